This design comes from an exercise in tuning for small area, a short achievable clock period and few clock cycles per item on the open sky130 flow, not from production work. At most, simulation tests tie the RTL to the original design; equivalence was not proved. Runs are listed by start time; runs that overlapped did not see each other's results, and the first one shown may already differ from the original design. Some runs may be left out. An edit can pass the tests and still lose a function that they never use. The RTL of runs 2 to 8, 11, 12, 14, 19, 20 and 28 was laid out without a check of its function. Power and IR drop assume default switching activity.

$ cat design/flow/design.v
`timescale 1ns/1ps
`default_nettype none
module multiplier #(parameter WIDTH = 64) (
    input  wire [WIDTH+1:0] s_in,
    input  wire [WIDTH+1:0] c_in,
    input  wire             e_in,
    input  wire [1:0]       a_in,
    input  wire [WIDTH-1:0] b_in,
    input  wire [WIDTH-1:0] n_in,
    input  wire             n1_in,    
    input  wire             iter,     
    input  wire             sub,      
    output logic [WIDTH+1:0] s_out,
    output logic [WIDTH+1:0] c_out,
    output logic            e_out
    );
    localparam TW = WIDTH + 4;
    logic [TW-1:0] s, c, r1, r2, r3, r4;
    logic [TW-1:0] s1, c1, s2, c2, s3, c3, s4, c4;
    logic [1:0] t, q;
    assign s  = {2'b00, s_in};
    assign c  = {2'b00, c_in};
    assign r1 = a_in[0] ? {4'b0000, b_in} : {TW{1'b0}};
    assign r2 = a_in[1] ? {3'b000, b_in, 1'b0} : {TW{1'b0}};
    assign t = s_in[1:0] + c_in[1:0] + {1'b0, e_in} + r1[1:0] + r2[1:0];
    assign q = {iter & (t[1] ^ (t[0] & ~n1_in)), iter & t[0]};
    assign r3 = sub  ? {4'b1111, ~n_in} : (q[0] ? {4'b0000, n_in} : {TW{1'b0}});
    assign r4 = q[1] ? {3'b000, n_in, 1'b0} : {TW{1'b0}};
    assign s1 = s ^ c ^ r1;
    assign c1 = {(s[TW-2:0] & c[TW-2:0]) | (s[TW-2:0] & r1[TW-2:0]) | (c[TW-2:0] & r1[TW-2:0]), e_in};
    assign s2 = s1 ^ c1 ^ r2;
    assign c2 = {(s1[TW-2:0] & c1[TW-2:0]) | (s1[TW-2:0] & r2[TW-2:0]) | (c1[TW-2:0] & r2[TW-2:0]), sub};
    assign s3 = s2 ^ c2 ^ r3;
    assign c3 = {(s2[TW-2:0] & c2[TW-2:0]) | (s2[TW-2:0] & r3[TW-2:0]) | (c2[TW-2:0] & r3[TW-2:0]), 1'b0};
    assign s4 = s3 ^ c3 ^ r4;
    assign c4 = {(s3[TW-2:0] & c3[TW-2:0]) | (s3[TW-2:0] & r4[TW-2:0]) | (c3[TW-2:0] & r4[TW-2:0]), 1'b0};
    always_comb begin
        if (iter) begin
            s_out = s4[TW-1:2];
            c_out = c4[TW-1:2];
            e_out = s4[1] & c4[1];
        end else begin
            s_out = s4[WIDTH+1:0];
            c_out = c4[WIDTH+1:0];
            e_out = 1'b0;
        end
    end
endmodule
`default_nettype wire
`timescale 1ns/1ps
`default_nettype none
module mont_reduction (
    input  wire [7:0]  x,
    output logic [2:0] pos
    );
    always_comb begin
        pos = 3'd0;
        for (int i = 0; i < 8; i++)
            if (x[i]) pos = i[2:0];
    end
endmodule
`default_nettype wire
`timescale 1ns/1ps
`default_nettype none
module mod_exponent #(parameter WIDTH = 64) (
    input wire clk_in,
    input wire rst_in,
    input wire [WIDTH-1:0] base,
    input wire [WIDTH-1:0] exponent,
    input wire [WIDTH-1:0] modulo,
    input wire [WIDTH-1:0] inv_modulo,
    input wire [WIDTH:0] R,
    input wire [WIDTH-1:0] start_product,
    input wire valid_in,
    input wire ready_in,
    output logic [WIDTH-1:0] c_out,
    output logic valid_out,
    output logic busy_out
    );
    localparam ST_IDLE = 3'd0, ST_SCAN = 3'd1, ST_ITER = 3'd2, ST_SETTLE = 3'd3,
               ST_FIX = 3'd4, ST_DONE = 3'd5;
    localparam OP_SQ = 2'd0, OP_MUL = 2'd1, OP_CONV = 2'd2;
    logic [2:0] state;
    logic [1:0] op;
    logic [WIDTH-1:0] acc, n_r, b_r;
    logic [WIDTH+1:0] s_r, c_r;
    logic e_r;
    logic [1:0] a_r;
    logic [4:0] cnt;
    logic [6:0] idx, idx_n;      
    logic [7:0] grp;             
    logic [WIDTH+1:0] s_nx, c_nx;
    logic e_nx;
    logic iter, sub;
    multiplier #(.WIDTH(WIDTH)) step (
        .s_in(s_r), .c_in(c_r), .e_in(e_r), .a_in(a_r), .b_in(acc), .n_in(n_r),
        .n1_in(n_r[1]), .iter(iter), .sub(sub),
        .s_out(s_nx), .c_out(c_nx), .e_out(e_nx));
    logic [2:0] top_pos;
    mont_reduction lead (.x(grp), .pos(top_pos));
    assign c_out = acc;
    wire settled = (c_r == '0) && !e_r;
    wire ebit = grp[idx[2:0]];
    wire [WIDTH-1:0] res = s_r[WIDTH-1:0];
    logic fin_sq, fin_mul, fin_conv, need_sub;
    always_comb begin
        need_sub = s_r[WIDTH];
        fin_sq   = state == ST_SETTLE && settled && !need_sub && op == OP_SQ;
        fin_mul  = state == ST_SETTLE && settled && !need_sub && op == OP_MUL;
        fin_conv = state == ST_SETTLE && settled && !need_sub && op == OP_CONV;
    end
    always_comb begin
        iter = state == ST_ITER;
        sub  = (state == ST_SETTLE && settled && (need_sub || op == OP_CONV));
    end
    always_comb begin
        idx_n = idx;
        case (state)
            ST_IDLE: idx_n = 7'd63;
            ST_SCAN: begin
                if (grp != 8'd0) idx_n = {1'b0, idx[5:3], top_pos} - 7'd1;
                else idx_n = idx - 7'd8;
            end
            ST_SETTLE: if ((fin_sq && !ebit) || fin_mul) idx_n = idx - 7'd1;
            default: ;
        endcase
    end
    always_ff @(posedge clk_in) begin
        n_r <= modulo;
        b_r <= base;
        grp <= exponent[{idx_n[5:3], 3'b000} +: 8];
        idx <= idx_n;
        if (rst_in) begin
            state <= ST_IDLE;
            busy_out <= 1'b0;
            valid_out <= 1'b0;
        end else begin
            case (state)
                ST_IDLE: begin
                    if (valid_in) begin
                        busy_out <= 1'b1;
                        state <= ST_SCAN;
                    end
                end
                ST_SCAN: begin
                    acc <= b_r;
                    s_r <= '0;
                    c_r <= '0;
                    e_r <= 1'b0;
                    cnt <= 5'd0;
                    if (grp != 8'd0) begin
                        state <= ST_ITER;
                        if (idx[5:3] == 3'd0 && top_pos == 3'd0) begin
                            op <= OP_CONV;
                            a_r <= 2'b01;
                        end else begin
                            op <= OP_SQ;
                            a_r <= b_r[1:0];
                        end
                    end else if (idx[5:3] == 3'd0) begin
                        op <= OP_CONV;
                        s_r <= {{(WIDTH+1){1'b0}}, 1'b1};
                        state <= ST_SETTLE;
                    end
                end
                ST_ITER: begin
                    s_r <= s_nx;
                    c_r <= c_nx;
                    e_r <= e_nx;
                    cnt <= cnt + 5'd1;
                    if (cnt == 5'd31) begin
                        a_r <= 2'b00;
                        state <= ST_SETTLE;
                    end else begin
                        case (op)
                            OP_SQ:   a_r <= acc[{cnt + 5'd1, 1'b0} +: 2];
                            OP_MUL:  a_r <= b_r[{cnt + 5'd1, 1'b0} +: 2];
                            default: a_r <= 2'b00;
                        endcase
                    end
                end
                ST_SETTLE: begin
                    if (!settled || need_sub) begin
                        s_r <= s_nx;
                        c_r <= c_nx;
                        e_r <= e_nx;
                    end else begin
                        acc <= res;
                        cnt <= 5'd0;
                        if (op == OP_CONV) begin
                            s_r <= s_nx;
                            c_r <= c_nx;
                            e_r <= e_nx;
                            state <= ST_FIX;
                        end else begin
                            s_r <= '0;
                            c_r <= '0;
                            e_r <= 1'b0;
                            state <= ST_ITER;
                            if (op == OP_SQ && ebit) begin
                                op <= OP_MUL;
                                a_r <= b_r[1:0];
                            end else if (idx[5:0] == 6'd0) begin
                                op <= OP_CONV;
                                a_r <= 2'b01;
                            end else begin
                                op <= OP_SQ;
                                a_r <= res[1:0];
                            end
                        end
                    end
                end
                ST_FIX: begin
                    if (!settled) begin
                        s_r <= s_nx;
                        c_r <= c_nx;
                        e_r <= e_nx;
                    end else begin
                        if (!s_r[WIDTH+1]) acc <= res;
                        valid_out <= 1'b1;
                        busy_out <= 1'b0;
                        state <= ST_DONE;
                    end
                end
                ST_DONE: begin
                    if (ready_in) begin
                        valid_out <= 1'b0;
                        state <= ST_IDLE;
                    end
                end
                default: state <= ST_IDLE;
            endcase
        end
    end
endmodule
`default_nettype wire
$ cat design/flow/run.sh
#!/bin/bash
# synth_recipe.tcl (not shown) runs the flow's synth.tcl, then flattens the netlist and writes it again
# the make line also repeats each setting of config.mk as NAME=value (left out here)
make -C /OpenROAD-flow-scripts/flow DESIGN_CONFIG=/design/flow/config.mk WORK_HOME=/design/flow/orfs CLKGATE_MAP_FILE= SYNTH_SCRIPT=/design/flow/synth_recipe.tcl finish
$ cat design/flow/config.mk
export PLATFORM = sky130hd
export DESIGN_NAME = mod_exponent
export DESIGN_NICKNAME = mod_exponent
export VERILOG_FILES = /design/flow/design.v
export SDC_FILE = /design/flow/constraint.sdc
export NUM_CORES = 4
export LEC_CHECK = 0
export CAP_MARGIN = 20
export CORE_MARGIN = 2
export CORE_UTILIZATION = 30
export PLACE_DENSITY = 0.4
export SLEW_MARGIN = 20
$ cat design/flow/constraint.sdc
create_clock -name core_clock -period 10.0 [get_ports {clk_in}]
set_input_delay 2.0000 -clock core_clock [delete_from_list [all_inputs] [get_ports {clk_in}]]
set_output_delay 2.0000 -clock core_clock [all_outputs]
set_load 0.01 [all_outputs]
==> results of run 1 <==
-- cell type report --
class / count / area [um^2]
clock buffer: 65 / 1450
clock inverter: 21 / 188
fill: 7452 / 46700
inverter: 244 / 916
multi-input combinational: 1464 / 12200
sequential: 352 / 9130
tap: 969 / 1210
timing repair buffer: 280 / 2770
-- metal layers --
metal | share of wire | global-route usage | routed length [um] | vias up
li1 | - | - | - | 7617
met1 | 0.48 | 0.287 | 36300 | 8408
met2 | 0.45 | 0.309 | 34200 | 458
met3 | 0.049 | 0.0286 | 3680 | 76
met4 | 0.016 | 0.0380 | 1220 | 0
met5 | 0 | 0 | 0 | -
-- through the flow --
step	instances	hold slack [ns]
6_report	3395	0.512
5_1_grt	3395	0.530
2_1_floorplan	2181	0.486
3_3_place_gp	3309	0.501
3_5_place_dp	3309	0.501
4_1_cts	3395	0.516
-- critical path: cells and delay by family, from the launching register on --
kind | cells | cell delay [ns]
buf+inv | 1 | 0.42
flops | 1 | 0.47
compound gates | 3 | 0.46
simple gates | 7 | 2.67
fa+ha+maj | 2 | 1.07
-- sequential cells by signal, summed over array words and instances (netlist names), 5 cells and up --
| signal | cells |
|---|---|
| c_r | 66 |
| s_r | 66 |
| acc | 64 |
| b_r | 64 |
| n_r | 64 |
| grp | 8 |
| idx | 6 |
| cnt | 5 |
-- power groups by stage --
stage	clock (mW)	sequential [mW]	combinational, mW
2_1_floorplan	0	2.19	3.32
3_3_place_gp	0	2.27	4.97
3_5_place_dp	0	2.27	4.96
4_1_cts	1.83	2.24	5.03
5_1_grt	1.88	2.28	5.66
6_report	1.77	2.23	4.95
-- path summary, 6_finish.rpt --
| kind | startpoint | end | slack, ns | depth (start not counted) |
|---|---|---|---|---|
| max | c_r[51] | s_r[0] | 4.60 | 13 |
| min | b_r[53] | acc[53] | 0.51 | 2 |
| min reg2reg | b_r[53] | acc[53] | 0.51 | 2 |
| max reg2reg | c_r[51] | s_r[0] | 4.60 | 13 |
-- cell families (layout without fill, tap and decap cells) --
| group | count (synthesis) | in the layout | synth area share |
|---|---|---|---|
| fa+ha+maj | 274 | 274 | 0.237 |
| compound gates | 292 | 292 | 0.0767 |
| xor+xnor | 10 | 10 | 0.00387 |
| flops | 352 | 352 | 0.404 |
| buf+inv | 365 | 610 | 0.0618 |
| simple gates | 824 | 824 | 0.162 |
| mux | 64 | 64 | 0.0549 |
-- cells in the mapped netlist, drive strengths merged, types with 7 or more instances --
master | count | area share
a2111oi | 8 | 0.0031
xnor2 | 7 | 0.0027
ha | 17 | 0.0094
nor4 | 22 | 0.0069
and2 | 80 | 0.022
nand2 | 528 | 0.088
edfxtp | 208 | 0.28
o211ai | 15 | 0.0050
mux2 | 15 | 0.0076
dfxtp | 144 | 0.13
o311ai | 7 | 0.0027
a31o | 9 | 0.0035
nor3b | 7 | 0.0023
nor2 | 76 | 0.013
inv | 244 | 0.040
fa | 257 | 0.23
nor3 | 10 | 0.0022
o21ai | 71 | 0.016
a22oi | 19 | 0.0063
a211oi | 17 | 0.0056
a21oi | 127 | 0.028
mux4 | 46 | 0.046
clkbuf | 102 | 0.017
and3 | 63 | 0.017
buf | 19 | 0.0044
==> impl_metrics.toml, run 1 <==
[final_layout]
finalCoreUtilization = 0.374
drive_gt1_frac = 0.0754
syn2layout_area_growth_pct = 23.2
nets = 3051
final_common_cell = "sky130_fd_sc_hd__nand2_1"
final_cell_area_mm2 = 0.0279
antennaDiodeCount = 0
layout.cells.most_common_list = "sky130_fd_sc_hd__nand2_1, sky130_fd_sc_hd__clkdlybuf4s50_1, sky130_fd_sc_hd__fa_1"

[worst_setup_path]
worst-endpoint-required_ns = 10.30
worstSetupStartpointType = "register"
cp_slowest_stage_delay_ns = 0.69
cp.arrival_ns = 5.70
critical_path.max_fanout = 68
worst_setup_path_end_kind = "register"
start_to_end_type_of_the_worst_setup_path = "reg2reg"
crit_path_cell_trace = "nor4_1, nand4_1, nor4_2, nand2_1, or3_2, buf_4, nor2_1, a21oi_1, fa_1, fa_1, nor2_1, a41oi_1, o31ai_1"
crit_slowest_cell = "sky130_fd_sc_hd__nor4_1"

[yosys]
synth-warning-count = 3
synth_top_flop_cell = "sky130_fd_sc_hd__edfxtp_1"
register_bit_total_from_synthesis = 352
synth_async_sr_flop_share = 0
syn-instance-count = 2181
synth-edff-count = 208
synth_fp_nets = 2844
synth-seq-area-share = 0.404
synth.avg_cell_area_um2 = 10.4
syn_area_mm2 = 0.0226
synth.lib_cells_used.distinct = 62

[global_routing]
first_global_vias = 17633
grt_overflow_total = 0
track_usage = 0.196
wire_length_of_the_first_global_routing_pass_mm = 115
antenna_found_initial = 4
grt_max_degree = 189

[cts]
clk_latency_ns = 0.59
total_clock_buffers_created_by_cts = 46
htree_levels = 2
cts_hold_repair.buffers = 0
ctsRootBufferMaster = "sky130_fd_sc_hd__clkbuf_16"
post_cts_resized = 0
tritoncts_num_sinks = 352
cts_max_path_buffers = 3
cts_tree = "built"
post-cts-setup-buffer-count = 0
clock_input_transition_at_the_sequential_cells_of_the_worst_setup_and_hold_paths_ns = 0.06

[sta]
report.final.setup_viol = 0
fmaxAchievable_mhz = 185
rsz0062_at_grt = "false"
timing_max_transition_violations_final = 0
worstMarginPinSlew_ns = 1.08
maxSlewHeadroom = 0.274
hold_viol_final = 0
final_period_minus_worst_setup_slack_ns = 5.40
fin_setup_tns_ns = 0
layout_worst_path_cycle_share = 0.540
fin_skew_ns = 0.0218
post-route-worst-setup-slack_ns = 4.60

[die]
die_h_um = 279
site_row_count = 100
die_area_mm2 = 0.0776
num_io_pins = 455
dieWidth_um = 279
floorplan.initialDensity = 0.303
floorplan.core_area_mm2 = 0.0746

[worst_hold_path]
hp-class = "reg2reg"

[pwr]
cellInternalPower_mw = 5.00
p_total_mw = 8.96
peakVddDrop_mv = 0.223
seqPwrFrac = 0.249
combinationalPowerShare = 0.553
sw_frac_of_total = 0.441
static-leakage-power_nw = 11.2
power_per_cell_area_mw_per_mm2 = 321
power.switching_mw = 3.95
power.clock.fraction = 0.198

[drt]
antenna_left = 0
drt-wirelength-per-cell_um = 22.2
drt_wl_total_mm = 75.3
drc_errors = 0
routed-via-count = 16559
drt_pre_antenna_iters = 6
route.detailed.vias_per_inst = 4.88
first_iter_violations = 823

[placed_design]
dp.final_hpwl_mm = 53.1
post_dp_cell_area_mm2 = 0.0262
pre_cts_slack_ns = 4.58
globalplace.congestion = 0.825
place.port_buffers = 261

[run_status]
outcome = "finished clean"

[run]
timing.max_cap.violations = 0
Testbench counts, summed over its fixed seeds: cycles 62,945, items 32.
==> inputs of run 2 (changes only) <==
--- a/design/flow/design.v
+++ b/design/flow/design.v
@@ -78,7 +78,7 @@
     output logic busy_out
     );
     localparam ST_IDLE = 3'd0, ST_SCAN = 3'd1, ST_ITER = 3'd2, ST_SETTLE = 3'd3,
-               ST_FIX = 3'd4, ST_DONE = 3'd5;
+               ST_FIX = 3'd4, ST_DONE = 3'd5, ST_SUB = 3'd6;
     localparam OP_SQ = 2'd0, OP_MUL = 2'd1, OP_CONV = 2'd2;
     logic [2:0] state;
     logic [1:0] op;
@@ -111,7 +111,7 @@
     end
     always_comb begin
         iter = state == ST_ITER;
-        sub  = (state == ST_SETTLE && settled && (need_sub || op == OP_CONV));
+        sub  = state == ST_SUB;
     end
     always_comb begin
         idx_n = idx;
@@ -130,6 +130,9 @@
         b_r <= base;
         grp <= exponent[{idx_n[5:3], 3'b000} +: 8];
         idx <= idx_n;
+        s_r <= s_nx;
+        c_r <= c_nx;
+        e_r <= e_nx;
         if (rst_in) begin
             state <= ST_IDLE;
             busy_out <= 1'b0;
@@ -164,9 +167,6 @@
                     end
                 end
                 ST_ITER: begin
-                    s_r <= s_nx;
-                    c_r <= c_nx;
-                    e_r <= e_nx;
                     cnt <= cnt + 5'd1;
                     if (cnt == 5'd31) begin
                         a_r <= 2'b00;
@@ -179,19 +179,17 @@
                         endcase
                     end
                 end
+                ST_SUB: begin
+                    state <= (op == OP_CONV) ? ST_FIX : ST_SETTLE;
+                end
                 ST_SETTLE: begin
-                    if (!settled || need_sub) begin
-                        s_r <= s_nx;
-                        c_r <= c_nx;
-                        e_r <= e_nx;
-                    end else begin
+                    if (settled && need_sub) begin
+                        state <= ST_SUB;
+                    end else if (settled) begin
                         acc <= res;
                         cnt <= 5'd0;
                         if (op == OP_CONV) begin
-                            s_r <= s_nx;
-                            c_r <= c_nx;
-                            e_r <= e_nx;
-                            state <= ST_FIX;
+                            state <= ST_SUB;
                         end else begin
                             s_r <= '0;
                             c_r <= '0;
@@ -211,11 +209,7 @@
                     end
                 end
                 ST_FIX: begin
-                    if (!settled) begin
-                        s_r <= s_nx;
-                        c_r <= c_nx;
-                        e_r <= e_nx;
-                    end else begin
+                    if (settled) begin
                         if (!s_r[WIDTH+1]) acc <= res;
                         valid_out <= 1'b1;
                         busy_out <= 1'b0;
--- a/design/flow/config.mk
+++ b/design/flow/config.mk
@@ -5,6 +5,7 @@
 export SDC_FILE = /design/flow/constraint.sdc
 export NUM_CORES = 4
 export LEC_CHECK = 0
+export ABC_CLOCK_PERIOD_IN_PS = 3000
 export CAP_MARGIN = 20
 export CORE_MARGIN = 2
 export CORE_UTILIZATION = 30
==> run 2 against run 1 <==
Compared with the run above: synthesized area shrank 1.5%; core utilization about the same; clock power decreased by 3%; largest cell class unchanged; flip-flop and latch count unchanged; via count about the same.
==> impl_metrics.toml, run 2 <==
[worst_setup_path]
crit_slowest_cell = "sky130_fd_sc_hd__nor4_1"
crit_path_cell_trace = "nor4_1, nand4_1, or4_1, buf_4, nor3_1, nand2_1, a21boi_4, buf_4, buf_4, a211oi_1"
crit_top_cell = "sky130_fd_sc_hd__buf_4"
critical_path.max_fanout = 61
cp_slowest_stage_delay_ns = 0.76
worst_setup_path_end_kind = "register"
start_to_end_type_of_the_worst_setup_path = "reg2reg"
worstSetupStartpointType = "register"
cp.arrival_ns = 5.54
worst-endpoint-required_ns = 10.42

[worst_hold_path]
hp-class = "reg2reg"

[placed_design]
place.port_buffers = 261
pre_cts_slack_ns = 4.75
globalplace.congestion = 0.803
dp.final_hpwl_mm = 53.6

[yosys]
synth_fp_nets = 2736
post-synth-top-area-cell = "sky130_fd_sc_hd__dfxtp_1"
synth-warning-count = 3
synth_top_area_frac = 0.248
ys_top_cells_by_count = "sky130_fd_sc_hd__dfxtp_1, sky130_fd_sc_hd__fa_1, sky130_fd_sc_hd__and2_1"
synth_async_sr_flop_share = 0
synth_top_flop_cell = "sky130_fd_sc_hd__dfxtp_1"
synth.avg_cell_area_um2 = 10.7
yosys-top-cells-area = "sky130_fd_sc_hd__dfxtp_1, sky130_fd_sc_hd__fa_1, sky130_fd_sc_hd__edfxtp_1"
syn_area_mm2 = 0.0223
synth.lib_cells_used.distinct = 61
post-synth-top-count-cell = "sky130_fd_sc_hd__dfxtp_1"
synth-edff-count = 76
synth-seq-area-share = 0.351
syn-instance-count = 2074
register_bit_total_from_synthesis = 352

[global_routing]
antenna_found_initial = 5
first_global_vias = 17811
grt_max_degree = 95
track_usage = 0.200
grt_overflow_total = 0
wire_length_of_the_first_global_routing_pass_mm = 117

[drt]
drc_errors = 0
antenna_left = 0
drt_pre_antenna_iters = 7
drt_wl_total_mm = 76.8
drt-wirelength-per-cell_um = 23.7
first_iter_violations = 1150
route.detailed.vias_per_inst = 5.10
routed-via-count = 16569

[sta]
rsz0062_at_grt = "false"
post-route-worst-setup-slack_ns = 4.88
fin_setup_tns_ns = 0
layout_worst_path_cycle_share = 0.512
maxSlewHeadroom = 0.242
final_period_minus_worst_setup_slack_ns = 5.12
fin_skew_ns = 0.0193
timing_max_transition_violations_final = 0
worstMarginPinSlew_ns = 1.13
fmaxAchievable_mhz = 195
hold_viol_final = 0
report.final.setup_viol = 0

[cts]
post-cts-setup-buffer-count = 0
cts_max_path_buffers = 3
total_clock_buffers_created_by_cts = 45
clk_latency_ns = 0.58
clock_input_transition_at_the_sequential_cells_of_the_worst_setup_and_hold_paths_ns = 0.06
ctsRootBufferMaster = "sky130_fd_sc_hd__clkbuf_16"
cts_tree = "built"
cts_hold_repair.buffers = 0
post_cts_resized = 0
tritoncts_num_sinks = 352
htree_levels = 2

[run_status]
outcome = "finished clean"

[die]
num_io_pins = 455
site_row_count = 99
die_h_um = 276
die_area_mm2 = 0.0764
floorplan.core_area_mm2 = 0.0732
floorplan.initialDensity = 0.304
dieWidth_um = 276

[pwr]
peakVddDrop_mv = 0.117
power_per_cell_area_mw_per_mm2 = 357
static-leakage-power_nw = 9.83

[run]
timing.max_cap.violations = 0

[final_layout]
reg.largest.list = "c_r (66), s_r (66)"
drive_gt1_frac = 0.105
syn2layout_area_growth_pct = 22.8
final_common_cell = "sky130_fd_sc_hd__dfxtp_1"
nets = 2913
layout.cells.most_common_list = "sky130_fd_sc_hd__dfxtp_1, sky130_fd_sc_hd__clkdlybuf4s50_1, sky130_fd_sc_hd__fa_1"
[run 2: cell count changes in the layout (fill, tap and decap cells not counted), moves of 56 or more]
cell | before | now
sky130_fd_sc_hd__and2_1 | 80 | 181
sky130_fd_sc_hd__inv_1 | 242 | 151
sky130_fd_sc_hd__a211oi_1 | 17 | 129
sky130_fd_sc_hd__nand2_1 | 526 | 153
sky130_fd_sc_hd__mux2_2 | 14 | 70
sky130_fd_sc_hd__dfxtp_1 | 144 | 275
sky130_fd_sc_hd__edfxtp_1 | 208 | 76
[run 2: worst max-delay path: cells and delay by family (launching register included)]
kind	cells	cell delay [ns]
AOI/OAI and AO/OA	2	0.77
buffers and inverters	3	1.67
DFF	1	0.34
and+or+nand+nor	5	2.10
[run 2: final cells by class]
type                            instances  area (um^2)
Multi-Input combinational cell       1409        13400
Fill cell                            7135        45900
Clock buffer                           55         1230
Inverter                              151          567
Clock inverter                         27          320
Antenna cell                            2         5.00
Tap cell                              959         1200
Sequential cell                       352         7810
Timing Repair Buffer                  292         2850
[run 2: cells by family (layout without fill, tap and decap cells)]
family,after synthesis,count (layout),synth area share
buffers and inverters,313,525,0.0548
other,0,2,0
and+or+nand+nor,652,652,0.156
xor gates and xnor gates,8,8,0.00315
AOI/OAI and AO/OA,345,345,0.109
adders and majority gates,273,273,0.240
DFF,352,352,0.351
muxes,131,131,0.0870
[run 2: path summary, 6_finish.rpt]
path         cells after the start       end  slack (ns)  startpoint
min reg2reg                      2  busy_out        0.53    busy_out
max                             10   s_r[22]        4.88     c_r[22]
min                              2  busy_out        0.53    busy_out
max reg2reg                     10   s_r[22]        4.88     c_r[22]
[run 2: power breakdown]
group	switching, mW	internal [mW]	total, mW
clock network	0.685	1.03	1.72
logic	3.13	2.62	5.75
registers	0.387	1.91	2.29
[run 2: metal layers]
metal / vias up / share of wire / global-route usage
li1: 7651 / - / -
met1: 8440 / 0.46 / 0.280
met2: 391 / 0.48 / 0.333
met3: 87 / 0.040 / 0.0256
met4: 0 / 0.017 / 0.0422
met5: - / 0 / 0
[run 2: metrics by stage]
step | std cells | util | hold WS [ns] | total power [mW] | cell area, um^2
global placement | 3163 | 0.352 | 0.531 | 8.11 | 25800
floorplan | 2074 | - | 0.499 | 6.13 | 22300
detailed placement | 3163 | 0.352 | 0.521 | 8.11 | 25800
global route | 3247 | 0.373 | 0.547 | 10.7 | 27300
finish | 3247 | 0.373 | 0.530 | 9.76 | 27300
CTS | 3245 | 0.373 | 0.534 | 9.94 | 27300
==> inputs of run 3 (changes only) <==
--- a/design/flow/config.mk
+++ b/design/flow/config.mk
@@ -5,7 +5,6 @@
 export SDC_FILE = /design/flow/constraint.sdc
 export NUM_CORES = 4
 export LEC_CHECK = 0
-export ABC_CLOCK_PERIOD_IN_PS = 3000
 export CAP_MARGIN = 20
 export CORE_MARGIN = 2
 export CORE_UTILIZATION = 30
==> run 3 against run 2 <==
Compared with the run above: register-to-register slack is essentially flat; largest cell class unchanged; die area unchanged; cell count stayed put; highest routed layer unchanged; non-clock buffer count unchanged; via count is the same; combinational power about the same; global-route usage unchanged; design area is the same; largest power group unchanged; setup slack unchanged; critical path type unchanged; critical path depth did not move; routed wire length is the same.
==> impl_metrics.toml, run 3 <==
[run_status]
outcome = "finished clean"

[worst_setup_path]
cp_num_buf_inv = 3
crit_top_cell = "sky130_fd_sc_hd__buf_4"
r2r-end = "s_r[22]"
cp_slowest_stage_delay_ns = 0.76
worst_r2r_startpoint = "c_r[22]"
ff2ff_setup_slack_ns = 4.88
worst_setup_path_end_kind = "register"
worstSetupStartpointType = "register"
crit_path_cell_trace = "nor4_1, nand4_1, or4_1, buf_4, nor3_1, nand2_1, a21boi_4, buf_4, buf_4, a211oi_1"
logic_depth_of_the_worst_register_to_register_path = 10
cp_delay_by_family_top = "simple AND/OR/NAND/NOR gates"
cp.arrival_ns = 5.54
worst-endpoint-required_ns = 10.42
crit_slowest_cell = "sky130_fd_sc_hd__nor4_1"
start_to_end_type_of_the_worst_setup_path = "reg2reg"
critical_path.max_fanout = 61

[final_layout]
finalCoreUtilization = 0.373
fin_cells = 3247
nets = 2913
layout.cells.most_common_list = "sky130_fd_sc_hd__dfxtp_1, sky130_fd_sc_hd__clkdlybuf4s50_1, sky130_fd_sc_hd__fa_1"
syn2layout_area_growth_pct = 22.8
drive_gt1_frac = 0.105
reg.largest.list = "c_r (66), s_r (66)"
final_cell_area_mm2 = 0.0273
layout.filler_cells = 7135
final_common_cell = "sky130_fd_sc_hd__dfxtp_1"

[sta]
timing_max_transition_violations_final = 0
layout_worst_path_cycle_share = 0.512
rsz0062_at_grt = "false"
hold_ws_ns = 0.530
final_period_minus_worst_setup_slack_ns = 5.12
fmaxAchievable_mhz = 195
maxSlewHeadroom = 0.242
hold_viol_final = 0
report.final.setup_viol = 0
worstMarginPinSlew_ns = 1.13
fin_skew_ns = 0.0193
fin_setup_tns_ns = 0
post-route-worst-setup-slack_ns = 4.88

[yosys]
syn_area_mm2 = 0.0223
post-synth-top-count-cell = "sky130_fd_sc_hd__dfxtp_1"
post-synth-top-area-cell = "sky130_fd_sc_hd__dfxtp_1"
synth.avg_cell_area_um2 = 10.7
yosys-top-cells-area = "sky130_fd_sc_hd__dfxtp_1, sky130_fd_sc_hd__fa_1, sky130_fd_sc_hd__edfxtp_1"
synth-warning-count = 3
syn-instance-count = 2074
ys_top_cells_by_count = "sky130_fd_sc_hd__dfxtp_1, sky130_fd_sc_hd__fa_1, sky130_fd_sc_hd__and2_1"
synth-edff-count = 76
synth_async_sr_flop_share = 0
register_bit_total_from_synthesis = 352
synth_top_flop_cell = "sky130_fd_sc_hd__dfxtp_1"
synth-seq-area-share = 0.351
synth_fp_nets = 2736
synth.lib_cells_used.distinct = 61
synth_top_area_frac = 0.248

[global_routing]
track_usage = 0.200
grt_max_degree = 95
first_global_vias = 17811
wire_length_of_the_first_global_routing_pass_mm = 117
antenna_found_initial = 5
grt_overflow_total = 0

[placed_design]
globalplace.congestion = 0.803
pre_cts_slack_ns = 4.75
place.port_buffers = 261
dpl.cell_count = 3163
dp.final_hpwl_mm = 53.6
post_dp_cell_area_mm2 = 0.0258

[die]
die_area_mm2 = 0.0764
site_row_count = 99
dieWidth_um = 276
floorplan.initialDensity = 0.304
floorplan.core_area_mm2 = 0.0732
die_h_um = 276
num_io_pins = 455

[drt]
drt_pre_antenna_iters = 7
drt_wl_total_mm = 76.8
routed-via-count = 16569
first_iter_violations = 1150
drc_errors = 0
route.detailed.vias_per_inst = 5.10
antenna_left = 0
drt-wirelength-per-cell_um = 23.7

[pwr]
combinationalPowerShare = 0.589
seqPwrFrac = 0.235
sw_frac_of_total = 0.430
cellInternalPower_mw = 5.56
power.clock.fraction = 0.176
peakVddDrop_mv = 0.117
static-leakage-power_nw = 9.83
p_total_mw = 9.76
power.switching_mw = 4.20
power_per_cell_area_mw_per_mm2 = 357

[cts]
clock_input_transition_at_the_sequential_cells_of_the_worst_setup_and_hold_paths_ns = 0.06
total_clock_buffers_created_by_cts = 45
clk_latency_ns = 0.58
htree_levels = 2
post_cts_resized = 0
cts_tree = "built"
cts_max_path_buffers = 3
cts_hold_repair.buffers = 0
tritoncts_num_sinks = 352
post-cts-setup-buffer-count = 0
ctsRootBufferMaster = "sky130_fd_sc_hd__clkbuf_16"

[worst_hold_path]
hold-path-endpoint = "busy_out"
worstHoldPathCells = 2
hold_start = "busy_out"
hp-class = "reg2reg"

[run]
timing.max_cap.violations = 0
run 3: cell counts after synthesis:
Identical to the previous run, type by type.
run 3: cell families (layout without fill, tap and decap cells):
family | count (synthesis) | after routing | share of synthesized area
other | 0 | 2 | 0
adder cells (fa/ha/maj) | 273 | 273 | 0.240
buffers and inverters | 313 | 525 | 0.0548
multiplexers | 131 | 131 | 0.0870
flip-flops | 352 | 352 | 0.351
AND/OR/NAND/NOR | 652 | 652 | 0.156
XOR/XNOR | 8 | 8 | 0.00315
AO/OA/AOI/OAI | 345 | 345 | 0.109
run 3: worst reg2reg max path, stage by stage, from the launching register on:
cell	delay [ns]
sky130_fd_sc_hd__dfxtp_1	0.34
sky130_fd_sc_hd__nor4_1	0.76
sky130_fd_sc_hd__nand4_1	0.39
sky130_fd_sc_hd__or4_1	0.57
sky130_fd_sc_hd__buf_4	0.30
sky130_fd_sc_hd__nor3_1	0.25
sky130_fd_sc_hd__nand2_1	0.13
sky130_fd_sc_hd__a21boi_4	0.66
sky130_fd_sc_hd__buf_4	0.65
sky130_fd_sc_hd__buf_4	0.73
sky130_fd_sc_hd__a211oi_1	0.17
run 3: power groups by stage:
stage / registers (mW) / clock network [mW] / logic (mW)
2_1_floorplan: 2.17 / 0 / 3.97
3_3_place_gp: 2.34 / 0 / 5.77
3_5_place_dp: 2.34 / 0 / 5.78
4_1_cts: 2.31 / 1.77 / 5.85
5_1_grt: 2.36 / 1.82 / 6.51
6_report: 2.29 / 1.72 / 5.75
run 3: cell type report:
type                    instances  area [um^2]  share of cell area
diodes                          2         5.00            0.000183
well taps                     959         1200              0.0439
multi-input cells            1409        13400               0.489
inverters                     151          567              0.0207
repair buffers                292         2850               0.104
flip-flops and latches        352         7810               0.286
clock buffers                  55         1230              0.0448
clock inverters                27          320              0.0117
run 3: layer usage:
layer	routed length [um]	global-route usage
met1	35600	0.280
met5	0	0
met3	3070	0.0256
met2	36900	0.333
met4	1310	0.0422
run 3: worst max-delay path by stage:
| stage | startpoint | to | slack (ns) | cells after the start |
|---|---|---|---|---|
| final | c_r[22] | s_r[22] | 4.88 | 10 |
| after global routing | c_r[22] | c_r[32] | 4.58 | 10 |
| after CTS | c_r[22] | s_r[38] | 4.80 | 10 |
| after detailed placement | rst_in | s_r[38] | 4.75 | 6 |
| after global placement | rst_in | s_r[39] | 4.70 | 6 |
| after floorplan | rst_in | acc[0] | 4.20 | 2 |
==> inputs of run 4 (changes only) <==
==> design/flow/design.v (replaced) <==
`timescale 1ns/1ps
`default_nettype none
module multiplier #(parameter WIDTH = 64) (
    input  wire [WIDTH+1:0] s_in,
    input  wire [WIDTH+1:0] c_in,
    input  wire             e_in,
    input  wire [1:0]       a_in,
    input  wire [WIDTH-1:0] b_in,
    input  wire [WIDTH-1:0] n_in,
    input  wire             n1_in,    
    input  wire             iter,     
    input  wire             sub,      
    output logic [WIDTH+1:0] s_out,
    output logic [WIDTH+1:0] c_out,
    output logic            e_out
    );
    localparam TW = WIDTH + 4;
    logic [TW-1:0] s, c, r1, r2, r3, r4;
    logic [TW-1:0] s1, c1, s2, c2, s3, c3, s4, c4;
    logic [1:0] t, q;
    assign s  = {2'b00, s_in};
    assign c  = {2'b00, c_in};
    assign r1 = a_in[0] ? {4'b0000, b_in} : {TW{1'b0}};
    assign r2 = a_in[1] ? {3'b000, b_in, 1'b0} : {TW{1'b0}};
    assign t = s_in[1:0] + c_in[1:0] + {1'b0, e_in} + r1[1:0] + r2[1:0];
    assign q = {iter & (t[1] ^ (t[0] & ~n1_in)), iter & t[0]};
    assign r3 = sub  ? {4'b1111, ~n_in} : (q[0] ? {4'b0000, n_in} : {TW{1'b0}});
    assign r4 = q[1] ? {3'b000, n_in, 1'b0} : {TW{1'b0}};
    assign s1 = s ^ c ^ r1;
    assign c1 = {(s[TW-2:0] & c[TW-2:0]) | (s[TW-2:0] & r1[TW-2:0]) | (c[TW-2:0] & r1[TW-2:0]), e_in};
    assign s2 = s1 ^ c1 ^ r2;
    assign c2 = {(s1[TW-2:0] & c1[TW-2:0]) | (s1[TW-2:0] & r2[TW-2:0]) | (c1[TW-2:0] & r2[TW-2:0]), sub};
    assign s3 = s2 ^ c2 ^ r3;
    assign c3 = {(s2[TW-2:0] & c2[TW-2:0]) | (s2[TW-2:0] & r3[TW-2:0]) | (c2[TW-2:0] & r3[TW-2:0]), 1'b0};
    assign s4 = s3 ^ c3 ^ r4;
    assign c4 = {(s3[TW-2:0] & c3[TW-2:0]) | (s3[TW-2:0] & r4[TW-2:0]) | (c3[TW-2:0] & r4[TW-2:0]), 1'b0};
    always_comb begin
        if (iter) begin
            s_out = s4[TW-1:2];
            c_out = c4[TW-1:2];
            e_out = s4[1] & c4[1];
        end else begin
            s_out = s4[WIDTH+1:0];
            c_out = c4[WIDTH+1:0];
            e_out = 1'b0;
        end
    end
endmodule
`default_nettype wire
`timescale 1ns/1ps
`default_nettype none
module mont_reduction (
    input  wire [7:0]  x,
    output logic [2:0] pos
    );
    always_comb begin
        pos = 3'd0;
        for (int i = 0; i < 8; i++)
            if (x[i]) pos = i[2:0];
    end
endmodule
`default_nettype wire
`timescale 1ns/1ps
`default_nettype none
module mod_exponent #(parameter WIDTH = 64) (
    input wire clk_in,
    input wire rst_in,
    input wire [WIDTH-1:0] base,
    input wire [WIDTH-1:0] exponent,
    input wire [WIDTH-1:0] modulo,
    input wire [WIDTH-1:0] inv_modulo,
    input wire [WIDTH:0] R,
    input wire [WIDTH-1:0] start_product,
    input wire valid_in,
    input wire ready_in,
    output logic [WIDTH-1:0] c_out,
    output logic valid_out,
    output logic busy_out
    );
    localparam ST_IDLE = 3'd0, ST_SCAN = 3'd1, ST_ITER = 3'd2, ST_SETTLE = 3'd3,
               ST_FIX = 3'd4, ST_DONE = 3'd5, ST_SUB = 3'd6;
    localparam OP_SQ = 2'd0, OP_MUL = 2'd1, OP_CONV = 2'd2;
    logic [2:0] state, state_n;
    logic [1:0] op, op_n;
    logic [WIDTH-1:0] acc, n_r;
    logic [7:0] bgrp;            
    logic [WIDTH+1:0] s_r, c_r;
    logic e_r;
    logic [1:0] a_r;
    logic [4:0] cnt;
    logic [6:0] idx, idx_n;      
    logic [7:0] grp;             
    logic iter_r, sub_r;         
    logic [WIDTH+1:0] s_nx, c_nx;
    logic e_nx;
    multiplier #(.WIDTH(WIDTH)) step (
        .s_in(s_r), .c_in(c_r), .e_in(e_r), .a_in(a_r), .b_in(acc), .n_in(n_r),
        .n1_in(n_r[1]), .iter(iter_r), .sub(sub_r),
        .s_out(s_nx), .c_out(c_nx), .e_out(e_nx));
    logic [2:0] top_pos;
    mont_reduction lead (.x(grp), .pos(top_pos));
    assign c_out = acc;
    logic zq, sv;
    wire settled = zq && sv;
    wire ebit = grp[idx[2:0]];
    wire need_sub = s_r[WIDTH];
    wire [4:0] cnt1 = cnt + 5'd1;
    wire [4:0] cnt2 = cnt + 5'd2;
    logic ld_acc, ld_base, clr, set_one;
    logic [1:0] a_n;
    always_comb begin
        state_n = state;
        op_n = op;
        idx_n = idx;
        ld_acc = 1'b0;       
        ld_base = 1'b0;      
        clr = 1'b0;          
        set_one = 1'b0;      
        a_n = 2'b00;
        case (op)
            OP_SQ:   a_n = acc[{cnt1, 1'b0} +: 2];
            OP_MUL:  a_n = bgrp[{cnt1[1:0], 1'b0} +: 2];
            default: a_n = 2'b00;
        endcase
        if (state != ST_ITER || cnt == 5'd31) a_n = 2'b00;
        case (state)
            ST_IDLE: begin
                idx_n = 7'd63;
                if (valid_in) state_n = ST_SCAN;
            end
            ST_SCAN: begin
                ld_base = 1'b1;
                clr = 1'b1;
                if (grp != 8'd0) begin
                    idx_n = {1'b0, idx[5:3], top_pos} - 7'd1;
                    state_n = ST_ITER;
                    if (idx[5:3] == 3'd0 && top_pos == 3'd0) begin
                        op_n = OP_CONV;
                        a_n = 2'b01;
                    end else begin
                        op_n = OP_SQ;
                        a_n = base[1:0];
                    end
                end else if (idx[5:3] == 3'd0) begin
                    op_n = OP_CONV;
                    set_one = 1'b1;
                    state_n = ST_SETTLE;
                end else begin
                    idx_n = idx - 7'd8;
                end
            end
            ST_ITER: begin
                if (cnt == 5'd31) state_n = ST_SETTLE;
            end
            ST_SETTLE: begin
                if (settled && need_sub) begin
                    state_n = ST_SUB;
                end else if (settled) begin
                    ld_acc = 1'b1;
                    if (op == OP_CONV) begin
                        state_n = ST_SUB;
                    end else begin
                        clr = 1'b1;
                        state_n = ST_ITER;
                        if (op == OP_SQ && ebit) begin
                            op_n = OP_MUL;
                            a_n = bgrp[1:0];
                        end else if (idx[5:0] == 6'd0) begin
                            op_n = OP_CONV;
                            a_n = 2'b01;
                        end else begin
                            idx_n = idx - 7'd1;
                            op_n = OP_SQ;
                            a_n = s_r[1:0];
                        end
                    end
                end
            end
            ST_SUB: state_n = (op == OP_CONV) ? ST_FIX : ST_SETTLE;
            ST_FIX: begin
                if (settled) begin
                    ld_acc = !s_r[WIDTH+1];
                    state_n = ST_DONE;
                end
            end
            ST_DONE: if (ready_in) state_n = ST_IDLE;
            default: state_n = ST_IDLE;
        endcase
        if (rst_in) begin
            state_n = ST_IDLE;
            idx_n = 7'd63;
        end
    end
    always_ff @(posedge clk_in) begin
        n_r <= modulo;
        bgrp <= base[{(state == ST_ITER) ? cnt2[4:2] : 3'd0, 3'b000} +: 8];
        grp <= exponent[{idx_n[5:3], 3'b000} +: 8];
        idx <= idx_n;
        state <= state_n;
        op <= op_n;
        iter_r <= state_n == ST_ITER;
        sub_r <= state_n == ST_SUB;
        a_r <= a_n;
        cnt <= (state == ST_ITER) ? cnt1 : 5'd0;
        if (clr || set_one) begin
            s_r <= {{(WIDTH+1){1'b0}}, set_one};
            c_r <= '0;
            e_r <= 1'b0;
        end else begin
            s_r <= s_nx;
            c_r <= c_nx;
            e_r <= e_nx;
        end
        zq <= (c_r == '0) && !e_r;
        sv <= (state == ST_SETTLE || state == ST_FIX) && !settled;
        if (ld_base) acc <= base;
        else if (ld_acc) acc <= s_r[WIDTH-1:0];
        if (rst_in) begin
            busy_out <= 1'b0;
            valid_out <= 1'b0;
        end else begin
            if (state == ST_IDLE && valid_in) busy_out <= 1'b1;
            if (state == ST_FIX && settled) begin
                busy_out <= 1'b0;
                valid_out <= 1'b1;
            end
            if (state == ST_DONE && ready_in) valid_out <= 1'b0;
        end
    end
endmodule
`default_nettype wire
==> run 4 against run 3 <==
Compared with the run above: still clean; design area shrank 6.4%; via count fell by 10%; synthesized cell count down 4.6%; setup slack better by 0.62 ns; core utilization rose by 0.099 points; clock-buffer cell count decreased by 3.
==> impl_metrics.toml, run 4 <==
[global_routing]
grt_overflow_total = 0
track_usage = 0.198
grt_max_degree = 75
wire_length_of_the_first_global_routing_pass_mm = 105
antenna_found_initial = 4
first_global_vias = 16257

[final_layout]
syn2layout_area_growth_pct = 23.9
nets = 2848
seq_area_mm2 = 0.00667
layout.filler_cells = 6843
finalCoreUtilization = 0.374
total_area_of_multi_input_combinational_cells_mm2 = 0.0125
final_common_cell = "sky130_fd_sc_hd__inv_1"
reg.largest.list = "c_r (66), s_r (66)"
layout.cells.most_common_list = "sky130_fd_sc_hd__inv_1, sky130_fd_sc_hd__clkdlybuf4s50_1, sky130_fd_sc_hd__fa_1"
drive_gt1_frac = 0.0861

[placed_design]
pre_cts_slack_ns = 4.93
place.port_buffers = 261
globalplace.congestion = 0.806
dp.final_hpwl_mm = 52.4

[yosys]
synth_async_sr_flop_share = 0
register_bit_total_from_synthesis = 300
synth_fp_nets = 2642
synth_top_flop_cell = "sky130_fd_sc_hd__dfxtp_1"
synth.lib_cells_used.distinct = 65
syn_area_mm2 = 0.0207
synth-warning-count = 3
synth-edff-count = 66
synth-seq-area-share = 0.323
ys_top_cells_by_count = "sky130_fd_sc_hd__inv_1, sky130_fd_sc_hd__fa_1, sky130_fd_sc_hd__dfxtp_1"
yosys-top-cells-area = "sky130_fd_sc_hd__fa_1, sky130_fd_sc_hd__dfxtp_1, sky130_fd_sc_hd__mux2i_1"
synth.avg_cell_area_um2 = 10.4
syn-instance-count = 1978
post-synth-top-area-cell = "sky130_fd_sc_hd__fa_1"
post-synth-top-count-cell = "sky130_fd_sc_hd__inv_1"
synth_top_area_frac = 0.250

[sta]
fin_setup_tns_ns = 0
layout_worst_path_cycle_share = 0.450
rsz0062_at_grt = "false"
hold_viol_final = 0
report.final.setup_viol = 0
fin_skew_ns = 0.0167
post-route-worst-setup-slack_ns = 5.50
fmaxAchievable_mhz = 222
maxSlewHeadroom = 0.277
worstMarginPinSlew_ns = 1.08
timing_max_transition_violations_final = 0
final_period_minus_worst_setup_slack_ns = 4.50
hold_ws_ns = 0.530

[drt]
drt_pre_antenna_iters = 5
first_iter_violations = 921
drt-wirelength-per-cell_um = 22.3
drt_wl_total_mm = 69.3
routed-via-count = 14860
drc_errors = 0
route.detailed.vias_per_inst = 4.79
antenna_left = 0

[cts]
cts_hold_repair.buffers = 0
cts_tree = "built"
post-cts-setup-buffer-count = 0
clk_latency_ns = 0.57
clock_input_transition_at_the_sequential_cells_of_the_worst_setup_and_hold_paths_ns = 0.05
ctsRootBufferMaster = "sky130_fd_sc_hd__clkbuf_16"
total_clock_buffers_created_by_cts = 43
cts_max_path_buffers = 3
tritoncts_num_sinks = 300
post_cts_resized = 0
htree_levels = 2

[die]
site_row_count = 96
floorplan.core_area_mm2 = 0.0683
dieWidth_um = 266
num_io_pins = 455
floorplan.initialDensity = 0.302
die_area_mm2 = 0.0710
die_h_um = 266

[worst_setup_path]
critical_path.max_fanout = 17
worstSetupStartpointType = "input pin"
worst_r2r_startpoint = "idx[0]"
crit_start = "rst_in"
start_to_end_type_of_the_worst_setup_path = "in2reg"
cp.arrival_ns = 4.88
worst-endpoint-required_ns = 10.39
worst_setup_path_end_kind = "register"

[worst_hold_path]
hold_start = "busy_out"
hp-class = "reg2reg"

[pwr]
peakVddDrop_mv = 0.115
static-leakage-power_nw = 10.7
power_per_cell_area_mw_per_mm2 = 221

[run]
timing.max_cap.violations = 0

[run_status]
outcome = "finished clean"
run 4: cell count changes after synthesis, sizes merged, moves of 33 or more:
cell,change
mux2i,+185
inv,+121
a211oi,-112
and2,-109
nor2,+89
and3,+86
a21oi,-50
dfxtp,-42
nor4,-33
run 4: layer usage:
metal,up-vias,share of wire,global-route usage
met5,-,0.00029,0
met4,4,0.020,0.0481
met1,7604,0.45,0.260
li1,6909,-,-
met2,269,0.50,0.342
met3,74,0.036,0.0281
run 4: path summary, 6_finish.rpt:
kind / end / slack (ns) / depth (start not counted)
hold reg to reg: busy_out / 0.53 / 2
hold / removal: busy_out / 0.53 / 2
setup / recovery: grp[6] / 5.50 / 6
setup reg to reg: grp[6] / 5.86 / 10
run 4: power by group:
group / internal, mW / switching, mW / total, mW
Clock: 0.962 / 0.625 / 1.59
Combinational: 1.03 / 1.29 / 2.31
Sequential: 1.51 / 0.251 / 1.77
run 4: cells by family (layout without fill, tap and decap cells):
group	Yosys count	in the layout	share of synthesized area
other	0	1	0
AND/OR/NAND/NOR	571	571	0.134
multiplexers	289	289	0.158
XOR/XNOR	11	11	0.00466
adder cells (fa/ha/maj)	275	275	0.260
flip-flops	300	300	0.323
AO/OA/AOI/OAI	142	142	0.0475
buffers and inverters	390	631	0.0729
run 4: stage by stage:
| step | instances | cell area, um^2 | power [mW] |
|---|---|---|---|
| floorplan | 1978 | 20700 | 3.20 |
| global placement | 3019 | 24100 | 4.13 |
| detailed placement | 3021 | 24100 | 4.14 |
| CTS | 3101 | 25600 | 5.78 |
| global route | 3101 | 25600 | 6.09 |
| finish | 3102 | 25600 | 5.67 |
run 4: cell type report:
type / instances / share of cell area
Timing Repair Buffer: 277 / 0.108
Clock inverter: 28 / 0.0104
Multi-Input combinational cell: 1288 / 0.490
Sequential cell: 300 / 0.261
Antenna cell: 1 / 0.0000978
Inverter: 274 / 0.0407
Tap cell: 882 / 0.0431
Clock buffer: 52 / 0.0470
run 4: critical path, cell delays in order:
cell and delay (ns):
sky130_fd_sc_hd__clkdlybuf4s50_1 0.60, sky130_fd_sc_hd__a31oi_1 0.26, sky130_fd_sc_hd__o31a_1 0.59, sky130_fd_sc_hd__clkinv_1 0.49, sky130_fd_sc_hd__nor2_1 0.68, sky130_fd_sc_hd__a2111oi_1 0.25
==> inputs of run 5 (changes only) <==
--- a/design/flow/config.mk
+++ b/design/flow/config.mk
@@ -9,4 +9,5 @@
 export CORE_MARGIN = 2
 export CORE_UTILIZATION = 30
 export PLACE_DENSITY = 0.4
+export SETUP_SLACK_MARGIN = 5
 export SLEW_MARGIN = 20
==> run 5 against run 4 <==
Compared with the run above: sequential share of layout area unchanged; routed wire length is the same; largest cell class unchanged; hold slack unchanged; flip-flop and latch count did not move; combinational power is essentially flat; still clean; largest power group unchanged; maximum frequency did not move; highest routed layer unchanged; first-iteration DRC count unchanged; synthesized cell count unchanged; core utilization did not move.
==> impl_metrics.toml, run 5 <==
[cts]
tritoncts_num_sinks = 300
cts_max_path_buffers = 3
ctsRootBufferMaster = "sky130_fd_sc_hd__clkbuf_16"
total_clock_buffers_created_by_cts = 43
cts_hold_repair.buffers = 0
clk_latency_ns = 0.57
post_cts_resized = 0
htree_levels = 2
cts_tree = "built"
clock_input_transition_at_the_sequential_cells_of_the_worst_setup_and_hold_paths_ns = 0.05
post-cts-setup-buffer-count = 0

[final_layout]
layout.filler_cells = 6843
syn2layout_area_growth_pct = 23.9
finalCoreUtilization = 0.374
reg.largest.list = "c_r (66), s_r (66)"
drive_gt1_frac = 0.0861
seq_area_mm2 = 0.00667
total_area_of_multi_input_combinational_cells_mm2 = 0.0125
final_common_cell = "sky130_fd_sc_hd__inv_1"
nets = 2848
layout.cells.most_common_list = "sky130_fd_sc_hd__inv_1, sky130_fd_sc_hd__clkdlybuf4s50_1, sky130_fd_sc_hd__fa_1"

[global_routing]
grt_overflow_total = 0
track_usage = 0.198
antenna_found_initial = 4
wire_length_of_the_first_global_routing_pass_mm = 105
first_global_vias = 16257
grt_max_degree = 75

[worst_setup_path]
start_to_end_type_of_the_worst_setup_path = "in2reg"
worst-endpoint-required_ns = 10.39
worstSetupStartpointType = "input pin"
cp.arrival_ns = 4.88
crit_slowest_cell = "sky130_fd_sc_hd__nor2_1"
cp_delay_by_family_top = "compound AO/OA/AOI/OAI gates"
critical_path.max_fanout = 17
cp_num_buf_inv = 2
crit_path_cell_trace = "clkdlybuf4s50_1, a31oi_1, o31a_1, clkinv_1, nor2_1, a2111oi_1"
cp_slowest_stage_delay_ns = 0.68
worst_setup_path_end_kind = "register"

[sta]
fmaxAchievable_mhz = 222
final_period_minus_worst_setup_slack_ns = 4.50
hold_viol_final = 0
rsz0062_at_grt = "false"
timing_max_transition_violations_final = 0
layout_worst_path_cycle_share = 0.450
hold_ws_ns = 0.530
worstMarginPinSlew_ns = 1.08
fin_skew_ns = 0.0167
fin_setup_tns_ns = 0
maxSlewHeadroom = 0.277
post-route-worst-setup-slack_ns = 5.50
report.final.setup_viol = 0

[yosys]
synth.avg_cell_area_um2 = 10.4
synth-warning-count = 3
synth_fp_nets = 2642
post-synth-top-count-cell = "sky130_fd_sc_hd__inv_1"
synth.lib_cells_used.distinct = 65
synth_async_sr_flop_share = 0
syn_area_mm2 = 0.0207
register_bit_total_from_synthesis = 300
syn-instance-count = 1978
synth-seq-area-share = 0.323
ys_top_cells_by_count = "sky130_fd_sc_hd__inv_1, sky130_fd_sc_hd__fa_1, sky130_fd_sc_hd__dfxtp_1"
synth-edff-count = 66
synth_top_flop_cell = "sky130_fd_sc_hd__dfxtp_1"
post-synth-top-area-cell = "sky130_fd_sc_hd__fa_1"
synth_top_area_frac = 0.250
yosys-top-cells-area = "sky130_fd_sc_hd__fa_1, sky130_fd_sc_hd__dfxtp_1, sky130_fd_sc_hd__mux2i_1"

[die]
die_h_um = 266
site_row_count = 96
die_area_mm2 = 0.0710
floorplan.core_area_mm2 = 0.0683
num_io_pins = 455
dieWidth_um = 266
floorplan.initialDensity = 0.302

[placed_design]
dp.final_hpwl_mm = 52.4
globalplace.congestion = 0.806
place.port_buffers = 261
pre_cts_slack_ns = 4.93

[pwr]
static-leakage-power_nw = 10.7
peakVddDrop_mv = 0.115
p_total_mw = 5.67
power_per_cell_area_mw_per_mm2 = 221

[drt]
route.detailed.vias_per_inst = 4.79
antenna_left = 0
routed-via-count = 14860
drt-wirelength-per-cell_um = 22.3
drc_errors = 0
first_iter_violations = 921
drt_wl_total_mm = 69.3
drt_pre_antenna_iters = 5

[run]
timing.max_cap.violations = 0

[worst_hold_path]
hp-class = "reg2reg"

[run_status]
outcome = "finished clean"
run 5: cell counts after synthesis:
No cell type changed its count.
run 5: cells by family after synthesis:
group / synth area share
buffers and inverters: 0.0729
multiplexers: 0.158
XOR/XNOR: 0.00466
AND/OR/NAND/NOR: 0.134
flip-flops: 0.323
AO/OA/AOI/OAI: 0.0475
adder cells (fa/ha/maj): 0.260
run 5: per-layer routing:
layer	track usage	vias up	part of all wire
met5	0	-	0.00029
met4	0.0481	4	0.020
met3	0.0281	74	0.036
met2	0.342	269	0.50
met1	0.260	7604	0.45
li1	-	6909	-
run 5: stage by stage:
step / instance area [um^2] / instances
CTS: 25600 / 3101
floorplan: 20700 / 1978
detailed placement: 24100 / 3021
finish: 25600 / 3102
global placement: 24100 / 3019
global route: 25600 / 3101
run 5: final cells by class:
class	instances	area share
Clock inverter	28	0.0104
Sequential cell	300	0.261
Multi-Input combinational cell	1288	0.490
Timing Repair Buffer	277	0.108
Clock buffer	52	0.0470
Antenna cell	1	0.0000978
Tap cell	882	0.0431
Inverter	274	0.0407
run 5: path summary, 6_finish.rpt:
| check | startpoint | endpoint | slack [ns] | cells after the start |
|---|---|---|---|---|
| worst max-delay path | rst_in | grp[6] | 5.50 | 6 |
| worst min-delay path | busy_out | busy_out | 0.53 | 2 |
| worst max register to register | idx[0] | grp[6] | 5.86 | 10 |
| worst min register to register | busy_out | busy_out | 0.53 | 2 |
run 5: worst min-delay path: cells and delay by family, from the launching register on:
family	cells	cell delay, ns
AOI/OAI and AO/OA	1	0.07
and+or+nand+nor	1	0.07
DFF	1	0.35
run 5: report_power, final:
part / internal [mW] / total, mW / switching [mW]
Clock: 0.962 / 1.59 / 0.625
Combinational: 1.03 / 2.31 / 1.29
Sequential: 1.51 / 1.77 / 0.251
Total: 3.50 / 5.67 / 2.16
==> inputs of run 6 (changes only) <==
--- a/design/flow/design.v
+++ b/design/flow/design.v
@@ -24,7 +24,7 @@
     assign r2 = a_in[1] ? {3'b000, b_in, 1'b0} : {TW{1'b0}};
     assign t = s_in[1:0] + c_in[1:0] + {1'b0, e_in} + r1[1:0] + r2[1:0];
     assign q = {iter & (t[1] ^ (t[0] & ~n1_in)), iter & t[0]};
-    assign r3 = sub  ? {4'b1111, ~n_in} : (q[0] ? {4'b0000, n_in} : {TW{1'b0}});
+    assign r3 = {{4{sub}}, (n_in & {WIDTH{q[0]}}) | (~n_in & {WIDTH{sub}})};
     assign r4 = q[1] ? {3'b000, n_in, 1'b0} : {TW{1'b0}};
     assign s1 = s ^ c ^ r1;
     assign c1 = {(s[TW-2:0] & c[TW-2:0]) | (s[TW-2:0] & r1[TW-2:0]) | (c[TW-2:0] & r1[TW-2:0]), e_in};
@@ -186,10 +186,7 @@
             ST_DONE: if (ready_in) state_n = ST_IDLE;
             default: state_n = ST_IDLE;
         endcase
-        if (rst_in) begin
-            state_n = ST_IDLE;
-            idx_n = 7'd63;
-        end
+        if (rst_in) state_n = ST_IDLE;
     end
     always_ff @(posedge clk_in) begin
         n_r <= modulo;
--- a/design/flow/config.mk
+++ b/design/flow/config.mk
@@ -9,5 +9,4 @@
 export CORE_MARGIN = 2
 export CORE_UTILIZATION = 30
 export PLACE_DENSITY = 0.4
-export SETUP_SLACK_MARGIN = 5
 export SLEW_MARGIN = 20
==> run 6 against run 5 <==
Compared with the run above: setup slack worse by 0.31 ns; clock-buffer cell count up 8; critical path depth up 4; highest routed layer is now met4; flip-flop and latch count unchanged; sequential share of layout area up 0.32 points; hold slack worse by 0.0019 ns; routed wire length up 3.1%; cell count down 0.48%; critical endpoint is now s_r[40]; still clean; critical path type is now reg2reg.
==> impl_metrics.toml, run 6 <==
[pwr]
p_total_mw = 5.29
power_per_cell_area_mw_per_mm2 = 208
peakVddDrop_mv = 0.130
static-leakage-power_nw = 10.6

[yosys]
synth.lib_cells_used.distinct = 58
synth-edff-count = 69
post-synth-top-area-cell = "sky130_fd_sc_hd__fa_1"
synth_top_area_frac = 0.252
synth-warning-count = 3
ys_top_cells_by_count = "sky130_fd_sc_hd__inv_1, sky130_fd_sc_hd__fa_1, sky130_fd_sc_hd__dfxtp_1"
synth_top_flop_cell = "sky130_fd_sc_hd__dfxtp_1"
syn-instance-count = 1965
syn_area_mm2 = 0.0206
synth_fp_nets = 2629
post-synth-top-count-cell = "sky130_fd_sc_hd__inv_1"
synth-seq-area-share = 0.325
register_bit_total_from_synthesis = 300
yosys-top-cells-area = "sky130_fd_sc_hd__fa_1, sky130_fd_sc_hd__dfxtp_1, sky130_fd_sc_hd__edfxtp_1"
synth_async_sr_flop_share = 0
synth.avg_cell_area_um2 = 10.5

[drt]
drc_errors = 0
drt_pre_antenna_iters = 4
first_iter_violations = 824
antenna_left = 0
drt_wl_total_mm = 71.4
drt-wirelength-per-cell_um = 23.1
routed-via-count = 14979
route.detailed.vias_per_inst = 4.85

[worst_setup_path]
worst_setup_path_end_kind = "register"
ff2ff_setup_slack_ns = 5.19
r2r-end = "s_r[40]"
logic_depth_of_the_worst_register_to_register_path = 10
worstSetupStartpointType = "register"
worst_r2r_startpoint = "a_r[0]"
critical_path.max_fanout = 64
worst-endpoint-required_ns = 10.43
cp.arrival_ns = 5.24
start_to_end_type_of_the_worst_setup_path = "reg2reg"

[placed_design]
dp.final_hpwl_mm = 53.6
post_dp_cell_area_mm2 = 0.0241
place.port_buffers = 261
globalplace.congestion = 0.813
pre_cts_slack_ns = 5.12

[final_layout]
reg.largest.list = "c_r (66), s_r (66)"
final_cell_area_mm2 = 0.0254
syn2layout_area_growth_pct = 23.3
layout.filler_cells = 6788
drive_gt1_frac = 0.0853
nets = 2835
layout.cells.most_common_list = "sky130_fd_sc_hd__inv_1, sky130_fd_sc_hd__clkdlybuf4s50_1, sky130_fd_sc_hd__fa_1"
final_common_cell = "sky130_fd_sc_hd__inv_1"

[cts]
cts_hold_repair.buffers = 0
post_cts_resized = 0
ctsRootBufferMaster = "sky130_fd_sc_hd__clkbuf_16"
cts_max_path_buffers = 3
htree_levels = 2
clock_input_transition_at_the_sequential_cells_of_the_worst_setup_and_hold_paths_ns = 0.06
clk_latency_ns = 0.58
total_clock_buffers_created_by_cts = 42
post-cts-setup-buffer-count = 0
cts_tree = "built"
tritoncts_num_sinks = 300

[die]
floorplan.initialDensity = 0.302
num_io_pins = 455
die_area_mm2 = 0.0708
dieWidth_um = 266
floorplan.core_area_mm2 = 0.0683
die_h_um = 266
site_row_count = 96

[run_status]
outcome = "finished clean"

[global_routing]
first_global_vias = 15960
antenna_found_initial = 0
grt_max_degree = 73
grt_overflow_total = 0
wire_length_of_the_first_global_routing_pass_mm = 106
track_usage = 0.203

[sta]
maxSlewHeadroom = 0.307
fmaxAchievable_mhz = 208
report.final.setup_viol = 0
layout_worst_path_cycle_share = 0.481
hold_ws_ns = 0.528
fin_skew_ns = 0.0209
worstMarginPinSlew_ns = 1.04
rsz0062_at_grt = "false"
final_period_minus_worst_setup_slack_ns = 4.81
hold_viol_final = 0
timing_max_transition_violations_final = 0
post-route-worst-setup-slack_ns = 5.19
fin_setup_tns_ns = 0

[worst_hold_path]
hp-class = "reg2reg"
hold_start = "c_r[64]"
hold-path-endpoint = "zq"
worstHoldPathCells = 3

[run]
timing.max_cap.violations = 0
==> run 6: worst max-delay path by stage <==
stage / start / to / slack [ns] / cells after the start
floorplan: state[2] / acc[0] / 1.98 / 4
global placement: a_r[0] / s_r[40] / 5.09 / 10
detailed placement: a_r[0] / s_r[40] / 5.12 / 10
CTS: a_r[0] / s_r[61] / 5.11 / 10
global route: a_r[0] / s_r[56] / 4.87 / 10
finish: a_r[0] / s_r[40] / 5.19 / 10
==> run 6: through the flow <==
stage                     std cells   util
final                          3087  0.372
after CTS                      3086  0.372
after global routing           3086  0.372
after floorplan                1965      -
after detailed placement       3009  0.352
after global placement         3009  0.352
==> run 6: report_power, final <==
group | total [mW] | switching, mW | internal, mW
Clock | 1.50 | 0.608 | 0.890
Sequential | 1.75 | 0.250 | 1.50
Combinational | 2.04 | 1.12 | 0.922
==> run 6: worst max-delay path, cell delays in order, from the launching register on <==
cell and delay, ns:
sky130_fd_sc_hd__dfxtp_4 0.94, sky130_fd_sc_hd__nand2_1 0.15, sky130_fd_sc_hd__fa_1 0.56, sky130_fd_sc_hd__nor2b_4 0.75
sky130_fd_sc_hd__buf_4 0.64, sky130_fd_sc_hd__mux2i_1 0.21, sky130_fd_sc_hd__fa_1 0.57, sky130_fd_sc_hd__inv_1 0.05
sky130_fd_sc_hd__fa_1 0.51, sky130_fd_sc_hd__mux2i_1 0.20, sky130_fd_sc_hd__nor2_1 0.05
==> run 6: layout make-up <==
cell class / instances / area [um^2] / share of cell area
repair buffers: 277 / 2730 / 0.108
multi-input cells: 1276 / 12500 / 0.492
inverters: 274 / 1030 / 0.0405
flip-flops and latches: 300 / 6710 / 0.264
clock inverters: 17 / 135 / 0.00532
diodes: 1 / 2.50 / 0.0000984
clock buffers: 60 / 1210 / 0.0476
well taps: 882 / 1100 / 0.0434
==> run 6: cells by family (layout without fill, tap and decap cells) <==
family | Yosys count | after routing | share of synthesized area
adder cells (fa/ha/maj) | 275 | 275 | 0.261
buffers and inverters | 389 | 628 | 0.0716
flip-flops | 300 | 300 | 0.325
XOR/XNOR | 11 | 11 | 0.00467
other | 0 | 1 | 0
AND/OR/NAND/NOR | 569 | 569 | 0.134
AO/OA/AOI/OAI | 138 | 138 | 0.0462
multiplexers | 283 | 283 | 0.157
==> run 6: layer usage <==
layer	track usage	wire length, um
met5	0	0
met4	0.0468	1470
met3	0.0279	2620
met2	0.334	33900
met1	0.284	33400
==> inputs of run 7 (changes only) <==
==> design/flow/flow/run.sh (new file) <==
#!/bin/bash
# Standard layout, with timing repair aiming well below the clock period so
# the resizer works on the paths that set the achieved period.
set -euo pipefail
export SETUP_SLACK_MARGIN=7
bash standard.sh > standard.log 2>&1
==> design/flow/standard.sh (new file) <==
#!/bin/bash
# synth_recipe.tcl (not shown) runs the flow's synth.tcl, then flattens the netlist and writes it again
# the make line also repeats each setting of config.mk as NAME=value (left out here)
make -C /OpenROAD-flow-scripts/flow DESIGN_CONFIG=/design/flow/config.mk WORK_HOME=/design/flow/orfs CLKGATE_MAP_FILE= SYNTH_SCRIPT=/design/flow/synth_recipe.tcl "${@:-finish}"
removed: design/flow/run.sh
==> run 7 against run 6 <==
Compared with the run above: clock power grew 3%; cell count grew 5.0%; power rose by 8.3%; register-to-register slack gained 1.5 ns; combinational power grew about 20%; core utilization increased by 4.3 points; critical endpoint is now s_r[26]; largest cell class unchanged; critical path depth increased by 2; clock skew increased by 0.0011 ns; setup slack improved by 1.5 ns; hold slack better by 0.067 ns; synthesized area unchanged; design area grew 12%.
==> impl_metrics.toml, run 7 <==
[worst_setup_path]
ff2ff_setup_slack_ns = 6.65
start_to_end_type_of_the_worst_setup_path = "reg2reg"
crit_slowest_cell = "sky130_fd_sc_hd__fa_2"
crit_top_cell = "sky130_fd_sc_hd__fa_2"
critical_path.max_fanout = 8
worstSetupStartpointType = "register"
crit_path_cell_trace = "buf_6, buf_12, buf_16, and2_4, fa_2, inv_2, fa_2, fa_1, inv_1, fa_2, mux2i_1, nor2_1"
worst_setup_path_end_kind = "register"
logic_depth_of_the_worst_register_to_register_path = 12
cp_slowest_stage_delay_ns = 0.52
cp.arrival_ns = 3.78
worst-endpoint-required_ns = 10.43
r2r-end = "s_r[26]"
worst_r2r_startpoint = "a_r[0]"

[global_routing]
wire_length_of_the_first_global_routing_pass_mm = 116
antenna_found_initial = 3
grt_max_degree = 70
grt_overflow_total = 0
track_usage = 0.225
first_global_vias = 17028

[cts]
cts_max_path_buffers = 3
cts_hold_repair.buffers = 0
cts_tree = "built"
clock_input_transition_at_the_sequential_cells_of_the_worst_setup_and_hold_paths_ns = 0.06
clk_latency_ns = 0.60
tritoncts_num_sinks = 300
htree_levels = 2
total_clock_buffers_created_by_cts = 42
ctsRootBufferMaster = "sky130_fd_sc_hd__clkbuf_16"

[sta]
hold_viol_final = 0
hold_ws_ns = 0.594
worstMarginPinSlew_ns = 1.01
fmaxAchievable_mhz = 299
timing_max_transition_violations_final = 0
rsz0062_at_grt = "true"
fin_skew_ns = 0.0220
report.final.setup_viol = 0
layout_worst_path_cycle_share = 0.335
fin_setup_tns_ns = 0
final_period_minus_worst_setup_slack_ns = 3.35
maxSlewHeadroom = 0.325
post-route-worst-setup-slack_ns = 6.65

[worst_hold_path]
worstHoldPathCells = 2
hold_start = "busy_out"
hp-class = "reg2reg"
hold-path-endpoint = "busy_out"

[die]
dieWidth_um = 266
num_io_pins = 455
site_row_count = 96
die_area_mm2 = 0.0708
die_h_um = 266
floorplan.core_area_mm2 = 0.0683
floorplan.initialDensity = 0.302

[yosys]
syn-instance-count = 1965
syn_area_mm2 = 0.0206
register_bit_total_from_synthesis = 300
ys_top_cells_by_count = "sky130_fd_sc_hd__inv_1, sky130_fd_sc_hd__fa_1, sky130_fd_sc_hd__dfxtp_1"
synth-warning-count = 3
synth-seq-area-share = 0.325
synth-edff-count = 69
synth.avg_cell_area_um2 = 10.5
yosys-top-cells-area = "sky130_fd_sc_hd__fa_1, sky130_fd_sc_hd__dfxtp_1, sky130_fd_sc_hd__edfxtp_1"
synth.lib_cells_used.distinct = 58
synth_fp_nets = 2629
post-synth-top-count-cell = "sky130_fd_sc_hd__inv_1"
post-synth-top-area-cell = "sky130_fd_sc_hd__fa_1"
synth_top_area_frac = 0.252
synth_async_sr_flop_share = 0
synth_top_flop_cell = "sky130_fd_sc_hd__dfxtp_1"

[placed_design]
globalplace.congestion = 0.827
dp.final_hpwl_mm = 53.1
place.port_buffers = 261
pre_cts_slack_ns = 5.67
post_dp_cell_area_mm2 = 0.0241

[drt]
antenna_left = 0
first_iter_violations = 879
drt_pre_antenna_iters = 5
drt-wirelength-per-cell_um = 24.5
drc_errors = 0
drt_wl_total_mm = 79.5
route.detailed.vias_per_inst = 4.92
routed-via-count = 15945

[final_layout]
final_common_cell = "sky130_fd_sc_hd__inv_1"
drive_gt1_frac = 0.285
layout.filler_cells = 6615
layout.cells.most_common_list = "sky130_fd_sc_hd__inv_1, sky130_fd_sc_hd__dfxtp_1, sky130_fd_sc_hd__clkdlybuf4s50_1"
syn2layout_area_growth_pct = 37.7
finalCoreUtilization = 0.415
nets = 2990
seq_area_mm2 = 0.00672
reg.largest.list = "c_r (66), s_r (66)"
total_area_of_multi_input_combinational_cells_mm2 = 0.0138
antennaDiodeCount = 0
final_cell_area_mm2 = 0.0284

[pwr]
static-leakage-power_nw = 11.5
power_per_cell_area_mw_per_mm2 = 202
peakVddDrop_mv = 0.106

[run]
timing.max_cap.violations = 0

[run_status]
outcome = "finished clean"
run 7: cell count changes in the layout (fill, tap and decap cells not counted), moves of 46 or more:
cell                              previous run  this run
sky130_fd_sc_hd__buf_6                       0        51
sky130_fd_sc_hd__buf_4                      16       104
sky130_fd_sc_hd__fa_1                      259       172
sky130_fd_sc_hd__clkdlybuf4s50_1           261       194
sky130_fd_sc_hd__buf_2                       0        46
sky130_fd_sc_hd__fa_2                        0        87
run 7: area by class of cell:
cell class	instances	area share
Tap cell	882	0.0389
Clock inverter	6	0.00450
Inverter	274	0.0367
Sequential cell	300	0.237
Clock buffer	71	0.0451
Timing Repair Buffer	429	0.152
Multi-Input combinational cell	1279	0.486
run 7: per-stage QoR:
stage	cells	power (mW)
2_1_floorplan	1965	3.02
3_3_place_gp	3012	3.83
3_5_place_dp	3012	3.82
4_1_cts	3210	5.66
5_1_grt	3241	6.13
6_report	3241	5.73
run 7: worst max-delay path: cells and delay by family (launching register included):
kind / cells / cell delay [ns]
buffers and inverters: 5 / 0.54
and+or+nand+nor: 2 / 0.22
DFF: 1 / 0.37
muxes: 1 / 0.18
adders and majority gates: 4 / 1.89
run 7: power breakdown:
part / total [mW] / leakage, nW / switching, mW / internal, mW
Sequential: 1.73 / 2.57 / 0.228 / 1.50
Clock: 1.55 / 0.684 / 0.604 / 0.948
Combinational: 2.45 / 8.25 / 1.31 / 1.15
run 7: worst max-delay path by stage:
stage / startpoint / endpoint / slack (ns) / cells past startpoint
after floorplan: state[2] / acc[0] / 6.75 / 4
after detailed placement: acc[0] / s_r[62] / 5.67 / 10
after global placement: acc[0] / s_r[62] / 5.71 / 10
after CTS: acc[63] / c_out[63] / 6.66 / 1
final: a_r[0] / s_r[26] / 6.65 / 12
after global routing: a_r[0] / s_r[26] / 6.57 / 12
run 7: what timing repair did:
| action | in CTS | in global routing |
|---|---|---|
| pin swaps | 31 | 105 |
| gates cloned | 17 | 1 |
| setup buffers | 104 | 30 |
| resized for setup | 519 | 184 |
| setup endpoints to repair | 209 | 208 |
run 7: kinds of logic (layout without fill, tap and decap cells):
| kind of cell | count (synthesis) | in the layout | share of synthesized area |
|---|---|---|---|
| AND/OR/NAND/NOR | 569 | 572 | 0.134 |
| buffers and inverters | 389 | 780 | 0.0716 |
| flip-flops | 300 | 300 | 0.325 |
| multiplexers | 283 | 283 | 0.157 |
| adder cells (fa/ha/maj) | 275 | 275 | 0.261 |
| AO/OA/AOI/OAI | 138 | 138 | 0.0462 |
| XOR/XNOR | 11 | 11 | 0.00467 |
run 7: metal layers:
metal	GRT usage	part of all wire	up-vias
met1	0.313	0.46	8135
met3	0.0323	0.047	133
met4	0.0805	0.037	2
met5	0	0.00013	-
met2	0.355	0.46	443
li1	-	-	7232
==> inputs of run 8 (changes only) <==
--- a/design/flow/design.v
+++ b/design/flow/design.v
@@ -82,7 +82,8 @@
     localparam OP_SQ = 2'd0, OP_MUL = 2'd1, OP_CONV = 2'd2;
     logic [2:0] state, state_n;
     logic [1:0] op, op_n;
-    logic [WIDTH-1:0] acc, n_r;
+    logic [WIDTH-1:0] acc;
+    logic n1_r;                  
     logic [7:0] bgrp;            
     logic [WIDTH+1:0] s_r, c_r;
     logic e_r;
@@ -94,14 +95,13 @@
     logic [WIDTH+1:0] s_nx, c_nx;
     logic e_nx;
     multiplier #(.WIDTH(WIDTH)) step (
-        .s_in(s_r), .c_in(c_r), .e_in(e_r), .a_in(a_r), .b_in(acc), .n_in(n_r),
-        .n1_in(n_r[1]), .iter(iter_r), .sub(sub_r),
+        .s_in(s_r), .c_in(c_r), .e_in(e_r), .a_in(a_r), .b_in(acc), .n_in(modulo),
+        .n1_in(n1_r), .iter(iter_r), .sub(sub_r),
         .s_out(s_nx), .c_out(c_nx), .e_out(e_nx));
     logic [2:0] top_pos;
     mont_reduction lead (.x(grp), .pos(top_pos));
     assign c_out = acc;
-    logic zq, sv;
-    wire settled = zq && sv;
+    wire settled = (c_r == '0) && !e_r;
     wire ebit = grp[idx[2:0]];
     wire need_sub = s_r[WIDTH];
     wire [4:0] cnt1 = cnt + 5'd1;
@@ -189,7 +189,7 @@
         if (rst_in) state_n = ST_IDLE;
     end
     always_ff @(posedge clk_in) begin
-        n_r <= modulo;
+        n1_r <= modulo[1];
         bgrp <= base[{(state == ST_ITER) ? cnt2[4:2] : 3'd0, 3'b000} +: 8];
         grp <= exponent[{idx_n[5:3], 3'b000} +: 8];
         idx <= idx_n;
@@ -208,8 +208,6 @@
             c_r <= c_nx;
             e_r <= e_nx;
         end
-        zq <= (c_r == '0) && !e_r;
-        sv <= (state == ST_SETTLE || state == ST_FIX) && !settled;
         if (ld_base) acc <= base;
         else if (ld_acc) acc <= s_r[WIDTH-1:0];
         if (rst_in) begin
==> design/flow/flow/run.sh (replaced) <==
#!/bin/bash
# Standard layout, with timing repair aiming well below the clock period so
# the resizer works on the paths that set the achieved period.
set -euo pipefail
export SETUP_SLACK_MARGIN=6.7
bash standard.sh > standard.log 2>&1
==> run 8 against run 7 <==
Compared with the run above: routed wire length increased by 1.4%; largest cell class unchanged; largest power group unchanged; synthesized area down 5.1%; die area decreased by 5.0%; clock skew increased by 0.0021 ns; maximum frequency is 0.46% lower; via count shrank 2.0%; cell count fell by 3.5%; critical endpoint is now grp[5]; sequential power is 12% lower; clock power shrank 18%; highest routed layer is now met4.
==> impl_metrics.toml, run 8 <==
[run_status]
outcome = "finished clean"

[sta]
hold_viol_final = 0
hold_ws_ns = 0.532
maxSlewHeadroom = 0.329
worstMarginPinSlew_ns = 1.01
fin_setup_tns_ns = 0
rsz0062_at_grt = "true"
report.final.setup_viol = 0
final_period_minus_worst_setup_slack_ns = 3.36
fin_skew_ns = 0.0241
timing_max_transition_violations_final = 0
fmaxAchievable_mhz = 297
layout_worst_path_cycle_share = 0.336

[worst_setup_path]
worst_setup_path_end_kind = "register"
ff2ff_setup_slack_ns = 6.64
crit_path_end = "grp[5]"
r2r-end = "grp[5]"
logic_depth_of_the_worst_register_to_register_path = 11
worst-endpoint-required_ns = 10.41
crit_start = "c_r[24]"
worst_r2r_startpoint = "c_r[24]"
cp.arrival_ns = 3.77
critical_path.max_fanout = 14
start_to_end_type_of_the_worst_setup_path = "reg2reg"
worstSetupStartpointType = "register"

[final_layout]
layout.filler_cells = 6316
nets = 2909
finalCoreUtilization = 0.420
syn2layout_area_growth_pct = 38.4
reg.largest.list = "c_r (66), s_r (66), acc (64)"
drive_gt1_frac = 0.274
layout.cells.most_common_list = "sky130_fd_sc_hd__inv_1, sky130_fd_sc_hd__fa_1, sky130_fd_sc_hd__nor2_1"
final_common_cell = "sky130_fd_sc_hd__inv_1"

[run]
timing.max_cap.violations = 0

[cts]
clock_input_transition_at_the_sequential_cells_of_the_worst_setup_and_hold_paths_ns = 0.06
cts_max_path_buffers = 3
clk_latency_ns = 0.55
htree_levels = 2
cts_hold_repair.buffers = 0
total_clock_buffers_created_by_cts = 34
tritoncts_num_sinks = 235
ctsRootBufferMaster = "sky130_fd_sc_hd__clkbuf_16"
cts_tree = "built"

[worst_hold_path]
hp-class = "reg2reg"

[drt]
antenna_left = 0
first_iter_violations = 1120
routed-via-count = 15623
drt-wirelength-per-cell_um = 25.8
drt_wl_total_mm = 80.7
drt_pre_antenna_iters = 6
drc_errors = 0
route.detailed.vias_per_inst = 5.00

[placed_design]
place.port_buffers = 261
globalplace.congestion = 0.814
dp.final_hpwl_mm = 53.4

[yosys]
synth_async_sr_flop_share = 0
synth-edff-count = 69
register_bit_total_from_synthesis = 235
synth.lib_cells_used.distinct = 69
synth.mux.area_fraction = 0.172
synth_fa_ha_area_frac = 0.275
synth_fp_nets = 2559
post_synth_and_or_nand_nor_area_fraction = 0.126
syn_area_mm2 = 0.0196
synth-compound-area-share = 0.0610
yosys-top-cells-area = "sky130_fd_sc_hd__fa_1, sky130_fd_sc_hd__dfxtp_1, sky130_fd_sc_hd__edfxtp_1"
post_synth_xor_area_fraction = 0.00493
synth_top_area_frac = 0.265
synth.avg_cell_area_um2 = 10.3
synth_top_flop_cell = "sky130_fd_sc_hd__dfxtp_1"
post-synth-top-count-cell = "sky130_fd_sc_hd__inv_1"
post-synth-top-area-cell = "sky130_fd_sc_hd__fa_1"
synth-seq-area-share = 0.276
ys_top_cells_by_count = "sky130_fd_sc_hd__inv_1, sky130_fd_sc_hd__fa_1, sky130_fd_sc_hd__mux2i_1"
synth-warning-count = 3
main_combinational_cell_family_by_area_after_synthesis = "adder cells"
syn-instance-count = 1895

[die]
dieWidth_um = 259
die_h_um = 259
die_area_mm2 = 0.0673
site_row_count = 93
num_io_pins = 455
floorplan.initialDensity = 0.303
floorplan.core_area_mm2 = 0.0645

[global_routing]
met3_routing_resource_usage_after_global_routing = 0.0461
track_usage = 0.235
grt_overflow_total = 0
wire_length_of_the_first_global_routing_pass_mm = 115
grt_max_degree = 66
met1_usage = 0.314
global_route.usage.met2 = 0.379
antenna_found_initial = 3
busiest_layer = "met2"
first_global_vias = 16457

[pwr]
power_per_cell_area_mw_per_mm2 = 229
static-leakage-power_nw = 11.2
peakVddDrop_mv = 0.140
run 8: cell count changes after synthesis, moves of 7 or more:
cell and delta:
sky130_fd_sc_hd__nand2_1 -24, sky130_fd_sc_hd__nand3_1 -13, sky130_fd_sc_hd__buf_2 +8, sky130_fd_sc_hd__inv_1 +30, sky130_fd_sc_hd__dfxtp_1 -65, sky130_fd_sc_hd__and3_1 -32, sky130_fd_sc_hd__a211oi_1 +23, sky130_fd_sc_hd__clkbuf_1 -7
run 8: worst min-delay path by stage:
stage                     endpoint  cells past startpoint      from  slack (ns)
after floorplan           busy_out                      2  busy_out        0.53
after global placement    busy_out                      2  busy_out        0.51
after detailed placement  busy_out                      2  busy_out        0.53
after CTS                 busy_out                      2  busy_out        0.53
after global routing      busy_out                      2  busy_out        0.59
final                     busy_out                      2  busy_out        0.53
run 8: metal layers:
metal	share of wire	vias up
met3	0.052	118
li1	-	6995
met5	0	-
met4	0.036	0
met2	0.48	427
met1	0.44	8083
run 8: power by group:
part	leakage [nW]	internal [mW]	switching [mW]
clock network	0.561	0.769	0.500
logic	8.59	1.54	1.88
registers	2.02	1.27	0.245
run 8: cell type report:
class                           instances  area (um^2)  share of cell area
Multi-Input combinational cell       1245        14000               0.517
Sequential cell                       235         5420               0.200
Timing Repair Buffer                  424         4290               0.158
Inverter                              305         1160              0.0430
Tap cell                              855         1070              0.0395
Clock buffer                           42          933              0.0345
Clock inverter                         19          209             0.00772
Antenna cell                            2         5.00            0.000185
run 8: critical path, stage by stage (launching register included):
cell,delay [ns]
sky130_fd_sc_hd__dfxtp_4,0.37
sky130_fd_sc_hd__nor4_4,0.35
sky130_fd_sc_hd__nand4_1,0.30
sky130_fd_sc_hd__nor4_4,0.48
sky130_fd_sc_hd__buf_4,0.21
sky130_fd_sc_hd__nand4_1,0.13
sky130_fd_sc_hd__a22o_4,0.32
sky130_fd_sc_hd__buf_12,0.16
sky130_fd_sc_hd__a21o_4,0.25
sky130_fd_sc_hd__buf_4,0.17
sky130_fd_sc_hd__a2111oi_4,0.39
sky130_fd_sc_hd__nor4_4,0.07
run 8: logic make-up (layout without fill, tap and decap cells):
family,count (synthesis),in the layout
AO/OA/AOI/OAI,162,167
AND/OR/NAND/NOR,501,502
flip-flops,235,235
buffers and inverters,421,790
XOR/XNOR,11,11
multiplexers,290,290
other,0,2
adder cells (fa/ha/maj),275,275
run 8: timing repair:
item	CTS	global route
endpoints found under the setup margin	282	210
buffers inserted	100	31
gates resized for setup	440	239
gates cloned	14	7
endpoints found under the hold margin	0	0
pin swaps	100	151
run 8: metrics by stage:
| step | power [mW] | cell area [um^2] | setup WS (ns) | instances |
|---|---|---|---|---|
| after floorplan | 3.31 | 19600 | 6.58 | 1895 |
| after global placement | 4.37 | 22900 | 4.69 | 2912 |
| after detailed placement | 4.36 | 22900 | 4.73 | 2912 |
| after CTS | 6.04 | 25800 | 6.53 | 3087 |
| after global routing | 6.68 | 27100 | 6.56 | 3126 |
| final | 6.21 | 27100 | 6.64 | 3127 |
==> inputs of run 9 (changes only) <==
--- a/design/flow/design.v
+++ b/design/flow/design.v
@@ -82,8 +82,7 @@
     localparam OP_SQ = 2'd0, OP_MUL = 2'd1, OP_CONV = 2'd2;
     logic [2:0] state, state_n;
     logic [1:0] op, op_n;
-    logic [WIDTH-1:0] acc;
-    logic n1_r;                  
+    logic [WIDTH-1:0] acc, n_r;
     logic [7:0] bgrp;            
     logic [WIDTH+1:0] s_r, c_r;
     logic e_r;
@@ -95,8 +94,8 @@
     logic [WIDTH+1:0] s_nx, c_nx;
     logic e_nx;
     multiplier #(.WIDTH(WIDTH)) step (
-        .s_in(s_r), .c_in(c_r), .e_in(e_r), .a_in(a_r), .b_in(acc), .n_in(modulo),
-        .n1_in(n1_r), .iter(iter_r), .sub(sub_r),
+        .s_in(s_r), .c_in(c_r), .e_in(e_r), .a_in(a_r), .b_in(acc), .n_in(n_r),
+        .n1_in(n_r[1]), .iter(iter_r), .sub(sub_r),
         .s_out(s_nx), .c_out(c_nx), .e_out(e_nx));
     logic [2:0] top_pos;
     mont_reduction lead (.x(grp), .pos(top_pos));
@@ -189,7 +188,7 @@
         if (rst_in) state_n = ST_IDLE;
     end
     always_ff @(posedge clk_in) begin
-        n1_r <= modulo[1];
+        n_r <= modulo;
         bgrp <= base[{(state == ST_ITER) ? cnt2[4:2] : 3'd0, 3'b000} +: 8];
         grp <= exponent[{idx_n[5:3], 3'b000} +: 8];
         idx <= idx_n;
==> run 9 against run 8 <==
Compared with the run above: non-clock buffer count is 29 lower; routed wire length fell by 2.8%; still clean on timing, DRC and antenna; largest power group unchanged; critical endpoint is now c_out[0]; combinational power fell by 9.1%; synthesized area is 4.9% higher; critical path depth fell by 8; hold slack gained 0.0013 ns; clock-buffer cell count is 19 higher; first-iteration DRC count down 28%; clock power up 13%; power rose by 1.9%; largest cell class unchanged; sequential power increased by 18%.
==> impl_metrics.toml, run 9 <==
[run_status]
outcome = "finished clean"

[drt]
drt_wl_total_mm = 78.4
detailroute.wirelength.met3_mm = 3.96
drt-wirelength-per-cell_um = 25.0
route.detailed.vias_per_inst = 4.78
drc_errors = 0
met2_wirelength_mm = 37.4
drt_pre_antenna_iters = 5
routed-via-count = 14982
route.top_layer_used = "met5"
antenna_left = 0
wl_met1_mm = 34.4
first_iter_violations = 809

[cts]
tritoncts_num_sinks = 298
htree_levels = 2
total_clock_buffers_created_by_cts = 41
cts_hold_repair.buffers = 0
ctsRootBufferMaster = "sky130_fd_sc_hd__clkbuf_16"
cts_max_path_buffers = 3
clock_input_transition_at_the_sequential_cells_of_the_worst_setup_and_hold_paths_ns = 0.06
cts_tree = "built"
clk_latency_ns = 0.58

[yosys]
syn-instance-count = 1887
post-synth-top-count-cell = "sky130_fd_sc_hd__inv_1"
ys_top_cells_by_count = "sky130_fd_sc_hd__inv_1, sky130_fd_sc_hd__fa_1, sky130_fd_sc_hd__mux2i_1"
synth.lib_cells_used.distinct = 61
yosys-top-cells-area = "sky130_fd_sc_hd__fa_1, sky130_fd_sc_hd__dfxtp_1, sky130_fd_sc_hd__mux2i_1"
register_bit_total_from_synthesis = 298
synth_top_flop_cell = "sky130_fd_sc_hd__dfxtp_1"
synth_async_sr_flop_share = 0
synth-warning-count = 3
synth.avg_cell_area_um2 = 10.9
post-synth-top-area-cell = "sky130_fd_sc_hd__fa_1"
synth_fp_nets = 2551
synth-seq-area-share = 0.325
synth-edff-count = 69
synth_top_area_frac = 0.253
syn_area_mm2 = 0.0205

[pwr]
power_per_cell_area_mw_per_mm2 = 236
power.clock.fraction = 0.226
sw_frac_of_total = 0.405
cellInternalPower_mw = 3.77
peakVddDrop_mv = 0.118
seqPwrFrac = 0.282
p_total_mw = 6.33
power.switching_mw = 2.56
static-leakage-power_nw = 11.5
combinationalPowerShare = 0.492

[run]
timing.max_cap.violations = 0

[global_routing]
track_usage = 0.215
grt_overflow_total = 0
antenna_found_initial = 8
grt_max_degree = 69
first_global_vias = 16047
wire_length_of_the_first_global_routing_pass_mm = 110

[sta]
fmaxAchievable_mhz = 297
fin_setup_tns_ns = 0
report.final.setup_viol = 0
worstMarginPinSlew_ns = 1.03
maxSlewHeadroom = 0.314
hold_ws_ns = 0.533
post-route-worst-setup-slack_ns = 6.64
rsz0062_at_grt = "true"
timing_max_transition_violations_final = 0
fin_skew_ns = 0.0203
layout_worst_path_cycle_share = 0.336
hold_viol_final = 0
final_period_minus_worst_setup_slack_ns = 3.36

[die]
floorplan.core_area_mm2 = 0.0674
die_area_mm2 = 0.0705
die_h_um = 265
site_row_count = 95
dieWidth_um = 265
num_io_pins = 455
floorplan.initialDensity = 0.304

[worst_hold_path]
worstHoldPathCells = 2
hold-path-endpoint = "busy_out"
hp-class = "reg2reg"
hold_start = "busy_out"

[final_layout]
layout.cells.most_common_list = "sky130_fd_sc_hd__inv_1, sky130_fd_sc_hd__fa_1, sky130_fd_sc_hd__mux2i_1"
syn2layout_area_growth_pct = 30.9
layout.filler_cells = 6583
reg.largest.list = "c_r (66), s_r (66)"
fin_cells = 3134
final_common_cell = "sky130_fd_sc_hd__inv_1"
drive_gt1_frac = 0.190
nets = 2891

[worst_setup_path]
worst_setup_path_end_kind = "primary output"
r2r-end = "s_r[49]"
ff2ff_setup_slack_ns = 6.72
worst-endpoint-required_ns = 8.00
critical_path.max_fanout = 3
logic_depth_of_the_worst_register_to_register_path = 11
worstSetupStartpointType = "register"
start_to_end_type_of_the_worst_setup_path = "reg2out"
worst_r2r_startpoint = "a_r[0]"
cp.arrival_ns = 1.36

[placed_design]
place.port_buffers = 261
pre_cts_slack_ns = 5.51
dp.final_hpwl_mm = 52.6
globalplace.congestion = 0.827
dpl.cell_count = 2934
## run 9: cell types whose count changed in the layout (fill, tap and decap cells not counted), moves of 33 or more
cell / delta
sky130_fd_sc_hd__dfxtp_1: +65
sky130_fd_sc_hd__fa_1: +33
sky130_fd_sc_hd__clkdlybuf4s50_1: +63
sky130_fd_sc_hd__fa_2: -33
sky130_fd_sc_hd__mux2i_1: +62
sky130_fd_sc_hd__dlygate4sd2_1: -34
## run 9: area by class of cell
class | instances | area [um^2] | area share
multi-input combinational | 1219 | 12900 | 0.479
sequential | 298 | 6680 | 0.249
timing repair buffer | 395 | 3910 | 0.146
clock buffer | 61 | 1180 | 0.0440
tap | 873 | 1090 | 0.0407
inverter | 272 | 1020 | 0.0380
clock inverter | 13 | 96.3 | 0.00359
antenna | 3 | 7.51 | 0.000280
## run 9: worst max-delay path: stages (launching register included)
cell and delay, ns:
sky130_fd_sc_hd__edfxtp_1 0.39, sky130_fd_sc_hd__buf_4 0.15, sky130_fd_sc_hd__buf_6 0.12, sky130_fd_sc_hd__buf_2 0.14
## run 9: how the worst max path moves through the flow
| stage | from | endpoint | slack [ns] | cells after the start |
|---|---|---|---|---|
| after floorplan | a_r[0] | s_r[1] | 6.65 | 13 |
| after global placement | a_r[0] | s_r[6] | 5.46 | 11 |
| after detailed placement | a_r[0] | s_r[6] | 5.51 | 11 |
| after CTS | acc[0] | s_r[6] | 6.67 | 11 |
| after global routing | c_r[46] | grp[6] | 6.58 | 13 |
| final | acc[0] | c_out[0] | 6.64 | 3 |
## run 9: timing repair
action                                  CTS  global route
pin swaps                                 7            16
endpoints found under the setup margin  270           190
gates resized for setup                 223            97
gates cloned                              5             8
buffers inserted                         92            18
## run 9: metrics by stage
step / utilization / instance area, um^2
CTS: 0.388 / 26100
global placement: 0.355 / 23900
detailed placement: 0.355 / 23900
floorplan: - / 20500
global route: 0.398 / 26800
finish: 0.398 / 26800
## run 9: cells by family (layout without fill, tap and decap cells)
kind of cell,count (synthesis),in the layout,synth area share
buffers and inverters,375,741,0.0720
muxes,346,346,0.192
DFF,298,298,0.325
xor gates and xnor gates,12,13,0.00512
and+or+nand+nor,480,483,0.112
adders and majority gates,275,275,0.263
AOI/OAI and AO/OA,101,102,0.0318
other,0,3,0
## run 9: power groups by stage
stage / sequential [mW] / combinational [mW] / clock, mW
floorplan: 1.74 / 1.72 / 0
global placement: 1.88 / 2.65 / 0
detailed placement: 1.87 / 2.65 / 0
CTS: 1.80 / 2.93 / 1.48
global route: 1.82 / 3.43 / 1.51
finish: 1.79 / 3.11 / 1.43
## run 9: per-layer routing
layer,track usage,up-vias
met4,0.0738,6
met1,0.285,7631
met5,0,-
met3,0.0392,113
li1,-,6851
met2,0.354,381
Testbench counts for the RTL of run 9, summed over its fixed seeds: cycles 63,204, items 32.
==> inputs of run 10 (changes only) <==
==> design/flow/flow/run.sh (replaced) <==
#!/bin/bash
# Standard layout, with timing repair aiming well below the clock period so
# the resizer works on the paths that set the achieved period, and small
# port buffers (every port still gets one).
set -euo pipefail
export SETUP_SLACK_MARGIN=6.7
export BUFFER_PORTS_ARGS="-buffer_cell sky130_fd_sc_hd__buf_1"
bash standard.sh > standard.log 2>&1
==> run 10 against run 9 <==
Compared with the run above: critical path depth rose by 9; sequential share of layout area rose by 2.0 points; critical endpoint is now grp[6]; clock-buffer cell count rose by 5; hold slack got worse by 0.013 ns; design area fell by 7.6%; register-to-register slack got worse by 0.02 ns; clock power rose by 8%; largest cell class unchanged; via count fell by 2.3%.
==> impl_metrics.toml, run 10 <==
[drt]
routed-via-count = 14635
drc_errors = 0
drt_wl_total_mm = 75.0
drt_pre_antenna_iters = 5
first_iter_violations = 806
antenna_left = 0
drt-wirelength-per-cell_um = 24.5
route.detailed.vias_per_inst = 4.78

[worst_setup_path]
crit_top_cell = "sky130_fd_sc_hd__buf_4"
worst_r2r_startpoint = "c_r[51]"
start_to_end_type_of_the_worst_setup_path = "reg2reg"
critical_path.max_fanout = 5
worst_setup_path_end_kind = "register"
cp_slowest_stage_delay_ns = 0.39
worst-endpoint-required_ns = 10.45
crit_path_cell_trace = "nor4_4, buf_4, nand4_1, nor4_4, buf_4, nand4_1, buf_4, nand2b_4, o31a_1, o21a_4, mux2i_1, mux2_2"
cp_num_buf_inv = 3
cp_delay_by_family_top = "simple AND/OR/NAND/NOR gates"
crit_start = "c_r[51]"
cp.arrival_ns = 3.75
worstSetupStartpointType = "register"
crit_slowest_cell = "sky130_fd_sc_hd__nor4_4"

[sta]
final_period_minus_worst_setup_slack_ns = 3.30
fin_setup_tns_ns = 0
rsz0062_at_grt = "true"
fmaxAchievable_mhz = 303
layout_worst_path_cycle_share = 0.330
report.final.setup_viol = 0
maxSlewHeadroom = 0.311
timing_max_transition_violations_final = 0
post-route-worst-setup-slack_ns = 6.70
hold_viol_final = 0
worstMarginPinSlew_ns = 1.03
fin_skew_ns = 0.0199

[yosys]
synth_top_flop_cell = "sky130_fd_sc_hd__dfxtp_1"
synth_async_sr_flop_share = 0
post-synth-top-area-cell = "sky130_fd_sc_hd__fa_1"
synth.lib_cells_used.distinct = 61
syn_area_mm2 = 0.0205
ys_top_cells_by_count = "sky130_fd_sc_hd__inv_1, sky130_fd_sc_hd__fa_1, sky130_fd_sc_hd__mux2i_1"
syn-instance-count = 1887
register_bit_total_from_synthesis = 298
synth_top_area_frac = 0.253
synth.avg_cell_area_um2 = 10.9
synth-warning-count = 3
synth-edff-count = 69
synth-seq-area-share = 0.325
yosys-top-cells-area = "sky130_fd_sc_hd__fa_1, sky130_fd_sc_hd__dfxtp_1, sky130_fd_sc_hd__mux2i_1"
post-synth-top-count-cell = "sky130_fd_sc_hd__inv_1"
synth_fp_nets = 2551

[global_routing]
met1_usage = 0.277
busiest_layer = "met2"
grt_max_degree = 80
met3_routing_resource_usage_after_global_routing = 0.0288
first_global_vias = 15938
grt_overflow_total = 0
track_usage = 0.207
wire_length_of_the_first_global_routing_pass_mm = 107
antenna_found_initial = 5
global_route.usage.met2 = 0.342

[die]
floorplan.core_area_mm2 = 0.0674
site_row_count = 95
die_area_mm2 = 0.0705
die_h_um = 265
dieWidth_um = 265
num_io_pins = 455
floorplan.initialDensity = 0.304

[final_layout]
final_cell_area_mm2 = 0.0248
drive_gt1_frac = 0.139
layout.cells.most_common_list = "sky130_fd_sc_hd__inv_1, sky130_fd_sc_hd__buf_1, sky130_fd_sc_hd__fa_1"
syn2layout_area_growth_pct = 20.9
final_common_cell = "sky130_fd_sc_hd__inv_1"
fin_cells = 3060
finalCoreUtilization = 0.368
reg.largest.list = "c_r (66), s_r (66)"
nets = 2813

[placed_design]
pre_cts_slack_ns = 5.16
dp.final_hpwl_mm = 51.8
place.port_buffers = 261
globalplace.congestion = 0.833
dpl.cell_count = 2934
post_dp_cell_area_mm2 = 0.0223

[cts]
cts_hold_repair.buffers = 0
cts_max_path_buffers = 3
ctsRootBufferMaster = "sky130_fd_sc_hd__clkbuf_16"
htree_levels = 2
tritoncts_num_sinks = 298
clk_latency_ns = 0.58
clock_input_transition_at_the_sequential_cells_of_the_worst_setup_and_hold_paths_ns = 0.05
total_clock_buffers_created_by_cts = 42
cts_tree = "built"

[run]
timing.max_cap.violations = 0

[pwr]
peakVddDrop_mv = 0.110
power_per_cell_area_mw_per_mm2 = 247
static-leakage-power_nw = 10.4

[run_status]
outcome = "finished clean"

[worst_hold_path]
hold_start = "busy_out"
hp-class = "reg2reg"
[run 10: what timing repair did]
| item | in CTS | in global routing |
|---|---|---|
| setup buffers | 22 | 10 |
| gates cloned | 5 | 7 |
| pin swaps | 6 | 32 |
| resized for setup | 38 | 67 |
| endpoints found under the setup margin | 228 | 166 |
[run 10: layout make-up]
cell class / instances / area, um^2
clock inverter: 11 / 106
sequential: 298 / 6670
multi-input combinational: 1217 / 12800
inverter: 272 / 1020
tap: 873 / 1090
fill: 6710 / 42600
timing repair buffer: 318 / 1780
antenna: 5 / 12.5
clock buffer: 66 / 1290
[run 10: stage by stage]
step           total power [mW]  hold WS, ns
2_1_floorplan              3.46        0.473
3_3_place_gp               4.39        0.514
3_5_place_dp               4.40        0.519
4_1_cts                    6.13        0.525
5_1_grt                    6.59        0.559
6_report                   6.13        0.520
[run 10: report_power, final]
part / switching, mW / internal (mW) / leakage, nW
clock network: 0.600 / 0.936 / 0.694
logic: 1.60 / 1.18 / 7.11
registers: 0.281 / 1.54 / 2.55
[run 10: tightest hold or removal path, delay by kind of cell, from the launching register on]
family | cells | cell delay, ns
compound gates | 2 | 0.16
flops | 1 | 0.31
[run 10: kinds of logic (layout without fill, tap and decap cells)]
logic type,count (synthesis),in the layout,synth area share
buf+inv,375,667,0.0720
fa+ha+maj,275,275,0.263
mux,346,346,0.192
other cells,0,5,0
simple gates,480,480,0.112
compound gates,101,104,0.0318
xor+xnor,12,12,0.00512
flops,298,298,0.325
[run 10: final timing paths]
kind	to	slack, ns	cells after the start
min	busy_out	0.52	2
min reg2reg	busy_out	0.52	2
max	grp[6]	6.70	12
max reg2reg	grp[6]	6.70	12
[run 10: metal layers]
metal  up-vias  wire length (um)
met1      7480             33400
met5         -                23
met4         4              2440
met3        97              3340
li1       6709                 -
met2       345             35700
## Run 11: large edit since run 10, in outline
design/flow/design.v: 225 -> 1391 lines; modules unchanged: 1
  multiplier: edited, 46 -> 1188 lines, shown in part
  mod_exponent: edited, 160 -> 184 lines
==> module multiplier, changes in run 11, first 43 of 1225 lines <==
@@ -1,45 +1,1187 @@
 module multiplier #(parameter WIDTH = 64) (
-    input  wire [WIDTH+1:0] s_in,
-    input  wire [WIDTH+1:0] c_in,
-    input  wire             e_in,
-    input  wire [1:0]       a_in,
-    input  wire [WIDTH-1:0] b_in,
-    input  wire [WIDTH-1:0] n_in,
-    input  wire             n1_in,    
-    input  wire             iter,     
-    input  wire             sub,      
-    output logic [WIDTH+1:0] s_out,
-    output logic [WIDTH+1:0] c_out,
-    output logic            e_out
+    input  wire [64:0] s_in,
+    input  wire [64:0] c_in,
+    input  wire        e_in,
+    input  wire [3:0]  a_in,      
+    input  wire [3:0]  pb_in,     
+    input  wire [63:0] b_in,
+    input  wire [63:0] n_in,
+    input  wire [3:0]  nn_in,     
+    input  wire        iter,      
+    input  wire        sub,       
+    output logic [64:0] s_out,
+    output logic [64:0] c_out,
+    output logic       e_out
     );
-    localparam TW = WIDTH + 4;
-    logic [TW-1:0] s, c, r1, r2, r3, r4;
-    logic [TW-1:0] s1, c1, s2, c2, s3, c3, s4, c4;
-    logic [1:0] t, q;
-    assign s  = {2'b00, s_in};
-    assign c  = {2'b00, c_in};
-    assign r1 = a_in[0] ? {4'b0000, b_in} : {TW{1'b0}};
-    assign r2 = a_in[1] ? {3'b000, b_in, 1'b0} : {TW{1'b0}};
-    assign t = s_in[1:0] + c_in[1:0] + {1'b0, e_in} + r1[1:0] + r2[1:0];
-    assign q = {iter & (t[1] ^ (t[0] & ~n1_in)), iter & t[0]};
-    assign r3 = {{4{sub}}, (n_in & {WIDTH{q[0]}}) | (~n_in & {WIDTH{sub}})};
-    assign r4 = q[1] ? {3'b000, n_in, 1'b0} : {TW{1'b0}};
-    assign s1 = s ^ c ^ r1;
-    assign c1 = {(s[TW-2:0] & c[TW-2:0]) | (s[TW-2:0] & r1[TW-2:0]) | (c[TW-2:0] & r1[TW-2:0]), e_in};
-    assign s2 = s1 ^ c1 ^ r2;
==> module mod_exponent as of run 11 <==
module mod_exponent #(parameter WIDTH = 64) (
    input wire clk_in,
    input wire rst_in,
    input wire [WIDTH-1:0] base,
    input wire [WIDTH-1:0] exponent,
    input wire [WIDTH-1:0] modulo,
    input wire [WIDTH-1:0] inv_modulo,
    input wire [WIDTH:0] R,
    input wire [WIDTH-1:0] start_product,
    input wire valid_in,
    input wire ready_in,
    output logic [WIDTH-1:0] c_out,
    output logic valid_out,
    output logic busy_out
    );
    localparam K = 4;                                 
    localparam D = (WIDTH + K - 1) / K;               
    localparam SHIFT = D * K - WIDTH;
    localparam CW = $clog2(D);
    localparam [WIDTH-1:0] ONE = 1;
    localparam [CW-1:0] ZD = 0, LAST = D - 1;
    localparam ST_IDLE = 3'd0, ST_SCAN = 3'd1, ST_ITER = 3'd2, ST_SETTLE = 3'd3,
               ST_FIX = 3'd4, ST_DONE = 3'd5, ST_SUB = 3'd6;
    localparam OP_SQ = 2'd0, OP_MUL = 2'd1, OP_CONV = 2'd2;
    logic [2:0] state, state_n;
    logic [1:0] op, op_n;
    logic [WIDTH-1:0] acc, n_r;
    logic [WIDTH:0] s_r, c_r;
    logic e_r;
    logic [K-1:0] a_r, pb_r, nn_r;
    logic [CW-1:0] cnt;
    logic [6:0] idx, idx_n;      
    logic [7:0] grp;             
    logic iter_r, sub_r;         
    logic [WIDTH:0] s_nx, c_nx;
    logic e_nx;
    multiplier #(.WIDTH(WIDTH)) step (
        .s_in(s_r), .c_in(c_r), .e_in(e_r), .a_in(a_r), .pb_in(pb_r), .b_in(acc),
        .n_in(n_r), .nn_in(nn_r), .iter(iter_r), .sub(sub_r),
        .s_out(s_nx), .c_out(c_nx), .e_out(e_nx));
    logic [2:0] top_pos;
    mont_reduction lead (.x(grp), .pos(top_pos));
    assign c_out = acc;
    function automatic [K-1:0] digit(input [WIDTH-1:0] x, input [CW-1:0] i);
        logic [D*K-1:0] xs;
        xs = '0;
        xs[WIDTH-1:0] = x;
        xs = xs << SHIFT;
        digit = xs[K*i +: K];
    endfunction
    function automatic [K-1:0] neg_inv(input [K-1:0] n);
        logic [K-1:0] x, y, two;
        two = 2;
        x = n;
        y = n * x;
        y = two - y;
        x = x * y;
        neg_inv = ~x + 1'b1;
    endfunction
    wire settled = ((s_r & c_r) == '0) && !e_r;
    wire [WIDTH:0] val = s_r | c_r;
    wire ebit = grp[idx[2:0]];
    wire need_sub = val[WIDTH];
    wire [CW-1:0] cnt1 = cnt + 1'b1;
    logic ld_acc, ld_base, clr, set_one;
    logic [K-1:0] a_n;
    logic [WIDTH-1:0] b_n;
    always_comb begin
        state_n = state;
        op_n = op;
        idx_n = idx;
        ld_acc = 1'b0;       
        ld_base = 1'b0;      
        clr = 1'b0;          
        set_one = 1'b0;      
        a_n = '0;
        if (state == ST_ITER && cnt != LAST) begin
            case (op)
                OP_SQ:   a_n = digit(acc, cnt1);
                OP_MUL:  a_n = digit(base, cnt1);
                default: a_n = '0;
            endcase
        end
        case (state)
            ST_IDLE: begin
                idx_n = 7'd63;
                if (valid_in) state_n = ST_SCAN;
            end
            ST_SCAN: begin
                ld_base = 1'b1;
                clr = 1'b1;
                if (grp != 8'd0) begin
                    idx_n = {1'b0, idx[5:3], top_pos} - 7'd1;
                    state_n = ST_ITER;
                    if (idx[5:3] == 3'd0 && top_pos == 3'd0) begin
                        op_n = OP_CONV;
                        a_n = digit(ONE, ZD);
                    end else begin
                        op_n = OP_SQ;
                        a_n = digit(base, ZD);
                    end
                end else if (idx[5:3] == 3'd0) begin
                    op_n = OP_CONV;
                    set_one = 1'b1;
                    state_n = ST_SETTLE;
                end else begin
                    idx_n = idx - 7'd8;
                end
            end
            ST_ITER: begin
                if (cnt == LAST) state_n = ST_SETTLE;
            end
            ST_SETTLE: begin
                if (settled && need_sub) begin
                    state_n = ST_SUB;
                end else if (settled) begin
                    ld_acc = 1'b1;
                    if (op == OP_CONV) begin
                        state_n = ST_SUB;
                    end else begin
                        clr = 1'b1;
                        state_n = ST_ITER;
                        if (op == OP_SQ && ebit) begin
                            op_n = OP_MUL;
                            a_n = digit(base, ZD);
                        end else if (idx[5:0] == 6'd0) begin
                            op_n = OP_CONV;
                            a_n = digit(ONE, ZD);
                        end else begin
                            idx_n = idx - 7'd1;
                            op_n = OP_SQ;
                            a_n = digit(val[WIDTH-1:0], ZD);
                        end
                    end
                end
            end
            ST_SUB: state_n = (op == OP_CONV) ? ST_FIX : ST_SETTLE;
            ST_FIX: begin
                if (settled) begin
                    ld_acc = !val[WIDTH];
                    state_n = ST_DONE;
                end
            end
            ST_DONE: if (ready_in) state_n = ST_IDLE;
            default: state_n = ST_IDLE;
        endcase
        if (rst_in) state_n = ST_IDLE;
        b_n = ld_base ? base : (ld_acc ? val[WIDTH-1:0] : acc);
    end
    always_ff @(posedge clk_in) begin
        n_r <= modulo;
        nn_r <= neg_inv(modulo[K-1:0]);
        grp <= exponent[{idx_n[5:3], 3'b000} +: 8];
        idx <= idx_n;
        state <= state_n;
        op <= op_n;
        iter_r <= state_n == ST_ITER;
        sub_r <= state_n == ST_SUB;
        a_r <= a_n;
        pb_r <= a_n * b_n[K-1:0];
        cnt <= (state == ST_ITER) ? cnt1 : '0;
        if (clr || set_one) begin
            s_r <= {{WIDTH{1'b0}}, set_one};
            c_r <= '0;
            e_r <= 1'b0;
        end else begin
            s_r <= s_nx;
            c_r <= c_nx;
            e_r <= e_nx;
        end
        acc <= b_n;
        if (rst_in) begin
            busy_out <= 1'b0;
            valid_out <= 1'b0;
        end else begin
            if (state == ST_IDLE && valid_in) busy_out <= 1'b1;
            if (state == ST_FIX && settled) begin
                busy_out <= 1'b0;
                valid_out <= 1'b1;
            end
            if (state == ST_DONE && ready_in) valid_out <= 1'b0;
        end
    end
endmodule
==> design/flow/flow/run.sh (replaced) <==
#!/bin/bash
# Standard layout, with timing repair aiming well below the clock period so
# the resizer works on the paths that set the achieved period, and small
# port buffers (every port still gets one).
set -euo pipefail
export SETUP_SLACK_MARGIN=5.8
export BUFFER_PORTS_ARGS="-buffer_cell sky130_fd_sc_hd__buf_1"
bash standard.sh > standard.log 2>&1
==> run 11 against run 10 <==
Compared with the run above: still clean on timing, DRC and antenna; power up 72%; global-route usage grew 0.11 points; first-iteration DRC count up 55%; synthesized area rose by 47%; sequential share of layout area is 8.2 points lower; clock-buffer cell count decreased by 10; critical endpoint is now c_r[51].
==> impl_metrics.toml, run 11 <==
[global_routing]
grt_overflow_total = 0
first_global_vias = 23909
wire_length_of_the_first_global_routing_pass_mm = 158
antenna_found_initial = 9
grt_max_degree = 71
track_usage = 0.208

[drt]
drt_pre_antenna_iters = 5
route.detailed.vias_per_inst = 4.63
drc_errors = 0
routed-via-count = 21374
drt-wirelength-per-cell_um = 22.5
antenna_left = 0
drt_wl_total_mm = 104
first_iter_violations = 1246

[final_layout]
layout.cells.most_common_list = "sky130_fd_sc_hd__inv_1, sky130_fd_sc_hd__fa_1, sky130_fd_sc_hd__nand2_1"
drive_gt1_frac = 0.135
reg.largest.list = "c_r (65), s_r (65), acc (64)"
nets = 4334
syn2layout_area_growth_pct = 17.1
final_common_cell = "sky130_fd_sc_hd__inv_1"
finalCoreUtilization = 0.353

[die]
dieWidth_um = 321
die_area_mm2 = 0.103
num_io_pins = 455
floorplan.initialDensity = 0.302
floorplan.core_area_mm2 = 0.0999
die_h_um = 321
site_row_count = 116

[yosys]
yosys-top-cells-area = "sky130_fd_sc_hd__fa_1, sky130_fd_sc_hd__dfxtp_1, sky130_fd_sc_hd__inv_1"
syn_area_mm2 = 0.0301
synth.avg_cell_area_um2 = 9.89
synth-seq-area-share = 0.219
synth_top_area_frac = 0.340
synth-warning-count = 3
register_bit_total_from_synthesis = 297
ys_top_cells_by_count = "sky130_fd_sc_hd__inv_1, sky130_fd_sc_hd__fa_1, sky130_fd_sc_hd__nand2_1"
post-synth-top-count-cell = "sky130_fd_sc_hd__inv_1"
synth-edff-count = 65
synth_top_flop_cell = "sky130_fd_sc_hd__dfxtp_1"
synth.lib_cells_used.distinct = 62
synth_fp_nets = 4104
synth_async_sr_flop_share = 0
post-synth-top-area-cell = "sky130_fd_sc_hd__fa_1"
syn-instance-count = 3048

[pwr]
seqPwrFrac = 0.181
peakVddDrop_mv = 0.169
power.switching_mw = 5.06
combinationalPowerShare = 0.660
sw_frac_of_total = 0.479
cellInternalPower_mw = 5.50
power_per_cell_area_mw_per_mm2 = 299
power.clock.fraction = 0.158
static-leakage-power_nw = 15.8
p_total_mw = 10.6

[worst_setup_path]
cp.arrival_ns = 6.06
worstSetupStartpointType = "register"
worst_setup_path_end_kind = "register"
ff2ff_setup_slack_ns = 4.48
worst-endpoint-required_ns = 10.54
critical_path.max_fanout = 7
logic_depth_of_the_worst_register_to_register_path = 22
start_to_end_type_of_the_worst_setup_path = "reg2reg"

[worst_hold_path]
hp-class = "reg2reg"
worstHoldPathCells = 2

[run_status]
outcome = "finished clean"

[sta]
maxSlewHeadroom = 0.288
fin_skew_ns = 0.0330
post-route-worst-setup-slack_ns = 4.48
fmaxAchievable_mhz = 181
worstMarginPinSlew_ns = 1.07
fin_setup_tns_ns = 0
layout_worst_path_cycle_share = 0.552
rsz0062_at_grt = "true"
report.final.setup_viol = 0
hold_viol_final = 0
timing_max_transition_violations_final = 0
hold_ws_ns = 0.535
final_period_minus_worst_setup_slack_ns = 5.52

[placed_design]
globalplace.congestion = 0.834
dp.final_hpwl_mm = 79.2
place.port_buffers = 261
pre_cts_slack_ns = 3.07

[cts]
cts_tree = "built"
cts_hold_repair.buffers = 0
clk_latency_ns = 0.62
cts_max_path_buffers = 3
ctsRootBufferMaster = "sky130_fd_sc_hd__clkbuf_16"
tritoncts_num_sinks = 297
htree_levels = 2
total_clock_buffers_created_by_cts = 44
clock_input_transition_at_the_sequential_cells_of_the_worst_setup_and_hold_paths_ns = 0.06

[run]
timing.max_cap.violations = 0
[run 11: metal layers]
metal / track usage / part of all wire / up-vias
met3: 0.0308 / 0.055 / 99
met5: 0 / 0.00012 / -
met1: 0.293 / 0.46 / 11132
met4: 0.0464 / 0.019 / 2
met2: 0.336 / 0.47 / 549
li1: - / - / 9592
[run 11: final cells by class]
cell class / instances / area (um^2)
fillers: 10184 / 64600
multi-input cells: 1904 / 21200
flip-flops and latches: 297 / 6620
inverters: 718 / 2700
well taps: 1298 / 1620
repair buffers: 313 / 1620
clock buffers: 56 / 1220
clock inverters: 26 / 307
diodes: 3 / 7.51
[run 11: cells by family after synthesis]
family,after synthesis,synth area share
buf+inv,848,0.107
simple gates,779,0.121
fa+ha+maj,667,0.404
mux,298,0.114
flops,297,0.219
compound gates,136,0.0265
xor+xnor,23,0.00801
[run 11: what timing repair did]
action	CTS	global route
pin swaps	111	88
resized for setup	179	53
setup buffers	23	7
gates cloned	4	0
endpoints found under the setup margin	258	134
[run 11: worst paths after layout]
kind         endpoint     start
min reg2reg  busy_out  busy_out
max           c_r[51]    c_r[0]
min          busy_out  busy_out
max reg2reg   c_r[51]    c_r[0]
[run 11: power groups by stage]
stage	clock [mW]	combinational (mW)	sequential [mW]
final	1.67	6.97	1.91
after global placement	0	6.25	1.93
after CTS	1.73	6.98	1.92
after global routing	1.77	7.82	1.96
after detailed placement	0	6.26	1.94
after floorplan	0	4.15	1.75
[run 11: stage by stage]
step                      std cells  cell area [um^2]
final                          4615             35300
after CTS                      4605             35000
after floorplan                3048             30400
after global routing           4613             35300
after detailed placement       4496             32600
after global placement         4496             32600
[run 11: critical path, stage by stage (launching register included)]
cell	delay, ns
sky130_fd_sc_hd__dfxtp_4	0.35
sky130_fd_sc_hd__fa_1	0.54
sky130_fd_sc_hd__ha_2	0.19
sky130_fd_sc_hd__fa_2	0.48
sky130_fd_sc_hd__and2_4	0.17
sky130_fd_sc_hd__ha_4	0.26
sky130_fd_sc_hd__ha_4	0.19
sky130_fd_sc_hd__ha_4	0.17
sky130_fd_sc_hd__xnor2_4	0.13
sky130_fd_sc_hd__xnor2_2	0.15
sky130_fd_sc_hd__xnor2_2	0.25
sky130_fd_sc_hd__xnor2_4	0.17
sky130_fd_sc_hd__and2_4	0.21
sky130_fd_sc_hd__buf_6	0.11
sky130_fd_sc_hd__buf_12	0.14
sky130_fd_sc_hd__buf_12	0.17
sky130_fd_sc_hd__nand2_4	0.06
sky130_fd_sc_hd__fa_2	0.34
sky130_fd_sc_hd__inv_2	0.07
sky130_fd_sc_hd__fa_1	0.45
sky130_fd_sc_hd__fa_2	0.63
sky130_fd_sc_hd__mux2i_1	0.08
sky130_fd_sc_hd__nor2_1	0.11
==> inputs of run 12 (changes only) <==
==> design/flow/flow/run.sh (replaced) <==
#!/bin/bash
# Standard layout, with timing repair aiming well below the clock period so
# the resizer works on the paths that set the achieved period, and small
# port buffers (every port still gets one).
set -euo pipefail
export SETUP_SLACK_MARGIN=6.3
export BUFFER_PORTS_ARGS="-buffer_cell sky130_fd_sc_hd__buf_1"
bash standard.sh > standard.log 2>&1
==> run 12 against run 11 <==
Compared with the run above: still clean on timing, DRC and antenna; cell count rose by 0.20%; power fell by 0.77%; via count rose by 0.43%.
==> impl_metrics.toml, run 12 <==
[pwr]
peakVddDrop_mv = 0.155
static-leakage-power_nw = 15.7
power_per_cell_area_mw_per_mm2 = 296

[yosys]
post_synth_and_or_nand_nor_area_fraction = 0.121
synth_fa_ha_area_frac = 0.404
main_combinational_cell_family_by_area_after_synthesis = "adder cells"
synth_async_sr_flop_share = 0
register_bit_total_from_synthesis = 297
synth-warning-count = 3
synth_top_flop_cell = "sky130_fd_sc_hd__dfxtp_1"
post-synth-top-area-cell = "sky130_fd_sc_hd__fa_1"
ys_top_cells_by_count = "sky130_fd_sc_hd__inv_1, sky130_fd_sc_hd__fa_1, sky130_fd_sc_hd__nand2_1"
yosys-top-cells-area = "sky130_fd_sc_hd__fa_1, sky130_fd_sc_hd__dfxtp_1, sky130_fd_sc_hd__inv_1"
synth.avg_cell_area_um2 = 9.89
post-synth-top-count-cell = "sky130_fd_sc_hd__inv_1"
post_synth_xor_area_fraction = 0.00801
synth-compound-area-share = 0.0265
synth.mux.area_fraction = 0.114
synth_top_area_frac = 0.340
syn-instance-count = 3048
synth-edff-count = 65
synth_fp_nets = 4104
synth.lib_cells_used.distinct = 62
synth-seq-area-share = 0.219
syn_area_mm2 = 0.0301

[sta]
final_period_minus_worst_setup_slack_ns = 5.45
maxSlewHeadroom = 0.259
fin_skew_ns = 0.0188
layout_worst_path_cycle_share = 0.545
report.final.setup_viol = 0
hold_viol_final = 0
fmaxAchievable_mhz = 184
timing_max_transition_violations_final = 0
rsz0062_at_grt = "true"
fin_setup_tns_ns = 0
worstMarginPinSlew_ns = 1.11

[worst_setup_path]
worst_setup_path_end_kind = "register"
worst_r2r_startpoint = "pb_r[0]"
r2r-end = "c_r[52]"
start_to_end_type_of_the_worst_setup_path = "reg2reg"
crit_path_cell_trace = "fa_1, ha_2, fa_2, and2_4, ha_4, ha_4, ha_4, xnor2_4, xnor2_2, xnor2_2, xnor2_2, and2_4, buf_4, buf_12, buf_16, buf_12, nand2_2, fa_2, inv_2, fa_1, fa_2, mux2i_1, nor2_1"
crit_slowest_cell = "sky130_fd_sc_hd__fa_2"
worst-endpoint-required_ns = 10.55
cp.arrival_ns = 5.99
cp_slowest_stage_delay_ns = 0.60
worstSetupStartpointType = "register"
logic_depth_of_the_worst_register_to_register_path = 23
critical_path.max_fanout = 6
ff2ff_setup_slack_ns = 4.55

[run]
timing.max_cap.violations = 0

[global_routing]
met3_routing_resource_usage_after_global_routing = 0.0446
first_global_vias = 23914
track_usage = 0.207
global_route.usage.met2 = 0.326
grt_overflow_total = 0
antenna_found_initial = 18
grt_max_degree = 79
busiest_layer = "met2"
wire_length_of_the_first_global_routing_pass_mm = 157
met1_usage = 0.286

[placed_design]
globalplace.congestion = 0.829
place.port_buffers = 261
dp.final_hpwl_mm = 79.1
post_dp_cell_area_mm2 = 0.0327

[die]
num_io_pins = 455
floorplan.core_area_mm2 = 0.0999
site_row_count = 116
die_h_um = 321
dieWidth_um = 321
floorplan.initialDensity = 0.302
die_area_mm2 = 0.103

[cts]
total_clock_buffers_created_by_cts = 45
clock_input_transition_at_the_sequential_cells_of_the_worst_setup_and_hold_paths_ns = 0.06
cts_max_path_buffers = 3
clk_latency_ns = 0.62
cts_tree = "built"
tritoncts_num_sinks = 297
cts_hold_repair.buffers = 0
htree_levels = 2
ctsRootBufferMaster = "sky130_fd_sc_hd__clkbuf_16"

[drt]
drt_wl_total_mm = 104
routed-via-count = 21465
first_iter_violations = 1230
drc_errors = 0
antenna_left = 0
drt_pre_antenna_iters = 5
drt-wirelength-per-cell_um = 22.5
route.detailed.vias_per_inst = 4.64

[final_layout]
layout.filler_cells = 10213
reg.largest.list = "c_r (65), s_r (65), acc (64)"
nets = 4340
syn2layout_area_growth_pct = 17.3
layout.cells.most_common_list = "sky130_fd_sc_hd__inv_1, sky130_fd_sc_hd__fa_1, sky130_fd_sc_hd__nand2_1"
drive_gt1_frac = 0.131
final_common_cell = "sky130_fd_sc_hd__inv_1"
final_cell_area_mm2 = 0.0354

[worst_hold_path]
hp-class = "reg2reg"
hold_start = "valid_out"
worstHoldPathCells = 2
hold-path-endpoint = "valid_out"

[run_status]
outcome = "finished clean"
[run 12: cell type report]
class / count / area (um^2) / area share
multi-input cells: 1905 / 21200 / 0.598
flip-flops and latches: 297 / 6620 / 0.187
inverters: 718 / 2700 / 0.0762
repair buffers: 317 / 1680 / 0.0475
well taps: 1298 / 1620 / 0.0459
clock buffers: 68 / 1370 / 0.0387
clock inverters: 16 / 199 / 0.00563
diodes: 5 / 12.5 / 0.000354
[run 12: how the worst max path moves through the flow]
stage | startpoint | endpoint | cells after the start
4_1_cts | s_r[0] | c_r[62] | 22
6_report | pb_r[0] | c_r[52] | 23
3_3_place_gp | c_r[0] | c_r[42] | 20
2_1_floorplan | c_r[0] | c_r[32] | 22
3_5_place_dp | c_r[0] | c_r[42] | 20
5_1_grt | pb_r[0] | c_r[62] | 22
[run 12: cell families (layout without fill, tap and decap cells)]
kind of cell | count (synthesis) | in the layout
compound gates | 136 | 137
xor+xnor | 23 | 23
fa+ha+maj | 667 | 667
buf+inv | 848 | 1119
flops | 297 | 297
mux | 298 | 298
other cells | 0 | 5
simple gates | 779 | 780
[run 12: stage by stage]
step                      total power [mW]  instances   util  hold slack (ns)  worst slack [ns]
after floorplan                       5.90       3048      -            0.529              4.77
after global placement                8.21       4499  0.327            0.519              2.93
after detailed placement              8.23       4499  0.327            0.516              2.90
after CTS                             10.5       4610  0.351            0.532              4.44
after global routing                  11.5       4620  0.354            0.587              4.37
final                                 10.5       4624  0.354            0.534              4.55
[run 12: routing by layer]
metal	part of all wire	vias up	wire length, um
li1	-	9609	-
met1	0.45	11058	46900
met2	0.45	633	47100
met3	0.069	151	7190
met4	0.029	14	3020
met5	0.00077	-	80
[run 12: where the power goes]
part	internal (mW)	leakage (nW)	total, mW	switching (mW)
sequential	1.57	2.55	1.89	0.323
clock	1.05	0.755	1.70	0.656
combinational	2.88	12.4	6.88	4.00
[run 12: worst max-delay path: cells and delay by family, from the launching register on]
kind / cells / cell delay (ns)
and+or+nand+nor: 4 / 0.52
DFF: 1 / 0.32
adders and majority gates: 9 / 3.22
xor gates and xnor gates: 4 / 0.64
muxes: 1 / 0.09
buffers and inverters: 5 / 0.55
[run 12: what timing repair did]
action / in CTS / in global routing
resized for setup: 121 / 64
pin swaps: 40 / 47
endpoints found under the setup margin: 212 / 142
cloned: 4 / 0
buffers inserted: 23 / 9
==> inputs of run 13 (changes only) <==
==> design/flow/design.v: back to that of run 9 <==
==> design/flow/flow/run.sh (replaced) <==
#!/bin/bash
# Standard layout, with timing repair aiming well below the clock period so
# the resizer works on the paths that set the achieved period, and small
# port buffers (every port still gets one).
set -euo pipefail
export SETUP_SLACK_MARGIN=6.7
export BUFFER_PORTS_ARGS="-buffer_cell sky130_fd_sc_hd__buf_1"
bash standard.sh > standard.log 2>&1
--- a/design/flow/config.mk
+++ b/design/flow/config.mk
@@ -7,6 +7,6 @@
 export LEC_CHECK = 0
 export CAP_MARGIN = 20
 export CORE_MARGIN = 2
-export CORE_UTILIZATION = 30
-export PLACE_DENSITY = 0.4
+export CORE_UTILIZATION = 55
+export PLACE_DENSITY = 0.65
 export SLEW_MARGIN = 20
==> run 13 against run 12 <==
Compared with the run above: still clean; setup slack gained 2.1 ns; register-to-register slack gained 2.1 ns; critical path depth down 20; maximum frequency is 61% higher; clock power decreased by 19%; sequential power down 4%; synthesized area fell by 32%; power fell by 45%; sequential share of layout area grew 9.6 points; largest cell class unchanged.
==> impl_metrics.toml, run 13 <==
[placed_design]
place.port_buffers = 261
dp.final_hpwl_mm = 42.4
globalplace.congestion = 0.917
dpl.cell_count = 2528

[global_routing]
wire_length_of_the_first_global_routing_pass_mm = 90.0
grt_max_degree = 79
antenna_found_initial = 7
grt_overflow_total = 0
first_global_vias = 15243
track_usage = 0.312

[sta]
rsz0062_at_grt = "true"
report.final.setup_viol = 0
hold_viol_final = 0
fmaxAchievable_mhz = 296
maxSlewHeadroom = 0.309
fin_skew_ns = 0.0228
layout_worst_path_cycle_share = 0.337
final_period_minus_worst_setup_slack_ns = 3.37
fin_setup_tns_ns = 0
worstMarginPinSlew_ns = 1.04
timing_max_transition_violations_final = 0

[yosys]
ys_top_cells_by_count = "sky130_fd_sc_hd__inv_1, sky130_fd_sc_hd__fa_1, sky130_fd_sc_hd__mux2i_1"
syn_area_mm2 = 0.0205
synth-edff-count = 69
post-synth-top-count-cell = "sky130_fd_sc_hd__inv_1"
synth_top_flop_cell = "sky130_fd_sc_hd__dfxtp_1"
yosys-top-cells-area = "sky130_fd_sc_hd__fa_1, sky130_fd_sc_hd__dfxtp_1, sky130_fd_sc_hd__mux2i_1"
post-synth-top-area-cell = "sky130_fd_sc_hd__fa_1"
synth_fp_nets = 2551
register_bit_total_from_synthesis = 298
synth_async_sr_flop_share = 0
synth_top_area_frac = 0.253
synth-warning-count = 3
synth.avg_cell_area_um2 = 10.9
synth-seq-area-share = 0.325
syn-instance-count = 1887
synth.lib_cells_used.distinct = 61

[worst_setup_path]
worstSetupStartpointType = "register"
worst-endpoint-required_ns = 8.00
critical_path.max_fanout = 3
worst_setup_path_end_kind = "primary output"
cp.arrival_ns = 1.37
start_to_end_type_of_the_worst_setup_path = "reg2out"

[die]
site_row_count = 70
num_io_pins = 455
die_h_um = 197
floorplan.initialDensity = 0.559
floorplan.core_area_mm2 = 0.0367
dieWidth_um = 197
die_area_mm2 = 0.0389

[pwr]
p_total_mw = 5.81
static-leakage-power_nw = 10.2
peakVddDrop_mv = 0.140
power_per_cell_area_mw_per_mm2 = 246

[drt]
drt_wl_total_mm = 60.8
antenna_left = 0
drt-wirelength-per-cell_um = 23.2
routed-via-count = 14928
route.detailed.vias_per_inst = 5.70
drt_pre_antenna_iters = 6
drc_errors = 0
first_iter_violations = 1121

[run]
timing.max_cap.violations = 0

[cts]
clock_input_transition_at_the_sequential_cells_of_the_worst_setup_and_hold_paths_ns = 0.06
cts_hold_repair.buffers = 0
cts_max_path_buffers = 3
clk_latency_ns = 0.56
htree_levels = 2
ctsRootBufferMaster = "sky130_fd_sc_hd__clkbuf_16"
total_clock_buffers_created_by_cts = 37
tritoncts_num_sinks = 298
cts_tree = "built"

[final_layout]
syn2layout_area_growth_pct = 14.9
layout.cells.most_common_list = "sky130_fd_sc_hd__inv_1, sky130_fd_sc_hd__buf_1, sky130_fd_sc_hd__fa_1"
reg.largest.list = "c_r (66), s_r (66)"
layout.filler_cells = 3037
finalCoreUtilization = 0.642
final_common_cell = "sky130_fd_sc_hd__inv_1"
drive_gt1_frac = 0.108
fin_cells = 2620
nets = 2786

[worst_hold_path]
hp-class = "reg2reg"

[run_status]
outcome = "finished clean"
[run 13: changes by cell type in the layout (fill, tap and decap cells not counted), moves of 41 or more]
| cell | change |
|---|---|
| sky130_fd_sc_hd__fa_2 | -100 |
| sky130_fd_sc_hd__fa_1 | -153 |
| sky130_fd_sc_hd__inv_1 | -405 |
| sky130_fd_sc_hd__mux2_2 | +56 |
| sky130_fd_sc_hd__and2_1 | -127 |
| sky130_fd_sc_hd__and3_1 | +55 |
| sky130_fd_sc_hd__ha_1 | -126 |
| sky130_fd_sc_hd__inv_2 | -41 |
| sky130_fd_sc_hd__o21ai_0 | -47 |
| sky130_fd_sc_hd__nand2_1 | -211 |
[run 13: worst paths after layout]
| kind | startpoint | to | slack, ns | depth (start not counted) |
|---|---|---|---|---|
| min | busy_out | busy_out | 0.53 | 2 |
| max | acc[0] | c_out[0] | 6.63 | 3 |
| min reg2reg | busy_out | busy_out | 0.53 | 2 |
| max reg2reg | acc[0] | s_r[28] | 6.68 | 10 |
[run 13: cell families after synthesis]
group,Yosys count,share of synthesized area
muxes,346,0.192
AOI/OAI and AO/OA,101,0.0318
adders and majority gates,275,0.263
xor gates and xnor gates,12,0.00512
buffers and inverters,375,0.0720
DFF,298,0.325
and+or+nand+nor,480,0.112
[run 13: final cells by class]
type	instances	area, um^2	area share
inverter	272	1020	0.0433
antenna	1	2.50	0.000106
sequential	298	6670	0.283
multi-input combinational	1215	12600	0.534
clock buffer	53	1090	0.0463
clock inverter	15	149	0.00632
timing repair buffer	298	1460	0.0618
tap	468	586	0.0249
[run 13: repair_timing]
item,in CTS,in global routing
gates cloned,3,6
resized for setup,20,28
setup endpoints to repair,212,165
buffers inserted,3,11
pin swaps,1,11
[run 13: metrics by stage]
| step | worst slack, ns | hold WS (ns) | area, um^2 |
|---|---|---|---|
| finish | 6.63 | 0.527 | 23600 |
| global route | 6.58 | 0.539 | 23600 |
| CTS | 6.70 | 0.523 | 23200 |
| detailed placement | 5.73 | 0.516 | 21800 |
| global placement | 5.82 | 0.510 | 21800 |
| floorplan | 6.65 | 0.473 | 20500 |
[run 13: critical path: stages (launching register included)]
cell	delay, ns
sky130_fd_sc_hd__edfxtp_1	0.41
sky130_fd_sc_hd__buf_4	0.15
sky130_fd_sc_hd__buf_4	0.14
sky130_fd_sc_hd__buf_1	0.12
[run 13: report_power, final]
| part | switching (mW) | internal [mW] |
|---|---|---|
| Clock | 0.548 | 0.836 |
| Combinational | 1.50 | 1.10 |
| Sequential | 0.283 | 1.54 |
| Total | 2.33 | 3.48 |
[run 13: layer usage]
metal	global-route usage	part of all wire	up-vias	routed length, um
li1	-	-	6632	-
met1	0.439	0.42	7505	25300
met2	0.473	0.45	647	27400
met3	0.0693	0.093	134	5640
met4	0.121	0.040	10	2410
met5	0	0.0011	-	68
Testbench counts for the RTL of run 13, summed over its fixed seeds: cycles 63,204, items 32.
==> inputs of run 14 (changes only) <==
==> design/flow/design.v (replaced) <==
`timescale 1ns/1ps
`default_nettype none
module multiplier #(parameter WIDTH = 64) (
    input  wire [64:0] s_in,
    input  wire [64:0] c_in,
    input  wire        e_in,
    input  wire [1:0]  a_in,      
    input  wire [1:0]  pb_in,     
    input  wire [63:0] b_in,
    input  wire [63:0] n_in,
    input  wire [1:0]  nn_in,     
    input  wire        iter,      
    input  wire        sub,       
    output logic [64:0] s_out,
    output logic [64:0] c_out,
    output logic       e_out
    );
    logic [1:0] t, q, tq;
    assign t = s_in[1:0] + c_in[1:0] + {1'd0, e_in} + pb_in;
    assign tq = t * nn_in;
    assign q = iter ? tq : 2'd0;
    logic fs0, fc0, fs1, fc1, fs2, fc2, fs3, fc3;
    logic fs4, fc4, fs5, fc5, fs6, fc6, fs7, fc7;
    logic fs8, fc8, fs9, fc9, fs10, fc10, fs11, fc11;
    logic fs12, fc12, fs13, fc13, fs14, fc14, fs15, fc15;
    logic fs16, fc16, fs17, fc17, fs18, fc18, fs19, fc19;
    logic fs20, fc20, fs21, fc21, fs22, fc22, fs23, fc23;
    logic fs24, fc24, fs25, fc25, fs26, fc26, fs27, fc27;
    logic fs28, fc28, fs29, fc29, fs30, fc30, fs31, fc31;
    logic fs32, fc32, fs33, fc33, fs34, fc34, fs35, fc35;
    logic fs36, fc36, fs37, fc37, fs38, fc38, fs39, fc39;
    logic fs40, fc40, fs41, fc41, fs42, fc42, fs43, fc43;
    logic fs44, fc44, fs45, fc45, fs46, fc46, fs47, fc47;
    logic fs48, fc48, fs49, fc49, fs50, fc50, fs51, fc51;
    logic fs52, fc52, fs53, fc53, fs54, fc54, fs55, fc55;
    logic fs56, fc56, fs57, fc57, fs58, fc58, fs59, fc59;
    logic fs60, fc60, fs61, fc61, fs62, fc62, fs63, fc63;
    logic fs64, fc64, fs65, fc65, fs66, fc66, fs67, fc67;
    logic fs68, fc68, fs69, fc69, fs70, fc70, fs71, fc71;
    logic fs72, fc72, fs73, fc73, fs74, fc74, fs75, fc75;
    logic fs76, fc76, fs77, fc77, fs78, fc78, fs79, fc79;
    logic fs80, fc80, fs81, fc81, fs82, fc82, fs83, fc83;
    logic fs84, fc84, fs85, fc85, fs86, fc86, fs87, fc87;
    logic fs88, fc88, fs89, fc89, fs90, fc90, fs91, fc91;
    logic fs92, fc92, fs93, fc93, fs94, fc94, fs95, fc95;
    logic fs96, fc96, fs97, fc97, fs98, fc98, fs99, fc99;
    logic fs100, fc100, fs101, fc101, fs102, fc102, fs103, fc103;
    logic fs104, fc104, fs105, fc105, fs106, fc106, fs107, fc107;
    logic fs108, fc108, fs109, fc109, fs110, fc110, fs111, fc111;
    logic fs112, fc112, fs113, fc113, fs114, fc114, fs115, fc115;
    logic fs116, fc116, fs117, fc117, fs118, fc118, fs119, fc119;
    logic fs120, fc120, fs121, fc121, fs122, fc122, fs123, fc123;
    logic fs124, fc124, fs125, fc125, fs126, fc126, fs127, fc127;
    logic fs128, fc128, fs129, fc129, fs130, fc130, fs131, fc131;
    logic fs132, fc132, fs133, fc133, fs134, fc134, fs135, fc135;
    logic fs136, fc136, fs137, fc137, fs138, fc138, fs139, fc139;
    logic fs140, fc140, fs141, fc141, fs142, fc142, fs143, fc143;
    logic fs144, fc144, fs145, fc145, fs146, fc146, fs147, fc147;
    logic fs148, fc148, fs149, fc149, fs150, fc150, fs151, fc151;
    logic fs152, fc152, fs153, fc153, fs154, fc154, fs155, fc155;
    logic fs156, fc156, fs157, fc157, fs158, fc158, fs159, fc159;
    logic fs160, fc160, fs161, fc161, fs162, fc162, fs163, fc163;
    logic fs164, fc164, fs165, fc165, fs166, fc166, fs167, fc167;
    logic fs168, fc168, fs169, fc169, fs170, fc170, fs171, fc171;
    logic fs172, fc172, fs173, fc173, fs174, fc174, fs175, fc175;
    logic fs176, fc176, fs177, fc177, fs178, fc178, fs179, fc179;
    logic fs180, fc180, fs181, fc181, fs182, fc182, fs183, fc183;
    logic fs184, fc184, fs185, fc185, fs186, fc186, fs187, fc187;
    logic fs188, fc188, fs189, fc189, fs190, fc190, fs191, fc191;
    logic fs192, fc192, fs193, fc193, fs194, fc194, fs195, fc195;
    logic fs196, fc196, fs197, fc197, fs198, fc198, fs199, fc199;
    logic fs200, fc200, fs201, fc201, fs202, fc202, fs203, fc203;
    logic fs204, fc204, fs205, fc205, fs206, fc206, fs207, fc207;
    logic fs208, fc208, fs209, fc209, fs210, fc210, fs211, fc211;
    logic fs212, fc212, fs213, fc213, fs214, fc214, fs215, fc215;
    logic fs216, fc216, fs217, fc217, fs218, fc218, fs219, fc219;
    logic fs220, fc220, fs221, fc221, fs222, fc222, fs223, fc223;
    logic fs224, fc224, fs225, fc225, fs226, fc226, fs227, fc227;
    logic fs228, fc228, fs229, fc229, fs230, fc230, fs231, fc231;
    logic fs232, fc232, fs233, fc233, fs234, fc234, fs235, fc235;
    logic fs236, fc236, fs237, fc237, fs238, fc238, fs239, fc239;
    logic fs240, fc240, fs241, fc241, fs242, fc242, fs243, fc243;
    logic fs244, fc244, fs245, fc245, fs246, fc246, fs247, fc247;
    logic fs248, fc248, fs249, fc249, fs250, fc250, fs251, fc251;
    logic fs252, fc252, fs253, fc253, fs254, fc254, fs255, fc255;
    logic fs256, fc256, fs257, fc257;
    assign fs0 = s_in[0] ^ c_in[0] ^ e_in;
    assign fc0 = (s_in[0] & c_in[0]) | (s_in[0] & e_in) | (c_in[0] & e_in);
    assign fs1 = sub ^ fs0 ^ (a_in[0] & b_in[0]);
    assign fc1 = (sub & fs0) | (sub & (a_in[0] & b_in[0])) | (fs0 & (a_in[0] & b_in[0]));
    assign fs2 = s_in[1] ^ c_in[1] ^ fc0;
    assign fc2 = (s_in[1] & c_in[1]) | (s_in[1] & fc0) | (c_in[1] & fc0);
    assign fs3 = (a_in[0] & b_in[1]) ^ (a_in[1] & b_in[0]) ^ fs2;
    assign fc3 = ((a_in[0] & b_in[1]) & (a_in[1] & b_in[0])) | ((a_in[0] & b_in[1]) & fs2) | ((a_in[1] & b_in[0]) & fs2);
    assign fs4 = fc1 ^ (n_in[1] ? q[0] : sub) ^ fs3;
    assign fc4 = (fc1 & (n_in[1] ? q[0] : sub)) | (fc1 & fs3) | ((n_in[1] ? q[0] : sub) & fs3);
    assign fs5 = s_in[2] ^ c_in[2] ^ (a_in[0] & b_in[2]);
    assign fc5 = (s_in[2] & c_in[2]) | (s_in[2] & (a_in[0] & b_in[2])) | (c_in[2] & (a_in[0] & b_in[2]));
    assign fs6 = fc2 ^ fs5 ^ (a_in[1] & b_in[1]);
    assign fc6 = (fc2 & fs5) | (fc2 & (a_in[1] & b_in[1])) | (fs5 & (a_in[1] & b_in[1]));
    assign fs7 = (n_in[2] ? q[0] : sub) ^ fs6 ^ fc3;
    assign fc7 = ((n_in[2] ? q[0] : sub) & fs6) | ((n_in[2] ? q[0] : sub) & fc3) | (fs6 & fc3);
    assign fs8 = (q[1] & n_in[1]) ^ fc4;
    assign fc8 = (q[1] & n_in[1]) & fc4;
    assign fs9 = s_in[3] ^ c_in[3] ^ (a_in[0] & b_in[3]);
    assign fc9 = (s_in[3] & c_in[3]) | (s_in[3] & (a_in[0] & b_in[3])) | (c_in[3] & (a_in[0] & b_in[3]));
    assign fs10 = fc5 ^ fs9 ^ (a_in[1] & b_in[2]);
    assign fc10 = (fc5 & fs9) | (fc5 & (a_in[1] & b_in[2])) | (fs9 & (a_in[1] & b_in[2]));
    assign fs11 = (n_in[3] ? q[0] : sub) ^ fc6 ^ fs10;
    assign fc11 = ((n_in[3] ? q[0] : sub) & fc6) | ((n_in[3] ? q[0] : sub) & fs10) | (fc6 & fs10);
    assign fs12 = fc7 ^ fs11 ^ (q[1] & n_in[2]);
    assign fc12 = (fc7 & fs11) | (fc7 & (q[1] & n_in[2])) | (fs11 & (q[1] & n_in[2]));
    assign fs13 = s_in[4] ^ c_in[4] ^ (a_in[0] & b_in[4]);
    assign fc13 = (s_in[4] & c_in[4]) | (s_in[4] & (a_in[0] & b_in[4])) | (c_in[4] & (a_in[0] & b_in[4]));
    assign fs14 = fc9 ^ fs13 ^ (a_in[1] & b_in[3]);
    assign fc14 = (fc9 & fs13) | (fc9 & (a_in[1] & b_in[3])) | (fs13 & (a_in[1] & b_in[3]));
    assign fs15 = (n_in[4] ? q[0] : sub) ^ fc10 ^ fs14;
    assign fc15 = ((n_in[4] ? q[0] : sub) & fc10) | ((n_in[4] ? q[0] : sub) & fs14) | (fc10 & fs14);
    assign fs16 = fc11 ^ fs15 ^ (q[1] & n_in[3]);
    assign fc16 = (fc11 & fs15) | (fc11 & (q[1] & n_in[3])) | (fs15 & (q[1] & n_in[3]));
    assign fs17 = s_in[5] ^ c_in[5] ^ (a_in[0] & b_in[5]);
    assign fc17 = (s_in[5] & c_in[5]) | (s_in[5] & (a_in[0] & b_in[5])) | (c_in[5] & (a_in[0] & b_in[5]));
    assign fs18 = fc13 ^ fs17 ^ (a_in[1] & b_in[4]);
    assign fc18 = (fc13 & fs17) | (fc13 & (a_in[1] & b_in[4])) | (fs17 & (a_in[1] & b_in[4]));
    assign fs19 = (n_in[5] ? q[0] : sub) ^ fc14 ^ fs18;
    assign fc19 = ((n_in[5] ? q[0] : sub) & fc14) | ((n_in[5] ? q[0] : sub) & fs18) | (fc14 & fs18);
    assign fs20 = fc15 ^ fs19 ^ (q[1] & n_in[4]);
    assign fc20 = (fc15 & fs19) | (fc15 & (q[1] & n_in[4])) | (fs19 & (q[1] & n_in[4]));
    assign fs21 = s_in[6] ^ c_in[6] ^ (a_in[0] & b_in[6]);
    assign fc21 = (s_in[6] & c_in[6]) | (s_in[6] & (a_in[0] & b_in[6])) | (c_in[6] & (a_in[0] & b_in[6]));
    assign fs22 = fc17 ^ fs21 ^ (a_in[1] & b_in[5]);
    assign fc22 = (fc17 & fs21) | (fc17 & (a_in[1] & b_in[5])) | (fs21 & (a_in[1] & b_in[5]));
    assign fs23 = (n_in[6] ? q[0] : sub) ^ fc18 ^ fs22;
    assign fc23 = ((n_in[6] ? q[0] : sub) & fc18) | ((n_in[6] ? q[0] : sub) & fs22) | (fc18 & fs22);
    assign fs24 = fc19 ^ fs23 ^ (q[1] & n_in[5]);
    assign fc24 = (fc19 & fs23) | (fc19 & (q[1] & n_in[5])) | (fs23 & (q[1] & n_in[5]));
    assign fs25 = s_in[7] ^ c_in[7] ^ (a_in[0] & b_in[7]);
    assign fc25 = (s_in[7] & c_in[7]) | (s_in[7] & (a_in[0] & b_in[7])) | (c_in[7] & (a_in[0] & b_in[7]));
    assign fs26 = fc21 ^ fs25 ^ (a_in[1] & b_in[6]);
    assign fc26 = (fc21 & fs25) | (fc21 & (a_in[1] & b_in[6])) | (fs25 & (a_in[1] & b_in[6]));
    assign fs27 = (n_in[7] ? q[0] : sub) ^ fc22 ^ fs26;
    assign fc27 = ((n_in[7] ? q[0] : sub) & fc22) | ((n_in[7] ? q[0] : sub) & fs26) | (fc22 & fs26);
    assign fs28 = fc23 ^ fs27 ^ (q[1] & n_in[6]);
    assign fc28 = (fc23 & fs27) | (fc23 & (q[1] & n_in[6])) | (fs27 & (q[1] & n_in[6]));
    assign fs29 = s_in[8] ^ c_in[8] ^ (a_in[0] & b_in[8]);
    assign fc29 = (s_in[8] & c_in[8]) | (s_in[8] & (a_in[0] & b_in[8])) | (c_in[8] & (a_in[0] & b_in[8]));
    assign fs30 = fc25 ^ fs29 ^ (a_in[1] & b_in[7]);
    assign fc30 = (fc25 & fs29) | (fc25 & (a_in[1] & b_in[7])) | (fs29 & (a_in[1] & b_in[7]));
    assign fs31 = (n_in[8] ? q[0] : sub) ^ fc26 ^ fs30;
    assign fc31 = ((n_in[8] ? q[0] : sub) & fc26) | ((n_in[8] ? q[0] : sub) & fs30) | (fc26 & fs30);
    assign fs32 = fc27 ^ fs31 ^ (q[1] & n_in[7]);
    assign fc32 = (fc27 & fs31) | (fc27 & (q[1] & n_in[7])) | (fs31 & (q[1] & n_in[7]));
    assign fs33 = s_in[9] ^ c_in[9] ^ (a_in[0] & b_in[9]);
    assign fc33 = (s_in[9] & c_in[9]) | (s_in[9] & (a_in[0] & b_in[9])) | (c_in[9] & (a_in[0] & b_in[9]));
    assign fs34 = fc29 ^ fs33 ^ (a_in[1] & b_in[8]);
    assign fc34 = (fc29 & fs33) | (fc29 & (a_in[1] & b_in[8])) | (fs33 & (a_in[1] & b_in[8]));
    assign fs35 = (n_in[9] ? q[0] : sub) ^ fc30 ^ fs34;
    assign fc35 = ((n_in[9] ? q[0] : sub) & fc30) | ((n_in[9] ? q[0] : sub) & fs34) | (fc30 & fs34);
    assign fs36 = fc31 ^ fs35 ^ (q[1] & n_in[8]);
    assign fc36 = (fc31 & fs35) | (fc31 & (q[1] & n_in[8])) | (fs35 & (q[1] & n_in[8]));
    assign fs37 = s_in[10] ^ c_in[10] ^ (a_in[0] & b_in[10]);
    assign fc37 = (s_in[10] & c_in[10]) | (s_in[10] & (a_in[0] & b_in[10])) | (c_in[10] & (a_in[0] & b_in[10]));
    assign fs38 = fc33 ^ fs37 ^ (a_in[1] & b_in[9]);
    assign fc38 = (fc33 & fs37) | (fc33 & (a_in[1] & b_in[9])) | (fs37 & (a_in[1] & b_in[9]));
    assign fs39 = (n_in[10] ? q[0] : sub) ^ fc34 ^ fs38;
    assign fc39 = ((n_in[10] ? q[0] : sub) & fc34) | ((n_in[10] ? q[0] : sub) & fs38) | (fc34 & fs38);
    assign fs40 = fc35 ^ fs39 ^ (q[1] & n_in[9]);
    assign fc40 = (fc35 & fs39) | (fc35 & (q[1] & n_in[9])) | (fs39 & (q[1] & n_in[9]));
    assign fs41 = s_in[11] ^ c_in[11] ^ (a_in[0] & b_in[11]);
    assign fc41 = (s_in[11] & c_in[11]) | (s_in[11] & (a_in[0] & b_in[11])) | (c_in[11] & (a_in[0] & b_in[11]));
    assign fs42 = fc37 ^ fs41 ^ (a_in[1] & b_in[10]);
    assign fc42 = (fc37 & fs41) | (fc37 & (a_in[1] & b_in[10])) | (fs41 & (a_in[1] & b_in[10]));
    assign fs43 = (n_in[11] ? q[0] : sub) ^ fc38 ^ fs42;
    assign fc43 = ((n_in[11] ? q[0] : sub) & fc38) | ((n_in[11] ? q[0] : sub) & fs42) | (fc38 & fs42);
    assign fs44 = fc39 ^ fs43 ^ (q[1] & n_in[10]);
    assign fc44 = (fc39 & fs43) | (fc39 & (q[1] & n_in[10])) | (fs43 & (q[1] & n_in[10]));
    assign fs45 = s_in[12] ^ c_in[12] ^ (a_in[0] & b_in[12]);
    assign fc45 = (s_in[12] & c_in[12]) | (s_in[12] & (a_in[0] & b_in[12])) | (c_in[12] & (a_in[0] & b_in[12]));
    assign fs46 = fc41 ^ fs45 ^ (a_in[1] & b_in[11]);
    assign fc46 = (fc41 & fs45) | (fc41 & (a_in[1] & b_in[11])) | (fs45 & (a_in[1] & b_in[11]));
    assign fs47 = (n_in[12] ? q[0] : sub) ^ fc42 ^ fs46;
    assign fc47 = ((n_in[12] ? q[0] : sub) & fc42) | ((n_in[12] ? q[0] : sub) & fs46) | (fc42 & fs46);
    assign fs48 = fc43 ^ fs47 ^ (q[1] & n_in[11]);
    assign fc48 = (fc43 & fs47) | (fc43 & (q[1] & n_in[11])) | (fs47 & (q[1] & n_in[11]));
    assign fs49 = s_in[13] ^ c_in[13] ^ (a_in[0] & b_in[13]);
    assign fc49 = (s_in[13] & c_in[13]) | (s_in[13] & (a_in[0] & b_in[13])) | (c_in[13] & (a_in[0] & b_in[13]));
    assign fs50 = fc45 ^ fs49 ^ (a_in[1] & b_in[12]);
    assign fc50 = (fc45 & fs49) | (fc45 & (a_in[1] & b_in[12])) | (fs49 & (a_in[1] & b_in[12]));
    assign fs51 = (n_in[13] ? q[0] : sub) ^ fc46 ^ fs50;
    assign fc51 = ((n_in[13] ? q[0] : sub) & fc46) | ((n_in[13] ? q[0] : sub) & fs50) | (fc46 & fs50);
    assign fs52 = fc47 ^ fs51 ^ (q[1] & n_in[12]);
    assign fc52 = (fc47 & fs51) | (fc47 & (q[1] & n_in[12])) | (fs51 & (q[1] & n_in[12]));
    assign fs53 = s_in[14] ^ c_in[14] ^ (a_in[0] & b_in[14]);
    assign fc53 = (s_in[14] & c_in[14]) | (s_in[14] & (a_in[0] & b_in[14])) | (c_in[14] & (a_in[0] & b_in[14]));
    assign fs54 = fc49 ^ fs53 ^ (a_in[1] & b_in[13]);
    assign fc54 = (fc49 & fs53) | (fc49 & (a_in[1] & b_in[13])) | (fs53 & (a_in[1] & b_in[13]));
    assign fs55 = (n_in[14] ? q[0] : sub) ^ fc50 ^ fs54;
    assign fc55 = ((n_in[14] ? q[0] : sub) & fc50) | ((n_in[14] ? q[0] : sub) & fs54) | (fc50 & fs54);
    assign fs56 = fc51 ^ fs55 ^ (q[1] & n_in[13]);
    assign fc56 = (fc51 & fs55) | (fc51 & (q[1] & n_in[13])) | (fs55 & (q[1] & n_in[13]));
    assign fs57 = s_in[15] ^ c_in[15] ^ (a_in[0] & b_in[15]);
    assign fc57 = (s_in[15] & c_in[15]) | (s_in[15] & (a_in[0] & b_in[15])) | (c_in[15] & (a_in[0] & b_in[15]));
    assign fs58 = fc53 ^ fs57 ^ (a_in[1] & b_in[14]);
    assign fc58 = (fc53 & fs57) | (fc53 & (a_in[1] & b_in[14])) | (fs57 & (a_in[1] & b_in[14]));
    assign fs59 = (n_in[15] ? q[0] : sub) ^ fc54 ^ fs58;
    assign fc59 = ((n_in[15] ? q[0] : sub) & fc54) | ((n_in[15] ? q[0] : sub) & fs58) | (fc54 & fs58);
    assign fs60 = fc55 ^ fs59 ^ (q[1] & n_in[14]);
    assign fc60 = (fc55 & fs59) | (fc55 & (q[1] & n_in[14])) | (fs59 & (q[1] & n_in[14]));
    assign fs61 = s_in[16] ^ c_in[16] ^ (a_in[0] & b_in[16]);
    assign fc61 = (s_in[16] & c_in[16]) | (s_in[16] & (a_in[0] & b_in[16])) | (c_in[16] & (a_in[0] & b_in[16]));
    assign fs62 = fc57 ^ fs61 ^ (a_in[1] & b_in[15]);
    assign fc62 = (fc57 & fs61) | (fc57 & (a_in[1] & b_in[15])) | (fs61 & (a_in[1] & b_in[15]));
    assign fs63 = (n_in[16] ? q[0] : sub) ^ fc58 ^ fs62;
    assign fc63 = ((n_in[16] ? q[0] : sub) & fc58) | ((n_in[16] ? q[0] : sub) & fs62) | (fc58 & fs62);
    assign fs64 = fc59 ^ fs63 ^ (q[1] & n_in[15]);
    assign fc64 = (fc59 & fs63) | (fc59 & (q[1] & n_in[15])) | (fs63 & (q[1] & n_in[15]));
    assign fs65 = s_in[17] ^ c_in[17] ^ (a_in[0] & b_in[17]);
    assign fc65 = (s_in[17] & c_in[17]) | (s_in[17] & (a_in[0] & b_in[17])) | (c_in[17] & (a_in[0] & b_in[17]));
    assign fs66 = fc61 ^ fs65 ^ (a_in[1] & b_in[16]);
    assign fc66 = (fc61 & fs65) | (fc61 & (a_in[1] & b_in[16])) | (fs65 & (a_in[1] & b_in[16]));
    assign fs67 = (n_in[17] ? q[0] : sub) ^ fc62 ^ fs66;
    assign fc67 = ((n_in[17] ? q[0] : sub) & fc62) | ((n_in[17] ? q[0] : sub) & fs66) | (fc62 & fs66);
    assign fs68 = fc63 ^ fs67 ^ (q[1] & n_in[16]);
    assign fc68 = (fc63 & fs67) | (fc63 & (q[1] & n_in[16])) | (fs67 & (q[1] & n_in[16]));
    assign fs69 = s_in[18] ^ c_in[18] ^ (a_in[0] & b_in[18]);
    assign fc69 = (s_in[18] & c_in[18]) | (s_in[18] & (a_in[0] & b_in[18])) | (c_in[18] & (a_in[0] & b_in[18]));
    assign fs70 = fc65 ^ fs69 ^ (a_in[1] & b_in[17]);
    assign fc70 = (fc65 & fs69) | (fc65 & (a_in[1] & b_in[17])) | (fs69 & (a_in[1] & b_in[17]));
    assign fs71 = (n_in[18] ? q[0] : sub) ^ fc66 ^ fs70;
    assign fc71 = ((n_in[18] ? q[0] : sub) & fc66) | ((n_in[18] ? q[0] : sub) & fs70) | (fc66 & fs70);
    assign fs72 = fc67 ^ fs71 ^ (q[1] & n_in[17]);
    assign fc72 = (fc67 & fs71) | (fc67 & (q[1] & n_in[17])) | (fs71 & (q[1] & n_in[17]));
    assign fs73 = s_in[19] ^ c_in[19] ^ (a_in[0] & b_in[19]);
    assign fc73 = (s_in[19] & c_in[19]) | (s_in[19] & (a_in[0] & b_in[19])) | (c_in[19] & (a_in[0] & b_in[19]));
    assign fs74 = fc69 ^ fs73 ^ (a_in[1] & b_in[18]);
    assign fc74 = (fc69 & fs73) | (fc69 & (a_in[1] & b_in[18])) | (fs73 & (a_in[1] & b_in[18]));
    assign fs75 = (n_in[19] ? q[0] : sub) ^ fc70 ^ fs74;
    assign fc75 = ((n_in[19] ? q[0] : sub) & fc70) | ((n_in[19] ? q[0] : sub) & fs74) | (fc70 & fs74);
    assign fs76 = fc71 ^ fs75 ^ (q[1] & n_in[18]);
    assign fc76 = (fc71 & fs75) | (fc71 & (q[1] & n_in[18])) | (fs75 & (q[1] & n_in[18]));
    assign fs77 = s_in[20] ^ c_in[20] ^ (a_in[0] & b_in[20]);
    assign fc77 = (s_in[20] & c_in[20]) | (s_in[20] & (a_in[0] & b_in[20])) | (c_in[20] & (a_in[0] & b_in[20]));
    assign fs78 = fc73 ^ fs77 ^ (a_in[1] & b_in[19]);
    assign fc78 = (fc73 & fs77) | (fc73 & (a_in[1] & b_in[19])) | (fs77 & (a_in[1] & b_in[19]));
    assign fs79 = (n_in[20] ? q[0] : sub) ^ fc74 ^ fs78;
    assign fc79 = ((n_in[20] ? q[0] : sub) & fc74) | ((n_in[20] ? q[0] : sub) & fs78) | (fc74 & fs78);
    assign fs80 = fc75 ^ fs79 ^ (q[1] & n_in[19]);
    assign fc80 = (fc75 & fs79) | (fc75 & (q[1] & n_in[19])) | (fs79 & (q[1] & n_in[19]));
    assign fs81 = s_in[21] ^ c_in[21] ^ (a_in[0] & b_in[21]);
    assign fc81 = (s_in[21] & c_in[21]) | (s_in[21] & (a_in[0] & b_in[21])) | (c_in[21] & (a_in[0] & b_in[21]));
    assign fs82 = fc77 ^ fs81 ^ (a_in[1] & b_in[20]);
    assign fc82 = (fc77 & fs81) | (fc77 & (a_in[1] & b_in[20])) | (fs81 & (a_in[1] & b_in[20]));
    assign fs83 = (n_in[21] ? q[0] : sub) ^ fc78 ^ fs82;
    assign fc83 = ((n_in[21] ? q[0] : sub) & fc78) | ((n_in[21] ? q[0] : sub) & fs82) | (fc78 & fs82);
    assign fs84 = fc79 ^ fs83 ^ (q[1] & n_in[20]);
    assign fc84 = (fc79 & fs83) | (fc79 & (q[1] & n_in[20])) | (fs83 & (q[1] & n_in[20]));
    assign fs85 = s_in[22] ^ c_in[22] ^ (a_in[0] & b_in[22]);
    assign fc85 = (s_in[22] & c_in[22]) | (s_in[22] & (a_in[0] & b_in[22])) | (c_in[22] & (a_in[0] & b_in[22]));
    assign fs86 = fc81 ^ fs85 ^ (a_in[1] & b_in[21]);
    assign fc86 = (fc81 & fs85) | (fc81 & (a_in[1] & b_in[21])) | (fs85 & (a_in[1] & b_in[21]));
    assign fs87 = (n_in[22] ? q[0] : sub) ^ fc82 ^ fs86;
    assign fc87 = ((n_in[22] ? q[0] : sub) & fc82) | ((n_in[22] ? q[0] : sub) & fs86) | (fc82 & fs86);
    assign fs88 = fc83 ^ fs87 ^ (q[1] & n_in[21]);
    assign fc88 = (fc83 & fs87) | (fc83 & (q[1] & n_in[21])) | (fs87 & (q[1] & n_in[21]));
    assign fs89 = s_in[23] ^ c_in[23] ^ (a_in[0] & b_in[23]);
    assign fc89 = (s_in[23] & c_in[23]) | (s_in[23] & (a_in[0] & b_in[23])) | (c_in[23] & (a_in[0] & b_in[23]));
    assign fs90 = fc85 ^ fs89 ^ (a_in[1] & b_in[22]);
    assign fc90 = (fc85 & fs89) | (fc85 & (a_in[1] & b_in[22])) | (fs89 & (a_in[1] & b_in[22]));
    assign fs91 = (n_in[23] ? q[0] : sub) ^ fc86 ^ fs90;
    assign fc91 = ((n_in[23] ? q[0] : sub) & fc86) | ((n_in[23] ? q[0] : sub) & fs90) | (fc86 & fs90);
    assign fs92 = fc87 ^ fs91 ^ (q[1] & n_in[22]);
    assign fc92 = (fc87 & fs91) | (fc87 & (q[1] & n_in[22])) | (fs91 & (q[1] & n_in[22]));
    assign fs93 = s_in[24] ^ c_in[24] ^ (a_in[0] & b_in[24]);
    assign fc93 = (s_in[24] & c_in[24]) | (s_in[24] & (a_in[0] & b_in[24])) | (c_in[24] & (a_in[0] & b_in[24]));
    assign fs94 = fc89 ^ fs93 ^ (a_in[1] & b_in[23]);
    assign fc94 = (fc89 & fs93) | (fc89 & (a_in[1] & b_in[23])) | (fs93 & (a_in[1] & b_in[23]));
    assign fs95 = (n_in[24] ? q[0] : sub) ^ fc90 ^ fs94;
    assign fc95 = ((n_in[24] ? q[0] : sub) & fc90) | ((n_in[24] ? q[0] : sub) & fs94) | (fc90 & fs94);
    assign fs96 = fc91 ^ fs95 ^ (q[1] & n_in[23]);
    assign fc96 = (fc91 & fs95) | (fc91 & (q[1] & n_in[23])) | (fs95 & (q[1] & n_in[23]));
    assign fs97 = s_in[25] ^ c_in[25] ^ (a_in[0] & b_in[25]);
    assign fc97 = (s_in[25] & c_in[25]) | (s_in[25] & (a_in[0] & b_in[25])) | (c_in[25] & (a_in[0] & b_in[25]));
    assign fs98 = fc93 ^ fs97 ^ (a_in[1] & b_in[24]);
    assign fc98 = (fc93 & fs97) | (fc93 & (a_in[1] & b_in[24])) | (fs97 & (a_in[1] & b_in[24]));
    assign fs99 = (n_in[25] ? q[0] : sub) ^ fc94 ^ fs98;
    assign fc99 = ((n_in[25] ? q[0] : sub) & fc94) | ((n_in[25] ? q[0] : sub) & fs98) | (fc94 & fs98);
    assign fs100 = fc95 ^ fs99 ^ (q[1] & n_in[24]);
    assign fc100 = (fc95 & fs99) | (fc95 & (q[1] & n_in[24])) | (fs99 & (q[1] & n_in[24]));
    assign fs101 = s_in[26] ^ c_in[26] ^ (a_in[0] & b_in[26]);
    assign fc101 = (s_in[26] & c_in[26]) | (s_in[26] & (a_in[0] & b_in[26])) | (c_in[26] & (a_in[0] & b_in[26]));
    assign fs102 = fc97 ^ fs101 ^ (a_in[1] & b_in[25]);
    assign fc102 = (fc97 & fs101) | (fc97 & (a_in[1] & b_in[25])) | (fs101 & (a_in[1] & b_in[25]));
    assign fs103 = (n_in[26] ? q[0] : sub) ^ fc98 ^ fs102;
    assign fc103 = ((n_in[26] ? q[0] : sub) & fc98) | ((n_in[26] ? q[0] : sub) & fs102) | (fc98 & fs102);
    assign fs104 = fc99 ^ fs103 ^ (q[1] & n_in[25]);
    assign fc104 = (fc99 & fs103) | (fc99 & (q[1] & n_in[25])) | (fs103 & (q[1] & n_in[25]));
    assign fs105 = s_in[27] ^ c_in[27] ^ (a_in[0] & b_in[27]);
    assign fc105 = (s_in[27] & c_in[27]) | (s_in[27] & (a_in[0] & b_in[27])) | (c_in[27] & (a_in[0] & b_in[27]));
    assign fs106 = fc101 ^ fs105 ^ (a_in[1] & b_in[26]);
    assign fc106 = (fc101 & fs105) | (fc101 & (a_in[1] & b_in[26])) | (fs105 & (a_in[1] & b_in[26]));
    assign fs107 = (n_in[27] ? q[0] : sub) ^ fc102 ^ fs106;
    assign fc107 = ((n_in[27] ? q[0] : sub) & fc102) | ((n_in[27] ? q[0] : sub) & fs106) | (fc102 & fs106);
    assign fs108 = fc103 ^ fs107 ^ (q[1] & n_in[26]);
    assign fc108 = (fc103 & fs107) | (fc103 & (q[1] & n_in[26])) | (fs107 & (q[1] & n_in[26]));
    assign fs109 = s_in[28] ^ c_in[28] ^ (a_in[0] & b_in[28]);
    assign fc109 = (s_in[28] & c_in[28]) | (s_in[28] & (a_in[0] & b_in[28])) | (c_in[28] & (a_in[0] & b_in[28]));
    assign fs110 = fc105 ^ fs109 ^ (a_in[1] & b_in[27]);
    assign fc110 = (fc105 & fs109) | (fc105 & (a_in[1] & b_in[27])) | (fs109 & (a_in[1] & b_in[27]));
    assign fs111 = (n_in[28] ? q[0] : sub) ^ fc106 ^ fs110;
    assign fc111 = ((n_in[28] ? q[0] : sub) & fc106) | ((n_in[28] ? q[0] : sub) & fs110) | (fc106 & fs110);
    assign fs112 = fc107 ^ fs111 ^ (q[1] & n_in[27]);
    assign fc112 = (fc107 & fs111) | (fc107 & (q[1] & n_in[27])) | (fs111 & (q[1] & n_in[27]));
    assign fs113 = s_in[29] ^ c_in[29] ^ (a_in[0] & b_in[29]);
    assign fc113 = (s_in[29] & c_in[29]) | (s_in[29] & (a_in[0] & b_in[29])) | (c_in[29] & (a_in[0] & b_in[29]));
    assign fs114 = fc109 ^ fs113 ^ (a_in[1] & b_in[28]);
    assign fc114 = (fc109 & fs113) | (fc109 & (a_in[1] & b_in[28])) | (fs113 & (a_in[1] & b_in[28]));
    assign fs115 = (n_in[29] ? q[0] : sub) ^ fc110 ^ fs114;
    assign fc115 = ((n_in[29] ? q[0] : sub) & fc110) | ((n_in[29] ? q[0] : sub) & fs114) | (fc110 & fs114);
    assign fs116 = fc111 ^ fs115 ^ (q[1] & n_in[28]);
    assign fc116 = (fc111 & fs115) | (fc111 & (q[1] & n_in[28])) | (fs115 & (q[1] & n_in[28]));
    assign fs117 = s_in[30] ^ c_in[30] ^ (a_in[0] & b_in[30]);
    assign fc117 = (s_in[30] & c_in[30]) | (s_in[30] & (a_in[0] & b_in[30])) | (c_in[30] & (a_in[0] & b_in[30]));
    assign fs118 = fc113 ^ fs117 ^ (a_in[1] & b_in[29]);
    assign fc118 = (fc113 & fs117) | (fc113 & (a_in[1] & b_in[29])) | (fs117 & (a_in[1] & b_in[29]));
    assign fs119 = (n_in[30] ? q[0] : sub) ^ fc114 ^ fs118;
    assign fc119 = ((n_in[30] ? q[0] : sub) & fc114) | ((n_in[30] ? q[0] : sub) & fs118) | (fc114 & fs118);
    assign fs120 = fc115 ^ fs119 ^ (q[1] & n_in[29]);
    assign fc120 = (fc115 & fs119) | (fc115 & (q[1] & n_in[29])) | (fs119 & (q[1] & n_in[29]));
    assign fs121 = s_in[31] ^ c_in[31] ^ (a_in[0] & b_in[31]);
    assign fc121 = (s_in[31] & c_in[31]) | (s_in[31] & (a_in[0] & b_in[31])) | (c_in[31] & (a_in[0] & b_in[31]));
    assign fs122 = fc117 ^ fs121 ^ (a_in[1] & b_in[30]);
    assign fc122 = (fc117 & fs121) | (fc117 & (a_in[1] & b_in[30])) | (fs121 & (a_in[1] & b_in[30]));
    assign fs123 = (n_in[31] ? q[0] : sub) ^ fc118 ^ fs122;
    assign fc123 = ((n_in[31] ? q[0] : sub) & fc118) | ((n_in[31] ? q[0] : sub) & fs122) | (fc118 & fs122);
    assign fs124 = fc119 ^ fs123 ^ (q[1] & n_in[30]);
    assign fc124 = (fc119 & fs123) | (fc119 & (q[1] & n_in[30])) | (fs123 & (q[1] & n_in[30]));
    assign fs125 = s_in[32] ^ c_in[32] ^ (a_in[0] & b_in[32]);
    assign fc125 = (s_in[32] & c_in[32]) | (s_in[32] & (a_in[0] & b_in[32])) | (c_in[32] & (a_in[0] & b_in[32]));
    assign fs126 = fc121 ^ fs125 ^ (a_in[1] & b_in[31]);
    assign fc126 = (fc121 & fs125) | (fc121 & (a_in[1] & b_in[31])) | (fs125 & (a_in[1] & b_in[31]));
    assign fs127 = (n_in[32] ? q[0] : sub) ^ fc122 ^ fs126;
    assign fc127 = ((n_in[32] ? q[0] : sub) & fc122) | ((n_in[32] ? q[0] : sub) & fs126) | (fc122 & fs126);
    assign fs128 = fc123 ^ fs127 ^ (q[1] & n_in[31]);
    assign fc128 = (fc123 & fs127) | (fc123 & (q[1] & n_in[31])) | (fs127 & (q[1] & n_in[31]));
    assign fs129 = s_in[33] ^ c_in[33] ^ (a_in[0] & b_in[33]);
    assign fc129 = (s_in[33] & c_in[33]) | (s_in[33] & (a_in[0] & b_in[33])) | (c_in[33] & (a_in[0] & b_in[33]));
    assign fs130 = fc125 ^ fs129 ^ (a_in[1] & b_in[32]);
    assign fc130 = (fc125 & fs129) | (fc125 & (a_in[1] & b_in[32])) | (fs129 & (a_in[1] & b_in[32]));
    assign fs131 = (n_in[33] ? q[0] : sub) ^ fc126 ^ fs130;
    assign fc131 = ((n_in[33] ? q[0] : sub) & fc126) | ((n_in[33] ? q[0] : sub) & fs130) | (fc126 & fs130);
    assign fs132 = fc127 ^ fs131 ^ (q[1] & n_in[32]);
    assign fc132 = (fc127 & fs131) | (fc127 & (q[1] & n_in[32])) | (fs131 & (q[1] & n_in[32]));
    assign fs133 = s_in[34] ^ c_in[34] ^ (a_in[0] & b_in[34]);
    assign fc133 = (s_in[34] & c_in[34]) | (s_in[34] & (a_in[0] & b_in[34])) | (c_in[34] & (a_in[0] & b_in[34]));
    assign fs134 = fc129 ^ fs133 ^ (a_in[1] & b_in[33]);
    assign fc134 = (fc129 & fs133) | (fc129 & (a_in[1] & b_in[33])) | (fs133 & (a_in[1] & b_in[33]));
    assign fs135 = (n_in[34] ? q[0] : sub) ^ fc130 ^ fs134;
    assign fc135 = ((n_in[34] ? q[0] : sub) & fc130) | ((n_in[34] ? q[0] : sub) & fs134) | (fc130 & fs134);
    assign fs136 = fc131 ^ fs135 ^ (q[1] & n_in[33]);
    assign fc136 = (fc131 & fs135) | (fc131 & (q[1] & n_in[33])) | (fs135 & (q[1] & n_in[33]));
    assign fs137 = s_in[35] ^ c_in[35] ^ (a_in[0] & b_in[35]);
    assign fc137 = (s_in[35] & c_in[35]) | (s_in[35] & (a_in[0] & b_in[35])) | (c_in[35] & (a_in[0] & b_in[35]));
    assign fs138 = fc133 ^ fs137 ^ (a_in[1] & b_in[34]);
    assign fc138 = (fc133 & fs137) | (fc133 & (a_in[1] & b_in[34])) | (fs137 & (a_in[1] & b_in[34]));
    assign fs139 = (n_in[35] ? q[0] : sub) ^ fc134 ^ fs138;
    assign fc139 = ((n_in[35] ? q[0] : sub) & fc134) | ((n_in[35] ? q[0] : sub) & fs138) | (fc134 & fs138);
    assign fs140 = fc135 ^ fs139 ^ (q[1] & n_in[34]);
    assign fc140 = (fc135 & fs139) | (fc135 & (q[1] & n_in[34])) | (fs139 & (q[1] & n_in[34]));
    assign fs141 = s_in[36] ^ c_in[36] ^ (a_in[0] & b_in[36]);
    assign fc141 = (s_in[36] & c_in[36]) | (s_in[36] & (a_in[0] & b_in[36])) | (c_in[36] & (a_in[0] & b_in[36]));
    assign fs142 = fc137 ^ fs141 ^ (a_in[1] & b_in[35]);
    assign fc142 = (fc137 & fs141) | (fc137 & (a_in[1] & b_in[35])) | (fs141 & (a_in[1] & b_in[35]));
    assign fs143 = (n_in[36] ? q[0] : sub) ^ fc138 ^ fs142;
    assign fc143 = ((n_in[36] ? q[0] : sub) & fc138) | ((n_in[36] ? q[0] : sub) & fs142) | (fc138 & fs142);
    assign fs144 = fc139 ^ fs143 ^ (q[1] & n_in[35]);
    assign fc144 = (fc139 & fs143) | (fc139 & (q[1] & n_in[35])) | (fs143 & (q[1] & n_in[35]));
    assign fs145 = s_in[37] ^ c_in[37] ^ (a_in[0] & b_in[37]);
    assign fc145 = (s_in[37] & c_in[37]) | (s_in[37] & (a_in[0] & b_in[37])) | (c_in[37] & (a_in[0] & b_in[37]));
    assign fs146 = fc141 ^ fs145 ^ (a_in[1] & b_in[36]);
    assign fc146 = (fc141 & fs145) | (fc141 & (a_in[1] & b_in[36])) | (fs145 & (a_in[1] & b_in[36]));
    assign fs147 = (n_in[37] ? q[0] : sub) ^ fc142 ^ fs146;
    assign fc147 = ((n_in[37] ? q[0] : sub) & fc142) | ((n_in[37] ? q[0] : sub) & fs146) | (fc142 & fs146);
    assign fs148 = fc143 ^ fs147 ^ (q[1] & n_in[36]);
    assign fc148 = (fc143 & fs147) | (fc143 & (q[1] & n_in[36])) | (fs147 & (q[1] & n_in[36]));
    assign fs149 = s_in[38] ^ c_in[38] ^ (a_in[0] & b_in[38]);
    assign fc149 = (s_in[38] & c_in[38]) | (s_in[38] & (a_in[0] & b_in[38])) | (c_in[38] & (a_in[0] & b_in[38]));
    assign fs150 = fc145 ^ fs149 ^ (a_in[1] & b_in[37]);
    assign fc150 = (fc145 & fs149) | (fc145 & (a_in[1] & b_in[37])) | (fs149 & (a_in[1] & b_in[37]));
    assign fs151 = (n_in[38] ? q[0] : sub) ^ fc146 ^ fs150;
    assign fc151 = ((n_in[38] ? q[0] : sub) & fc146) | ((n_in[38] ? q[0] : sub) & fs150) | (fc146 & fs150);
    assign fs152 = fc147 ^ fs151 ^ (q[1] & n_in[37]);
    assign fc152 = (fc147 & fs151) | (fc147 & (q[1] & n_in[37])) | (fs151 & (q[1] & n_in[37]));
    assign fs153 = s_in[39] ^ c_in[39] ^ (a_in[0] & b_in[39]);
    assign fc153 = (s_in[39] & c_in[39]) | (s_in[39] & (a_in[0] & b_in[39])) | (c_in[39] & (a_in[0] & b_in[39]));
    assign fs154 = fc149 ^ fs153 ^ (a_in[1] & b_in[38]);
    assign fc154 = (fc149 & fs153) | (fc149 & (a_in[1] & b_in[38])) | (fs153 & (a_in[1] & b_in[38]));
    assign fs155 = (n_in[39] ? q[0] : sub) ^ fc150 ^ fs154;
    assign fc155 = ((n_in[39] ? q[0] : sub) & fc150) | ((n_in[39] ? q[0] : sub) & fs154) | (fc150 & fs154);
    assign fs156 = fc151 ^ fs155 ^ (q[1] & n_in[38]);
    assign fc156 = (fc151 & fs155) | (fc151 & (q[1] & n_in[38])) | (fs155 & (q[1] & n_in[38]));
    assign fs157 = s_in[40] ^ c_in[40] ^ (a_in[0] & b_in[40]);
    assign fc157 = (s_in[40] & c_in[40]) | (s_in[40] & (a_in[0] & b_in[40])) | (c_in[40] & (a_in[0] & b_in[40]));
    assign fs158 = fc153 ^ fs157 ^ (a_in[1] & b_in[39]);
    assign fc158 = (fc153 & fs157) | (fc153 & (a_in[1] & b_in[39])) | (fs157 & (a_in[1] & b_in[39]));
    assign fs159 = (n_in[40] ? q[0] : sub) ^ fc154 ^ fs158;
    assign fc159 = ((n_in[40] ? q[0] : sub) & fc154) | ((n_in[40] ? q[0] : sub) & fs158) | (fc154 & fs158);
    assign fs160 = fc155 ^ fs159 ^ (q[1] & n_in[39]);
    assign fc160 = (fc155 & fs159) | (fc155 & (q[1] & n_in[39])) | (fs159 & (q[1] & n_in[39]));
    assign fs161 = s_in[41] ^ c_in[41] ^ (a_in[0] & b_in[41]);
    assign fc161 = (s_in[41] & c_in[41]) | (s_in[41] & (a_in[0] & b_in[41])) | (c_in[41] & (a_in[0] & b_in[41]));
    assign fs162 = fc157 ^ fs161 ^ (a_in[1] & b_in[40]);
    assign fc162 = (fc157 & fs161) | (fc157 & (a_in[1] & b_in[40])) | (fs161 & (a_in[1] & b_in[40]));
    assign fs163 = (n_in[41] ? q[0] : sub) ^ fc158 ^ fs162;
    assign fc163 = ((n_in[41] ? q[0] : sub) & fc158) | ((n_in[41] ? q[0] : sub) & fs162) | (fc158 & fs162);
    assign fs164 = fc159 ^ fs163 ^ (q[1] & n_in[40]);
    assign fc164 = (fc159 & fs163) | (fc159 & (q[1] & n_in[40])) | (fs163 & (q[1] & n_in[40]));
    assign fs165 = s_in[42] ^ c_in[42] ^ (a_in[0] & b_in[42]);
    assign fc165 = (s_in[42] & c_in[42]) | (s_in[42] & (a_in[0] & b_in[42])) | (c_in[42] & (a_in[0] & b_in[42]));
    assign fs166 = fc161 ^ fs165 ^ (a_in[1] & b_in[41]);
    assign fc166 = (fc161 & fs165) | (fc161 & (a_in[1] & b_in[41])) | (fs165 & (a_in[1] & b_in[41]));
    assign fs167 = (n_in[42] ? q[0] : sub) ^ fc162 ^ fs166;
    assign fc167 = ((n_in[42] ? q[0] : sub) & fc162) | ((n_in[42] ? q[0] : sub) & fs166) | (fc162 & fs166);
    assign fs168 = fc163 ^ fs167 ^ (q[1] & n_in[41]);
    assign fc168 = (fc163 & fs167) | (fc163 & (q[1] & n_in[41])) | (fs167 & (q[1] & n_in[41]));
    assign fs169 = s_in[43] ^ c_in[43] ^ (a_in[0] & b_in[43]);
    assign fc169 = (s_in[43] & c_in[43]) | (s_in[43] & (a_in[0] & b_in[43])) | (c_in[43] & (a_in[0] & b_in[43]));
    assign fs170 = fc165 ^ fs169 ^ (a_in[1] & b_in[42]);
    assign fc170 = (fc165 & fs169) | (fc165 & (a_in[1] & b_in[42])) | (fs169 & (a_in[1] & b_in[42]));
    assign fs171 = (n_in[43] ? q[0] : sub) ^ fc166 ^ fs170;
    assign fc171 = ((n_in[43] ? q[0] : sub) & fc166) | ((n_in[43] ? q[0] : sub) & fs170) | (fc166 & fs170);
    assign fs172 = fc167 ^ fs171 ^ (q[1] & n_in[42]);
    assign fc172 = (fc167 & fs171) | (fc167 & (q[1] & n_in[42])) | (fs171 & (q[1] & n_in[42]));
    assign fs173 = s_in[44] ^ c_in[44] ^ (a_in[0] & b_in[44]);
    assign fc173 = (s_in[44] & c_in[44]) | (s_in[44] & (a_in[0] & b_in[44])) | (c_in[44] & (a_in[0] & b_in[44]));
    assign fs174 = fc169 ^ fs173 ^ (a_in[1] & b_in[43]);
    assign fc174 = (fc169 & fs173) | (fc169 & (a_in[1] & b_in[43])) | (fs173 & (a_in[1] & b_in[43]));
    assign fs175 = (n_in[44] ? q[0] : sub) ^ fc170 ^ fs174;
    assign fc175 = ((n_in[44] ? q[0] : sub) & fc170) | ((n_in[44] ? q[0] : sub) & fs174) | (fc170 & fs174);
    assign fs176 = fc171 ^ fs175 ^ (q[1] & n_in[43]);
    assign fc176 = (fc171 & fs175) | (fc171 & (q[1] & n_in[43])) | (fs175 & (q[1] & n_in[43]));
    assign fs177 = s_in[45] ^ c_in[45] ^ (a_in[0] & b_in[45]);
    assign fc177 = (s_in[45] & c_in[45]) | (s_in[45] & (a_in[0] & b_in[45])) | (c_in[45] & (a_in[0] & b_in[45]));
    assign fs178 = fc173 ^ fs177 ^ (a_in[1] & b_in[44]);
    assign fc178 = (fc173 & fs177) | (fc173 & (a_in[1] & b_in[44])) | (fs177 & (a_in[1] & b_in[44]));
    assign fs179 = (n_in[45] ? q[0] : sub) ^ fc174 ^ fs178;
    assign fc179 = ((n_in[45] ? q[0] : sub) & fc174) | ((n_in[45] ? q[0] : sub) & fs178) | (fc174 & fs178);
    assign fs180 = fc175 ^ fs179 ^ (q[1] & n_in[44]);
    assign fc180 = (fc175 & fs179) | (fc175 & (q[1] & n_in[44])) | (fs179 & (q[1] & n_in[44]));
    assign fs181 = s_in[46] ^ c_in[46] ^ (a_in[0] & b_in[46]);
    assign fc181 = (s_in[46] & c_in[46]) | (s_in[46] & (a_in[0] & b_in[46])) | (c_in[46] & (a_in[0] & b_in[46]));
    assign fs182 = fc177 ^ fs181 ^ (a_in[1] & b_in[45]);
    assign fc182 = (fc177 & fs181) | (fc177 & (a_in[1] & b_in[45])) | (fs181 & (a_in[1] & b_in[45]));
    assign fs183 = (n_in[46] ? q[0] : sub) ^ fc178 ^ fs182;
    assign fc183 = ((n_in[46] ? q[0] : sub) & fc178) | ((n_in[46] ? q[0] : sub) & fs182) | (fc178 & fs182);
    assign fs184 = fc179 ^ fs183 ^ (q[1] & n_in[45]);
    assign fc184 = (fc179 & fs183) | (fc179 & (q[1] & n_in[45])) | (fs183 & (q[1] & n_in[45]));
    assign fs185 = s_in[47] ^ c_in[47] ^ (a_in[0] & b_in[47]);
    assign fc185 = (s_in[47] & c_in[47]) | (s_in[47] & (a_in[0] & b_in[47])) | (c_in[47] & (a_in[0] & b_in[47]));
    assign fs186 = fc181 ^ fs185 ^ (a_in[1] & b_in[46]);
    assign fc186 = (fc181 & fs185) | (fc181 & (a_in[1] & b_in[46])) | (fs185 & (a_in[1] & b_in[46]));
    assign fs187 = (n_in[47] ? q[0] : sub) ^ fc182 ^ fs186;
    assign fc187 = ((n_in[47] ? q[0] : sub) & fc182) | ((n_in[47] ? q[0] : sub) & fs186) | (fc182 & fs186);
    assign fs188 = fc183 ^ fs187 ^ (q[1] & n_in[46]);
    assign fc188 = (fc183 & fs187) | (fc183 & (q[1] & n_in[46])) | (fs187 & (q[1] & n_in[46]));
    assign fs189 = s_in[48] ^ c_in[48] ^ (a_in[0] & b_in[48]);
    assign fc189 = (s_in[48] & c_in[48]) | (s_in[48] & (a_in[0] & b_in[48])) | (c_in[48] & (a_in[0] & b_in[48]));
    assign fs190 = fc185 ^ fs189 ^ (a_in[1] & b_in[47]);
    assign fc190 = (fc185 & fs189) | (fc185 & (a_in[1] & b_in[47])) | (fs189 & (a_in[1] & b_in[47]));
    assign fs191 = (n_in[48] ? q[0] : sub) ^ fc186 ^ fs190;
    assign fc191 = ((n_in[48] ? q[0] : sub) & fc186) | ((n_in[48] ? q[0] : sub) & fs190) | (fc186 & fs190);
    assign fs192 = fc187 ^ fs191 ^ (q[1] & n_in[47]);
    assign fc192 = (fc187 & fs191) | (fc187 & (q[1] & n_in[47])) | (fs191 & (q[1] & n_in[47]));
    assign fs193 = s_in[49] ^ c_in[49] ^ (a_in[0] & b_in[49]);
    assign fc193 = (s_in[49] & c_in[49]) | (s_in[49] & (a_in[0] & b_in[49])) | (c_in[49] & (a_in[0] & b_in[49]));
    assign fs194 = fc189 ^ fs193 ^ (a_in[1] & b_in[48]);
    assign fc194 = (fc189 & fs193) | (fc189 & (a_in[1] & b_in[48])) | (fs193 & (a_in[1] & b_in[48]));
    assign fs195 = (n_in[49] ? q[0] : sub) ^ fc190 ^ fs194;
    assign fc195 = ((n_in[49] ? q[0] : sub) & fc190) | ((n_in[49] ? q[0] : sub) & fs194) | (fc190 & fs194);
    assign fs196 = fc191 ^ fs195 ^ (q[1] & n_in[48]);
    assign fc196 = (fc191 & fs195) | (fc191 & (q[1] & n_in[48])) | (fs195 & (q[1] & n_in[48]));
    assign fs197 = s_in[50] ^ c_in[50] ^ (a_in[0] & b_in[50]);
    assign fc197 = (s_in[50] & c_in[50]) | (s_in[50] & (a_in[0] & b_in[50])) | (c_in[50] & (a_in[0] & b_in[50]));
    assign fs198 = fc193 ^ fs197 ^ (a_in[1] & b_in[49]);
    assign fc198 = (fc193 & fs197) | (fc193 & (a_in[1] & b_in[49])) | (fs197 & (a_in[1] & b_in[49]));
    assign fs199 = (n_in[50] ? q[0] : sub) ^ fc194 ^ fs198;
    assign fc199 = ((n_in[50] ? q[0] : sub) & fc194) | ((n_in[50] ? q[0] : sub) & fs198) | (fc194 & fs198);
    assign fs200 = fc195 ^ fs199 ^ (q[1] & n_in[49]);
    assign fc200 = (fc195 & fs199) | (fc195 & (q[1] & n_in[49])) | (fs199 & (q[1] & n_in[49]));
    assign fs201 = s_in[51] ^ c_in[51] ^ (a_in[0] & b_in[51]);
    assign fc201 = (s_in[51] & c_in[51]) | (s_in[51] & (a_in[0] & b_in[51])) | (c_in[51] & (a_in[0] & b_in[51]));
    assign fs202 = fc197 ^ fs201 ^ (a_in[1] & b_in[50]);
    assign fc202 = (fc197 & fs201) | (fc197 & (a_in[1] & b_in[50])) | (fs201 & (a_in[1] & b_in[50]));
    assign fs203 = (n_in[51] ? q[0] : sub) ^ fc198 ^ fs202;
    assign fc203 = ((n_in[51] ? q[0] : sub) & fc198) | ((n_in[51] ? q[0] : sub) & fs202) | (fc198 & fs202);
    assign fs204 = fc199 ^ fs203 ^ (q[1] & n_in[50]);
    assign fc204 = (fc199 & fs203) | (fc199 & (q[1] & n_in[50])) | (fs203 & (q[1] & n_in[50]));
    assign fs205 = s_in[52] ^ c_in[52] ^ (a_in[0] & b_in[52]);
    assign fc205 = (s_in[52] & c_in[52]) | (s_in[52] & (a_in[0] & b_in[52])) | (c_in[52] & (a_in[0] & b_in[52]));
    assign fs206 = fc201 ^ fs205 ^ (a_in[1] & b_in[51]);
    assign fc206 = (fc201 & fs205) | (fc201 & (a_in[1] & b_in[51])) | (fs205 & (a_in[1] & b_in[51]));
    assign fs207 = (n_in[52] ? q[0] : sub) ^ fc202 ^ fs206;
    assign fc207 = ((n_in[52] ? q[0] : sub) & fc202) | ((n_in[52] ? q[0] : sub) & fs206) | (fc202 & fs206);
    assign fs208 = fc203 ^ fs207 ^ (q[1] & n_in[51]);
    assign fc208 = (fc203 & fs207) | (fc203 & (q[1] & n_in[51])) | (fs207 & (q[1] & n_in[51]));
    assign fs209 = s_in[53] ^ c_in[53] ^ (a_in[0] & b_in[53]);
    assign fc209 = (s_in[53] & c_in[53]) | (s_in[53] & (a_in[0] & b_in[53])) | (c_in[53] & (a_in[0] & b_in[53]));
    assign fs210 = fc205 ^ fs209 ^ (a_in[1] & b_in[52]);
    assign fc210 = (fc205 & fs209) | (fc205 & (a_in[1] & b_in[52])) | (fs209 & (a_in[1] & b_in[52]));
    assign fs211 = (n_in[53] ? q[0] : sub) ^ fc206 ^ fs210;
    assign fc211 = ((n_in[53] ? q[0] : sub) & fc206) | ((n_in[53] ? q[0] : sub) & fs210) | (fc206 & fs210);
    assign fs212 = fc207 ^ fs211 ^ (q[1] & n_in[52]);
    assign fc212 = (fc207 & fs211) | (fc207 & (q[1] & n_in[52])) | (fs211 & (q[1] & n_in[52]));
    assign fs213 = s_in[54] ^ c_in[54] ^ (a_in[0] & b_in[54]);
    assign fc213 = (s_in[54] & c_in[54]) | (s_in[54] & (a_in[0] & b_in[54])) | (c_in[54] & (a_in[0] & b_in[54]));
    assign fs214 = fc209 ^ fs213 ^ (a_in[1] & b_in[53]);
    assign fc214 = (fc209 & fs213) | (fc209 & (a_in[1] & b_in[53])) | (fs213 & (a_in[1] & b_in[53]));
    assign fs215 = (n_in[54] ? q[0] : sub) ^ fc210 ^ fs214;
    assign fc215 = ((n_in[54] ? q[0] : sub) & fc210) | ((n_in[54] ? q[0] : sub) & fs214) | (fc210 & fs214);
    assign fs216 = fc211 ^ fs215 ^ (q[1] & n_in[53]);
    assign fc216 = (fc211 & fs215) | (fc211 & (q[1] & n_in[53])) | (fs215 & (q[1] & n_in[53]));
    assign fs217 = s_in[55] ^ c_in[55] ^ (a_in[0] & b_in[55]);
    assign fc217 = (s_in[55] & c_in[55]) | (s_in[55] & (a_in[0] & b_in[55])) | (c_in[55] & (a_in[0] & b_in[55]));
    assign fs218 = fc213 ^ fs217 ^ (a_in[1] & b_in[54]);
    assign fc218 = (fc213 & fs217) | (fc213 & (a_in[1] & b_in[54])) | (fs217 & (a_in[1] & b_in[54]));
    assign fs219 = (n_in[55] ? q[0] : sub) ^ fc214 ^ fs218;
    assign fc219 = ((n_in[55] ? q[0] : sub) & fc214) | ((n_in[55] ? q[0] : sub) & fs218) | (fc214 & fs218);
    assign fs220 = fc215 ^ fs219 ^ (q[1] & n_in[54]);
    assign fc220 = (fc215 & fs219) | (fc215 & (q[1] & n_in[54])) | (fs219 & (q[1] & n_in[54]));
    assign fs221 = s_in[56] ^ c_in[56] ^ (a_in[0] & b_in[56]);
    assign fc221 = (s_in[56] & c_in[56]) | (s_in[56] & (a_in[0] & b_in[56])) | (c_in[56] & (a_in[0] & b_in[56]));
    assign fs222 = fc217 ^ fs221 ^ (a_in[1] & b_in[55]);
    assign fc222 = (fc217 & fs221) | (fc217 & (a_in[1] & b_in[55])) | (fs221 & (a_in[1] & b_in[55]));
    assign fs223 = (n_in[56] ? q[0] : sub) ^ fc218 ^ fs222;
    assign fc223 = ((n_in[56] ? q[0] : sub) & fc218) | ((n_in[56] ? q[0] : sub) & fs222) | (fc218 & fs222);
    assign fs224 = fc219 ^ fs223 ^ (q[1] & n_in[55]);
    assign fc224 = (fc219 & fs223) | (fc219 & (q[1] & n_in[55])) | (fs223 & (q[1] & n_in[55]));
    assign fs225 = s_in[57] ^ c_in[57] ^ (a_in[0] & b_in[57]);
    assign fc225 = (s_in[57] & c_in[57]) | (s_in[57] & (a_in[0] & b_in[57])) | (c_in[57] & (a_in[0] & b_in[57]));
    assign fs226 = fc221 ^ fs225 ^ (a_in[1] & b_in[56]);
    assign fc226 = (fc221 & fs225) | (fc221 & (a_in[1] & b_in[56])) | (fs225 & (a_in[1] & b_in[56]));
    assign fs227 = (n_in[57] ? q[0] : sub) ^ fc222 ^ fs226;
    assign fc227 = ((n_in[57] ? q[0] : sub) & fc222) | ((n_in[57] ? q[0] : sub) & fs226) | (fc222 & fs226);
    assign fs228 = fc223 ^ fs227 ^ (q[1] & n_in[56]);
    assign fc228 = (fc223 & fs227) | (fc223 & (q[1] & n_in[56])) | (fs227 & (q[1] & n_in[56]));
    assign fs229 = s_in[58] ^ c_in[58] ^ (a_in[0] & b_in[58]);
    assign fc229 = (s_in[58] & c_in[58]) | (s_in[58] & (a_in[0] & b_in[58])) | (c_in[58] & (a_in[0] & b_in[58]));
    assign fs230 = fc225 ^ fs229 ^ (a_in[1] & b_in[57]);
    assign fc230 = (fc225 & fs229) | (fc225 & (a_in[1] & b_in[57])) | (fs229 & (a_in[1] & b_in[57]));
    assign fs231 = (n_in[58] ? q[0] : sub) ^ fc226 ^ fs230;
    assign fc231 = ((n_in[58] ? q[0] : sub) & fc226) | ((n_in[58] ? q[0] : sub) & fs230) | (fc226 & fs230);
    assign fs232 = fc227 ^ fs231 ^ (q[1] & n_in[57]);
    assign fc232 = (fc227 & fs231) | (fc227 & (q[1] & n_in[57])) | (fs231 & (q[1] & n_in[57]));
    assign fs233 = s_in[59] ^ c_in[59] ^ (a_in[0] & b_in[59]);
    assign fc233 = (s_in[59] & c_in[59]) | (s_in[59] & (a_in[0] & b_in[59])) | (c_in[59] & (a_in[0] & b_in[59]));
    assign fs234 = fc229 ^ fs233 ^ (a_in[1] & b_in[58]);
    assign fc234 = (fc229 & fs233) | (fc229 & (a_in[1] & b_in[58])) | (fs233 & (a_in[1] & b_in[58]));
    assign fs235 = (n_in[59] ? q[0] : sub) ^ fc230 ^ fs234;
    assign fc235 = ((n_in[59] ? q[0] : sub) & fc230) | ((n_in[59] ? q[0] : sub) & fs234) | (fc230 & fs234);
    assign fs236 = fc231 ^ fs235 ^ (q[1] & n_in[58]);
    assign fc236 = (fc231 & fs235) | (fc231 & (q[1] & n_in[58])) | (fs235 & (q[1] & n_in[58]));
    assign fs237 = s_in[60] ^ c_in[60] ^ (a_in[0] & b_in[60]);
    assign fc237 = (s_in[60] & c_in[60]) | (s_in[60] & (a_in[0] & b_in[60])) | (c_in[60] & (a_in[0] & b_in[60]));
    assign fs238 = fc233 ^ fs237 ^ (a_in[1] & b_in[59]);
    assign fc238 = (fc233 & fs237) | (fc233 & (a_in[1] & b_in[59])) | (fs237 & (a_in[1] & b_in[59]));
    assign fs239 = (n_in[60] ? q[0] : sub) ^ fc234 ^ fs238;
    assign fc239 = ((n_in[60] ? q[0] : sub) & fc234) | ((n_in[60] ? q[0] : sub) & fs238) | (fc234 & fs238);
    assign fs240 = fc235 ^ fs239 ^ (q[1] & n_in[59]);
    assign fc240 = (fc235 & fs239) | (fc235 & (q[1] & n_in[59])) | (fs239 & (q[1] & n_in[59]));
    assign fs241 = s_in[61] ^ c_in[61] ^ (a_in[0] & b_in[61]);
    assign fc241 = (s_in[61] & c_in[61]) | (s_in[61] & (a_in[0] & b_in[61])) | (c_in[61] & (a_in[0] & b_in[61]));
    assign fs242 = fc237 ^ fs241 ^ (a_in[1] & b_in[60]);
    assign fc242 = (fc237 & fs241) | (fc237 & (a_in[1] & b_in[60])) | (fs241 & (a_in[1] & b_in[60]));
    assign fs243 = (n_in[61] ? q[0] : sub) ^ fc238 ^ fs242;
    assign fc243 = ((n_in[61] ? q[0] : sub) & fc238) | ((n_in[61] ? q[0] : sub) & fs242) | (fc238 & fs242);
    assign fs244 = fc239 ^ fs243 ^ (q[1] & n_in[60]);
    assign fc244 = (fc239 & fs243) | (fc239 & (q[1] & n_in[60])) | (fs243 & (q[1] & n_in[60]));
    assign fs245 = s_in[62] ^ c_in[62] ^ (a_in[0] & b_in[62]);
    assign fc245 = (s_in[62] & c_in[62]) | (s_in[62] & (a_in[0] & b_in[62])) | (c_in[62] & (a_in[0] & b_in[62]));
    assign fs246 = fc241 ^ fs245 ^ (a_in[1] & b_in[61]);
    assign fc246 = (fc241 & fs245) | (fc241 & (a_in[1] & b_in[61])) | (fs245 & (a_in[1] & b_in[61]));
    assign fs247 = (n_in[62] ? q[0] : sub) ^ fc242 ^ fs246;
    assign fc247 = ((n_in[62] ? q[0] : sub) & fc242) | ((n_in[62] ? q[0] : sub) & fs246) | (fc242 & fs246);
    assign fs248 = fc243 ^ fs247 ^ (q[1] & n_in[61]);
    assign fc248 = (fc243 & fs247) | (fc243 & (q[1] & n_in[61])) | (fs247 & (q[1] & n_in[61]));
    assign fs249 = s_in[63] ^ c_in[63] ^ (a_in[0] & b_in[63]);
    assign fc249 = (s_in[63] & c_in[63]) | (s_in[63] & (a_in[0] & b_in[63])) | (c_in[63] & (a_in[0] & b_in[63]));
    assign fs250 = fc245 ^ fs249 ^ (a_in[1] & b_in[62]);
    assign fc250 = (fc245 & fs249) | (fc245 & (a_in[1] & b_in[62])) | (fs249 & (a_in[1] & b_in[62]));
    assign fs251 = (n_in[63] ? q[0] : sub) ^ fc246 ^ fs250;
    assign fc251 = ((n_in[63] ? q[0] : sub) & fc246) | ((n_in[63] ? q[0] : sub) & fs250) | (fc246 & fs250);
    assign fs252 = fc247 ^ fs251 ^ (q[1] & n_in[62]);
    assign fc252 = (fc247 & fs251) | (fc247 & (q[1] & n_in[62])) | (fs251 & (q[1] & n_in[62]));
    assign fs253 = s_in[64] ^ c_in[64] ^ (a_in[1] & b_in[63]);
    assign fc253 = (s_in[64] & c_in[64]) | (s_in[64] & (a_in[1] & b_in[63])) | (c_in[64] & (a_in[1] & b_in[63]));
    assign fs254 = fc249 ^ fs253 ^ sub;
    assign fc254 = (fc249 & fs253) | (fc249 & sub) | (fs253 & sub);
    assign fs255 = fc250 ^ fs254 ^ (q[1] & n_in[63]);
    assign fc255 = (fc250 & fs254) | (fc250 & (q[1] & n_in[63])) | (fs254 & (q[1] & n_in[63]));
    assign fs256 = fc251 ^ fs255;
    assign fc256 = fc251 & fs255;
    assign fs257 = fc253 ^ fc254 ^ fc255;
    assign fc257 = (fc253 & fc254) | (fc253 & fc255) | (fc254 & fc255);
    always_comb begin
        if (iter) begin
            s_out = {fc257, fc256, fc252, fc248, fc244, fc240, fc236, fc232, fc228, fc224, fc220, fc216, fc212, fc208, fc204, fc200, fc196, fc192, fc188, fc184, fc180, fc176, fc172, fc168, fc164, fc160, fc156, fc152, fc148, fc144, fc140, fc136, fc132, fc128, fc124, fc120, fc116, fc112, fc108, fc104, fc100, fc96, fc92, fc88, fc84, fc80, fc76, fc72, fc68, fc64, fc60, fc56, fc52, fc48, fc44, fc40, fc36, fc32, fc28, fc24, fc20, fc16, fc12, fc8, fs7};
            c_out = {1'b0, fs257, fs256, fs252, fs248, fs244, fs240, fs236, fs232, fs228, fs224, fs220, fs216, fs212, fs208, fs204, fs200, fs196, fs192, fs188, fs184, fs180, fs176, fs172, fs168, fs164, fs160, fs156, fs152, fs148, fs144, fs140, fs136, fs132, fs128, fs124, fs120, fs116, fs112, fs108, fs104, fs100, fs96, fs92, fs88, fs84, fs80, fs76, fs72, fs68, fs64, fs60, fs56, fs52, fs48, fs44, fs40, fs36, fs32, fs28, fs24, fs20, fs16, fs12, fs8};
            e_out = (n_in[0] ? q[0] : sub) | fs1 | (q[1] & n_in[0]) | fs4;
        end else begin
            s_out = {fc252, fc248, fc244, fc240, fc236, fc232, fc228, fc224, fc220, fc216, fc212, fc208, fc204, fc200, fc196, fc192, fc188, fc184, fc180, fc176, fc172, fc168, fc164, fc160, fc156, fc152, fc148, fc144, fc140, fc136, fc132, fc128, fc124, fc120, fc116, fc112, fc108, fc104, fc100, fc96, fc92, fc88, fc84, fc80, fc76, fc72, fc68, fc64, fc60, fc56, fc52, fc48, fc44, fc40, fc36, fc32, fc28, fc24, fc20, fc16, fc12, fc8, fs7, (q[1] & n_in[0]), (n_in[0] ? q[0] : sub)};
            c_out = {fs256, fs252, fs248, fs244, fs240, fs236, fs232, fs228, fs224, fs220, fs216, fs212, fs208, fs204, fs200, fs196, fs192, fs188, fs184, fs180, fs176, fs172, fs168, fs164, fs160, fs156, fs152, fs148, fs144, fs140, fs136, fs132, fs128, fs124, fs120, fs116, fs112, fs108, fs104, fs100, fs96, fs92, fs88, fs84, fs80, fs76, fs72, fs68, fs64, fs60, fs56, fs52, fs48, fs44, fs40, fs36, fs32, fs28, fs24, fs20, fs16, fs12, fs8, fs4, fs1};
            e_out = 1'b0;
        end
    end
endmodule
`default_nettype wire
`timescale 1ns/1ps
`default_nettype none
module mont_reduction (
    input  wire [7:0]  x,
    output logic [2:0] pos
    );
    always_comb begin
        pos = 3'd0;
        for (int i = 0; i < 8; i++)
            if (x[i]) pos = i[2:0];
    end
endmodule
`default_nettype wire
`timescale 1ns/1ps
`default_nettype none
module mod_exponent #(parameter WIDTH = 64) (
    input wire clk_in,
    input wire rst_in,
    input wire [WIDTH-1:0] base,
    input wire [WIDTH-1:0] exponent,
    input wire [WIDTH-1:0] modulo,
    input wire [WIDTH-1:0] inv_modulo,
    input wire [WIDTH:0] R,
    input wire [WIDTH-1:0] start_product,
    input wire valid_in,
    input wire ready_in,
    output logic [WIDTH-1:0] c_out,
    output logic valid_out,
    output logic busy_out
    );
    localparam K = 2;                                 
    localparam D = (WIDTH + K - 1) / K;               
    localparam SHIFT = D * K - WIDTH;
    localparam CW = $clog2(D);
    localparam [WIDTH-1:0] ONE = 1;
    localparam [CW-1:0] ZD = 0, LAST = D - 1;
    localparam ST_IDLE = 3'd0, ST_SCAN = 3'd1, ST_ITER = 3'd2, ST_SETTLE = 3'd3,
               ST_FIX = 3'd4, ST_DONE = 3'd5, ST_SUB = 3'd6;
    localparam OP_SQ = 2'd0, OP_MUL = 2'd1, OP_CONV = 2'd2;
    logic [2:0] state, state_n;
    logic [1:0] op, op_n;
    logic [WIDTH-1:0] acc, n_r;
    logic [WIDTH:0] s_r, c_r;
    logic e_r;
    logic [K-1:0] a_r, pb_r, nn_r;
    logic [CW-1:0] cnt;
    logic [6:0] idx, idx_n;      
    logic [7:0] grp;             
    logic iter_r, sub_r;         
    logic [WIDTH:0] s_nx, c_nx;
    logic e_nx;
    multiplier #(.WIDTH(WIDTH)) step (
        .s_in(s_r), .c_in(c_r), .e_in(e_r), .a_in(a_r), .pb_in(pb_r), .b_in(acc),
        .n_in(n_r), .nn_in(nn_r), .iter(iter_r), .sub(sub_r),
        .s_out(s_nx), .c_out(c_nx), .e_out(e_nx));
    logic [2:0] top_pos;
    mont_reduction lead (.x(grp), .pos(top_pos));
    assign c_out = acc;
    function automatic [K-1:0] digit(input [WIDTH-1:0] x, input [CW-1:0] i);
        logic [D*K-1:0] xs;
        xs = '0;
        xs[WIDTH-1:0] = x;
        xs = xs << SHIFT;
        digit = xs[K*i +: K];
    endfunction
    function automatic [K-1:0] neg_inv(input [K-1:0] n);
        logic [K-1:0] x, y, two;
        two = 2;
        x = n;
        y = n * x;
        y = two - y;
        x = x * y;
        neg_inv = ~x + 1'b1;
    endfunction
    wire settled = ((s_r & c_r) == '0) && !e_r;
    wire [WIDTH:0] val = s_r | c_r;
    wire ebit = grp[idx[2:0]];
    wire need_sub = val[WIDTH];
    wire [CW-1:0] cnt1 = cnt + 1'b1;
    logic ld_acc, ld_base, clr, set_one;
    logic [K-1:0] a_n;
    logic [WIDTH-1:0] b_n;
    always_comb begin
        state_n = state;
        op_n = op;
        idx_n = idx;
        ld_acc = 1'b0;       
        ld_base = 1'b0;      
        clr = 1'b0;          
        set_one = 1'b0;      
        a_n = '0;
        if (state == ST_ITER && cnt != LAST) begin
            case (op)
                OP_SQ:   a_n = digit(acc, cnt1);
                OP_MUL:  a_n = digit(base, cnt1);
                default: a_n = '0;
            endcase
        end
        case (state)
            ST_IDLE: begin
                idx_n = 7'd63;
                if (valid_in) state_n = ST_SCAN;
            end
            ST_SCAN: begin
                ld_base = 1'b1;
                clr = 1'b1;
                if (grp != 8'd0) begin
                    idx_n = {1'b0, idx[5:3], top_pos} - 7'd1;
                    state_n = ST_ITER;
                    if (idx[5:3] == 3'd0 && top_pos == 3'd0) begin
                        op_n = OP_CONV;
                        a_n = digit(ONE, ZD);
                    end else begin
                        op_n = OP_SQ;
                        a_n = digit(base, ZD);
                    end
                end else if (idx[5:3] == 3'd0) begin
                    op_n = OP_CONV;
                    set_one = 1'b1;
                    state_n = ST_SETTLE;
                end else begin
                    idx_n = idx - 7'd8;
                end
            end
            ST_ITER: begin
                if (cnt == LAST) state_n = ST_SETTLE;
            end
            ST_SETTLE: begin
                if (settled && need_sub) begin
                    state_n = ST_SUB;
                end else if (settled) begin
                    ld_acc = 1'b1;
                    if (op == OP_CONV) begin
                        state_n = ST_SUB;
                    end else begin
                        clr = 1'b1;
                        state_n = ST_ITER;
                        if (op == OP_SQ && ebit) begin
                            op_n = OP_MUL;
                            a_n = digit(base, ZD);
                        end else if (idx[5:0] == 6'd0) begin
                            op_n = OP_CONV;
                            a_n = digit(ONE, ZD);
                        end else begin
                            idx_n = idx - 7'd1;
                            op_n = OP_SQ;
                            a_n = digit(val[WIDTH-1:0], ZD);
                        end
                    end
                end
            end
            ST_SUB: state_n = (op == OP_CONV) ? ST_FIX : ST_SETTLE;
            ST_FIX: begin
                if (settled) begin
                    ld_acc = !val[WIDTH];
                    state_n = ST_DONE;
                end
            end
            ST_DONE: if (ready_in) state_n = ST_IDLE;
            default: state_n = ST_IDLE;
        endcase
        if (rst_in) state_n = ST_IDLE;
        b_n = ld_base ? base : (ld_acc ? val[WIDTH-1:0] : acc);
    end
    always_ff @(posedge clk_in) begin
        n_r <= modulo;
        nn_r <= neg_inv(modulo[K-1:0]);
        grp <= exponent[{idx_n[5:3], 3'b000} +: 8];
        idx <= idx_n;
        state <= state_n;
        op <= op_n;
        iter_r <= state_n == ST_ITER;
        sub_r <= state_n == ST_SUB;
        a_r <= a_n;
        pb_r <= a_n * b_n[K-1:0];
        cnt <= (state == ST_ITER) ? cnt1 : '0;
        if (clr || set_one) begin
            s_r <= {{WIDTH{1'b0}}, set_one};
            c_r <= '0;
            e_r <= 1'b0;
        end else begin
            s_r <= s_nx;
            c_r <= c_nx;
            e_r <= e_nx;
        end
        acc <= b_n;
        if (rst_in) begin
            busy_out <= 1'b0;
            valid_out <= 1'b0;
        end else begin
            if (state == ST_IDLE && valid_in) busy_out <= 1'b1;
            if (state == ST_FIX && settled) begin
                busy_out <= 1'b0;
                valid_out <= 1'b1;
            end
            if (state == ST_DONE && ready_in) valid_out <= 1'b0;
        end
    end
endmodule
`default_nettype wire
--- a/design/flow/config.mk
+++ b/design/flow/config.mk
@@ -7,6 +7,6 @@
 export LEC_CHECK = 0
 export CAP_MARGIN = 20
 export CORE_MARGIN = 2
-export CORE_UTILIZATION = 55
-export PLACE_DENSITY = 0.65
+export CORE_UTILIZATION = 30
+export PLACE_DENSITY = 0.4
 export SLEW_MARGIN = 20
==> run 14 against run 13 <==
Compared with the run above: still clean on timing, DRC and antenna; clock skew barely moved; hold slack worse by 0.0086 ns; sequential power is essentially flat; sequential share of layout area is 4.8 points lower; combinational power rose by 66%.
==> impl_metrics.toml, run 14 <==
[cts]
clock_input_transition_at_the_sequential_cells_of_the_worst_setup_and_hold_paths_ns = 0.06
cts_max_path_buffers = 3
total_clock_buffers_created_by_cts = 42
htree_levels = 2
tritoncts_num_sinks = 292
cts_tree = "built"
ctsRootBufferMaster = "sky130_fd_sc_hd__clkbuf_16"
clk_latency_ns = 0.58

[final_layout]
reg.largest.list = "c_r (65), s_r (65), acc (64)"
drive_gt1_frac = 0.221
syn2layout_area_growth_pct = 28.4
layout.cells.most_common_list = "sky130_fd_sc_hd__inv_1, sky130_fd_sc_hd__buf_1, sky130_fd_sc_hd__dfxtp_1"
antennaDiodeCount = 0
nets = 3182
finalCoreUtilization = 0.389
final_cell_area_mm2 = 0.0278
final_common_cell = "sky130_fd_sc_hd__inv_1"

[placed_design]
globalplace.congestion = 0.797
dp.final_hpwl_mm = 51.0
post_dp_cell_area_mm2 = 0.0235
place.port_buffers = 261

[sta]
worstMarginPinSlew_ns = 1.24
rsz0062_at_grt = "true"
fmaxAchievable_mhz = 292
hold_viol_final = 0
hold_ws_ns = 0.519
fin_skew_ns = 0.0233
report.final.setup_viol = 0
fin_setup_tns_ns = 0
maxSlewHeadroom = 0.170
final_period_minus_worst_setup_slack_ns = 3.43
timing_max_transition_violations_final = 0
layout_worst_path_cycle_share = 0.343

[die]
dieWidth_um = 273
floorplan.initialDensity = 0.303
die_h_um = 273
site_row_count = 98
num_io_pins = 455
floorplan.core_area_mm2 = 0.0715
die_area_mm2 = 0.0744

[yosys]
synth_fp_nets = 2851
synth-edff-count = 67
synth-seq-area-share = 0.301
synth_top_flop_cell = "sky130_fd_sc_hd__dfxtp_1"
yosys-top-cells-area = "sky130_fd_sc_hd__fa_1, sky130_fd_sc_hd__dfxtp_1, sky130_fd_sc_hd__edfxtp_1"
synth-warning-count = 3
register_bit_total_from_synthesis = 292
post-synth-top-area-cell = "sky130_fd_sc_hd__fa_1"
syn_area_mm2 = 0.0217
synth.avg_cell_area_um2 = 10.5
synth.lib_cells_used.distinct = 68
synth_top_area_frac = 0.237
synth_async_sr_flop_share = 0
syn-instance-count = 2065
ys_top_cells_by_count = "sky130_fd_sc_hd__inv_1, sky130_fd_sc_hd__fa_1, sky130_fd_sc_hd__dfxtp_1"
post-synth-top-count-cell = "sky130_fd_sc_hd__inv_1"

[worst_setup_path]
worst-endpoint-required_ns = 10.50
crit_top_cell = "sky130_fd_sc_hd__buf_12"
crit_slowest_cell = "sky130_fd_sc_hd__fa_2"
start_to_end_type_of_the_worst_setup_path = "reg2reg"
worst_setup_path_end_kind = "register"
worstSetupStartpointType = "register"
critical_path.max_fanout = 8
crit_path_cell_trace = "fa_1, ha_4, and3_4, buf_12, buf_12, buf_16, buf_12, mux2i_4, fa_2, fa_2, buf_4, a211oi_2"
cp_slowest_stage_delay_ns = 0.64
cp.arrival_ns = 3.93

[global_routing]
track_usage = 0.206
grt_max_degree = 94
grt_overflow_total = 0
wire_length_of_the_first_global_routing_pass_mm = 113
first_global_vias = 17328
antenna_found_initial = 4

[worst_hold_path]
hp-class = "reg2reg"

[drt]
route.detailed.vias_per_inst = 4.79
drt-wirelength-per-cell_um = 23.1
drt_pre_antenna_iters = 4
routed-via-count = 16184
drt_wl_total_mm = 78.1
first_iter_violations = 950
antenna_left = 0
drc_errors = 0

[pwr]
static-leakage-power_nw = 10.5
power_per_cell_area_mw_per_mm2 = 276
p_total_mw = 7.67
peakVddDrop_mv = 0.122

[run]
timing.max_cap.violations = 0

[run_status]
outcome = "finished clean"
[run 14: cell count changes after synthesis, moves of 14 or more]
cell and delta:
sky130_fd_sc_hd__ha_1 +124, sky130_fd_sc_hd__nor2b_1 +114, sky130_fd_sc_hd__nand2_1 +127, sky130_fd_sc_hd__o21ai_0 +51, sky130_fd_sc_hd__inv_1 +14, sky130_fd_sc_hd__a211oi_1 +109, sky130_fd_sc_hd__nor2_1 -140, sky130_fd_sc_hd__and3_1 -60
sky130_fd_sc_hd__mux2_2 -58, sky130_fd_sc_hd__mux2i_1 -121
[run 14: cell type report]
class / instances / area [um^2]
multi-input combinational: 1378 / 14800
timing repair buffer: 397 / 2850
sequential: 292 / 6540
inverter: 285 / 1070
clock buffer: 60 / 1230
clock inverter: 16 / 130
fill: 7176 / 43700
tap: 950 / 1190
[run 14: per-stage QoR]
stage / setup WS (ns) / std cells
final: 6.57 / 3378
after global placement: 5.26 / 3179
after detailed placement: 5.29 / 3179
after CTS: 6.57 / 3331
after global routing: 6.48 / 3378
after floorplan: 6.38 / 2065
[run 14: worst max-delay path: cells and delay by family, from the launching register on]
kind | cells | cell delay, ns
fa+ha+maj | 4 | 1.89
buf+inv | 5 | 0.65
flops | 1 | 0.36
simple gates | 1 | 0.23
compound gates | 1 | 0.15
mux | 1 | 0.06
[run 14: worst paths after layout]
path | startpoint | to | slack (ns) | depth (start not counted)
max | c_r[0] | c_r[46] | 6.57 | 12
min | busy_out | busy_out | 0.52 | 2
max reg2reg | c_r[0] | c_r[46] | 6.57 | 12
min reg2reg | busy_out | busy_out | 0.52 | 2
[run 14: power breakdown]
| part | internal [mW] | switching [mW] |
|---|---|---|
| Sequential | 1.52 | 0.335 |
| Combinational | 2.13 | 2.18 |
| Clock | 0.902 | 0.602 |
[run 14: cells by family after synthesis]
group | count (synthesis) | synth area share
xor+xnor | 10 | 0.00404
buf+inv | 398 | 0.0715
compound gates | 251 | 0.0773
simple gates | 545 | 0.127
flops | 292 | 0.301
fa+ha+maj | 397 | 0.318
mux | 172 | 0.101
[run 14: what timing repair did]
item / CTS / global route
cloned: 14 / 7
endpoints found under the setup margin: 284 / 174
hold buffers: 0 / 0
setup buffers: 62 / 40
pin swaps: 77 / 164
gates resized for setup: 199 / 201
[run 14: metal layers]
layer	vias to the layer above	global-route usage	part of all wire
met4	4	0.0461	0.023
met2	349	0.339	0.47
met5	-	0	0.00032
li1	7420	-	-
met1	8324	0.288	0.46
met3	87	0.0254	0.044
==> inputs of run 15 (changes only) <==
==> design/flow/design.v (replaced) <==
`timescale 1ns/1ps
`default_nettype none
module multiplier #(parameter WIDTH = 64) (
    input  wire [WIDTH:0]   s_in,
    input  wire [WIDTH:0]   c_in,
    input  wire             e_in,
    input  wire [1:0]       a_in,
    input  wire [WIDTH-1:0] b_in,
    input  wire [WIDTH-1:0] n_in,
    input  wire             n1_in,    
    input  wire             iter,     
    input  wire             sub,      
    output logic [WIDTH:0]   s_out,
    output logic [WIDTH:0]   c_out,
    output logic            e_out
    );
    localparam TW = WIDTH + 3;
    logic [TW-1:0] s, c, r1, r2, r3, r4;
    logic [TW-1:0] s1, c1, s2, c2, s3, c3, s4, c4;
    logic [1:0] t, q;
    assign s  = {2'b00, s_in};
    assign c  = {2'b00, c_in};
    assign r1 = a_in[0] ? {3'b000, b_in} : {TW{1'b0}};
    assign r2 = a_in[1] ? {2'b00, b_in, 1'b0} : {TW{1'b0}};
    assign t = s_in[1:0] + c_in[1:0] + {1'b0, e_in} + r1[1:0] + r2[1:0];
    assign q = {iter & (t[1] ^ (t[0] & ~n1_in)), iter & t[0]};
    assign r3 = {{3{sub}}, (n_in & {WIDTH{q[0]}}) | (~n_in & {WIDTH{sub}})};
    assign r4 = q[1] ? {2'b00, n_in, 1'b0} : {TW{1'b0}};
    assign s1 = s ^ c ^ r1;
    assign c1 = {(s[TW-2:0] & c[TW-2:0]) | (s[TW-2:0] & r1[TW-2:0]) | (c[TW-2:0] & r1[TW-2:0]), e_in};
    assign s2 = s1 ^ c1 ^ r2;
    assign c2 = {(s1[TW-2:0] & c1[TW-2:0]) | (s1[TW-2:0] & r2[TW-2:0]) | (c1[TW-2:0] & r2[TW-2:0]), sub};
    assign s3 = s2 ^ c2 ^ r3;
    assign c3 = {(s2[TW-2:0] & c2[TW-2:0]) | (s2[TW-2:0] & r3[TW-2:0]) | (c2[TW-2:0] & r3[TW-2:0]), 1'b0};
    assign s4 = s3 ^ c3 ^ r4;
    assign c4 = {(s3[TW-2:0] & c3[TW-2:0]) | (s3[TW-2:0] & r4[TW-2:0]) | (c3[TW-2:0] & r4[TW-2:0]), 1'b0};
    always_comb begin
        if (iter) begin
            s_out = s4[TW-1:2];
            c_out = c4[TW-1:2];
            e_out = s4[1] & c4[1];
        end else begin
            s_out = s4[WIDTH:0];
            c_out = c4[WIDTH:0];
            e_out = 1'b0;
        end
    end
endmodule
`default_nettype wire
`timescale 1ns/1ps
`default_nettype none
module mont_reduction (
    input  wire [7:0]  x,
    output logic [2:0] pos
    );
    always_comb begin
        pos = 3'd0;
        for (int i = 0; i < 8; i++)
            if (x[i]) pos = i[2:0];
    end
endmodule
`default_nettype wire
`timescale 1ns/1ps
`default_nettype none
module mod_exponent #(parameter WIDTH = 64) (
    input wire clk_in,
    input wire rst_in,
    input wire [WIDTH-1:0] base,
    input wire [WIDTH-1:0] exponent,
    input wire [WIDTH-1:0] modulo,
    input wire [WIDTH-1:0] inv_modulo,
    input wire [WIDTH:0] R,
    input wire [WIDTH-1:0] start_product,
    input wire valid_in,
    input wire ready_in,
    output logic [WIDTH-1:0] c_out,
    output logic valid_out,
    output logic busy_out
    );
    localparam ST_IDLE = 3'd0, ST_SCAN = 3'd1, ST_ITER = 3'd2, ST_SETTLE = 3'd3,
               ST_FIX = 3'd4, ST_DONE = 3'd5, ST_SUB = 3'd6;
    localparam OP_SQ = 2'd0, OP_MUL = 2'd1, OP_CONV = 2'd2;
    logic [2:0] state, state_n;
    logic [1:0] op, op_n;
    logic [WIDTH-1:0] acc, n_r;
    logic [7:0] bgrp;            
    logic [WIDTH:0] s_r, c_r;
    logic e_r;
    logic [1:0] a_r;
    logic [4:0] cnt;
    logic [6:0] idx, idx_n;      
    logic [7:0] grp;             
    logic scan_wait;             
    logic iter_r, sub_r;         
    logic [WIDTH:0] s_nx, c_nx;
    logic e_nx;
    multiplier #(.WIDTH(WIDTH)) step (
        .s_in(s_r), .c_in(c_r), .e_in(e_r), .a_in(a_r), .b_in(acc), .n_in(n_r),
        .n1_in(n_r[1]), .iter(iter_r), .sub(sub_r),
        .s_out(s_nx), .c_out(c_nx), .e_out(e_nx));
    logic [2:0] top_pos;
    mont_reduction lead (.x(grp), .pos(top_pos));
    assign c_out = acc;
    wire settled = (c_r == '0) && !e_r;
    wire ebit = grp[idx[2:0]];
    wire need_sub = s_r[WIDTH];
    wire [4:0] cnt1 = cnt + 5'd1;
    wire [4:0] cnt2 = cnt + 5'd2;
    logic ld_acc, ld_base, clr, set_one;
    logic [1:0] a_n;
    always_comb begin
        state_n = state;
        op_n = op;
        idx_n = idx;
        ld_acc = 1'b0;       
        ld_base = 1'b0;      
        clr = 1'b0;          
        set_one = 1'b0;      
        a_n = 2'b00;
        case (op)
            OP_SQ:   a_n = acc[{cnt1, 1'b0} +: 2];
            OP_MUL:  a_n = bgrp[{cnt1[1:0], 1'b0} +: 2];
            default: a_n = 2'b00;
        endcase
        if (state != ST_ITER || cnt == 5'd31) a_n = 2'b00;
        case (state)
            ST_IDLE: begin
                idx_n = 7'd63;
                if (valid_in) state_n = ST_SCAN;
            end
            ST_SCAN: begin
                ld_base = 1'b1;
                clr = 1'b1;
                if (scan_wait) begin
                end else if (grp != 8'd0) begin
                    idx_n = {1'b0, idx[5:3], top_pos} - 7'd1;
                    state_n = ST_ITER;
                    if (idx[5:3] == 3'd0 && top_pos == 3'd0) begin
                        op_n = OP_CONV;
                        a_n = 2'b01;
                    end else begin
                        op_n = OP_SQ;
                        a_n = base[1:0];
                    end
                end else if (idx[5:3] == 3'd0) begin
                    op_n = OP_CONV;
                    set_one = 1'b1;
                    state_n = ST_SETTLE;
                end else begin
                    idx_n = idx - 7'd8;
                end
            end
            ST_ITER: begin
                if (cnt == 5'd31) state_n = ST_SETTLE;
            end
            ST_SETTLE: begin
                if (settled && need_sub) begin
                    state_n = ST_SUB;
                end else if (settled) begin
                    ld_acc = 1'b1;
                    if (op == OP_CONV) begin
                        state_n = ST_SUB;
                    end else begin
                        clr = 1'b1;
                        state_n = ST_ITER;
                        if (op == OP_SQ && ebit) begin
                            op_n = OP_MUL;
                            a_n = bgrp[1:0];
                        end else if (idx[5:0] == 6'd0) begin
                            op_n = OP_CONV;
                            a_n = 2'b01;
                        end else begin
                            idx_n = idx - 7'd1;
                            op_n = OP_SQ;
                            a_n = s_r[1:0];
                        end
                    end
                end
            end
            ST_SUB: state_n = (op == OP_CONV) ? ST_FIX : ST_SETTLE;
            ST_FIX: begin
                if (settled) begin
                    ld_acc = !s_r[WIDTH];
                    state_n = ST_DONE;
                end
            end
            ST_DONE: if (ready_in) state_n = ST_IDLE;
            default: state_n = ST_IDLE;
        endcase
        if (rst_in) state_n = ST_IDLE;
    end
    always_ff @(posedge clk_in) begin
        n_r <= modulo;
        bgrp <= base[{(state == ST_ITER) ? cnt2[4:2] : 3'd0, 3'b000} +: 8];
        grp <= exponent[{idx[5:3], 3'b000} +: 8];
        scan_wait <= (state == ST_IDLE) || ((state == ST_SCAN) && !scan_wait);
        idx <= idx_n;
        state <= state_n;
        op <= op_n;
        iter_r <= state_n == ST_ITER;
        sub_r <= state_n == ST_SUB;
        a_r <= a_n;
        cnt <= (state == ST_ITER) ? cnt1 : 5'd0;
        if (clr || set_one) begin
            s_r <= {{WIDTH{1'b0}}, set_one};
            c_r <= '0;
            e_r <= 1'b0;
        end else begin
            s_r <= s_nx;
            c_r <= c_nx;
            e_r <= e_nx;
        end
        if (ld_base) acc <= base;
        else if (ld_acc) acc <= s_r[WIDTH-1:0];
        if (rst_in) begin
            busy_out <= 1'b0;
            valid_out <= 1'b0;
        end else begin
            if (state == ST_IDLE && valid_in) busy_out <= 1'b1;
            if (state == ST_FIX && settled) begin
                busy_out <= 1'b0;
                valid_out <= 1'b1;
            end
            if (state == ST_DONE && ready_in) valid_out <= 1'b0;
        end
    end
endmodule
`default_nettype wire
==> run 15 against run 14 <==
Compared with the run above: synthesized area down 6.2%; die area down 6.1%; highest routed layer unchanged; clock power down 3%; critical path depth down 1; hold slack worse by 0.033 ns; still clean on timing, DRC and antenna; design area down 13%; sequential share of layout area up 4.0 points.
==> impl_metrics.toml, run 15 <==
[run_status]
outcome = "finished clean"

[final_layout]
layout.cells.most_common_list = "sky130_fd_sc_hd__nand2_1, sky130_fd_sc_hd__inv_1, sky130_fd_sc_hd__buf_1"
nets = 2954
layout.filler_cells = 6894
drive_gt1_frac = 0.0945
reg.largest.list = "c_r (65), s_r (65)"
final_common_cell = "sky130_fd_sc_hd__nand2_1"
syn2layout_area_growth_pct = 19.4
finalCoreUtilization = 0.361

[drt]
first_iter_violations = 982
drc_errors = 0
antenna_left = 0
drt-wirelength-per-cell_um = 24.1
route.detailed.vias_per_inst = 4.85
drt_pre_antenna_iters = 4
drt_wl_total_mm = 77.2
routed-via-count = 15552

[global_routing]
first_global_vias = 16675
antenna_found_initial = 3
wire_length_of_the_first_global_routing_pass_mm = 111
grt_max_degree = 77
track_usage = 0.216
grt_overflow_total = 0

[worst_setup_path]
worst-endpoint-required_ns = 10.51
critical_path.max_fanout = 12
cp_num_buf_inv = 4
crit_slowest_cell = "sky130_fd_sc_hd__fa_2"
cp.arrival_ns = 3.78
crit_top_cell = "sky130_fd_sc_hd__fa_1"
crit_path_cell_trace = "buf_12, buf_12, and2_1, fa_1, inv_1, fa_1, fa_1, inv_1, fa_2, mux2i_1, nor2_1"
cp_delay_by_family_top = "adder cells"
cp_slowest_stage_delay_ns = 0.56
start_to_end_type_of_the_worst_setup_path = "reg2reg"
worst_setup_path_end_kind = "register"
worstSetupStartpointType = "register"

[sta]
hold_ws_ns = 0.485
fin_setup_tns_ns = 0
post-route-worst-setup-slack_ns = 6.73
final_period_minus_worst_setup_slack_ns = 3.27
layout_worst_path_cycle_share = 0.327
maxSlewHeadroom = 0.291
timing_max_transition_violations_final = 0
worstMarginPinSlew_ns = 1.06
rsz0062_at_grt = "true"
hold_viol_final = 0
fin_skew_ns = 0.0256
report.final.setup_viol = 0
fmaxAchievable_mhz = 305

[yosys]
synth_top_flop_cell = "sky130_fd_sc_hd__dfxtp_1"
synth.mux.area_fraction = 0.138
synth_fp_nets = 2693
post_synth_and_or_nand_nor_area_fraction = 0.159
synth-warning-count = 3
yosys-top-cells-area = "sky130_fd_sc_hd__fa_1, sky130_fd_sc_hd__dfxtp_1, sky130_fd_sc_hd__edfxtp_1"
register_bit_total_from_synthesis = 297
synth.avg_cell_area_um2 = 9.99
synth.lib_cells_used.distinct = 52
syn-instance-count = 2034
main_combinational_cell_family_by_area_after_synthesis = "adder cells"
syn_area_mm2 = 0.0203
synth-seq-area-share = 0.328
ys_top_cells_by_count = "sky130_fd_sc_hd__nand2_1, sky130_fd_sc_hd__inv_1, sky130_fd_sc_hd__fa_1"
post-synth-top-area-cell = "sky130_fd_sc_hd__fa_1"
post_synth_xor_area_fraction = 0.00603
synth-edff-count = 72
synth-compound-area-share = 0.0350
synth_fa_ha_area_frac = 0.261
post-synth-top-count-cell = "sky130_fd_sc_hd__nand2_1"
synth_async_sr_flop_share = 0
synth_top_area_frac = 0.253

[pwr]
peakVddDrop_mv = 0.129
sw_frac_of_total = 0.421
power_per_cell_area_mw_per_mm2 = 233
seqPwrFrac = 0.343
power.switching_mw = 2.38
cellInternalPower_mw = 3.28
power.clock.fraction = 0.258
p_total_mw = 5.66
static-leakage-power_nw = 10.2
combinationalPowerShare = 0.398

[die]
num_io_pins = 455
die_h_um = 264
dieWidth_um = 264
floorplan.core_area_mm2 = 0.0672
site_row_count = 95
floorplan.initialDensity = 0.303
die_area_mm2 = 0.0699

[cts]
clock_input_transition_at_the_sequential_cells_of_the_worst_setup_and_hold_paths_ns = 0.06
cts_hold_repair.buffers = 0
cts_max_path_buffers = 3
tritoncts_num_sinks = 297
total_clock_buffers_created_by_cts = 42
cts_tree = "built"
ctsRootBufferMaster = "sky130_fd_sc_hd__clkbuf_16"
clk_latency_ns = 0.59
htree_levels = 2

[placed_design]
place.port_buffers = 261
globalplace.congestion = 0.816
dp.final_hpwl_mm = 52.0
pre_cts_slack_ns = 5.39

[worst_hold_path]
hp-class = "reg2reg"

[run]
timing.max_cap.violations = 0
-- run 15: changes by cell type in the layout (fill, tap and decap cells not counted), moves of 54 or more --
cell | previous run | this run
sky130_fd_sc_hd__nor2b_1 | 94 | 2
sky130_fd_sc_hd__a211oi_1 | 73 | 19
sky130_fd_sc_hd__fa_1 | 183 | 249
sky130_fd_sc_hd__nor2_1 | 53 | 195
sky130_fd_sc_hd__mux2i_1 | 107 | 191
sky130_fd_sc_hd__and3_1 | 5 | 70
sky130_fd_sc_hd__ha_1 | 135 | 13
sky130_fd_sc_hd__nand2_1 | 197 | 312
sky130_fd_sc_hd__fa_2 | 74 | 8
-- run 15: repair_timing --
| action | CTS | global route |
|---|---|---|
| resized for setup | 28 | 31 |
| pin swaps | 2 | 15 |
| setup endpoints to repair | 211 | 172 |
| gates cloned | 5 | 7 |
| setup buffers | 23 | 14 |
-- run 15: logic make-up after synthesis --
logic type,after synthesis
AND/OR/NAND/NOR,719
buffers and inverters,385
flip-flops,297
AO/OA/AOI/OAI,112
XOR/XNOR,14
adder cells (fa/ha/maj),270
multiplexers,237
-- run 15: per-layer routing --
metal | vias to the layer above | wire, um | share of wire | track usage
li1 | 7067 | - | - | -
met1 | 8008 | 34500 | 0.45 | 0.290
met2 | 387 | 37600 | 0.49 | 0.366
met3 | 88 | 3460 | 0.045 | 0.0337
met4 | 2 | 1570 | 0.020 | 0.0467
met5 | - | 8 | 0.00010 | 0
-- run 15: per-stage QoR --
stage / cell area, um^2 / cells
2_1_floorplan: 20300 / 2034
3_3_place_gp: 22100 / 3074
3_5_place_dp: 22200 / 3075
4_1_cts: 23900 / 3181
5_1_grt: 24300 / 3204
6_report: 24300 / 3204
-- run 15: tightest hold or removal path, cell delays in order, from the launching register on --
cell	delay, ns
sky130_fd_sc_hd__dfxtp_1	0.31
sky130_fd_sc_hd__o21ai_0	0.07
sky130_fd_sc_hd__a21oi_1	0.06
-- run 15: area by class of cell --
type	count	area, um^2	share of cell area
Antenna cell	2	5.00	0.000206
Clock buffer	54	1120	0.0460
Clock inverter	24	193	0.00794
Inverter	272	1020	0.0421
Multi-Input combinational cell	1354	12300	0.507
Sequential cell	297	6680	0.275
Tap cell	873	1090	0.0450
Timing Repair Buffer	328	1850	0.0763
-- run 15: final timing paths --
kind / depth (start not counted) / startpoint / end / slack (ns)
setup / recovery: 11 / a_r[0] / s_r[35] / 6.73
hold reg to reg: 2 / valid_out / valid_out / 0.49
setup reg to reg: 11 / a_r[0] / s_r[35] / 6.73
hold / removal: 2 / valid_out / valid_out / 0.49
-- run 15: power by group through the flow --
stage | registers [mW] | logic [mW] | clock network [mW]
2_1_floorplan | 1.85 | 1.23 | 0
3_3_place_gp | 2.02 | 1.98 | 0
3_5_place_dp | 2.01 | 2.00 | 0
4_1_cts | 1.96 | 2.19 | 1.51
5_1_grt | 1.98 | 2.51 | 1.55
6_report | 1.94 | 2.26 | 1.46
Testbench counts for the RTL of run 15, summed over its fixed seeds: cycles 63,316, items 32.
==> inputs of run 16 (changes only) <==
--- a/design/flow/config.mk
+++ b/design/flow/config.mk
@@ -7,6 +7,9 @@
 export LEC_CHECK = 0
 export CAP_MARGIN = 20
 export CORE_MARGIN = 2
-export CORE_UTILIZATION = 30
-export PLACE_DENSITY = 0.4
+export CORE_UTILIZATION = 55
+export CTS_BUF_LIST = sky130_fd_sc_hd__clkbuf_4 sky130_fd_sc_hd__clkbuf_8
+export CTS_CLUSTER_DIAMETER = 60
+export CTS_CLUSTER_SIZE = 30
+export PLACE_DENSITY = 0.65
 export SLEW_MARGIN = 20
==> run 16 against run 15 <==
Compared with the run above: design area is 5.2% lower; core utilization is 27 points higher; routed wire length is 20% lower; clock power is 31% lower; flip-flop and latch count stayed put; critical path depth is 1 lower; setup slack worse by 0.027 ns; maximum frequency is 0.83% lower; hold slack worse by 0.0063 ns; first-iteration DRC count is 18% higher; synthesized area stayed put; critical path type unchanged; largest cell class unchanged; highest routed layer is now met4.
==> impl_metrics.toml, run 16 <==
[run_status]
outcome = "finished clean"

[final_layout]
reg.largest.list = "c_r (65), s_r (65)"
drive_gt1_frac = 0.0829
final_common_cell = "sky130_fd_sc_hd__nand2_1"
layout.filler_cells = 3092
layout.cells.most_common_list = "sky130_fd_sc_hd__nand2_1, sky130_fd_sc_hd__inv_1, sky130_fd_sc_hd__buf_1"
syn2layout_area_growth_pct = 13.2
nets = 2938
final_cell_area_mm2 = 0.0230
finalCoreUtilization = 0.630
fin_cells = 2773

[yosys]
synth_top_area_frac = 0.253
syn_area_mm2 = 0.0203
synth-seq-area-share = 0.328
synth-edff-count = 72
synth-warning-count = 3
synth.avg_cell_area_um2 = 9.99
synth.lib_cells_used.distinct = 52
synth_top_flop_cell = "sky130_fd_sc_hd__dfxtp_1"
synth_fp_nets = 2693
post-synth-top-count-cell = "sky130_fd_sc_hd__nand2_1"
yosys-top-cells-area = "sky130_fd_sc_hd__fa_1, sky130_fd_sc_hd__dfxtp_1, sky130_fd_sc_hd__edfxtp_1"
post-synth-top-area-cell = "sky130_fd_sc_hd__fa_1"
syn-instance-count = 2034
synth_async_sr_flop_share = 0
ys_top_cells_by_count = "sky130_fd_sc_hd__nand2_1, sky130_fd_sc_hd__inv_1, sky130_fd_sc_hd__fa_1"
register_bit_total_from_synthesis = 297

[worst_setup_path]
worst-endpoint-required_ns = 10.46
worstSetupStartpointType = "register"
critical_path.max_fanout = 64
crit_slowest_cell = "sky130_fd_sc_hd__fa_2"
cp.arrival_ns = 3.77
cp_slowest_stage_delay_ns = 0.62
worst_setup_path_end_kind = "register"
start_to_end_type_of_the_worst_setup_path = "reg2reg"
crit_path_cell_trace = "nand2_2, fa_2, nor2_1, xnor2_1, xnor2_2, buf_8, and3_1, fa_1, a21oi_1, o22ai_1"

[global_routing]
grt_max_degree = 77
wire_length_of_the_first_global_routing_pass_mm = 93.3
antenna_found_initial = 1
track_usage = 0.322
grt_overflow_total = 0
first_global_vias = 16025

[sta]
maxSlewHeadroom = 0.186
rsz0062_at_grt = "true"
worstMarginPinSlew_ns = 1.21
timing_max_transition_violations_final = 0
fin_skew_ns = 0.0342
hold_viol_final = 0
fmaxAchievable_mhz = 303
layout_worst_path_cycle_share = 0.330
final_period_minus_worst_setup_slack_ns = 3.30
report.final.setup_viol = 0
post-route-worst-setup-slack_ns = 6.70
fin_setup_tns_ns = 0

[die]
floorplan.core_area_mm2 = 0.0365
floorplan.initialDensity = 0.557
dieWidth_um = 196
num_io_pins = 455
site_row_count = 70
die_area_mm2 = 0.0385
die_h_um = 196

[drt]
drc_errors = 0
routed-via-count = 15793
drt_wl_total_mm = 62.1
first_iter_violations = 1155
antenna_left = 0
drt_pre_antenna_iters = 5
drt-wirelength-per-cell_um = 22.4
route.detailed.vias_per_inst = 5.70

[pwr]
peakVddDrop_mv = 0.142
static-leakage-power_nw = 9.90
power_per_cell_area_mw_per_mm2 = 218

[cts]
cts_hold_repair.buffers = 0
ctsRootBufferMaster = "sky130_fd_sc_hd__clkbuf_8"
total_clock_buffers_created_by_cts = 34
htree_levels = 2
cts_tree = "built"
clock_input_transition_at_the_sequential_cells_of_the_worst_setup_and_hold_paths_ns = 0.09
clk_latency_ns = 0.62
cts_max_path_buffers = 3
tritoncts_num_sinks = 297

[run]
timing.max_cap.violations = 0

[placed_design]
dpl.cell_count = 2665
pre_cts_slack_ns = 5.37
globalplace.congestion = 0.896
place.port_buffers = 261
post_dp_cell_area_mm2 = 0.0216
dp.final_hpwl_mm = 43.0

[worst_hold_path]
hp-class = "reg2reg"
-- run 16: metal layers --
| layer | track usage | share of wire | up-vias |
|---|---|---|---|
| met5 | 0 | 0 | - |
| met4 | 0.125 | 0.041 | 0 |
| met3 | 0.0588 | 0.091 | 157 |
| met2 | 0.516 | 0.46 | 756 |
| met1 | 0.439 | 0.41 | 7866 |
| li1 | - | - | 7014 |
-- run 16: timing repair --
action / CTS / global route
gates resized for setup: 20 / 17
setup endpoints to repair: 212 / 185
cloned: 4 / 4
pin swaps: 1 / 5
buffers inserted: 27 / 10
endpoints found under the hold margin: 0 / 0
-- run 16: final cells by class --
type,instances,area [um^2],area share
Multi-Input combinational cell,1355,12300,0.535
Sequential cell,297,6680,0.290
Timing Repair Buffer,319,1630,0.0707
Inverter,272,1020,0.0444
Tap cell,468,586,0.0254
Clock buffer,37,497,0.0216
Clock inverter,24,299,0.0130
Antenna cell,1,2.50,0.000109
-- run 16: path summary, 6_finish.rpt --
kind,cells past startpoint,endpoint,start,slack (ns)
setup / recovery,10,s_r[0],a_r[0],6.70
hold / removal,2,valid_out,valid_out,0.48
setup reg to reg,10,s_r[0],a_r[0],6.70
hold reg to reg,2,valid_out,valid_out,0.48
-- run 16: report_power, final --
group	internal (mW)	switching, mW	total, mW	leakage, nW
sequential	1.58	0.333	1.91	2.57
clock	0.486	0.521	1.01	0.388
combinational	0.803	1.29	2.09	6.94
-- run 16: worst max-delay path, delay by kind of cell, from the launching register on --
kind	cells	cell delay, ns
fa+ha+maj	2	1.08
flops	1	0.47
simple gates	3	0.46
xor+xnor	2	0.42
compound gates	2	0.31
buf+inv	1	0.30
-- run 16: cell families (layout without fill, tap and decap cells) --
logic type / Yosys count / count (layout) / synth area share
flip-flops: 297 / 297 / 0.328
buffers and inverters: 385 / 652 / 0.0728
AND/OR/NAND/NOR: 719 / 720 / 0.159
AO/OA/AOI/OAI: 112 / 114 / 0.0350
adder cells (fa/ha/maj): 270 / 270 / 0.261
other: 0 / 1 / 0
multiplexers: 237 / 237 / 0.138
XOR/XNOR: 14 / 14 / 0.00603
-- run 16: per-stage QoR --
| step | hold slack (ns) | power, mW |
|---|---|---|
| final | 0.479 | 5.01 |
| after global placement | 0.461 | 3.79 |
| after detailed placement | 0.475 | 3.84 |
| after CTS | 0.488 | 4.96 |
| after global routing | 0.548 | 5.32 |
| after floorplan | 0.492 | 3.08 |
==> inputs of run 17 (changes only) <==
--- a/design/flow/design.v
+++ b/design/flow/design.v
@@ -82,7 +82,8 @@
     localparam OP_SQ = 2'd0, OP_MUL = 2'd1, OP_CONV = 2'd2;
     logic [2:0] state, state_n;
     logic [1:0] op, op_n;
-    logic [WIDTH-1:0] acc, n_r;
+    logic [WIDTH-1:0] acc;
+    logic n1_r;                  
     logic [7:0] bgrp;            
     logic [WIDTH:0] s_r, c_r;
     logic e_r;
@@ -95,8 +96,8 @@
     logic [WIDTH:0] s_nx, c_nx;
     logic e_nx;
     multiplier #(.WIDTH(WIDTH)) step (
-        .s_in(s_r), .c_in(c_r), .e_in(e_r), .a_in(a_r), .b_in(acc), .n_in(n_r),
-        .n1_in(n_r[1]), .iter(iter_r), .sub(sub_r),
+        .s_in(s_r), .c_in(c_r), .e_in(e_r), .a_in(a_r), .b_in(acc), .n_in(modulo),
+        .n1_in(n1_r), .iter(iter_r), .sub(sub_r),
         .s_out(s_nx), .c_out(c_nx), .e_out(e_nx));
     logic [2:0] top_pos;
     mont_reduction lead (.x(grp), .pos(top_pos));
@@ -190,7 +191,7 @@
         if (rst_in) state_n = ST_IDLE;
     end
     always_ff @(posedge clk_in) begin
-        n_r <= modulo;
+        n1_r <= modulo[1];
         bgrp <= base[{(state == ST_ITER) ? cnt2[4:2] : 3'd0, 3'b000} +: 8];
         grp <= exponent[{idx[5:3], 3'b000} +: 8];
         scan_wait <= (state == ST_IDLE) || ((state == ST_SCAN) && !scan_wait);
==> design/flow/flow/run.sh (replaced) <==
#!/bin/bash
# Standard layout, with timing repair aiming well below the clock period so
# the resizer works on the paths that set the achieved period, and small
# port buffers (every port still gets one).
set -euo pipefail
export SETUP_SLACK_MARGIN=6.55
export BUFFER_PORTS_ARGS="-buffer_cell sky130_fd_sc_hd__buf_1"
bash standard.sh > standard.log 2>&1
--- a/design/flow/config.mk
+++ b/design/flow/config.mk
@@ -8,8 +8,5 @@
 export CAP_MARGIN = 20
 export CORE_MARGIN = 2
 export CORE_UTILIZATION = 55
-export CTS_BUF_LIST = sky130_fd_sc_hd__clkbuf_4 sky130_fd_sc_hd__clkbuf_8
-export CTS_CLUSTER_DIAMETER = 60
-export CTS_CLUSTER_SIZE = 30
 export PLACE_DENSITY = 0.65
 export SLEW_MARGIN = 20
==> run 17 against run 16 <==
Compared with the run above: still clean; clock skew fell by 0.022 ns; critical path depth rose by 1; maximum frequency fell by 2.6%; combinational power fell by 14%; via count fell by 6.8%; critical path type unchanged; largest cell class unchanged.
==> impl_metrics.toml, run 17 <==
[die]
num_io_pins = 455
site_row_count = 68
die_h_um = 190
floorplan.initialDensity = 0.555
die_area_mm2 = 0.0361
floorplan.core_area_mm2 = 0.0343
dieWidth_um = 190

[yosys]
post-synth-top-count-cell = "sky130_fd_sc_hd__nand2_1"
syn-instance-count = 1933
synth_top_flop_cell = "sky130_fd_sc_hd__dfxtp_1"
post-synth-top-area-cell = "sky130_fd_sc_hd__fa_1"
synth_fp_nets = 2592
synth_top_area_frac = 0.270
synth-edff-count = 72
synth.avg_cell_area_um2 = 9.85
syn_area_mm2 = 0.0190
synth-seq-area-share = 0.284
synth_async_sr_flop_share = 0
synth.lib_cells_used.distinct = 55
ys_top_cells_by_count = "sky130_fd_sc_hd__nand2_1, sky130_fd_sc_hd__inv_1, sky130_fd_sc_hd__fa_1"
synth-warning-count = 3
yosys-top-cells-area = "sky130_fd_sc_hd__fa_1, sky130_fd_sc_hd__dfxtp_1, sky130_fd_sc_hd__edfxtp_1"
register_bit_total_from_synthesis = 234

[placed_design]
globalplace.congestion = 0.914
dpl.cell_count = 2553
place.port_buffers = 261
dp.final_hpwl_mm = 41.2
post_dp_cell_area_mm2 = 0.0203
pre_cts_slack_ns = 5.91

[worst_setup_path]
start_to_end_type_of_the_worst_setup_path = "reg2reg"
cp_num_buf_inv = 3
worst_setup_path_end_kind = "register"
worstSetupStartpointType = "register"
cp_slowest_stage_delay_ns = 0.62
crit_path_cell_trace = "and2_4, fa_2, and2_4, buf_12, buf_6, mux2i_1, fa_1, inv_1, fa_1, mux2i_1, nor2_1"
crit_slowest_cell = "sky130_fd_sc_hd__fa_2"
worst_r2r_startpoint = "acc[0]"
crit_start = "acc[0]"
critical_path.max_fanout = 5
ff2ff_setup_slack_ns = 6.61
cp_delay_by_family_top = "adder cells"
worst-endpoint-required_ns = 10.43
cp.arrival_ns = 3.82

[final_layout]
layout.cells.most_common_list = "sky130_fd_sc_hd__nand2_1, sky130_fd_sc_hd__inv_1, sky130_fd_sc_hd__buf_1"
layout.filler_cells = 2960
final_common_cell = "sky130_fd_sc_hd__nand2_1"
syn2layout_area_growth_pct = 12.7
drive_gt1_frac = 0.0679
nets = 2802
fin_cells = 2621
final_cell_area_mm2 = 0.0215
reg.largest.list = "c_r (65), s_r (65), acc (64)"

[cts]
cts_max_path_buffers = 3
ctsRootBufferMaster = "sky130_fd_sc_hd__clkbuf_16"
htree_levels = 1
total_clock_buffers_created_by_cts = 28
tritoncts_num_sinks = 234
clk_latency_ns = 0.55
clock_input_transition_at_the_sequential_cells_of_the_worst_setup_and_hold_paths_ns = 0.06
cts_tree = "built"
cts_hold_repair.buffers = 0

[sta]
post-route-worst-setup-slack_ns = 6.61
maxSlewHeadroom = 0.358
report.final.setup_viol = 0
timing_max_transition_violations_final = 0
hold_viol_final = 0
fin_setup_tns_ns = 0
fin_skew_ns = 0.0119
rsz0062_at_grt = "true"
layout_worst_path_cycle_share = 0.339
worstMarginPinSlew_ns = 0.963
fmaxAchievable_mhz = 295
final_period_minus_worst_setup_slack_ns = 3.39

[pwr]
p_total_mw = 4.44
seqPwrFrac = 0.368
power.switching_mw = 1.84
cellInternalPower_mw = 2.59
static-leakage-power_nw = 9.26
combinationalPowerShare = 0.403
peakVddDrop_mv = 0.145
power_per_cell_area_mw_per_mm2 = 207
power.clock.fraction = 0.229
sw_frac_of_total = 0.415

[worst_hold_path]
hp-class = "reg2reg"
hold_start = "valid_out"

[global_routing]
antenna_found_initial = 6
first_global_vias = 15130
grt_max_degree = 80
grt_overflow_total = 0
wire_length_of_the_first_global_routing_pass_mm = 85.8
track_usage = 0.314

[drt]
drt_wl_total_mm = 56.0
antenna_left = 0
drt_pre_antenna_iters = 5
route.detailed.vias_per_inst = 5.62
first_iter_violations = 1019
routed-via-count = 14717
drc_errors = 0
drt-wirelength-per-cell_um = 21.4

[run]
timing.max_cap.violations = 0

[run_status]
outcome = "finished clean"
run 17: cell types whose count changed after synthesis, moves of 5 or more:
cell / previous run / this run
sky130_fd_sc_hd__mux2_2: 9 / 16
sky130_fd_sc_hd__clkbuf_1: 77 / 83
sky130_fd_sc_hd__buf_2: 28 / 10
sky130_fd_sc_hd__mux2i_1: 194 / 199
sky130_fd_sc_hd__nor2_1: 196 / 184
sky130_fd_sc_hd__dfxtp_1: 225 / 162
sky130_fd_sc_hd__a21oi_1: 35 / 29
sky130_fd_sc_hd__buf_4: 0 / 14
sky130_fd_sc_hd__nand3_1: 16 / 24
sky130_fd_sc_hd__nand2_1: 312 / 281
run 17: cell families after synthesis:
logic type | count (synthesis) | synth area share
simple gates | 679 | 0.162
fa+ha+maj | 270 | 0.279
flops | 234 | 0.284
mux | 252 | 0.157
xor+xnor | 13 | 0.00598
buf+inv | 384 | 0.0791
compound gates | 101 | 0.0333
run 17: worst paths after layout:
kind / endpoint / cells past startpoint
setup / recovery: s_r[54] / 11
hold / removal: valid_out / 1
setup reg to reg: s_r[54] / 11
hold reg to reg: valid_out / 1
run 17: metal layers:
layer  GRT usage  share of wire  vias to the layer above
li1            -              -                     6646
met1       0.448           0.43                     7331
met2       0.483           0.45                      632
met3      0.0714          0.093                      104
met4      0.0894          0.027                        4
met5           0        0.00048                        -
run 17: through the flow:
stage | hold WS (ns) | utilization
floorplan | 0.508 | -
global placement | 0.457 | 0.591
detailed placement | 0.457 | 0.591
CTS | 0.470 | 0.622
global route | 0.504 | 0.626
finish | 0.463 | 0.626
run 17: cell type report:
class / instances / area, um^2 / share of cell area
Timing Repair Buffer: 290 / 1330 / 0.0619
Clock inverter: 8 / 72.6 / 0.00338
Sequential cell: 234 / 5420 / 0.252
Antenna cell: 1 / 2.50 / 0.000117
Tap cell: 455 / 569 / 0.0265
Inverter: 271 / 1020 / 0.0474
Multi-Input combinational cell: 1318 / 12200 / 0.569
Clock buffer: 44 / 842 / 0.0392
run 17: worst register-to-register path: cells and delay by family, from the launching register on:
family / cells / cell delay (ns)
AND/OR/NAND/NOR: 3 / 0.49
multiplexers: 2 / 0.28
adder cells (fa/ha/maj): 3 / 1.69
buffers and inverters: 3 / 0.38
flip-flops: 1 / 0.42
run 17: timing repair:
item                                    CTS  global route
gates resized for setup                   9            11
pin swaps                                 1            22
setup buffers                             5             2
gates cloned                              3             4
endpoints found under the setup margin  155           143
run 17: power groups by stage:
| stage | combinational [mW] | sequential (mW) | clock, mW |
|---|---|---|---|
| after floorplan | 1.14 | 1.56 | 0 |
| after global placement | 1.68 | 1.65 | 0 |
| after detailed placement | 1.72 | 1.65 | 0 |
| after CTS | 1.76 | 1.63 | 1.02 |
| after global routing | 2.00 | 1.67 | 1.06 |
| final | 1.79 | 1.63 | 1.02 |
Testbench counts for the RTL of run 17, summed over its fixed seeds: cycles 63,316, items 32.
==> inputs of run 18 (changes only) <==
==> design/flow/flow/run.sh (replaced) <==
#!/bin/bash
# Standard layout, with timing repair aiming well below the clock period so
# the resizer works on the paths that set the achieved period, and small
# port buffers (every port still gets one).
set -euo pipefail
export SETUP_SLACK_MARGIN=6.7
export BUFFER_PORTS_ARGS="-buffer_cell sky130_fd_sc_hd__buf_1"
bash standard.sh > standard.log 2>&1
==> run 18 against run 17 <==
Compared with the run above: still clean; clock skew is 0.0052 ns higher; non-clock buffer count rose by 3; routed wire length grew 3.7%; design area is 1.1% higher; hold slack improved by 0.012 ns; power up 3.3%; setup slack better by 0.077 ns; critical path type unchanged; largest cell class unchanged; largest power group unchanged.
==> impl_metrics.toml, run 18 <==
[pwr]
power.clock.fraction = 0.233
power.switching_mw = 1.90
seqPwrFrac = 0.358
power_per_cell_area_mw_per_mm2 = 211
combinationalPowerShare = 0.409
peakVddDrop_mv = 0.132
cellInternalPower_mw = 2.68
sw_frac_of_total = 0.414
static-leakage-power_nw = 9.35

[die]
num_io_pins = 455
die_area_mm2 = 0.0361
floorplan.initialDensity = 0.555
site_row_count = 68
floorplan.core_area_mm2 = 0.0343
die_h_um = 190
dieWidth_um = 190

[final_layout]
total_area_of_multi_input_combinational_cells_mm2 = 0.0123
nets = 2805
seq_area_mm2 = 0.00542
fin_cells = 2622
reg.largest.list = "c_r (65), s_r (65), acc (64)"
drive_gt1_frac = 0.0918
syn2layout_area_growth_pct = 13.9
final_common_cell = "sky130_fd_sc_hd__nand2_1"
layout.cells.most_common_list = "sky130_fd_sc_hd__nand2_1, sky130_fd_sc_hd__buf_1, sky130_fd_sc_hd__inv_1"
layout.filler_cells = 2975
antennaDiodeCount = 0
final_cell_area_mm2 = 0.0217

[sta]
hold_viol_final = 0
hold_ws_ns = 0.475
layout_worst_path_cycle_share = 0.331
report.final.setup_viol = 0
timing_max_transition_violations_final = 0
rsz0062_at_grt = "true"
worstMarginPinSlew_ns = 1.13
fin_skew_ns = 0.0171
fmaxAchievable_mhz = 302
fin_setup_tns_ns = 0
maxSlewHeadroom = 0.244
final_period_minus_worst_setup_slack_ns = 3.31

[worst_setup_path]
cp.arrival_ns = 3.73
crit_top_cell = "sky130_fd_sc_hd__fa_1"
cp_slowest_stage_delay_ns = 0.57
cp_num_buf_inv = 3
start_to_end_type_of_the_worst_setup_path = "reg2reg"
worstSetupStartpointType = "register"
critical_path.max_fanout = 16
crit_slowest_cell = "sky130_fd_sc_hd__fa_1"
worst-endpoint-required_ns = 10.42
crit_path_cell_trace = "clkbuf_16, and2_1, fa_1, inv_1, fa_1, fa_1, inv_1, fa_1, mux2i_1, nor2_1"
worst_setup_path_end_kind = "register"
cp_delay_by_family_top = "adder cells"

[placed_design]
dp.final_hpwl_mm = 41.9
place.port_buffers = 261
dpl.cell_count = 2553
globalplace.congestion = 0.905
post_dp_cell_area_mm2 = 0.0203

[global_routing]
grt_overflow_total = 0
wire_length_of_the_first_global_routing_pass_mm = 87.1
first_global_vias = 15091
antenna_found_initial = 4
grt_max_degree = 76
track_usage = 0.317

[cts]
ctsRootBufferMaster = "sky130_fd_sc_hd__clkbuf_16"
cts_hold_repair.buffers = 0
clock_input_transition_at_the_sequential_cells_of_the_worst_setup_and_hold_paths_ns = 0.06
htree_levels = 1
total_clock_buffers_created_by_cts = 27
clk_latency_ns = 0.55
cts_tree = "built"
cts_max_path_buffers = 3
tritoncts_num_sinks = 234

[drt]
drc_errors = 0
drt_wl_total_mm = 58.1
routed-via-count = 14891
first_iter_violations = 1180
drt_pre_antenna_iters = 5
route.detailed.vias_per_inst = 5.68
drt-wirelength-per-cell_um = 22.2
antenna_left = 0

[yosys]
register_bit_total_from_synthesis = 234
synth-edff-count = 72
yosys-top-cells-area = "sky130_fd_sc_hd__fa_1, sky130_fd_sc_hd__dfxtp_1, sky130_fd_sc_hd__edfxtp_1"
syn_area_mm2 = 0.0190
synth_fp_nets = 2592
synth.lib_cells_used.distinct = 55
synth.avg_cell_area_um2 = 9.85
syn-instance-count = 1933
post-synth-top-area-cell = "sky130_fd_sc_hd__fa_1"
synth_async_sr_flop_share = 0
synth_top_flop_cell = "sky130_fd_sc_hd__dfxtp_1"
ys_top_cells_by_count = "sky130_fd_sc_hd__nand2_1, sky130_fd_sc_hd__inv_1, sky130_fd_sc_hd__fa_1"
synth-seq-area-share = 0.284
synth-warning-count = 3
synth_top_area_frac = 0.270
post-synth-top-count-cell = "sky130_fd_sc_hd__nand2_1"

[worst_hold_path]
hp-class = "reg2reg"

[run_status]
outcome = "finished clean"

[run]
timing.max_cap.violations = 0
[run 18: cell counts after synthesis]
Identical to the previous run, type by type.
[run 18: timing repair]
action,4_1_cts,5_1_grt
hold endpoints to repair,0,0
setup buffers,4,3
pin swaps,1,38
resized for setup,16,49
gates cloned,4,7
endpoints found under the setup margin,166,167
[run 18: logic make-up (layout without fill, tap and decap cells)]
kind of cell / count (synthesis) / after routing / synth area share
compound gates: 101 / 102 / 0.0333
fa+ha+maj: 270 / 270 / 0.279
simple gates: 679 / 682 / 0.162
buf+inv: 384 / 614 / 0.0791
mux: 252 / 252 / 0.157
xor+xnor: 13 / 13 / 0.00598
flops: 234 / 234 / 0.284
[run 18: final cells by class]
class                   count  share of cell area
multi-input cells        1319               0.567
repair buffers            293              0.0656
clock buffers              37              0.0381
inverters                 271              0.0469
clock inverters            13             0.00686
flip-flops and latches    234               0.250
well taps                 455              0.0262
[run 18: worst paths after layout]
kind / startpoint / end / slack (ns) / cells after the start
worst max register to register: a_r[0] / s_r[18] / 6.69 / 10
worst min-delay path: valid_out / valid_out / 0.47 / 1
worst max-delay path: a_r[0] / s_r[18] / 6.69 / 10
worst min register to register: valid_out / valid_out / 0.47 / 1
[run 18: through the flow]
stage               total power, mW  setup slack, ns  utilization
floorplan                      2.74             6.59            -
global placement               3.37             6.00        0.591
detailed placement             3.42             5.91        0.591
CTS                            4.53             6.72        0.624
global route                   4.87             6.63        0.633
finish                         4.58             6.69        0.633
[run 18: power by group through the flow]
stage / sequential [mW] / clock, mW / combinational (mW)
6_report: 1.64 / 1.07 / 1.87
5_1_grt: 1.67 / 1.11 / 2.09
4_1_cts: 1.63 / 1.08 / 1.82
3_5_place_dp: 1.65 / 0 / 1.77
3_3_place_gp: 1.65 / 0 / 1.72
2_1_floorplan: 1.56 / 0 / 1.18
[run 18: metal layers]
layer / routed length (um) / track usage
met5: 33 / 0
met4: 1600 / 0.0713
met3: 5010 / 0.0535
met2: 26400 / 0.498
met1: 25000 / 0.465
[run 18: worst register-to-register path: stages, from the launching register on]
cell and delay (ns):
sky130_fd_sc_hd__dfxtp_4 0.49, sky130_fd_sc_hd__clkbuf_16 0.25, sky130_fd_sc_hd__and2_1 0.16, sky130_fd_sc_hd__fa_1 0.42
sky130_fd_sc_hd__inv_1 0.08, sky130_fd_sc_hd__fa_1 0.47, sky130_fd_sc_hd__fa_1 0.57, sky130_fd_sc_hd__inv_1 0.05
sky130_fd_sc_hd__fa_1 0.47, sky130_fd_sc_hd__mux2i_1 0.18, sky130_fd_sc_hd__nor2_1 0.06
==> inputs of run 19 (changes only) <==
--- a/design/flow/design.v
+++ b/design/flow/design.v
@@ -93,16 +93,23 @@
     logic [7:0] grp;             
     logic scan_wait;             
     logic iter_r, sub_r;         
+    logic subbed;                
+    logic first_r, one_r;
+    logic [WIDTH:0] s_g, c_g;
+    logic e_g;
+    assign s_g = first_r ? '0 : s_r;
+    assign c_g = first_r ? '0 : c_r;
+    assign e_g = first_r ? one_r : e_r;
     logic [WIDTH:0] s_nx, c_nx;
     logic e_nx;
     multiplier #(.WIDTH(WIDTH)) step (
-        .s_in(s_r), .c_in(c_r), .e_in(e_r), .a_in(a_r), .b_in(acc), .n_in(modulo),
+        .s_in(s_g), .c_in(c_g), .e_in(e_g), .a_in(a_r), .b_in(acc), .n_in(modulo),
         .n1_in(n1_r), .iter(iter_r), .sub(sub_r),
         .s_out(s_nx), .c_out(c_nx), .e_out(e_nx));
     logic [2:0] top_pos;
     mont_reduction lead (.x(grp), .pos(top_pos));
     assign c_out = acc;
-    wire settled = (c_r == '0) && !e_r;
+    wire settled = !first_r && (c_r == '0) && !e_r;
     wire ebit = grp[idx[2:0]];
     wire need_sub = s_r[WIDTH];
     wire [4:0] cnt1 = cnt + 5'd1;
@@ -157,6 +164,8 @@
             ST_SETTLE: begin
                 if (settled && need_sub) begin
                     state_n = ST_SUB;
+                end else if (!settled && !first_r && !subbed && (s_r[WIDTH] || c_r[WIDTH])) begin
+                    state_n = ST_SUB;
                 end else if (settled) begin
                     ld_acc = 1'b1;
                     if (op == OP_CONV) begin
@@ -200,17 +209,15 @@
         op <= op_n;
         iter_r <= state_n == ST_ITER;
         sub_r <= state_n == ST_SUB;
+        if (state == ST_SUB) subbed <= 1'b1;
+        else if (state == ST_ITER) subbed <= 1'b0;
         a_r <= a_n;
         cnt <= (state == ST_ITER) ? cnt1 : 5'd0;
-        if (clr || set_one) begin
-            s_r <= {{WIDTH{1'b0}}, set_one};
-            c_r <= '0;
-            e_r <= 1'b0;
-        end else begin
-            s_r <= s_nx;
-            c_r <= c_nx;
-            e_r <= e_nx;
-        end
+        s_r <= s_nx;
+        c_r <= c_nx;
+        e_r <= e_nx;
+        first_r <= clr || set_one;
+        one_r <= set_one;
         if (ld_base) acc <= base;
         else if (ld_acc) acc <= s_r[WIDTH-1:0];
         if (rst_in) begin
==> run 19 against run 18 <==
Compared with the run above: still clean on timing, DRC and antenna; clock power is essentially flat; routed wire length grew 9.6%; synthesized area grew 3.7%; core utilization grew 1.7 points; hold slack gained 0.022 ns; power shrank 9.3%; highest routed layer unchanged.
==> impl_metrics.toml, run 19 <==
[global_routing]
wire_length_of_the_first_global_routing_pass_mm = 96.6
grt_max_degree = 80
antenna_found_initial = 8
track_usage = 0.341
first_global_vias = 16009
grt_overflow_total = 0

[worst_setup_path]
worst_setup_path_end_kind = "register"
worstSetupStartpointType = "register"
ff2ff_setup_slack_ns = 6.45
crit_path_cell_trace = "and2_4, fa_1, ha_4, nor2b_4, xnor2_2, xnor2_2, xnor2_4, buf_6, buf_12, buf_16, and3_4, fa_2, mux2_2"
cp_delay_by_family_top = "adder cells"
r2r-end = "s_r[43]"
crit_slowest_cell = "sky130_fd_sc_hd__fa_1"
cp_num_buf_inv = 3
start_to_end_type_of_the_worst_setup_path = "reg2reg"
worst_r2r_startpoint = "acc[0]"
cp_slowest_stage_delay_ns = 0.48
crit_top_cell = "sky130_fd_sc_hd__xnor2_2"
cp.arrival_ns = 3.98
critical_path.max_fanout = 8
worst-endpoint-required_ns = 10.43
logic_depth_of_the_worst_register_to_register_path = 13

[run]
timing.max_cap.violations = 0

[yosys]
syn_area_mm2 = 0.0197
synth.avg_cell_area_um2 = 10.0
ys_top_cells_by_count = "sky130_fd_sc_hd__nand2_1, sky130_fd_sc_hd__inv_1, sky130_fd_sc_hd__fa_1"
synth_top_flop_cell = "sky130_fd_sc_hd__dfxtp_1"
synth_top_area_frac = 0.263
post-synth-top-count-cell = "sky130_fd_sc_hd__nand2_1"
post-synth-top-area-cell = "sky130_fd_sc_hd__fa_1"
syn-instance-count = 1974
yosys-top-cells-area = "sky130_fd_sc_hd__fa_1, sky130_fd_sc_hd__dfxtp_1, sky130_fd_sc_hd__edfxtp_1"
synth-edff-count = 72
synth-seq-area-share = 0.277
synth-warning-count = 3
synth.lib_cells_used.distinct = 62
register_bit_total_from_synthesis = 237
synth_async_sr_flop_share = 0
synth_fp_nets = 2635

[placed_design]
post_dp_cell_area_mm2 = 0.0211
dp.final_hpwl_mm = 43.5
globalplace.congestion = 0.921
pre_cts_slack_ns = 5.37
place.port_buffers = 261

[final_layout]
nets = 2859
final_common_cell = "sky130_fd_sc_hd__nand2_1"
reg.largest.list = "c_r (65), s_r (65), acc (64)"
final_cell_area_mm2 = 0.0231
syn2layout_area_growth_pct = 16.8
drive_gt1_frac = 0.176
layout.filler_cells = 2962
layout.cells.most_common_list = "sky130_fd_sc_hd__nand2_1, sky130_fd_sc_hd__inv_1, sky130_fd_sc_hd__buf_1"

[sta]
post-route-worst-setup-slack_ns = 6.45
maxSlewHeadroom = 0.278
report.final.setup_viol = 0
fin_skew_ns = 0.0162
fin_setup_tns_ns = 0
hold_viol_final = 0
rsz0062_at_grt = "true"
layout_worst_path_cycle_share = 0.355
fmaxAchievable_mhz = 282
worstMarginPinSlew_ns = 1.08
timing_max_transition_violations_final = 0
final_period_minus_worst_setup_slack_ns = 3.55

[drt]
drt-wirelength-per-cell_um = 23.7
routed-via-count = 15419
drt_wl_total_mm = 63.7
antenna_left = 0
drt_pre_antenna_iters = 5
route.detailed.vias_per_inst = 5.74
first_iter_violations = 1283
drc_errors = 0

[pwr]
static-leakage-power_nw = 9.90
peakVddDrop_mv = 0.162
power_per_cell_area_mw_per_mm2 = 180

[cts]
cts_tree = "built"
clock_input_transition_at_the_sequential_cells_of_the_worst_setup_and_hold_paths_ns = 0.06
ctsRootBufferMaster = "sky130_fd_sc_hd__clkbuf_16"
cts_max_path_buffers = 3
tritoncts_num_sinks = 237
htree_levels = 1
total_clock_buffers_created_by_cts = 28
clk_latency_ns = 0.56
cts_hold_repair.buffers = 0

[worst_hold_path]
hp-class = "reg2reg"
worstHoldPathCells = 2
hold-path-endpoint = "subbed"
hold_start = "subbed"

[run_status]
outcome = "finished clean"

[die]
floorplan.core_area_mm2 = 0.0355
die_area_mm2 = 0.0374
floorplan.initialDensity = 0.556
die_h_um = 193
site_row_count = 69
dieWidth_um = 193
num_io_pins = 455
[run 19: cell count changes after synthesis, moves of 14 or more]
cell,delta
sky130_fd_sc_hd__a21oi_1,-18
sky130_fd_sc_hd__buf_4,-14
sky130_fd_sc_hd__mux2_2,+111
sky130_fd_sc_hd__mux2i_1,-128
sky130_fd_sc_hd__nand2_1,+76
sky130_fd_sc_hd__nor2_1,-157
sky130_fd_sc_hd__nor2b_1,+126
[run 19: worst max-delay path by stage]
| stage | startpoint | endpoint | slack [ns] | depth (start not counted) |
|---|---|---|---|---|
| 6_report | acc[0] | s_r[43] | 6.45 | 13 |
| 5_1_grt | acc[0] | s_r[61] | 6.36 | 13 |
| 4_1_cts | acc[0] | s_r[38] | 6.44 | 13 |
| 3_5_place_dp | first_r | s_r[48] | 5.37 | 11 |
| 3_3_place_gp | first_r | s_r[2] | 5.42 | 9 |
| 2_1_floorplan | modulo[2] | s_r[2] | 6.50 | 5 |
[run 19: stage by stage]
| step | hold slack, ns | power [mW] | cells | utilization |
|---|---|---|---|---|
| finish | 0.497 | 4.15 | 2688 | 0.650 |
| global route | 0.529 | 4.35 | 2687 | 0.650 |
| CTS | 0.489 | 4.12 | 2678 | 0.646 |
| detailed placement | 0.468 | 2.75 | 2593 | 0.596 |
| global placement | 0.443 | 2.71 | 2593 | 0.596 |
| floorplan | 0.426 | 2.24 | 1974 | - |
[run 19: kinds of logic after synthesis]
logic type,Yosys count,synth area share
compound gates,84,0.0313
mux,232,0.147
buf+inv,389,0.0766
flops,237,0.277
xor+xnor,20,0.00925
simple gates,740,0.188
fa+ha+maj,272,0.271
[run 19: worst min-delay path, delay by kind of cell (launching register included)]
kind / cells / cell delay (ns)
DFF: 1 / 0.32
AOI/OAI and AO/OA: 1 / 0.07
and+or+nand+nor: 1 / 0.05
[run 19: power by group]
part           switching, mW  internal (mW)  total [mW]
registers              0.229           1.23        1.46
clock network          0.435          0.665        1.10
logic                  0.921          0.675        1.60
[run 19: routing by layer]
metal	share of wire	global-route usage	vias to the layer above
li1	-	-	6788
met1	0.42	0.475	7774
met2	0.46	0.536	705
met3	0.079	0.0582	150
met4	0.044	0.132	2
met5	0.00020	0	-
[run 19: cell type report]
cell class / count / area (um^2) / area share
Timing Repair Buffer: 306 / 1670 / 0.0723
Clock inverter: 10 / 106 / 0.00461
Inverter: 274 / 1030 / 0.0446
Antenna cell: 7 / 17.5 / 0.000760
Tap cell: 461 / 577 / 0.0250
Sequential cell: 237 / 5480 / 0.238
Multi-Input combinational cell: 1351 / 13300 / 0.576
Clock buffer: 42 / 888 / 0.0385
[run 19: what timing repair did]
action	4_1_cts	5_1_grt
endpoints found under the setup margin	194	131
pin swaps	24	6
buffers inserted	24	0
cloned	9	1
endpoints found under the hold margin	0	0
resized for setup	73	16
==> inputs of run 20 (changes only) <==
--- a/design/flow/design.v
+++ b/design/flow/design.v
@@ -94,22 +94,16 @@
     logic scan_wait;             
     logic iter_r, sub_r;         
     logic subbed;                
-    logic first_r, one_r;
-    logic [WIDTH:0] s_g, c_g;
-    logic e_g;
-    assign s_g = first_r ? '0 : s_r;
-    assign c_g = first_r ? '0 : c_r;
-    assign e_g = first_r ? one_r : e_r;
     logic [WIDTH:0] s_nx, c_nx;
     logic e_nx;
     multiplier #(.WIDTH(WIDTH)) step (
-        .s_in(s_g), .c_in(c_g), .e_in(e_g), .a_in(a_r), .b_in(acc), .n_in(modulo),
+        .s_in(s_r), .c_in(c_r), .e_in(e_r), .a_in(a_r), .b_in(acc), .n_in(modulo),
         .n1_in(n1_r), .iter(iter_r), .sub(sub_r),
         .s_out(s_nx), .c_out(c_nx), .e_out(e_nx));
     logic [2:0] top_pos;
     mont_reduction lead (.x(grp), .pos(top_pos));
     assign c_out = acc;
-    wire settled = !first_r && (c_r == '0) && !e_r;
+    wire settled = (c_r == '0) && !e_r;
     wire ebit = grp[idx[2:0]];
     wire need_sub = s_r[WIDTH];
     wire [4:0] cnt1 = cnt + 5'd1;
@@ -164,7 +158,7 @@
             ST_SETTLE: begin
                 if (settled && need_sub) begin
                     state_n = ST_SUB;
-                end else if (!settled && !first_r && !subbed && (s_r[WIDTH] || c_r[WIDTH])) begin
+                end else if (!settled && !subbed && (s_r[WIDTH] || c_r[WIDTH])) begin
                     state_n = ST_SUB;
                 end else if (settled) begin
                     ld_acc = 1'b1;
@@ -213,11 +207,15 @@
         else if (state == ST_ITER) subbed <= 1'b0;
         a_r <= a_n;
         cnt <= (state == ST_ITER) ? cnt1 : 5'd0;
-        s_r <= s_nx;
-        c_r <= c_nx;
-        e_r <= e_nx;
-        first_r <= clr || set_one;
-        one_r <= set_one;
+        if (clr || set_one) begin
+            s_r <= {{WIDTH{1'b0}}, set_one};
+            c_r <= '0;
+            e_r <= 1'b0;
+        end else begin
+            s_r <= s_nx;
+            c_r <= c_nx;
+            e_r <= e_nx;
+        end
         if (ld_base) acc <= base;
         else if (ld_acc) acc <= s_r[WIDTH-1:0];
         if (rst_in) begin
--- a/design/flow/config.mk
+++ b/design/flow/config.mk
@@ -8,5 +8,8 @@
 export CAP_MARGIN = 20
 export CORE_MARGIN = 2
 export CORE_UTILIZATION = 55
+export CTS_BUF_LIST = sky130_fd_sc_hd__clkbuf_16
+export CTS_CLUSTER_DIAMETER = 60
+export CTS_CLUSTER_SIZE = 22
 export PLACE_DENSITY = 0.65
 export SLEW_MARGIN = 20
==> run 20 against run 19 <==
Compared with the run above: setup slack gained 0.23 ns; routed wire length shrank 4.2%; combinational power is essentially flat; core utilization shrank 1.4 points; global-route usage shrank 1.4 points; power shrank 5.4%; critical endpoint is now s_r[41]; largest cell class unchanged.
==> impl_metrics.toml, run 20 <==
[worst_setup_path]
crit_path_cell_trace = "buf_12, and2_1, fa_1, and2_4, buf_4, buf_12, mux2i_1, fa_1, inv_1, fa_1, mux2i_1, nor2_1"
ff2ff_setup_slack_ns = 6.68
start_to_end_type_of_the_worst_setup_path = "reg2reg"
cp_num_buf_inv = 4
r2r-end = "s_r[41]"
worst-endpoint-required_ns = 10.41
cp.arrival_ns = 3.73
cp_delay_by_family_top = "adder cells"
crit_top_cell = "sky130_fd_sc_hd__fa_1"
critical_path.max_fanout = 10
worst_r2r_startpoint = "a_r[0]"
crit_slowest_cell = "sky130_fd_sc_hd__fa_1"
worstSetupStartpointType = "register"
logic_depth_of_the_worst_register_to_register_path = 12
cp_slowest_stage_delay_ns = 0.52
worst_setup_path_end_kind = "register"

[yosys]
post-synth-top-count-cell = "sky130_fd_sc_hd__nand2_1"
synth.mux.area_fraction = 0.157
synth.avg_cell_area_um2 = 9.83
synth-seq-area-share = 0.284
synth-compound-area-share = 0.0290
main_combinational_cell_family_by_area_after_synthesis = "adder cells"
synth.lib_cells_used.distinct = 55
syn-instance-count = 1945
synth-warning-count = 3
register_bit_total_from_synthesis = 235
post_synth_and_or_nand_nor_area_fraction = 0.166
synth-edff-count = 72
ys_top_cells_by_count = "sky130_fd_sc_hd__nand2_1, sky130_fd_sc_hd__inv_1, sky130_fd_sc_hd__fa_1"
synth_fp_nets = 2604
syn_area_mm2 = 0.0191
yosys-top-cells-area = "sky130_fd_sc_hd__fa_1, sky130_fd_sc_hd__dfxtp_1, sky130_fd_sc_hd__edfxtp_1"
synth_fa_ha_area_frac = 0.278
synth_top_area_frac = 0.269
post-synth-top-area-cell = "sky130_fd_sc_hd__fa_1"
synth_top_flop_cell = "sky130_fd_sc_hd__dfxtp_1"
synth_async_sr_flop_share = 0
post_synth_xor_area_fraction = 0.00779

[sta]
hold_ws_ns = 0.526
rsz0062_at_grt = "true"
hold_viol_final = 0
maxSlewHeadroom = 0.351
worstMarginPinSlew_ns = 0.972
fin_skew_ns = 0.0156
fmaxAchievable_mhz = 301
layout_worst_path_cycle_share = 0.332
fin_setup_tns_ns = 0
final_period_minus_worst_setup_slack_ns = 3.32
report.final.setup_viol = 0
timing_max_transition_violations_final = 0

[final_layout]
layout.cells.most_common_list = "sky130_fd_sc_hd__nand2_1, sky130_fd_sc_hd__buf_1, sky130_fd_sc_hd__inv_1"
layout.filler_cells = 2963
syn2layout_area_growth_pct = 14.4
final_common_cell = "sky130_fd_sc_hd__nand2_1"
finalCoreUtilization = 0.636
drive_gt1_frac = 0.0892
nets = 2828
reg.largest.list = "c_r (65), s_r (65), acc (64)"

[cts]
total_clock_buffers_created_by_cts = 22
cts_tree = "built"
htree_levels = 1
clock_input_transition_at_the_sequential_cells_of_the_worst_setup_and_hold_paths_ns = 0.07
cts_max_path_buffers = 3
ctsRootBufferMaster = "sky130_fd_sc_hd__clkbuf_16"
cts_hold_repair.buffers = 0
tritoncts_num_sinks = 235
clk_latency_ns = 0.54

[die]
floorplan.initialDensity = 0.556
site_row_count = 68
dieWidth_um = 190
die_h_um = 190
floorplan.core_area_mm2 = 0.0344
num_io_pins = 455
die_area_mm2 = 0.0363

[drt]
route.detailed.vias_per_inst = 5.73
drc_errors = 0
antenna_left = 0
drt_wl_total_mm = 61.0
routed-via-count = 15139
first_iter_violations = 1586
drt_pre_antenna_iters = 5
drt-wirelength-per-cell_um = 23.1

[run]
timing.max_cap.violations = 0

[global_routing]
wire_length_of_the_first_global_routing_pass_mm = 88.5
grt_max_degree = 83
first_global_vias = 15126
grt_overflow_total = 0
track_usage = 0.327
antenna_found_initial = 3

[worst_hold_path]
worstHoldPathCells = 1
hold_start = "subbed"
hp-class = "reg2reg"
hold-path-endpoint = "subbed"

[pwr]
static-leakage-power_nw = 9.34
power_per_cell_area_mw_per_mm2 = 180
peakVddDrop_mv = 0.123

[run_status]
outcome = "finished clean"

[placed_design]
globalplace.congestion = 0.888
dp.final_hpwl_mm = 42.9
place.port_buffers = 261
-- run 20: cell count changes after synthesis, moves of 8 or more --
cell | previous run | this run
sky130_fd_sc_hd__nor2_1 | 27 | 179
sky130_fd_sc_hd__mux2_2 | 127 | 9
sky130_fd_sc_hd__nand4_1 | 15 | 3
sky130_fd_sc_hd__nor2b_1 | 132 | 4
sky130_fd_sc_hd__a21oi_1 | 11 | 27
sky130_fd_sc_hd__mux2i_1 | 71 | 208
sky130_fd_sc_hd__buf_4 | 0 | 16
sky130_fd_sc_hd__buf_1 | 12 | 4
sky130_fd_sc_hd__nand2_1 | 357 | 309
sky130_fd_sc_hd__a311oi_1 | 10 | 0
-- run 20: metrics by stage --
step	cells	total power [mW]	setup WS, ns	instance area, um^2
after floorplan	1945	2.43	6.59	19100
after global placement	2564	2.93	5.45	20300
after detailed placement	2564	2.96	5.43	20300
after CTS	2613	3.88	6.68	21300
after global routing	2641	4.19	6.62	21900
final	2643	3.93	6.68	21900
-- run 20: worst max path at each step --
stage,startpoint,endpoint,slack [ns],cells past startpoint
2_1_floorplan,modulo[3],s_r[1],6.59,6
3_3_place_gp,a_r[0],s_r[41],5.45,11
3_5_place_dp,a_r[0],s_r[41],5.43,11
4_1_cts,c_r[33],idx[5],6.68,6
5_1_grt,a_r[0],s_r[41],6.62,12
6_report,a_r[0],s_r[41],6.68,12
-- run 20: layout make-up --
cell class / instances / area [um^2] / area share
multi-input cells: 1330 / 12400 / 0.568
flip-flops and latches: 235 / 5440 / 0.249
repair buffers: 309 / 1660 / 0.0761
inverters: 271 / 1020 / 0.0465
well taps: 455 / 569 / 0.0260
clock buffers: 22 / 551 / 0.0252
clock inverters: 18 / 205 / 0.00938
diodes: 3 / 7.51 / 0.000343
-- run 20: kinds of logic after synthesis --
family,after synthesis
simple gates,704
buf+inv,383
fa+ha+maj,270
mux,253
flops,235
compound gates,83
xor+xnor,17
-- run 20: layer usage --
| metal | GRT usage | up-vias | routed length [um] |
|---|---|---|---|
| met1 | 0.467 | 7512 | 24400 |
| met2 | 0.507 | 764 | 27800 |
| met3 | 0.0488 | 155 | 5820 |
| met5 | 0 | - | 139 |
| met4 | 0.123 | 4 | 2750 |
| li1 | - | 6704 | - |
-- run 20: repair_timing --
action	4_1_cts	5_1_grt
pin swaps	0	35
endpoints found under the setup margin	194	170
gates cloned	5	9
setup buffers	4	17
gates resized for setup	21	65
-- run 20: worst register-to-register path, stage by stage, from the launching register on --
cell and delay, ns:
sky130_fd_sc_hd__dfxtp_4 0.39, sky130_fd_sc_hd__buf_12 0.16, sky130_fd_sc_hd__and2_1 0.15, sky130_fd_sc_hd__fa_1 0.50, sky130_fd_sc_hd__and2_4 0.23, sky130_fd_sc_hd__buf_4 0.15, sky130_fd_sc_hd__buf_12 0.15, sky130_fd_sc_hd__mux2i_1 0.13
sky130_fd_sc_hd__fa_1 0.52, sky130_fd_sc_hd__inv_1 0.06, sky130_fd_sc_hd__fa_1 0.47, sky130_fd_sc_hd__mux2i_1 0.23, sky130_fd_sc_hd__nor2_1 0.07
-- run 20: power by group --
group / internal, mW / total [mW] / switching [mW] / leakage, nW
Combinational: 0.634 / 1.58 / 0.947 / 6.95
Sequential: 1.22 / 1.46 / 0.241 / 2.01
Clock: 0.437 / 0.885 / 0.448 / 0.374
Total: 2.29 / 3.93 / 1.64 / 9.34
==> inputs of run 21 (changes only) <==
--- a/design/flow/design.v
+++ b/design/flow/design.v
@@ -93,7 +93,6 @@
     logic [7:0] grp;             
     logic scan_wait;             
     logic iter_r, sub_r;         
-    logic subbed;                
     logic [WIDTH:0] s_nx, c_nx;
     logic e_nx;
     multiplier #(.WIDTH(WIDTH)) step (
@@ -158,8 +157,6 @@
             ST_SETTLE: begin
                 if (settled && need_sub) begin
                     state_n = ST_SUB;
-                end else if (!settled && !subbed && (s_r[WIDTH] || c_r[WIDTH])) begin
-                    state_n = ST_SUB;
                 end else if (settled) begin
                     ld_acc = 1'b1;
                     if (op == OP_CONV) begin
@@ -203,8 +200,6 @@
         op <= op_n;
         iter_r <= state_n == ST_ITER;
         sub_r <= state_n == ST_SUB;
-        if (state == ST_SUB) subbed <= 1'b1;
-        else if (state == ST_ITER) subbed <= 1'b0;
         a_r <= a_n;
         cnt <= (state == ST_ITER) ? cnt1 : 5'd0;
         if (clr || set_one) begin
--- a/design/flow/config.mk
+++ b/design/flow/config.mk
@@ -7,9 +7,9 @@
 export LEC_CHECK = 0
 export CAP_MARGIN = 20
 export CORE_MARGIN = 2
-export CORE_UTILIZATION = 55
+export CORE_UTILIZATION = 70
 export CTS_BUF_LIST = sky130_fd_sc_hd__clkbuf_16
 export CTS_CLUSTER_DIAMETER = 60
 export CTS_CLUSTER_SIZE = 22
-export PLACE_DENSITY = 0.65
+export PLACE_DENSITY = 0.8
 export SLEW_MARGIN = 20
==> run 21 against run 20 <==
Compared with the run above: largest power group unchanged; core utilization grew 17 points; global-route usage grew 6.5 points; die area shrank 21%; design area shrank 1.3%; largest cell class unchanged; critical path type unchanged; critical path depth shrank 1; flip-flop and latch count shrank 1.
==> impl_metrics.toml, run 21 <==
[run_status]
outcome = "finished clean"

[drt]
route.detailed.vias_per_inst = 6.17
routed-via-count = 15472
drc_errors = 0
antenna_left = 0
first_iter_violations = 1737
drt_wl_total_mm = 58.7
drt_pre_antenna_iters = 6
drt-wirelength-per-cell_um = 23.4

[yosys]
ys_top_cells_by_count = "sky130_fd_sc_hd__nand2_1, sky130_fd_sc_hd__inv_1, sky130_fd_sc_hd__fa_1"
syn_area_mm2 = 0.0190
synth_fp_nets = 2592
synth-seq-area-share = 0.284
synth_async_sr_flop_share = 0
synth_top_flop_cell = "sky130_fd_sc_hd__dfxtp_1"
syn-instance-count = 1933
synth_top_area_frac = 0.270
register_bit_total_from_synthesis = 234
post-synth-top-count-cell = "sky130_fd_sc_hd__nand2_1"
synth-edff-count = 72
synth.avg_cell_area_um2 = 9.85
synth.lib_cells_used.distinct = 55
post-synth-top-area-cell = "sky130_fd_sc_hd__fa_1"
yosys-top-cells-area = "sky130_fd_sc_hd__fa_1, sky130_fd_sc_hd__dfxtp_1, sky130_fd_sc_hd__edfxtp_1"
synth-warning-count = 3

[sta]
worstMarginPinSlew_ns = 1.05
fin_skew_ns = 0.0316
fmaxAchievable_mhz = 293
final_period_minus_worst_setup_slack_ns = 3.42
layout_worst_path_cycle_share = 0.342
rsz0062_at_grt = "true"
timing_max_transition_violations_final = 0
hold_viol_final = 0
fin_setup_tns_ns = 0
report.final.setup_viol = 0
maxSlewHeadroom = 0.302

[final_layout]
drive_gt1_frac = 0.105
final_common_cell = "sky130_fd_sc_hd__nand2_1"
fin_cells = 2509
layout.cells.most_common_list = "sky130_fd_sc_hd__nand2_1, sky130_fd_sc_hd__buf_1, sky130_fd_sc_hd__inv_1"
reg.largest.list = "c_r (65), s_r (65), acc (64)"
nets = 2813
syn2layout_area_growth_pct = 13.4

[die]
dieWidth_um = 169
floorplan.core_area_mm2 = 0.0268
floorplan.initialDensity = 0.710
site_row_count = 60
num_io_pins = 455
die_area_mm2 = 0.0285
die_h_um = 169

[worst_setup_path]
cp_delay_by_family_top = "adder cells"
crit_top_cell = "sky130_fd_sc_hd__fa_1"
crit_path_cell_trace = "buf_12, clkbuf_16, and2_4, fa_1, inv_2, fa_1, fa_1, inv_2, fa_1, mux2i_1, nor2_1"
crit_slowest_cell = "sky130_fd_sc_hd__fa_1"
critical_path.max_fanout = 8
cp.arrival_ns = 3.81
start_to_end_type_of_the_worst_setup_path = "reg2reg"
cp_slowest_stage_delay_ns = 0.54
worstSetupStartpointType = "register"
worst_setup_path_end_kind = "register"
cp_num_buf_inv = 4
worst-endpoint-required_ns = 10.39

[pwr]
sw_frac_of_total = 0.443
static-leakage-power_nw = 9.26
combinationalPowerShare = 0.449
power_per_cell_area_mw_per_mm2 = 206
power.clock.fraction = 0.184
cellInternalPower_mw = 2.48
seqPwrFrac = 0.367
power.switching_mw = 1.98
peakVddDrop_mv = 0.120

[cts]
cts_tree = "built"
ctsRootBufferMaster = "sky130_fd_sc_hd__clkbuf_16"
htree_levels = 1
clock_input_transition_at_the_sequential_cells_of_the_worst_setup_and_hold_paths_ns = 0.08
tritoncts_num_sinks = 234
total_clock_buffers_created_by_cts = 20
clk_latency_ns = 0.53
cts_max_path_buffers = 3

[placed_design]
dpl.cell_count = 2439
place.port_buffers = 261
globalplace.congestion = 0.930
dp.final_hpwl_mm = 39.8

[global_routing]
antenna_found_initial = 5
first_global_vias = 15399
wire_length_of_the_first_global_routing_pass_mm = 84.9
grt_overflow_total = 0
track_usage = 0.392
grt_max_degree = 77

[run]
timing.max_cap.violations = 0

[worst_hold_path]
hp-class = "reg2reg"
==> run 21: repair_timing <==
item / in CTS / in global routing
resized for setup: 24 / 85
hold buffers: 0 / 0
setup endpoints to repair: 173 / 116
buffers inserted: 5 / 15
pin swaps: 2 / 65
gates cloned: 4 / 9
==> run 21: final cells by class <==
type	count	area (um^2)
Timing Repair Buffer	310	1700
Tap cell	341	427
Clock inverter	14	150
Sequential cell	234	5420
Antenna cell	1	2.50
Multi-Input combinational cell	1317	12300
Clock buffer	21	526
Fill cell	1716	5210
Inverter	271	1020
==> run 21: cells by family after synthesis <==
family / Yosys count / synth area share
adders and majority gates: 270 / 0.279
buffers and inverters: 384 / 0.0791
and+or+nand+nor: 679 / 0.162
muxes: 252 / 0.157
AOI/OAI and AO/OA: 101 / 0.0333
xor gates and xnor gates: 13 / 0.00598
DFF: 234 / 0.284
==> run 21: worst paths after layout <==
path / start / endpoint / slack [ns] / cells past startpoint
worst min register to register: valid_out / valid_out / 0.50 / 1
worst max register to register: a_r[0] / s_r[6] / 6.58 / 11
worst min-delay path: valid_out / valid_out / 0.50 / 1
worst max-delay path: a_r[0] / s_r[6] / 6.58 / 11
==> run 21: power by group through the flow <==
stage	clock, mW	sequential [mW]	combinational (mW)
6_report	0.819	1.63	2.00
5_1_grt	0.855	1.66	2.19
3_5_place_dp	0	1.64	1.74
4_1_cts	0.816	1.62	1.80
2_1_floorplan	0	1.56	1.18
3_3_place_gp	0	1.63	1.68
==> run 21: metal layers <==
layer | track usage | up-vias | part of all wire
met4 | 0.124 | 6 | 0.042
met2 | 0.614 | 1081 | 0.46
met5 | 0 | - | 0.00070
met1 | 0.543 | 7528 | 0.36
li1 | - | 6662 | -
met3 | 0.101 | 195 | 0.14
==> run 21: stage by stage <==
step	setup slack [ns]	hold slack (ns)	power (mW)	instance area [um^2]	utilization
2_1_floorplan	6.59	0.508	2.74	19100	-
4_1_cts	6.68	0.487	4.25	21000	0.784
6_report	6.58	0.498	4.46	21600	0.805
5_1_grt	6.58	0.535	4.70	21600	0.805
3_5_place_dp	5.81	0.462	3.38	20100	0.751
3_3_place_gp	5.90	0.452	3.32	20100	0.751
Testbench counts for the RTL of run 21, summed over its fixed seeds: cycles 63,316, items 32.
==> inputs of run 22 (changes only) <==
--- a/design/flow/config.mk
+++ b/design/flow/config.mk
@@ -7,9 +7,9 @@
 export LEC_CHECK = 0
 export CAP_MARGIN = 20
 export CORE_MARGIN = 2
-export CORE_UTILIZATION = 70
+export CORE_UTILIZATION = 55
 export CTS_BUF_LIST = sky130_fd_sc_hd__clkbuf_16
 export CTS_CLUSTER_DIAMETER = 60
 export CTS_CLUSTER_SIZE = 22
-export PLACE_DENSITY = 0.8
+export PLACE_DENSITY = 0.65
 export SLEW_MARGIN = 20
==> run 22 against run 21 <==
Compared with the run above: maximum frequency increased by 4.1%; clock-buffer cell count increased by 4; synthesized area unchanged; clock power increased by 18%; hold slack got worse by 0.022 ns; flip-flop and latch count unchanged; register-to-register slack improved by 0.14 ns; global-route usage decreased by 7.5 points; design area decreased by 0.50%; critical path type unchanged; largest power group unchanged.
==> impl_metrics.toml, run 22 <==
[run_status]
outcome = "finished clean"

[global_routing]
grt_max_degree = 76
antenna_found_initial = 3
track_usage = 0.317
first_global_vias = 14989
wire_length_of_the_first_global_routing_pass_mm = 87.1
grt_overflow_total = 0

[yosys]
synth-warning-count = 3
post-synth-top-count-cell = "sky130_fd_sc_hd__nand2_1"
syn_area_mm2 = 0.0190
ys_top_cells_by_count = "sky130_fd_sc_hd__nand2_1, sky130_fd_sc_hd__inv_1, sky130_fd_sc_hd__fa_1"
synth-edff-count = 72
synth.lib_cells_used.distinct = 55
synth-seq-area-share = 0.284
synth.avg_cell_area_um2 = 9.85
register_bit_total_from_synthesis = 234
synth_async_sr_flop_share = 0
synth_top_flop_cell = "sky130_fd_sc_hd__dfxtp_1"
synth_top_area_frac = 0.270
post-synth-top-area-cell = "sky130_fd_sc_hd__fa_1"
synth_fp_nets = 2592
syn-instance-count = 1933
yosys-top-cells-area = "sky130_fd_sc_hd__fa_1, sky130_fd_sc_hd__dfxtp_1, sky130_fd_sc_hd__edfxtp_1"

[final_layout]
antennaDiodeCount = 0
final_cell_area_mm2 = 0.0215
final_common_cell = "sky130_fd_sc_hd__nand2_1"
layout.filler_cells = 3010
total_area_of_multi_input_combinational_cells_mm2 = 0.0122
reg.largest.list = "c_r (65), s_r (65), acc (64)"
finalCoreUtilization = 0.626
seq_area_mm2 = 0.00542
syn2layout_area_growth_pct = 12.8
layout.cells.most_common_list = "sky130_fd_sc_hd__nand2_1, sky130_fd_sc_hd__inv_1, sky130_fd_sc_hd__fa_1"
nets = 2798
drive_gt1_frac = 0.0742

[cts]
clock_input_transition_at_the_sequential_cells_of_the_worst_setup_and_hold_paths_ns = 0.07
htree_levels = 1
clk_latency_ns = 0.54
cts_hold_repair.buffers = 0
cts_max_path_buffers = 3
cts_tree = "built"
total_clock_buffers_created_by_cts = 24
ctsRootBufferMaster = "sky130_fd_sc_hd__clkbuf_16"
tritoncts_num_sinks = 234

[die]
dieWidth_um = 190
die_h_um = 190
site_row_count = 68
die_area_mm2 = 0.0361
floorplan.core_area_mm2 = 0.0343
floorplan.initialDensity = 0.555
num_io_pins = 455

[worst_hold_path]
hp-class = "reg2reg"

[placed_design]
post_dp_cell_area_mm2 = 0.0203
globalplace.congestion = 0.905
dp.final_hpwl_mm = 41.9
place.port_buffers = 261

[sta]
final_period_minus_worst_setup_slack_ns = 3.28
worstMarginPinSlew_ns = 1.13
fin_skew_ns = 0.0225
fin_setup_tns_ns = 0
hold_viol_final = 0
report.final.setup_viol = 0
timing_max_transition_violations_final = 0
rsz0062_at_grt = "true"
maxSlewHeadroom = 0.248
hold_ws_ns = 0.475
fmaxAchievable_mhz = 305
layout_worst_path_cycle_share = 0.328

[drt]
antenna_left = 0
route.detailed.vias_per_inst = 5.64
drt_wl_total_mm = 57.4
drt-wirelength-per-cell_um = 22.0
drc_errors = 0
drt_pre_antenna_iters = 5
routed-via-count = 14744
first_iter_violations = 1260

[worst_setup_path]
ff2ff_setup_slack_ns = 6.72
cp_num_buf_inv = 3
start_to_end_type_of_the_worst_setup_path = "reg2reg"
cp_delay_by_family_top = "adder cells"
worstSetupStartpointType = "register"
cp_slowest_stage_delay_ns = 0.56
crit_path_cell_trace = "clkbuf_16, and2_1, fa_1, inv_1, fa_1, fa_1, inv_1, fa_1, mux2i_1, nor2_1"
crit_top_cell = "sky130_fd_sc_hd__fa_1"
crit_slowest_cell = "sky130_fd_sc_hd__fa_1"
cp.arrival_ns = 3.70
critical_path.max_fanout = 16
worst-endpoint-required_ns = 10.41
worst_setup_path_end_kind = "register"

[pwr]
power_per_cell_area_mw_per_mm2 = 207
static-leakage-power_nw = 9.26
p_total_mw = 4.45
peakVddDrop_mv = 0.132

[run]
timing.max_cap.violations = 0
-- run 22: worst register-to-register path, cell delays in order, from the launching register on --
cell and delay [ns]:
sky130_fd_sc_hd__dfxtp_4 0.41, sky130_fd_sc_hd__clkbuf_16 0.22, sky130_fd_sc_hd__and2_1 0.16, sky130_fd_sc_hd__fa_1 0.49
sky130_fd_sc_hd__inv_1 0.05, sky130_fd_sc_hd__fa_1 0.50, sky130_fd_sc_hd__fa_1 0.56, sky130_fd_sc_hd__inv_1 0.05
sky130_fd_sc_hd__fa_1 0.47, sky130_fd_sc_hd__mux2i_1 0.19, sky130_fd_sc_hd__nor2_1 0.06
-- run 22: path summary, 6_finish.rpt --
| path | from | endpoint | cells after the start |
|---|---|---|---|
| min | valid_out | valid_out | 1 |
| max reg2reg | a_r[0] | s_r[18] | 10 |
| max | a_r[0] | s_r[18] | 10 |
| min reg2reg | valid_out | valid_out | 1 |
-- run 22: kinds of logic after synthesis --
group | share of synthesized area
simple gates | 0.162
buf+inv | 0.0791
fa+ha+maj | 0.279
mux | 0.157
flops | 0.284
compound gates | 0.0333
xor+xnor | 0.00598
-- run 22: power by group --
part / internal [mW] / total, mW / switching, mW
logic: 0.714 / 1.85 / 1.13
registers: 1.31 / 1.64 / 0.328
clock network: 0.511 / 0.964 / 0.454
total: 2.53 / 4.45 / 1.92
-- run 22: final cells by class --
| type | instances | share of cell area |
|---|---|---|
| multi-input combinational | 1318 | 0.570 |
| sequential | 234 | 0.252 |
| timing repair buffer | 290 | 0.0643 |
| inverter | 271 | 0.0474 |
| clock buffer | 25 | 0.0291 |
| tap | 455 | 0.0265 |
| clock inverter | 19 | 0.0109 |
-- run 22: timing repair --
item,in CTS,in global routing
setup endpoints to repair,174,142
gates resized for setup,18,18
endpoints found under the hold margin,0,0
pin swaps,2,12
gates cloned,4,5
buffers inserted,4,1
-- run 22: layer usage --
metal / global-route usage / up-vias / share of wire
li1: - / 6633 / -
met1: 0.468 / 7405 / 0.43
met2: 0.502 / 630 / 0.46
met3: 0.0465 / 72 / 0.085
met4: 0.0611 / 4 / 0.021
met5: 0 / - / 0.00058
-- run 22: per-stage QoR --
step,worst slack [ns],instances
floorplan,6.59,1933
global placement,6.00,2553
detailed placement,5.91,2553
CTS,6.70,2605
global route,6.64,2612
finish,6.72,2612
==> inputs of run 23 (changes only) <==
--- a/design/flow/config.mk
+++ b/design/flow/config.mk
@@ -7,9 +7,9 @@
 export LEC_CHECK = 0
 export CAP_MARGIN = 20
 export CORE_MARGIN = 2
-export CORE_UTILIZATION = 55
+export CORE_UTILIZATION = 60
 export CTS_BUF_LIST = sky130_fd_sc_hd__clkbuf_16
 export CTS_CLUSTER_DIAMETER = 60
 export CTS_CLUSTER_SIZE = 22
-export PLACE_DENSITY = 0.65
+export PLACE_DENSITY = 0.7
 export SLEW_MARGIN = 20
==> run 23 against run 22 <==
Compared with the run above: synthesized area is the same; cell count shrank 2.2%; critical path depth grew 1; routed wire length is essentially flat; largest power group unchanged.
==> impl_metrics.toml, run 23 <==
[cts]
cts_tree = "built"
tritoncts_num_sinks = 234
clk_latency_ns = 0.52
ctsRootBufferMaster = "sky130_fd_sc_hd__clkbuf_16"
htree_levels = 1
clock_input_transition_at_the_sequential_cells_of_the_worst_setup_and_hold_paths_ns = 0.08
total_clock_buffers_created_by_cts = 21
cts_max_path_buffers = 3

[final_layout]
seq_area_mm2 = 0.00542
fin_cells = 2554
reg.largest.list = "c_r (65), s_r (65), acc (64)"
layout.cells.most_common_list = "sky130_fd_sc_hd__nand2_1, sky130_fd_sc_hd__inv_1, sky130_fd_sc_hd__buf_1"
finalCoreUtilization = 0.680
syn2layout_area_growth_pct = 12.2
drive_gt1_frac = 0.0898
total_area_of_multi_input_combinational_cells_mm2 = 0.0123
final_common_cell = "sky130_fd_sc_hd__nand2_1"
nets = 2796
layout.filler_cells = 2535

[placed_design]
dp.final_hpwl_mm = 41.1
globalplace.congestion = 0.903
dpl.cell_count = 2499
place.port_buffers = 261

[yosys]
synth_fp_nets = 2592
synth-edff-count = 72
synth_async_sr_flop_share = 0
synth-warning-count = 3
syn_area_mm2 = 0.0190
register_bit_total_from_synthesis = 234
synth.lib_cells_used.distinct = 55
yosys-top-cells-area = "sky130_fd_sc_hd__fa_1, sky130_fd_sc_hd__dfxtp_1, sky130_fd_sc_hd__edfxtp_1"
synth_top_flop_cell = "sky130_fd_sc_hd__dfxtp_1"
synth.avg_cell_area_um2 = 9.85
post-synth-top-area-cell = "sky130_fd_sc_hd__fa_1"
synth_top_area_frac = 0.270
syn-instance-count = 1933
synth-seq-area-share = 0.284
post-synth-top-count-cell = "sky130_fd_sc_hd__nand2_1"
ys_top_cells_by_count = "sky130_fd_sc_hd__nand2_1, sky130_fd_sc_hd__inv_1, sky130_fd_sc_hd__fa_1"

[sta]
layout_worst_path_cycle_share = 0.331
fmaxAchievable_mhz = 302
fin_skew_ns = 0.0155
fin_setup_tns_ns = 0
timing_max_transition_violations_final = 0
report.final.setup_viol = 0
worstMarginPinSlew_ns = 1.07
hold_ws_ns = 0.578
hold_viol_final = 0
final_period_minus_worst_setup_slack_ns = 3.31
maxSlewHeadroom = 0.287
rsz0062_at_grt = "true"

[die]
site_row_count = 65
floorplan.core_area_mm2 = 0.0314
die_h_um = 182
num_io_pins = 455
die_area_mm2 = 0.0332
floorplan.initialDensity = 0.606
dieWidth_um = 182

[worst_setup_path]
cp_num_buf_inv = 4
crit_slowest_cell = "sky130_fd_sc_hd__fa_1"
cp_slowest_stage_delay_ns = 0.57
start_to_end_type_of_the_worst_setup_path = "reg2reg"
worstSetupStartpointType = "register"
worst-endpoint-required_ns = 10.40
crit_top_cell = "sky130_fd_sc_hd__fa_1"
cp_delay_by_family_top = "adder cells"
critical_path.max_fanout = 8
worst_setup_path_end_kind = "register"
cp.arrival_ns = 3.71
crit_path_cell_trace = "buf_6, buf_12, and2_1, fa_1, inv_1, fa_1, fa_1, inv_1, fa_1, mux2i_1, nor2_1"

[drt]
drt_pre_antenna_iters = 5
drt_wl_total_mm = 57.4
first_iter_violations = 1468
antenna_left = 0
routed-via-count = 14911
drc_errors = 0
drt-wirelength-per-cell_um = 22.5
route.detailed.vias_per_inst = 5.84

[global_routing]
antenna_found_initial = 5
grt_overflow_total = 0
wire_length_of_the_first_global_routing_pass_mm = 86.5
track_usage = 0.343
first_global_vias = 15265
grt_max_degree = 73

[pwr]
p_total_mw = 4.38
static-leakage-power_nw = 9.23
peakVddDrop_mv = 0.133
power_per_cell_area_mw_per_mm2 = 205

[run]
timing.max_cap.violations = 0

[worst_hold_path]
hp-class = "reg2reg"

[run_status]
outcome = "finished clean"
run 23: changes by cell type in the layout (fill, tap and decap cells not counted), sizes merged:
cell,before,now
buf,279,278
clkinv,11,4
o21ai,27,26
bufinv,1,3
diode,0,2
clkbuf,36,35
inv,277,278
run 23: cells by family after synthesis:
family / after synthesis / synth area share
mux: 252 / 0.157
fa+ha+maj: 270 / 0.279
xor+xnor: 13 / 0.00598
flops: 234 / 0.284
compound gates: 101 / 0.0333
simple gates: 679 / 0.162
buf+inv: 384 / 0.0791
run 23: metal layers:
layer  vias up  part of all wire  GRT usage
li1       6611                 -          -
met1      7354              0.40      0.483
met2       804              0.45      0.526
met3       138              0.11     0.0838
met4         4             0.041      0.114
met5         -           0.00049          0
run 23: path summary, 6_finish.rpt:
check	to	start	slack (ns)	cells past startpoint
worst min register to register	acc[41]	s_r[41]	0.58	2
worst min-delay path	acc[41]	s_r[41]	0.58	2
worst max-delay path	s_r[29]	a_r[0]	6.69	11
worst max register to register	s_r[29]	a_r[0]	6.69	11
run 23: timing repair:
item                                    4_1_cts  5_1_grt
setup buffers                                 3        3
pin swaps                                     1       47
endpoints found under the setup margin      145      158
cloned                                        2        8
resized for setup                            15       68
hold buffers                                  0        0
run 23: final cells by class:
class,count,share of cell area
flip-flops and latches,234,0.254
clock inverters,15,0.00791
repair buffers,292,0.0677
diodes,2,0.000234
multi-input cells,1317,0.575
well taps,402,0.0236
clock buffers,21,0.0246
inverters,271,0.0476
run 23: per-stage QoR:
step / setup WS [ns] / cell area [um^2]
after detailed placement: 5.97 / 20200
final: 6.69 / 21400
after CTS: 6.70 / 21000
after global placement: 6.03 / 20200
after global routing: 6.62 / 21400
after floorplan: 6.59 / 19100
run 23: worst register-to-register path, delay by kind of cell, from the launching register on:
family                   cells  cell delay (ns)
flip-flops                   1             0.41
AND/OR/NAND/NOR              2             0.21
adder cells (fa/ha/maj)      4             2.03
multiplexers                 1             0.16
buffers and inverters        4             0.39
run 23: power breakdown:
group	internal [mW]	switching [mW]	leakage, nW
clock network	0.468	0.390	0.354
registers	1.31	0.339	2.03
logic	0.735	1.14	6.85
==> inputs of run 24 (changes only) <==
==> design/flow/flow/run.sh (replaced) <==
#!/bin/bash
# Standard layout, with timing repair aiming well below the clock period so
# the resizer works on the paths that set the achieved period, and small
# port buffers (every port still gets one).
set -euo pipefail
export SETUP_SLACK_MARGIN=6.8
export BUFFER_PORTS_ARGS="-buffer_cell sky130_fd_sc_hd__buf_1"
bash standard.sh > standard.log 2>&1
--- a/design/flow/config.mk
+++ b/design/flow/config.mk
@@ -7,9 +7,9 @@
 export LEC_CHECK = 0
 export CAP_MARGIN = 20
 export CORE_MARGIN = 2
-export CORE_UTILIZATION = 60
+export CORE_UTILIZATION = 55
 export CTS_BUF_LIST = sky130_fd_sc_hd__clkbuf_16
 export CTS_CLUSTER_DIAMETER = 60
 export CTS_CLUSTER_SIZE = 22
-export PLACE_DENSITY = 0.7
+export PLACE_DENSITY = 0.65
 export SLEW_MARGIN = 20
==> run 24 against run 23 <==
Compared with the run above: still clean; die area rose by 8.9%; first-iteration DRC count fell by 8.5%; sequential power barely moved; critical endpoint is now c_out[0].
==> impl_metrics.toml, run 24 <==
[yosys]
syn-instance-count = 1933
ys_top_cells_by_count = "sky130_fd_sc_hd__nand2_1, sky130_fd_sc_hd__inv_1, sky130_fd_sc_hd__fa_1"
register_bit_total_from_synthesis = 234
synth.avg_cell_area_um2 = 9.85
synth_top_flop_cell = "sky130_fd_sc_hd__dfxtp_1"
synth-seq-area-share = 0.284
post-synth-top-area-cell = "sky130_fd_sc_hd__fa_1"
syn_area_mm2 = 0.0190
synth_top_area_frac = 0.270
synth_async_sr_flop_share = 0
yosys-top-cells-area = "sky130_fd_sc_hd__fa_1, sky130_fd_sc_hd__dfxtp_1, sky130_fd_sc_hd__edfxtp_1"
synth-warning-count = 3
post-synth-top-count-cell = "sky130_fd_sc_hd__nand2_1"
synth.lib_cells_used.distinct = 55
synth_fp_nets = 2592
synth-edff-count = 72

[placed_design]
place.port_buffers = 261
pre_cts_slack_ns = 5.94
post_dp_cell_area_mm2 = 0.0204
dp.final_hpwl_mm = 42.0
dpl.cell_count = 2551
globalplace.congestion = 0.894

[worst_setup_path]
worst-endpoint-required_ns = 8.00
critical_path.max_fanout = 2
start_to_end_type_of_the_worst_setup_path = "reg2out"
crit_slowest_cell = "sky130_fd_sc_hd__edfxtp_1"
cp_num_buf_inv = 3
crit_path_cell_trace = "buf_6, buf_6, buf_6"
crit_top_cell = "sky130_fd_sc_hd__buf_6"
worstSetupStartpointType = "register"
cp_delay_by_family_top = "flip-flops"
cp.arrival_ns = 1.38
cp_slowest_stage_delay_ns = 0.46
worst_setup_path_end_kind = "primary output"

[sta]
report.final.setup_viol = 0
maxSlewHeadroom = 0.292
final_period_minus_worst_setup_slack_ns = 3.38
hold_viol_final = 0
rsz0062_at_grt = "true"
fmaxAchievable_mhz = 296
fin_setup_tns_ns = 0
worstMarginPinSlew_ns = 1.06
hold_ws_ns = 0.487
timing_max_transition_violations_final = 0
fin_skew_ns = 0.0290
layout_worst_path_cycle_share = 0.338
post-route-worst-setup-slack_ns = 6.62

[pwr]
power_per_cell_area_mw_per_mm2 = 215
static-leakage-power_nw = 9.56
peakVddDrop_mv = 0.150

[final_layout]
final_common_cell = "sky130_fd_sc_hd__nand2_1"
syn2layout_area_growth_pct = 18.7
layout.cells.most_common_list = "sky130_fd_sc_hd__nand2_1, sky130_fd_sc_hd__inv_1, sky130_fd_sc_hd__buf_1"
final_cell_area_mm2 = 0.0226
drive_gt1_frac = 0.145
reg.largest.list = "c_r (65), s_r (65), acc (64)"
fin_cells = 2685
nets = 2866

[global_routing]
antenna_found_initial = 6
first_global_vias = 15477
wire_length_of_the_first_global_routing_pass_mm = 90.2
grt_overflow_total = 0
track_usage = 0.333
grt_max_degree = 77

[cts]
htree_levels = 1
ctsRootBufferMaster = "sky130_fd_sc_hd__clkbuf_16"
cts_max_path_buffers = 3
cts_tree = "built"
clk_latency_ns = 0.56
clock_input_transition_at_the_sequential_cells_of_the_worst_setup_and_hold_paths_ns = 0.07
tritoncts_num_sinks = 234
total_clock_buffers_created_by_cts = 26

[drt]
antenna_left = 0
route.detailed.vias_per_inst = 5.68
drc_errors = 0
routed-via-count = 15256
drt-wirelength-per-cell_um = 22.5
drt_pre_antenna_iters = 5
drt_wl_total_mm = 60.4
first_iter_violations = 1343

[die]
die_area_mm2 = 0.0361
die_h_um = 190
floorplan.core_area_mm2 = 0.0343
site_row_count = 68
floorplan.initialDensity = 0.555
num_io_pins = 455
dieWidth_um = 190

[run]
timing.max_cap.violations = 0

[worst_hold_path]
hp-class = "reg2reg"

[run_status]
outcome = "finished clean"
==> run 24: worst paths after layout <==
| kind | start | endpoint | slack (ns) | depth (start not counted) |
|---|---|---|---|---|
| setup reg to reg | acc[0] | s_r[33] | 6.70 | 11 |
| hold reg to reg | valid_out | valid_out | 0.49 | 1 |
| hold / removal | valid_out | valid_out | 0.49 | 1 |
| setup / recovery | acc[0] | c_out[0] | 6.62 | 3 |
==> run 24: metrics by stage <==
step                 util  power (mW)
finish              0.659        4.86
global route        0.659        5.16
CTS                 0.645        4.75
detailed placement  0.596        3.46
global placement    0.596        3.41
floorplan               -        2.76
==> run 24: timing repair <==
item                                    CTS  global route
resized for setup                        42            36
pin swaps                                 8            10
endpoints found under the setup margin  218           245
hold buffers                              0             0
setup buffers                            38            32
cloned                                    9             3
==> run 24: layer usage <==
metal	vias to the layer above	wire length, um	part of all wire	GRT usage
li1	6777	-	-	-
met1	7618	25400	0.42	0.476
met2	752	27000	0.45	0.512
met3	105	5990	0.099	0.0742
met4	4	1900	0.031	0.0996
met5	-	30	0.00050	0
==> run 24: kinds of logic (layout without fill, tap and decap cells) <==
family	after synthesis	after routing	share of synthesized area
muxes	252	252	0.157
DFF	234	234	0.284
xor gates and xnor gates	13	14	0.00598
other	0	3	0
AOI/OAI and AO/OA	101	102	0.0333
adders and majority gates	270	270	0.279
buffers and inverters	384	674	0.0791
and+or+nand+nor	679	681	0.162
==> run 24: area by class of cell <==
cell class | count | area [um^2]
antenna | 3 | 7.51
clock buffer | 27 | 676
clock inverter | 21 | 272
fill | 2864 | 11700
inverter | 271 | 1020
multi-input combinational | 1319 | 12600
sequential | 234 | 5420
tap | 455 | 569
timing repair buffer | 355 | 2070
==> run 24: where the power goes <==
part | total (mW) | internal, mW | switching, mW
logic | 2.19 | 0.938 | 1.25
registers | 1.63 | 1.31 | 0.324
clock network | 1.05 | 0.541 | 0.508
==> inputs of run 25 (changes only) <==
==> design/flow/flow/run.sh (replaced) <==
#!/bin/bash
# Standard layout, with timing repair aiming well below the clock period so
# the resizer works on the paths that set the achieved period, and small
# port buffers (every port still gets one).
set -euo pipefail
export SETUP_SLACK_MARGIN=6.7
export BUFFER_PORTS_ARGS="-buffer_cell sky130_fd_sc_hd__buf_1"
bash standard.sh > standard.log 2>&1
--- a/design/flow/config.mk
+++ b/design/flow/config.mk
@@ -9,7 +9,7 @@
 export CORE_MARGIN = 2
 export CORE_UTILIZATION = 55
 export CTS_BUF_LIST = sky130_fd_sc_hd__clkbuf_16
-export CTS_CLUSTER_DIAMETER = 60
-export CTS_CLUSTER_SIZE = 22
+export CTS_CLUSTER_DIAMETER = 70
+export CTS_CLUSTER_SIZE = 28
 export PLACE_DENSITY = 0.65
 export SLEW_MARGIN = 20
==> run 25 against run 24 <==
Compared with the run above: synthesized area did not move; flip-flop and latch count stayed put; core utilization down 3.8 points; synthesized cell count is the same; critical path type is now in2reg; first-iteration DRC count shrank 5.4%; clock skew is 0.0075 ns higher; still clean on timing, DRC and antenna; setup slack better by 0.14 ns; global-route usage decreased by 1.7 points; critical path depth increased by 4.
==> impl_metrics.toml, run 25 <==
[cts]
ctsRootBufferMaster = "sky130_fd_sc_hd__clkbuf_16"
total_clock_buffers_created_by_cts = 19
cts_max_path_buffers = 3
htree_levels = 1
clk_latency_ns = 0.54
clock_input_transition_at_the_sequential_cells_of_the_worst_setup_and_hold_paths_ns = 0.09
cts_tree = "built"
tritoncts_num_sinks = 234

[worst_setup_path]
start_to_end_type_of_the_worst_setup_path = "in2reg"
logic_depth_of_the_worst_register_to_register_path = 10
worst-endpoint-required_ns = 10.42
crit_slowest_cell = "sky130_fd_sc_hd__fa_1"
cp_delay_by_family_top = "adder cells"
worstSetupStartpointType = "input pin"
r2r-end = "s_r[23]"
worst_setup_path_end_kind = "register"
cp_slowest_stage_delay_ns = 0.48
critical_path.max_fanout = 2
worst_r2r_startpoint = "a_r[0]"
cp_num_buf_inv = 2
ff2ff_setup_slack_ns = 6.77
cp.arrival_ns = 3.65
crit_path_cell_trace = "buf_1, mux2i_1, fa_1, inv_1, fa_1, mux2i_1, nor2_1"

[final_layout]
final_common_cell = "sky130_fd_sc_hd__nand2_1"
layout.cells.most_common_list = "sky130_fd_sc_hd__nand2_1, sky130_fd_sc_hd__inv_1, sky130_fd_sc_hd__fa_1, sky130_fd_sc_hd__buf_1, sky130_fd_sc_hd__mux2i_1"
syn2layout_area_growth_pct = 11.7
antennaDiodeCount = 0
final_cell_area_mm2 = 0.0213
reg.largest.list = "c_r (65), s_r (65), acc (64)"
drive_gt1_frac = 0.0703
nets = 2795

[drt]
drt-wirelength-per-cell_um = 21.9
routed-via-count = 14605
antenna_left = 0
first_iter_violations = 1270
drt_pre_antenna_iters = 5
drt_wl_total_mm = 56.9
drc_errors = 0
route.detailed.vias_per_inst = 5.61

[yosys]
synth_top_area_frac = 0.270
yosys-top-cells-area = "sky130_fd_sc_hd__fa_1, sky130_fd_sc_hd__dfxtp_1, sky130_fd_sc_hd__edfxtp_1"
ys_top_cells_by_count = "sky130_fd_sc_hd__nand2_1, sky130_fd_sc_hd__inv_1, sky130_fd_sc_hd__fa_1"
synth-warning-count = 3
syn_area_mm2 = 0.0190
synth-seq-area-share = 0.284
syn-instance-count = 1933
register_bit_total_from_synthesis = 234
synth_top_flop_cell = "sky130_fd_sc_hd__dfxtp_1"
synth.lib_cells_used.distinct = 55
synth.avg_cell_area_um2 = 9.85
synth-edff-count = 72
synth_fp_nets = 2592
post-synth-top-count-cell = "sky130_fd_sc_hd__nand2_1"
synth_async_sr_flop_share = 0
post-synth-top-area-cell = "sky130_fd_sc_hd__fa_1"

[placed_design]
place.port_buffers = 261
globalplace.congestion = 0.905
pre_cts_slack_ns = 5.91
dp.final_hpwl_mm = 41.9
post_dp_cell_area_mm2 = 0.0203

[pwr]
power_per_cell_area_mw_per_mm2 = 202
p_total_mw = 4.30
peakVddDrop_mv = 0.142
static-leakage-power_nw = 9.17

[sta]
layout_worst_path_cycle_share = 0.324
report.final.setup_viol = 0
maxSlewHeadroom = 0.248
worstMarginPinSlew_ns = 1.13
rsz0062_at_grt = "true"
timing_max_transition_violations_final = 0
fin_skew_ns = 0.0365
fmaxAchievable_mhz = 309
fin_setup_tns_ns = 0
hold_viol_final = 0
hold_ws_ns = 0.487
post-route-worst-setup-slack_ns = 6.76
final_period_minus_worst_setup_slack_ns = 3.24

[worst_hold_path]
worstHoldPathCells = 1
hold_start = "valid_out"
hold-path-endpoint = "valid_out"
hp-class = "reg2reg"

[run_status]
outcome = "finished clean"

[die]
dieWidth_um = 190
die_h_um = 190
num_io_pins = 455
floorplan.initialDensity = 0.555
site_row_count = 68
die_area_mm2 = 0.0361
floorplan.core_area_mm2 = 0.0343

[global_routing]
antenna_found_initial = 3
track_usage = 0.316
first_global_vias = 14880
grt_max_degree = 76
grt_overflow_total = 0
wire_length_of_the_first_global_routing_pass_mm = 86.7

[run]
timing.max_cap.violations = 0
[run 25: how the worst max path moves through the flow]
stage	slack [ns]	startpoint	depth (start not counted)	endpoint
global route	6.66	a_r[0]	10	s_r[6]
global placement	6.00	acc[0]	10	s_r[7]
detailed placement	5.91	acc[0]	10	s_r[7]
finish	6.76	modulo[40]	7	s_r[38]
floorplan	6.59	modulo[3]	6	s_r[1]
CTS	6.70	c_r[27]	6	idx[1]
[run 25: routing by layer]
layer / global-route usage / share of wire / up-vias / wire (um)
li1: - / - / 6615 / -
met1: 0.467 / 0.43 / 7289 / 24700
met2: 0.498 / 0.46 / 628 / 26100
met3: 0.0509 / 0.088 / 69 / 5000
met4: 0.0614 / 0.021 / 4 / 1170
met5: 0 / 0.00058 / - / 33
[run 25: final cells by class]
type / count / area [um^2]
tap: 455 / 569
multi-input combinational: 1318 / 12200
clock inverter: 14 / 175
fill: 3021 / 13000
inverter: 271 / 1020
sequential: 234 / 5420
clock buffer: 20 / 500
timing repair buffer: 292 / 1360
[run 25: power by group]
group          leakage [nW]  switching, mW  internal [mW]  total, mW
combinational          6.81           1.13          0.708       1.84
clock                 0.332          0.433          0.399      0.832
sequential             2.03          0.327           1.31       1.63
total                  9.17           1.89           2.41       4.30
[run 25: kinds of logic (layout without fill, tap and decap cells)]
group	Yosys count	in the layout	share of synthesized area
muxes	252	252	0.157
buffers and inverters	384	597	0.0791
adders and majority gates	270	270	0.279
AOI/OAI and AO/OA	101	102	0.0333
xor gates and xnor gates	13	13	0.00598
DFF	234	234	0.284
and+or+nand+nor	679	681	0.162
[run 25: timing repair]
| action | in CTS | in global routing |
|---|---|---|
| setup buffers | 4 | 5 |
| cloned | 4 | 3 |
| hold buffers | 0 | 0 |
| setup endpoints to repair | 182 | 165 |
| resized for setup | 17 | 12 |
| pin swaps | 1 | 2 |
[run 25: through the flow]
| stage | util | std cells |
|---|---|---|
| after floorplan | - | 1933 |
| after global placement | 0.591 | 2553 |
| after detailed placement | 0.591 | 2553 |
| after CTS | 0.615 | 2595 |
| after global routing | 0.620 | 2604 |
| final | 0.620 | 2604 |
==> inputs of run 26 (changes only) <==
--- a/design/flow/config.mk
+++ b/design/flow/config.mk
@@ -9,7 +9,7 @@
 export CORE_MARGIN = 2
 export CORE_UTILIZATION = 55
 export CTS_BUF_LIST = sky130_fd_sc_hd__clkbuf_16
-export CTS_CLUSTER_DIAMETER = 70
-export CTS_CLUSTER_SIZE = 28
+export CTS_CLUSTER_DIAMETER = 80
+export CTS_CLUSTER_SIZE = 34
 export PLACE_DENSITY = 0.65
 export SLEW_MARGIN = 20
==> run 26 against run 25 <==
Compared with the run above: maximum frequency down 1.4%; sequential share of layout area up 0.090 points; sequential power about the same; synthesized cell count unchanged; design area down 0.35%; power down 2.1%; critical path type is now reg2reg; highest routed layer unchanged.
==> impl_metrics.toml, run 26 <==
[pwr]
static-leakage-power_nw = 9.11
power_per_cell_area_mw_per_mm2 = 199
p_total_mw = 4.22
peakVddDrop_mv = 0.144

[drt]
drt_pre_antenna_iters = 5
drt_wl_total_mm = 56.9
first_iter_violations = 1232
route.detailed.vias_per_inst = 5.66
routed-via-count = 14691
antenna_left = 0
drt-wirelength-per-cell_um = 21.9
drc_errors = 0

[global_routing]
grt_overflow_total = 0
global_route.usage.met2 = 0.495
wire_length_of_the_first_global_routing_pass_mm = 86.1
track_usage = 0.314
met1_usage = 0.465
busiest_layer = "met2"
grt_max_degree = 76
met3_routing_resource_usage_after_global_routing = 0.0443
antenna_found_initial = 3
first_global_vias = 14916

[cts]
clock_input_transition_at_the_sequential_cells_of_the_worst_setup_and_hold_paths_ns = 0.10
ctsRootBufferMaster = "sky130_fd_sc_hd__clkbuf_16"
clk_latency_ns = 0.51
htree_levels = 1
cts_hold_repair.buffers = 0
tritoncts_num_sinks = 234
total_clock_buffers_created_by_cts = 15
cts_tree = "built"
cts_max_path_buffers = 3

[worst_hold_path]
hp-class = "reg2reg"
hold_start = "valid_out"

[yosys]
synth.avg_cell_area_um2 = 9.85
syn_area_mm2 = 0.0190
synth_top_flop_cell = "sky130_fd_sc_hd__dfxtp_1"
synth_top_area_frac = 0.270
synth_fp_nets = 2592
synth_async_sr_flop_share = 0
synth-seq-area-share = 0.284
register_bit_total_from_synthesis = 234
post-synth-top-area-cell = "sky130_fd_sc_hd__fa_1"
synth-edff-count = 72
yosys-top-cells-area = "sky130_fd_sc_hd__fa_1, sky130_fd_sc_hd__dfxtp_1, sky130_fd_sc_hd__edfxtp_1"
post-synth-top-count-cell = "sky130_fd_sc_hd__nand2_1"
ys_top_cells_by_count = "sky130_fd_sc_hd__nand2_1, sky130_fd_sc_hd__inv_1, sky130_fd_sc_hd__fa_1"
synth-warning-count = 3
syn-instance-count = 1933
synth.lib_cells_used.distinct = 55

[sta]
hold_viol_final = 0
fin_setup_tns_ns = 0
final_period_minus_worst_setup_slack_ns = 3.28
worstMarginPinSlew_ns = 1.13
rsz0062_at_grt = "true"
timing_max_transition_violations_final = 0
maxSlewHeadroom = 0.245
post-route-worst-setup-slack_ns = 6.72
fin_skew_ns = 0.0309
hold_ws_ns = 0.485
layout_worst_path_cycle_share = 0.328
fmaxAchievable_mhz = 305
report.final.setup_viol = 0

[final_layout]
finalCoreUtilization = 0.618
reg.largest.list = "c_r (65), s_r (65), acc (64)"
fin_cells = 2595
drive_gt1_frac = 0.0752
final_common_cell = "sky130_fd_sc_hd__nand2_1"
antennaDiodeCount = 0
final_cell_area_mm2 = 0.0212
nets = 2790
layout.cells.most_common_list = "sky130_fd_sc_hd__nand2_1, sky130_fd_sc_hd__inv_1, sky130_fd_sc_hd__buf_1"
syn2layout_area_growth_pct = 11.3
layout.filler_cells = 3041

[run_status]
outcome = "finished clean"

[worst_setup_path]
critical_path.max_fanout = 8
start_to_end_type_of_the_worst_setup_path = "reg2reg"
crit_slowest_cell = "sky130_fd_sc_hd__fa_1"
worst_setup_path_end_kind = "register"
worst_r2r_startpoint = "a_r[0]"
crit_start = "a_r[0]"
crit_path_cell_trace = "clkbuf_16, and2_4, fa_1, inv_2, fa_2, fa_1, inv_1, fa_1, mux2i_1, nor2_1"
worst-endpoint-required_ns = 10.38
cp_slowest_stage_delay_ns = 0.53
worstSetupStartpointType = "register"
cp.arrival_ns = 3.66
crit_top_cell = "sky130_fd_sc_hd__fa_1"

[die]
floorplan.initialDensity = 0.555
num_io_pins = 455
die_area_mm2 = 0.0361
site_row_count = 68
floorplan.core_area_mm2 = 0.0343
die_h_um = 190
dieWidth_um = 190

[placed_design]
dp.final_hpwl_mm = 41.9
globalplace.congestion = 0.905
dpl.cell_count = 2553
pre_cts_slack_ns = 5.91
place.port_buffers = 261
post_dp_cell_area_mm2 = 0.0203

[run]
timing.max_cap.violations = 0
-- run 26: changes by cell type in the layout (fill, tap and decap cells not counted), sizes merged --
cell	delta
clkinv	-3
inv	-4
clkbuf	-5
clkinvlp	+1
bufinv	+2
-- run 26: cells by family after synthesis --
kind of cell,after synthesis,synth area share
adder cells (fa/ha/maj),270,0.279
AO/OA/AOI/OAI,101,0.0333
AND/OR/NAND/NOR,679,0.162
flip-flops,234,0.284
multiplexers,252,0.157
XOR/XNOR,13,0.00598
buffers and inverters,384,0.0791
-- run 26: final cells by class --
| class | instances | area [um^2] | share of cell area |
|---|---|---|---|
| Clock buffer | 16 | 400 | 0.0189 |
| Clock inverter | 10 | 146 | 0.00691 |
| Inverter | 271 | 1020 | 0.0480 |
| Multi-Input combinational cell | 1318 | 12300 | 0.579 |
| Sequential cell | 234 | 5420 | 0.256 |
| Tap cell | 455 | 569 | 0.0269 |
| Timing Repair Buffer | 291 | 1360 | 0.0643 |
-- run 26: worst paths after layout --
| kind | end | slack [ns] | cells past startpoint |
|---|---|---|---|
| max | s_r[16] | 6.72 | 10 |
| min | valid_out | 0.49 | 1 |
| max reg2reg | s_r[16] | 6.72 | 10 |
| min reg2reg | valid_out | 0.49 | 1 |
-- run 26: critical path: cells and delay by family, from the launching register on --
kind,cells,cell delay (ns)
muxes,1,0.17
and+or+nand+nor,2,0.22
buffers and inverters,3,0.36
adders and majority gates,4,1.91
DFF,1,0.49
-- run 26: per-layer routing --
layer  share of wire  wire (um)
met4           0.022       1260
met1            0.44      24900
met5         0.00058         33
met2            0.46      26200
met3           0.080       4550
-- run 26: timing repair --
item                                    in CTS  in global routing
gates cloned                                 4                  5
resized for setup                           18                 33
buffers inserted                             4                  1
endpoints found under the setup margin     175                122
pin swaps                                    2                 16
-- run 26: where the power goes --
part,internal [mW],switching (mW)
clock,0.359,0.366
sequential,1.31,0.331
combinational,0.716,1.14
total,2.38,1.83
==> inputs of run 27 (changes only) <==
--- a/design/flow/config.mk
+++ b/design/flow/config.mk
@@ -7,9 +7,9 @@
 export LEC_CHECK = 0
 export CAP_MARGIN = 20
 export CORE_MARGIN = 2
-export CORE_UTILIZATION = 55
+export CORE_UTILIZATION = 60
 export CTS_BUF_LIST = sky130_fd_sc_hd__clkbuf_16
-export CTS_CLUSTER_DIAMETER = 80
-export CTS_CLUSTER_SIZE = 34
-export PLACE_DENSITY = 0.65
+export CTS_CLUSTER_DIAMETER = 70
+export CTS_CLUSTER_SIZE = 28
+export PLACE_DENSITY = 0.7
 export SLEW_MARGIN = 20
==> run 27 against run 26 <==
Compared with the run above: non-clock buffer count decreased by 2; critical path depth unchanged; maximum frequency increased by 0.11%; sequential share of layout area increased by 0.054 points; routed wire length increased by 0.25%; first-iteration DRC count increased by 25%; core utilization increased by 5.6 points; hold slack improved by 0.083 ns.
==> impl_metrics.toml, run 27 <==
[final_layout]
finalCoreUtilization = 0.674
nets = 2789
syn2layout_area_growth_pct = 11.2
reg.largest.list = "c_r (65), s_r (65), acc (64)"
final_common_cell = "sky130_fd_sc_hd__nand2_1"
drive_gt1_frac = 0.0813
layout.cells.most_common_list = "sky130_fd_sc_hd__nand2_1, sky130_fd_sc_hd__inv_1, sky130_fd_sc_hd__fa_1, sky130_fd_sc_hd__buf_1, sky130_fd_sc_hd__mux2i_1"
fin_cells = 2545
layout.filler_cells = 2563

[global_routing]
met1_usage = 0.483
grt_max_degree = 73
grt_overflow_total = 0
track_usage = 0.341
global_route.usage.met2 = 0.519
busiest_layer = "met2"
antenna_found_initial = 6
first_global_vias = 15191
met3_routing_resource_usage_after_global_routing = 0.0872
wire_length_of_the_first_global_routing_pass_mm = 86.0

[worst_setup_path]
cp_delay_by_family_top = "adder cells"
crit_path_cell_trace = "clkbuf_16, and2_4, fa_1, fa_1, inv_1, fa_1, inv_2, fa_1, mux2i_1, nor2_1"
start_to_end_type_of_the_worst_setup_path = "reg2reg"
cp.arrival_ns = 3.69
crit_top_cell = "sky130_fd_sc_hd__fa_1"
logic_depth_of_the_worst_register_to_register_path = 10
worst-endpoint-required_ns = 10.41
crit_slowest_cell = "sky130_fd_sc_hd__fa_1"
cp_num_buf_inv = 3
cp_slowest_stage_delay_ns = 0.51
worst_setup_path_end_kind = "register"
cp.depth = 10
worstSetupStartpointType = "register"
critical_path.max_fanout = 8

[yosys]
post-synth-top-area-cell = "sky130_fd_sc_hd__fa_1"
syn-instance-count = 1933
synth_fp_nets = 2592
synth-edff-count = 72
post-synth-top-count-cell = "sky130_fd_sc_hd__nand2_1"
register_bit_total_from_synthesis = 234
synth.avg_cell_area_um2 = 9.85
synth_top_flop_cell = "sky130_fd_sc_hd__dfxtp_1"
synth_top_area_frac = 0.270
synth.lib_cells_used.distinct = 55
synth-seq-area-share = 0.284
ys_top_cells_by_count = "sky130_fd_sc_hd__nand2_1, sky130_fd_sc_hd__inv_1, sky130_fd_sc_hd__fa_1"
synth_async_sr_flop_share = 0
yosys-top-cells-area = "sky130_fd_sc_hd__fa_1, sky130_fd_sc_hd__dfxtp_1, sky130_fd_sc_hd__edfxtp_1"
syn_area_mm2 = 0.0190
synth-warning-count = 3

[die]
floorplan.initialDensity = 0.606
site_row_count = 65
dieWidth_um = 182
die_h_um = 182
num_io_pins = 455
die_area_mm2 = 0.0332
floorplan.core_area_mm2 = 0.0314

[pwr]
sw_frac_of_total = 0.439
seqPwrFrac = 0.387
static-leakage-power_nw = 9.13
power_per_cell_area_mw_per_mm2 = 201
power.clock.fraction = 0.179
power.switching_mw = 1.87
peakVddDrop_mv = 0.128
combinationalPowerShare = 0.435
cellInternalPower_mw = 2.39

[sta]
worstMarginPinSlew_ns = 1.04
report.final.setup_viol = 0
maxSlewHeadroom = 0.307
fin_skew_ns = 0.0274
rsz0062_at_grt = "true"
post-route-worst-setup-slack_ns = 6.72
fmaxAchievable_mhz = 305
timing_max_transition_violations_final = 0
hold_viol_final = 0
hold_ws_ns = 0.569
final_period_minus_worst_setup_slack_ns = 3.28
layout_worst_path_cycle_share = 0.328
fin_setup_tns_ns = 0

[run]
timing.max_cap.violations = 0

[worst_hold_path]
worstHoldPathCells = 2
hp-class = "reg2reg"

[drt]
drt_wl_total_mm = 57.1
antenna_left = 0
drt-wirelength-per-cell_um = 22.4
first_iter_violations = 1539
drt_pre_antenna_iters = 6
routed-via-count = 14865
drc_errors = 0
route.detailed.vias_per_inst = 5.84

[placed_design]
dpl.cell_count = 2499
globalplace.congestion = 0.903
dp.final_hpwl_mm = 41.1
pre_cts_slack_ns = 5.97
place.port_buffers = 261

[cts]
cts_tree = "built"
tritoncts_num_sinks = 234
clk_latency_ns = 0.52
cts_hold_repair.buffers = 0
cts_max_path_buffers = 3
clock_input_transition_at_the_sequential_cells_of_the_worst_setup_and_hold_paths_ns = 0.11
ctsRootBufferMaster = "sky130_fd_sc_hd__clkbuf_16"
total_clock_buffers_created_by_cts = 17
htree_levels = 1

[run_status]
outcome = "finished clean"
## run 27: cell counts after synthesis
Identical to the previous run, type by type.
## run 27: power groups by stage
stage	combinational, mW	sequential (mW)	clock [mW]
6_report	1.85	1.65	0.761
5_1_grt	2.07	1.68	0.798
3_3_place_gp	1.70	1.65	0
2_1_floorplan	1.18	1.56	0
3_5_place_dp	1.75	1.66	0
4_1_cts	1.79	1.64	0.760
## run 27: worst paths after layout
path,slack [ns],to,startpoint
worst min-delay path,0.57,acc[49],s_r[49]
worst min register to register,0.57,acc[49],s_r[49]
worst max-delay path,6.72,s_r[61],a_r[0]
worst max register to register,6.72,s_r[61],a_r[0]
## run 27: cell families after synthesis
logic type,Yosys count,share of synthesized area
fa+ha+maj,270,0.279
xor+xnor,13,0.00598
buf+inv,384,0.0791
simple gates,679,0.162
mux,252,0.157
compound gates,101,0.0333
flops,234,0.284
## run 27: cell type report
cell class	count	area [um^2]	area share
Antenna cell	3	7.51	0.000355
Multi-Input combinational cell	1317	12300	0.579
Clock buffer	17	425	0.0201
Clock inverter	12	154	0.00727
Timing Repair Buffer	289	1380	0.0650
Inverter	271	1020	0.0481
Sequential cell	234	5420	0.256
Tap cell	402	503	0.0238
## run 27: metal layers
layer  part of all wire  routed length, um
met1               0.41              23400
met2               0.45              25500
met3               0.11               6060
met4              0.038               2150
met5            0.00047                 27
## run 27: worst register-to-register path: cells and delay by family, from the launching register on
| family | cells | cell delay, ns |
|---|---|---|
| multiplexers | 1 | 0.20 |
| AND/OR/NAND/NOR | 2 | 0.20 |
| buffers and inverters | 3 | 0.33 |
| flip-flops | 1 | 0.50 |
| adder cells (fa/ha/maj) | 4 | 1.96 |
## run 27: per-stage QoR
stage	total power [mW]	instance area (um^2)
2_1_floorplan	2.74	19100
3_3_place_gp	3.36	20200
3_5_place_dp	3.41	20200
4_1_cts	4.18	20900
5_1_grt	4.54	21200
6_report	4.26	21200
## run 27: repair_timing
| action | 4_1_cts | 5_1_grt |
|---|---|---|
| setup endpoints to repair | 157 | 164 |
| pin swaps | 0 | 34 |
| setup buffers | 2 | 2 |
| resized for setup | 15 | 57 |
| cloned | 2 | 7 |
==> inputs of run 28 (changes only) <==
--- a/design/flow/design.v
+++ b/design/flow/design.v
@@ -93,6 +93,7 @@
     logic [7:0] grp;             
     logic scan_wait;             
     logic iter_r, sub_r;         
+    logic subbed;                
     logic [WIDTH:0] s_nx, c_nx;
     logic e_nx;
     multiplier #(.WIDTH(WIDTH)) step (
@@ -157,6 +158,8 @@
             ST_SETTLE: begin
                 if (settled && need_sub) begin
                     state_n = ST_SUB;
+                end else if (!settled && !subbed && (s_r[WIDTH] || c_r[WIDTH])) begin
+                    state_n = ST_SUB;
                 end else if (settled) begin
                     ld_acc = 1'b1;
                     if (op == OP_CONV) begin
@@ -200,6 +203,8 @@
         op <= op_n;
         iter_r <= state_n == ST_ITER;
         sub_r <= state_n == ST_SUB;
+        if (state == ST_SUB) subbed <= 1'b1;
+        else if (state == ST_ITER) subbed <= 1'b0;
         a_r <= a_n;
         cnt <= (state == ST_ITER) ? cnt1 : 5'd0;
         if (clr || set_one) begin
--- a/design/flow/config.mk
+++ b/design/flow/config.mk
@@ -7,9 +7,9 @@
 export LEC_CHECK = 0
 export CAP_MARGIN = 20
 export CORE_MARGIN = 2
-export CORE_UTILIZATION = 60
+export CORE_UTILIZATION = 55
 export CTS_BUF_LIST = sky130_fd_sc_hd__clkbuf_16
 export CTS_CLUSTER_DIAMETER = 70
 export CTS_CLUSTER_SIZE = 28
-export PLACE_DENSITY = 0.7
+export PLACE_DENSITY = 0.65
 export SLEW_MARGIN = 20
==> run 28 against run 27 <==
Compared with the run above: cell count is 3.1% higher; synthesized cell count is 0.62% higher; register-to-register slack worse by 0.03 ns; critical endpoint is now s_r[38]; design area is 2.0% higher.
==> impl_metrics.toml, run 28 <==
[drt]
first_iter_violations = 1518
drt-wirelength-per-cell_um = 23.1
drc_errors = 0
antenna_left = 0
route.detailed.vias_per_inst = 5.72
drt_wl_total_mm = 60.6
routed-via-count = 15002
drt_pre_antenna_iters = 6

[sta]
fin_setup_tns_ns = 0
layout_worst_path_cycle_share = 0.331
fin_skew_ns = 0.0209
hold_viol_final = 0
final_period_minus_worst_setup_slack_ns = 3.31
timing_max_transition_violations_final = 0
report.final.setup_viol = 0
maxSlewHeadroom = 0.335
worstMarginPinSlew_ns = 0.996
rsz0062_at_grt = "true"
hold_ws_ns = 0.525
fmaxAchievable_mhz = 302

[placed_design]
place.port_buffers = 261
globalplace.congestion = 0.888
dp.final_hpwl_mm = 42.9

[worst_setup_path]
critical_path.max_fanout = 17
worst_setup_path_end_kind = "register"
worst_r2r_startpoint = "a_r[0]"
worstSetupStartpointType = "register"
worst-endpoint-required_ns = 10.43
start_to_end_type_of_the_worst_setup_path = "reg2reg"
crit_start = "a_r[0]"
cp.arrival_ns = 3.74

[final_layout]
layout.filler_cells = 2992
drive_gt1_frac = 0.0757
nets = 2813
layout.cells.most_common_list = "sky130_fd_sc_hd__nand2_1, sky130_fd_sc_hd__inv_1, sky130_fd_sc_hd__buf_1"
final_common_cell = "sky130_fd_sc_hd__nand2_1"
reg.largest.list = "c_r (65), s_r (65), acc (64)"
syn2layout_area_growth_pct = 12.9

[die]
floorplan.initialDensity = 0.556
die_area_mm2 = 0.0363
num_io_pins = 455
die_h_um = 190
site_row_count = 68
dieWidth_um = 190
floorplan.core_area_mm2 = 0.0344

[cts]
cts_hold_repair.buffers = 0
clock_input_transition_at_the_sequential_cells_of_the_worst_setup_and_hold_paths_ns = 0.09
cts_max_path_buffers = 3
htree_levels = 1
cts_tree = "built"
clk_latency_ns = 0.52
tritoncts_num_sinks = 235
ctsRootBufferMaster = "sky130_fd_sc_hd__clkbuf_16"
total_clock_buffers_created_by_cts = 18

[yosys]
syn_area_mm2 = 0.0191
synth_top_area_frac = 0.269
synth.avg_cell_area_um2 = 9.83
synth.lib_cells_used.distinct = 55
register_bit_total_from_synthesis = 235
synth_fp_nets = 2604
post-synth-top-area-cell = "sky130_fd_sc_hd__fa_1"
yosys-top-cells-area = "sky130_fd_sc_hd__fa_1, sky130_fd_sc_hd__dfxtp_1, sky130_fd_sc_hd__edfxtp_1"
synth-warning-count = 3
synth-edff-count = 72
post-synth-top-count-cell = "sky130_fd_sc_hd__nand2_1"
synth_async_sr_flop_share = 0
ys_top_cells_by_count = "sky130_fd_sc_hd__nand2_1, sky130_fd_sc_hd__inv_1, sky130_fd_sc_hd__fa_1"
syn-instance-count = 1945
synth_top_flop_cell = "sky130_fd_sc_hd__dfxtp_1"
synth-seq-area-share = 0.284

[run]
timing.max_cap.violations = 0

[pwr]
power.switching_mw = 1.57
peakVddDrop_mv = 0.115
seqPwrFrac = 0.385
static-leakage-power_nw = 9.19
cellInternalPower_mw = 2.23
power.clock.fraction = 0.205
combinationalPowerShare = 0.410
power_per_cell_area_mw_per_mm2 = 176
sw_frac_of_total = 0.414

[worst_hold_path]
hp-class = "reg2reg"
hold_start = "subbed"

[global_routing]
first_global_vias = 15116
track_usage = 0.326
wire_length_of_the_first_global_routing_pass_mm = 88.7
grt_overflow_total = 0
antenna_found_initial = 4
grt_max_degree = 83

[run_status]
outcome = "finished clean"
[run 28: repair_timing]
item,4_1_cts,5_1_grt
buffers inserted,4,6
setup endpoints to repair,194,189
cloned,4,10
pin swaps,3,22
gates resized for setup,23,45
[run 28: cell type report]
cell class / instances / area [um^2] / share of cell area
Timing Repair Buffer: 298 / 1530 / 0.0710
Antenna cell: 3 / 7.51 / 0.000348
Tap cell: 455 / 569 / 0.0264
Clock buffer: 20 / 500 / 0.0232
Sequential cell: 235 / 5440 / 0.252
Clock inverter: 12 / 111 / 0.00516
Inverter: 271 / 1020 / 0.0471
Multi-Input combinational cell: 1330 / 12400 / 0.575
[run 28: critical path: stages (launching register included)]
cell and delay [ns]:
sky130_fd_sc_hd__dfxtp_4 0.38, sky130_fd_sc_hd__buf_12 0.16, sky130_fd_sc_hd__and2_1 0.16, sky130_fd_sc_hd__fa_1 0.50, sky130_fd_sc_hd__and2_4 0.17, sky130_fd_sc_hd__buf_12 0.16
sky130_fd_sc_hd__clkbuf_16 0.23, sky130_fd_sc_hd__mux2i_1 0.10, sky130_fd_sc_hd__fa_1 0.51, sky130_fd_sc_hd__inv_1 0.06, sky130_fd_sc_hd__fa_1 0.52, sky130_fd_sc_hd__mux2i_1 0.08
sky130_fd_sc_hd__nor2_1 0.17
[run 28: cell families (layout without fill, tap and decap cells)]
group	Yosys count	count (layout)	share of synthesized area
AOI/OAI and AO/OA	83	86	0.0290
adders and majority gates	270	270	0.278
and+or+nand+nor	704	704	0.166
DFF	235	235	0.284
other	0	3	0
muxes	253	253	0.157
buffers and inverters	383	601	0.0790
xor gates and xnor gates	17	17	0.00779
[run 28: per-stage QoR]
| stage | cells | utilization | worst slack, ns | power, mW | cell area (um^2) |
|---|---|---|---|---|---|
| after floorplan | 1945 | - | 6.59 | 2.43 | 19100 |
| after global placement | 2564 | 0.592 | 5.45 | 2.93 | 20300 |
| after detailed placement | 2564 | 0.592 | 5.43 | 2.96 | 20300 |
| after CTS | 2604 | 0.615 | 6.64 | 3.76 | 21100 |
| after global routing | 2623 | 0.628 | 6.61 | 4.05 | 21600 |
| final | 2624 | 0.628 | 6.69 | 3.80 | 21600 |
[run 28: power groups by stage]
stage,clock (mW),combinational (mW),sequential [mW]
finish,0.780,1.56,1.46
detailed placement,0,1.48,1.48
floorplan,0,1.03,1.40
global route,0.816,1.75,1.49
CTS,0.780,1.53,1.46
global placement,0,1.45,1.48
[run 28: final timing paths]
kind | end | slack [ns] | cells after the start
worst max-delay path | s_r[38] | 6.69 | 12
worst min-delay path | subbed | 0.52 | 1
worst max register to register | s_r[38] | 6.69 | 12
worst min register to register | subbed | 0.52 | 1
[run 28: metal layers]
metal / global-route usage / vias to the layer above / part of all wire
met5: 0 / - / 0.00021
met4: 0.109 / 2 / 0.044
met3: 0.0572 / 149 / 0.099
met2: 0.511 / 758 / 0.46
met1: 0.463 / 7422 / 0.40
li1: - / 6671 / -
==> inputs of run 29 (changes only) <==
--- a/design/flow/design.v
+++ b/design/flow/design.v
@@ -93,7 +93,6 @@
     logic [7:0] grp;             
     logic scan_wait;             
     logic iter_r, sub_r;         
-    logic subbed;                
     logic [WIDTH:0] s_nx, c_nx;
     logic e_nx;
     multiplier #(.WIDTH(WIDTH)) step (
@@ -158,8 +157,6 @@
             ST_SETTLE: begin
                 if (settled && need_sub) begin
                     state_n = ST_SUB;
-                end else if (!settled && !subbed && (s_r[WIDTH] || c_r[WIDTH])) begin
-                    state_n = ST_SUB;
                 end else if (settled) begin
                     ld_acc = 1'b1;
                     if (op == OP_CONV) begin
@@ -203,8 +200,6 @@
         op <= op_n;
         iter_r <= state_n == ST_ITER;
         sub_r <= state_n == ST_SUB;
-        if (state == ST_SUB) subbed <= 1'b1;
-        else if (state == ST_ITER) subbed <= 1'b0;
         a_r <= a_n;
         cnt <= (state == ST_ITER) ? cnt1 : 5'd0;
         if (clr || set_one) begin
--- a/design/flow/config.mk
+++ b/design/flow/config.mk
@@ -13,3 +13,4 @@
 export CTS_CLUSTER_SIZE = 28
 export PLACE_DENSITY = 0.65
 export SLEW_MARGIN = 20
+export TNS_END_PERCENT = 10
==> run 29 against run 28 <==
Compared with the run above: still clean on timing, DRC and antenna; first-iteration DRC count shrank 19%; register-to-register slack about the same; combinational power grew 24%; non-clock buffer count fell by 3; setup slack got worse by 0.0026 ns; hold slack got worse by 0.048 ns; critical path depth fell by 3; sequential share of layout area grew 0.083 points; cell count shrank 0.69%; clock power up 9.2%; critical endpoint is now s_r[0]; largest cell class unchanged; largest power group unchanged.
==> impl_metrics.toml, run 29 <==
[run_status]
outcome = "finished clean"

[final_layout]
finalCoreUtilization = 0.625
layout.filler_cells = 2982
reg.largest.list = "c_r (65), s_r (65), acc (64)"
final_common_cell = "sky130_fd_sc_hd__nand2_1"
antennaDiodeCount = 0
fin_cells = 2606
layout.cells.most_common_list = "sky130_fd_sc_hd__nand2_1, sky130_fd_sc_hd__inv_1, sky130_fd_sc_hd__buf_1"
syn2layout_area_growth_pct = 12.6
drive_gt1_frac = 0.0702
nets = 2797

[placed_design]
pre_cts_slack_ns = 6.07
place.port_buffers = 261
globalplace.congestion = 0.905
dp.final_hpwl_mm = 41.2
dpl.cell_count = 2553

[die]
site_row_count = 68
num_io_pins = 455
floorplan.initialDensity = 0.555
dieWidth_um = 190
die_area_mm2 = 0.0361
floorplan.core_area_mm2 = 0.0343
die_h_um = 190

[cts]
clk_latency_ns = 0.54
cts_tree = "built"
htree_levels = 1
cts_max_path_buffers = 3
total_clock_buffers_created_by_cts = 19
tritoncts_num_sinks = 234
clock_input_transition_at_the_sequential_cells_of_the_worst_setup_and_hold_paths_ns = 0.09
cts_hold_repair.buffers = 0
ctsRootBufferMaster = "sky130_fd_sc_hd__clkbuf_16"

[drt]
routed-via-count = 14846
drc_errors = 0
first_iter_violations = 1222
route.detailed.vias_per_inst = 5.70
drt_pre_antenna_iters = 5
drt_wl_total_mm = 58.6
antenna_left = 0
drt-wirelength-per-cell_um = 22.5

[yosys]
post_synth_xor_area_fraction = 0.00598
synth-warning-count = 3
synth-edff-count = 72
post_synth_and_or_nand_nor_area_fraction = 0.162
synth_fa_ha_area_frac = 0.279
synth.lib_cells_used.distinct = 55
register_bit_total_from_synthesis = 234
synth-seq-area-share = 0.284
synth.avg_cell_area_um2 = 9.85
synth_fp_nets = 2592
ys_top_cells_by_count = "sky130_fd_sc_hd__nand2_1, sky130_fd_sc_hd__inv_1, sky130_fd_sc_hd__fa_1"
yosys-top-cells-area = "sky130_fd_sc_hd__fa_1, sky130_fd_sc_hd__dfxtp_1, sky130_fd_sc_hd__edfxtp_1"
synth_top_area_frac = 0.270
post-synth-top-area-cell = "sky130_fd_sc_hd__fa_1"
synth_top_flop_cell = "sky130_fd_sc_hd__dfxtp_1"
syn_area_mm2 = 0.0190
main_combinational_cell_family_by_area_after_synthesis = "adder cells"
syn-instance-count = 1933
synth.mux.area_fraction = 0.157
synth-compound-area-share = 0.0333
synth_async_sr_flop_share = 0
post-synth-top-count-cell = "sky130_fd_sc_hd__nand2_1"

[sta]
fmaxAchievable_mhz = 302
hold_viol_final = 0
final_period_minus_worst_setup_slack_ns = 3.31
worstMarginPinSlew_ns = 0.915
rsz0062_at_grt = "true"
fin_setup_tns_ns = 0
post-route-worst-setup-slack_ns = 6.69
timing_max_transition_violations_final = 0
report.final.setup_viol = 0
fin_skew_ns = 0.0390
maxSlewHeadroom = 0.390
layout_worst_path_cycle_share = 0.331

[worst_hold_path]
hp-class = "reg2reg"

[worst_setup_path]
worst_setup_path_end_kind = "register"
worstSetupStartpointType = "register"
cp.arrival_ns = 3.71
ff2ff_setup_slack_ns = 6.69
start_to_end_type_of_the_worst_setup_path = "reg2reg"
worst-endpoint-required_ns = 10.39
critical_path.max_fanout = 16

[global_routing]
track_usage = 0.319
grt_max_degree = 72
grt_overflow_total = 0
wire_length_of_the_first_global_routing_pass_mm = 87.2
antenna_found_initial = 5
first_global_vias = 15191

[run]
timing.max_cap.violations = 0

[pwr]
static-leakage-power_nw = 9.21
power_per_cell_area_mw_per_mm2 = 206
peakVddDrop_mv = 0.218
[run 29: metal layers]
layer,global-route usage,vias up,share of wire
met1,0.460,7393,0.42
met3,0.0616,105,0.096
met5,0,-,0.00049
met4,0.0891,4,0.031
li1,-,6632,-
met2,0.495,712,0.45
[run 29: where the power goes]
group | internal [mW] | switching, mW
clock | 0.424 | 0.428
sequential | 1.31 | 0.320
combinational | 0.762 | 1.17
total | 2.49 | 1.92
[run 29: final timing paths]
check,to,from,cells after the start
worst min register to register,valid_out,valid_out,1
worst min-delay path,valid_out,valid_out,1
worst max-delay path,s_r[0],a_r[0],9
worst max register to register,s_r[0],a_r[0],9
[run 29: kinds of logic after synthesis]
family	count (synthesis)
compound gates	101
buf+inv	384
fa+ha+maj	270
mux	252
xor+xnor	13
simple gates	679
flops	234
[run 29: area by class of cell]
type / instances / area (um^2) / share of cell area
multi-input cells: 1317 / 12300 / 0.574
flip-flops and latches: 234 / 5420 / 0.253
repair buffers: 295 / 1460 / 0.0681
inverters: 271 / 1020 / 0.0475
well taps: 455 / 569 / 0.0266
clock buffers: 19 / 475 / 0.0222
clock inverters: 15 / 186 / 0.00870
[run 29: per-stage QoR]
step / hold WS [ns] / instance area, um^2 / power, mW
6_report: 0.476 / 21400 / 4.41
5_1_grt: 0.511 / 21400 / 4.70
3_5_place_dp: 0.457 / 20300 / 3.41
3_3_place_gp: 0.456 / 20300 / 3.37
2_1_floorplan: 0.508 / 19000 / 2.74
4_1_cts: 0.475 / 21200 / 4.38
[run 29: timing repair]
action / 4_1_cts / 5_1_grt
cloned: 2 / 7
pin swaps: 4 / 3
endpoints found under the setup margin: 191 / 187
resized for setup: 17 / 23
setup buffers: 7 / 2
[run 29: critical path, cell delays in order, from the launching register on]
cell,delay (ns)
sky130_fd_sc_hd__dfxtp_4,0.44
sky130_fd_sc_hd__buf_12,0.21
sky130_fd_sc_hd__nand2_1,0.18
sky130_fd_sc_hd__fa_1,0.53
sky130_fd_sc_hd__inv_1,0.05
sky130_fd_sc_hd__fa_1,0.43
sky130_fd_sc_hd__fa_1,0.50
sky130_fd_sc_hd__fa_1,0.52
sky130_fd_sc_hd__a21oi_1,0.20
sky130_fd_sc_hd__o22ai_1,0.10
Testbench counts for the RTL of run 29, summed over its fixed seeds: cycles 63,316, items 32.
==> inputs of run 30 (changes only) <==
--- a/design/flow/config.mk
+++ b/design/flow/config.mk
@@ -11,6 +11,6 @@
 export CTS_BUF_LIST = sky130_fd_sc_hd__clkbuf_16
 export CTS_CLUSTER_DIAMETER = 70
 export CTS_CLUSTER_SIZE = 28
+export GPL_ROUTABILITY_DRIVEN = 0
 export PLACE_DENSITY = 0.65
 export SLEW_MARGIN = 20
-export TNS_END_PERCENT = 10
==> run 30 against run 29 <==
Compared with the run above: still clean on timing, DRC and antenna; first-iteration DRC count down 11%; clock power down 7.2%; critical path depth down 2; core utilization down 0.74 points; hold slack worse by 0.0014 ns; largest cell class unchanged.
==> impl_metrics.toml, run 30 <==
[final_layout]
syn2layout_area_growth_pct = 11.2
layout.cells.most_common_list = "sky130_fd_sc_hd__nand2_1, sky130_fd_sc_hd__inv_1, sky130_fd_sc_hd__fa_1, sky130_fd_sc_hd__buf_1, sky130_fd_sc_hd__mux2i_1"
final_common_cell = "sky130_fd_sc_hd__nand2_1"
nets = 2788
finalCoreUtilization = 0.618
reg.largest.list = "c_r (65), s_r (65), acc (64)"
final_cell_area_mm2 = 0.0212
drive_gt1_frac = 0.0696

[cts]
cts_max_path_buffers = 3
cts_hold_repair.buffers = 0
htree_levels = 1
tritoncts_num_sinks = 234
clk_latency_ns = 0.52
ctsRootBufferMaster = "sky130_fd_sc_hd__clkbuf_16"
total_clock_buffers_created_by_cts = 18
cts_tree = "built"
clock_input_transition_at_the_sequential_cells_of_the_worst_setup_and_hold_paths_ns = 0.09

[drt]
routed-via-count = 14658
antenna_left = 0
drt-wirelength-per-cell_um = 21.7
first_iter_violations = 1083
drt_pre_antenna_iters = 5
drc_errors = 0
drt_wl_total_mm = 56.2
route.detailed.vias_per_inst = 5.64

[yosys]
post-synth-top-count-cell = "sky130_fd_sc_hd__nand2_1"
synth_async_sr_flop_share = 0
post-synth-top-area-cell = "sky130_fd_sc_hd__fa_1"
syn-instance-count = 1933
synth.avg_cell_area_um2 = 9.85
ys_top_cells_by_count = "sky130_fd_sc_hd__nand2_1, sky130_fd_sc_hd__inv_1, sky130_fd_sc_hd__fa_1"
synth_fp_nets = 2592
synth-seq-area-share = 0.284
synth-warning-count = 3
syn_area_mm2 = 0.0190
synth_top_area_frac = 0.270
yosys-top-cells-area = "sky130_fd_sc_hd__fa_1, sky130_fd_sc_hd__dfxtp_1, sky130_fd_sc_hd__edfxtp_1"
register_bit_total_from_synthesis = 234
synth.lib_cells_used.distinct = 55
synth-edff-count = 72
synth_top_flop_cell = "sky130_fd_sc_hd__dfxtp_1"

[sta]
maxSlewHeadroom = 0.263
worstMarginPinSlew_ns = 1.10
report.final.setup_viol = 0
fin_setup_tns_ns = 0
layout_worst_path_cycle_share = 0.329
fin_skew_ns = 0.0193
rsz0062_at_grt = "true"
fmaxAchievable_mhz = 304
hold_viol_final = 0
timing_max_transition_violations_final = 0
post-route-worst-setup-slack_ns = 6.71
final_period_minus_worst_setup_slack_ns = 3.29

[global_routing]
grt_max_degree = 73
antenna_found_initial = 4
wire_length_of_the_first_global_routing_pass_mm = 85.5
track_usage = 0.310
grt_overflow_total = 0
first_global_vias = 14804

[pwr]
peakVddDrop_mv = 0.189
static-leakage-power_nw = 9.12
power_per_cell_area_mw_per_mm2 = 201

[die]
site_row_count = 68
num_io_pins = 455
die_h_um = 190
floorplan.core_area_mm2 = 0.0343
floorplan.initialDensity = 0.555
die_area_mm2 = 0.0361
dieWidth_um = 190

[worst_setup_path]
crit_slowest_cell = "sky130_fd_sc_hd__fa_1"
worstSetupStartpointType = "input pin"
critical_path.max_fanout = 2
worst-endpoint-required_ns = 10.40
cp_slowest_stage_delay_ns = 0.44
cp.arrival_ns = 3.68
ff2ff_setup_slack_ns = 6.72
logic_depth_of_the_worst_register_to_register_path = 10
start_to_end_type_of_the_worst_setup_path = "in2reg"
worst_setup_path_end_kind = "register"
crit_path_cell_trace = "buf_1, mux2i_1, fa_1, inv_1, fa_1, mux2i_1, nor2_1"

[run_status]
outcome = "finished clean"

[placed_design]
pre_cts_slack_ns = 5.89
post_dp_cell_area_mm2 = 0.0203
dp.final_hpwl_mm = 41.0
place.port_buffers = 261

[worst_hold_path]
worstHoldPathCells = 1
hp-class = "reg2reg"

[run]
timing.max_cap.violations = 0
run 30: cell count changes in the layout (fill, tap and decap cells not counted), sizes merged:
cell,change
diode,+1
bufinv,-2
inv,-2
clkinv,+2
xnor2,-1
and2,+2
buf,-15
clkbuf,+6
run 30: critical path, delay by kind of cell:
family | cells | cell delay (ns)
adder cells (fa/ha/maj) | 2 | 0.88
AND/OR/NAND/NOR | 1 | 0.07
multiplexers | 2 | 0.45
buffers and inverters | 2 | 0.28
run 30: per-layer routing:
layer  vias up  wire [um]  GRT usage
met4         6       1320     0.0659
met1      7366      24600      0.458
met5         -         45          0
met3        92       4720     0.0505
li1       6592          -          -
met2       602      25600      0.486
run 30: path summary, 6_finish.rpt:
check        startpoint        end
max          modulo[62]    s_r[62]
min           valid_out  valid_out
max reg2reg      a_r[0]     s_r[7]
min reg2reg   valid_out  valid_out
run 30: repair_timing:
| item | CTS | global route |
|---|---|---|
| resized for setup | 18 | 18 |
| setup endpoints to repair | 194 | 168 |
| cloned | 2 | 5 |
| buffers inserted | 2 | 3 |
| endpoints found under the hold margin | 0 | 0 |
| pin swaps | 1 | 2 |
run 30: power by group:
group / internal (mW) / total [mW] / switching, mW
logic: 0.701 / 1.81 / 1.11
registers: 1.31 / 1.65 / 0.342
clock network: 0.376 / 0.791 / 0.415
total: 2.38 / 4.25 / 1.86
run 30: cell families (layout without fill, tap and decap cells):
| kind of cell | count (synthesis) | after routing | synth area share |
|---|---|---|---|
| multiplexers | 252 | 252 | 0.157 |
| flip-flops | 234 | 234 | 0.284 |
| buffers and inverters | 384 | 589 | 0.0791 |
| adder cells (fa/ha/maj) | 270 | 270 | 0.279 |
| XOR/XNOR | 13 | 13 | 0.00598 |
| AND/OR/NAND/NOR | 679 | 682 | 0.162 |
| AO/OA/AOI/OAI | 101 | 101 | 0.0333 |
| other | 0 | 1 | 0 |
run 30: through the flow:
step,hold WS (ns),power (mW),instances
2_1_floorplan,0.508,2.74,1933
3_3_place_gp,0.459,3.37,2551
3_5_place_dp,0.463,3.41,2551
4_1_cts,0.483,4.22,2587
5_1_grt,0.496,4.54,2596
6_report,0.475,4.25,2597
run 30: layout make-up:
cell class / instances / area (um^2)
Clock inverter: 13 / 150
Multi-Input combinational cell: 1318 / 12200
Tap cell: 455 / 569
Antenna cell: 1 / 2.50
Fill cell: 2970 / 13100
Inverter: 271 / 1020
Timing Repair Buffer: 286 / 1300
Sequential cell: 234 / 5420
Clock buffer: 19 / 475
==> inputs of run 31 (changes only) <==
--- a/design/flow/config.mk
+++ b/design/flow/config.mk
@@ -7,10 +7,9 @@
 export LEC_CHECK = 0
 export CAP_MARGIN = 20
 export CORE_MARGIN = 2
-export CORE_UTILIZATION = 55
+export CORE_UTILIZATION = 50
 export CTS_BUF_LIST = sky130_fd_sc_hd__clkbuf_16
 export CTS_CLUSTER_DIAMETER = 70
 export CTS_CLUSTER_SIZE = 28
-export GPL_ROUTABILITY_DRIVEN = 0
-export PLACE_DENSITY = 0.65
+export PLACE_DENSITY = 0.6
 export SLEW_MARGIN = 20
==> run 31 against run 30 <==
Compared with the run above: clock-buffer cell count increased by 2; design area increased by 2.9%; clock power increased by 9.7%; critical path depth increased by 5; largest cell class unchanged; combinational power increased by 4%; sequential share of layout area decreased by 0.72 points; critical path type is now reg2reg; still clean on timing, DRC and antenna; clock skew increased by 0.013 ns; global-route usage decreased by 1.6 points; non-clock buffer count increased by 14; sequential power about the same; core utilization decreased by 3.8 points.
==> impl_metrics.toml, run 31 <==
[drt]
drc_errors = 0
routed-via-count = 14717
drt-wirelength-per-cell_um = 22.0
route.detailed.vias_per_inst = 5.51
first_iter_violations = 1086
antenna_left = 0
drt_wl_total_mm = 58.8
drt_pre_antenna_iters = 5

[yosys]
synth.avg_cell_area_um2 = 9.85
register_bit_total_from_synthesis = 234
synth-seq-area-share = 0.284
post-synth-top-area-cell = "sky130_fd_sc_hd__fa_1"
synth-warning-count = 3
synth_async_sr_flop_share = 0
ys_top_cells_by_count = "sky130_fd_sc_hd__nand2_1, sky130_fd_sc_hd__inv_1, sky130_fd_sc_hd__fa_1"
yosys-top-cells-area = "sky130_fd_sc_hd__fa_1, sky130_fd_sc_hd__dfxtp_1, sky130_fd_sc_hd__edfxtp_1"
synth_top_area_frac = 0.270
syn-instance-count = 1933
synth_top_flop_cell = "sky130_fd_sc_hd__dfxtp_1"
synth_fp_nets = 2592
syn_area_mm2 = 0.0190
synth-edff-count = 72
post-synth-top-count-cell = "sky130_fd_sc_hd__nand2_1"
synth.lib_cells_used.distinct = 55

[worst_setup_path]
cp_num_buf_inv = 4
worst_setup_path_end_kind = "register"
r2r-end = "s_r[7]"
critical_path.max_fanout = 6
start_to_end_type_of_the_worst_setup_path = "reg2reg"
worstSetupStartpointType = "register"
cp_slowest_stage_delay_ns = 0.56
cp_delay_by_family_top = "adder cells"
crit_slowest_cell = "sky130_fd_sc_hd__fa_2"
ff2ff_setup_slack_ns = 6.64
crit_start = "a_r[0]"
worst-endpoint-required_ns = 10.40
crit_path_cell_trace = "buf_12, and2_4, fa_2, and2_4, buf_12, buf_16, mux2i_1, fa_1, inv_1, fa_1, mux2i_2, nor2_1"
crit_path_end = "s_r[7]"
cp.depth = 12
cp.arrival_ns = 3.76
worst_r2r_startpoint = "a_r[0]"
logic_depth_of_the_worst_register_to_register_path = 12

[placed_design]
post_dp_cell_area_mm2 = 0.0203
globalplace.congestion = 0.882
place.port_buffers = 261
dp.final_hpwl_mm = 42.0
dpl.cell_count = 2608

[sta]
maxSlewHeadroom = 0.247
hold_viol_final = 0
final_period_minus_worst_setup_slack_ns = 3.36
fin_skew_ns = 0.0324
timing_max_transition_violations_final = 0
layout_worst_path_cycle_share = 0.336
fmaxAchievable_mhz = 298
fin_setup_tns_ns = 0
rsz0062_at_grt = "true"
worstMarginPinSlew_ns = 1.12
report.final.setup_viol = 0

[final_layout]
final_common_cell = "sky130_fd_sc_hd__nand2_1"
syn2layout_area_growth_pct = 14.5
layout.cells.most_common_list = "sky130_fd_sc_hd__nand2_1, sky130_fd_sc_hd__buf_1, sky130_fd_sc_hd__inv_1"
fin_cells = 2670
nets = 2803
final_cell_area_mm2 = 0.0218
reg.largest.list = "c_r (65), s_r (65), acc (64)"
drive_gt1_frac = 0.104

[cts]
clk_latency_ns = 0.55
tritoncts_num_sinks = 234
cts_tree = "built"
ctsRootBufferMaster = "sky130_fd_sc_hd__clkbuf_16"
clock_input_transition_at_the_sequential_cells_of_the_worst_setup_and_hold_paths_ns = 0.08
cts_max_path_buffers = 3
total_clock_buffers_created_by_cts = 20
htree_levels = 1

[die]
die_h_um = 199
num_io_pins = 455
dieWidth_um = 199
die_area_mm2 = 0.0396
floorplan.initialDensity = 0.507
site_row_count = 71
floorplan.core_area_mm2 = 0.0376

[run_status]
outcome = "finished clean"

[worst_hold_path]
hp-class = "reg2reg"

[pwr]
static-leakage-power_nw = 9.22
power_per_cell_area_mw_per_mm2 = 202
peakVddDrop_mv = 0.139

[global_routing]
grt_max_degree = 87
first_global_vias = 14883
track_usage = 0.294
grt_overflow_total = 0
wire_length_of_the_first_global_routing_pass_mm = 87.2
antenna_found_initial = 1

[run]
timing.max_cap.violations = 0
run 31: cell counts after synthesis:
No cell type changed its count.
run 31: kinds of logic (layout without fill, tap and decap cells):
kind of cell / after synthesis / count (layout) / share of synthesized area
simple gates: 679 / 681 / 0.162
buf+inv: 384 / 607 / 0.0791
fa+ha+maj: 270 / 270 / 0.279
mux: 252 / 252 / 0.157
flops: 234 / 234 / 0.284
compound gates: 101 / 101 / 0.0333
xor+xnor: 13 / 13 / 0.00598
other cells: 0 / 1 / 0
run 31: worst min path at each step:
stage	from	endpoint	slack (ns)	cells after the start
3_3_place_gp	valid_out	valid_out	0.46	1
3_5_place_dp	valid_out	valid_out	0.46	1
5_1_grt	valid_out	valid_out	0.51	1
6_report	valid_out	valid_out	0.47	1
2_1_floorplan	scan_wait	scan_wait	0.51	1
4_1_cts	valid_out	valid_out	0.48	1
run 31: per-stage QoR:
step / hold slack, ns / setup WS [ns] / utilization / power, mW
after floorplan: 0.508 / 6.59 / - / 2.74
after global placement: 0.460 / 5.62 / 0.541 / 3.40
after detailed placement: 0.457 / 5.63 / 0.541 / 3.43
after CTS: 0.476 / 6.67 / 0.567 / 4.34
after global routing: 0.511 / 6.56 / 0.580 / 4.71
final: 0.468 / 6.64 / 0.580 / 4.41
run 31: worst reg2reg max path, stage by stage, from the launching register on:
cell,delay [ns]
sky130_fd_sc_hd__dfxtp_4,0.39
sky130_fd_sc_hd__buf_12,0.15
sky130_fd_sc_hd__and2_4,0.15
sky130_fd_sc_hd__fa_2,0.56
sky130_fd_sc_hd__and2_4,0.23
sky130_fd_sc_hd__buf_12,0.16
sky130_fd_sc_hd__buf_16,0.15
sky130_fd_sc_hd__mux2i_1,0.10
sky130_fd_sc_hd__fa_1,0.52
sky130_fd_sc_hd__inv_1,0.05
sky130_fd_sc_hd__fa_1,0.48
sky130_fd_sc_hd__mux2i_2,0.23
sky130_fd_sc_hd__nor2_1,0.07
run 31: power by group:
group	switching [mW]	internal, mW	total (mW)
sequential	0.345	1.31	1.65
combinational	1.14	0.744	1.88
clock	0.451	0.417	0.868
run 31: final cells by class:
cell class                 count  area (um^2)
sequential                   234         5420
timing repair buffer         300         1620
tap                          511          639
inverter                     271         1020
clock inverter                15          180
clock buffer                  21          526
antenna                        1         2.50
fill                        3373        15800
multi-input combinational   1317        12400
run 31: metal layers:
| metal | part of all wire | track usage | wire, um |
|---|---|---|---|
| met1 | 0.43 | 0.413 | 25400 |
| met2 | 0.47 | 0.477 | 27400 |
| met3 | 0.074 | 0.0488 | 4330 |
| met4 | 0.029 | 0.0746 | 1690 |
| met5 | 0.00027 | 0 | 16 |
run 31: what timing repair did:
item / 4_1_cts / 5_1_grt
hold buffers: 0 / 0
buffers inserted: 4 / 9
endpoints found under the setup margin: 194 / 178
resized for setup: 24 / 82
pin swaps: 2 / 55
gates cloned: 4 / 7

-- re-timing with driven ports --
How much do the figures lean on ideal ports? The routed layouts below were timed once more, with nothing changed but the port constraints. Step 1, drivers: a clkbuf_16 drives clk_in and a buf_2 each remaining input, both assumed. Step 2 also shifts input and output timing later by t, the mid clock arrival at the registers, as if the neighbouring blocks saw the same clock. Three values: ideal, step 1, step 2; two values: the first two.
run | t, ns | setup slack, ns | latest minus earliest clock arrival (ns) | worst data-port slew with drivers (ns)
run 1 | 0.637 | 4.596 / 4.596 / 4.596 | 0.022 / 0.021 | 0.11
run 2 | 0.634 | 4.882 / 4.882 / 4.699 | 0.020 / 0.020 | 0.09
run 3 | 0.634 | 4.882 / 4.882 / 4.699 | 0.020 / 0.020 | 0.09
run 4 | 0.634 | 5.504 / 5.534 / 4.900 | 0.021 / 0.020 | 0.09
run 5 | 0.634 | 5.504 / 5.534 / 4.900 | 0.021 / 0.020 | 0.09
run 6 | 0.632 | 5.190 / 5.190 / 5.190 | 0.021 / 0.022 | 0.07
run 7 | 0.645 | 6.651 / 6.607 / 6.532 | 0.029 / 0.029 | 0.10
run 8 | 0.596 | 6.635 / 6.612 / 6.101 | 0.024 / 0.024 | 0.10
run 9 | 0.627 | 6.636 / 6.574 / 6.489 | 0.021 / 0.021 | 0.07
run 10 | 0.623 | 6.698 / 6.673 / 6.698 | 0.021 / 0.021 | 0.09
run 11 | 0.679 | 4.478 / 4.478 / 4.478 | 0.033 / 0.033 | 0.15
run 12 | 0.678 | 4.554 / 4.554 / 4.554 | 0.020 / 0.019 | 0.17
run 13 | 0.603 | 6.626 / 6.569 / 6.684 | 0.023 / 0.023 | 0.08
run 14 | 0.635 | 6.570 / 6.570 / 6.011 | 0.023 / 0.023 | 0.10
run 15 | 0.637 | 6.726 / 6.665 / 6.726 | 0.026 / 0.025 | 0.05
run 16 | 0.651 | 6.698 / 6.672 / 6.698 | 0.035 / 0.035 | 0.05
run 17 | 0.604 | 6.610 / 6.559 / 6.108 | 0.012 / 0.012 | 0.11
run 18 | 0.595 | 6.687 / 6.685 / 6.176 | 0.017 / 0.017 | 0.08
run 19 | 0.589 | 6.451 / 6.451 / 6.068 | 0.016 / 0.016 | 0.10
run 20 | 0.587 | 6.677 / 6.646 / 6.171 | 0.016 / 0.015 | 0.09
run 21 | 0.570 | 6.582 / 6.582 / 6.156 | 0.031 / 0.032 | 0.11
run 22 | 0.587 | 6.717 / 6.712 / 6.191 | 0.023 / 0.023 | 0.08
run 23 | 0.559 | 6.689 / 6.689 / 6.207 | 0.015 / 0.015 | 0.13
run 24 | 0.597 | 6.624 / 6.570 / 6.148 | 0.029 / 0.029 | 0.09
run 25 | 0.579 | 6.763 / 6.711 / 6.218 | 0.036 / 0.037 | 0.09
run 26 | 0.557 | 6.716 / 6.716 / 6.197 | 0.031 / 0.031 | 0.09
run 27 | 0.559 | 6.720 / 6.720 / 6.195 | 0.028 / 0.027 | 0.13
run 28 | 0.560 | 6.689 / 6.689 / 6.202 | 0.021 / 0.021 | 0.09
run 29 | 0.581 | 6.686 / 6.686 / 6.153 | 0.039 / 0.039 | 0.09
run 30 | 0.570 | 6.712 / 6.685 / 6.171 | 0.022 / 0.022 | 0.08
run 31 | 0.593 | 6.639 / 6.639 / 6.185 | 0.033 / 0.032 | 0.09
After both steps every run listed still meets setup and hold.
